Context: an optimization exercise on an open-source flow, tuned for small area, a short achievable clock period and few clock cycles. The choices shown serve that exercise and are no tape-out recipe.
RTL that was checked went through simulation tests only; none was proved equivalent to the original.
The runs stand in the order in which they began. Some may have run side by side, so a run need not build on the results above it, and the first need not be the original design.
Some runs may be left out. An edit can pass the tests and still lose a function that they never use.
No functional check of the RTL was part of runs 2 to 6, 9 to 17, 24, 26, 27 and 34 to 38.

$ cat design/flow/run.sh
#!/bin/bash
# synth_recipe.tcl (not shown) runs the flow's synth.tcl, then flattens the netlist and writes it again
# the make line also repeats each setting of config.mk as NAME=value (left out here)
make -C /OpenROAD-flow-scripts/flow DESIGN_CONFIG=/design/flow/config.mk WORK_HOME=/design/flow/orfs CLKGATE_MAP_FILE= SYNTH_SCRIPT=/design/flow/synth_recipe.tcl finish
$ cat design/flow/config.mk
export PLATFORM = sky130hd
export DESIGN_NAME = cpu_main
export DESIGN_NICKNAME = cpu_main
export VERILOG_FILES = /design/flow/design.v
export SDC_FILE = /design/flow/constraint.sdc
export NUM_CORES = 4
export LEC_CHECK = 0
export CAP_MARGIN = 20
export CORE_MARGIN = 2
export CORE_UTILIZATION = 40
export SLEW_MARGIN = 20
$ cat design/flow/constraint.sdc
create_clock -name core_clock -period 7.0 [get_ports {clk}]
set_input_delay 1.4000 -clock core_clock [delete_from_list [all_inputs] [get_ports {clk}]]
set_output_delay 1.4000 -clock core_clock [all_outputs]
set_load 0.01 [all_outputs]
$ cat design/flow/design.v
`default_nettype none                
`timescale 1ns/1ps                   
/*verilator lint_off UNUSED*/
typedef enum logic [3:0] {
    NOP     = 4'b0000,       
    LDA     = 4'b0001,       
    ADD     = 4'b0010,       
    SUB     = 4'b0011,       
    STA     = 4'b0100,       
    LDI     = 4'b0101,       
    JMP     = 4'b0110,       
    JC      = 4'b0111,       
    JZ      = 4'b1000,       
    NOP_9   = 4'b1001,       
    NOP_A   = 4'b1010,       
    NOP_B   = 4'b1011,       
    NOP_C   = 4'b1100,       
    NOP_D   = 4'b1101,       
    OUT     = 4'b1110,       
    HLT     = 4'b1111        
} op_t;
typedef logic [3:0] addr_t;
typedef logic [7:0] byte_t;
/*verilator lint_on UNUSED*/
`default_nettype none                
`timescale 1ns/1ps                   
module cpu_core(
    output      logic       hlt_o,               
    output      logic       mem_write_o,         
    output      addr_t      mem_addr_o,          
    input wire  byte_t      mem_data_i,          
    output      byte_t      mem_data_o,          
    output      logic       out_strobe_o,        
    output      byte_t      out_value_o,         
    input wire  logic       reset_i,             
    input wire  logic       clk_en_i,            
    input wire  logic       clk                  
);
typedef enum logic [2:0] {
    TC0 = 3'b000,
    TC1 = 3'b001,
    TC2 = 3'b010,
    TC3 = 3'b011,
    TC4 = 3'b100,
    TC5 = 3'b101,
    TC6 = 3'b110,
    TC7 = 3'b111
} tcyc_t;
tcyc_t      t_cyc;                               
logic       clk_en;                              
op_t        opcode;                              
logic       o_rdy;                               
addr_t      pc;                                  
addr_t      mar;                                 
byte_t      ir;                                  
byte_t      a;                                   
byte_t      b;                                   
byte_t      o;                                   
logic       cf;                                  
logic       zf;                                  
byte_t      cpu_bus;                             
logic       ce;                                  
logic       id;                                  
logic       h;                                   
logic       co;                                  
logic       j;                                   
logic       jc;                                  
logic       jz;                                  
logic       mi;                                  
logic       ri;                                  
logic       ro;                                  
logic       ii;                                  
logic       io;                                  
logic       ai;                                  
logic       ao;                                  
logic       bi;                                  
logic       bo;                                  
byte_t      e;                                   
logic       su;                                  
logic       ec;                                  
logic       eo;                                  
logic       oi;                                  
always_comb clk_en      = clk_en_i && !h;        
always_comb zf          = (a == 0);              
always_comb out_strobe_o    = o_rdy;             
always_comb out_value_o     = o;                 
always_comb mem_addr_o      = mar;               
always_comb mem_data_o      = cpu_bus;           
always_comb mem_write_o     = (ri && clk_en);    
always_ff @(posedge clk) begin : bus_in_block
    if (reset_i) begin
        cf      <= 1'b0;
        pc      <= '0;
        mar     <= '0;
        ir      <= '0;
        a       <= '0;
        b       <= '0;
        o       <= '0;
        o_rdy   <= 1'b0;
    end else begin
        o_rdy   <= 1'b0;                         
    if (clk_en) begin
        if (ce) begin
            pc  <= pc + 1'b1;
        end;
        if (j || (jc && cf) || (jz && zf)) begin
            pc      <= cpu_bus[3:0];
        end
        if (mi) begin
            mar     <= cpu_bus[3:0];
        end
        if (ii) begin
            ir      <= cpu_bus;
        end
        if (ai) begin
            a       <= cpu_bus;
        end
        if (bi) begin
            b       <= cpu_bus;
        end
        if (oi) begin
            o       <= cpu_bus;
            o_rdy   <= 1'b1;
        end
        if (eo) begin
            cf      <= ec;   
        end
    end
    end
end
always_comb begin : bus_out_block
    cpu_bus     = '0;
    if (co) begin
        cpu_bus     = { 4'h0, pc };
    end
    if (ro) begin
        cpu_bus     = mem_data_i;
    end
    if (io) begin
        cpu_bus     = { 4'h0, 4'(ir) };
    end
    if (ao) begin
        cpu_bus     = a;
    end
    if (eo) begin
        cpu_bus     = e;
    end
    if (bo) begin
        cpu_bus     = b;
    end
end
always_comb begin : ALU_block
    if (su) begin
        {ec, e} = {1'b0, a} - {1'b0, b};    
    end else begin
        {ec, e} = {1'b0, a} + {1'b0, b};    
    end
end
always_ff @(posedge clk) begin
    if (reset_i) begin
        opcode  <= NOP;
        t_cyc   <= TC0;
        hlt_o   <= 1'b0;
    end else begin
        if (id) begin
            t_cyc   <= TC0;
            hlt_o   <= h;
        end else if (clk_en) begin
            t_cyc   <= tcyc_t'(t_cyc + 1'b1);
        end
    end
end
always_ff @(negedge clk) begin : control_block
    if (reset_i) begin
        ii <= 1'b0; io <= 1'b0;
        ce <= 1'b0; co <= 1'b0;
        mi <= 1'b0; id <= 1'b0;
        ri <= 1'b0; ro <= 1'b0;
        ai <= 1'b0; ao <= 1'b0;
        bi <= 1'b0; bo <= 1'b0;
        oi <= 1'b0; h  <= 1'b0;
        su <= 1'b0; eo <= 1'b0;
        j  <= 1'b0; jc <= 1'b0; jz <= 1'b0;
    end else if (clk_en) begin
        ii <= 1'b0; io <= 1'b0;
        ce <= 1'b0; co <= 1'b0;
        mi <= 1'b0; id <= 1'b0;
        ri <= 1'b0; ro <= 1'b0;
        ai <= 1'b0; ao <= 1'b0;
        bi <= 1'b0; bo <= 1'b0;
        oi <= 1'b0; h  <= 1'b0;
        su <= 1'b0; eo <= 1'b0;
        j  <= 1'b0; jc <= 1'b0; jz <= 1'b0;
        case (t_cyc)
            TC0: begin  co <= 1'b1; mi <= 1'b1;                         end      
            TC1: begin  ro <= 1'b1; ii <= 1'b1; ce <= 1'b1;             end      
            default:    begin
            case (4'(ir >> 4))
                NOP:         
                    case (t_cyc)
                        TC2: begin  id <= 1'b1;                                     end      
                        default:    ;
                    endcase
                LDA:         
                    case (t_cyc)
                        TC2: begin  io <= 1'b1; mi <= 1'b1;                         end      
                        TC3: begin  ro <= 1'b1; ai <= 1'b1; id <= 1'b1;             end      
                        default:    ;
                    endcase
                ADD:         
                    case (t_cyc)
                        TC2: begin  io <= 1'b1; mi <= 1'b1;                         end      
                        TC3: begin  ro <= 1'b1; bi <= 1'b1;                         end      
                        TC4: begin  eo <= 1'b1; ai <= 1'b1; su <= 1'b0; id <= 1'b1; end      
                        default:    ;
                    endcase
                SUB:         
                    case (t_cyc)
                        TC2: begin  io <= 1'b1; mi <= 1'b1;                         end      
                        TC3: begin  ro <= 1'b1; bi <= 1'b1;                         end      
                        TC4: begin  eo <= 1'b1; ai <= 1'b1; su <= 1'b1; id <= 1'b1; end      
                        default:    ;
                    endcase
                STA:         
                    case (t_cyc)
                        TC2: begin  io <= 1'b1; mi <= 1'b1;                         end      
                        TC3: begin  ao <= 1'b1; ri <= 1'b1; id <= 1'b1;             end      
                        default:    ;
                    endcase
                LDI:         
                    case (t_cyc)
                        TC2: begin  io <= 1'b1; ai <= 1'b1; id <= 1'b1;             end      
                        default:    ;
                    endcase
                JMP:         
                    case (t_cyc)
                        TC2: begin  io <= 1'b1; j  <= 1'b1; id <= 1'b1;             end      
                        default:    ;
                    endcase
                JC:          
                    case (t_cyc)
                        TC2: begin  io <= 1'b1; jc <= 1'b1; id <= 1'b1;             end      
                        default:    ;
                    endcase
                JZ:          
                    case (t_cyc)
                        TC2: begin  io <= 1'b1; jz <= 1'b1; id <= 1'b1;             end      
                        default:    ;
                    endcase
                NOP_9:       
                    case (t_cyc)
                        TC2: begin  id <= 1'b1;                                     end      
                        default:    ;
                    endcase
                NOP_A:       
                    case (t_cyc)
                        TC2: begin  id <= 1'b1;                                     end      
                        default:    ;
                    endcase
                NOP_B:       
                    case (t_cyc)
                        TC2: begin  id <= 1'b1;                                     end      
                        default:    ;
                    endcase
                NOP_C:       
                    case (t_cyc)
                        TC2: begin  id <= 1'b1;                                     end      
                        default:    ;
                    endcase
                NOP_D:       
                    case (t_cyc)
                        TC2: begin  id <= 1'b1;                                     end      
                        default:    ;
                    endcase
                OUT:         
                    case (t_cyc)
                        TC2: begin  ao <= 1'b1; oi <= 1'b1; id <= 1'b1;             end      
                        default:    ;
                    endcase
                HLT:         
                    case (t_cyc)
                        TC2: begin  h  <= 1'b1; id <= 1'b1;                         end      
                        default:    ;
                    endcase
                default:        ;
            endcase
        end
        endcase
    end
end
logic unused_signals = &{ 1'b0, opcode };            
endmodule
`default_nettype wire                
`default_nettype none                
`timescale 1ns/1ps                   
module cpu_mem #(
    parameter   ADDR_W      =   4,
    parameter	DATA_W      =   8
) (
    input wire  logic                   we_i,
    input wire  logic [ADDR_W-1:0]      addr_i,
    input wire  logic [DATA_W-1:0]      data_in_i,
    output      logic [DATA_W-1:0]      data_out_o,
    input wire  logic                   clk
);
byte_t memory[0:2**ADDR_W-1];
always_ff @(negedge clk) begin
    if (we_i) begin
        memory[addr_i] <= data_in_i;
    end
end
always_ff @(negedge clk) begin
    data_out_o <= memory[addr_i];
end
endmodule
`default_nettype wire                
`default_nettype none                
`timescale 1ns/1ps                   
module cpu_main (
    input wire  logic       clk_en_i,
    input wire  logic       reset_i,
    output      logic       out_strobe_o,
    output      byte_t      out_value_o,
    output      logic       halt_o,
    input wire  logic       prog_we_i,           
    input wire  addr_t      prog_addr_i,         
    input wire  byte_t      prog_data_i,         
    input wire  logic       clk
);
logic       mem_we;
addr_t      mem_addr;
byte_t      data_mem_to_cpu;
byte_t      data_cpu_to_ram;
cpu_core core (
    .hlt_o(halt_o),
    .mem_write_o(mem_we),
    .mem_addr_o(mem_addr),
    .mem_data_i(data_mem_to_cpu),
    .mem_data_o(data_cpu_to_ram),
    .out_strobe_o(out_strobe_o),
    .out_value_o(out_value_o),
    .reset_i(reset_i),
    .clk_en_i(clk_en_i),
    .clk(clk)
);
cpu_mem #(
    .ADDR_W(4),
    .DATA_W(8)
    ) mem (
    .we_i(reset_i ? prog_we_i : mem_we),
    .addr_i(reset_i ? prog_addr_i : mem_addr),
    .data_in_i(reset_i ? prog_data_i : data_cpu_to_ram),
    .data_out_o(data_mem_to_cpu),
    .clk(clk)
);
endmodule
`default_nettype wire                
==> summary.md, run 1 <==
| Metric | Value |
|---|---|
| Status | `no timing/DRC/antenna violations` |
| Mapped Cells | `709` |
| Die X-Extent | `150.5 microns` |
| Ant diodes | `0` |
| Number of synthesized flops with an enable pin | `128` |
| Synth area leaders | `edfxtp_1 (45%), dfxtp_1 (17%), a21oi_1 (3.7%), mux4_2 (3.4%), a22oi_1 (3.1%)` |
| Die Y | `150.5 microns` |
| Core Region | `21020 sq um` |
| Yosys top cell area share | `0.4479` |
| Root buf cell | `clkbuf_16` |
| Reg2Reg Launch Point | `core.b[2]` |
| Core Rows | `53` |
| Worst-margin pin slew | `953.3 ps` |
| Setup_tns | `0 ps` |
| Global-route wire length before repair | `33.52 mm` |
| Final Max Slew Viols | `0` |
| Setup violators final | `0` |
| Post-synthesis sequential area ratio | `0.6135` |
| RSZ-0062 raised after global routing | `no` |
| Hold Crit Class | `flop to flop` |
| All-Layer GR Usage | `0.1962` |
| Critical Path End | `mem.data_out_o[4]` |
| Router iterations before antenna repair | `5` |
| Largest net degree at the start of global routing | `38` |
| HPWL Detailed | `14.49 mm` |
| Area growth syn-to-layout | `23.46%` |
| Worst-Skew Late Latency | `480 ps` |
| Avg Cell Area, Syn | `12.10 sq um` |
| Drt drc | `0` |
| Worst r2r path cells | `11` |
| Min-Delay Path Depth | `2` |
| # IOs | `26` |
| Via count | `6515` |
| Seq cells post-synth | `199` |
| Synth warn | `2` |
| Worst Path Arrival | `3380 ps` |
| Setup bufs post-CTS | `0` |
| Kind of critical path | `primary input to flop` |
| Vias per cell | `5.429` |
| Setup crit start | `prog_addr_i[0]` |
| Critical Path Source Type | `primary input` |
| Req. time, crit path | `3840 ps` |
| Most frequent cells in the layout | `inv_1 (173), edfxtp_1 (128), dfxtp_1 (71)` |
| WL/cell | `17.53 microns` |
| Total Wirelength | `21.03 mm` |
| Share of layout cells above drive strength 1 | `0.1124` |
| Routability Congestion | `0.8416` |
| Synth area leader | `edfxtp_1` |
| Clk buf depth | `2` |
| Max transition margin | `0.3645` |
| Top_reg_cell synth | `edfxtp_1` |
| Post-Syn Nets | `741` |
| Initial antenna violation count | `0` |
| Starting Density | `0.4082` |
| Synth cell types | `60` |
| IO buf count | `25` |
| Fin. Hold Viols | `0` |
| Worst clock skew | `42.97 ps` |
| CTS resizes | `0` |
| Post-Synthesis Cell Area | `8582 sq um` |
| Clk sinks | `199` |
| Ys async rst share | `0` |
| Max-cap violations | `0` |
| Clock-pin slew on the worst setup and hold paths | `40 ps` |
| H-tree depth | `4` |
| Reg2reg end | `mem.memory[2][6]` |
| TritonCTS clock tree | `yes` |
| Commonest non-fill, non-tap cell in the layout | `inv_1` |
| Vias in the first global route | `6547` |
| Post-route ant nets | `0` |
| Worst-path maximum fanout | `20` |
| Overflow after GRT | `0` |
| Critical Path End Type | `flop` |
| Num CTS Buffers | `17` |
| Cts hold-fix bufs | `0` |
| Flop2flop setup slack | `490 ps` |
| Net count, final | `944` |
| Full die area | `22640 sq um` |
| 1st-iter DRT viols | `585` |
[critical path: stages]
cell and delay [ps]:
clkdlybuf4s50_1 410, nand2_1 90, and2_4 360, mux4_1 610, a22o_1 200, or3_1 310
[synthesized netlist by cell type, types with 7 or more instances]
cell type / count
nand2b_1: 8
clkbuf_1: 28
dfxtp_1: 71
a211oi_1: 21
or3_1: 13
a21oi_1: 64
a22o_1: 9
a22oi_1: 36
nand3_1: 7
xnor2_1: 10
ha_1: 15
nor2_1: 68
nand2_1: 62
mux4_2: 13
nor3_1: 8
o21ai_0: 17
inv_1: 21
nor2b_1: 7
nand3b_1: 10
edfxtp_1: 128
[state kept, by name, summed over array words and instances (netlist names), 3 cells and up]
register        cells
mem.data_out_o      8
core.ir             8
core.t_cyc          3
core.pc             4
mem.memory        128
core.o              8
core.b              8
core.mar            4
core.a              8
[kinds of logic after synthesis]
group	count (synthesis)	share of synthesized area
AO/OA/AOI/OAI	188	0.1459
XOR/XNOR	11	0.01123
adder cells (fa/ha/maj)	16	0.02420
buffers and inverters	60	0.03018
flip-flops	199	0.6135
multiplexers	27	0.05715
AND/OR/NAND/NOR	208	0.1178
[cell type report]
class | instances | area [sq um]
inverter | 20 | 75.07
clock inverter | 168 | 782.0
multi-input combinational | 450 | 3075
sequential | 199 | 5265
timing repair buffer | 71 | 628.1
tap | 275 | 344.1
fill | 1831 | 10430
clock buffer | 17 | 425.4
[routing by layer]
| layer | vias to the layer above | share of wire | GRT usage |
|---|---|---|---|
| met4 | 0 | 0.025 | 0.09340 |
| met3 | 34 | 0.061 | 0.05242 |
| met2 | 229 | 0.47 | 0.3018 |
| li1 | 3098 | - | - |
| met1 | 3154 | 0.44 | 0.2583 |
| met5 | - | 0 | 0 |
[metrics by stage]
step	setup WS [ps]	cell area, sq um	cells	utilization	hold slack (ps)
finish	462.9	10600	1200	0.5040	459.6
global route	294.8	10600	1200	0.5040	486.1
CTS	455.2	10600	1200	0.5040	461.0
detailed placement	-36.95	9392	1016	0.4468	454.1
global placement	24.58	9392	1016	0.4468	441.0
floorplan	153.4	8582	709	-	431.8
[how the worst min path moves through the flow]
stage / slack (ps) / to / start
6_report: 460 / core.j / core.j
5_1_grt: 490 / core.j / core.j
4_1_cts: 460 / core.j / core.j
3_5_place_dp: 450 / core.ir[0] / core.ir[0]
3_3_place_gp: 440 / core.ir[0] / core.ir[0]
2_1_floorplan: 430 / core.ri / core.ri
Testbench counts, summed over its fixed seeds: cycles 63,435.
Power of run 1 is not shown: the default activity estimate is doubtful for this run.
==> run 2: changes to the inputs <==
==> design/flow/design.v (replaced) <==
`default_nettype none                
`timescale 1ns/1ps                   
/*verilator lint_off UNUSED*/
typedef enum logic [3:0] {
    NOP     = 4'b0000,       
    LDA     = 4'b0001,       
    ADD     = 4'b0010,       
    SUB     = 4'b0011,       
    STA     = 4'b0100,       
    LDI     = 4'b0101,       
    JMP     = 4'b0110,       
    JC      = 4'b0111,       
    JZ      = 4'b1000,       
    NOP_9   = 4'b1001,       
    NOP_A   = 4'b1010,       
    NOP_B   = 4'b1011,       
    NOP_C   = 4'b1100,       
    NOP_D   = 4'b1101,       
    OUT     = 4'b1110,       
    HLT     = 4'b1111        
} op_t;
typedef logic [3:0] addr_t;
typedef logic [7:0] byte_t;
/*verilator lint_on UNUSED*/
`default_nettype none
`timescale 1ns/1ps
module cpu_core (
    output      logic   hlt_o,           
    output      logic   mem_write_o,     
    output      addr_t  mem_waddr_o,     
    output      byte_t  mem_wdata_o,     
    output      addr_t  mem_faddr_o,     
    input  wire byte_t  mem_fdata_i,     
    output      addr_t  mem_eaddr_o,     
    input  wire byte_t  mem_edata_i,     
    input  wire byte_t  mem_word0_i,     
    input  wire logic   prog_we_i,       
    input  wire addr_t  prog_addr_i,
    input  wire byte_t  prog_data_i,
    output      logic   out_strobe_o,    
    output      byte_t  out_value_o,     
    input  wire logic   reset_i,
    input  wire logic   clk_en_i,
    input  wire logic   clk
);
addr_t      pc;                          
byte_t      ir;                          
byte_t      a;                           
logic       cf;                          
logic       o_rdy;                       
op_t        op;
addr_t      arg;
logic       run;
logic       taken;
addr_t      faddr;
byte_t      fetched;
logic [8:0] sum;
logic [8:0] dif;
always_comb op      = op_t'(ir[7:4]);
always_comb arg     = ir[3:0];
always_comb run     = clk_en_i && !hlt_o;
always_comb taken   = (op == JMP) || (op == JC && cf) || (op == JZ && a == 8'h00);
always_comb faddr   = taken ? arg : pc;
always_comb fetched = (op == STA && arg == pc) ? a : mem_fdata_i;
always_comb sum     = {1'b0, a} + {1'b0, mem_edata_i};
always_comb dif     = {1'b0, a} - {1'b0, mem_edata_i};
always_comb mem_faddr_o  = faddr;
always_comb mem_eaddr_o  = arg;
always_comb mem_write_o  = run && (op == STA);
always_comb mem_waddr_o  = arg;
always_comb mem_wdata_o  = a;
always_comb out_strobe_o = o_rdy;
always_comb out_value_o  = a;            
always_ff @(posedge clk) begin
    if (reset_i) begin
        pc      <= 4'h1;
        ir      <= (prog_we_i && prog_addr_i == 4'h0) ? prog_data_i : mem_word0_i;
        a       <= '0;
        cf      <= 1'b0;
        o_rdy   <= 1'b0;
        hlt_o   <= 1'b0;
    end else begin
        o_rdy   <= 1'b0;
        if (run) begin
            ir      <= fetched;
            pc      <= faddr + 4'h1;
            case (op)
                LDA:    a        <= mem_edata_i;
                ADD:    {cf, a}  <= sum;
                SUB:    {cf, a}  <= dif;
                LDI:    a        <= {4'h0, arg};
                OUT:    o_rdy    <= 1'b1;
                HLT:    hlt_o    <= 1'b1;
                default: ;
            endcase
            if (fetched[7:4] == HLT) begin
                hlt_o   <= 1'b1;
            end
        end
    end
end
endmodule
`default_nettype wire
`default_nettype none
`timescale 1ns/1ps
module cpu_mem (
    input  wire logic   we_i,            
    input  wire addr_t  waddr_i,         
    input  wire byte_t  wdata_i,         
    input  wire addr_t  raddr_f_i,       
    output      byte_t  rdata_f_o,       
    input  wire addr_t  raddr_e_i,       
    output      byte_t  rdata_e_o,       
    output      byte_t  word0_o,         
    input  wire logic   clk
);
byte_t memory [0:15];
always_ff @(posedge clk) begin
    if (we_i) begin
        memory[waddr_i] <= wdata_i;
    end
end
always_comb rdata_f_o = memory[raddr_f_i];
always_comb rdata_e_o = memory[raddr_e_i];
always_comb word0_o   = memory[0];
endmodule
`default_nettype wire
`default_nettype none
`timescale 1ns/1ps
module cpu_main (
    input wire  logic       clk_en_i,
    input wire  logic       reset_i,
    output      logic       out_strobe_o,
    output      byte_t      out_value_o,
    output      logic       halt_o,
    input wire  logic       prog_we_i,           
    input wire  addr_t      prog_addr_i,         
    input wire  byte_t      prog_data_i,         
    input wire  logic       clk
);
logic       cpu_we;
addr_t      cpu_waddr;
byte_t      cpu_wdata;
addr_t      faddr;
byte_t      fdata;
addr_t      eaddr;
byte_t      edata;
byte_t      word0;
cpu_core core (
    .hlt_o(halt_o),
    .mem_write_o(cpu_we),
    .mem_waddr_o(cpu_waddr),
    .mem_wdata_o(cpu_wdata),
    .mem_faddr_o(faddr),
    .mem_fdata_i(fdata),
    .mem_eaddr_o(eaddr),
    .mem_edata_i(edata),
    .mem_word0_i(word0),
    .prog_we_i(prog_we_i),
    .prog_addr_i(prog_addr_i),
    .prog_data_i(prog_data_i),
    .out_strobe_o(out_strobe_o),
    .out_value_o(out_value_o),
    .reset_i(reset_i),
    .clk_en_i(clk_en_i),
    .clk(clk)
);
cpu_mem mem (
    .we_i(reset_i ? prog_we_i : cpu_we),
    .waddr_i(reset_i ? prog_addr_i : cpu_waddr),
    .wdata_i(reset_i ? prog_data_i : cpu_wdata),
    .raddr_f_i(faddr),
    .rdata_f_o(fdata),
    .raddr_e_i(eaddr),
    .rdata_e_o(edata),
    .word0_o(word0),
    .clk(clk)
);
endmodule
`default_nettype wire
==> run 2 against run 1 <==
Still clean. Non-clock buffer count shrank 36. Wire length grew 5.2%. Clock-buffer cell count increased by 1. Worst hold slack gained 37 ps. Die area is 1.5% lower. Sequential share of layout area is 2.7 points lower. Highest routed layer unchanged.
==> summary.md, run 2 <==
| Metric | Value |
|---|---|
| Status | `no timing/DRC/antenna violations` |
| Largest net degree at the start of global routing | `63` |
| Most flop-heavy register | `mem.memory` |
| DR WL met3 | `1.660 mm` |
| Starting Density | `0.4044` |
| Worst-margin pin slew | `1065 ps` |
| Seq cells post-synth | `155` |
| Router iterations before antenna repair | `5` |
| Setup violators final | `0` |
| Final min period | `4272 ps` |
| Hold Crit Class | `flop to flop` |
| Worst r2r path cells | `13` |
| Final core utilization | `0.4549` |
| Max reg flops | `128` |
| Fin Hold WS | `496.1 ps` |
| Share of layout cells above drive strength 1 | `0.1565` |
| Synth cell types | `65` |
| WL/cell | `23.39 microns` |
| Clock-pin slew on the worst setup and hold paths | `60 ps` |
| Full die area | `22300 sq um` |
| CTS resizes | `0` |
| Net count, final | `694` |
| Top_reg_cell synth | `edfxtp_1` |
| Yosys top cell area share | `0.4834` |
| HPWL Detailed | `15.52 mm` |
| Setup_tns | `0 ps` |
| Synth warn | `2` |
| Max-cap violations | `0` |
| Most frequent cells in the layout | `edfxtp_1 (136), mux2i_1 (78), nand2_1 (61)` |
| Root buf cell | `clkbuf_16` |
| Fin crit share | `0.6102` |
| H-tree depth | `4` |
| Ys async rst share | `0` |
| Total Wirelength | `22.13 mm` |
| Via count | `5641` |
| Setup bufs post-CTS | `0` |
| Initial antenna violation count | `0` |
| All-Layer GR Usage | `0.2074` |
| Post-synthesis sequential area ratio | `0.5284` |
| Die X-Extent | `149.3 microns` |
| Avg Cell Area, Syn | `13.08 sq um` |
| Max transition margin | `0.2875` |
| Worst Path Arrival | `4620 ps` |
| Most common library cells after synthesis | `edfxtp_1 (136), mux2i_1 (79), nand2_1 (61), nor2_1 (44), mux4_2 (40)` |
| Post-Synthesis Cell Area | `8448 sq um` |
| TritonCTS clock tree | `yes` |
| Multi-input logic area | `3714 sq um` |
| FF/Latch Area | `4466 sq um` |
| Final Max Slew Viols | `0` |
| Clk sinks | `155` |
| Synth area leaders | `edfxtp_1 (48%), mux4_2 (11%), mux2i_1 (9.4%), dfxtp_1 (4.5%), nand2_1 (2.7%)` |
| Fin cells | `946` |
| Critical Path End Type | `flop` |
| Vias in the first global route | `5609` |
| Area growth syn-to-layout | `12.49%` |
| Core Region | `20890 sq um` |
| Die Y | `149.3 microns` |
| Vias per cell | `5.963` |
| Fin. Hold Viols | `0` |
| Post-route ant nets | `0` |
| Placed insts | `915` |
| Fmax achieved | `234.1 MHz` |
| Overflow after GRT | `0` |
| IO buf count | `25` |
| Routability Congestion | `0.8691` |
| Global-route wire length before repair | `34.12 mm` |
| RSZ-0062 raised after global routing | `no` |
| Worst-path maximum fanout | `19` |
| Biggest regs | `mem.memory: 128 flops, core.a: 8 flops, core.ir: 8 flops` |
| Kind of critical path | `flop to flop` |
| # IOs | `26` |
| WL met2 | `10.36 mm` |
| Mapped Cells | `646` |
| Num CTS Buffers | `17` |
| Req. time, crit path | `7350 ps` |
| Drt drc | `0` |
| Clk buf depth | `2` |
| Commonest non-fill, non-tap cell in the layout | `edfxtp_1` |
| Most frequent cell after synthesis | `edfxtp_1` |
| Number of synthesized flops with an enable pin | `136` |
| Highest routed layer | `met4` |
| Critical Path Source Type | `flop` |
| Cts hold-fix bufs | `0` |
| Ant diodes | `0` |
| Min-Delay Path Depth | `2` |
| Routed length on met1 | `9.822 mm` |
| Worst clock skew | `11.74 ps` |
| Core Rows | `53` |
| Fillers | `1878` |
| 1st-iter DRT viols | `498` |
| Worst-Skew Late Latency | `430 ps` |
| Synth area leader | `edfxtp_1` |
| Post-Syn Nets | `681` |
## run 2: cell count changes in the layout (fill, tap and decap cells not counted), moves of 9 or more
cell,change
a22o_1,-9
dfxtp_1,-53
nor2_1,-24
mux2_2,+10
buf_4,-33
mux4_2,+27
inv_1,-152
a22oi_1,-33
a21oi_1,-42
mux2i_1,+72
or3_1,-12
## run 2: critical path, cell delays in order (launching register included)
cell	delay [ps]
dfxtp_2	770
buf_4	420
mux4_2	540
mux4_2	520
ha_1	250
fa_1	420
o21ai_0	220
a21o_1	170
a21o_1	120
a21o_1	120
a21oi_1	70
xnor2_1	190
a22oi_1	110
a211oi_1	250
## run 2: routing by layer
layer / vias to the layer above / global-route usage
li1: 2522 / -
met1: 2853 / 0.2961
met2: 240 / 0.3240
met3: 26 / 0.04495
met4: 0 / 0.05238
met5: - / 0
## run 2: path summary, 6_finish.rpt
kind	slack [ps]	start	end
worst max-delay path	2730	flop	core.a[6]
worst min-delay path	500	core.pc[2]	core.pc[2]
worst min register to register	500	core.pc[2]	core.pc[2]
worst max register to register	2730	flop	core.a[6]
## run 2: metrics by stage
stage	worst slack (ps)	cell area, sq um
after floorplan	2991	8448
after global placement	2587	8931
after detailed placement	2502	8931
after CTS	2673	9503
after global routing	2411	9503
final	2728	9503
## run 2: logic make-up after synthesis
kind of cell | synth area share
muxes | 0.2189
adders and majority gates | 0.02992
buffers and inverters | 0.03421
and+or+nand+nor | 0.08398
AOI/OAI and AO/OA | 0.09212
DFF | 0.5284
xor gates and xnor gates | 0.01244
## run 2: cell type report
class | instances | share of cell area
Multi-Input combinational cell | 428 | 0.3908
Timing Repair Buffer | 35 | 0.03371
Clock inverter | 13 | 0.01501
Tap cell | 275 | 0.03621
Clock buffer | 18 | 0.04516
Sequential cell | 155 | 0.4699
Inverter | 22 | 0.009217
Power of run 2 is not shown: the default activity estimate is doubtful for this run.
==> run 3: changes to the inputs <==
--- a/design/flow/config.mk
+++ b/design/flow/config.mk
@@ -6,6 +6,8 @@
 export NUM_CORES = 4
 export LEC_CHECK = 0
+export ABC_CLOCK_PERIOD_IN_PS = 2500
 export CAP_MARGIN = 20
 export CORE_MARGIN = 2
 export CORE_UTILIZATION = 40
+export SETUP_SLACK_MARGIN = 4.5
 export SLEW_MARGIN = 20
==> run 3 against run 2 <==
Final area grew 20%. Setup slack gained 740 ps. Via count grew 11%. Die area is the same. First-iteration DRC count grew 0.40%. Worst hold slack lost 9.9 ps.
==> summary.md, run 3 <==
| Metric | Value |
|---|---|
| Status | `no timing/DRC/antenna violations` |
| Die X-Extent | `149.3 microns` |
| IO buf count | `25` |
| Critical Path End Type | `flop` |
| Most frequent cell after synthesis | `edfxtp_1` |
| Overflow after GRT | `0` |
| Full die area | `22300 sq um` |
| Max reg flops | `128` |
| Ant diodes | `0` |
| Via count | `6234` |
| Net count, final | `784` |
| Router iterations before antenna repair | `6` |
| Yosys top cell area share | `0.4834` |
| Global-route wire length before repair | `37.43 mm` |
| Kind of critical path | `flop to flop` |
| WL/cell | `25.62 microns` |
| Fillers | `1647` |
| Post-route ant nets | `0` |
| # IOs | `26` |
| Biggest regs | `mem.memory: 128 flops, core.a: 8 flops, core.ir: 8 flops` |
| Core Region | `20890 sq um` |
| Mapped Cells | `646` |
| Multi-input logic area | `4369 sq um` |
| Clk sinks | `155` |
| RSZ-0062 raised after global routing | `yes` |
| Avg Cell Area, Syn | `13.08 sq um` |
| Setup_tns | `0 ps` |
| Synth warn | `2` |
| HPWL Detailed | `15.45 mm` |
| Hold Crit Class | `flop to flop` |
| Most flop-heavy register | `mem.memory` |
| Worst-path maximum fanout | `8` |
| Share of layout cells above drive strength 1 | `0.3961` |
| Req. time, crit path | `7350 ps` |
| TritonCTS clock tree | `yes` |
| Critical Path Source Type | `flop` |
| Commonest non-fill, non-tap cell in the layout | `edfxtp_1` |
| Seq cells post-synth | `155` |
| Die Y | `149.3 microns` |
| Worst-margin pin slew | `863.9 ps` |
| Drt drc | `0` |
| Post-synthesis sequential area ratio | `0.5284` |
| Vias per cell | `6.023` |
| Fin. Hold Viols | `0` |
| Cts hold-fix bufs | `0` |
| Fmax achieved | `283.4 MHz` |
| Setup violators final | `0` |
| Starting Density | `0.4044` |
| Area growth syn-to-layout | `34.91%` |
| Worst-Skew Late Latency | `440 ps` |
| Initial antenna violation count | `0` |
| Largest net degree at the start of global routing | `51` |
| Worst clock skew | `6.626 ps` |
| Total Wirelength | `26.52 mm` |
| Core Rows | `53` |
| Clock-pin slew on the worst setup and hold paths | `60 ps` |
| Most common library cells after synthesis | `edfxtp_1 (136), mux2i_1 (79), nand2_1 (61), nor2_1 (44), mux4_2 (40)` |
| Top_reg_cell synth | `edfxtp_1` |
| All-Layer GR Usage | `0.2326` |
| Max transition margin | `0.4233` |
| Final min period | `3529 ps` |
| Final Max Slew Viols | `0` |
| Vias in the first global route | `6131` |
| Synth cell types | `65` |
| Synth area leaders | `edfxtp_1 (48%), mux4_2 (11%), mux2i_1 (9.4%), dfxtp_1 (4.5%), nand2_1 (2.7%)` |
| Routability Congestion | `0.8470` |
| Worst Path Arrival | `3880 ps` |
| Ys async rst share | `0` |
| Post-Syn Nets | `681` |
| H-tree depth | `4` |
| Number of synthesized flops with an enable pin | `136` |
| Max-cap violations | `0` |
| Root buf cell | `clkbuf_16` |
| Synth area leader | `edfxtp_1` |
| Clk buf depth | `2` |
| Num CTS Buffers | `17` |
| 1st-iter DRT viols | `500` |
| Post-Synthesis Cell Area | `8448 sq um` |
| Fin crit share | `0.5041` |
| Most frequent cells in the layout | `edfxtp_1 (136), mux2i_1 (77), nand2_1 (53)` |
| FF/Latch Area | `4499 sq um` |
[run 3: layer usage]
metal	wire, microns	up-vias	global-route usage	share of wire
met5	0	-	0	0
met4	844	0	0.09095	0.032
met3	1897	60	0.04312	0.072
met2	12960	269	0.3820	0.49
met1	10820	3185	0.3069	0.41
li1	-	2720	-	-
[run 3: path summary, 6_finish.rpt]
kind,cells past startpoint,slack (ps),from,to
hold reg to reg,2,490,core.cf,core.cf
setup / recovery,14,3470,flop,core.a[7]
setup reg to reg,14,3470,flop,core.a[7]
hold / removal,2,490,core.cf,core.cf
[run 3: worst max-delay path, stage by stage (launching register included)]
cell and delay [ps]:
dfxtp_4 420, buf_12 160, mux4_2 520, mux4_2 580, inv_1 100, ha_1 240, inv_2 100, o21ai_1 100
a21o_1 170, a21o_1 190, a2111oi_4 300, a221oi_2 70, xor2_1 160, a22oi_1 80, a211oi_1 230
[run 3: kinds of logic (layout without fill, tap and decap cells)]
kind of cell | count (synthesis) | count (layout) | synth area share
buffers and inverters | 63 | 175 | 0.03421
and+or+nand+nor | 152 | 153 | 0.08398
xor gates and xnor gates | 12 | 12 | 0.01244
muxes | 133 | 134 | 0.2189
adders and majority gates | 19 | 19 | 0.02992
AOI/OAI and AO/OA | 112 | 112 | 0.09212
DFF | 155 | 155 | 0.5284
[run 3: area by class of cell]
type / instances / share of cell area
clock buffer: 17 / 0.03733
clock inverter: 13 / 0.01669
inverter: 22 / 0.009880
multi-input combinational: 430 / 0.3834
sequential: 155 / 0.3948
tap: 275 / 0.03019
timing repair buffer: 120 / 0.1242
timing repair inverter: 3 / 0.003623
[run 3: through the flow]
stage               instance area [sq um]  utilization  setup WS (ps)  instances  hold slack (ps)
floorplan                            8847            -           3721        646            450.0
global placement                     9180       0.4395           3047        912            477.6
detailed placement                   9180       0.4395           2948        912            476.8
CTS                                 10770       0.5156           3535       1003            491.5
global route                        11400       0.5456           3340       1035            521.4
finish                              11400       0.5456           3471       1035            486.2
[run 3: what timing repair did]
| action | 4_1_cts | 5_1_grt |
|---|---|---|
| resized for setup | 102 | 64 |
| cloned | 4 | 6 |
| pin swaps | 39 | 40 |
| setup buffers | 57 | 26 |
| endpoints found under the setup margin | 236 | 130 |
Power of run 3 is not shown: the default activity estimate is doubtful for this run.
==> run 4: changes to the inputs <==
--- a/design/flow/config.mk
+++ b/design/flow/config.mk
@@ -6,8 +6,7 @@
 export NUM_CORES = 4
 export LEC_CHECK = 0
-export ABC_CLOCK_PERIOD_IN_PS = 2500
+export ABC_AREA = 1
 export CAP_MARGIN = 20
 export CORE_MARGIN = 2
 export CORE_UTILIZATION = 40
-export SETUP_SLACK_MARGIN = 4.5
 export SLEW_MARGIN = 20
==> run 4 against run 3 <==
Still clean on timing, DRC and antenna. Via count is 23% higher. Critical path type unchanged. Die area increased by 6.1%. Non-clock buffer count shrank 79. Setup slack worse by 560 ps. Register-to-register slack got worse by 560 ps. Highest routed layer unchanged. Synthesized area rose by 6.2%. Cell count up 31%.
==> summary.md, run 4 <==
| Metric | Value |
|---|---|
| Number of synthesized flops with an enable pin | `136` |
| Num CTS Buffers | `17` |
| RSZ-0062 raised after global routing | `no` |
| Reg2reg end | `core.cf` |
| All-Layer GR Usage | `0.2428` |
| Fin crit share | `0.5846` |
| Final Max Slew Viols | `0` |
| Hold_sp | `core.hlt_o` |
| Synth area leader | `edfxtp_1` |
| Die Y | `153.8 microns` |
| Post-route ant nets | `0` |
| Seq cells post-synth | `155` |
| Starting Density | `0.4100` |
| Most flop-heavy register | `mem.memory` |
| Drt drc | `0` |
| Avg Cell Area, Syn | `8.467 sq um` |
| Post-synthesis sequential area ratio | `0.4974` |
| Max reg flops | `128` |
| Top_reg_cell synth | `edfxtp_1` |
| Worst-margin pin slew | `1066 ps` |
| Biggest regs | `mem.memory: 128 flops, core.a: 8 flops, core.ir: 8 flops` |
| Critical Path Source Type | `flop` |
| Initial antenna violation count | `0` |
| Overflow after GRT | `0` |
| Final min period | `4092 ps` |
| Core Region | `21890 sq um` |
| Total Wirelength | `28.50 mm` |
| Crit path max-delay cell type | `dfxtp_2` |
| Fin Hold WS | `478.6 ps` |
| Hold Crit Class | `flop to flop` |
| CTS resizes | `0` |
| Largest stage delay, worst path | `850 ps` |
| # IOs | `26` |
| Critical Path End Type | `flop` |
| WHS Endpoint | `core.hlt_o` |
| Synth cell types | `48` |
| Fin. Hold Viols | `0` |
| Global-route wire length before repair | `42.85 mm` |
| Clk sinks | `155` |
| Routability Congestion | `0.9226` |
| Flop2flop setup slack | `2910 ps` |
| Largest net degree at the start of global routing | `62` |
| Crit-path cells | `inv_1 > buf_4 > o21ai_0 > o22ai_1 > o221ai_1 > nand2_1 > ha_1 > fa_1 > o31ai_1 > inv_1 > nor2_1 > o21ai_0 > nand2_1 > nand2_1 > a21boi_0 > o21ai_0 > nand4_1 > a21oi_1` |
| Worst-Skew Late Latency | `420 ps` |
| Post-Synthesis Cell Area | `8975 sq um` |
| Ys async rst share | `0` |
| Cts hold-fix bufs | `0` |
| IO buf count | `25` |
| Worst clock skew | `10.07 ps` |
| Vias per cell | `5.643` |
| Share of layout cells above drive strength 1 | `0.07222` |
| 1st-iter DRT viols | `800` |
| Setup violators final | `0` |
| Most common library cells after synthesis | `nand2_1 (187), inv_1 (152), edfxtp_1 (136), o21ai_0 (131), nor2_1 (89)` |
| Vias in the first global route | `6903` |
| Final core utilization | `0.4597` |
| Mapped Cells | `1060` |
| Yosys top cell area share | `0.4550` |
| Most frequent cells in the layout | `nand2_1 (187), inv_1 (152), edfxtp_1 (136)` |
| Req. time, crit path | `7310 ps` |
| Worst-path maximum fanout | `42` |
| Die X-Extent | `153.8 microns` |
| Net count, final | `1103` |
| Clock-pin slew on the worst setup and hold paths | `60 ps` |
| Via count | `7675` |
| Setup_tns | `0 ps` |
| Worst Path Arrival | `4400 ps` |
| Most frequent cell after synthesis | `nand2_1` |
| Ant diodes | `0` |
| Worst r2r path cells | `18` |
| Core Rows | `54` |
| HPWL Detailed | `19.04 mm` |
| H-tree depth | `4` |
| Root buf cell | `clkbuf_16` |
| Min-Delay Path Depth | `2` |
| Area growth syn-to-layout | `12.13%` |
| Commonest non-fill, non-tap cell in the layout | `nand2_1` |
| Clk buf depth | `2` |
| Fmax achieved | `244.4 MHz` |
| Max transition margin | `0.2894` |
| Max-cap violations | `0` |
| Post-Syn Nets | `1095` |
| Router iterations before antenna repair | `8` |
| Setup bufs post-CTS | `0` |
| TritonCTS clock tree | `yes` |
| Synth area leaders | `edfxtp_1 (46%), nand2_1 (7.8%), o21ai_0 (7.3%), inv_1 (6.4%), nand3_1 (4.7%)` |
| Synth warn | `2` |
| Kind of critical path | `flop to flop` |
| Full die area | `23650 sq um` |
| Status | `no timing/DRC/antenna violations` |
| WL/cell | `20.96 microns` |
## run 4: changes by cell type after synthesis, moves of 40 or more
cell	delta
o21ai_0	+110
nand3_1	+72
mux4_2	-40
nor2_1	+45
mux2i_1	-79
nand2_1	+126
inv_1	+131
## run 4: worst max-delay path by stage
| stage | startpoint | endpoint | cells after the start |
|---|---|---|---|
| finish | flop | core.cf | 18 |
| global route | flop | core.cf | 18 |
| CTS | flop | core.cf | 18 |
| detailed placement | reset_i | mem.memory[6][6] | 8 |
| global placement | reset_i | mem.memory[10][5] | 7 |
| floorplan | flop | core.a[7] | 22 |
## run 4: area by class of cell
cell class,instances,area [sq um]
repair buffers,41,382.9
inverters,155,581.8
clock buffers,21,440.4
multi-input cells,698,3676
well taps,280,350.3
fillers,2123,11830
flip-flops and latches,155,4466
clock inverters,10,166.4
## run 4: metal layers
layer,vias up,wire length (microns),GRT usage
li1,3650,-,-
met1,3567,12220,0.3410
met2,386,12540,0.3647
met3,72,2502,0.04453
met4,0,1238,0.1131
met5,-,0,0
## run 4: worst max-delay path, delay by kind of cell, from the launching register on
family                     cells  cell delay, ps
AOI/OAI and AO/OA              8            1390
adders and majority gates      2             710
buffers and inverters          3             430
DFF                            1             850
and+or+nand+nor                5             570
## run 4: kinds of logic (layout without fill, tap and decap cells)
group / Yosys count / after routing / share of synthesized area
simple gates: 398 / 398 / 0.1924
compound gates: 276 / 276 / 0.1818
buf+inv: 207 / 227 / 0.09536
flops: 155 / 155 / 0.4974
fa+ha+maj: 19 / 19 / 0.02816
xor+xnor: 5 / 5 / 0.004879
## run 4: metrics by stage
step           cells  worst slack, ps  cell area (sq um)
6_report        1360             2908              10060
5_1_grt         1360             2543              10060
4_1_cts         1360             2940              10060
3_5_place_dp    1329             2624               9457
3_3_place_gp    1329             2379               9443
2_1_floorplan   1060             3767               8975
Power of run 4 is not shown: the default activity estimate is doubtful for this run.
==> run 5: changes to the inputs <==
==> design/flow/design.v (replaced) <==
`default_nettype none                
`timescale 1ns/1ps                   
/*verilator lint_off UNUSED*/
typedef enum logic [3:0] {
    NOP     = 4'b0000,       
    LDA     = 4'b0001,       
    ADD     = 4'b0010,       
    SUB     = 4'b0011,       
    STA     = 4'b0100,       
    LDI     = 4'b0101,       
    JMP     = 4'b0110,       
    JC      = 4'b0111,       
    JZ      = 4'b1000,       
    NOP_9   = 4'b1001,       
    NOP_A   = 4'b1010,       
    NOP_B   = 4'b1011,       
    NOP_C   = 4'b1100,       
    NOP_D   = 4'b1101,       
    OUT     = 4'b1110,       
    HLT     = 4'b1111        
} op_t;
typedef logic [3:0] addr_t;
typedef logic [7:0] byte_t;
/*verilator lint_on UNUSED*/
`default_nettype none
`timescale 1ns/1ps
module cpu_core (
    output      logic   hlt_o,           
    output      logic   mem_write_o,     
    output      addr_t  mem_waddr_o,     
    output      byte_t  mem_wdata_o,     
    input  wire logic   wr_en_i,         
    input  wire addr_t  wr_addr_i,       
    input  wire byte_t  wr_data_i,       
    output      addr_t  mem_addr0_o,     
    input  wire byte_t  mem_data0_i,
    output      addr_t  mem_addr1_o,     
    input  wire byte_t  mem_data1_i,
    output      addr_t  mem_eaddr_o,     
    input  wire byte_t  mem_edata_i,
    output      logic   out_strobe_o,    
    output      byte_t  out_value_o,     
    input  wire logic   reset_i,
    input  wire logic   clk_en_i,
    input  wire logic   clk
);
addr_t      q;                           
byte_t      ir0;                         
byte_t      ir1;                         
logic       ctl0;                        
byte_t      a;                           
logic       cf;                          
logic       o_rdy;                       
function automatic logic is_ctl(input logic [3:0] op);
    is_ctl = (op == NOP) || (op == JMP) || (op == JC) || (op == JZ) ||
           (op == NOP_9) || (op == NOP_A) || (op == NOP_B) || (op == NOP_C) || (op == NOP_D);
endfunction
function automatic logic is_nop(input logic [3:0] op);
    is_nop = (op == NOP) || (op == NOP_9) || (op == NOP_A) || (op == NOP_B) || (op == NOP_C) || (op == NOP_D);
endfunction
op_t        op0, op1, dop;
addr_t      arg0, arg1, darg;
logic       run;
logic       zf;
logic       tk0, tk1;
logic       fold1;
logic       dval;
logic       halt_e;
addr_t      nq, nq1;
logic       fwd0, fwd1;
byte_t      f0, f1;
logic       sub;
logic [8:0] alu;
always_comb op0     = op_t'(ir0[7:4]);
always_comb op1     = op_t'(ir1[7:4]);
always_comb arg0    = ir0[3:0];
always_comb arg1    = ir1[3:0];
always_comb run     = clk_en_i && !hlt_o;
always_comb zf      = (a == 8'h00);
always_comb dop     = ctl0 ? op1 : op0;
always_comb darg    = ctl0 ? arg1 : arg0;
always_comb tk0     = (op0 == JMP) || (op0 == JC && cf) || (op0 == JZ && zf);
always_comb tk1     = (op1 == JMP) || (op1 == JC && cf) ||
                      (op1 == JZ && ((op0 == LDI) ? (arg0 == 4'h0) : zf));
always_comb fold1   = (is_nop(op1) || op1 == JMP || op1 == HLT ||
                       (op1 == JC && op0 != ADD && op0 != SUB) ||
                       (op1 == JZ && (op0 == STA || op0 == OUT || op0 == LDI))) &&
                      !(op0 == STA && arg0 == q + 4'h1);
always_comb begin
    dval    = 1'b0;
    halt_e  = 1'b0;
    nq      = q + 4'h1;
    nq1     = q + 4'h2;
    if (ctl0) begin
        if (tk0) begin
            nq      = arg0;
            nq1     = arg0 + 4'h1;
        end else begin
            dval    = 1'b1;
            halt_e  = (op1 == HLT);
            if (is_ctl(op1) && tk1) begin
                nq      = arg1;
                nq1     = arg1 + 4'h1;
            end else begin
                nq      = q + 4'h2;
                nq1     = q + 4'h3;
            end
        end
    end else if (op0 == HLT) begin
        halt_e  = 1'b1;
    end else begin
        dval    = 1'b1;
        if (fold1) begin
            halt_e  = (op1 == HLT);
            if (tk1) begin
                nq      = arg1;
                nq1     = arg1 + 4'h1;
            end else begin
                nq      = q + 4'h2;
                nq1     = q + 4'h3;
            end
        end
    end
    if (reset_i) begin
        nq      = 4'h0;
        nq1     = 4'h1;
    end
end
always_comb fwd0    = wr_en_i && wr_addr_i == nq;
always_comb fwd1    = wr_en_i && wr_addr_i == nq1;
always_comb f0      = fwd0 ? wr_data_i : mem_data0_i;
always_comb f1      = fwd1 ? wr_data_i : mem_data1_i;
always_comb sub     = (dop == SUB);
always_comb alu     = {1'b0, a} + {1'b0, mem_edata_i ^ {8{sub}}} + {8'h00, sub};
always_comb mem_addr0_o  = nq;
always_comb mem_addr1_o  = nq1;
always_comb mem_eaddr_o  = darg;
always_comb mem_write_o  = run && dval && (dop == STA);
always_comb mem_waddr_o  = darg;
always_comb mem_wdata_o  = a;
always_comb out_strobe_o = o_rdy;
always_comb out_value_o  = a;            
always_ff @(posedge clk) begin
    if (reset_i) begin
        q       <= 4'h0;
        ir0     <= f0;
        ir1     <= f1;
        ctl0    <= is_ctl(f0[7:4]);
        a       <= '0;
        cf      <= 1'b0;
        o_rdy   <= 1'b0;
        hlt_o   <= 1'b0;
    end else begin
        o_rdy   <= 1'b0;
        if (run) begin
            q       <= nq;
            ir0     <= f0;
            ir1     <= f1;
            ctl0    <= is_ctl(f0[7:4]);
            if (dval) begin
                case (dop)
                    LDA:    a        <= mem_edata_i;
                    ADD, SUB: begin
                        a       <= alu[7:0];
                        cf      <= alu[8] ^ sub;
                    end
                    LDI:    a        <= {4'h0, darg};
                    OUT:    o_rdy    <= 1'b1;
                    default: ;
                endcase
            end
            if (halt_e || f0[7:4] == HLT || (is_nop(f0[7:4]) && f1[7:4] == HLT)) begin
                hlt_o   <= 1'b1;
            end
        end
    end
end
endmodule
`default_nettype wire
`default_nettype none
`timescale 1ns/1ps
module cpu_mem (
    input  wire logic   we_i,            
    input  wire addr_t  waddr_i,         
    input  wire byte_t  wdata_i,         
    input  wire addr_t  raddr_0_i,       
    output      byte_t  rdata_0_o,
    input  wire addr_t  raddr_1_i,       
    output      byte_t  rdata_1_o,
    input  wire addr_t  raddr_e_i,       
    output      byte_t  rdata_e_o,
    input  wire logic   clk
);
byte_t memory [0:15];
always_ff @(posedge clk) begin
    if (we_i) begin
        memory[waddr_i] <= wdata_i;
    end
end
always_comb rdata_0_o = memory[raddr_0_i];
always_comb rdata_1_o = memory[raddr_1_i];
always_comb rdata_e_o = memory[raddr_e_i];
endmodule
`default_nettype wire
`default_nettype none
`timescale 1ns/1ps
module cpu_main (
    input wire  logic       clk_en_i,
    input wire  logic       reset_i,
    output      logic       out_strobe_o,
    output      byte_t      out_value_o,
    output      logic       halt_o,
    input wire  logic       prog_we_i,           
    input wire  addr_t      prog_addr_i,         
    input wire  byte_t      prog_data_i,         
    input wire  logic       clk
);
logic       cpu_we;
addr_t      cpu_waddr;
byte_t      cpu_wdata;
logic       we;
addr_t      waddr;
byte_t      wdata;
addr_t      addr0, addr1, eaddr;
byte_t      data0, data1, edata;
always_comb we      = reset_i ? prog_we_i   : cpu_we;
always_comb waddr   = reset_i ? prog_addr_i : cpu_waddr;
always_comb wdata   = reset_i ? prog_data_i : cpu_wdata;
cpu_core core (
    .hlt_o(halt_o),
    .mem_write_o(cpu_we),
    .mem_waddr_o(cpu_waddr),
    .mem_wdata_o(cpu_wdata),
    .wr_en_i(we),
    .wr_addr_i(waddr),
    .wr_data_i(wdata),
    .mem_addr0_o(addr0),
    .mem_data0_i(data0),
    .mem_addr1_o(addr1),
    .mem_data1_i(data1),
    .mem_eaddr_o(eaddr),
    .mem_edata_i(edata),
    .out_strobe_o(out_strobe_o),
    .out_value_o(out_value_o),
    .reset_i(reset_i),
    .clk_en_i(clk_en_i),
    .clk(clk)
);
cpu_mem mem (
    .we_i(we),
    .waddr_i(waddr),
    .wdata_i(wdata),
    .raddr_0_i(addr0),
    .rdata_0_o(data0),
    .raddr_1_i(addr1),
    .rdata_1_o(data1),
    .raddr_e_i(eaddr),
    .rdata_e_o(edata),
    .clk(clk)
);
endmodule
`default_nettype wire
--- a/design/flow/config.mk
+++ b/design/flow/config.mk
@@ -6,5 +6,4 @@
 export NUM_CORES = 4
 export LEC_CHECK = 0
-export ABC_AREA = 1
 export CAP_MARGIN = 20
 export CORE_MARGIN = 2
==> run 5 against run 4 <==
Synthesized cell count shrank 9.2%. Wire length grew 20%. Critical path depth shrank 6. First-iteration DRC count grew 43%. Utilization shrank 1.1 points. Clock-buffer cell count shrank 4. Worst hold slack gained 83 ps. Clock skew shrank 0.60 ps. Final area grew 20%. Synthesized area grew 21%. Die area grew 21%. Critical path type unchanged.
==> summary.md, run 5 <==
| Metric | Value |
|---|---|
| WHS Endpoint | `core.a[0]` |
| Critical Path Source Type | `flop` |
| Setup crit start | `core.a[0]` |
| Buf+Inv Stages, Crit Path | `1` |
| Share of layout cells above drive strength 1 | `0.1701` |
| Reg2reg end | `core.ctl0` |
| Commonest non-fill, non-tap cell in the layout | `edfxtp_1` |
| Core Region | `26800 sq um` |
| IO buf count | `25` |
| Via count | `8489` |
| Hold_sp | `core.a[0]` |
| Top_reg_cell synth | `edfxtp_1` |
| Kind of critical path | `flop to flop` |
| Num CTS Buffers | `17` |
| Max transition margin | `0.2775` |
| Overflow after GRT | `0` |
| Avg Cell Area, Syn | `11.30 sq um` |
| Setup bufs post-CTS | `0` |
| Dpl cell area | `11490 sq um` |
| Yosys top cell area share | `0.4006` |
| Synth area leaders | `edfxtp_1 (40%), mux4_2 (12%), mux2i_1 (6.4%), nand2_1 (3.5%), dfxtp_1 (2.8%)` |
| Net count, final | `1000` |
| CTS resizes | `0` |
| Most flop-heavy register | `mem.memory` |
| Root buf cell | `clkbuf_16` |
| Min-Delay Path Depth | `2` |
| Die X-Extent | `168.8 microns` |
| Area growth syn-to-layout | `10.66%` |
| Final min period | `5045 ps` |
| Fmax achieved | `198.2 MHz` |
| Crit-path cells | `nor4_1 > nand4_1 > and4_1 > nor4_1 > o311a_1 > buf_4 > xnor2_1 > nand4_1 > or2_1 > o21ai_1 > and2_1 > o22ai_2` |
| Critical Path End Type | `flop` |
| WL/cell | `25.80 microns` |
| Worst-margin pin slew | `1063 ps` |
| Fin crit share | `0.7207` |
| Fin. Hold Viols | `0` |
| Post-synthesis sequential area ratio | `0.4282` |
| FF/Latch Area | `4654 sq um` |
| Most frequent cells in the layout | `edfxtp_1 (145), nand2_1 (100), mux2i_1 (67)` |
| Clk sinks | `160` |
| Multi-input logic area | `5814 sq um` |
| Max-cap violations | `0` |
| Fillers | `2415` |
| Core Rows | `60` |
| Top delay family on crit path | `simple AND/OR/NAND/NOR gates` |
| Post-route ant nets | `0` |
| Hold Crit Class | `flop to flop` |
| Most common library cells after synthesis | `edfxtp_1 (145), nand2_1 (100), mux2i_1 (69), mux4_2 (57), nand3_1 (49)` |
| Setup_tns | `0 ps` |
| Global-route wire length before repair | `51.63 mm` |
| Largest stage delay, worst path | `780 ps` |
| Most frequent cell after synthesis | `edfxtp_1` |
| TritonCTS clock tree | `yes` |
| Clk buf depth | `2` |
| Total Wirelength | `34.13 mm` |
| Flop2flop setup slack | `1960 ps` |
| Worst clock skew | `9.475 ps` |
| Ant diodes | `0` |
| Fin cells | `1323` |
| All-Layer GR Usage | `0.2442` |
| Req. time, crit path | `7190 ps` |
| Status | `no timing/DRC/antenna violations` |
| # IOs | `26` |
| Worst Path Arrival | `5240 ps` |
| Worst-Skew Late Latency | `440 ps` |
| Router iterations before antenna repair | `5` |
| Synth area leader | `edfxtp_1` |
| Synth cell types | `94` |
| HPWL Detailed | `23.68 mm` |
| Vias per cell | `6.416` |
| Reg2Reg Launch Point | `core.a[0]` |
| Placed insts | `1291` |
| Die Y | `168.8 microns` |
| Starting Density | `0.4056` |
| Initial antenna violation count | `0` |
| Cts hold-fix bufs | `0` |
| Setup violators final | `0` |
| Ys async rst share | `0` |
| H-tree depth | `4` |
| Final Max Slew Viols | `0` |
| Synth warn | `3` |
| Largest net degree at the start of global routing | `51` |
| Worst r2r path cells | `12` |
| Mapped Cells | `962` |
| Number of synthesized flops with an enable pin | `145` |
| Drt drc | `0` |
| Design Area, Final | `12030 sq um` |
| Post-Synthesis Cell Area | `10870 sq um` |
| Seq cells post-synth | `160` |
| Vias in the first global route | `8052` |
| 1st-iter DRT viols | `1140` |
| Max reg flops | `128` |
| Clock-pin slew on the worst setup and hold paths | `70 ps` |
| Full die area | `28510 sq um` |
| Post-Syn Nets | `993` |
| Routability Congestion | `0.9813` |
| Worst-path maximum fanout | `19` |
| Crit path max-delay cell type | `nor4_1` |
| RSZ-0062 raised after global routing | `no` |
## run 5: changes by cell type in the layout (fill, tap and decap cells not counted), moves of 35 or more
cell | previous run | this run
inv_1 | 152 | 27
mux2i_1 | 0 | 67
mux4_2 | 0 | 57
nand2_1 | 187 | 100
nand3_1 | 84 | 49
nor2_1 | 89 | 45
o21ai_0 | 123 | 47
## run 5: cell type report
class | count | share of cell area
Multi-Input combinational cell | 704 | 0.4834
Sequential cell | 160 | 0.3870
Timing Repair Buffer | 58 | 0.04099
Tap cell | 341 | 0.03547
Clock buffer | 17 | 0.03537
Clock inverter | 15 | 0.009050
Inverter | 28 | 0.008738
## run 5: through the flow
stage | utilization | setup WS, ps | hold slack [ps]
2_1_floorplan | - | 2325 | 494.1
3_3_place_gp | 0.4288 | 1747 | 541.3
6_report | 0.4488 | 1955 | 561.9
5_1_grt | 0.4488 | 1534 | 606.9
4_1_cts | 0.4487 | 1977 | 551.2
3_5_place_dp | 0.4288 | 1673 | 538.6
## run 5: worst reg2reg max path, delay by kind of cell (launching register included)
family,cells,cell delay (ps)
AND/OR/NAND/NOR,7,2790
AO/OA/AOI/OAI,3,1110
flip-flops,1,370
buffers and inverters,1,370
XOR/XNOR,1,150
## run 5: metal layers
layer / GRT usage / share of wire / up-vias
met5: 0 / 0 / -
met4: 0.1023 / 0.040 / 0
met3: 0.04279 / 0.079 / 94
met2: 0.3781 / 0.45 / 425
met1: 0.3399 / 0.43 / 4183
li1: - / - / 3787
## run 5: cells by family (layout without fill, tap and decap cells)
| family | Yosys count | in the layout | share of synthesized area |
|---|---|---|---|
| AND/OR/NAND/NOR | 288 | 288 | 0.1333 |
| XOR/XNOR | 33 | 33 | 0.02866 |
| flip-flops | 160 | 160 | 0.4282 |
| adder cells (fa/ha/maj) | 15 | 15 | 0.01796 |
| multiplexers | 144 | 144 | 0.2023 |
| buffers and inverters | 98 | 118 | 0.04087 |
| AO/OA/AOI/OAI | 224 | 224 | 0.1487 |
## run 5: worst max path at each step
stage	to	slack, ps	cells past startpoint
floorplan	core.cf	2330	18
global placement	core.hlt_o	1750	13
detailed placement	core.hlt_o	1670	13
CTS	core.ctl0	1980	12
global route	core.hlt_o	1530	12
finish	core.ctl0	1960	12
Power of run 5 is not shown: the default activity estimate is doubtful for this run.
==> run 6: changes to the inputs <==
==> design/flow/design.v (replaced) <==
`default_nettype none                
`timescale 1ns/1ps                   
/*verilator lint_off UNUSED*/
typedef enum logic [3:0] {
    NOP     = 4'b0000,       
    LDA     = 4'b0001,       
    ADD     = 4'b0010,       
    SUB     = 4'b0011,       
    STA     = 4'b0100,       
    LDI     = 4'b0101,       
    JMP     = 4'b0110,       
    JC      = 4'b0111,       
    JZ      = 4'b1000,       
    NOP_9   = 4'b1001,       
    NOP_A   = 4'b1010,       
    NOP_B   = 4'b1011,       
    NOP_C   = 4'b1100,       
    NOP_D   = 4'b1101,       
    OUT     = 4'b1110,       
    HLT     = 4'b1111        
} op_t;
typedef logic [3:0] addr_t;
typedef logic [7:0] byte_t;
/*verilator lint_on UNUSED*/
`default_nettype none
`timescale 1ns/1ps
module cpu_core (
    output      logic   hlt_o,           
    output      logic   mem_write_o,     
    output      addr_t  mem_waddr_o,     
    output      byte_t  mem_wdata_o,     
    output      addr_t  mem_faddr_o,     
    input  wire byte_t  mem_fdata_i,     
    output      addr_t  mem_eaddr_o,     
    input  wire byte_t  mem_edata_i,     
    input  wire byte_t  mem_word0_i,     
    input  wire logic   prog_we_i,       
    input  wire addr_t  prog_addr_i,
    input  wire byte_t  prog_data_i,
    output      logic   out_strobe_o,    
    output      byte_t  out_value_o,     
    input  wire logic   reset_i,
    input  wire logic   clk_en_i,
    input  wire logic   clk
);
addr_t      pc;                          
byte_t      ir;                          
byte_t      a;                           
logic       cf;                          
logic       o_rdy;                       
op_t        op;
addr_t      arg;
logic       run;
logic       taken;
addr_t      faddr;
byte_t      fetched;
logic       sub;
logic [8:0] alu;
always_comb op      = op_t'(ir[7:4]);
always_comb arg     = ir[3:0];
always_comb run     = clk_en_i && !hlt_o;
always_comb taken   = (op == JMP) || (op == JC && cf) || (op == JZ && a == 8'h00);
always_comb faddr   = taken ? arg : pc;
always_comb fetched = (op == STA && arg == pc) ? a : mem_fdata_i;
always_comb sub     = (op == SUB);
always_comb alu     = {1'b0, a} + {1'b0, mem_edata_i ^ {8{sub}}} + {8'h00, sub};
always_comb mem_faddr_o  = faddr;
always_comb mem_eaddr_o  = arg;
always_comb mem_write_o  = run && (op == STA);
always_comb mem_waddr_o  = arg;
always_comb mem_wdata_o  = a;
always_comb out_strobe_o = o_rdy;
always_comb out_value_o  = a;            
always_ff @(posedge clk) begin
    if (reset_i) begin
        pc      <= 4'h1;
        ir      <= (prog_we_i && prog_addr_i == 4'h0) ? prog_data_i : mem_word0_i;
        a       <= '0;
        cf      <= 1'b0;
        o_rdy   <= 1'b0;
        hlt_o   <= 1'b0;
    end else begin
        o_rdy   <= 1'b0;
        if (run) begin
            ir      <= fetched;
            pc      <= faddr + 4'h1;
            case (op)
                LDA:    a        <= mem_edata_i;
                ADD, SUB: begin
                    a       <= alu[7:0];
                    cf      <= alu[8] ^ sub;
                end
                LDI:    a        <= {4'h0, arg};
                OUT:    o_rdy    <= 1'b1;
                HLT:    hlt_o    <= 1'b1;
                default: ;
            endcase
            if (fetched[7:4] == HLT) begin
                hlt_o   <= 1'b1;
            end
        end
    end
end
endmodule
`default_nettype wire
`default_nettype none
`timescale 1ns/1ps
module cpu_mem (
    input  wire logic   we_i,            
    input  wire addr_t  waddr_i,         
    input  wire byte_t  wdata_i,         
    input  wire addr_t  raddr_f_i,       
    output      byte_t  rdata_f_o,       
    input  wire addr_t  raddr_e_i,       
    output      byte_t  rdata_e_o,       
    output      byte_t  word0_o,         
    input  wire logic   clk
);
byte_t memory [0:15];
always_ff @(posedge clk) begin
    if (we_i) begin
        memory[waddr_i] <= wdata_i;
    end
end
always_comb begin
    rdata_f_o = '0;
    rdata_e_o = '0;
    for (int i = 0; i < 16; i++) begin
        rdata_f_o = rdata_f_o | (memory[i] & {8{raddr_f_i == 4'(i)}});
        rdata_e_o = rdata_e_o | (memory[i] & {8{raddr_e_i == 4'(i)}});
    end
end
always_comb word0_o   = memory[0];
endmodule
`default_nettype wire
`default_nettype none
`timescale 1ns/1ps
module cpu_main (
    input wire  logic       clk_en_i,
    input wire  logic       reset_i,
    output      logic       out_strobe_o,
    output      byte_t      out_value_o,
    output      logic       halt_o,
    input wire  logic       prog_we_i,           
    input wire  addr_t      prog_addr_i,         
    input wire  byte_t      prog_data_i,         
    input wire  logic       clk
);
logic       cpu_we;
addr_t      cpu_waddr;
byte_t      cpu_wdata;
addr_t      faddr;
byte_t      fdata;
addr_t      eaddr;
byte_t      edata;
byte_t      word0;
cpu_core core (
    .hlt_o(halt_o),
    .mem_write_o(cpu_we),
    .mem_waddr_o(cpu_waddr),
    .mem_wdata_o(cpu_wdata),
    .mem_faddr_o(faddr),
    .mem_fdata_i(fdata),
    .mem_eaddr_o(eaddr),
    .mem_edata_i(edata),
    .mem_word0_i(word0),
    .prog_we_i(prog_we_i),
    .prog_addr_i(prog_addr_i),
    .prog_data_i(prog_data_i),
    .out_strobe_o(out_strobe_o),
    .out_value_o(out_value_o),
    .reset_i(reset_i),
    .clk_en_i(clk_en_i),
    .clk(clk)
);
cpu_mem mem (
    .we_i(reset_i ? prog_we_i : cpu_we),
    .waddr_i(reset_i ? prog_addr_i : cpu_waddr),
    .wdata_i(reset_i ? prog_data_i : cpu_wdata),
    .raddr_f_i(faddr),
    .rdata_f_o(fdata),
    .raddr_e_i(eaddr),
    .rdata_e_o(edata),
    .word0_o(word0),
    .clk(clk)
);
endmodule
`default_nettype wire
--- a/design/flow/config.mk
+++ b/design/flow/config.mk
@@ -6,4 +6,5 @@
 export NUM_CORES = 4
 export LEC_CHECK = 0
+export ABC_AREA = 1
 export CAP_MARGIN = 20
 export CORE_MARGIN = 2
==> run 6 against run 5 <==
Largest cell class is now registers. Clock-buffer cell count up 2. Synthesized area down 26%. Synthesized cell count down 6.1%. Utilization up 2.1 points. Critical path type unchanged. Cell count down 8.0%.
==> summary.md, run 6 <==
| Metric | Value |
|---|---|
| Multi-input logic area | `3142 sq um` |
| Ant diodes | `0` |
| Hold Crit Class | `flop to flop` |
| Net count, final | `963` |
| TritonCTS clock tree | `yes` |
| CTS resizes | `0` |
| Clk sinks | `151` |
| Vias per cell | `5.875` |
| Biggest regs | `mem.memory: 128 flops, core.a: 8 flops, core.ir: 8 flops` |
| Post-Synthesis Cell Area | `8059 sq um` |
| Num CTS Buffers | `17` |
| Full die area | `21300 sq um` |
| Mapped Cells | `903` |
| Die Y | `145.9 microns` |
| Fin Hold WS | `486.0 ps` |
| Flop2flop setup slack | `2670 ps` |
| Design Area, Final | `9203 sq um` |
| Worst clock skew | `9.687 ps` |
| Largest net degree at the start of global routing | `31` |
| Core Rows | `51` |
| RSZ-0062 raised after global routing | `no` |
| Avg Cell Area, Syn | `8.925 sq um` |
| Total Wirelength | `29.46 mm` |
| Max reg flops | `128` |
| Synth area leader | `edfxtp_1` |
| # IOs | `26` |
| Fillers | `1889` |
| Most flop-heavy register | `mem.memory` |
| Kind of critical path | `flop to flop` |
| Die X-Extent | `145.9 microns` |
| Setup violators final | `0` |
| Number of synthesized flops with an enable pin | `136` |
| Clock-pin slew on the worst setup and hold paths | `70 ps` |
| FF/Latch Area | `4384 sq um` |
| Fin cells | `1217` |
| Max transition margin | `0.1930` |
| Worst-Skew Late Latency | `430 ps` |
| Final Max Slew Viols | `0` |
| Vias in the first global route | `6615` |
| Worst-path maximum fanout | `7` |
| Placed insts | `1183` |
| Critical Path End Type | `flop` |
| Worst r2r path cells | `23` |
| WL met2 | `12.29 mm` |
| Post-synthesis sequential area ratio | `0.5440` |
| Clk buf depth | `2` |
| Critical Path Source Type | `flop` |
| Root buf cell | `clkbuf_16` |
| Reg2Reg Launch Point | `core.ir[3]` |
| Most frequent cell after synthesis | `nand2_1` |
| Synth cell types | `48` |
| Final min period | `4328 ps` |
| Starting Density | `0.4114` |
| Status | `no timing/DRC/antenna violations` |
| IO buf count | `25` |
| Area growth syn-to-layout | `14.19%` |
| Global-route wire length before repair | `43.35 mm` |
| WL/cell | `24.21 microns` |
| Drt drc | `0` |
| 1st-iter DRT viols | `1089` |
| HPWL Detailed | `21.76 mm` |
| Synth warn | `2` |
| Req. time, crit path | `7330 ps` |
| Cts hold-fix bufs | `0` |
| Worst-margin pin slew | `1210 ps` |
| Most frequent cells in the layout | `nand2_1 (213), edfxtp_1 (136), inv_1 (111)` |
| Share of layout cells above drive strength 1 | `0.08403` |
| Ys async rst share | `0` |
| Via count | `7150` |
| Core Region | `19590 sq um` |
| Fmax achieved | `231.1 MHz` |
| Max-cap violations | `0` |
| Setup bufs post-CTS | `0` |
| Most common library cells after synthesis | `nand2_1 (213), edfxtp_1 (136), inv_1 (111), nor2_1 (84), nand3_1 (75)` |
| Commonest non-fill, non-tap cell in the layout | `nand2_1` |
| H-tree depth | `4` |
| Post-Syn Nets | `927` |
| Fin crit share | `0.6182` |
| Dpl cell area | `8598 sq um` |
| DR WL met3 | `3.219 mm` |
| Routed length on met1 | `12.39 mm` |
| Reg2reg end | `core.cf` |
| Highest routed layer | `met4` |
| Routability Congestion | `1.058` |
| Fin. Hold Viols | `0` |
| Critical Path End | `core.cf` |
| Yosys top cell area share | `0.5068` |
| Worst Path Arrival | `4660 ps` |
| All-Layer GR Usage | `0.2791` |
| Top_reg_cell synth | `edfxtp_1` |
| Overflow after GRT | `0` |
| Initial antenna violation count | `0` |
| Setup_tns | `0 ps` |
| Router iterations before antenna repair | `7` |
| Synth area leaders | `edfxtp_1 (51%), nand2_1 (9.9%), inv_1 (5.2%), nand3_1 (4.7%), nor2_1 (3.9%)` |
| Setup crit start | `core.ir[3]` |
| Seq cells post-synth | `151` |
| Post-route ant nets | `0` |
==> run 6: cell types whose count changed after synthesis, sizes merged, moves of 21 or more <==
| cell | previous run | this run |
|---|---|---|
| nand2 | 101 | 224 |
| inv | 27 | 117 |
| mux2i | 70 | 0 |
| mux4 | 58 | 0 |
| nor2 | 50 | 98 |
| buf | 42 | 9 |
| nand3 | 49 | 75 |
| a31oi | 29 | 7 |
| o22ai | 5 | 27 |
| xnor2 | 23 | 2 |
==> run 6: worst min path at each step <==
| stage | start | end | slack, ps | cells after the start |
|---|---|---|---|---|
| floorplan | core.pc[3] | core.pc[3] | 490 | 2 |
| global placement | core.hlt_o | core.hlt_o | 460 | 2 |
| detailed placement | core.hlt_o | core.hlt_o | 480 | 2 |
| CTS | core.hlt_o | core.hlt_o | 480 | 2 |
| global route | core.hlt_o | core.hlt_o | 550 | 2 |
| finish | core.hlt_o | core.hlt_o | 490 | 2 |
==> run 6: through the flow <==
stage | worst slack (ps) | utilization
after floorplan | 3731 | -
after global placement | 2642 | 0.4389
after detailed placement | 2520 | 0.4389
after CTS | 2780 | 0.4684
after global routing | 2408 | 0.4698
final | 2672 | 0.4698
==> run 6: logic make-up (layout without fill, tap and decap cells) <==
logic type	count (synthesis)	after routing	share of synthesized area
AO/OA/AOI/OAI	162	162	0.1240
XOR/XNOR	9	9	0.009782
adder cells (fa/ha/maj)	8	8	0.01335
buffers and inverters	136	185	0.06831
flip-flops	151	151	0.5440
AND/OR/NAND/NOR	437	437	0.2405
==> run 6: layout make-up <==
cell class                      instances  share of cell area
Inverter                              119             0.04867
Sequential cell                       151              0.4764
Timing Repair Buffer                   34             0.03467
Tap cell                              265             0.03603
Clock inverter                         13             0.01577
Clock buffer                           19             0.04704
Multi-Input combinational cell        616              0.3414
==> run 6: critical path: stages, from the launching register on <==
cell      delay, ps
edfxtp_1        510
inv_1           180
nor2_1          140
nand2_1         150
inv_1           130
nand2_1          80
nand3_1         100
a221oi_1        340
nand4_1         150
nor4_1          590
xor2_1          150
ha_1            370
a21oi_1         150
o31ai_1         100
inv_1            60
nor2_1           40
o21a_1          170
o21ai_0         210
nand2_1          90
a21oi_1         160
xnor2_1         130
nand2_1          70
o211ai_1         80
inv_1            50
==> run 6: routing by layer <==
layer	vias to the layer above	GRT usage
li1	3212	-
met1	3373	0.3961
met2	479	0.3927
met3	86	0.07210
met4	0	0.1422
met5	-	0
Power of run 6 is not shown: the default activity estimate is doubtful for this run.
==> run 7: changes to the inputs <==
==> design/flow/design.v (replaced) <==
`default_nettype none                
`timescale 1ns/1ps                   
/*verilator lint_off UNUSED*/
typedef enum logic [3:0] {
    NOP     = 4'b0000,       
    LDA     = 4'b0001,       
    ADD     = 4'b0010,       
    SUB     = 4'b0011,       
    STA     = 4'b0100,       
    LDI     = 4'b0101,       
    JMP     = 4'b0110,       
    JC      = 4'b0111,       
    JZ      = 4'b1000,       
    NOP_9   = 4'b1001,       
    NOP_A   = 4'b1010,       
    NOP_B   = 4'b1011,       
    NOP_C   = 4'b1100,       
    NOP_D   = 4'b1101,       
    OUT     = 4'b1110,       
    HLT     = 4'b1111        
} op_t;
typedef logic [3:0] addr_t;
typedef logic [7:0] byte_t;
/*verilator lint_on UNUSED*/
`default_nettype none
`timescale 1ns/1ps
module cpu_core (
    output      logic   hlt_o,           
    output      logic   mem_write_o,     
    output      addr_t  mem_waddr_o,     
    output      byte_t  mem_wdata_o,     
    input  wire logic   wr_en_i,         
    input  wire addr_t  wr_addr_i,       
    input  wire byte_t  wr_data_i,       
    output      logic [2:0] mem_addr_ev_o,   
    input  wire byte_t  mem_data_ev_i,
    output      logic [2:0] mem_addr_od_o,   
    input  wire byte_t  mem_data_od_i,
    output      addr_t  mem_eaddr_o,     
    input  wire byte_t  mem_edata_i,
    output      logic   out_strobe_o,    
    output      byte_t  out_value_o,     
    input  wire logic   reset_i,
    input  wire logic   clk_en_i,
    input  wire logic   clk
);
addr_t      q;                           
byte_t      ir0;                         
byte_t      ir1;                         
logic       ctl0;                        
byte_t      a;                           
logic       cf;                          
logic       o_rdy;                       
function automatic logic is_ctl(input logic [3:0] op);
    is_ctl = (op == NOP) || (op == JMP) || (op == JC) || (op == JZ) ||
           (op == NOP_9) || (op == NOP_A) || (op == NOP_B) || (op == NOP_C) || (op == NOP_D);
endfunction
function automatic logic is_nop(input logic [3:0] op);
    is_nop = (op == NOP) || (op == NOP_9) || (op == NOP_A) || (op == NOP_B) || (op == NOP_C) || (op == NOP_D);
endfunction
op_t        op0, op1, dop;
addr_t      arg0, arg1, darg;
logic       run;
logic       zf;
logic       tk0, tk1;
logic       fold1;
logic       dval;
logic       halt_e;
addr_t      nq, nq1;
logic       fwd0, fwd1;
byte_t      f0, f1;
logic       sub;
logic [8:0] alu;
always_comb op0     = op_t'(ir0[7:4]);
always_comb op1     = op_t'(ir1[7:4]);
always_comb arg0    = ir0[3:0];
always_comb arg1    = ir1[3:0];
always_comb run     = clk_en_i && !hlt_o;
always_comb zf      = (a == 8'h00);
always_comb dop     = ctl0 ? op1 : op0;
always_comb darg    = ctl0 ? arg1 : arg0;
always_comb tk0     = (op0 == JMP) || (op0 == JC && cf) || (op0 == JZ && zf);
always_comb tk1     = (op1 == JMP) || (op1 == JC && cf) ||
                      (op1 == JZ && ((op0 == LDI) ? (arg0 == 4'h0) : zf));
always_comb fold1   = (is_nop(op1) || op1 == JMP || op1 == HLT ||
                       (op1 == JC && op0 != ADD && op0 != SUB) ||
                       (op1 == JZ && (op0 == STA || op0 == OUT || op0 == LDI))) &&
                      !(op0 == STA && arg0 == q + 4'h1);
always_comb begin
    dval    = 1'b0;
    halt_e  = 1'b0;
    nq      = q + 4'h1;
    nq1     = q + 4'h2;
    if (ctl0) begin
        if (tk0) begin
            nq      = arg0;
            nq1     = arg0 + 4'h1;
        end else begin
            dval    = 1'b1;
            halt_e  = (op1 == HLT);
            if (is_ctl(op1) && tk1) begin
                nq      = arg1;
                nq1     = arg1 + 4'h1;
            end else begin
                nq      = q + 4'h2;
                nq1     = q + 4'h3;
            end
        end
    end else if (op0 == HLT) begin
        halt_e  = 1'b1;
    end else begin
        dval    = 1'b1;
        if (fold1) begin
            halt_e  = (op1 == HLT);
            if (tk1) begin
                nq      = arg1;
                nq1     = arg1 + 4'h1;
            end else begin
                nq      = q + 4'h2;
                nq1     = q + 4'h3;
            end
        end
    end
    if (reset_i) begin
        nq      = 4'h0;
        nq1     = 4'h1;
    end
end
always_comb fwd0    = wr_en_i && wr_addr_i == nq;
always_comb fwd1    = wr_en_i && wr_addr_i == nq1;
always_comb f0      = fwd0 ? wr_data_i : (nq[0] ? mem_data_od_i : mem_data_ev_i);
always_comb f1      = fwd1 ? wr_data_i : (nq[0] ? mem_data_ev_i : mem_data_od_i);
always_comb sub     = (dop == SUB);
always_comb alu     = {1'b0, a} + {1'b0, mem_edata_i ^ {8{sub}}} + {8'h00, sub};
always_comb mem_addr_ev_o = nq1[3:1];
always_comb mem_addr_od_o = nq[3:1];
always_comb mem_eaddr_o  = darg;
always_comb mem_write_o  = run && dval && (dop == STA);
always_comb mem_waddr_o  = darg;
always_comb mem_wdata_o  = a;
always_comb out_strobe_o = o_rdy;
always_comb out_value_o  = a;            
always_ff @(posedge clk) begin
    if (reset_i) begin
        q       <= 4'h0;
        ir0     <= f0;
        ir1     <= f1;
        ctl0    <= is_ctl(f0[7:4]);
        a       <= '0;
        cf      <= 1'b0;
        o_rdy   <= 1'b0;
        hlt_o   <= 1'b0;
    end else begin
        o_rdy   <= 1'b0;
        if (run) begin
            q       <= nq;
            ir0     <= f0;
            ir1     <= f1;
            ctl0    <= is_ctl(f0[7:4]);
            if (dval) begin
                case (dop)
                    LDA:    a        <= mem_edata_i;
                    ADD, SUB: begin
                        a       <= alu[7:0];
                        cf      <= alu[8] ^ sub;
                    end
                    LDI:    a        <= {4'h0, darg};
                    OUT:    o_rdy    <= 1'b1;
                    default: ;
                endcase
            end
            if (halt_e || f0[7:4] == HLT || (is_nop(f0[7:4]) && f1[7:4] == HLT)) begin
                hlt_o   <= 1'b1;
            end
        end
    end
end
endmodule
`default_nettype wire
`default_nettype none
`timescale 1ns/1ps
module cpu_mem (
    input  wire logic       we_i,        
    input  wire addr_t      waddr_i,     
    input  wire byte_t      wdata_i,     
    input  wire logic [2:0] raddr_ev_i,  
    output      byte_t      rdata_ev_o,
    input  wire logic [2:0] raddr_od_i,  
    output      byte_t      rdata_od_o,
    input  wire addr_t      raddr_e_i,   
    output      byte_t      rdata_e_o,
    input  wire logic       clk
);
byte_t memory [0:15];
always_ff @(posedge clk) begin
    if (we_i) begin
        memory[waddr_i] <= wdata_i;
    end
end
always_comb begin
    rdata_ev_o = '0;
    rdata_od_o = '0;
    for (int i = 0; i < 8; i++) begin
        rdata_ev_o = rdata_ev_o | (memory[2*i]   & {8{raddr_ev_i == 3'(i)}});
        rdata_od_o = rdata_od_o | (memory[2*i+1] & {8{raddr_od_i == 3'(i)}});
    end
end
always_comb begin
    rdata_e_o = '0;
    for (int i = 0; i < 16; i++) begin
        rdata_e_o = rdata_e_o | (memory[i] & {8{raddr_e_i == 4'(i)}});
    end
end
endmodule
`default_nettype wire
`default_nettype none
`timescale 1ns/1ps
module cpu_main (
    input wire  logic       clk_en_i,
    input wire  logic       reset_i,
    output      logic       out_strobe_o,
    output      byte_t      out_value_o,
    output      logic       halt_o,
    input wire  logic       prog_we_i,           
    input wire  addr_t      prog_addr_i,         
    input wire  byte_t      prog_data_i,         
    input wire  logic       clk
);
logic       cpu_we;
addr_t      cpu_waddr;
byte_t      cpu_wdata;
logic       we;
addr_t      waddr;
byte_t      wdata;
logic [2:0] addr_ev, addr_od;
addr_t      eaddr;
byte_t      data_ev, data_od, edata;
always_comb we      = reset_i ? prog_we_i   : cpu_we;
always_comb waddr   = reset_i ? prog_addr_i : cpu_waddr;
always_comb wdata   = reset_i ? prog_data_i : cpu_wdata;
cpu_core core (
    .hlt_o(halt_o),
    .mem_write_o(cpu_we),
    .mem_waddr_o(cpu_waddr),
    .mem_wdata_o(cpu_wdata),
    .wr_en_i(we),
    .wr_addr_i(waddr),
    .wr_data_i(wdata),
    .mem_addr_ev_o(addr_ev),
    .mem_data_ev_i(data_ev),
    .mem_addr_od_o(addr_od),
    .mem_data_od_i(data_od),
    .mem_eaddr_o(eaddr),
    .mem_edata_i(edata),
    .out_strobe_o(out_strobe_o),
    .out_value_o(out_value_o),
    .reset_i(reset_i),
    .clk_en_i(clk_en_i),
    .clk(clk)
);
cpu_mem mem (
    .we_i(we),
    .waddr_i(waddr),
    .wdata_i(wdata),
    .raddr_ev_i(addr_ev),
    .rdata_ev_o(data_ev),
    .raddr_od_i(addr_od),
    .rdata_od_o(data_od),
    .raddr_e_i(eaddr),
    .rdata_e_o(edata),
    .clk(clk)
);
endmodule
`default_nettype wire
--- a/design/flow/config.mk
+++ b/design/flow/config.mk
@@ -10,3 +10,4 @@
 export CORE_MARGIN = 2
 export CORE_UTILIZATION = 40
+export SETUP_SLACK_MARGIN = 3.5
 export SLEW_MARGIN = 20
==> run 7 against run 6 <==
Worst hold slack improved by 16 ps. Synthesized cell count increased by 23%. First-iteration DRC count increased by 22%. Register-to-register slack improved by 270 ps. Wire length increased by 23%. Die area increased by 18%. Final area increased by 33%. Clock-buffer cell count decreased by 2. Sequential cell count increased by 9. Via count increased by 28%. Critical path type unchanged. Largest cell class is now multi-input combinational cells. Highest routed layer unchanged.
==> summary.md, run 7 <==
| Metric | Value |
|---|---|
| Fmax achieved | `246.7 MHz` |
| Status | `no timing/DRC/antenna violations` |
| Crit-path cells | `buf_6 > buf_12 > o21ai_4 > nor2_4 > nand2_1 > inv_2 > a2111oi_4 > o2111a_2 > xor2_1 > ha_1 > a21oi_2 > o31ai_4 > inv_1 > nor2_2 > nor2_1 > inv_1 > a21oi_2 > nor2_2 > o21ai_1 > nand2_1 > xor2_1 > nor2_1 > a211oi_2` |
| Min-Delay Path Depth | `2` |
| Seq cells post-synth | `160` |
| Synth cell types | `55` |
| Core Region | `23470 sq um` |
| Core Rows | `56` |
| Post-synthesis sequential area ratio | `0.4874` |
| Post-route ant nets | `0` |
| Most frequent cells in the layout | `nand2_1 (226), edfxtp_1 (145), inv_1 (112)` |
| TritonCTS clock tree | `yes` |
| Clock-pin slew on the worst setup and hold paths | `70 ps` |
| HPWL Detailed | `25.37 mm` |
| Post-Syn Nets | `1146` |
| Mapped Cells | `1115` |
| Buf+Inv Stages, Crit Path | `5` |
| 1st-iter DRT viols | `1327` |
| Crit path max-delay cell type | `edfxtp_1` |
| Num CTS Buffers | `17` |
| Worst-path maximum fanout | `6` |
| Worst-Skew Late Latency | `440 ps` |
| Max-cap violations | `0` |
| Routability Congestion | `1.080` |
| Critical Path Source Type | `flop` |
| Initial antenna violation count | `0` |
| Setup violators final | `0` |
| Largest stage delay, worst path | `420 ps` |
| Area growth syn-to-layout | `28.52%` |
| Die Y | `158.5 microns` |
| Yosys top cell area share | `0.4560` |
| Clk sinks | `160` |
| Drt drc | `0` |
| Via count | `9159` |
| Clk buf depth | `2` |
| Kind of critical path | `flop to flop` |
| Fin. Hold Viols | `0` |
| Top delay family on crit path | `compound AO/OA/AOI/OAI gates` |
| Critical Path End Type | `flop` |
| Top_reg_cell synth | `edfxtp_1` |
| All-Layer GR Usage | `0.2872` |
| Ant diodes | `0` |
| Final Max Slew Viols | `0` |
| Most frequent cell after synthesis | `nand2_1` |
| Hold Crit Class | `flop to flop` |
| Commonest non-fill, non-tap cell in the layout | `nand2_1` |
| Fin crit share | `0.5790` |
| WL/cell | `23.22 microns` |
| Vias per cell | `5.886` |
| Net count, final | `1255` |
| Full die area | `25130 sq um` |
| Router iterations before antenna repair | `5` |
| Overflow after GRT | `0` |
| Die X-Extent | `158.5 microns` |
| Root buf cell | `clkbuf_16` |
| # IOs | `26` |
| Setup_tns | `0 ps` |
| Worst r2r path cells | `23` |
| Ys async rst share | `0` |
| Stages on worst setup path | `23` |
| Total Wirelength | `36.12 mm` |
| Worst clock skew | `10.43 ps` |
| Req. time, crit path | `7320 ps` |
| H-tree depth | `4` |
| Most flop-heavy register | `mem.memory` |
| Synth area leaders | `edfxtp_1 (46%), nand2_1 (9.8%), nand3_1 (5.7%), inv_1 (5.2%), nor2_1 (3.8%)` |
| Post-Synthesis Cell Area | `9549 sq um` |
| Number of synthesized flops with an enable pin | `145` |
| Vias in the first global route | `8470` |
| Most common library cells after synthesis | `nand2_1 (249), edfxtp_1 (145), inv_1 (133), nand3_1 (108), nor2_1 (97)` |
| Synth area leader | `edfxtp_1` |
| Cts hold-fix bufs | `0` |
| Max transition margin | `0.3403` |
| Avg Cell Area, Syn | `8.564 sq um` |
| Synth warn | `3` |
| Max reg flops | `128` |
| RSZ-0062 raised after global routing | `yes` |
| Worst Path Arrival | `4370 ps` |
| Largest net degree at the start of global routing | `26` |
| Share of layout cells above drive strength 1 | `0.2749` |
| Worst-margin pin slew | `989.3 ps` |
| Global-route wire length before repair | `52.08 mm` |
| Final min period | `4053 ps` |
| IO buf count | `25` |
| Starting Density | `0.4068` |
run 7: cell types whose count changed after synthesis, sizes merged, moves of 8 or more:
cell    previous run  this run
a221oi            13        21
buf                9        17
edfxtp           136       145
inv              117       154
nand2            224       266
nand3             75       116
nand4             16        33
nor2              98       109
o21ai             59        73
or2                3        13
run 7: final cells by class:
type	count	area (sq um)
fillers	2145	11200
multi-input cells	777	4954
flip-flops and latches	160	4663
repair buffers	110	993.5
inverters	156	633.1
clock buffers	17	425.4
well taps	319	399.1
clock inverters	15	192.7
repair inverters	2	12.51
run 7: what timing repair did:
item,4_1_cts,5_1_grt
cloned,5,1
endpoints found under the setup margin,139,102
pin swaps,29,51
gates resized for setup,126,100
setup buffers,43,35
run 7: metal layers:
metal / up-vias / track usage / wire [microns]
li1: 4120 / - / -
met1: 4337 / 0.3690 / 14600
met2: 569 / 0.4677 / 16840
met3: 133 / 0.06287 / 2936
met4: 0 / 0.1253 / 1748
met5: - / 0 / 0
run 7: metrics by stage:
stage / cell area (sq um) / instances / setup slack, ps / hold slack [ps] / utilization
3_3_place_gp: 10110 / 1440 / 2027 / 474.7 / 0.4308
2_1_floorplan: 9577 / 1115 / 3431 / 463.6 / -
3_5_place_dp: 10110 / 1440 / 1920 / 489.2 / 0.4308
6_report: 12270 / 1556 / 2947 / 501.8 / 0.5229
5_1_grt: 12270 / 1556 / 2683 / 533.6 / 0.5229
4_1_cts: 11550 / 1520 / 2994 / 504.7 / 0.4922
run 7: tightest hold or removal path, stage by stage (launching register included):
cell and delay (ps):
dfxtp_1 320, inv_1 80, a21oi_2 50
run 7: cell families after synthesis:
logic type,count (synthesis),synth area share
AOI/OAI and AO/OA,190,0.1306
buffers and inverters,181,0.08019
DFF,160,0.4874
adders and majority gates,15,0.02044
xor gates and xnor gates,16,0.01468
and+or+nand+nor,553,0.2666
run 7: worst paths after layout:
check,slack [ps],startpoint,endpoint
min,500,core.hlt_o,core.hlt_o
min reg2reg,500,core.hlt_o,core.hlt_o
max,2950,core.ctl0,core.cf
max reg2reg,2950,core.ctl0,core.cf
Testbench counts for the RTL of run 7, summed over its fixed seeds: cycles 12,008.
Power of run 7 is not shown: the default activity estimate is doubtful for this run.
==> run 8: changes to the inputs <==
--- a/design/flow/config.mk
+++ b/design/flow/config.mk
@@ -10,4 +10,4 @@
 export CORE_MARGIN = 2
 export CORE_UTILIZATION = 40
-export SETUP_SLACK_MARGIN = 3.5
+export SETUP_SLACK_MARGIN = 2.5
 export SLEW_MARGIN = 20
==> run 8 against run 7 <==
Global-route usage down 1.2 points. Sequential share of layout area up 4.8 points. Critical path depth down 2. Still clean. Critical path type is now primary input to flop. Synthesized area unchanged.
==> summary.md, run 8 <==
| Metric | Value |
|---|---|
| Core Region | `23470 sq um` |
| Critical Path End Type | `flop` |
| Seq cells post-synth | `160` |
| Yosys top cell area share | `0.4560` |
| Via count | `8711` |
| Kind of critical path | `primary input to flop` |
| IO buf count | `25` |
| Worst Path Arrival | `4670 ps` |
| Root buf cell | `clkbuf_16` |
| Critical Path Source Type | `primary input` |
| Overflow after GRT | `0` |
| Post-synthesis mux area share | `0` |
| Fmax achieved | `233.4 MHz` |
| Largest family of logic cells by synthesized area | `simple AND/OR/NAND/NOR gates` |
| Cts hold-fix bufs | `0` |
| Max-cap violations | `0` |
| Clk buf depth | `2` |
| Req. time, crit path | `7390 ps` |
| Synth area leader | `edfxtp_1` |
| HPWL Detailed | `25.90 mm` |
| Post-synthesis compound-gate area fraction | `0.1306` |
| Commonest non-fill, non-tap cell in the layout | `nand2_1` |
| Synth area leaders | `edfxtp_1 (46%), nand2_1 (9.8%), nand3_1 (5.7%), inv_1 (5.2%), nor2_1 (3.8%)` |
| Routability Congestion | `1.087` |
| Synth warn | `3` |
| Avg Cell Area, Syn | `8.564 sq um` |
| Area growth syn-to-layout | `13.95%` |
| Net count, final | `1182` |
| Synth Area in Adders | `0.02044` |
| Router iterations before antenna repair | `6` |
| Synth Area in Simple Gates | `0.2666` |
| All-Layer GR Usage | `0.2754` |
| Post-Syn Nets | `1146` |
| Mapped Cells | `1115` |
| Number of synthesized flops with an enable pin | `145` |
| Clock-pin slew on the worst setup and hold paths | `80 ps` |
| Post-route ant nets | `0` |
| Global-route wire length before repair | `49.74 mm` |
| Top_reg_cell synth | `edfxtp_1` |
| Vias per cell | `5.870` |
| Worst-margin pin slew | `1031 ps` |
| WL/cell | `23.05 microns` |
| Fin crit share | `0.6120` |
| Max transition margin | `0.3101` |
| Final min period | `4284 ps` |
| Setup_tns | `0 ps` |
| Total Wirelength | `34.20 mm` |
| Fin cells | `1484` |
| 1st-iter DRT viols | `1148` |
| Clk sinks | `160` |
| Hold Crit Class | `flop to flop` |
| Die X-Extent | `158.5 microns` |
| TritonCTS clock tree | `yes` |
| Drt drc | `0` |
| Fin. Hold Viols | `0` |
| Worst-path maximum fanout | `22` |
| Die Y | `158.5 microns` |
| Max reg flops | `128` |
| Worst-Skew Late Latency | `450 ps` |
| Placed insts | `1441` |
| Most common library cells after synthesis | `nand2_1 (249), edfxtp_1 (145), inv_1 (133), nand3_1 (108), nor2_1 (97)` |
| Setup violators final | `0` |
| Vias in the first global route | `8019` |
| H-tree depth | `4` |
| Starting Density | `0.4068` |
| Most frequent cell after synthesis | `nand2_1` |
| Full die area | `25130 sq um` |
| Largest net degree at the start of global routing | `26` |
| Worst clock skew | `17.82 ps` |
| Most frequent cells in the layout | `nand2_1 (248), edfxtp_1 (145), inv_1 (126)` |
| RSZ-0062 raised after global routing | `yes` |
| Synth cell types | `55` |
| Ys async rst share | `0` |
| Core Rows | `56` |
| Status | `no timing/DRC/antenna violations` |
| Post-synthesis sequential area ratio | `0.4874` |
| Fillers | `2304` |
| Share of layout cells above drive strength 1 | `0.1349` |
| Most flop-heavy register | `mem.memory` |
| # IOs | `26` |
| XOR/XNOR Fraction of Synth Area | `0.01468` |
| Num CTS Buffers | `17` |
| Initial antenna violation count | `0` |
| Post-Synthesis Cell Area | `9549 sq um` |
| Final Max Slew Viols | `0` |
==> run 8: cell counts after synthesis <==
Identical to the previous run, type by type.
==> run 8: final timing paths <==
path	cells after the start	to	start	slack, ps
setup / recovery	21	core.hlt_o	reset_i	2720
hold reg to reg	2	core.hlt_o	core.hlt_o	500
hold / removal	2	core.hlt_o	core.hlt_o	500
setup reg to reg	25	core.cf	core.ir0[2]	2760
==> run 8: final cells by class <==
type                            instances  area [sq um]  area share
Tap cell                              319         399.1     0.03668
Timing Repair Buffer                   42         372.9     0.03426
Clock buffer                           17         425.4     0.03909
Sequential cell                       160          4654      0.4277
Inverter                              156         601.8     0.05531
Antenna cell                            1         2.502   0.0002300
Multi-Input combinational cell        774          4259      0.3914
Clock inverter                         15         166.4     0.01529
==> run 8: critical path, cell delays in order <==
cell and delay [ps]:
clkdlybuf4s50_1 540, clkinvlp_4 370, o21ai_1 200, inv_1 60, nand2_1 70, inv_2 40
nand2_4 130, inv_2 60, nor2_2 520, nand3_1 180, nand2_1 170, nor2_1 70
nand3_1 60, nand3_1 110, nand2_2 140, nand2_1 80, nor3_1 150, nor2_1 60
nand2_1 70, nand2_1 60, a21oi_2 100
==> run 8: what timing repair did <==
| action | CTS | global route |
|---|---|---|
| pin swaps | 0 | 3 |
| gates resized for setup | 7 | 30 |
| endpoints found under the setup margin | 6 | 7 |
| setup buffers | 5 | 5 |
==> run 8: metrics by stage <==
stage	utilization	setup WS [ps]	hold slack, ps	cell area, sq um
floorplan	-	3294	463.6	9549
global placement	0.4297	1799	475.8	10090
detailed placement	0.4297	1811	480.0	10090
CTS	0.4574	2449	498.0	10740
global route	0.4635	2365	513.2	10880
finish	0.4636	2716	496.2	10880
==> run 8: cells by family after synthesis <==
kind of cell	after synthesis
compound gates	190
buf+inv	181
fa+ha+maj	15
xor+xnor	16
flops	160
simple gates	553
==> run 8: routing by layer <==
metal	wire (microns)	vias to the layer above	global-route usage
met5	0	-	0
met4	1801	0	0.1304
met3	2800	115	0.03974
met2	15330	493	0.4348
met1	14270	4139	0.3743
li1	-	3964	-
Power of run 8 is not shown: the default activity estimate is doubtful for this run.
==> run 9: changes to the inputs <==
--- a/design/flow/design.v
+++ b/design/flow/design.v
@@ -28,7 +28,8 @@
     output      logic   hlt_o,           
     output      logic   mem_write_o,     
+    output      logic   mem_store_o,     
     output      addr_t  mem_waddr_o,     
     output      byte_t  mem_wdata_o,     
-    input  wire logic   wr_en_i,         
+    input  wire logic   wr_fwd_i,        
     input  wire addr_t  wr_addr_i,       
     input  wire byte_t  wr_data_i,       
@@ -49,4 +50,5 @@
 byte_t      ir1;                         
 logic       ctl0;                        
+addr_t      darg;                        
 byte_t      a;                           
 logic       cf;                          
@@ -60,5 +62,5 @@
 endfunction
 op_t        op0, op1, dop;
-addr_t      arg0, arg1, darg;
+addr_t      arg0, arg1;
 logic       run;
 logic       zf;
@@ -79,5 +81,4 @@
 always_comb zf      = (a == 8'h00);
 always_comb dop     = ctl0 ? op1 : op0;
-always_comb darg    = ctl0 ? arg1 : arg0;
 always_comb tk0     = (op0 == JMP) || (op0 == JC && cf) || (op0 == JZ && zf);
 always_comb tk1     = (op1 == JMP) || (op1 == JC && cf) ||
@@ -127,6 +128,6 @@
     end
 end
-always_comb fwd0    = wr_en_i && wr_addr_i == nq;
-always_comb fwd1    = wr_en_i && wr_addr_i == nq1;
+always_comb fwd0    = wr_fwd_i && wr_addr_i == nq;
+always_comb fwd1    = wr_fwd_i && wr_addr_i == nq1;
 always_comb f0      = fwd0 ? wr_data_i : (nq[0] ? mem_data_od_i : mem_data_ev_i);
 always_comb f1      = fwd1 ? wr_data_i : (nq[0] ? mem_data_ev_i : mem_data_od_i);
@@ -136,5 +137,6 @@
 always_comb mem_addr_od_o = nq[3:1];
 always_comb mem_eaddr_o  = darg;
-always_comb mem_write_o  = run && dval && (dop == STA);
+always_comb mem_store_o  = dval && (dop == STA);
+always_comb mem_write_o  = run && mem_store_o;
 always_comb mem_waddr_o  = darg;
 always_comb mem_wdata_o  = a;
@@ -147,4 +149,5 @@
         ir1     <= f1;
         ctl0    <= is_ctl(f0[7:4]);
+        darg    <= is_ctl(f0[7:4]) ? f1[3:0] : f0[3:0];
         a       <= '0;
         cf      <= 1'b0;
@@ -158,4 +161,5 @@
             ir1     <= f1;
             ctl0    <= is_ctl(f0[7:4]);
+            darg    <= is_ctl(f0[7:4]) ? f1[3:0] : f0[3:0];
             if (dval) begin
                 case (dop)
@@ -228,4 +232,6 @@
 );
 logic       cpu_we;
+logic       cpu_st;
+logic       wfwd;
 addr_t      cpu_waddr;
 byte_t      cpu_wdata;
@@ -237,4 +243,5 @@
 byte_t      data_ev, data_od, edata;
 always_comb we      = reset_i ? prog_we_i   : cpu_we;
+always_comb wfwd    = reset_i ? prog_we_i   : cpu_st;
 always_comb waddr   = reset_i ? prog_addr_i : cpu_waddr;
 always_comb wdata   = reset_i ? prog_data_i : cpu_wdata;
@@ -242,7 +249,8 @@
     .hlt_o(halt_o),
     .mem_write_o(cpu_we),
+    .mem_store_o(cpu_st),
     .mem_waddr_o(cpu_waddr),
     .mem_wdata_o(cpu_wdata),
-    .wr_en_i(we),
+    .wr_fwd_i(wfwd),
     .wr_addr_i(waddr),
     .wr_data_i(wdata),
==> run 9 against run 8 <==
Highest routed layer unchanged. Global-route usage down 1.8 points. Non-clock buffer count shrank 8. Utilization decreased by 0.55 points. Wire length is 3.9% lower. Register-to-register slack improved by 80 ps. Worst hold slack lost 13 ps. Critical path type unchanged.
==> summary.md, run 9 <==
| Metric | Value |
|---|---|
| Setup_tns | `0 ps` |
| Ant diodes | `0` |
| Routability Congestion | `0.9985` |
| Max transition margin | `0.2407` |
| Status | `no timing/DRC/antenna violations` |
| PnR worst setup slack | `2666 ps` |
| Synth cell types | `60` |
| Die Y | `160.2 microns` |
| WL/cell | `22.01 microns` |
| Top_reg_cell synth | `edfxtp_1` |
| Worst r2r path cells | `23` |
| Yosys top cell area share | `0.4585` |
| Avg Cell Area, Syn | `8.683 sq um` |
| Starting Density | `0.4049` |
| Core Region | `24110 sq um` |
| Area growth syn-to-layout | `13.14%` |
| Crit path max-delay cell type | `clkdlybuf4s50_1` |
| Post-route ant nets | `0` |
| Post-synthesis sequential area ratio | `0.4892` |
| Most flop-heavy register | `mem.memory` |
| Router iterations before antenna repair | `6` |
| Final min period | `4334 ps` |
| Clock-pin slew on the worst setup and hold paths | `80 ps` |
| Most frequent cells in the layout | `nand2_1 (265), edfxtp_1 (149), inv_1 (131)` |
| Fmax achieved | `230.7 MHz` |
| Fin crit share | `0.6191` |
| Total Wirelength | `32.86 mm` |
| Clk buf depth | `2` |
| 1st-iter DRT viols | `1369` |
| TritonCTS clock tree | `yes` |
| Reg2Reg Launch Point | `core.darg[2]` |
| Worst-margin pin slew | `1135 ps` |
| All-Layer GR Usage | `0.2572` |
| Number of synthesized flops with an enable pin | `149` |
| Global-route wire length before repair | `49.47 mm` |
| Net count, final | `1187` |
| Seq cells post-synth | `164` |
| Num CTS Buffers | `17` |
| RSZ-0062 raised after global routing | `no` |
| Kind of critical path | `primary input to flop` |
| Req. time, crit path | `7200 ps` |
| Vias in the first global route | `7921` |
| Fin. Hold Viols | `0` |
| Most frequent cell after synthesis | `nand2_1` |
| Flop2flop setup slack | `2840 ps` |
| Setup violators final | `0` |
| Root buf cell | `clkbuf_16` |
| Most common library cells after synthesis | `nand2_1 (265), edfxtp_1 (149), inv_1 (132), nand3_1 (108), nor2_1 (101)` |
| Hold Crit Class | `flop to flop` |
| Critical Path End | `core.darg[2]` |
| Fillers | `2357` |
| Via count | `8608` |
| Vias per cell | `5.766` |
| Synth warn | `3` |
| Core Rows | `57` |
| Synth area leader | `edfxtp_1` |
| Worst-Skew Late Latency | `450 ps` |
| Synth area leaders | `edfxtp_1 (46%), nand2_1 (10%), nand3_1 (5.5%), inv_1 (5.1%), nor2_1 (3.9%)` |
| Full die area | `25660 sq um` |
| Multi-input logic area | `4309 sq um` |
| Initial antenna violation count | `0` |
| Post-Synthesis Cell Area | `9759 sq um` |
| FF/Latch Area | `4775 sq um` |
| Crit-path cells | `clkdlybuf4s50_1 > buf_4 > clkinvlp_4 > buf_4 > o21ai_0 > inv_1 > nand2_1 > inv_1 > nand2_4 > inv_2 > nor2_1 > nor2_4 > nand3_4 > clkinv_4 > nand2_1 > nand2_2 > nor2_2 > a22oi_2 > nand2_2 > nand2_4 > nand2_1 > nand2_1` |
| Clk sinks | `164` |
| Overflow after GRT | `0` |
| Max reg flops | `128` |
| Die X-Extent | `160.2 microns` |
| Final Max Slew Viols | `0` |
| Post-Syn Nets | `1155` |
| Largest net degree at the start of global routing | `25` |
| Setup WS pre-CTS | `1913 ps` |
| Ys async rst share | `0` |
| Critical Path Source Type | `primary input` |
| Worst Path Arrival | `4530 ps` |
| Setup crit start | `reset_i` |
| Share of layout cells above drive strength 1 | `0.1206` |
| # IOs | `26` |
| HPWL Detailed | `24.55 mm` |
| Largest stage delay, worst path | `450 ps` |
| Worst clock skew | `25.73 ps` |
| Drt drc | `0` |
| Reg2reg end | `core.cf` |
| Commonest non-fill, non-tap cell in the layout | `nand2_1` |
| Max-cap violations | `0` |
| Most frequent CP cell | `nand2_1` |
| Mapped Cells | `1124` |
| H-tree depth | `4` |
| Critical Path End Type | `flop` |
| Worst-path maximum fanout | `24` |
| IO buf count | `25` |
## run 9: cell count changes after synthesis, moves of 4 or more
cell and delta:
o21ai_2 -7, a221oi_1 +5, nor2_1 +4, o21ai_0 -9, edfxtp_1 +4, nand2_4 +5
a32o_1 -4, xnor2_1 +4, nand2_1 +16, nor3_1 -6, nor2_2 +6
## run 9: worst max-delay path, delay by kind of cell
family,cells,cell delay [ps]
buffers and inverters,8,1510
AO/OA/AOI/OAI,2,130
AND/OR/NAND/NOR,12,1450
## run 9: layer usage
metal,share of wire,vias up,track usage
met5,0,-,0
li1,-,3963,-
met3,0.095,65,0.04468
met1,0.44,4080,0.3743
met2,0.44,500,0.3853
met4,0.034,0,0.09378
## run 9: layout make-up
class,instances,share of cell area
clock buffers,17,0.03853
multi-input cells,783,0.3903
repair buffers,34,0.02878
well taps,324,0.03671
clock inverters,15,0.01836
flip-flops and latches,164,0.4324
inverters,154,0.05382
repair inverters,2,0.001133
## run 9: how the worst min path moves through the flow
stage / startpoint / endpoint / slack (ps) / cells past startpoint
after detailed placement: core.hlt_o / core.hlt_o / 480 / 2
after floorplan: core.cf / core.cf / 460 / 2
final: core.hlt_o / core.hlt_o / 480 / 2
after global routing: core.hlt_o / core.hlt_o / 530 / 2
after CTS: core.hlt_o / core.hlt_o / 490 / 2
after global placement: core.hlt_o / core.hlt_o / 490 / 2
## run 9: kinds of logic after synthesis
kind of cell	after synthesis	share of synthesized area
DFF	164	0.4892
and+or+nand+nor	578	0.2809
adders and majority gates	15	0.02000
AOI/OAI and AO/OA	171	0.1162
buffers and inverters	177	0.07667
xor gates and xnor gates	19	0.01705
## run 9: through the flow
stage | cells | utilization | hold WS, ps | cell area [sq um]
6_report | 1493 | 0.4581 | 483.2 | 11040
5_1_grt | 1493 | 0.4581 | 532.9 | 11040
4_1_cts | 1489 | 0.4549 | 492.9 | 10970
3_5_place_dp | 1457 | 0.4277 | 481.2 | 10310
3_3_place_gp | 1457 | 0.4277 | 486.2 | 10310
2_1_floorplan | 1124 | - | 461.0 | 9759
## run 9: repair_timing
item / in CTS / in global routing
gates cloned: 0 / 2
pin swaps: 0 / 1
gates resized for setup: 5 / 13
hold buffers: 0 / 0
endpoints found under the hold margin: 0 / 0
endpoints found under the setup margin: 6 / 15
setup buffers: 0 / 2
Power of run 9 is not shown: the default activity estimate is doubtful for this run.
==> run 10: changes to the inputs <==
--- a/design/flow/design.v
+++ b/design/flow/design.v
@@ -53,4 +53,5 @@
 byte_t      a;                           
 logic       cf;                          
+logic       zf;                          
 logic       o_rdy;                       
 function automatic logic is_ctl(input logic [3:0] op);
@@ -61,9 +62,28 @@
     is_nop = (op == NOP) || (op == NOP_9) || (op == NOP_A) || (op == NOP_B) || (op == NOP_C) || (op == NOP_D);
 endfunction
+function automatic logic [8:0] add8(input logic [7:0] x, input logic [7:0] y, input logic ci);
+    logic [8:0] g, p, gn, pn;
+    logic [8:0] c;
+    g = {x & y, ci};
+    p = {x ^ y, 1'b0};
+    for (int d = 1; d < 9; d = d * 2) begin
+        gn = g;
+        pn = p;
+        for (int i = d; i < 9; i++) begin
+            gn[i] = g[i] | (p[i] & g[i-d]);
+            pn[i] = p[i] & p[i-d];
+        end
+        g = gn;
+        p = pn;
+    end
+    c = g;
+    add8 = {c[8], (x ^ y) ^ c[7:0]};
+endfunction
 op_t        op0, op1, dop;
 addr_t      arg0, arg1;
 logic       run;
-logic       zf;
 logic       tk0, tk1;
+byte_t      opnd;
+logic       sum_zero;
 logic       fold1;
 logic       dval;
@@ -79,10 +99,9 @@
 always_comb arg1    = ir1[3:0];
 always_comb run     = clk_en_i && !hlt_o;
-always_comb zf      = (a == 8'h00);
 always_comb dop     = ctl0 ? op1 : op0;
 always_comb tk0     = (op0 == JMP) || (op0 == JC && cf) || (op0 == JZ && zf);
 always_comb tk1     = (op1 == JMP) || (op1 == JC && cf) ||
                       (op1 == JZ && ((op0 == LDI) ? (arg0 == 4'h0) : zf));
-always_comb fold1   = (is_nop(op1) || op1 == JMP || op1 == HLT ||
+always_comb fold1   = (is_nop(op1) || op1 == JMP || op1 == HLT || (op1 == OUT && op0 != OUT) ||
                        (op1 == JC && op0 != ADD && op0 != SUB) ||
                        (op1 == JZ && (op0 == STA || op0 == OUT || op0 == LDI))) &&
@@ -133,5 +152,7 @@
 always_comb f1      = fwd1 ? wr_data_i : (nq[0] ? mem_data_ev_i : mem_data_od_i);
 always_comb sub     = (dop == SUB);
-always_comb alu     = {1'b0, a} + {1'b0, mem_edata_i ^ {8{sub}}} + {8'h00, sub};
+always_comb opnd    = mem_edata_i ^ {8{sub}};
+always_comb alu     = add8(a, opnd, sub);
+always_comb sum_zero = ((a ^ opnd) == {a[6:0] | opnd[6:0], sub});
 always_comb mem_addr_ev_o = nq1[3:1];
 always_comb mem_addr_od_o = nq[3:1];
@@ -152,4 +173,5 @@
         a       <= '0;
         cf      <= 1'b0;
+        zf      <= 1'b1;
         o_rdy   <= 1'b0;
         hlt_o   <= 1'b0;
@@ -164,13 +186,23 @@
             if (dval) begin
                 case (dop)
-                    LDA:    a        <= mem_edata_i;
+                    LDA: begin
+                        a       <= mem_edata_i;
+                        zf      <= (mem_edata_i == 8'h00);
+                    end
                     ADD, SUB: begin
                         a       <= alu[7:0];
                         cf      <= alu[8] ^ sub;
+                        zf      <= sum_zero;
                     end
-                    LDI:    a        <= {4'h0, darg};
+                    LDI: begin
+                        a       <= {4'h0, darg};
+                        zf      <= (darg == 4'h0);
+                    end
                     OUT:    o_rdy    <= 1'b1;
                     default: ;
                 endcase
+            end
+            if (!ctl0 && fold1 && op1 == OUT) begin
+                o_rdy   <= 1'b1;
             end
             if (halt_e || f0[7:4] == HLT || (is_nop(f0[7:4]) && f1[7:4] == HLT)) begin
==> run 10 against run 9 <==
Still clean on timing, DRC and antenna. Via count is 3.7% higher. Setup slack improved by 54 ps. Utilization fell by 0.43 points. Sequential cell count grew 1. Global-route usage is 0.48 points lower. Synthesized area up 3.9%. Synthesized cell count rose by 5.4%. Clock-buffer cell count up 1.
==> summary.md, run 10 <==
| Metric | Value |
|---|---|
| Status | `no timing/DRC/antenna violations` |
| Hold_sp | `core.hlt_o` |
| # IOs | `26` |
| Fin. Hold Viols | `0` |
| Final core utilization | `0.4537` |
| Routability Congestion | `1.013` |
| 1st-iter DRT viols | `941` |
| H-tree depth | `4` |
| Critical Path End Type | `flop` |
| Synth Area in Adders | `0.02713` |
| Avg Cell Area, Syn | `8.561 sq um` |
| Post-Synthesis Cell Area | `10140 sq um` |
| Area growth syn-to-layout | `11.98%` |
| Ant diodes | `0` |
| All-Layer GR Usage | `0.2524` |
| IO buf count | `25` |
| Setup violators final | `0` |
| Worst Path Arrival | `4620 ps` |
| Post-Syn Nets | `1223` |
| Post-route ant nets | `0` |
| Critical Path Source Type | `flop` |
| Root buf cell | `clkbuf_16` |
| Largest family of logic cells by synthesized area | `simple AND/OR/NAND/NOR gates` |
| PnR worst setup slack | `2720 ps` |
| Synth warn | `3` |
| Fin crit share | `0.6115` |
| Vias per cell | `5.738` |
| Fmax achieved | `233.6 MHz` |
| Num CTS Buffers | `17` |
| Starting Density | `0.4052` |
| Cts hold-fix bufs | `0` |
| Number of synthesized flops with an enable pin | `149` |
| Initial antenna violation count | `0` |
| Worst-margin pin slew | `980.6 ps` |
| Max transition margin | `0.3439` |
| WL/cell | `21.33 microns` |
| Setup_tns | `0 ps` |
| Req. time, crit path | `7340 ps` |
| Core Rows | `58` |
| Global-route wire length before repair | `49.69 mm` |
| Synth area leaders | `edfxtp_1 (44%), nand2_1 (9.1%), inv_1 (6.0%), nand3_1 (5.5%), nor2_1 (3.9%)` |
| Worst r2r path cells | `22` |
| Setup WS pre-CTS | `2321 ps` |
| Die X-Extent | `163.3 microns` |
| Final min period | `4280 ps` |
| XOR/XNOR Fraction of Synth Area | `0.01986` |
| Worst clock skew | `13.42 ps` |
| Largest net degree at the start of global routing | `33` |
| Core Region | `25040 sq um` |
| Via count | `8929` |
| Router iterations before antenna repair | `6` |
| Total Wirelength | `33.19 mm` |
| Share of layout cells above drive strength 1 | `0.1085` |
| Worst-Skew Late Latency | `440 ps` |
| Mapped Cells | `1185` |
| Kind of critical path | `flop to flop` |
| Worst-path maximum fanout | `6` |
| Reg2reg end | `core.cf` |
| Net count, final | `1251` |
| Clk buf depth | `2` |
| Post-synthesis sequential area ratio | `0.4726` |
| HPWL Detailed | `25.45 mm` |
| TritonCTS clock tree | `yes` |
| Clock-pin slew on the worst setup and hold paths | `70 ps` |
| Most frequent cell after synthesis | `nand2_1` |
| Post-synthesis compound-gate area fraction | `0.1336` |
| Max reg flops | `128` |
| Drt drc | `0` |
| Seq cells post-synth | `165` |
| Vias in the first global route | `8300` |
| Flop2flop setup slack | `2720 ps` |
| Dpl cell area | `10670 sq um` |
| Overflow after GRT | `0` |
| Full die area | `26650 sq um` |
| Most common library cells after synthesis | `nand2_1 (247), inv_1 (163), edfxtp_1 (149), nand3_1 (111), nor2_1 (105)` |
| Commonest non-fill, non-tap cell in the layout | `nand2_1` |
| Die Y | `163.3 microns` |
| WHS Endpoint | `core.hlt_o` |
| Synth area leader | `edfxtp_1` |
| Clk sinks | `165` |
| Post-synthesis mux area share | `0` |
| RSZ-0062 raised after global routing | `yes` |
| Final Max Slew Viols | `0` |
| Design Area, Final | `11360 sq um` |
| Ys async rst share | `0` |
| Max-cap violations | `0` |
| Min-Delay Path Depth | `2` |
| Synth Area in Simple Gates | `0.2637` |
| Most flop-heavy register | `mem.memory` |
| Reg2Reg Launch Point | `core.darg[0]` |
| Top_reg_cell synth | `edfxtp_1` |
| Synth cell types | `51` |
| Hold Crit Class | `flop to flop` |
| Yosys top cell area share | `0.4410` |
| Most frequent cells in the layout | `nand2_1 (247), inv_1 (162), edfxtp_1 (149)` |
[run 10: cell types whose count changed in the layout (fill, tap and decap cells not counted), moves of 5 or more]
cell,delta
nand2_4,-6
a22o_1,+5
inv_1,+31
a21oi_1,+9
nand2_1,-18
nor3_1,+8
inv_2,-6
ha_1,+8
nand2_2,+8
o22ai_1,+10
[run 10: worst max-delay path by stage]
stage                             from            to  slack (ps)  depth (start not counted)
after floorplan              core.ctl0       core.cf        3610                         21
after global placement         reset_i  core.darg[3]        2390                         15
after detailed placement       reset_i  core.darg[3]        2320                         15
after CTS                 core.darg[1]       core.cf        2540                         18
after global routing      core.darg[3]       core.cf        2490                         18
final                     core.darg[0]       core.cf        2720                         22
[run 10: timing repair]
item | in CTS | in global routing
setup endpoints to repair | 0 | 10
resized for setup | 0 | 9
setup buffers | 0 | 6
[run 10: through the flow]
step / hold WS (ps) / instances
6_report: 488.5 / 1556
5_1_grt: 515.7 / 1556
4_1_cts: 490.5 / 1550
3_5_place_dp: 481.3 / 1518
3_3_place_gp: 469.0 / 1518
2_1_floorplan: 482.3 / 1185
[run 10: cell type report]
class                      count  area, sq um
sequential                   165         4795
multi-input combinational    816         4537
inverter                     176        664.4
timing repair buffer          37        352.8
clock buffer                  18        429.2
tap                          330        412.9
clock inverter                14        168.9
fill                        2462        13680
[run 10: cells by family (layout without fill, tap and decap cells)]
kind of cell,Yosys count,after routing
AOI/OAI and AO/OA,202,202
xor gates and xnor gates,23,23
adders and majority gates,22,22
buffers and inverters,204,245
DFF,165,165
and+or+nand+nor,569,569
[run 10: worst max-delay path, cell delays in order (launching register included)]
cell and delay [ps]:
edfxtp_1 580, inv_1 130, nor2_1 520, nand2_1 220
inv_1 230, nand2_1 90, o21ai_0 80, a21oi_1 50
nand4_1 260, xor2_1 160, ha_1 400, nand3_1 100
nand2_1 120, a21oi_1 80, o21bai_1 180, nand2_1 90
o21ai_0 290, nand2_1 100, nand2_1 70, a21oi_1 80
nor2_1 100, nor2_1 50, a221oi_1 210
[run 10: layer usage]
metal | global-route usage | routed length (microns) | part of all wire
met5 | 0 | 0 | 0
met4 | 0.08246 | 914 | 0.028
met3 | 0.05536 | 2840 | 0.086
met2 | 0.4066 | 15400 | 0.46
met1 | 0.3382 | 14040 | 0.42
Power of run 10 is not shown: the default activity estimate is doubtful for this run.
==> run 11: changes to the inputs <==
--- a/design/flow/design.v
+++ b/design/flow/design.v
@@ -50,9 +50,11 @@
 byte_t      ir1;                         
 logic       ctl0;                        
+logic       pass0;                       
 addr_t      darg;                        
 byte_t      a;                           
 logic       cf;                          
-logic       zf;                          
 logic       o_rdy;                       
+byte_t      out_hold;                    
+logic       out_old;                     
 function automatic logic is_ctl(input logic [3:0] op);
     is_ctl = (op == NOP) || (op == JMP) || (op == JC) || (op == JZ) ||
@@ -62,4 +64,7 @@
     is_nop = (op == NOP) || (op == NOP_9) || (op == NOP_A) || (op == NOP_B) || (op == NOP_C) || (op == NOP_D);
 endfunction
+function automatic logic is_pass(input logic [3:0] op);
+    is_pass = is_ctl(op) || (op == OUT) || (op == STA);
+endfunction
 function automatic logic [8:0] add8(input logic [7:0] x, input logic [7:0] y, input logic ci);
     logic [8:0] g, p, gn, pn;
@@ -83,10 +88,12 @@
 addr_t      arg0, arg1;
 logic       run;
+logic       zf;
 logic       tk0, tk1;
-byte_t      opnd;
-logic       sum_zero;
+logic       ctl1;
 logic       fold1;
+logic       exec0, exec1;
 logic       dval;
 logic       halt_e;
+logic       st;
 addr_t      nq, nq1;
 logic       fwd0, fwd1;
@@ -99,39 +106,40 @@
 always_comb arg1    = ir1[3:0];
 always_comb run     = clk_en_i && !hlt_o;
-always_comb dop     = ctl0 ? op1 : op0;
+always_comb zf      = (a == 8'h00);
+always_comb ctl1    = is_ctl(op1);
+always_comb dop     = pass0 ? op1 : op0;
 always_comb tk0     = (op0 == JMP) || (op0 == JC && cf) || (op0 == JZ && zf);
 always_comb tk1     = (op1 == JMP) || (op1 == JC && cf) ||
                       (op1 == JZ && ((op0 == LDI) ? (arg0 == 4'h0) : zf));
-always_comb fold1   = (is_nop(op1) || op1 == JMP || op1 == HLT || (op1 == OUT && op0 != OUT) ||
-                       (op1 == JC && op0 != ADD && op0 != SUB) ||
-                       (op1 == JZ && (op0 == STA || op0 == OUT || op0 == LDI))) &&
-                      !(op0 == STA && arg0 == q + 4'h1);
 always_comb begin
-    dval    = 1'b0;
+    case (op0)
+        OUT:     fold1 = (op1 != OUT);
+        STA:     fold1 = ((op1 == LDA || op1 == ADD || op1 == SUB) && arg1 != arg0) ||
+                         op1 == LDI || op1 == OUT || ctl1 || op1 == HLT;
+        LDA:     fold1 = is_nop(op1) || op1 == JMP || op1 == JC || op1 == HLT || op1 == OUT;
+        LDI:     fold1 = ctl1 || op1 == HLT || op1 == OUT;
+        default: fold1 = is_nop(op1) || op1 == JMP || op1 == HLT || op1 == OUT;   
+    endcase
+    if (op0 == STA && arg0 == q + 4'h1) begin
+        fold1 = 1'b0;                    
+    end
+end
+always_comb begin
+    exec0   = 1'b0;                      
+    exec1   = 1'b0;                      
     halt_e  = 1'b0;
     nq      = q + 4'h1;
     nq1     = q + 4'h2;
-    if (ctl0) begin
-        if (tk0) begin
-            nq      = arg0;
-            nq1     = arg0 + 4'h1;
-        end else begin
-            dval    = 1'b1;
-            halt_e  = (op1 == HLT);
-            if (is_ctl(op1) && tk1) begin
-                nq      = arg1;
-                nq1     = arg1 + 4'h1;
-            end else begin
-                nq      = q + 4'h2;
-                nq1     = q + 4'h3;
-            end
-        end
+    if (ctl0 && tk0) begin
+        nq      = arg0;
+        nq1     = arg0 + 4'h1;
     end else if (op0 == HLT) begin
         halt_e  = 1'b1;
     end else begin
-        dval    = 1'b1;
-        if (fold1) begin
+        exec0   = !ctl0;
+        if (ctl0 || fold1) begin
+            exec1   = 1'b1;
             halt_e  = (op1 == HLT);
-            if (tk1) begin
+            if (ctl1 && tk1) begin
                 nq      = arg1;
                 nq1     = arg1 + 4'h1;
@@ -147,4 +155,6 @@
     end
 end
+always_comb dval    = pass0 ? exec1 : exec0;
+always_comb st      = (exec0 && op0 == STA) || (exec1 && op1 == STA);
 always_comb fwd0    = wr_fwd_i && wr_addr_i == nq;
 always_comb fwd1    = wr_fwd_i && wr_addr_i == nq1;
@@ -152,16 +162,17 @@
 always_comb f1      = fwd1 ? wr_data_i : (nq[0] ? mem_data_ev_i : mem_data_od_i);
 always_comb sub     = (dop == SUB);
-always_comb opnd    = mem_edata_i ^ {8{sub}};
-always_comb alu     = add8(a, opnd, sub);
-always_comb sum_zero = ((a ^ opnd) == {a[6:0] | opnd[6:0], sub});
+always_comb alu     = add8(a, mem_edata_i ^ {8{sub}}, sub);
 always_comb mem_addr_ev_o = nq1[3:1];
 always_comb mem_addr_od_o = nq[3:1];
 always_comb mem_eaddr_o  = darg;
-always_comb mem_store_o  = dval && (dop == STA);
-always_comb mem_write_o  = run && mem_store_o;
-always_comb mem_waddr_o  = darg;
+always_comb mem_store_o  = st;
+always_comb mem_write_o  = run && st;
+always_comb mem_waddr_o  = (op0 == STA) ? arg0 : arg1;
 always_comb mem_wdata_o  = a;
 always_comb out_strobe_o = o_rdy;
-always_comb out_value_o  = a;            
+always_comb out_value_o  = out_old ? out_hold : a;
+always_ff @(posedge clk) begin
+    out_hold <= a;
+end
 always_ff @(posedge clk) begin
     if (reset_i) begin
@@ -170,9 +181,10 @@
         ir1     <= f1;
         ctl0    <= is_ctl(f0[7:4]);
-        darg    <= is_ctl(f0[7:4]) ? f1[3:0] : f0[3:0];
+        pass0   <= is_pass(f0[7:4]);
+        darg    <= is_pass(f0[7:4]) ? f1[3:0] : f0[3:0];
         a       <= '0;
         cf      <= 1'b0;
-        zf      <= 1'b1;
         o_rdy   <= 1'b0;
+        out_old <= 1'b0;
         hlt_o   <= 1'b0;
     end else begin
@@ -183,25 +195,19 @@
             ir1     <= f1;
             ctl0    <= is_ctl(f0[7:4]);
-            darg    <= is_ctl(f0[7:4]) ? f1[3:0] : f0[3:0];
+            pass0   <= is_pass(f0[7:4]);
+            darg    <= is_pass(f0[7:4]) ? f1[3:0] : f0[3:0];
             if (dval) begin
                 case (dop)
-                    LDA: begin
-                        a       <= mem_edata_i;
-                        zf      <= (mem_edata_i == 8'h00);
-                    end
+                    LDA:    a        <= mem_edata_i;
                     ADD, SUB: begin
                         a       <= alu[7:0];
                         cf      <= alu[8] ^ sub;
-                        zf      <= sum_zero;
-                    end
-                    LDI: begin
-                        a       <= {4'h0, darg};
-                        zf      <= (darg == 4'h0);
                     end
-                    OUT:    o_rdy    <= 1'b1;
+                    LDI:    a        <= {4'h0, darg};
                     default: ;
                 endcase
             end
-            if (!ctl0 && fold1 && op1 == OUT) begin
+            out_old <= exec0 && op0 == OUT;
+            if ((exec0 && op0 == OUT) || (exec1 && op1 == OUT)) begin
                 o_rdy   <= 1'b1;
             end
--- a/design/flow/config.mk
+++ b/design/flow/config.mk
@@ -10,4 +10,5 @@
 export CORE_MARGIN = 2
 export CORE_UTILIZATION = 40
-export SETUP_SLACK_MARGIN = 2.5
+export CTS_BUF_LIST = sky130_fd_sc_hd__clkbuf_4 sky130_fd_sc_hd__clkbuf_8
+export SETUP_SLACK_MARGIN = 2.8
 export SLEW_MARGIN = 20
==> run 11 against run 10 <==
Clock skew rose by 6.7 ps. Still clean. Wire length is 6.1% higher. Critical path depth increased by 6. Synthesized area decreased by 0.89%. Non-clock buffer count increased by 100. Sequential share of layout area fell by 1.9 points. Via count up 6.2%. Critical endpoint unchanged. Global-route usage rose by 0.64 points. Maximum frequency rose by 1.2%. Sequential cell count increased by 9. Clock-buffer cell count unchanged.
==> summary.md, run 11 <==
| Metric | Value |
|---|---|
| Worst r2r path cells | `28` |
| Most frequent cell after synthesis | `nand2_1` |
| Most flop-heavy register | `mem.memory` |
| Drt drc | `0` |
| Largest net degree at the start of global routing | `28` |
| Req. time, crit path | `7400 ps` |
| Stages on worst setup path | `28` |
| Setup violators final | `0` |
| Kind of critical path | `flop to flop` |
| Vias in the first global route | `8944` |
| Vias per cell | `5.727` |
| Top_reg_cell synth | `edfxtp_1` |
| Net count, final | `1343` |
| Largest stage delay, worst path | `520 ps` |
| Fin crit share | `0.6040` |
| Area growth syn-to-layout | `23.26%` |
| Seq cells post-synth | `174` |
| Initial antenna violation count | `0` |
| Fmax achieved | `236.5 MHz` |
| Worst-margin pin slew | `1000 ps` |
| RSZ-0062 raised after global routing | `yes` |
| Overflow after GRT | `0` |
| Die Y | `162.5 microns` |
| Most common library cells after synthesis | `nand2_1 (292), edfxtp_1 (150), inv_1 (131), nand3_1 (119), nor2_1 (94)` |
| Critical Path End Type | `flop` |
| Setup_tns | `0 ps` |
| Reg2Reg Launch Point | `core.darg[2]` |
| Clock-pin slew on the worst setup and hold paths | `100 ps` |
| Root buf cell | `clkbuf_8` |
| GR peak layer | `met2` |
| Post-synthesis sequential area ratio | `0.4958` |
| Number of synthesized flops with an enable pin | `150` |
| Die X-Extent | `162.5 microns` |
| Top delay family on crit path | `simple AND/OR/NAND/NOR gates` |
| Synth warn | `3` |
| Hold Crit Class | `flop to flop` |
| Post-Syn Nets | `1211` |
| Fin Hold WS | `383.1 ps` |
| H-tree depth | `4` |
| 1st-iter DRT viols | `1252` |
| Max reg flops | `128` |
| Buf+Inv Stages, Crit Path | `6` |
| Max-cap violations | `0` |
| WHS Endpoint | `core.out_hold[5]` |
| Critical Path Source Type | `flop` |
| Worst-Skew Late Latency | `490 ps` |
| Flop2flop setup slack | `2770 ps` |
| Final min period | `4228 ps` |
| Yosys top cell area share | `0.4480` |
| Num CTS Buffers | `17` |
| Global-route wire length before repair | `51.63 mm` |
| TritonCTS clock tree | `yes` |
| Share of layout cells above drive strength 1 | `0.2377` |
| Full die area | `26420 sq um` |
| Clk buf depth | `2` |
| Clk sinks | `174` |
| Synth cell types | `48` |
| Min-Delay Path Depth | `0` |
| Most frequent cells in the layout | `nand2_1 (273), edfxtp_1 (150), inv_1 (119)` |
| Fin. Hold Viols | `0` |
| IO buf count | `25` |
| Mapped Cells | `1180` |
| Ys async rst share | `0` |
| Commonest non-fill, non-tap cell in the layout | `nand2_1` |
| Fillers | `2358` |
| Core Region | `24960 sq um` |
| Global Route met3 Usage | `0.05195` |
| Worst-path maximum fanout | `5` |
| WL/cell | `21.27 microns` |
| Router iterations before antenna repair | `6` |
| Worst clock skew | `20.13 ps` |
| Crit path max-delay cell type | `edfxtp_1` |
| All-Layer GR Usage | `0.2588` |
| Total Wirelength | `35.21 mm` |
| Status | `no timing/DRC/antenna violations` |
| Ant diodes | `0` |
| Max transition margin | `0.3307` |
| Routability Congestion | `0.9975` |
| Grt met2 use | `0.4201` |
| Starting Density | `0.4028` |
| # IOs | `26` |
| Post-route ant nets | `0` |
| Reg2reg end | `core.cf` |
| Worst Path Arrival | `4630 ps` |
| Most frequent CP cell | `nor2_2` |
| Hold_sp | `core.a[5]` |
| Via count | `9479` |
| Core Rows | `58` |
| Post-Synthesis Cell Area | `10050 sq um` |
| Synth area leader | `edfxtp_1` |
| Avg Cell Area, Syn | `8.521 sq um` |
| Synth area leaders | `edfxtp_1 (45%), nand2_1 (11%), nand3_1 (5.9%), inv_1 (4.9%), dfxtp_1 (4.8%)` |
| GR Util met1 | `0.3427` |
| HPWL Detailed | `23.70 mm` |
| Final Max Slew Viols | `0` |
-- run 11: what timing repair did --
action	in CTS	in global routing
buffers inserted	61	34
endpoints found under the setup margin	86	71
hold buffers	0	0
cloned	2	5
gates resized for setup	69	87
pin swaps	15	37
endpoints found under the hold margin	0	0
-- run 11: kinds of logic after synthesis --
logic type,count (synthesis),share of synthesized area
XOR/XNOR,23,0.02003
buffers and inverters,176,0.07379
AND/OR/NAND/NOR,594,0.2673
AO/OA/AOI/OAI,198,0.1244
adder cells (fa/ha/maj),15,0.01867
flip-flops,174,0.4958
-- run 11: routing by layer --
layer | wire, microns | vias to the layer above
li1 | - | 4349
met1 | 14240 | 4482
met2 | 16110 | 510
met3 | 3141 | 138
met4 | 1707 | 0
met5 | 0 | -
-- run 11: how the worst max path moves through the flow --
stage	start	endpoint	slack, ps
floorplan	reset_i	mem.memory[11][0]	2830
global placement	reset_i	core.darg[1]	1630
detailed placement	reset_i	core.darg[3]	1480
CTS	core.darg[2]	core.cf	2800
global route	core.darg[3]	core.cf	2540
finish	core.darg[2]	core.cf	2770
-- run 11: layout make-up --
cell class	instances	area, sq um	share of cell area
Sequential cell	174	4991	0.4027
Multi-Input combinational cell	836	4887	0.3943
Timing Repair Buffer	137	1170	0.09440
Inverter	146	565.5	0.04563
Tap cell	330	412.9	0.03332
Clock buffer	18	241.5	0.01949
Clock inverter	14	125.1	0.01010
-- run 11: metrics by stage --
stage / instance area (sq um) / util / worst slack [ps] / instances
after global routing: 12390 / 0.4964 / 2536 / 1655
after global placement: 10650 / 0.4267 / 1628 / 1521
after floorplan: 10050 / - / 2834 / 1180
final: 12390 / 0.4964 / 2772 / 1655
after detailed placement: 10660 / 0.4270 / 1479 / 1521
after CTS: 11760 / 0.4711 / 2802 / 1616
-- run 11: worst reg2reg max path: cells and delay by family, from the launching register on --
kind / cells / cell delay (ps)
AOI/OAI and AO/OA: 6 / 950
and+or+nand+nor: 13 / 1390
adders and majority gates: 1 / 310
buffers and inverters: 6 / 710
DFF: 1 / 520
xor gates and xnor gates: 2 / 270
Power of run 11 is not shown: the default activity estimate is doubtful for this run.
==> run 12: changes to the inputs <==
--- a/design/flow/config.mk
+++ b/design/flow/config.mk
@@ -11,4 +11,4 @@
 export CORE_UTILIZATION = 40
 export CTS_BUF_LIST = sky130_fd_sc_hd__clkbuf_4 sky130_fd_sc_hd__clkbuf_8
-export SETUP_SLACK_MARGIN = 2.8
+export SETUP_SLACK_MARGIN = 2.5
 export SLEW_MARGIN = 20
==> run 12 against run 11 <==
Still clean. Clock-buffer cell count unchanged. Utilization decreased by 2.9 points. Global-route usage decreased by 1.2 points. Die area unchanged. First-iteration DRC count decreased by 16%. Final area decreased by 5.8%. Cell count decreased by 3.9%. Critical path type unchanged. Critical endpoint unchanged. Largest cell class unchanged.
==> summary.md, run 12 <==
| Metric | Value |
|---|---|
| Worst-Skew Late Latency | `480 ps` |
| Fillers | `2431` |
| Max reg flops | `128` |
| Fin crit share | `0.6257` |
| WL/cell | `20.58 microns` |
| Min-Delay Path Depth | `0` |
| Critical Path Source Type | `flop` |
| Synth area leaders | `edfxtp_1 (45%), nand2_1 (11%), nand3_1 (5.9%), inv_1 (4.9%), dfxtp_1 (4.8%)` |
| Worst Path Arrival | `4770 ps` |
| TritonCTS clock tree | `yes` |
| Fin. Hold Viols | `0` |
| Core Rows | `58` |
| All-Layer GR Usage | `0.2471` |
| Setup violators final | `0` |
| Share of layout cells above drive strength 1 | `0.1792` |
| Ys async rst share | `0` |
| Total Wirelength | `32.74 mm` |
| Drt drc | `0` |
| Ant diodes | `0` |
| Largest stage delay, worst path | `520 ps` |
| Hold_sp | `core.a[5]` |
| # IOs | `26` |
| Most common library cells after synthesis | `nand2_1 (292), edfxtp_1 (150), inv_1 (131), nand3_1 (119), nor2_1 (94)` |
| Post-Syn Nets | `1211` |
| Crit path max-delay cell type | `edfxtp_1` |
| Synth area leader | `edfxtp_1` |
| Global-route wire length before repair | `49.09 mm` |
| Final Max Slew Viols | `0` |
| Worst-margin pin slew | `1019 ps` |
| H-tree depth | `4` |
| Core Region | `24960 sq um` |
| WHS Endpoint | `core.out_hold[5]` |
| Post-synthesis sequential area ratio | `0.4958` |
| Routability Congestion | `0.9975` |
| Fmax achieved | `228.3 MHz` |
| Via count | `9043` |
| Area growth syn-to-layout | `16.06%` |
| Number of synthesized flops with an enable pin | `150` |
| Avg Cell Area, Syn | `8.521 sq um` |
| Most frequent cells in the layout | `nand2_1 (277), edfxtp_1 (150), inv_1 (118), nand3_1 (118), nor2_1 (75)` |
| Critical Path End Type | `flop` |
| Most frequent cell after synthesis | `nand2_1` |
| Buf+Inv Stages, Crit Path | `6` |
| Vias per cell | `5.684` |
| HPWL Detailed | `23.70 mm` |
| Initial antenna violation count | `0` |
| Cts hold-fix bufs | `0` |
| Reg2reg end | `core.cf` |
| Flop2flop setup slack | `2620 ps` |
| Post-Synthesis Cell Area | `10050 sq um` |
| Req. time, crit path | `7390 ps` |
| Commonest non-fill, non-tap cell in the layout | `nand2_1` |
| Worst r2r path cells | `27` |
| Most frequent CP cell | `nor2_2` |
| Seq cells post-synth | `174` |
| Synth warn | `3` |
| Kind of critical path | `flop to flop` |
| Router iterations before antenna repair | `7` |
| Clk buf depth | `2` |
| IO buf count | `25` |
| Die X-Extent | `162.5 microns` |
| Max transition margin | `0.3179` |
| Num CTS Buffers | `17` |
| Worst clock skew | `19.41 ps` |
| Clock-pin slew on the worst setup and hold paths | `100 ps` |
| Synth cell types | `48` |
| RSZ-0062 raised after global routing | `yes` |
| Overflow after GRT | `0` |
| Net count, final | `1279` |
| Die Y | `162.5 microns` |
| Max-cap violations | `0` |
| Worst-path maximum fanout | `6` |
| Status | `no timing/DRC/antenna violations` |
| Setup_tns | `0 ps` |
| Final min period | `4380 ps` |
| Top_reg_cell synth | `edfxtp_1` |
| Root buf cell | `clkbuf_8` |
| Top delay family on crit path | `compound AO/OA/AOI/OAI gates` |
| Mapped Cells | `1180` |
| Full die area | `26420 sq um` |
| Hold Crit Class | `flop to flop` |
| Starting Density | `0.4028` |
| Yosys top cell area share | `0.4480` |
| Most flop-heavy register | `mem.memory` |
| 1st-iter DRT viols | `1054` |
| Clk sinks | `174` |
| Reg2Reg Launch Point | `core.darg[2]` |
| Post-route ant nets | `0` |
| Setup crit start | `core.darg[2]` |
| Largest net degree at the start of global routing | `36` |
| Vias in the first global route | `8438` |
run 12: cell types whose count changed in the layout (fill, tap and decap cells not counted), moves of 3 or more:
cell | previous run | this run
nand2_1 | 273 | 277
nor2_2 | 25 | 21
nor2_1 | 64 | 75
a221oi_1 | 12 | 15
buf_4 | 100 | 51
nor2_4 | 24 | 14
nand2_2 | 27 | 22
a221oi_2 | 7 | 4
buf_6 | 9 | 0
inv_2 | 21 | 24
run 12: worst register-to-register path: cells and delay by family, from the launching register on:
kind | cells | cell delay (ps)
and+or+nand+nor | 11 | 1170
DFF | 1 | 520
buffers and inverters | 6 | 720
AOI/OAI and AO/OA | 7 | 1330
adders and majority gates | 1 | 310
xor gates and xnor gates | 2 | 250
run 12: repair_timing:
item	CTS	global route
pin swaps	2	30
resized for setup	11	88
setup endpoints to repair	35	80
setup buffers	7	29
gates cloned	1	1
endpoints found under the hold margin	0	0
run 12: through the flow:
step | cells | hold slack, ps | setup slack (ps) | util | instance area (sq um)
floorplan | 1180 | 354.6 | 2834 | - | 10050
global placement | 1521 | 369.9 | 1628 | 0.4267 | 10650
detailed placement | 1521 | 370.0 | 1479 | 0.4270 | 10660
CTS | 1561 | 383.3 | 2511 | 0.4460 | 11130
global route | 1591 | 399.6 | 2337 | 0.4675 | 11670
finish | 1591 | 384.0 | 2620 | 0.4675 | 11670
run 12: layout make-up:
type | count | area, sq um | area share
clock buffers | 18 | 241.5 | 0.02069
inverters | 146 | 565.5 | 0.04846
well taps | 330 | 412.9 | 0.03538
multi-input cells | 831 | 4657 | 0.3991
repair buffers | 78 | 680.7 | 0.05833
clock inverters | 14 | 125.1 | 0.01072
flip-flops and latches | 174 | 4987 | 0.4274
run 12: how the worst max path moves through the flow:
stage / slack, ps / cells past startpoint / endpoint
finish: 2620 / 27 / core.cf
global route: 2340 / 28 / core.cf
CTS: 2510 / 27 / core.cf
detailed placement: 1480 / 20 / core.darg[3]
global placement: 1630 / 20 / core.darg[1]
floorplan: 2830 / 8 / mem.memory[11][0]
run 12: logic make-up (layout without fill, tap and decap cells):
kind of cell,count (synthesis),count (layout),share of synthesized area
AND/OR/NAND/NOR,594,594,0.2673
XOR/XNOR,23,23,0.02003
buffers and inverters,176,256,0.07379
flip-flops,174,174,0.4958
adder cells (fa/ha/maj),15,15,0.01867
AO/OA/AOI/OAI,198,199,0.1244
run 12: per-layer routing:
metal | vias to the layer above | wire (microns) | track usage
met5 | - | 0 | 0
met4 | 0 | 1211 | 0.08286
met3 | 87 | 2679 | 0.04151
met2 | 442 | 14910 | 0.3996
met1 | 4294 | 13940 | 0.3382
li1 | 4220 | - | -
Power of run 12 is not shown: the default activity estimate is doubtful for this run.
==> run 13: changes to the inputs <==
--- a/design/flow/design.v
+++ b/design/flow/design.v
@@ -50,11 +50,8 @@
 byte_t      ir1;                         
 logic       ctl0;                        
-logic       pass0;                       
 addr_t      darg;                        
 byte_t      a;                           
 logic       cf;                          
 logic       o_rdy;                       
-byte_t      out_hold;                    
-logic       out_old;                     
 function automatic logic is_ctl(input logic [3:0] op);
     is_ctl = (op == NOP) || (op == JMP) || (op == JC) || (op == JZ) ||
@@ -64,7 +61,4 @@
     is_nop = (op == NOP) || (op == NOP_9) || (op == NOP_A) || (op == NOP_B) || (op == NOP_C) || (op == NOP_D);
 endfunction
-function automatic logic is_pass(input logic [3:0] op);
-    is_pass = is_ctl(op) || (op == OUT) || (op == STA);
-endfunction
 function automatic logic [8:0] add8(input logic [7:0] x, input logic [7:0] y, input logic ci);
     logic [8:0] g, p, gn, pn;
@@ -90,14 +84,13 @@
 logic       zf;
 logic       tk0, tk1;
-logic       ctl1;
 logic       fold1;
-logic       exec0, exec1;
 logic       dval;
 logic       halt_e;
-logic       st;
 addr_t      nq, nq1;
 logic       fwd0, fwd1;
 byte_t      f0, f1;
+logic       f0_ctl, f0_hlt, f0_nop, f1_hlt;
 logic       sub;
+byte_t      ax;
 logic [8:0] alu;
 always_comb op0     = op_t'(ir0[7:4]);
@@ -107,39 +100,39 @@
 always_comb run     = clk_en_i && !hlt_o;
 always_comb zf      = (a == 8'h00);
-always_comb ctl1    = is_ctl(op1);
-always_comb dop     = pass0 ? op1 : op0;
+always_comb dop     = ctl0 ? op1 : op0;
 always_comb tk0     = (op0 == JMP) || (op0 == JC && cf) || (op0 == JZ && zf);
 always_comb tk1     = (op1 == JMP) || (op1 == JC && cf) ||
                       (op1 == JZ && ((op0 == LDI) ? (arg0 == 4'h0) : zf));
+always_comb fold1   = (is_nop(op1) || op1 == JMP || op1 == HLT || (op1 == OUT && op0 != OUT) ||
+                       (op1 == JC && op0 != ADD && op0 != SUB) ||
+                       (op1 == JZ && (op0 == STA || op0 == OUT || op0 == LDI))) &&
+                      !(op0 == STA && arg0 == q + 4'h1);
 always_comb begin
-    case (op0)
-        OUT:     fold1 = (op1 != OUT);
-        STA:     fold1 = ((op1 == LDA || op1 == ADD || op1 == SUB) && arg1 != arg0) ||
-                         op1 == LDI || op1 == OUT || ctl1 || op1 == HLT;
-        LDA:     fold1 = is_nop(op1) || op1 == JMP || op1 == JC || op1 == HLT || op1 == OUT;
-        LDI:     fold1 = ctl1 || op1 == HLT || op1 == OUT;
-        default: fold1 = is_nop(op1) || op1 == JMP || op1 == HLT || op1 == OUT;   
-    endcase
-    if (op0 == STA && arg0 == q + 4'h1) begin
-        fold1 = 1'b0;                    
-    end
-end
-always_comb begin
-    exec0   = 1'b0;                      
-    exec1   = 1'b0;                      
+    dval    = 1'b0;
     halt_e  = 1'b0;
     nq      = q + 4'h1;
     nq1     = q + 4'h2;
-    if (ctl0 && tk0) begin
-        nq      = arg0;
-        nq1     = arg0 + 4'h1;
+    if (ctl0) begin
+        if (tk0) begin
+            nq      = arg0;
+            nq1     = arg0 + 4'h1;
+        end else begin
+            dval    = 1'b1;
+            halt_e  = (op1 == HLT);
+            if (is_ctl(op1) && tk1) begin
+                nq      = arg1;
+                nq1     = arg1 + 4'h1;
+            end else begin
+                nq      = q + 4'h2;
+                nq1     = q + 4'h3;
+            end
+        end
     end else if (op0 == HLT) begin
         halt_e  = 1'b1;
     end else begin
-        exec0   = !ctl0;
-        if (ctl0 || fold1) begin
-            exec1   = 1'b1;
+        dval    = 1'b1;
+        if (fold1) begin
             halt_e  = (op1 == HLT);
-            if (ctl1 && tk1) begin
+            if (tk1) begin
                 nq      = arg1;
                 nq1     = arg1 + 4'h1;
@@ -155,24 +148,26 @@
     end
 end
-always_comb dval    = pass0 ? exec1 : exec0;
-always_comb st      = (exec0 && op0 == STA) || (exec1 && op1 == STA);
 always_comb fwd0    = wr_fwd_i && wr_addr_i == nq;
 always_comb fwd1    = wr_fwd_i && wr_addr_i == nq1;
 always_comb f0      = fwd0 ? wr_data_i : (nq[0] ? mem_data_od_i : mem_data_ev_i);
 always_comb f1      = fwd1 ? wr_data_i : (nq[0] ? mem_data_ev_i : mem_data_od_i);
+always_comb begin
+    f0_ctl  = fwd0 ? is_ctl(wr_data_i[7:4]) : (nq[0] ? is_ctl(mem_data_od_i[7:4]) : is_ctl(mem_data_ev_i[7:4]));
+    f0_hlt  = fwd0 ? (wr_data_i[7:4] == HLT) : (nq[0] ? (mem_data_od_i[7:4] == HLT) : (mem_data_ev_i[7:4] == HLT));
+    f0_nop  = fwd0 ? is_nop(wr_data_i[7:4]) : (nq[0] ? is_nop(mem_data_od_i[7:4]) : is_nop(mem_data_ev_i[7:4]));
+    f1_hlt  = fwd1 ? (wr_data_i[7:4] == HLT) : (nq[0] ? (mem_data_ev_i[7:4] == HLT) : (mem_data_od_i[7:4] == HLT));
+end
 always_comb sub     = (dop == SUB);
-always_comb alu     = add8(a, mem_edata_i ^ {8{sub}}, sub);
+always_comb ax      = a ^ {8{sub}};
+always_comb alu     = add8(ax, mem_edata_i, 1'b0);
 always_comb mem_addr_ev_o = nq1[3:1];
 always_comb mem_addr_od_o = nq[3:1];
 always_comb mem_eaddr_o  = darg;
-always_comb mem_store_o  = st;
-always_comb mem_write_o  = run && st;
-always_comb mem_waddr_o  = (op0 == STA) ? arg0 : arg1;
+always_comb mem_store_o  = dval && (dop == STA);
+always_comb mem_write_o  = run && mem_store_o;
+always_comb mem_waddr_o  = darg;
 always_comb mem_wdata_o  = a;
 always_comb out_strobe_o = o_rdy;
-always_comb out_value_o  = out_old ? out_hold : a;
-always_ff @(posedge clk) begin
-    out_hold <= a;
-end
+always_comb out_value_o  = a;            
 always_ff @(posedge clk) begin
     if (reset_i) begin
@@ -180,11 +175,9 @@
         ir0     <= f0;
         ir1     <= f1;
-        ctl0    <= is_ctl(f0[7:4]);
-        pass0   <= is_pass(f0[7:4]);
-        darg    <= is_pass(f0[7:4]) ? f1[3:0] : f0[3:0];
+        ctl0    <= f0_ctl;
+        darg    <= f0_ctl ? f1[3:0] : f0[3:0];
         a       <= '0;
         cf      <= 1'b0;
         o_rdy   <= 1'b0;
-        out_old <= 1'b0;
         hlt_o   <= 1'b0;
     end else begin
@@ -194,23 +187,22 @@
             ir0     <= f0;
             ir1     <= f1;
-            ctl0    <= is_ctl(f0[7:4]);
-            pass0   <= is_pass(f0[7:4]);
-            darg    <= is_pass(f0[7:4]) ? f1[3:0] : f0[3:0];
+            ctl0    <= f0_ctl;
+            darg    <= f0_ctl ? f1[3:0] : f0[3:0];
             if (dval) begin
                 case (dop)
                     LDA:    a        <= mem_edata_i;
                     ADD, SUB: begin
-                        a       <= alu[7:0];
-                        cf      <= alu[8] ^ sub;
+                        a       <= alu[7:0] ^ {8{sub}};
+                        cf      <= alu[8];
                     end
                     LDI:    a        <= {4'h0, darg};
+                    OUT:    o_rdy    <= 1'b1;
                     default: ;
                 endcase
             end
-            out_old <= exec0 && op0 == OUT;
-            if ((exec0 && op0 == OUT) || (exec1 && op1 == OUT)) begin
+            if (!ctl0 && fold1 && op1 == OUT) begin
                 o_rdy   <= 1'b1;
             end
-            if (halt_e || f0[7:4] == HLT || (is_nop(f0[7:4]) && f1[7:4] == HLT)) begin
+            if (halt_e || f0_hlt || (f0_nop && f1_hlt)) begin
                 hlt_o   <= 1'b1;
             end
--- a/design/flow/config.mk
+++ b/design/flow/config.mk
@@ -11,4 +11,4 @@
 export CORE_UTILIZATION = 40
 export CTS_BUF_LIST = sky130_fd_sc_hd__clkbuf_4 sky130_fd_sc_hd__clkbuf_8
-export SETUP_SLACK_MARGIN = 2.5
+export SETUP_SLACK_MARGIN = 2.8
 export SLEW_MARGIN = 20
==> run 13 against run 12 <==
Wire length down 1.1%. Cell count decreased by 3.3%. Maximum frequency grew 7.1%. Synthesized area fell by 1.1%. Sequential cell count is 10 lower. Die area decreased by 1.1%. Largest cell class unchanged.
==> summary.md, run 13 <==
| Metric | Value |
|---|---|
| Status | `no timing/DRC/antenna violations` |
| Largest stage delay, worst path | `490 ps` |
| WL/cell | `21.04 microns` |
| # IOs | `26` |
| Worst Path Arrival | `4330 ps` |
| Most frequent CP cell | `nand2_1` |
| Full die area | `26140 sq um` |
| Max reg flops | `128` |
| Vias in the first global route | `8101` |
| Most frequent cell after synthesis | `nand2_1` |
| Routability Congestion | `0.9404` |
| Setup WS pre-CTS | `1380 ps` |
| Critical Path End Type | `flop` |
| Critical Path Source Type | `primary input` |
| Final core utilization | `0.4589` |
| TritonCTS clock tree | `yes` |
| 1st-iter DRT viols | `884` |
| RSZ-0062 raised after global routing | `no` |
| PnR worst setup slack | `2911 ps` |
| Post-synthesis sequential area ratio | `0.4801` |
| Vias per cell | `5.680` |
| Worst clock skew | `14.17 ps` |
| Final Max Slew Viols | `0` |
| Fmax achieved | `244.6 MHz` |
| Starting Density | `0.4077` |
| All-Layer GR Usage | `0.2456` |
| Worst-margin pin slew | `1062 ps` |
| Seq cells post-synth | `164` |
| HPWL Detailed | `23.68 mm` |
| Via count | `8741` |
| Clock-pin slew on the worst setup and hold paths | `90 ps` |
| Ant diodes | `0` |
| Initial antenna violation count | `0` |
| Post-route ant nets | `0` |
| Global-route wire length before repair | `47.54 mm` |
| Number of synthesized flops with an enable pin | `149` |
| Worst-path maximum fanout | `25` |
| Root buf cell | `clkbuf_8` |
| Clk buf depth | `2` |
| Top delay family on crit path | `buffers and inverters` |
| Buf+Inv Stages, Crit Path | `5` |
| Hold Crit Class | `flop to flop` |
| Most flop-heavy register | `mem.memory` |
| H-tree depth | `4` |
| Crit path max-delay cell type | `clkdlybuf4s50_1` |
| Die Y | `161.7 microns` |
| Router iterations before antenna repair | `6` |
| Crit-path cells | `clkdlybuf4s50_1 > buf_8 > clkinvlp_4 > nand3_4 > inv_8 > nand2_2 > inv_1 > nand2_1 > o21ai_0 > a221oi_1 > nand2_1 > o21ai_0 > o22ai_1 > nand2_1 > nand2_1` |
| Top_reg_cell synth | `edfxtp_1` |
| Most frequent cells in the layout | `nand2_1 (226), inv_1 (154), edfxtp_1 (149)` |
| Worst-Skew Late Latency | `480 ps` |
| Setup violators final | `0` |
| Req. time, crit path | `7240 ps` |
| Net count, final | `1234` |
| Fin. Hold Viols | `0` |
| Kind of critical path | `primary input to flop` |
| Cts hold-fix bufs | `0` |
| Setup_tns | `0 ps` |
| Yosys top cell area share | `0.4499` |
| Area growth syn-to-layout | `12.54%` |
| Synth cell types | `53` |
| Ys async rst share | `0` |
| Final min period | `4089 ps` |
| Overflow after GRT | `0` |
| Mapped Cells | `1158` |
| Drt drc | `0` |
| Synth warn | `3` |
| Fin crit share | `0.5841` |
| Max transition margin | `0.2895` |
| IO buf count | `25` |
| Synth area leaders | `edfxtp_1 (45%), nand2_1 (8.5%), inv_1 (5.9%), nor2_1 (4.5%), nand3_1 (4.1%)` |
| Core Region | `24390 sq um` |
| Die X-Extent | `161.7 microns` |
| Share of layout cells above drive strength 1 | `0.1300` |
| Fillers | `2401` |
| Clk sinks | `164` |
| Core Rows | `57` |
| Max-cap violations | `0` |
| Synth area leader | `edfxtp_1` |
| Most common library cells after synthesis | `nand2_1 (226), inv_1 (157), edfxtp_1 (149), nor2_1 (119), nand3_1 (82)` |
| Post-Syn Nets | `1190` |
| Post-Synthesis Cell Area | `9945 sq um` |
| Total Wirelength | `32.38 mm` |
| Fin Hold WS | `505.3 ps` |
| Avg Cell Area, Syn | `8.588 sq um` |
| Num CTS Buffers | `17` |
| Commonest non-fill, non-tap cell in the layout | `nand2_1` |
| Largest net degree at the start of global routing | `26` |
-- run 13: cell count changes after synthesis, moves of 18 or more --
cell / change
nand4_1: +18
nand2_1: -66
inv_1: +26
nor2_1: +25
nand3_1: -37
o22ai_1: +20
-- run 13: layout make-up --
| cell class | count | area [sq um] | area share |
|---|---|---|---|
| sequential | 164 | 4776 | 0.4267 |
| multi-input combinational | 794 | 4464 | 0.3989 |
| inverter | 174 | 671.9 | 0.06003 |
| timing repair buffer | 49 | 450.4 | 0.04025 |
| tap | 324 | 405.4 | 0.03622 |
| clock buffer | 17 | 234.0 | 0.02091 |
| clock inverter | 15 | 177.7 | 0.01587 |
| timing repair inverter | 2 | 12.51 | 0.001118 |
-- run 13: path summary, 6_finish.rpt --
| kind | start | endpoint | slack (ps) | cells after the start |
|---|---|---|---|---|
| setup / recovery | reset_i | core.darg[0] | 2910 | 15 |
| hold / removal | core.hlt_o | core.hlt_o | 510 | 2 |
| setup reg to reg | core.q[0] | core.darg[1] | 3010 | 20 |
| hold reg to reg | core.hlt_o | core.hlt_o | 510 | 2 |
-- run 13: stage by stage --
stage | cell area, sq um | cells
global route | 11190 | 1539
CTS | 10970 | 1527
global placement | 10480 | 1491
floorplan | 9945 | 1158
finish | 11190 | 1539
detailed placement | 10480 | 1491
-- run 13: routing by layer --
metal / global-route usage / vias up / share of wire
li1: - / 4105 / -
met3: 0.05465 / 92 / 0.074
met1: 0.3075 / 4164 / 0.41
met2: 0.3916 / 380 / 0.46
met4: 0.1448 / 0 / 0.057
met5: 0 / - / 0
-- run 13: tightest hold or removal path: cells and delay by family (launching register included) --
kind                   cells  cell delay, ps
buffers and inverters      1              80
AO/OA/AOI/OAI              1              50
flip-flops                 1             330
-- run 13: kinds of logic after synthesis --
family          synth area share
xor+xnor                 0.02026
buf+inv                  0.08694
flops                     0.4801
compound gates            0.1413
fa+ha+maj                0.02089
simple gates              0.2505
-- run 13: timing repair --
action                     CTS  global route
setup endpoints to repair   64            48
buffers inserted             3             9
gates cloned                 1             3
resized for setup            9            33
pin swaps                    1             5
hold endpoints to repair     0             0
Power of run 13 is not shown: the default activity estimate is doubtful for this run.
==> run 14: changes to the inputs <==
--- a/design/flow/design.v
+++ b/design/flow/design.v
@@ -90,7 +90,5 @@
 logic       fwd0, fwd1;
 byte_t      f0, f1;
-logic       f0_ctl, f0_hlt, f0_nop, f1_hlt;
 logic       sub;
-byte_t      ax;
 logic [8:0] alu;
 always_comb op0     = op_t'(ir0[7:4]);
@@ -146,19 +144,15 @@
         nq      = 4'h0;
         nq1     = 4'h1;
+    end else if (!run) begin
+        nq      = q;
+        nq1     = q + 4'h1;
     end
 end
-always_comb fwd0    = wr_fwd_i && wr_addr_i == nq;
-always_comb fwd1    = wr_fwd_i && wr_addr_i == nq1;
+always_comb fwd0    = wr_fwd_i && (run || reset_i) && wr_addr_i == nq;
+always_comb fwd1    = wr_fwd_i && (run || reset_i) && wr_addr_i == nq1;
 always_comb f0      = fwd0 ? wr_data_i : (nq[0] ? mem_data_od_i : mem_data_ev_i);
 always_comb f1      = fwd1 ? wr_data_i : (nq[0] ? mem_data_ev_i : mem_data_od_i);
-always_comb begin
-    f0_ctl  = fwd0 ? is_ctl(wr_data_i[7:4]) : (nq[0] ? is_ctl(mem_data_od_i[7:4]) : is_ctl(mem_data_ev_i[7:4]));
-    f0_hlt  = fwd0 ? (wr_data_i[7:4] == HLT) : (nq[0] ? (mem_data_od_i[7:4] == HLT) : (mem_data_ev_i[7:4] == HLT));
-    f0_nop  = fwd0 ? is_nop(wr_data_i[7:4]) : (nq[0] ? is_nop(mem_data_od_i[7:4]) : is_nop(mem_data_ev_i[7:4]));
-    f1_hlt  = fwd1 ? (wr_data_i[7:4] == HLT) : (nq[0] ? (mem_data_ev_i[7:4] == HLT) : (mem_data_od_i[7:4] == HLT));
-end
 always_comb sub     = (dop == SUB);
-always_comb ax      = a ^ {8{sub}};
-always_comb alu     = add8(ax, mem_edata_i, 1'b0);
+always_comb alu     = add8(a, mem_edata_i ^ {8{sub}}, sub);
 always_comb mem_addr_ev_o = nq1[3:1];
 always_comb mem_addr_od_o = nq[3:1];
@@ -171,10 +165,12 @@
 always_comb out_value_o  = a;            
 always_ff @(posedge clk) begin
+    q       <= nq;
+    ir0     <= f0;
+    ir1     <= f1;
+    ctl0    <= is_ctl(f0[7:4]);
+    darg    <= is_ctl(f0[7:4]) ? f1[3:0] : f0[3:0];
+end
+always_ff @(posedge clk) begin
     if (reset_i) begin
-        q       <= 4'h0;
-        ir0     <= f0;
-        ir1     <= f1;
-        ctl0    <= f0_ctl;
-        darg    <= f0_ctl ? f1[3:0] : f0[3:0];
         a       <= '0;
         cf      <= 1'b0;
@@ -184,15 +180,10 @@
         o_rdy   <= 1'b0;
         if (run) begin
-            q       <= nq;
-            ir0     <= f0;
-            ir1     <= f1;
-            ctl0    <= f0_ctl;
-            darg    <= f0_ctl ? f1[3:0] : f0[3:0];
             if (dval) begin
                 case (dop)
                     LDA:    a        <= mem_edata_i;
                     ADD, SUB: begin
-                        a       <= alu[7:0] ^ {8{sub}};
-                        cf      <= alu[8];
+                        a       <= alu[7:0];
+                        cf      <= alu[8] ^ sub;
                     end
                     LDI:    a        <= {4'h0, darg};
@@ -204,5 +195,5 @@
                 o_rdy   <= 1'b1;
             end
-            if (halt_e || f0_hlt || (f0_nop && f1_hlt)) begin
+            if (halt_e || f0[7:4] == HLT || (is_nop(f0[7:4]) && f1[7:4] == HLT)) begin
                 hlt_o   <= 1'b1;
             end
==> run 14 against run 13 <==
Critical endpoint is now core.darg[2]. Utilization rose by 0.63 points. Maximum frequency grew 1.9%. Critical path depth up 10. Synthesized area down 4.3%. Non-clock buffer count unchanged. Global-route usage rose by 2.5 points. Register-to-register slack improved by 20 ps.
==> summary.md, run 14 <==
| Metric | Value |
|---|---|
| Status | `no timing/DRC/antenna violations` |
| Reg2Reg Launch Point | `core.darg[0]` |
| Cts hold-fix bufs | `0` |
| Router iterations before antenna repair | `8` |
| Max-cap violations | `0` |
| Post-Syn Nets | `1198` |
| Drt drc | `0` |
| Fillers | `2343` |
| Net count, final | `1245` |
| Max transition margin | `0.3267` |
| Max reg flops | `128` |
| Worst r2r path cells | `21` |
| Worst-path maximum fanout | `26` |
| Core Rows | `56` |
| Mapped Cells | `1167` |
| Ant diodes | `0` |
| Core Region | `23400 sq um` |
| # IOs | `26` |
| IO buf count | `25` |
| Hold Crit Class | `flop to flop` |
| Critical Path End Type | `flop` |
| Worst clock skew | `18.39 ps` |
| Die Y | `158.3 microns` |
| Critical Path End | `core.darg[2]` |
| WL/cell | `21.66 microns` |
| Ys async rst share | `0` |
| Post-synthesis sequential area ratio | `0.4795` |
| Req. time, crit path | `7400 ps` |
| Kind of critical path | `primary input to flop` |
| All-Layer GR Usage | `0.2708` |
| Setup_tns | `0 ps` |
| HPWL Detailed | `24.99 mm` |
| Initial antenna violation count | `0` |
| Vias per cell | `5.720` |
| Fmax achieved | `249.3 MHz` |
| Critical Path Source Type | `primary input` |
| Commonest non-fill, non-tap cell in the layout | `nand2_1` |
| Final min period | `4012 ps` |
| Largest net degree at the start of global routing | `27` |
| Avg Cell Area, Syn | `8.157 sq um` |
| Reg2reg end | `core.cf` |
| Seq cells post-synth | `164` |
| Vias in the first global route | `8094` |
| Most frequent CP cell | `nand2_1` |
| Post-route ant nets | `0` |
| Via count | `8843` |
| Setup violators final | `0` |
| Clk buf depth | `2` |
| Multi-input logic area | `4519 sq um` |
| Yosys top cell area share | `0.4038` |
| Fin crit share | `0.5731` |
| FF/Latch Area | `4582 sq um` |
| Full die area | `25050 sq um` |
| Synth area leaders | `edfxtp_1 (40%), nand2_1 (12%), dfxtp_1 (7.6%), nand3_1 (5.8%), inv_1 (5.1%)` |
| Top_reg_cell synth | `edfxtp_1` |
| Top delay family on crit path | `simple AND/OR/NAND/NOR gates` |
| Number of synthesized flops with an enable pin | `128` |
| Most common library cells after synthesis | `nand2_1 (304), inv_1 (130), edfxtp_1 (128), nor2_1 (123), nand3_1 (111)` |
| TritonCTS clock tree | `yes` |
| Overflow after GRT | `0` |
| Worst Path Arrival | `4410 ps` |
| Num CTS Buffers | `17` |
| Clock-pin slew on the worst setup and hold paths | `100 ps` |
| Flop2flop setup slack | `3030 ps` |
| Share of layout cells above drive strength 1 | `0.1402` |
| Worst-Skew Late Latency | `470 ps` |
| Final Max Slew Viols | `0` |
| Stages on worst setup path | `25` |
| Clk sinks | `164` |
| Synth cell types | `47` |
| Area growth syn-to-layout | `14.37%` |
| Die X-Extent | `158.3 microns` |
| Most frequent cell after synthesis | `nand2_1` |
| Routability Congestion | `1.058` |
| Setup crit start | `reset_i` |
| Most frequent cells in the layout | `nand2_1 (300), edfxtp_1 (128), inv_1 (125)` |
| Starting Density | `0.4068` |
| Root buf cell | `clkbuf_8` |
| Worst-margin pin slew | `1008 ps` |
| Post-Synthesis Cell Area | `9519 sq um` |
| Synth area leader | `edfxtp_1` |
| Crit path max-delay cell type | `clkdlybuf4s50_1` |
| Most flop-heavy register | `mem.memory` |
| Largest stage delay, worst path | `510 ps` |
| RSZ-0062 raised after global routing | `no` |
| Fin. Hold Viols | `0` |
| H-tree depth | `4` |
| Synth warn | `3` |
| 1st-iter DRT viols | `1308` |
| Total Wirelength | `33.48 mm` |
| Global-route wire length before repair | `49.71 mm` |
| Buf+Inv Stages, Crit Path | `6` |
run 14: changes by cell type after synthesis, moves of 21 or more:
cell / before / now
edfxtp_1: 149 / 128
o22ai_1: 40 / 13
nand3_1: 82 / 111
dfxtp_1: 15 / 36
nand2_1: 226 / 304
inv_1: 157 / 130
run 14: repair_timing:
action | in CTS | in global routing
endpoints found under the setup margin | 19 | 67
pin swaps | 0 | 16
setup buffers | 2 | 16
gates cloned | 0 | 1
resized for setup | 22 | 63
run 14: stage by stage:
stage	hold WS, ps	instance area [sq um]	setup WS [ps]	instances	utilization
finish	494.1	10890	2988	1546	0.4652
global route	535.2	10890	2774	1546	0.4652
CTS	495.2	10550	2808	1529	0.4509
detailed placement	480.1	10080	1797	1495	0.4306
global placement	476.8	10070	1884	1495	0.4303
floorplan	493.9	9519	3361	1167	-
run 14: worst min path at each step:
stage	startpoint	endpoint	slack (ps)	depth (start not counted)
after floorplan	core.hlt_o	core.hlt_o	490	2
after global placement	core.hlt_o	core.hlt_o	480	2
after detailed placement	core.hlt_o	core.hlt_o	480	2
after CTS	core.hlt_o	core.hlt_o	500	2
after global routing	core.hlt_o	core.hlt_o	540	2
final	core.hlt_o	core.hlt_o	490	2
run 14: worst reg2reg max path, delay by kind of cell, from the launching register on:
family	cells	cell delay (ps)
fa+ha+maj	1	380
xor+xnor	2	250
compound gates	12	2240
simple gates	5	490
flops	1	440
buf+inv	1	110
run 14: per-layer routing:
layer / share of wire / global-route usage / up-vias
li1: - / - / 4085
met1: 0.43 / 0.3826 / 4145
met2: 0.43 / 0.4093 / 503
met3: 0.080 / 0.04137 / 110
met4: 0.056 / 0.1270 / 0
met5: 0 / 0 / -
run 14: cell families after synthesis:
family,count (synthesis),synth area share
AO/OA/AOI/OAI,173,0.1130
XOR/XNOR,21,0.01932
adder cells (fa/ha/maj),15,0.01972
buffers and inverters,167,0.07242
flip-flops,164,0.4795
AND/OR/NAND/NOR,627,0.2960
run 14: final cells by class:
cell class / count / area share
well taps: 319 / 0.03666
clock inverters: 14 / 0.01287
multi-input cells: 837 / 0.4151
clock buffers: 18 / 0.02218
repair buffers: 49 / 0.04068
flip-flops and latches: 164 / 0.4209
inverters: 145 / 0.05160
Power of run 14 is not shown: the default activity estimate is doubtful for this run.
==> run 15: changes to the inputs <==
--- a/design/flow/design.v
+++ b/design/flow/design.v
@@ -91,4 +91,5 @@
 byte_t      f0, f1;
 logic       sub;
+byte_t      ax;
 logic [8:0] alu;
 always_comb op0     = op_t'(ir0[7:4]);
@@ -154,5 +155,6 @@
 always_comb f1      = fwd1 ? wr_data_i : (nq[0] ? mem_data_ev_i : mem_data_od_i);
 always_comb sub     = (dop == SUB);
-always_comb alu     = add8(a, mem_edata_i ^ {8{sub}}, sub);
+always_comb ax      = a ^ {8{sub}};
+always_comb alu     = add8(ax, mem_edata_i, 1'b0);
 always_comb mem_addr_ev_o = nq1[3:1];
 always_comb mem_addr_od_o = nq[3:1];
@@ -184,6 +186,6 @@
                     LDA:    a        <= mem_edata_i;
                     ADD, SUB: begin
-                        a       <= alu[7:0];
-                        cf      <= alu[8] ^ sub;
+                        a       <= alu[7:0] ^ {8{sub}};
+                        cf      <= alu[8];
                     end
                     LDI:    a        <= {4'h0, darg};
==> run 15 against run 14 <==
Cell count down 2.1%. First-iteration DRC count down 12%. Setup slack worse by 35 ps. Clock skew down 0.51 ps. Sequential cell count unchanged. Utilization down 0.78 points. Wire length down 0.67%.
==> summary.md, run 15 <==
| Metric | Value |
|---|---|
| Status | `no timing/DRC/antenna violations` |
| Number of synthesized flops with an enable pin | `128` |
| Global-route wire length before repair | `49.60 mm` |
| Critical Path Source Type | `primary input` |
| Overflow after GRT | `0` |
| # IOs | `26` |
| Ant diodes | `0` |
| Avg Cell Area, Syn | `8.413 sq um` |
| Synth warn | `3` |
| Seq cells post-synth | `164` |
| Clk sinks | `164` |
| Crit path max-delay cell type | `clkdlybuf4s50_1` |
| Fin crit share | `0.5781` |
| Fin. Hold Viols | `0` |
| Worst clock skew | `17.89 ps` |
| Largest net degree at the start of global routing | `25` |
| Post-Synthesis Cell Area | `9608 sq um` |
| Grt met2 use | `0.4250` |
| Final Max Slew Viols | `0` |
| Router iterations before antenna repair | `6` |
| Global Route met3 Usage | `0.03569` |
| Num CTS Buffers | `17` |
| Setup WS pre-CTS | `1846 ps` |
| Core Rows | `56` |
| Stages on worst setup path | `21` |
| Synth area leader | `edfxtp_1` |
| Routability Congestion | `0.9602` |
| Worst r2r path cells | `22` |
| Worst-margin pin slew | `1017 ps` |
| Mapped Cells | `1142` |
| Total Wirelength | `33.26 mm` |
| Yosys top cell area share | `0.4001` |
| Max transition margin | `0.3194` |
| Min-Delay Path Depth | `2` |
| Req. time, crit path | `7420 ps` |
| Crit-path cells | `clkdlybuf4s50_1 > nand2_2 > inv_1 > nor2_2 > inv_1 > nor2_2 > a21oi_2 > nor2_4 > nand3_1 > nand2_1 > nor2_1 > nand2_1 > nand2_1 > nand3_2 > nand2_4 > nand2_2 > a22oi_4 > nand2_4 > nand2_4 > nand2_1 > nand2_1` |
| 1st-iter DRT viols | `1151` |
| Post-route ant nets | `0` |
| Buf+Inv Stages, Crit Path | `3` |
| Vias per cell | `5.742` |
| Top delay family on crit path | `simple AND/OR/NAND/NOR gates` |
| Final min period | `4047 ps` |
| Die Y | `159.0 microns` |
| HPWL Detailed | `24.74 mm` |
| Ys async rst share | `0` |
| TritonCTS clock tree | `yes` |
| Starting Density | `0.4081` |
| Drt drc | `0` |
| Post-synthesis sequential area ratio | `0.4751` |
| Most common library cells after synthesis | `nand2_1 (280), edfxtp_1 (128), inv_1 (125), nand3_1 (112), nor2_1 (112)` |
| H-tree depth | `4` |
| Vias in the first global route | `8138` |
| Via count | `8693` |
| Worst Path Arrival | `4470 ps` |
| Most frequent CP cell | `nand2_1` |
| Synth area leaders | `edfxtp_1 (40%), nand2_1 (11%), dfxtp_1 (7.5%), nand3_1 (5.8%), inv_1 (4.9%)` |
| Top_reg_cell synth | `edfxtp_1` |
| GR Util met1 | `0.3464` |
| WL/cell | `21.96 microns` |
| Initial antenna violation count | `0` |
| Commonest non-fill, non-tap cell in the layout | `nand2_1` |
| Fmax achieved | `247.1 MHz` |
| Net count, final | `1214` |
| Post-Syn Nets | `1174` |
| All-Layer GR Usage | `0.2603` |
| Root buf cell | `clkbuf_8` |
| Full die area | `25280 sq um` |
| Area growth syn-to-layout | `12.07%` |
| Worst-path maximum fanout | `8` |
| Clk buf depth | `2` |
| Cts hold-fix bufs | `0` |
| Max-cap violations | `0` |
| Synth cell types | `55` |
| Critical Path End Type | `flop` |
| IO buf count | `25` |
| Clock-pin slew on the worst setup and hold paths | `90 ps` |
| Kind of critical path | `primary input to flop` |
| Most flop-heavy register | `mem.memory` |
| Share of layout cells above drive strength 1 | `0.1305` |
| RSZ-0062 raised after global routing | `no` |
| Die X-Extent | `159.0 microns` |
| Fillers | `2374` |
| Largest stage delay, worst path | `530 ps` |
| Most frequent cell after synthesis | `nand2_1` |
| PnR worst setup slack | `2953 ps` |
| Hold Crit Class | `flop to flop` |
| Setup_tns | `0 ps` |
| Max reg flops | `128` |
| Core Region | `23540 sq um` |
| Worst-Skew Late Latency | `470 ps` |
| Most frequent cells in the layout | `nand2_1 (278), edfxtp_1 (128), inv_1 (122)` |
| GR peak layer | `met2` |
| Setup violators final | `0` |
run 15: changes by cell type in the layout (fill, tap and decap cells not counted), sizes merged, moves of 5 or more:
cell / before / now
nor3: 7 / 14
nor2: 138 / 128
a221oi: 21 / 30
buf: 24 / 19
nand2: 321 / 303
o22ai: 13 / 22
nand4: 34 / 27
a21oi: 49 / 25
o21ai: 61 / 56
a32o: 0 / 6
run 15: worst paths after layout:
| path | startpoint | endpoint | slack [ps] |
|---|---|---|---|
| max | clk_en_i | core.darg[2] | 2950 |
| min | core.hlt_o | core.hlt_o | 520 |
| max reg2reg | core.darg[3] | core.a[7] | 3000 |
| min reg2reg | core.hlt_o | core.hlt_o | 520 |
run 15: repair_timing:
item,in CTS,in global routing
pin swaps,1,7
setup endpoints to repair,79,60
gates resized for setup,13,32
buffers inserted,0,13
cloned,1,0
run 15: cells by family (layout without fill, tap and decap cells):
logic type,Yosys count,count (layout),synth area share
xor gates and xnor gates,25,25,0.02279
DFF,164,164,0.4751
adders and majority gates,16,16,0.02162
buffers and inverters,165,217,0.07149
and+or+nand+nor,599,600,0.2842
AOI/OAI and AO/OA,173,173,0.1249
run 15: metal layers:
metal  wire length (microns)  part of all wire
met1                   13830              0.42
met4                    1729             0.052
met3                    2425             0.073
met2                   15270              0.46
met5                       0                 0
run 15: per-stage QoR:
| step | hold WS (ps) | utilization | cell area, sq um | instances |
|---|---|---|---|---|
| final | 519.3 | 0.4574 | 10770 | 1514 |
| after global routing | 548.0 | 0.4574 | 10770 | 1514 |
| after CTS | 493.3 | 0.4500 | 10600 | 1501 |
| after detailed placement | 480.1 | 0.4316 | 10160 | 1468 |
| after global placement | 480.2 | 0.4316 | 10160 | 1468 |
| after floorplan | 493.9 | - | 9608 | 1142 |
run 15: worst reg2reg max path: cells and delay by family (launching register included):
kind	cells	cell delay, ps
AND/OR/NAND/NOR	8	1260
AO/OA/AOI/OAI	7	1070
flip-flops	1	520
buffers and inverters	4	480
adder cells (fa/ha/maj)	1	320
XOR/XNOR	2	290
run 15: layout make-up:
type | instances | area [sq um] | share of cell area
Multi-Input combinational cell | 814 | 4489 | 0.4169
Timing Repair Buffer | 44 | 387.9 | 0.03602
Tap cell | 319 | 399.1 | 0.03707
Sequential cell | 164 | 4569 | 0.4244
Clock inverter | 14 | 135.1 | 0.01255
Inverter | 141 | 545.5 | 0.05066
Clock buffer | 18 | 241.5 | 0.02243
Power of run 15 is not shown: the default activity estimate is doubtful for this run.
==> run 16: changes to the inputs <==
--- a/design/flow/design.v
+++ b/design/flow/design.v
@@ -91,5 +91,4 @@
 byte_t      f0, f1;
 logic       sub;
-byte_t      ax;
 logic [8:0] alu;
 always_comb op0     = op_t'(ir0[7:4]);
@@ -155,6 +154,5 @@
 always_comb f1      = fwd1 ? wr_data_i : (nq[0] ? mem_data_ev_i : mem_data_od_i);
 always_comb sub     = (dop == SUB);
-always_comb ax      = a ^ {8{sub}};
-always_comb alu     = add8(ax, mem_edata_i, 1'b0);
+always_comb alu     = add8(a, mem_edata_i ^ {8{sub}}, sub);
 always_comb mem_addr_ev_o = nq1[3:1];
 always_comb mem_addr_od_o = nq[3:1];
@@ -186,6 +184,6 @@
                     LDA:    a        <= mem_edata_i;
                     ADD, SUB: begin
-                        a       <= alu[7:0] ^ {8{sub}};
-                        cf      <= alu[8];
+                        a       <= alu[7:0];
+                        cf      <= alu[8] ^ sub;
                     end
                     LDI:    a        <= {4'h0, darg};
--- a/design/flow/config.mk
+++ b/design/flow/config.mk
@@ -11,4 +11,4 @@
 export CORE_UTILIZATION = 40
 export CTS_BUF_LIST = sky130_fd_sc_hd__clkbuf_4 sky130_fd_sc_hd__clkbuf_8
-export SETUP_SLACK_MARGIN = 2.8
+export SETUP_SLACK_MARGIN = 3.0
 export SLEW_MARGIN = 20
==> run 16 against run 15 <==
Still clean on timing, DRC and antenna. Non-clock buffer count is 37 higher. Critical path depth is 2 higher. Via count is 5.8% higher. Critical path type is now flop to flop. Largest cell class is now multi-input combinational cells.
==> summary.md, run 16 <==
| Metric | Value |
|---|---|
| Ant diodes | `0` |
| Area growth syn-to-layout | `20.43%` |
| Max reg flops | `128` |
| Global-route wire length before repair | `49.84 mm` |
| Die Y | `158.3 microns` |
| Total Wirelength | `35.01 mm` |
| Router iterations before antenna repair | `6` |
| Mapped Cells | `1167` |
| HPWL Detailed | `24.99 mm` |
| Setup WS pre-CTS | `1797 ps` |
| Worst clock skew | `19.23 ps` |
| Routability Congestion | `1.058` |
| Synth cell types | `47` |
| Worst Path Arrival | `4310 ps` |
| Cts hold-fix bufs | `0` |
| Post-route ant nets | `0` |
| Design Area, Final | `11460 sq um` |
| Vias per cell | `5.815` |
| Final Max Slew Viols | `0` |
| Commonest non-fill, non-tap cell in the layout | `nand2_1` |
| Fin. Hold Viols | `0` |
| Overflow after GRT | `0` |
| Top_reg_cell synth | `edfxtp_1` |
| Most flop-heavy register | `mem.memory` |
| IO buf count | `25` |
| WL/cell | `22.13 microns` |
| Seq cells post-synth | `164` |
| Synth area leaders | `edfxtp_1 (40%), nand2_1 (12%), dfxtp_1 (7.6%), nand3_1 (5.8%), inv_1 (5.1%)` |
| Largest net degree at the start of global routing | `27` |
| Post-Synthesis Cell Area | `9519 sq um` |
| Clock-pin slew on the worst setup and hold paths | `100 ps` |
| Ys async rst share | `0` |
| Number of synthesized flops with an enable pin | `128` |
| Req. time, crit path | `7390 ps` |
| Worst-path maximum fanout | `5` |
| Core Rows | `56` |
| Status | `no timing/DRC/antenna violations` |
| Hold Crit Class | `flop to flop` |
| Starting Density | `0.4068` |
| Fin crit share | `0.5602` |
| Root buf cell | `clkbuf_8` |
| H-tree depth | `4` |
| Final min period | `3921 ps` |
| All-Layer GR Usage | `0.2716` |
| Fmax achieved | `255.0 MHz` |
| Final core utilization | `0.4898` |
| Post-Syn Nets | `1198` |
| Via count | `9200` |
| Most frequent cell after synthesis | `nand2_1` |
| Max-cap violations | `0` |
| Yosys top cell area share | `0.4038` |
| Setup violators final | `0` |
| # IOs | `26` |
| Clk buf depth | `2` |
| RSZ-0062 raised after global routing | `yes` |
| Synth area leader | `edfxtp_1` |
| Most common library cells after synthesis | `nand2_1 (304), inv_1 (130), edfxtp_1 (128), nor2_1 (123), nand3_1 (111)` |
| Initial antenna violation count | `0` |
| Die X-Extent | `158.3 microns` |
| Worst-Skew Late Latency | `470 ps` |
| Kind of critical path | `flop to flop` |
| Drt drc | `0` |
| 1st-iter DRT viols | `1431` |
| Full die area | `25050 sq um` |
| Most frequent cells in the layout | `nand2_1 (289), edfxtp_1 (128), inv_1 (116)` |
| Core Region | `23400 sq um` |
| Synth warn | `3` |
| PnR worst setup slack | `3079 ps` |
| Clk sinks | `164` |
| TritonCTS clock tree | `yes` |
| Net count, final | `1281` |
| Avg Cell Area, Syn | `8.157 sq um` |
| Share of layout cells above drive strength 1 | `0.2059` |
| Post-synthesis sequential area ratio | `0.4795` |
| Dpl cell area | `10080 sq um` |
| Worst-margin pin slew | `1023 ps` |
| Num CTS Buffers | `17` |
| Setup_tns | `0 ps` |
| Critical Path Source Type | `flop` |
| Max transition margin | `0.3161` |
| Critical Path End Type | `flop` |
| Vias in the first global route | `8120` |
run 16: cell count changes after synthesis, sizes merged, moves of 5 or more:
cell and delta:
a21oi +24, a221oi -9, a32o -6, nand2 +19, nand4 +7, nor2 +9, nor3 -7, o21ai +5
o22ai -9
run 16: worst max-delay path: stages, from the launching register on:
cell       delay (ps)
dfxtp_4           450
nor2_2             70
inv_2             130
nor2_4             90
inv_2              70
buf_4             110
o22ai_1            70
a211oi_2          330
nand4_1           210
a2111oi_4         290
buf_4             200
xor2_1             80
ha_1              360
nand3_2            90
nand2_2           100
a21oi_2            60
o21bai_1          200
nand2_1           130
o21ai_2           200
nand2_1            90
nand2_2            80
a21oi_2            60
xor2_1            140
a311oi_1          240
run 16: routing by layer:
layer | up-vias | GRT usage | routed length [microns]
li1 | 4165 | - | -
met1 | 4358 | 0.3818 | 14790
met2 | 557 | 0.4126 | 15210
met3 | 120 | 0.04300 | 3145
met4 | 0 | 0.1253 | 1859
met5 | - | 0 | 0
run 16: cell families after synthesis:
| group | after synthesis | synth area share |
|---|---|---|
| flops | 164 | 0.4795 |
| compound gates | 173 | 0.1130 |
| fa+ha+maj | 15 | 0.01972 |
| simple gates | 627 | 0.2960 |
| buf+inv | 167 | 0.07242 |
| xor+xnor | 21 | 0.01932 |
run 16: what timing repair did:
item	4_1_cts	5_1_grt
pin swaps	0	45
resized for setup	34	130
gates cloned	0	6
endpoints found under the setup margin	77	85
hold endpoints to repair	0	0
buffers inserted	3	46
run 16: layout make-up:
type,instances,area (sq um)
tap,319,399.1
inverter,145,576.8
clock inverter,14,140.1
sequential,164,4586
multi-input combinational,841,4792
clock buffer,18,241.5
timing repair buffer,81,728.2
fill,2301,11940
run 16: path summary, 6_finish.rpt:
path,start,depth (start not counted),slack (ps),end
min,core.hlt_o,2,510,core.hlt_o
min reg2reg,core.hlt_o,2,510,core.hlt_o
max reg2reg,core.darg[1],23,3080,core.cf
max,core.darg[1],23,3080,core.cf
run 16: per-stage QoR:
| stage | hold slack, ps | cells |
|---|---|---|
| floorplan | 493.9 | 1167 |
| global placement | 476.8 | 1495 |
| detailed placement | 480.1 | 1495 |
| CTS | 495.2 | 1530 |
| global route | 548.6 | 1582 |
| finish | 514.7 | 1582 |
Power of run 16 is not shown: the default activity estimate is doubtful for this run.
==> run 17: changes to the inputs <==
--- a/design/flow/config.mk
+++ b/design/flow/config.mk
@@ -11,4 +11,4 @@
 export CORE_UTILIZATION = 40
 export CTS_BUF_LIST = sky130_fd_sc_hd__clkbuf_4 sky130_fd_sc_hd__clkbuf_8
-export SETUP_SLACK_MARGIN = 3.0
+export SETUP_SLACK_MARGIN = 2.6
 export SLEW_MARGIN = 20
==> run 17 against run 16 <==
Maximum frequency shrank 6.7%. Sequential share of layout area grew 3.1 points. Global-route usage shrank 0.10 points. Clock skew shrank 2.2 ps. Cell count shrank 3.3%. Final area shrank 7.4%. Die area is the same. Wire length shrank 5.6%. Setup slack lost 280 ps. Critical path type is now primary input to flop.
==> summary.md, run 17 <==
| Metric | Value |
|---|---|
| Clock-pin slew on the worst setup and hold paths | `100 ps` |
| Mapped Cells | `1167` |
| All-Layer GR Usage | `0.2706` |
| Top_reg_cell synth | `edfxtp_1` |
| Worst-Skew Late Latency | `480 ps` |
| Seq cells post-synth | `164` |
| Fmax achieved | `237.9 MHz` |
| Final min period | `4204 ps` |
| Die X-Extent | `158.3 microns` |
| Overflow after GRT | `0` |
| IO buf count | `25` |
| Max-cap violations | `0` |
| Net count, final | `1229` |
| Critical Path Source Type | `primary input` |
| Core Rows | `56` |
| Number of synthesized flops with an enable pin | `128` |
| Post-Synthesis Cell Area | `9519 sq um` |
| WL/cell | `21.61 microns` |
| Initial antenna violation count | `0` |
| Total Wirelength | `33.06 mm` |
| Synth area leaders | `edfxtp_1 (40%), nand2_1 (12%), dfxtp_1 (7.6%), nand3_1 (5.8%), inv_1 (5.1%)` |
| Core Region | `23400 sq um` |
| Kind of critical path | `primary input to flop` |
| Commonest non-fill, non-tap cell in the layout | `nand2_1` |
| Area growth syn-to-layout | `11.54%` |
| Synth area leader | `edfxtp_1` |
| Fillers | `2384` |
| Synth warn | `3` |
| Status | `no timing/DRC/antenna violations` |
| # IOs | `26` |
| Most flop-heavy register | `mem.memory` |
| Worst clock skew | `17.01 ps` |
| Fin. Hold Viols | `0` |
| Worst Path Arrival | `4610 ps` |
| Most common library cells after synthesis | `nand2_1 (304), inv_1 (130), edfxtp_1 (128), nor2_1 (123), nand3_1 (111)` |
| Final Max Slew Viols | `0` |
| Worst-path maximum fanout | `26` |
| Setup_tns | `0 ps` |
| Vias in the first global route | `8055` |
| Clk sinks | `164` |
| Largest net degree at the start of global routing | `27` |
| Post-synthesis sequential area ratio | `0.4795` |
| Req. time, crit path | `7410 ps` |
| Routability Congestion | `1.058` |
| Share of layout cells above drive strength 1 | `0.1140` |
| Fin crit share | `0.6006` |
| Starting Density | `0.4068` |
| Die Y | `158.3 microns` |
| Critical Path End Type | `flop` |
| Yosys top cell area share | `0.4038` |
| Full die area | `25050 sq um` |
| Max reg flops | `128` |
| Avg Cell Area, Syn | `8.157 sq um` |
| H-tree depth | `4` |
| Via count | `8670` |
| Vias per cell | `5.667` |
| Num CTS Buffers | `17` |
| TritonCTS clock tree | `yes` |
| Synth cell types | `47` |
| Ant diodes | `0` |
| RSZ-0062 raised after global routing | `yes` |
| Post-route ant nets | `0` |
| Most frequent cells in the layout | `nand2_1 (301), inv_1 (128), edfxtp_1 (128)` |
| Clk buf depth | `2` |
| 1st-iter DRT viols | `1217` |
| Hold Crit Class | `flop to flop` |
| HPWL Detailed | `24.99 mm` |
| Setup violators final | `0` |
| Ys async rst share | `0` |
| Global-route wire length before repair | `49.65 mm` |
| Most frequent cell after synthesis | `nand2_1` |
| Max transition margin | `0.3421` |
| Root buf cell | `clkbuf_8` |
| Drt drc | `0` |
| Post-Syn Nets | `1198` |
| Router iterations before antenna repair | `5` |
| Worst-margin pin slew | `984.5 ps` |
| Cts hold-fix bufs | `0` |
-- run 17: path summary, 6_finish.rpt --
| kind | from | end | slack [ps] | cells after the start |
|---|---|---|---|---|
| worst min register to register | core.hlt_o | core.hlt_o | 500 | 2 |
| worst max register to register | core.darg[1] | core.a[7] | 2840 | 21 |
| worst max-delay path | reset_i | core.darg[3] | 2800 | 19 |
| worst min-delay path | core.hlt_o | core.hlt_o | 500 | 2 |
-- run 17: layout make-up --
class / count / area (sq um) / area share
clock buffer: 18 / 241.5 / 0.02274
clock inverter: 14 / 140.1 / 0.01320
inverter: 145 / 554.3 / 0.05220
multi-input combinational: 836 / 4385 / 0.4130
sequential: 164 / 4572 / 0.4306
tap: 319 / 399.1 / 0.03759
timing repair buffer: 34 / 325.3 / 0.03064
-- run 17: per-stage QoR --
| stage | instance area, sq um | hold slack (ps) | util | setup slack [ps] | instances |
|---|---|---|---|---|---|
| 6_report | 10620 | 498.8 | 0.4537 | 2796 | 1530 |
| 5_1_grt | 10620 | 535.2 | 0.4537 | 2597 | 1530 |
| 4_1_cts | 10490 | 495.2 | 0.4482 | 2617 | 1527 |
| 3_5_place_dp | 10080 | 480.1 | 0.4306 | 1797 | 1495 |
| 3_3_place_gp | 10070 | 476.8 | 0.4303 | 1884 | 1495 |
| 2_1_floorplan | 9519 | 493.9 | - | 3361 | 1167 |
-- run 17: cells by family after synthesis --
group	share of synthesized area
compound gates	0.1130
xor+xnor	0.01932
fa+ha+maj	0.01972
buf+inv	0.07242
flops	0.4795
simple gates	0.2960
-- run 17: repair_timing --
item / CTS / global route
resized for setup: 9 / 33
endpoints found under the setup margin: 10 / 15
pin swaps: 0 / 1
endpoints found under the hold margin: 0 / 0
setup buffers: 0 / 3
-- run 17: worst max-delay path, cell delays in order --
cell             delay (ps)
clkdlybuf4s50_1         490
buf_8                   220
clkinvlp_4              130
or2_2                   290
o21ai_0                 200
inv_1                   200
nand3_1                 180
nand2_1                  70
nor2_1                  170
nand3_4                 200
inv_4                   190
nand3_1                 120
nand2_1                 110
nand2_1                  80
a22oi_2                 160
nand2_2                 140
nand2_4                 110
nand2_1                  50
nand2_1                  70
-- run 17: layer usage --
metal / global-route usage / vias up / routed length [microns]
met3: 0.04137 / 102 / 2822
met4: 0.1257 / 0 / 1715
met5: 0 / - / 0
met1: 0.3837 / 4073 / 14210
li1: - / 4040 / -
met2: 0.4079 / 455 / 14310
Power of run 17 is not shown: the default activity estimate is doubtful for this run.
==> run 18: changes to the inputs <==
--- a/design/flow/design.v
+++ b/design/flow/design.v
@@ -50,12 +50,18 @@
 byte_t      ir1;                         
 logic       ctl0;                        
+logic       pass0;                       
 addr_t      darg;                        
 byte_t      a;                           
 logic       cf;                          
 logic       o_rdy;                       
+byte_t      out_hold;                    
+logic       out_old;                     
 function automatic logic is_ctl(input logic [3:0] op);
     is_ctl = (op == NOP) || (op == JMP) || (op == JC) || (op == JZ) ||
            (op == NOP_9) || (op == NOP_A) || (op == NOP_B) || (op == NOP_C) || (op == NOP_D);
 endfunction
+function automatic logic is_pass(input logic [3:0] op);
+    is_pass = is_ctl(op) || (op == OUT);
+endfunction
 function automatic logic is_nop(input logic [3:0] op);
     is_nop = (op == NOP) || (op == NOP_9) || (op == NOP_A) || (op == NOP_B) || (op == NOP_C) || (op == NOP_D);
@@ -84,5 +90,7 @@
 logic       zf;
 logic       tk0, tk1;
+logic       ctl1;
 logic       fold1;
+logic       exec0, exec1;
 logic       dval;
 logic       halt_e;
@@ -98,39 +106,38 @@
 always_comb run     = clk_en_i && !hlt_o;
 always_comb zf      = (a == 8'h00);
-always_comb dop     = ctl0 ? op1 : op0;
+always_comb ctl1    = is_ctl(op1);
+always_comb dop     = pass0 ? op1 : op0;
 always_comb tk0     = (op0 == JMP) || (op0 == JC && cf) || (op0 == JZ && zf);
 always_comb tk1     = (op1 == JMP) || (op1 == JC && cf) ||
                       (op1 == JZ && ((op0 == LDI) ? (arg0 == 4'h0) : zf));
-always_comb fold1   = (is_nop(op1) || op1 == JMP || op1 == HLT || (op1 == OUT && op0 != OUT) ||
-                       (op1 == JC && op0 != ADD && op0 != SUB) ||
-                       (op1 == JZ && (op0 == STA || op0 == OUT || op0 == LDI))) &&
-                      !(op0 == STA && arg0 == q + 4'h1);
 always_comb begin
-    dval    = 1'b0;
+    case (op0)
+        OUT:     fold1 = (op1 != OUT);
+        STA:     fold1 = ctl1 || op1 == HLT || op1 == OUT;
+        LDI:     fold1 = ctl1 || op1 == HLT || op1 == OUT;
+        LDA:     fold1 = is_nop(op1) || op1 == JMP || op1 == JC || op1 == HLT || op1 == OUT;
+        default: fold1 = is_nop(op1) || op1 == JMP || op1 == HLT || op1 == OUT;   
+    endcase
+    if (op0 == STA && arg0 == q + 4'h1) begin
+        fold1 = 1'b0;                    
+    end
+end
+always_comb begin
+    exec0   = 1'b0;                      
+    exec1   = 1'b0;                      
     halt_e  = 1'b0;
     nq      = q + 4'h1;
     nq1     = q + 4'h2;
-    if (ctl0) begin
-        if (tk0) begin
-            nq      = arg0;
-            nq1     = arg0 + 4'h1;
-        end else begin
-            dval    = 1'b1;
-            halt_e  = (op1 == HLT);
-            if (is_ctl(op1) && tk1) begin
-                nq      = arg1;
-                nq1     = arg1 + 4'h1;
-            end else begin
-                nq      = q + 4'h2;
-                nq1     = q + 4'h3;
-            end
-        end
+    if (ctl0 && tk0) begin
+        nq      = arg0;
+        nq1     = arg0 + 4'h1;
     end else if (op0 == HLT) begin
         halt_e  = 1'b1;
     end else begin
-        dval    = 1'b1;
-        if (fold1) begin
+        exec0   = !ctl0;
+        if (ctl0 || fold1) begin
+            exec1   = 1'b1;
             halt_e  = (op1 == HLT);
-            if (tk1) begin
+            if (ctl1 && tk1) begin
                 nq      = arg1;
                 nq1     = arg1 + 4'h1;
@@ -151,4 +158,5 @@
 always_comb fwd0    = wr_fwd_i && (run || reset_i) && wr_addr_i == nq;
 always_comb fwd1    = wr_fwd_i && (run || reset_i) && wr_addr_i == nq1;
+always_comb dval    = pass0 ? exec1 : exec0;
 always_comb f0      = fwd0 ? wr_data_i : (nq[0] ? mem_data_od_i : mem_data_ev_i);
 always_comb f1      = fwd1 ? wr_data_i : (nq[0] ? mem_data_ev_i : mem_data_od_i);
@@ -163,5 +171,8 @@
 always_comb mem_wdata_o  = a;
 always_comb out_strobe_o = o_rdy;
-always_comb out_value_o  = a;            
+always_comb out_value_o  = out_old ? out_hold : a;
+always_ff @(posedge clk) begin
+    out_hold <= a;
+end
 always_ff @(posedge clk) begin
     q       <= nq;
@@ -169,5 +180,6 @@
     ir1     <= f1;
     ctl0    <= is_ctl(f0[7:4]);
-    darg    <= is_ctl(f0[7:4]) ? f1[3:0] : f0[3:0];
+    pass0   <= is_pass(f0[7:4]);
+    darg    <= is_pass(f0[7:4]) ? f1[3:0] : f0[3:0];
 end
 always_ff @(posedge clk) begin
@@ -176,4 +188,5 @@
         cf      <= 1'b0;
         o_rdy   <= 1'b0;
+        out_old <= 1'b0;
         hlt_o   <= 1'b0;
     end else begin
@@ -188,9 +201,9 @@
                     end
                     LDI:    a        <= {4'h0, darg};
-                    OUT:    o_rdy    <= 1'b1;
                     default: ;
                 endcase
             end
-            if (!ctl0 && fold1 && op1 == OUT) begin
+            out_old <= exec0 && op0 == OUT;
+            if ((exec0 && op0 == OUT) || (exec1 && op1 == OUT)) begin
                 o_rdy   <= 1'b1;
             end
--- a/design/flow/config.mk
+++ b/design/flow/config.mk
@@ -11,4 +11,4 @@
 export CORE_UTILIZATION = 40
 export CTS_BUF_LIST = sky130_fd_sc_hd__clkbuf_4 sky130_fd_sc_hd__clkbuf_8
-export SETUP_SLACK_MARGIN = 2.6
+export SETUP_SLACK_MARGIN = 2.8
 export SLEW_MARGIN = 20
==> run 18 against run 17 <==
Setup slack better by 220 ps. Critical path depth up 2. Worst hold slack worse by 110 ps. Maximum frequency increased by 5.4%. Highest routed layer unchanged. Sequential share of layout area fell by 0.20 points. Synthesized cell count shrank 0.51%. Sequential cell count is 10 higher. Register-to-register slack improved by 170 ps. First-iteration DRC count down 13%. Die area rose by 3.1%. Largest cell class unchanged. Clock skew is 2.4 ps higher. Final area is 4.8% higher.
==> summary.md, run 18 <==
| Metric | Value |
|---|---|
| Synth warn | `3` |
| Area growth syn-to-layout | `13.30%` |
| Full die area | `25820 sq um` |
| Hold_sp | `core.a[3]` |
| # IOs | `26` |
| Synth area leader | `edfxtp_1` |
| Critical Path Source Type | `flop` |
| All-Layer GR Usage | `0.2604` |
| HPWL Detailed | `25.05 mm` |
| Largest stage delay, worst path | `400 ps` |
| Most common library cells after synthesis | `nand2_1 (268), inv_1 (149), edfxtp_1 (128), nand3_1 (114), nor2_1 (92)` |
| Seq cells post-synth | `174` |
| Largest net degree at the start of global routing | `32` |
| Ant diodes | `0` |
| Total Wirelength | `33.91 mm` |
| Crit-path cells | `nand2_1 > inv_1 > nand2_1 > inv_1 > nand2_1 > nand4_1 > a221oi_1 > nand4_1 > a21oi_1 > nand3_1 > a221oi_1 > nand3_1 > xor2_1 > ha_1 > o21ai_1 > nand2_1 > nand2_1 > nand2_1 > a21oi_1 > xor2_1 > a311oi_1` |
| Synth area leaders | `edfxtp_1 (39%), nand2_1 (10%), dfxtp_1 (9.4%), nand3_1 (5.8%), inv_1 (5.7%)` |
| Post-Syn Nets | `1192` |
| Router iterations before antenna repair | `6` |
| TritonCTS clock tree | `yes` |
| Share of layout cells above drive strength 1 | `0.1289` |
| Commonest non-fill, non-tap cell in the layout | `nand2_1` |
| Most frequent CP cell | `nand2_1` |
| Mapped Cells | `1161` |
| Reg2reg end | `core.cf` |
| Drt drc | `0` |
| Core Region | `24180 sq um` |
| Buf+Inv Stages, Crit Path | `2` |
| Flop2flop setup slack | `3010 ps` |
| Clock-pin slew on the worst setup and hold paths | `100 ps` |
| Kind of critical path | `flop to flop` |
| Top delay family on crit path | `simple AND/OR/NAND/NOR gates` |
| Worst-margin pin slew | `1111 ps` |
| Most frequent cells in the layout | `nand2_1 (265), inv_1 (148), edfxtp_1 (128)` |
| Min-Delay Path Depth | `0` |
| Most frequent cell after synthesis | `nand2_1` |
| Most flop-heavy register | `mem.memory` |
| Die X-Extent | `160.7 microns` |
| 1st-iter DRT viols | `1058` |
| Worst Path Arrival | `4400 ps` |
| Num CTS Buffers | `17` |
| Top_reg_cell synth | `edfxtp_1` |
| Net count, final | `1236` |
| Fmax achieved | `250.8 MHz` |
| Initial antenna violation count | `0` |
| Worst r2r path cells | `21` |
| Post-synthesis sequential area ratio | `0.4852` |
| Overflow after GRT | `0` |
| Vias per cell | `5.717` |
| Critical Path End Type | `flop` |
| Via count | `8815` |
| Clk buf depth | `2` |
| Final min period | `3988 ps` |
| Core Rows | `57` |
| Crit path max-delay cell type | `dfxtp_2` |
| Root buf cell | `clkbuf_8` |
| Cts hold-fix bufs | `0` |
| Clk sinks | `174` |
| H-tree depth | `4` |
| Worst clock skew | `19.38 ps` |
| Max-cap violations | `0` |
| Fin. Hold Viols | `0` |
| Synth cell types | `55` |
| Die Y | `160.7 microns` |
| Fin crit share | `0.5696` |
| Post-Synthesis Cell Area | `9819 sq um` |
| Yosys top cell area share | `0.3914` |
| WHS Endpoint | `core.out_hold[3]` |
| Worst-path maximum fanout | `6` |
| RSZ-0062 raised after global routing | `yes` |
| Vias in the first global route | `8127` |
| Max reg flops | `128` |
| Worst-Skew Late Latency | `500 ps` |
| Post-route ant nets | `0` |
| Setup violators final | `0` |
| Routability Congestion | `1.031` |
| WL/cell | `21.99 microns` |
| IO buf count | `25` |
| Starting Density | `0.4061` |
| Hold Crit Class | `flop to flop` |
| Req. time, crit path | `7420 ps` |
| Setup_tns | `0 ps` |
| Ys async rst share | `0` |
| Number of synthesized flops with an enable pin | `128` |
| Global-route wire length before repair | `49.78 mm` |
| Final Max Slew Viols | `0` |
| Max transition margin | `0.2563` |
| Status | `no timing/DRC/antenna violations` |
| Avg Cell Area, Syn | `8.458 sq um` |
| Reg2Reg Launch Point | `core.darg[1]` |
run 18: final cells by class:
class | count | area, sq um
Fill cell | 2374 | 13050
Sequential cell | 174 | 4768
Multi-Input combinational cell | 795 | 4442
Inverter | 169 | 656.9
Timing Repair Buffer | 48 | 467.9
Tap cell | 324 | 405.4
Clock buffer | 17 | 234.0
Clock inverter | 15 | 151.4
run 18: per-stage QoR:
stage	hold slack, ps	cell area [sq um]	worst slack, ps	util	instances
after floorplan	354.6	9819	3440	-	1161
after global placement	379.9	10420	1805	0.4309	1499
after detailed placement	383.7	10430	1776	0.4313	1500
after CTS	390.2	10860	2827	0.4491	1532
after global routing	395.8	11130	2751	0.4602	1542
final	391.2	11130	3012	0.4602	1542
run 18: timing repair:
action,CTS,global route
endpoints found under the setup margin,17,16
buffers inserted,0,9
pin swaps,0,6
cloned,0,1
gates resized for setup,12,38
run 18: logic make-up (layout without fill, tap and decap cells):
group | Yosys count | in the layout | synth area share
DFF | 174 | 174 | 0.4852
buffers and inverters | 192 | 249 | 0.08155
adders and majority gates | 15 | 15 | 0.01911
and+or+nand+nor | 573 | 573 | 0.2751
AOI/OAI and AO/OA | 188 | 188 | 0.1221
xor gates and xnor gates | 19 | 19 | 0.01695
run 18: how the worst max path moves through the flow:
stage                     slack (ps)      endpoint          from  cells past startpoint
final                           3010       core.cf  core.darg[1]                     21
after global routing            2750       core.cf  core.darg[1]                     21
after CTS                       2830    core.hlt_o       reset_i                     18
after detailed placement        1780  core.darg[1]       reset_i                     23
after global placement          1810  core.darg[2]       reset_i                     22
after floorplan                 3440  core.darg[0]       reset_i                     12
run 18: per-layer routing:
metal,track usage,vias to the layer above,share of wire
met1,0.3319,4162,0.41
met2,0.4338,447,0.47
met5,0,-,0
met4,0.1220,0,0.054
met3,0.04339,136,0.066
li1,-,4070,-
Testbench counts for the RTL of run 18, summed over its fixed seeds: cycles 10,980.
Power of run 18 is not shown: the default activity estimate is doubtful for this run.
==> run 19: changes to the inputs <==
--- a/design/flow/config.mk
+++ b/design/flow/config.mk
@@ -11,4 +11,4 @@
 export CORE_UTILIZATION = 40
 export CTS_BUF_LIST = sky130_fd_sc_hd__clkbuf_4 sky130_fd_sc_hd__clkbuf_8
-export SETUP_SLACK_MARGIN = 2.8
+export SETUP_SLACK_MARGIN = 2.9
 export SLEW_MARGIN = 20
==> run 19 against run 18 <==
Still clean on timing, DRC and antenna. Maximum frequency rose by 1.7%. Final area increased by 0.74%. Worst hold slack barely moved. First-iteration DRC count rose by 2.2%. Sequential share of layout area fell by 0.26 points. Critical path type is now primary input to flop.
==> summary.md, run 19 <==
| Metric | Value |
|---|---|
| Worst clock skew | `18.93 ps` |
| Setup violators final | `0` |
| Synth area leaders | `edfxtp_1 (39%), nand2_1 (10%), dfxtp_1 (9.4%), nand3_1 (5.8%), inv_1 (5.7%)` |
| Number of synthesized flops with an enable pin | `128` |
| HPWL Detailed | `25.05 mm` |
| Reg2reg end | `core.cf` |
| Max transition margin | `0.2534` |
| Clk buf depth | `2` |
| Req. time, crit path | `7430 ps` |
| Multi-input logic area | `4473 sq um` |
| # IOs | `26` |
| Most flop-heavy register | `mem.memory` |
| Worst-path maximum fanout | `13` |
| Reg2Reg Launch Point | `core.darg[1]` |
| Post-synthesis sequential area ratio | `0.4852` |
| Crit path max-delay cell type | `clkdlybuf4s50_1` |
| Largest family of logic cells by synthesized area | `simple AND/OR/NAND/NOR gates` |
| Avg Cell Area, Syn | `8.458 sq um` |
| Status | `no timing/DRC/antenna violations` |
| Global-route wire length before repair | `49.85 mm` |
| Most frequent cell after synthesis | `nand2_1` |
| Router iterations before antenna repair | `6` |
| Most frequent CP cell | `nand2_1` |
| Worst-margin pin slew | `1116 ps` |
| Overflow after GRT | `0` |
| Fin crit share | `0.5599` |
| Synth cell types | `55` |
| Max-cap violations | `0` |
| Die Y | `160.7 microns` |
| Critical Path End Type | `flop` |
| Global Route met3 Usage | `0.04700` |
| Post-synthesis compound-gate area fraction | `0.1221` |
| Clk sinks | `174` |
| Synth Area in Simple Gates | `0.2751` |
| Critical Path Source Type | `primary input` |
| Post-Syn Nets | `1192` |
| Fin. Hold Viols | `0` |
| Ant diodes | `0` |
| Mapped Cells | `1161` |
| Largest stage delay, worst path | `500 ps` |
| WL/cell | `21.86 microns` |
| All-Layer GR Usage | `0.2609` |
| Worst r2r path cells | `22` |
| Top_reg_cell synth | `edfxtp_1` |
| GR Util met1 | `0.3311` |
| Num CTS Buffers | `17` |
| Fillers | `2368` |
| Ys async rst share | `0` |
| Crit-path cells | `clkdlybuf4s50_1 > nand2_2 > nor2_4 > o21ai_0 > inv_1 > nand2_1 > nand2_4 > inv_4 > nor2_4 > buf_12 > nand3_1 > nand2_1 > nor2_1 > nand3_1 > nand3_1 > nand2_2 > inv_2 > nand2_1 > nand2_1 > nand2_2 > nand3_4 > inv_2 > nand2_1 > nand2_1` |
| 1st-iter DRT viols | `1081` |
| Via count | `8754` |
| Seq cells post-synth | `174` |
| Root buf cell | `clkbuf_8` |
| Fmax achieved | `255.1 MHz` |
| H-tree depth | `4` |
| Full die area | `25820 sq um` |
| FF/Latch Area | `4775 sq um` |
| Post-route ant nets | `0` |
| Vias in the first global route | `8154` |
| Most common library cells after synthesis | `nand2_1 (268), inv_1 (149), edfxtp_1 (128), nand3_1 (114), nor2_1 (92)` |
| Synth warn | `3` |
| GR peak layer | `met2` |
| Routability Congestion | `1.031` |
| Commonest non-fill, non-tap cell in the layout | `nand2_1` |
| Die X-Extent | `160.7 microns` |
| Post-Synthesis Cell Area | `9819 sq um` |
| Share of layout cells above drive strength 1 | `0.1422` |
| Stages on worst setup path | `24` |
| Buf+Inv Stages, Crit Path | `6` |
| Vias per cell | `5.655` |
| Hold Crit Class | `flop to flop` |
| Starting Density | `0.4061` |
| Final min period | `3919 ps` |
| Synth area leader | `edfxtp_1` |
| Core Region | `24180 sq um` |
| Most frequent cells in the layout | `nand2_1 (263), inv_1 (147), edfxtp_1 (128)` |
| Synth Area in Adders | `0.01911` |
| Critical Path End | `core.darg[0]` |
| Worst Path Arrival | `4350 ps` |
| Top delay family on crit path | `simple AND/OR/NAND/NOR gates` |
| Net count, final | `1242` |
| Yosys top cell area share | `0.3914` |
| RSZ-0062 raised after global routing | `no` |
| Kind of critical path | `primary input to flop` |
| Area growth syn-to-layout | `14.14%` |
| Setup crit start | `clk_en_i` |
| Worst-Skew Late Latency | `490 ps` |
| XOR/XNOR Fraction of Synth Area | `0.01695` |
| IO buf count | `25` |
| Initial antenna violation count | `0` |
| Post-synthesis mux area share | `0` |
| Setup_tns | `0 ps` |
| Grt met2 use | `0.4338` |
| Largest net degree at the start of global routing | `32` |
| Max reg flops | `128` |
| Final Max Slew Viols | `0` |
| TritonCTS clock tree | `yes` |
| Drt drc | `0` |
| Core Rows | `57` |
| Clock-pin slew on the worst setup and hold paths | `100 ps` |
| Total Wirelength | `33.84 mm` |
| Flop2flop setup slack | `3130 ps` |
## run 19: cell type report
class,count,share of cell area
sequential,174,0.4260
tap,324,0.03617
clock inverter,15,0.01351
multi-input combinational,795,0.3991
inverter,169,0.05861
timing repair buffer,54,0.04577
clock buffer,17,0.02088
## run 19: through the flow
stage / setup slack (ps) / utilization / instances / area (sq um) / hold slack (ps)
after floorplan: 3440 / - / 1161 / 9819 / 354.6
after global placement: 1805 / 0.4309 / 1499 / 10420 / 379.9
after detailed placement: 1776 / 0.4313 / 1500 / 10430 / 383.7
after CTS: 2905 / 0.4504 / 1532 / 10890 / 390.2
after global routing: 2863 / 0.4636 / 1548 / 11210 / 395.8
final: 3081 / 0.4636 / 1548 / 11210 / 391.1
## run 19: repair_timing
action                                  CTS  global route
buffers inserted                          0            15
gates resized for setup                  20            43
pin swaps                                 0            13
endpoints found under the setup margin   21            18
hold buffers                              0             0
hold endpoints to repair                  0             0
cloned                                    0             1
## run 19: routing by layer
layer,part of all wire,routed length [microns],vias to the layer above
li1,-,-,4078
met1,0.40,13650,4100
met2,0.47,15930,435
met3,0.070,2359,141
met4,0.056,1893,0
met5,0,0,-
## run 19: how the worst min path moves through the flow
stage	cells after the start	slack, ps	from	to
2_1_floorplan	0	350	core.a[3]	core.out_hold[3]
3_3_place_gp	0	380	core.a[3]	core.out_hold[3]
3_5_place_dp	0	380	core.a[3]	core.out_hold[3]
4_1_cts	0	390	core.a[3]	core.out_hold[3]
5_1_grt	0	400	core.a[3]	core.out_hold[3]
6_report	0	390	core.a[3]	core.out_hold[3]
## run 19: kinds of logic after synthesis
family                     count (synthesis)
AOI/OAI and AO/OA                        188
xor gates and xnor gates                  19
adders and majority gates                 15
buffers and inverters                    192
DFF                                      174
and+or+nand+nor                          573
Power of run 19 is not shown: the default activity estimate is doubtful for this run.
==> run 20: changes to the inputs <==
--- a/design/flow/config.mk
+++ b/design/flow/config.mk
@@ -11,4 +11,4 @@
 export CORE_UTILIZATION = 40
 export CTS_BUF_LIST = sky130_fd_sc_hd__clkbuf_4 sky130_fd_sc_hd__clkbuf_8
-export SETUP_SLACK_MARGIN = 2.9
+export SETUP_SLACK_MARGIN = 3.0
 export SLEW_MARGIN = 20
==> run 20 against run 19 <==
Sequential share of layout area is 0.93 points lower. Critical path depth unchanged. Clock-buffer cell count did not move. Register-to-register slack improved by 80 ps. Die area is the same. Via count rose by 2.4%. Synthesized cell count unchanged. Sequential cell count stayed put. Non-clock buffer count is 18 higher. Maximum frequency is 1.1% higher. Wire length rose by 2.4%.
==> summary.md, run 20 <==
| Metric | Value |
|---|---|
| Status | `no timing/DRC/antenna violations` |
| Synth area leaders | `edfxtp_1 (39%), nand2_1 (10%), dfxtp_1 (9.4%), nand3_1 (5.8%), inv_1 (5.7%)` |
| Post-synthesis sequential area ratio | `0.4852` |
| Clock-pin slew on the worst setup and hold paths | `100 ps` |
| Post-route ant nets | `0` |
| Max transition margin | `0.2801` |
| Final Max Slew Viols | `0` |
| Starting Density | `0.4061` |
| Die Y | `160.7 microns` |
| Crit-path cells | `clkdlybuf4s50_1 > nand2_2 > nor2_4 > buf_6 > o21ai_0 > inv_1 > nand2_2 > nand2_4 > inv_6 > nor2_4 > clkbuf_16 > nand3_1 > nand2_1 > nor2_1 > nand3_1 > nand3_2 > nand2_4 > nand2_1 > inv_1 > nand3_1 > nand3_4 > inv_4 > nand2_1 > nand2_1` |
| Full die area | `25820 sq um` |
| Worst-path maximum fanout | `8` |
| Crit path max-delay cell type | `clkdlybuf4s50_1` |
| Largest stage delay, worst path | `500 ps` |
| Fin crit share | `0.5541` |
| Drt drc | `0` |
| Net count, final | `1262` |
| Global-route wire length before repair | `49.95 mm` |
| Synth warn | `3` |
| Clk sinks | `174` |
| Kind of critical path | `primary input to flop` |
| # IOs | `26` |
| Worst r2r path cells | `22` |
| Worst-Skew Late Latency | `490 ps` |
| Number of synthesized flops with an enable pin | `128` |
| Die X-Extent | `160.7 microns` |
| Buf+Inv Stages, Crit Path | `7` |
| Share of layout cells above drive strength 1 | `0.1688` |
| Hold Crit Class | `flop to flop` |
| Commonest non-fill, non-tap cell in the layout | `nand2_1` |
| Core Rows | `57` |
| H-tree depth | `4` |
| TritonCTS clock tree | `yes` |
| Mapped Cells | `1161` |
| Ys async rst share | `0` |
| Synth cell types | `55` |
| Critical Path End Type | `flop` |
| Cts hold-fix bufs | `0` |
| Top delay family on crit path | `simple AND/OR/NAND/NOR gates` |
| Post-Syn Nets | `1192` |
| Top_reg_cell synth | `edfxtp_1` |
| Req. time, crit path | `7380 ps` |
| Max reg flops | `128` |
| HPWL Detailed | `25.05 mm` |
| Avg Cell Area, Syn | `8.458 sq um` |
| RSZ-0062 raised after global routing | `yes` |
| Largest net degree at the start of global routing | `32` |
| Fin. Hold Viols | `0` |
| Most frequent cells in the layout | `nand2_1 (258), inv_1 (147), edfxtp_1 (128)` |
| Via count | `8961` |
| Initial antenna violation count | `0` |
| Vias per cell | `5.715` |
| Root buf cell | `clkbuf_8` |
| 1st-iter DRT viols | `1180` |
| Num CTS Buffers | `17` |
| Clk buf depth | `2` |
| Yosys top cell area share | `0.3914` |
| Max-cap violations | `0` |
| Worst Path Arrival | `4260 ps` |
| Post-Synthesis Cell Area | `9819 sq um` |
| Seq cells post-synth | `174` |
| WL/cell | `22.09 microns` |
| Synth area leader | `edfxtp_1` |
| Min-Delay Path Depth | `0` |
| Setup_tns | `0 ps` |
| Ant diodes | `0` |
| Router iterations before antenna repair | `7` |
| Most frequent CP cell | `nand2_1` |
| Overflow after GRT | `0` |
| Most flop-heavy register | `mem.memory` |
| Area growth syn-to-layout | `16.87%` |
| Core Region | `24180 sq um` |
| Routability Congestion | `1.031` |
| Worst clock skew | `15.64 ps` |
| Fillers | `2337` |
| Worst-margin pin slew | `1076 ps` |
| Setup violators final | `0` |
| Most frequent cell after synthesis | `nand2_1` |
| IO buf count | `25` |
| Stages on worst setup path | `24` |
| Fmax achieved | `257.8 MHz` |
| Critical Path Source Type | `primary input` |
| Final min period | `3879 ps` |
| Total Wirelength | `34.64 mm` |
| Vias in the first global route | `8135` |
| Most common library cells after synthesis | `nand2_1 (268), inv_1 (149), edfxtp_1 (128), nand3_1 (114), nor2_1 (92)` |
| All-Layer GR Usage | `0.2619` |
-- run 20: cell counts after synthesis --
Identical to the previous run, type by type.
-- run 20: per-stage QoR --
| stage | worst slack [ps] | utilization | area [sq um] | instances | hold slack (ps) |
|---|---|---|---|---|---|
| final | 3121 | 0.4747 | 11480 | 1568 | 390.6 |
| after CTS | 3006 | 0.4543 | 10980 | 1535 | 390.2 |
| after detailed placement | 1776 | 0.4313 | 10430 | 1500 | 383.7 |
| after floorplan | 3440 | - | 9819 | 1161 | 354.6 |
| after global routing | 2957 | 0.4747 | 11480 | 1568 | 395.8 |
| after global placement | 1805 | 0.4309 | 10420 | 1499 | 379.9 |
-- run 20: worst register-to-register path, cell delays in order, from the launching register on --
cell      delay, ps
dfxtp_4         410
inv_1           130
nor2_1          110
nand2_1         260
inv_1           190
a21oi_2         220
nand2_1         110
nor4_4          370
xor2_1          130
ha_1            380
a21oi_1         150
nand2_1          60
inv_1            70
nor2_1           50
o21ai_1         160
a21oi_1         110
o21ai_1         130
nand2_1          90
nand2_1          70
nand2_1          50
a21oi_1         170
xor2_1           90
a311oi_1        200
-- run 20: final timing paths --
check,endpoint,slack [ps],from
max,core.darg[3],3120,clk_en_i
min,core.out_hold[3],390,core.a[3]
max reg2reg,core.cf,3210,core.darg[1]
min reg2reg,core.out_hold[3],390,core.a[3]
-- run 20: cells by family after synthesis --
kind of cell / Yosys count / synth area share
flops: 174 / 0.4852
xor+xnor: 19 / 0.01695
fa+ha+maj: 15 / 0.01911
compound gates: 188 / 0.1221
simple gates: 573 / 0.2751
buf+inv: 192 / 0.08155
-- run 20: timing repair --
action	4_1_cts	5_1_grt
endpoints found under the hold margin	0	0
endpoints found under the setup margin	36	34
resized for setup	34	59
gates cloned	0	4
setup buffers	3	29
pin swaps	2	21
-- run 20: area by class of cell --
type	count	area (sq um)	area share
Tap cell	324	405.4	0.03532
Sequential cell	174	4782	0.4167
Clock buffer	17	234.0	0.02039
Timing Repair Buffer	72	681.9	0.05942
Clock inverter	15	151.4	0.01319
Multi-Input combinational cell	797	4554	0.3969
Inverter	169	666.9	0.05811
-- run 20: routing by layer --
metal / GRT usage / up-vias / share of wire
met5: 0 / - / 0
met4: 0.1278 / 0 / 0.053
met2: 0.4353 / 492 / 0.47
met1: 0.3350 / 4219 / 0.40
li1: - / 4128 / -
met3: 0.03951 / 122 / 0.072
Power of run 20 is not shown: the default activity estimate is doubtful for this run.
==> run 21: changes to the inputs <==
--- a/design/flow/config.mk
+++ b/design/flow/config.mk
@@ -11,4 +11,6 @@
 export CORE_UTILIZATION = 40
 export CTS_BUF_LIST = sky130_fd_sc_hd__clkbuf_4 sky130_fd_sc_hd__clkbuf_8
-export SETUP_SLACK_MARGIN = 3.0
+export CTS_CLUSTER_DIAMETER = 80
+export CTS_CLUSTER_SIZE = 30
+export SETUP_SLACK_MARGIN = 2.9
 export SLEW_MARGIN = 20
==> run 21 against run 20 <==
Wire length is 2.3% lower. Maximum frequency decreased by 1.0%. Clock-buffer cell count did not move. Sequential cell count is the same.
==> summary.md, run 21 <==
| Metric | Value |
|---|---|
| Total Wirelength | `33.84 mm` |
| Most frequent cells in the layout | `nand2_1 (263), inv_1 (147), edfxtp_1 (128)` |
| Largest net degree at the start of global routing | `32` |
| Via count | `8754` |
| Reg2reg end | `core.cf` |
| Full die area | `25820 sq um` |
| Num CTS Buffers | `17` |
| Ant diodes | `0` |
| Number of synthesized flops with an enable pin | `128` |
| Reg2Reg Launch Point | `core.darg[1]` |
| Worst-Skew Late Latency | `490 ps` |
| Router iterations before antenna repair | `6` |
| Worst-margin pin slew | `1116 ps` |
| Worst clock skew | `18.93 ps` |
| HPWL Detailed | `25.05 mm` |
| Max reg flops | `128` |
| TritonCTS clock tree | `yes` |
| Most frequent cell after synthesis | `nand2_1` |
| RSZ-0062 raised after global routing | `no` |
| Worst-path maximum fanout | `13` |
| Fmax achieved | `255.1 MHz` |
| Critical Path Source Type | `primary input` |
| Starting Density | `0.4061` |
| Cts hold-fix bufs | `0` |
| Most common library cells after synthesis | `nand2_1 (268), inv_1 (149), edfxtp_1 (128), nand3_1 (114), nor2_1 (92)` |
| Synth area leaders | `edfxtp_1 (39%), nand2_1 (10%), dfxtp_1 (9.4%), nand3_1 (5.8%), inv_1 (5.7%)` |
| Clk buf depth | `2` |
| Drt drc | `0` |
| Yosys top cell area share | `0.3914` |
| Clock-pin slew on the worst setup and hold paths | `100 ps` |
| Overflow after GRT | `0` |
| Post-route ant nets | `0` |
| Vias in the first global route | `8154` |
| Worst r2r path cells | `22` |
| Synth area leader | `edfxtp_1` |
| Initial antenna violation count | `0` |
| Status | `no timing/DRC/antenna violations` |
| Min-Delay Path Depth | `0` |
| Max transition margin | `0.2534` |
| # IOs | `26` |
| Synth warn | `3` |
| Fin crit share | `0.5599` |
| Setup_tns | `0 ps` |
| Die Y | `160.7 microns` |
| Final min period | `3919 ps` |
| Critical Path End Type | `flop` |
| Area growth syn-to-layout | `14.14%` |
| Mapped Cells | `1161` |
| H-tree depth | `4` |
| 1st-iter DRT viols | `1081` |
| Worst Path Arrival | `4350 ps` |
| Kind of critical path | `primary input to flop` |
| Die X-Extent | `160.7 microns` |
| Clk sinks | `174` |
| Core Region | `24180 sq um` |
| Hold_sp | `core.a[3]` |
| Avg Cell Area, Syn | `8.458 sq um` |
| Post-Syn Nets | `1192` |
| WL/cell | `21.86 microns` |
| Flop2flop setup slack | `3130 ps` |
| Net count, final | `1242` |
| Root buf cell | `clkbuf_8` |
| Post-Synthesis Cell Area | `9819 sq um` |
| Post-synthesis sequential area ratio | `0.4852` |
| WHS Endpoint | `core.out_hold[3]` |
| Global-route wire length before repair | `49.85 mm` |
| Vias per cell | `5.655` |
| Fin. Hold Viols | `0` |
| Most flop-heavy register | `mem.memory` |
| Final Max Slew Viols | `0` |
| Share of layout cells above drive strength 1 | `0.1422` |
| Ys async rst share | `0` |
| Max-cap violations | `0` |
| Synth cell types | `55` |
| All-Layer GR Usage | `0.2609` |
| Setup violators final | `0` |
| IO buf count | `25` |
| Seq cells post-synth | `174` |
| Commonest non-fill, non-tap cell in the layout | `nand2_1` |
| Req. time, crit path | `7430 ps` |
| Core Rows | `57` |
| Routability Congestion | `1.031` |
| Top_reg_cell synth | `edfxtp_1` |
| Hold Crit Class | `flop to flop` |
| Fillers | `2368` |
## run 21: cell type report
class / instances / area (sq um) / share of cell area
Timing Repair Buffer: 54 / 513.0 / 0.04577
Clock buffer: 17 / 234.0 / 0.02088
Sequential cell: 174 / 4775 / 0.4260
Inverter: 169 / 656.9 / 0.05861
Tap cell: 324 / 405.4 / 0.03617
Multi-Input combinational cell: 795 / 4473 / 0.3991
Clock inverter: 15 / 151.4 / 0.01351
## run 21: routing by layer
metal	routed length [microns]	part of all wire	vias to the layer above	global-route usage
met1	13650	0.40	4100	0.3311
li1	-	-	4078	-
met2	15930	0.47	435	0.4338
met4	1893	0.056	0	0.1220
met5	0	0	-	0
met3	2359	0.070	141	0.04700
## run 21: worst max-delay path by stage
stage,startpoint,to,slack (ps),cells past startpoint
6_report,clk_en_i,core.darg[0],3080,24
5_1_grt,core.q[2],core.darg[0],2860,32
4_1_cts,reset_i,core.darg[3],2900,18
3_5_place_dp,reset_i,core.darg[1],1780,23
3_3_place_gp,reset_i,core.darg[2],1810,22
2_1_floorplan,reset_i,core.darg[0],3440,12
## run 21: what timing repair did
action | CTS | global route
buffers inserted | 0 | 15
resized for setup | 20 | 43
pin swaps | 0 | 13
endpoints found under the hold margin | 0 | 0
gates cloned | 0 | 1
setup endpoints to repair | 21 | 18
## run 21: cells by family (layout without fill, tap and decap cells)
logic type / Yosys count / count (layout) / synth area share
flip-flops: 174 / 174 / 0.4852
AND/OR/NAND/NOR: 573 / 573 / 0.2751
XOR/XNOR: 19 / 19 / 0.01695
buffers and inverters: 192 / 255 / 0.08155
adder cells (fa/ha/maj): 15 / 15 / 0.01911
AO/OA/AOI/OAI: 188 / 188 / 0.1221
## run 21: metrics by stage
stage                     worst slack (ps)  area (sq um)  std cells  utilization  hold WS (ps)
final                                 3081         11210       1548       0.4636         391.1
after global routing                  2863         11210       1548       0.4636         395.8
after CTS                             2905         10890       1532       0.4504         390.2
after detailed placement              1776         10430       1500       0.4313         383.7
after global placement                1805         10420       1499       0.4309         379.9
after floorplan                       3440          9819       1161            -         354.6
## run 21: worst max-delay path, cell delays in order
cell	delay, ps
clkdlybuf4s50_1	500
nand2_2	120
nor2_4	220
o21ai_0	120
inv_1	70
nand2_1	90
nand2_4	180
inv_4	100
nor2_4	140
buf_12	170
nand3_1	80
nand2_1	90
nor2_1	70
nand3_1	90
nand3_1	130
nand2_2	140
inv_2	50
nand2_1	70
nand2_1	70
nand2_2	90
nand3_4	120
inv_2	120
nand2_1	60
nand2_1	50
Power of run 21 is not shown: the default activity estimate is doubtful for this run.
==> run 22: changes to the inputs <==
--- a/design/flow/config.mk
+++ b/design/flow/config.mk
@@ -9,8 +9,6 @@
 export CAP_MARGIN = 20
 export CORE_MARGIN = 2
-export CORE_UTILIZATION = 40
+export CORE_UTILIZATION = 30
 export CTS_BUF_LIST = sky130_fd_sc_hd__clkbuf_4 sky130_fd_sc_hd__clkbuf_8
-export CTS_CLUSTER_DIAMETER = 80
-export CTS_CLUSTER_SIZE = 30
 export SETUP_SLACK_MARGIN = 2.9
 export SLEW_MARGIN = 20
==> run 22 against run 21 <==
Highest routed layer unchanged. Synthesized area did not move. Maximum frequency down 0.41%. Setup slack got worse by 16 ps.
==> summary.md, run 22 <==
| Metric | Value |
|---|---|
| Global-route wire length before repair | `49.68 mm` |
| Synth warn | `3` |
| Mapped Cells | `1161` |
| Fin cells | `1670` |
| Reg2reg end | `core.cf` |
| Most common library cells after synthesis | `nand2_1 (268), inv_1 (149), edfxtp_1 (128), nand3_1 (114), nor2_1 (92)` |
| Avg Cell Area, Syn | `8.458 sq um` |
| Post-route ant nets | `0` |
| Yosys top cell area share | `0.3914` |
| Fillers | `3393` |
| WL/cell | `20.45 microns` |
| Clock-pin slew on the worst setup and hold paths | `90 ps` |
| Stages on worst setup path | `19` |
| Core Rows | `66` |
| H-tree depth | `4` |
| Reg2Reg Launch Point | `core.darg[0]` |
| Kind of critical path | `primary input to flop` |
| Worst-path maximum fanout | `9` |
| Post-Syn Nets | `1192` |
| Synth cell types | `55` |
| Overflow after GRT | `0` |
| Most frequent CP cell | `nand2_1` |
| Most frequent cells in the layout | `nand2_1 (262), inv_1 (147), edfxtp_1 (128)` |
| Req. time, crit path | `7420 ps` |
| Post-synthesis sequential area ratio | `0.4852` |
| Final min period | `3935 ps` |
| Root buf cell | `clkbuf_8` |
| Critical Path Source Type | `primary input` |
| Largest stage delay, worst path | `460 ps` |
| Number of synthesized flops with an enable pin | `128` |
| Ant diodes | `0` |
| Vias in the first global route | `8037` |
| HPWL Detailed | `25.18 mm` |
| IO buf count | `25` |
| Design Area, Final | `11420 sq um` |
| Clk sinks | `174` |
| Seq cells post-synth | `174` |
| PnR worst setup slack | `3065 ps` |
| Share of layout cells above drive strength 1 | `0.1466` |
| Max transition margin | `0.2400` |
| Die Y | `184.9 microns` |
| Starting Density | `0.3033` |
| Hold Crit Class | `flop to flop` |
| 1st-iter DRT viols | `1239` |
| Total Wirelength | `34.15 mm` |
| Largest net degree at the start of global routing | `32` |
| Die X-Extent | `184.9 microns` |
| Worst clock skew | `18.75 ps` |
| Full die area | `34200 sq um` |
| Worst-margin pin slew | `1136 ps` |
| Synth area leaders | `edfxtp_1 (39%), nand2_1 (10%), dfxtp_1 (9.4%), nand3_1 (5.8%), inv_1 (5.7%)` |
| Top_reg_cell synth | `edfxtp_1` |
| Most frequent cell after synthesis | `nand2_1` |
| Final Max Slew Viols | `0` |
| Fin crit share | `0.5622` |
| Setup WS pre-CTS | `1677 ps` |
| Worst-Skew Late Latency | `490 ps` |
| Setup_tns | `0 ps` |
| Synth area leader | `edfxtp_1` |
| Placed insts | `1617` |
| Fmax achieved | `254.1 MHz` |
| Flop2flop setup slack | `3120 ps` |
| RSZ-0062 raised after global routing | `yes` |
| Via count | `8859` |
| Worst r2r path cells | `24` |
| Critical Path End | `core.darg[0]` |
| All-Layer GR Usage | `0.1974` |
| Setup violators final | `0` |
| Status | `no timing/DRC/antenna violations` |
| Initial antenna violation count | `0` |
| Net count, final | `1248` |
| Max-cap violations | `0` |
| Ys async rst share | `0` |
| Crit path max-delay cell type | `clkdlybuf4s50_1` |
| Dpl cell area | `10570 sq um` |
| Most flop-heavy register | `mem.memory` |
| # IOs | `26` |
| Fin. Hold Viols | `0` |
| Vias per cell | `5.305` |
| Max reg flops | `128` |
| Core Region | `32370 sq um` |
| Buf+Inv Stages, Crit Path | `6` |
| Worst Path Arrival | `4360 ps` |
| Post-Synthesis Cell Area | `9819 sq um` |
| TritonCTS clock tree | `yes` |
| Crit-path cells | `clkdlybuf4s50_1 > nand2_4 > inv_1 > nor2_4 > inv_1 > nor2_1 > inv_1 > nand2_4 > inv_4 > nor2_4 > buf_4 > nand2_1 > o22ai_1 > a311oi_1 > nand2_1 > nand2_1 > a31oi_1 > nand2_1 > nand2_1` |
| Area growth syn-to-layout | `16.27%` |
| Routability Congestion | `1.014` |
| Setup crit start | `clk_en_i` |
| Commonest non-fill, non-tap cell in the layout | `nand2_1` |
| Router iterations before antenna repair | `6` |
| Clk buf depth | `2` |
| Top delay family on crit path | `simple AND/OR/NAND/NOR gates` |
| Critical Path End Type | `flop` |
| Drt drc | `0` |
| Num CTS Buffers | `17` |
[run 22: cell families (layout without fill, tap and decap cells)]
group | count (synthesis) | in the layout | share of synthesized area
AOI/OAI and AO/OA | 188 | 188 | 0.1221
xor gates and xnor gates | 19 | 19 | 0.01695
adders and majority gates | 15 | 15 | 0.01911
buffers and inverters | 192 | 256 | 0.08155
DFF | 174 | 174 | 0.4852
and+or+nand+nor | 573 | 576 | 0.2751
[run 22: worst min-delay path by stage]
stage / endpoint / from / cells past startpoint / slack, ps
5_1_grt: core.out_hold[7] / core.a[7] / 0 / 410
4_1_cts: core.out_hold[7] / core.a[7] / 0 / 390
3_3_place_gp: core.out_hold[5] / core.a[5] / 0 / 380
3_5_place_dp: core.out_hold[7] / core.a[7] / 0 / 380
2_1_floorplan: core.out_hold[3] / core.a[3] / 0 / 350
6_report: core.out_hold[7] / core.a[7] / 0 / 390
[run 22: what timing repair did]
action                                  in CTS  in global routing
pin swaps                                    2                 12
endpoints found under the setup margin      26                 17
hold endpoints to repair                     0                  0
resized for setup                           24                 46
cloned                                       0                  4
setup buffers                                2                 17
hold buffers                                 0                  0
[run 22: final cells by class]
cell class                      count  area, sq um  area share
Sequential cell                   174         4773      0.4181
Multi-Input combinational cell    798         4526      0.3964
Inverter                          169        656.9     0.05753
Tap cell                          442        553.0     0.04844
Timing Repair Buffer               57        535.5     0.04690
Clock buffer                       17        234.0     0.02049
Clock inverter                     13        138.9     0.01216
[run 22: layer usage]
layer / global-route usage / up-vias / wire length (microns) / share of wire
li1: - / 4096 / - / -
met1: 0.2624 / 4177 / 14340 / 0.42
met2: 0.3101 / 488 / 15530 / 0.45
met3: 0.05368 / 98 / 3134 / 0.092
met4: 0.06635 / 0 / 1147 / 0.034
met5: 0 / - / 0 / 0
[run 22: through the flow]
step | hold slack, ps | utilization
final | 393.7 | 0.3527
after global routing | 409.9 | 0.3527
after CTS | 394.0 | 0.3413
after detailed placement | 381.2 | 0.3265
after global placement | 379.2 | 0.3263
after floorplan | 354.6 | -
Power of run 22 is not shown: the default activity estimate is doubtful for this run.
==> run 23: changes to the inputs <==
--- a/design/flow/config.mk
+++ b/design/flow/config.mk
@@ -9,5 +9,5 @@
 export CAP_MARGIN = 20
 export CORE_MARGIN = 2
-export CORE_UTILIZATION = 30
+export CORE_UTILIZATION = 50
 export CTS_BUF_LIST = sky130_fd_sc_hd__clkbuf_4 sky130_fd_sc_hd__clkbuf_8
 export SETUP_SLACK_MARGIN = 2.9
==> run 23 against run 22 <==
Still clean on timing, DRC and antenna. Wire length decreased by 0.32%. Highest routed layer unchanged. Utilization increased by 23 points. Non-clock buffer count increased by 3. Clock-buffer cell count unchanged. Cell count decreased by 10%. Clock skew increased by 1.7 ps. Critical endpoint is now core.darg[1].
==> summary.md, run 23 <==
| Metric | Value |
|---|---|
| Clk buf depth | `2` |
| Max transition margin | `0.2432` |
| Commonest non-fill, non-tap cell in the layout | `nand2_1` |
| Critical Path End | `core.darg[1]` |
| Post-route ant nets | `0` |
| Mapped Cells | `1161` |
| Post-Synthesis Cell Area | `9819 sq um` |
| FF/Latch Area | `4781 sq um` |
| Reg2reg end | `core.darg[1]` |
| DR WL met3 | `2.468 mm` |
| Hold Crit Class | `flop to flop` |
| Final min period | `4125 ps` |
| Root buf cell | `clkbuf_8` |
| Ys async rst share | `0` |
| Routability Congestion | `1.033` |
| WL met2 | `15.55 mm` |
| Overflow after GRT | `0` |
| Die Y | `144.1 microns` |
| Worst Path Arrival | `4500 ps` |
| Max reg flops | `128` |
| Total Wirelength | `34.04 mm` |
| Synth warn | `3` |
| 1st-iter DRT viols | `976` |
| Avg Cell Area, Syn | `8.458 sq um` |
| Synth cell types | `55` |
| Flop2flop setup slack | `3000 ps` |
| WL/cell | `22.72 microns` |
| Routed length on met1 | `13.59 mm` |
| Fin crit share | `0.5892` |
| Multi-input logic area | `4556 sq um` |
| Status | `no timing/DRC/antenna violations` |
| Req. time, crit path | `7370 ps` |
| Vias in the first global route | `7988` |
| Most frequent cells in the layout | `nand2_1 (259), inv_1 (145), edfxtp_1 (128)` |
| Highest routed layer | `met4` |
| Full die area | `20780 sq um` |
| H-tree depth | `4` |
| Post-Syn Nets | `1192` |
| Most flop-heavy register | `mem.memory` |
| IO buf count | `25` |
| Number of synthesized flops with an enable pin | `128` |
| Critical Path Source Type | `primary input` |
| Reg2Reg Launch Point | `core.q[1]` |
| Synth area leaders | `edfxtp_1 (39%), nand2_1 (10%), dfxtp_1 (9.4%), nand3_1 (5.8%), inv_1 (5.7%)` |
| Global-route wire length before repair | `47.99 mm` |
| Drt drc | `0` |
| Fmax achieved | `242.4 MHz` |
| Seq cells post-synth | `174` |
| Router iterations before antenna repair | `6` |
| Core Rows | `51` |
| Worst-Skew Late Latency | `480 ps` |
| RSZ-0062 raised after global routing | `yes` |
| Setup_tns | `0 ps` |
| HPWL Detailed | `24.79 mm` |
| Starting Density | `0.5062` |
| Largest net degree at the start of global routing | `32` |
| Via count | `8885` |
| Die X-Extent | `144.1 microns` |
| Critical Path End Type | `flop` |
| Synth area leader | `edfxtp_1` |
| Setup crit start | `clk_en_i` |
| Final Max Slew Viols | `0` |
| Worst-path maximum fanout | `13` |
| Cts hold-fix bufs | `0` |
| TritonCTS clock tree | `yes` |
| Core Region | `19400 sq um` |
| Area growth syn-to-layout | `14.91%` |
| Setup violators final | `0` |
| Yosys top cell area share | `0.3914` |
| Num CTS Buffers | `17` |
| Initial antenna violation count | `0` |
| Fillers | `1833` |
| Top_reg_cell synth | `edfxtp_1` |
| Ant diodes | `0` |
| Share of layout cells above drive strength 1 | `0.1541` |
| Max-cap violations | `0` |
| Worst r2r path cells | `25` |
| Most common library cells after synthesis | `nand2_1 (268), inv_1 (149), edfxtp_1 (128), nand3_1 (114), nor2_1 (92)` |
| All-Layer GR Usage | `0.3225` |
| Post-synthesis sequential area ratio | `0.4852` |
| Clk sinks | `174` |
| Vias per cell | `5.931` |
| Clock-pin slew on the worst setup and hold paths | `110 ps` |
| # IOs | `26` |
| Worst clock skew | `20.47 ps` |
| Most frequent cell after synthesis | `nand2_1` |
| Kind of critical path | `primary input to flop` |
| Net count, final | `1251` |
| Worst-margin pin slew | `1131 ps` |
| Fin. Hold Viols | `0` |
-- run 23: cell families after synthesis --
| family | count (synthesis) | synth area share |
|---|---|---|
| AOI/OAI and AO/OA | 188 | 0.1221 |
| xor gates and xnor gates | 19 | 0.01695 |
| adders and majority gates | 15 | 0.01911 |
| buffers and inverters | 192 | 0.08155 |
| DFF | 174 | 0.4852 |
| and+or+nand+nor | 573 | 0.2751 |
-- run 23: repair_timing --
action,4_1_cts,5_1_grt
gates resized for setup,22,64
buffers inserted,3,20
cloned,0,4
endpoints found under the setup margin,26,22
pin swaps,2,13
-- run 23: cell type report --
cell class / instances / area share
inverters: 169 / 0.05866
well taps: 265 / 0.02939
multi-input cells: 798 / 0.4037
clock inverters: 15 / 0.01430
repair buffers: 60 / 0.04946
flip-flops and latches: 174 / 0.4237
clock buffers: 17 / 0.02074
-- run 23: how the worst min path moves through the flow --
stage,startpoint,end,slack (ps),cells after the start
6_report,core.a[6],core.out_hold[6],380,0
2_1_floorplan,core.a[3],core.out_hold[3],350,0
3_5_place_dp,core.a[3],core.out_hold[3],370,0
5_1_grt,core.a[6],core.out_hold[6],390,0
3_3_place_gp,core.a[3],core.out_hold[3],370,0
4_1_cts,core.a[6],core.out_hold[6],380,0
-- run 23: worst max-delay path, stage by stage --
cell	delay [ps]
clkdlybuf4s50_1	510
nand2_2	120
inv_1	110
nor2_4	60
nand2_1	330
nand2_8	210
inv_6	180
nor2_4	80
buf_4	140
nand2_1	40
o21ai_0	80
a311oi_1	510
and3_1	340
nand2_1	70
nand3_1	70
o21ai_0	110
nand2_1	80
nand2_1	40
-- run 23: per-layer routing --
metal	up-vias	global-route usage
met1	4126	0.4078
met3	146	0.05596
met4	0	0.1814
li1	4121	-
met2	492	0.5261
met5	-	0
-- run 23: stage by stage --
stage	hold WS (ps)	utilization	worst slack, ps	cells	area [sq um]
6_report	380.9	0.5817	2875	1498	11280
5_1_grt	394.6	0.5817	2854	1498	11280
4_1_cts	383.9	0.5586	2879	1474	10840
3_5_place_dp	373.0	0.5328	1709	1439	10330
3_3_place_gp	366.6	0.5328	1722	1439	10330
2_1_floorplan	354.6	-	3440	1161	9819
Power of run 23 is not shown: the default activity estimate is doubtful for this run.
==> run 24: changes to the inputs <==
--- a/design/flow/design.v
+++ b/design/flow/design.v
@@ -54,4 +54,5 @@
 byte_t      a;                           
 logic       cf;                          
+logic       zf;                          
 logic       o_rdy;                       
 byte_t      out_hold;                    
@@ -88,6 +89,7 @@
 addr_t      arg0, arg1;
 logic       run;
-logic       zf;
 logic       tk0, tk1;
+byte_t      opnd;
+logic       sum_zero;
 logic       ctl1;
 logic       fold1;
@@ -105,5 +107,4 @@
 always_comb arg1    = ir1[3:0];
 always_comb run     = clk_en_i && !hlt_o;
-always_comb zf      = (a == 8'h00);
 always_comb ctl1    = is_ctl(op1);
 always_comb dop     = pass0 ? op1 : op0;
@@ -162,5 +163,7 @@
 always_comb f1      = fwd1 ? wr_data_i : (nq[0] ? mem_data_ev_i : mem_data_od_i);
 always_comb sub     = (dop == SUB);
-always_comb alu     = add8(a, mem_edata_i ^ {8{sub}}, sub);
+always_comb opnd    = mem_edata_i ^ {8{sub}};
+always_comb alu     = add8(a, opnd, sub);
+always_comb sum_zero = ((a ^ opnd) == {a[6:0] | opnd[6:0], sub});
 always_comb mem_addr_ev_o = nq1[3:1];
 always_comb mem_addr_od_o = nq[3:1];
@@ -187,4 +190,5 @@
         a       <= '0;
         cf      <= 1'b0;
+        zf      <= 1'b1;
         o_rdy   <= 1'b0;
         out_old <= 1'b0;
@@ -195,10 +199,17 @@
             if (dval) begin
                 case (dop)
-                    LDA:    a        <= mem_edata_i;
+                    LDA: begin
+                        a       <= mem_edata_i;
+                        zf      <= (mem_edata_i == 8'h00);
+                    end
                     ADD, SUB: begin
                         a       <= alu[7:0];
                         cf      <= alu[8] ^ sub;
+                        zf      <= sum_zero;
+                    end
+                    LDI: begin
+                        a       <= {4'h0, darg};
+                        zf      <= (darg == 4'h0);
                     end
-                    LDI:    a        <= {4'h0, darg};
                     default: ;
                 endcase
--- a/design/flow/config.mk
+++ b/design/flow/config.mk
@@ -9,5 +9,5 @@
 export CAP_MARGIN = 20
 export CORE_MARGIN = 2
-export CORE_UTILIZATION = 50
+export CORE_UTILIZATION = 40
 export CTS_BUF_LIST = sky130_fd_sc_hd__clkbuf_4 sky130_fd_sc_hd__clkbuf_8
 export SETUP_SLACK_MARGIN = 2.9
==> run 24 against run 23 <==
Non-clock buffer count fell by 3. Clock-buffer cell count unchanged. Global-route usage is 8.2 points lower. Clock skew fell by 4.6 ps. Utilization shrank 11 points. Wire length shrank 5.4%.
==> summary.md, run 24 <==
| Metric | Value |
|---|---|
| Status | `no timing/DRC/antenna violations` |
| Flop2flop setup slack | `3150 ps` |
| Max transition margin | `0.3184` |
| Max-cap violations | `0` |
| Worst r2r path cells | `27` |
| Kind of critical path | `primary input to flop` |
| Fin. Hold Viols | `0` |
| Cts hold-fix bufs | `0` |
| Setup violators final | `0` |
| Req. time, crit path | `7380 ps` |
| Ys async rst share | `0` |
| Min-Delay Path Depth | `0` |
| # IOs | `26` |
| Worst clock skew | `15.86 ps` |
| All-Layer GR Usage | `0.2404` |
| Vias per cell | `5.703` |
| Synth area leader | `edfxtp_1` |
| Clk buf depth | `2` |
| Net count, final | `1277` |
| Dpl cell area | `10550 sq um` |
| H-tree depth | `4` |
| Num CTS Buffers | `17` |
| Post-route ant nets | `0` |
| Synth cell types | `54` |
| RSZ-0062 raised after global routing | `no` |
| Commonest non-fill, non-tap cell in the layout | `nand2_1` |
| HPWL Detailed | `24.01 mm` |
| Worst-margin pin slew | `1019 ps` |
| Core Region | `24390 sq um` |
| Yosys top cell area share | `0.3853` |
| Die X-Extent | `161.9 microns` |
| Vias in the first global route | `8282` |
| Synth warn | `3` |
| Avg Cell Area, Syn | `8.411 sq um` |
| Via count | `8983` |
| Worst-path maximum fanout | `30` |
| Starting Density | `0.4090` |
| Post-Synthesis Cell Area | `9976 sq um` |
| Worst Path Arrival | `4340 ps` |
| Clk sinks | `175` |
| Share of layout cells above drive strength 1 | `0.1583` |
| Max reg flops | `128` |
| Synth area leaders | `edfxtp_1 (39%), nand2_1 (9.9%), dfxtp_1 (9.4%), inv_1 (6.3%), nand3_1 (5.0%)` |
| Seq cells post-synth | `175` |
| Largest net degree at the start of global routing | `31` |
| Reg2reg end | `core.darg[3]` |
| Drt drc | `0` |
| Setup_tns | `0 ps` |
| Final Max Slew Viols | `0` |
| WL/cell | `20.44 microns` |
| Mapped Cells | `1186` |
| Initial antenna violation count | `0` |
| Most frequent cells in the layout | `nand2_1 (258), inv_1 (160), edfxtp_1 (128)` |
| Hold Crit Class | `flop to flop` |
| Setup crit start | `reset_i` |
| Most common library cells after synthesis | `nand2_1 (264), inv_1 (167), edfxtp_1 (128), nand3_1 (99), nor2_1 (93)` |
| Final min period | `3955 ps` |
| Core Rows | `57` |
| Most flop-heavy register | `mem.memory` |
| Design Area, Final | `11440 sq um` |
| Critical Path End | `core.darg[3]` |
| Number of synthesized flops with an enable pin | `128` |
| Ant diodes | `0` |
| 1st-iter DRT viols | `1088` |
| Overflow after GRT | `0` |
| Root buf cell | `clkbuf_8` |
| Area growth syn-to-layout | `14.67%` |
| Fin crit share | `0.5651` |
| Routability Congestion | `1.166` |
| Fmax achieved | `252.8 MHz` |
| Post-synthesis sequential area ratio | `0.4796` |
| Post-Syn Nets | `1224` |
| IO buf count | `25` |
| Reg2Reg Launch Point | `core.q[0]` |
| TritonCTS clock tree | `yes` |
| Critical Path End Type | `flop` |
| Clock-pin slew on the worst setup and hold paths | `100 ps` |
| Top_reg_cell synth | `edfxtp_1` |
| Critical Path Source Type | `primary input` |
| Total Wirelength | `32.19 mm` |
| Router iterations before antenna repair | `9` |
| Full die area | `26220 sq um` |
| Global-route wire length before repair | `47.69 mm` |
| Fillers | `2409` |
| Die Y | `161.9 microns` |
| Worst-Skew Late Latency | `490 ps` |
| Most frequent cell after synthesis | `nand2_1` |
==> run 24: changes by cell type in the layout (fill, tap and decap cells not counted), sizes merged, moves of 3 or more <==
cell	previous run	this run
a22o	4	10
nand4	33	37
clkinv	8	4
nor3	6	2
nand2	290	282
o21ai	67	84
a21oi	36	31
nand3	124	109
clkinvlp	1	5
xnor2	0	5
ha	15	22
inv	174	193
a311oi	4	1
nor2	106	101
==> run 24: kinds of logic (layout without fill, tap and decap cells) <==
logic type | after synthesis | count (layout) | share of synthesized area
buffers and inverters | 211 | 276 | 0.08717
XOR/XNOR | 26 | 26 | 0.02283
AND/OR/NAND/NOR | 552 | 552 | 0.2572
flip-flops | 175 | 175 | 0.4796
adder cells (fa/ha/maj) | 22 | 22 | 0.02759
AO/OA/AOI/OAI | 200 | 200 | 0.1256
==> run 24: worst min path at each step <==
stage,from,end
floorplan,core.a[3],core.out_hold[3]
global route,core.a[6],core.out_hold[6]
CTS,core.a[6],core.out_hold[6]
detailed placement,core.a[6],core.out_hold[6]
global placement,core.a[3],core.out_hold[3]
finish,core.a[6],core.out_hold[6]
==> run 24: critical path, stage by stage <==
cell and delay (ps):
clkdlybuf4s50_1 510, buf_12 210, nor2_4 90, o21ai_0 90
inv_1 100, nand2_1 110, nand2_4 140, nand2_2 160
nor2_4 80, buf_4 150, inv_1 100, nor2_1 60
inv_1 50, o21ai_0 110, nor4_2 510, nand2_1 110
nand3_1 90, o21ai_0 110, nand2_1 90, nand2_1 40
==> run 24: area by class of cell <==
type                    count  area, sq um  share of cell area
flip-flops and latches    175         4791              0.4188
multi-input cells         800         4652              0.4067
inverters                 188        715.7             0.06256
repair buffers             57        503.0             0.04397
well taps                 324        405.4             0.03544
clock buffers              17        234.0             0.02045
clock inverters            14        138.9             0.01214
==> run 24: layer usage <==
layer / global-route usage / vias to the layer above / part of all wire
met5: 0 / - / 0
met4: 0.09010 / 0 / 0.041
met3: 0.06512 / 117 / 0.095
met2: 0.3781 / 536 / 0.44
met1: 0.3181 / 4175 / 0.42
li1: - / 4155 / -
==> run 24: what timing repair did <==
action	in CTS	in global routing
pin swaps	0	14
endpoints found under the hold margin	0	0
resized for setup	19	72
setup endpoints to repair	17	19
setup buffers	0	23
==> run 24: through the flow <==
stage | hold slack [ps] | worst slack [ps] | std cells | util
2_1_floorplan | 354.6 | 3379 | 1186 | -
3_3_place_gp | 361.6 | 1975 | 1521 | 0.4324
3_5_place_dp | 364.6 | 1959 | 1521 | 0.4324
4_1_cts | 379.3 | 2902 | 1552 | 0.4509
5_1_grt | 389.0 | 2869 | 1575 | 0.4690
6_report | 376.6 | 3045 | 1575 | 0.4690
Power of run 24 is not shown: the default activity estimate is doubtful for this run.
==> run 25: changes to the inputs <==
--- a/design/flow/design.v
+++ b/design/flow/design.v
@@ -54,5 +54,4 @@
 byte_t      a;                           
 logic       cf;                          
-logic       zf;                          
 logic       o_rdy;                       
 byte_t      out_hold;                    
@@ -89,7 +88,6 @@
 addr_t      arg0, arg1;
 logic       run;
+logic       zf;
 logic       tk0, tk1;
-byte_t      opnd;
-logic       sum_zero;
 logic       ctl1;
 logic       fold1;
@@ -101,4 +99,5 @@
 byte_t      f0, f1;
 logic       sub;
+byte_t      ax;
 logic [8:0] alu;
 always_comb op0     = op_t'(ir0[7:4]);
@@ -107,4 +106,5 @@
 always_comb arg1    = ir1[3:0];
 always_comb run     = clk_en_i && !hlt_o;
+always_comb zf      = (a == 8'h00);
 always_comb ctl1    = is_ctl(op1);
 always_comb dop     = pass0 ? op1 : op0;
@@ -163,7 +163,6 @@
 always_comb f1      = fwd1 ? wr_data_i : (nq[0] ? mem_data_ev_i : mem_data_od_i);
 always_comb sub     = (dop == SUB);
-always_comb opnd    = mem_edata_i ^ {8{sub}};
-always_comb alu     = add8(a, opnd, sub);
-always_comb sum_zero = ((a ^ opnd) == {a[6:0] | opnd[6:0], sub});
+always_comb ax      = a ^ {8{sub}};
+always_comb alu     = add8(ax, mem_edata_i, 1'b0);
 always_comb mem_addr_ev_o = nq1[3:1];
 always_comb mem_addr_od_o = nq[3:1];
@@ -190,5 +189,4 @@
         a       <= '0;
         cf      <= 1'b0;
-        zf      <= 1'b1;
         o_rdy   <= 1'b0;
         out_old <= 1'b0;
@@ -199,17 +197,10 @@
             if (dval) begin
                 case (dop)
-                    LDA: begin
-                        a       <= mem_edata_i;
-                        zf      <= (mem_edata_i == 8'h00);
-                    end
+                    LDA:    a        <= mem_edata_i;
                     ADD, SUB: begin
-                        a       <= alu[7:0];
-                        cf      <= alu[8] ^ sub;
-                        zf      <= sum_zero;
-                    end
-                    LDI: begin
-                        a       <= {4'h0, darg};
-                        zf      <= (darg == 4'h0);
+                        a       <= alu[7:0] ^ {8{sub}};
+                        cf      <= alu[8];
                     end
+                    LDI:    a        <= {4'h0, darg};
                     default: ;
                 endcase
==> run 25 against run 24 <==
Still clean. Synthesized area down 2.1%. First-iteration DRC count rose by 20%. Cell count fell by 1.3%. Final area down 2.4%. Via count decreased by 2.7%. Register-to-register slack worse by 20 ps. Maximum frequency grew 2.2%. Critical path depth rose by 4. Setup slack better by 83 ps. Critical path type is now flop to flop. Critical endpoint is now core.darg[2]. Largest cell class unchanged.
==> summary.md, run 25 <==
| Metric | Value |
|---|---|
| Most common library cells after synthesis | `nand2_1 (257), inv_1 (150), edfxtp_1 (128), nor2_1 (127), nand3_1 (98)` |
| Max transition margin | `0.3075` |
| Fin crit share | `0.5532` |
| Global-route wire length before repair | `49.92 mm` |
| Synth area leaders | `edfxtp_1 (39%), nand2_1 (9.9%), dfxtp_1 (9.4%), inv_1 (5.8%), nand3_1 (5.0%)` |
| Vias per cell | `5.619` |
| Setup_tns | `0 ps` |
| Die X-Extent | `160.3 microns` |
| Largest net degree at the start of global routing | `27` |
| WL/cell | `22.00 microns` |
| GR Util met1 | `0.3293` |
| Post-Syn Nets | `1194` |
| Most frequent cell after synthesis | `nand2_1` |
| Fmax achieved | `258.3 MHz` |
| Root buf cell | `clkbuf_8` |
| Routability Congestion | `1.047` |
| Full die area | `25680 sq um` |
| Number of synthesized flops with an enable pin | `128` |
| Overflow after GRT | `0` |
| Hold Crit Class | `flop to flop` |
| Status | `no timing/DRC/antenna violations` |
| Dpl cell area | `10370 sq um` |
| Setup WS pre-CTS | `1821 ps` |
| Fin Hold WS | `392.4 ps` |
| Initial antenna violation count | `0` |
| Most flop-heavy register | `mem.memory` |
| Mapped Cells | `1162` |
| Worst Path Arrival | `4260 ps` |
| Ant diodes | `0` |
| Kind of critical path | `flop to flop` |
| Worst-path maximum fanout | `11` |
| RSZ-0062 raised after global routing | `no` |
| Synth cell types | `50` |
| Min-Delay Path Depth | `0` |
| Fillers | `2354` |
| Most frequent cells in the layout | `nand2_1 (252), inv_1 (147), edfxtp_1 (128)` |
| Router iterations before antenna repair | `5` |
| Max reg flops | `128` |
| Yosys top cell area share | `0.3936` |
| PnR worst setup slack | `3128 ps` |
| Cts hold-fix bufs | `0` |
| 1st-iter DRT viols | `1302` |
| TritonCTS clock tree | `yes` |
| Critical Path End Type | `flop` |
| Req. time, crit path | `7390 ps` |
| Final Max Slew Viols | `0` |
| Post-synthesis sequential area ratio | `0.4879` |
| Final min period | `3872 ps` |
| Drt drc | `0` |
| Clk sinks | `174` |
| Global Route met3 Usage | `0.05325` |
| Synth warn | `3` |
| H-tree depth | `4` |
| Synth area leader | `edfxtp_1` |
| Post-route ant nets | `0` |
| # IOs | `26` |
| Worst-Skew Late Latency | `490 ps` |
| Net count, final | `1250` |
| Commonest non-fill, non-tap cell in the layout | `nand2_1` |
| Vias in the first global route | `8331` |
| Fin. Hold Viols | `0` |
| Top_reg_cell synth | `edfxtp_1` |
| Die Y | `160.3 microns` |
| HPWL Detailed | `25.46 mm` |
| Share of layout cells above drive strength 1 | `0.1470` |
| Clock-pin slew on the worst setup and hold paths | `100 ps` |
| Clk buf depth | `2` |
| Worst-margin pin slew | `1035 ps` |
| Total Wirelength | `34.20 mm` |
| Max-cap violations | `0` |
| GR peak layer | `met2` |
| FF/Latch Area | `4773 sq um` |
| Design Area, Final | `11170 sq um` |
| All-Layer GR Usage | `0.2642` |
| Core Rows | `57` |
| Worst r2r path cells | `24` |
| IO buf count | `25` |
| Avg Cell Area, Syn | `8.404 sq um` |
| Critical Path Source Type | `flop` |
| Via count | `8737` |
| Ys async rst share | `0` |
| Grt met2 use | `0.4410` |
| Area growth syn-to-layout | `14.36%` |
| Starting Density | `0.4039` |
| Seq cells post-synth | `174` |
| Setup violators final | `0` |
| Multi-input logic area | `4427 sq um` |
| Core Region | `24180 sq um` |
| Post-Synthesis Cell Area | `9766 sq um` |
| Worst clock skew | `17.64 ps` |
| Num CTS Buffers | `17` |
-- run 25: cell type report --
type,count,share of cell area
Sequential cell,174,0.4274
Multi-Input combinational cell,799,0.3964
Inverter,167,0.05781
Timing Repair Buffer,59,0.04952
Tap cell,324,0.03630
Clock buffer,18,0.02162
Clock inverter,14,0.01098
-- run 25: worst paths after layout --
| check | slack (ps) | start | to |
|---|---|---|---|
| max reg2reg | 3130 | core.q[0] | core.darg[2] |
| max | 3130 | core.q[0] | core.darg[2] |
| min | 390 | core.a[7] | core.out_hold[7] |
| min reg2reg | 390 | core.a[7] | core.out_hold[7] |
-- run 25: layer usage --
metal  vias up  wire length, microns
met5         -                     0
met4         0                  1722
met3       123                  2418
met2       436                 16180
met1      4100                 13890
li1       4078                     -
-- run 25: metrics by stage --
step           instances    util
2_1_floorplan       1162       -
3_3_place_gp        1499  0.4289
3_5_place_dp        1499  0.4289
4_1_cts             1536  0.4494
5_1_grt             1555  0.4619
6_report            1555  0.4619
-- run 25: kinds of logic after synthesis --
logic type	share of synthesized area
AOI/OAI and AO/OA	0.1268
buffers and inverters	0.08046
DFF	0.4879
xor gates and xnor gates	0.02242
adders and majority gates	0.02127
and+or+nand+nor	0.2611
-- run 25: worst max-delay path, stage by stage, from the launching register on --
cell and delay [ps]:
dfxtp_2 400, inv_1 140, ha_2 420, xnor2_1 130, nand2_1 60, nor2_1 80, nand3_1 100, nand3_2 130
nand2_4 100, nand2_4 110, nand2_1 60, nand3_1 90, nand2_2 120, nand2_4 170, buf_4 180, nor2_4 70
buf_4 150, nand2_1 100, nor2_1 50, nor4_1 640, nand2_1 100, nand3_1 110, o21ai_0 110, nand2_1 70
nand2_1 50
-- run 25: what timing repair did --
item,in CTS,in global routing
buffers inserted,4,16
pin swaps,2,10
resized for setup,27,45
setup endpoints to repair,27,39
gates cloned,1,3
Testbench counts for the RTL of run 25, summed over its fixed seeds: cycles 10,980.
Power of run 25 is not shown: the default activity estimate is doubtful for this run.
==> run 26: changes to the inputs <==
--- a/design/flow/design.v
+++ b/design/flow/design.v
@@ -98,4 +98,5 @@
 logic       fwd0, fwd1;
 byte_t      f0, f1;
+logic       f0_ctl, f0_pass, f0_hlt, f0_nop, f1_hlt;
 logic       sub;
 byte_t      ax;
@@ -162,4 +163,11 @@
 always_comb f0      = fwd0 ? wr_data_i : (nq[0] ? mem_data_od_i : mem_data_ev_i);
 always_comb f1      = fwd1 ? wr_data_i : (nq[0] ? mem_data_ev_i : mem_data_od_i);
+always_comb begin
+    f0_ctl  = fwd0 ? is_ctl(wr_data_i[7:4])  : (nq[0] ? is_ctl(mem_data_od_i[7:4])  : is_ctl(mem_data_ev_i[7:4]));
+    f0_pass = fwd0 ? is_pass(wr_data_i[7:4]) : (nq[0] ? is_pass(mem_data_od_i[7:4]) : is_pass(mem_data_ev_i[7:4]));
+    f0_hlt  = fwd0 ? (wr_data_i[7:4] == HLT) : (nq[0] ? (mem_data_od_i[7:4] == HLT) : (mem_data_ev_i[7:4] == HLT));
+    f0_nop  = fwd0 ? is_nop(wr_data_i[7:4])  : (nq[0] ? is_nop(mem_data_od_i[7:4])  : is_nop(mem_data_ev_i[7:4]));
+    f1_hlt  = fwd1 ? (wr_data_i[7:4] == HLT) : (nq[0] ? (mem_data_ev_i[7:4] == HLT) : (mem_data_od_i[7:4] == HLT));
+end
 always_comb sub     = (dop == SUB);
 always_comb ax      = a ^ {8{sub}};
@@ -181,7 +189,7 @@
     ir0     <= f0;
     ir1     <= f1;
-    ctl0    <= is_ctl(f0[7:4]);
-    pass0   <= is_pass(f0[7:4]);
-    darg    <= is_pass(f0[7:4]) ? f1[3:0] : f0[3:0];
+    ctl0    <= f0_ctl;
+    pass0   <= f0_pass;
+    darg    <= f0_pass ? f1[3:0] : f0[3:0];
 end
 always_ff @(posedge clk) begin
@@ -210,5 +218,5 @@
                 o_rdy   <= 1'b1;
             end
-            if (halt_e || f0[7:4] == HLT || (is_nop(f0[7:4]) && f1[7:4] == HLT)) begin
+            if (halt_e || f0_hlt || (f0_nop && f1_hlt)) begin
                 hlt_o   <= 1'b1;
             end
==> run 26 against run 25 <==
Global-route usage increased by 1.1 points. First-iteration DRC count shrank 4.0%. Highest routed layer unchanged. Clock-buffer cell count shrank 1. Synthesized cell count up 7.3%. Setup slack got worse by 130 ps. Non-clock buffer count is 6 higher. Worst hold slack worse by 2.0 ps. Die area increased by 4.8%. Critical path depth fell by 8.
==> summary.md, run 26 <==
| Metric | Value |
|---|---|
| Status | `no timing/DRC/antenna violations` |
| Synth warn | `3` |
| Worst-margin pin slew | `1012 ps` |
| Reg2Reg Launch Point | `core.darg[3]` |
| Most frequent cell after synthesis | `nand2_1` |
| Vias per cell | `5.714` |
| Yosys top cell area share | `0.3751` |
| Top delay family on crit path | `buffers and inverters` |
| Seq cells post-synth | `174` |
| Number of synthesized flops with an enable pin | `128` |
| Max-cap violations | `0` |
| Drt drc | `0` |
| Avg Cell Area, Syn | `8.217 sq um` |
| Fmax achieved | `250.2 MHz` |
| Critical Path Source Type | `primary input` |
| 1st-iter DRT viols | `1250` |
| Overflow after GRT | `0` |
| Max reg flops | `128` |
| Total Wirelength | `36.71 mm` |
| Cts hold-fix bufs | `0` |
| Most frequent cells in the layout | `nand2_1 (247), inv_1 (167), nor2_1 (130)` |
| All-Layer GR Usage | `0.2749` |
| Max transition margin | `0.3228` |
| Crit path max-delay cell type | `o2111ai_1` |
| Setup_tns | `0 ps` |
| Crit-path cells | `clkdlybuf4s50_1 > nand2_2 > inv_1 > nor2_4 > inv_4 > nor2_2 > inv_2 > nand2_8 > nor2_2 > buf_4 > nand2_1 > o2111ai_1 > nand2_1 > a31oi_1 > nand3_1 > nand2_1` |
| Most common library cells after synthesis | `nand2_1 (253), inv_1 (172), nor2_1 (150), edfxtp_1 (128), nand3_1 (84)` |
| IO buf count | `25` |
| Core Rows | `58` |
| Hold_sp | `core.a[1]` |
| H-tree depth | `4` |
| Flop2flop setup slack | `3030 ps` |
| Vias in the first global route | `8746` |
| Req. time, crit path | `7430 ps` |
| Fillers | `2456` |
| Area growth syn-to-layout | `14.57%` |
| Buf+Inv Stages, Crit Path | `5` |
| Die Y | `164.0 microns` |
| Synth area leader | `edfxtp_1` |
| Num CTS Buffers | `17` |
| WHS Endpoint | `core.out_hold[1]` |
| Critical Path End Type | `flop` |
| Post-Synthesis Cell Area | `10250 sq um` |
| Min-Delay Path Depth | `0` |
| Post-route ant nets | `0` |
| Router iterations before antenna repair | `6` |
| Reg2reg end | `core.a[6]` |
| Fin crit share | `0.5710` |
| Final min period | `3997 ps` |
| Design Area, Final | `11740 sq um` |
| Largest net degree at the start of global routing | `24` |
| Setup violators final | `0` |
| Core Region | `25180 sq um` |
| Die X-Extent | `164.0 microns` |
| Routability Congestion | `1.014` |
| Ys async rst share | `0` |
| Clock-pin slew on the worst setup and hold paths | `110 ps` |
| Clk buf depth | `2` |
| Worst clock skew | `27.83 ps` |
| Worst r2r path cells | `16` |
| Most flop-heavy register | `mem.memory` |
| Share of layout cells above drive strength 1 | `0.1485` |
| RSZ-0062 raised after global routing | `yes` |
| WL/cell | `22.25 microns` |
| Mapped Cells | `1247` |
| Synth area leaders | `edfxtp_1 (38%), nand2_1 (9.3%), dfxtp_1 (9.0%), inv_1 (6.3%), nor2_1 (5.5%)` |
| Top_reg_cell synth | `edfxtp_1` |
| Root buf cell | `clkbuf_8` |
| Worst-Skew Late Latency | `490 ps` |
| Synth cell types | `52` |
| Clk sinks | `174` |
| Initial antenna violation count | `0` |
| Via count | `9428` |
| Net count, final | `1339` |
| Final Max Slew Viols | `0` |
| Post-synthesis sequential area ratio | `0.4650` |
| HPWL Detailed | `27.25 mm` |
| Largest stage delay, worst path | `530 ps` |
| Worst-path maximum fanout | `10` |
| Hold Crit Class | `flop to flop` |
| Most frequent CP cell | `nand2_1` |
| Commonest non-fill, non-tap cell in the layout | `nand2_1` |
| Ant diodes | `0` |
| Kind of critical path | `primary input to flop` |
| TritonCTS clock tree | `yes` |
| Dpl cell area | `10780 sq um` |
| Full die area | `26910 sq um` |
| Global-route wire length before repair | `54.18 mm` |
| Fin. Hold Viols | `0` |
| # IOs | `26` |
| Worst Path Arrival | `4430 ps` |
| Starting Density | `0.4069` |
| Post-Syn Nets | `1279` |
==> run 26: logic make-up after synthesis <==
logic type | share of synthesized area
muxes | 0.002198
AOI/OAI and AO/OA | 0.1385
buffers and inverters | 0.08475
and+or+nand+nor | 0.2671
DFF | 0.4650
xor gates and xnor gates | 0.02222
adders and majority gates | 0.02027
==> run 26: layout make-up <==
cell class / count / area (sq um) / area share
repair buffers: 65 / 588.1 / 0.05010
clock inverters: 15 / 177.7 / 0.01514
clock buffers: 17 / 234.0 / 0.01993
multi-input cells: 868 / 4871 / 0.4149
flip-flops and latches: 174 / 4767 / 0.4061
inverters: 181 / 688.2 / 0.05862
well taps: 330 / 412.9 / 0.03517
==> run 26: timing repair <==
item	in CTS	in global routing
pin swaps	3	12
gates cloned	1	2
setup buffers	8	25
endpoints found under the hold margin	0	0
endpoints found under the setup margin	135	111
gates resized for setup	28	39
==> run 26: layer usage <==
layer	share of wire	track usage	up-vias	wire length [microns]
met5	0	0	-	0
met4	0.044	0.1236	0	1628
met3	0.078	0.04596	101	2868
met2	0.46	0.4398	527	16950
met1	0.42	0.3663	4424	15270
li1	-	-	4376	-
==> run 26: how the worst max path moves through the flow <==
stage | start | to | cells after the start
final | clk_en_i | core.darg[0] | 16
after global routing | reset_i | core.hlt_o | 15
after CTS | core.q[0] | core.darg[3] | 28
after detailed placement | reset_i | core.darg[3] | 15
after global placement | reset_i | mem.memory[4][1] | 8
after floorplan | clk_en_i | core.darg[1] | 23
==> run 26: metrics by stage <==
stage	utilization	hold slack (ps)	setup slack, ps	std cells
2_1_floorplan	-	361.0	3422	1247
3_3_place_gp	0.4280	381.0	1610	1582
3_5_place_dp	0.4282	374.5	1569	1582
4_1_cts	0.4517	386.9	2897	1623
5_1_grt	0.4662	387.8	2866	1650
6_report	0.4662	390.5	3003	1650
Power of run 26 is not shown: the default activity estimate is doubtful for this run.
==> run 27: changes to the inputs <==
--- a/design/flow/design.v
+++ b/design/flow/design.v
@@ -51,4 +51,5 @@
 logic       ctl0;                        
 logic       pass0;                       
+logic       self0;                       
 addr_t      darg;                        
 byte_t      a;                           
@@ -98,5 +99,4 @@
 logic       fwd0, fwd1;
 byte_t      f0, f1;
-logic       f0_ctl, f0_pass, f0_hlt, f0_nop, f1_hlt;
 logic       sub;
 byte_t      ax;
@@ -121,5 +121,5 @@
         default: fold1 = is_nop(op1) || op1 == JMP || op1 == HLT || op1 == OUT;   
     endcase
-    if (op0 == STA && arg0 == q + 4'h1) begin
+    if (self0) begin
         fold1 = 1'b0;                    
     end
@@ -163,11 +163,4 @@
 always_comb f0      = fwd0 ? wr_data_i : (nq[0] ? mem_data_od_i : mem_data_ev_i);
 always_comb f1      = fwd1 ? wr_data_i : (nq[0] ? mem_data_ev_i : mem_data_od_i);
-always_comb begin
-    f0_ctl  = fwd0 ? is_ctl(wr_data_i[7:4])  : (nq[0] ? is_ctl(mem_data_od_i[7:4])  : is_ctl(mem_data_ev_i[7:4]));
-    f0_pass = fwd0 ? is_pass(wr_data_i[7:4]) : (nq[0] ? is_pass(mem_data_od_i[7:4]) : is_pass(mem_data_ev_i[7:4]));
-    f0_hlt  = fwd0 ? (wr_data_i[7:4] == HLT) : (nq[0] ? (mem_data_od_i[7:4] == HLT) : (mem_data_ev_i[7:4] == HLT));
-    f0_nop  = fwd0 ? is_nop(wr_data_i[7:4])  : (nq[0] ? is_nop(mem_data_od_i[7:4])  : is_nop(mem_data_ev_i[7:4]));
-    f1_hlt  = fwd1 ? (wr_data_i[7:4] == HLT) : (nq[0] ? (mem_data_ev_i[7:4] == HLT) : (mem_data_od_i[7:4] == HLT));
-end
 always_comb sub     = (dop == SUB);
 always_comb ax      = a ^ {8{sub}};
@@ -189,7 +182,8 @@
     ir0     <= f0;
     ir1     <= f1;
-    ctl0    <= f0_ctl;
-    pass0   <= f0_pass;
-    darg    <= f0_pass ? f1[3:0] : f0[3:0];
+    ctl0    <= is_ctl(f0[7:4]);
+    pass0   <= is_pass(f0[7:4]);
+    darg    <= is_pass(f0[7:4]) ? f1[3:0] : f0[3:0];
+    self0   <= (f0[7:4] == STA) && (f0[3:0] == nq1);
 end
 always_ff @(posedge clk) begin
@@ -218,5 +212,5 @@
                 o_rdy   <= 1'b1;
             end
-            if (halt_e || f0_hlt || (f0_nop && f1_hlt)) begin
+            if (halt_e || f0[7:4] == HLT || (is_nop(f0[7:4]) && f1[7:4] == HLT)) begin
                 hlt_o   <= 1'b1;
             end
==> run 27 against run 26 <==
Still clean. First-iteration DRC count did not move. Wire length fell by 0.87%. Maximum frequency is 0.44% higher. Synthesized cell count fell by 8.7%. Clock skew grew 3.6 ps. Clock-buffer cell count is 1 higher. Sequential share of layout area is 2.0 points higher. Via count down 5.7%. Cell count decreased by 7.4%. Setup slack better by 17 ps. Critical path type is now flop to flop. Highest routed layer unchanged.
==> summary.md, run 27 <==
| Metric | Value |
|---|---|
| Post-synthesis sequential area ratio | `0.4866` |
| Most flop-heavy register | `mem.memory` |
| Synth cell types | `58` |
| Starting Density | `0.4055` |
| Clk sinks | `175` |
| Full die area | `25850 sq um` |
| Fin crit share | `0.5685` |
| Final Max Slew Viols | `0` |
| Vias in the first global route | `8364` |
| Yosys top cell area share | `0.3909` |
| Root buf cell | `clkbuf_8` |
| Req. time, crit path | `7370 ps` |
| Worst-path maximum fanout | `7` |
| Routability Congestion | `1.049` |
| H-tree depth | `4` |
| Post-route ant nets | `0` |
| FF/Latch Area | `4797 sq um` |
| Vias per cell | `5.816` |
| Kind of critical path | `flop to flop` |
| Hold Crit Class | `flop to flop` |
| Top_reg_cell synth | `edfxtp_1` |
| Clk buf depth | `2` |
| Num CTS Buffers | `17` |
| Post-Syn Nets | `1170` |
| Drt drc | `0` |
| Synth area leaders | `edfxtp_1 (39%), nand2_1 (9.7%), dfxtp_1 (9.6%), nand3_1 (5.2%), inv_1 (5.1%)` |
| RSZ-0062 raised after global routing | `yes` |
| Avg Cell Area, Syn | `8.641 sq um` |
| Worst clock skew | `31.41 ps` |
| WL/cell | `23.82 microns` |
| Via count | `8887` |
| Max transition margin | `0.2498` |
| Synth warn | `3` |
| 1st-iter DRT viols | `1250` |
| Core Rows | `57` |
| Final min period | `3980 ps` |
| Commonest non-fill, non-tap cell in the layout | `nand2_1` |
| Fillers | `2430` |
| Mapped Cells | `1138` |
| Worst-Skew Late Latency | `490 ps` |
| Initial antenna violation count | `0` |
| Most common library cells after synthesis | `nand2_1 (253), inv_1 (134), edfxtp_1 (128), nor2_1 (112), nand3_1 (102)` |
| Global-route wire length before repair | `53.23 mm` |
| Ant diodes | `0` |
| Multi-input logic area | `4613 sq um` |
| HPWL Detailed | `26.52 mm` |
| Critical Path Source Type | `flop` |
| Fmax achieved | `251.3 MHz` |
| Status | `no timing/DRC/antenna violations` |
| Max reg flops | `128` |
| Synth area leader | `edfxtp_1` |
| Cts hold-fix bufs | `0` |
| Overflow after GRT | `0` |
| Core Region | `24250 sq um` |
| Most frequent cell after synthesis | `nand2_1` |
| # IOs | `26` |
| Max-cap violations | `0` |
| Worst Path Arrival | `4350 ps` |
| Setup_tns | `0 ps` |
| Clock-pin slew on the worst setup and hold paths | `110 ps` |
| Total Wirelength | `36.40 mm` |
| Fin. Hold Viols | `0` |
| Share of layout cells above drive strength 1 | `0.1686` |
| Net count, final | `1223` |
| All-Layer GR Usage | `0.2811` |
| IO buf count | `25` |
| Worst-margin pin slew | `1125 ps` |
| Seq cells post-synth | `175` |
| Largest net degree at the start of global routing | `28` |
| Setup violators final | `0` |
| Area growth syn-to-layout | `14.54%` |
| Die Y | `160.8 microns` |
| Ys async rst share | `0` |
| Die X-Extent | `160.8 microns` |
| Number of synthesized flops with an enable pin | `128` |
| Post-Synthesis Cell Area | `9833 sq um` |
| Router iterations before antenna repair | `5` |
| TritonCTS clock tree | `yes` |
| Critical Path End Type | `flop` |
| Most frequent cells in the layout | `nand2_1 (249), inv_1 (128), edfxtp_1 (128)` |
[run 27: cell types whose count changed in the layout (fill, tap and decap cells not counted), sizes merged, moves of 3 or more]
cell	delta
buf	-10
xor2	-4
nand3	+12
nor2	-35
o211ai	-4
o21ai	-15
inv	-36
xnor2	+3
nand4	-11
a211oi	+5
a21oi	-27
a22o	+3
[run 27: worst max-delay path: stages, from the launching register on]
cell and delay [ps]:
dfxtp_2 440, nor2_1 80, inv_2 130, nor2_2 150, nand2_1 100, o211ai_1 100
a221oi_1 290, nand3_1 200, a221oi_2 400, nand4_1 150, a221oi_1 280, nand3_1 270
ha_1 400, o21ai_0 110, nand2_1 140, xnor2_2 150, xor2_1 170, nor2_1 50
a211oi_1 190, a211oi_1 60
[run 27: stage by stage]
stage          area, sq um  setup WS (ps)  hold slack (ps)  std cells    util
2_1_floorplan         9833           3224            374.5       1138       -
3_3_place_gp         10400           1602            385.7       1471  0.4289
3_5_place_dp         10400           1598            385.1       1471  0.4289
4_1_cts              10990           2906            400.6       1512  0.4534
5_1_grt              11260           2863            411.1       1528  0.4645
6_report             11260           3020            399.9       1528  0.4645
[run 27: repair_timing]
item,4_1_cts,5_1_grt
cloned,0,1
setup buffers,9,15
pin swaps,4,11
gates resized for setup,32,50
setup endpoints to repair,137,12
[run 27: cell families after synthesis]
logic type | Yosys count | share of synthesized area
muxes | 4 | 0.004580
and+or+nand+nor | 561 | 0.2635
DFF | 175 | 0.4866
AOI/OAI and AO/OA | 188 | 0.1309
adders and majority gates | 16 | 0.02112
xor gates and xnor gates | 25 | 0.02227
buffers and inverters | 169 | 0.07100
[run 27: worst paths after layout]
kind | startpoint | slack, ps | to | cells after the start
setup / recovery | core.darg[1] | 3020 | core.a[7] | 19
hold / removal | core.a[7] | 400 | core.out_hold[7] | 0
hold reg to reg | core.a[7] | 400 | core.out_hold[7] | 0
setup reg to reg | core.darg[1] | 3020 | core.a[7] | 19
[run 27: layer usage]
| metal | GRT usage | routed length [microns] | vias to the layer above |
|---|---|---|---|
| li1 | - | - | 4014 |
| met3 | 0.04804 | 3088 | 129 |
| met1 | 0.3786 | 15080 | 4201 |
| met4 | 0.1319 | 1910 | 0 |
| met5 | 0 | 0 | - |
| met2 | 0.4436 | 16320 | 543 |
[run 27: final cells by class]
cell class                      instances  area share
Clock inverter                         14     0.01277
Timing Repair Buffer                   55     0.04366
Multi-Input combinational cell        795      0.4096
Tap cell                              324     0.03599
Sequential cell                       175      0.4259
Clock buffer                           18     0.02200
Inverter                              147     0.05010
Power of run 27 is not shown: the default activity estimate is doubtful for this run.
==> run 28: changes to the inputs <==
--- a/design/flow/design.v
+++ b/design/flow/design.v
@@ -51,5 +51,4 @@
 logic       ctl0;                        
 logic       pass0;                       
-logic       self0;                       
 addr_t      darg;                        
 byte_t      a;                           
@@ -121,5 +120,5 @@
         default: fold1 = is_nop(op1) || op1 == JMP || op1 == HLT || op1 == OUT;   
     endcase
-    if (self0) begin
+    if (op0 == STA && arg0 == q + 4'h1) begin
         fold1 = 1'b0;                    
     end
@@ -185,5 +184,4 @@
     pass0   <= is_pass(f0[7:4]);
     darg    <= is_pass(f0[7:4]) ? f1[3:0] : f0[3:0];
-    self0   <= (f0[7:4] == STA) && (f0[3:0] == nq1);
 end
 always_ff @(posedge clk) begin
--- a/design/flow/config.mk
+++ b/design/flow/config.mk
@@ -11,4 +11,4 @@
 export CORE_UTILIZATION = 40
 export CTS_BUF_LIST = sky130_fd_sc_hd__clkbuf_4 sky130_fd_sc_hd__clkbuf_8
-export SETUP_SLACK_MARGIN = 2.9
+export SETUP_SLACK_MARGIN = 3.0
 export SLEW_MARGIN = 20
==> run 28 against run 27 <==
Worst hold slack worse by 10 ps. Sequential share of layout area is 0.42 points lower. Critical endpoint unchanged. Clock-buffer cell count stayed put. Wire length is 5.5% lower. Critical path type unchanged. Clock skew is 14 ps lower. Global-route usage is 1.6 points lower. Maximum frequency is 5.9% higher. Cell count is 2.1% higher. Die area is 0.67% lower. Via count is 1.3% lower. Setup slack better by 220 ps. First-iteration DRC count is 5.4% lower.
==> summary.md, run 28 <==
| Metric | Value |
|---|---|
| Largest net degree at the start of global routing | `27` |
| Full die area | `25680 sq um` |
| Num CTS Buffers | `17` |
| Fin crit share | `0.5370` |
| Most frequent CP cell | `nor2_1` |
| Synth area leaders | `edfxtp_1 (39%), nand2_1 (9.9%), dfxtp_1 (9.4%), inv_1 (5.8%), nand3_1 (5.0%)` |
| Global-route wire length before repair | `50.02 mm` |
| Fmax achieved | `266.0 MHz` |
| Total Wirelength | `34.41 mm` |
| Multi-input logic area | `4524 sq um` |
| PnR worst setup slack | `3241 ps` |
| Top_reg_cell synth | `edfxtp_1` |
| Largest stage delay, worst path | `450 ps` |
| Worst r2r path cells | `21` |
| Final core utilization | `0.4683` |
| Kind of critical path | `flop to flop` |
| Drt drc | `0` |
| Hold_sp | `core.a[7]` |
| 1st-iter DRT viols | `1182` |
| Die Y | `160.3 microns` |
| Most flop-heavy register | `mem.memory` |
| Synth cell types | `50` |
| Dpl cell area | `10370 sq um` |
| Max transition margin | `0.3152` |
| Cts hold-fix bufs | `0` |
| Synth area leader | `edfxtp_1` |
| Synth warn | `3` |
| Most common library cells after synthesis | `nand2_1 (257), inv_1 (150), edfxtp_1 (128), nor2_1 (127), nand3_1 (98)` |
| Worst clock skew | `17.16 ps` |
| Clock-pin slew on the worst setup and hold paths | `110 ps` |
| Max-cap violations | `0` |
| Starting Density | `0.4039` |
| Reg2reg end | `core.a[7]` |
| WL/cell | `22.05 microns` |
| Setup violators final | `0` |
| WHS Endpoint | `core.out_hold[7]` |
| Worst Path Arrival | `4130 ps` |
| Number of synthesized flops with an enable pin | `128` |
| Hold Crit Class | `flop to flop` |
| Vias in the first global route | `8342` |
| IO buf count | `25` |
| Die X-Extent | `160.3 microns` |
| Flop2flop setup slack | `3240 ps` |
| Clk buf depth | `2` |
| Yosys top cell area share | `0.3936` |
| # IOs | `26` |
| Largest family of logic cells by synthesized area | `simple AND/OR/NAND/NOR gates` |
| Worst-path maximum fanout | `7` |
| Post-synthesis sequential area ratio | `0.4879` |
| Core Region | `24180 sq um` |
| Final min period | `3759 ps` |
| H-tree depth | `4` |
| Min-Delay Path Depth | `0` |
| Routability Congestion | `1.047` |
| Mapped Cells | `1162` |
| Avg Cell Area, Syn | `8.404 sq um` |
| Fillers | `2337` |
| Setup_tns | `0 ps` |
| Net count, final | `1255` |
| Post-Syn Nets | `1194` |
| Synth Area in Simple Gates | `0.2611` |
| Buf+Inv Stages, Crit Path | `2` |
| Crit path max-delay cell type | `nor2_2` |
| Reg2Reg Launch Point | `core.darg[1]` |
| FF/Latch Area | `4775 sq um` |
| Top delay family on crit path | `simple AND/OR/NAND/NOR gates` |
| Critical Path Source Type | `flop` |
| Share of layout cells above drive strength 1 | `0.1691` |
| Req. time, crit path | `7370 ps` |
| Initial antenna violation count | `0` |
| Final Max Slew Viols | `0` |
| XOR/XNOR Fraction of Synth Area | `0.02242` |
| Design Area, Final | `11320 sq um` |
| Status | `no timing/DRC/antenna violations` |
| Critical Path End Type | `flop` |
| Clk sinks | `174` |
| Router iterations before antenna repair | `5` |
| Setup WS pre-CTS | `1821 ps` |
| Post-synthesis mux area share | `0` |
| Via count | `8773` |
| Overflow after GRT | `0` |
| Crit-path cells | `nor2_1 > inv_2 > nor2_2 > inv_1 > o22ai_1 > a221oi_1 > nand4_1 > ha_1 > a21oi_1 > nand2_1 > a21oi_1 > nor2_1 > nor2_1 > nor2_1 > o21ai_0 > nand2_1 > xnor2_1 > xor2_1 > nor2_1 > a211oi_1 > a211oi_1` |
| Seq cells post-synth | `174` |
| Max reg flops | `128` |
| Post-Synthesis Cell Area | `9766 sq um` |
| Post-route ant nets | `0` |
| Most frequent cells in the layout | `nand2_1 (248), inv_1 (143), edfxtp_1 (128)` |
| TritonCTS clock tree | `yes` |
| Most frequent cell after synthesis | `nand2_1` |
| Synth Area in Adders | `0.02127` |
| Post-synthesis compound-gate area fraction | `0.1268` |
| Worst-Skew Late Latency | `490 ps` |
| Ys async rst share | `0` |
| Worst-margin pin slew | `1023 ps` |
| Core Rows | `57` |
| HPWL Detailed | `25.46 mm` |
| All-Layer GR Usage | `0.2649` |
| Ant diodes | `0` |
| Commonest non-fill, non-tap cell in the layout | `nand2_1` |
| Area growth syn-to-layout | `15.94%` |
| Vias per cell | `5.624` |
| RSZ-0062 raised after global routing | `yes` |
| Fin. Hold Viols | `0` |
| Root buf cell | `clkbuf_8` |
## run 28: metal layers
metal,share of wire,vias up,global-route usage,wire length (microns)
li1,-,4082,-,-
met1,0.41,4130,0.3305,14010
met2,0.47,434,0.4418,16050
met3,0.072,127,0.05221,2462
met4,0.055,0,0.1278,1878
met5,0,-,0,0
## run 28: final cells by class
class | count | share of cell area
clock buffer | 18 | 0.02133
timing repair buffer | 65 | 0.05349
inverter | 167 | 0.05724
clock inverter | 14 | 0.01083
tap | 324 | 0.03581
sequential | 174 | 0.4217
multi-input combinational | 798 | 0.3996
## run 28: timing repair
item,4_1_cts,5_1_grt
pin swaps,4,22
gates cloned,1,2
setup buffers,6,20
setup endpoints to repair,87,32
resized for setup,33,77
## run 28: stage by stage
step | cells | hold WS (ps)
floorplan | 1162 | 374.5
global placement | 1499 | 386.4
detailed placement | 1499 | 388.6
CTS | 1538 | 395.3
global route | 1560 | 417.4
finish | 1560 | 389.8
## run 28: cell families (layout without fill, tap and decap cells)
family                     count (synthesis)  in the layout
and+or+nand+nor                          567            569
xor gates and xnor gates                  25             25
buffers and inverters                    192            264
AOI/OAI and AO/OA                        188            188
adders and majority gates                 16             16
DFF                                      174            174
## run 28: worst max-delay path by stage
| stage | start | end | slack [ps] | cells after the start |
|---|---|---|---|---|
| 6_report | core.darg[1] | core.a[7] | 3240 | 21 |
| 2_1_floorplan | core.pass0 | core.a[7] | 3200 | 23 |
| 5_1_grt | core.darg[1] | core.a[7] | 2980 | 21 |
| 4_1_cts | clk_en_i | core.darg[0] | 3010 | 24 |
| 3_3_place_gp | reset_i | core.darg[2] | 1890 | 22 |
| 3_5_place_dp | reset_i | core.darg[2] | 1820 | 18 |
Testbench counts for the RTL of run 28, summed over its fixed seeds: cycles 10,980.
Power of run 28 is not shown: the default activity estimate is doubtful for this run.
==> run 29: changes to the inputs <==
--- a/design/flow/config.mk
+++ b/design/flow/config.mk
@@ -11,4 +11,4 @@
 export CORE_UTILIZATION = 40
 export CTS_BUF_LIST = sky130_fd_sc_hd__clkbuf_4 sky130_fd_sc_hd__clkbuf_8
-export SETUP_SLACK_MARGIN = 3.0
+export SETUP_SLACK_MARGIN = 3.2
 export SLEW_MARGIN = 20
==> run 29 against run 28 <==
Critical path depth up 1. Maximum frequency rose by 3.1%. Wire length is 2.9% higher. Synthesized area stayed put. Clock skew rose by 5.9 ps.
==> summary.md, run 29 <==
| Metric | Value |
|---|---|
| Status | `no timing/DRC/antenna violations` |
| Most frequent cells in the layout | `nand2_1 (246), inv_1 (138), edfxtp_1 (128)` |
| Fin crit share | `0.5208` |
| Ant diodes | `0` |
| Overflow after GRT | `0` |
| Final min period | `3646 ps` |
| Post-synthesis sequential area ratio | `0.4879` |
| Largest stage delay, worst path | `390 ps` |
| Commonest non-fill, non-tap cell in the layout | `nand2_1` |
| All-Layer GR Usage | `0.2698` |
| Die X-Extent | `160.3 microns` |
| Largest family of logic cells by synthesized area | `simple AND/OR/NAND/NOR gates` |
| Fmax achieved | `274.3 MHz` |
| Total Wirelength | `35.39 mm` |
| Top_reg_cell synth | `edfxtp_1` |
| IO buf count | `25` |
| TritonCTS clock tree | `yes` |
| Critical Path End Type | `flop` |
| HPWL Detailed | `25.26 mm` |
| Worst-margin pin slew | `937.6 ps` |
| Crit path max-delay cell type | `dfxtp_2` |
| XOR/XNOR Fraction of Synth Area | `0.02242` |
| Initial antenna violation count | `0` |
| Req. time, crit path | `7380 ps` |
| Full die area | `25680 sq um` |
| Number of synthesized flops with an enable pin | `128` |
| Root buf cell | `clkbuf_8` |
| Worst clock skew | `23.07 ps` |
| Synth cell types | `50` |
| Clock-pin slew on the worst setup and hold paths | `100 ps` |
| Most common library cells after synthesis | `nand2_1 (257), inv_1 (150), edfxtp_1 (128), nor2_1 (127), nand3_1 (98)` |
| Post-synthesis mux area share | `0` |
| Min-Delay Path Depth | `0` |
| Net count, final | `1285` |
| Synth Area in Adders | `0.02127` |
| Synth Area in Simple Gates | `0.2611` |
| Hold Crit Class | `flop to flop` |
| Area growth syn-to-layout | `19.09%` |
| Post-Syn Nets | `1194` |
| Post-synthesis compound-gate area fraction | `0.1268` |
| Most flop-heavy register | `mem.memory` |
| Cts hold-fix bufs | `0` |
| Global-route wire length before repair | `51.37 mm` |
| Vias in the first global route | `8380` |
| Avg Cell Area, Syn | `8.404 sq um` |
| Clk sinks | `174` |
| Core Rows | `57` |
| # IOs | `26` |
| Ys async rst share | `0` |
| Crit-path cells | `nor2_1 > inv_2 > nor2_1 > buf_4 > inv_1 > o22ai_1 > a221oi_1 > nand4_1 > ha_1 > a21oi_1 > nand2_1 > a21oi_1 > nor2_1 > nor2_2 > nor2_1 > o21ai_0 > nand2_1 > xnor2_1 > xor2_1 > nor2_1 > a211oi_2 > a211oi_1` |
| Starting Density | `0.4039` |
| Synth area leaders | `edfxtp_1 (39%), nand2_1 (9.9%), dfxtp_1 (9.4%), inv_1 (5.8%), nand3_1 (5.0%)` |
| Routability Congestion | `1.016` |
| Largest net degree at the start of global routing | `25` |
| Yosys top cell area share | `0.3936` |
| 1st-iter DRT viols | `1419` |
| Clk buf depth | `2` |
| Seq cells post-synth | `174` |
| Share of layout cells above drive strength 1 | `0.1962` |
| Setup violators final | `0` |
| Kind of critical path | `flop to flop` |
| WL/cell | `22.29 microns` |
| Post-route ant nets | `0` |
| Final Max Slew Viols | `0` |
| Most frequent CP cell | `nor2_1` |
| Synth warn | `3` |
| Via count | `9015` |
| Setup crit start | `core.darg[1]` |
| Max-cap violations | `0` |
| Synth area leader | `edfxtp_1` |
| Fin. Hold Viols | `0` |
| Reg2Reg Launch Point | `core.darg[1]` |
| Drt drc | `0` |
| Worst Path Arrival | `4030 ps` |
| Post-Synthesis Cell Area | `9766 sq um` |
| Most frequent cell after synthesis | `nand2_1` |
| Worst-path maximum fanout | `7` |
| Worst r2r path cells | `22` |
| H-tree depth | `4` |
| Core Region | `24180 sq um` |
| Router iterations before antenna repair | `6` |
| Hold_sp | `core.a[7]` |
| Die Y | `160.3 microns` |
| Worst-Skew Late Latency | `480 ps` |
| Num CTS Buffers | `17` |
| Max transition margin | `0.3726` |
| Critical Path Source Type | `flop` |
| Mapped Cells | `1162` |
| Setup_tns | `0 ps` |
| Max reg flops | `128` |
| RSZ-0062 raised after global routing | `yes` |
| Vias per cell | `5.677` |
## run 29: cell counts after synthesis
Identical to the previous run, type by type.
## run 29: what timing repair did
item                       4_1_cts  5_1_grt
buffers inserted                18       31
setup endpoints to repair      128      123
gates cloned                     4        2
resized for setup               66       63
pin swaps                       13       25
## run 29: layout make-up
type	instances	area, sq um
Fill cell	2296	12550
Timing Repair Buffer	92	800.8
Tap cell	324	405.4
Multi-Input combinational cell	801	4633
Clock buffer	17	234.0
Inverter	167	645.6
Clock inverter	13	128.9
Sequential cell	174	4782
## run 29: worst max-delay path: cells and delay by family (launching register included)
| family | cells | cell delay [ps] |
|---|---|---|
| xor gates and xnor gates | 2 | 340 |
| DFF | 1 | 390 |
| and+or+nand+nor | 9 | 1030 |
| adders and majority gates | 1 | 330 |
| AOI/OAI and AO/OA | 7 | 1060 |
| buffers and inverters | 3 | 400 |
## run 29: path summary, 6_finish.rpt
kind                      endpoint  slack, ps
setup / recovery         core.a[7]       3350
hold / removal    core.out_hold[7]        410
setup reg to reg         core.a[7]       3350
hold reg to reg   core.out_hold[7]        410
## run 29: logic make-up after synthesis
group                      after synthesis
and+or+nand+nor                        567
xor gates and xnor gates                25
buffers and inverters                  192
DFF                                    174
AOI/OAI and AO/OA                      188
adders and majority gates               16
## run 29: layer usage
metal  track usage  vias to the layer above  routed length (microns)
li1              -                     4144                        -
met1        0.3464                     4268                    14320
met2        0.4526                      484                    16590
met3       0.04519                      119                     2652
met4        0.1130                        0                     1830
met5             0                        -                        0
## run 29: stage by stage
stage          area, sq um  std cells    util  hold slack [ps]  setup slack (ps)
2_1_floorplan         9767       1162       -            374.5              3306
3_5_place_dp         10400       1503  0.4300            389.0              1886
5_1_grt              11630       1588  0.4810            415.2              3129
4_1_cts              11160       1555  0.4617            411.3              3200
3_3_place_gp         10400       1503  0.4300            388.9              1930
6_report             11630       1588  0.4810            412.7              3354
Power of run 29 is not shown: the default activity estimate is doubtful for this run.
==> run 30: changes to the inputs <==
--- a/design/flow/config.mk
+++ b/design/flow/config.mk
@@ -11,4 +11,4 @@
 export CORE_UTILIZATION = 40
 export CTS_BUF_LIST = sky130_fd_sc_hd__clkbuf_4 sky130_fd_sc_hd__clkbuf_8
-export SETUP_SLACK_MARGIN = 3.2
+export SETUP_SLACK_MARGIN = 3.3
 export SLEW_MARGIN = 20
==> run 30 against run 29 <==
Still clean on timing, DRC and antenna. Clock-buffer cell count did not move. Non-clock buffer count rose by 21. Global-route usage barely moved. Setup slack improved by 46 ps. Synthesized area did not move. Sequential share of layout area fell by 1.1 points. Critical path type is now primary input to flop.
==> summary.md, run 30 <==
| Metric | Value |
|---|---|
| Setup violators final | `0` |
| Most frequent CP cell | `nand2_1` |
| Largest net degree at the start of global routing | `25` |
| Vias in the first global route | `8410` |
| Full die area | `25680 sq um` |
| Top_reg_cell synth | `edfxtp_1` |
| Die Y | `160.3 microns` |
| Largest stage delay, worst path | `360 ps` |
| Post-Synthesis Cell Area | `9766 sq um` |
| Critical Path Source Type | `primary input` |
| Net count, final | `1307` |
| Avg Cell Area, Syn | `8.404 sq um` |
| Die X-Extent | `160.3 microns` |
| Most common library cells after synthesis | `nand2_1 (257), inv_1 (150), edfxtp_1 (128), nor2_1 (127), nand3_1 (98)` |
| Total Wirelength | `35.53 mm` |
| Share of layout cells above drive strength 1 | `0.2372` |
| Final Max Slew Viols | `0` |
| 1st-iter DRT viols | `1361` |
| Area growth syn-to-layout | `22.91%` |
| Ant diodes | `0` |
| Fmax achieved | `277.8 MHz` |
| Cts hold-fix bufs | `0` |
| TritonCTS clock tree | `yes` |
| Buf+Inv Stages, Crit Path | `5` |
| Commonest non-fill, non-tap cell in the layout | `nand2_1` |
| Starting Density | `0.4039` |
| HPWL Detailed | `25.26 mm` |
| Overflow after GRT | `0` |
| Mapped Cells | `1162` |
| Drt drc | `0` |
| Via count | `9136` |
| Status | `no timing/DRC/antenna violations` |
| Top delay family on crit path | `simple AND/OR/NAND/NOR gates` |
| Synth area leaders | `edfxtp_1 (39%), nand2_1 (9.9%), dfxtp_1 (9.4%), inv_1 (5.8%), nand3_1 (5.0%)` |
| Routability Congestion | `1.016` |
| H-tree depth | `4` |
| Vias per cell | `5.675` |
| Synth cell types | `50` |
| Core Rows | `57` |
| # IOs | `26` |
| Final min period | `3600 ps` |
| Global-route wire length before repair | `51.41 mm` |
| Ys async rst share | `0` |
| Clk sinks | `174` |
| Max transition margin | `0.3855` |
| Most flop-heavy register | `mem.memory` |
| Worst-margin pin slew | `918.3 ps` |
| Yosys top cell area share | `0.3936` |
| Fin. Hold Viols | `0` |
| Synth warn | `3` |
| Number of synthesized flops with an enable pin | `128` |
| Clock-pin slew on the worst setup and hold paths | `100 ps` |
| Fin cells | `1610` |
| Post-route ant nets | `0` |
| Seq cells post-synth | `174` |
| Worst-Skew Late Latency | `480 ps` |
| Crit path max-delay cell type | `nor3_1` |
| Clk buf depth | `2` |
| IO buf count | `25` |
| Crit-path cells | `dlygate4sd2_1 > nand2_2 > inv_2 > nor2_4 > inv_6 > nor2_1 > inv_2 > nand2_8 > inv_8 > nor3_1 > a221oi_1 > nand2_1 > nand2_1 > a21oi_1 > nand2_1 > nand2_1` |
| Hold Crit Class | `flop to flop` |
| RSZ-0062 raised after global routing | `yes` |
| Worst-path maximum fanout | `20` |
| Max-cap violations | `0` |
| Kind of critical path | `primary input to flop` |
| Worst Path Arrival | `4000 ps` |
| Placed insts | `1503` |
| Worst clock skew | `23.21 ps` |
| Post-synthesis sequential area ratio | `0.4879` |
| Req. time, crit path | `7400 ps` |
| Post-Syn Nets | `1194` |
| Fillers | `2248` |
| Fin crit share | `0.5143` |
| Initial antenna violation count | `0` |
| All-Layer GR Usage | `0.2700` |
| Critical Path End Type | `flop` |
| Most frequent cells in the layout | `nand2_1 (239), inv_1 (132), edfxtp_1 (128)` |
| Router iterations before antenna repair | `5` |
| Most frequent cell after synthesis | `nand2_1` |
| Worst r2r path cells | `21` |
| Max reg flops | `128` |
| Num CTS Buffers | `17` |
| Min-Delay Path Depth | `0` |
| Stages on worst setup path | `16` |
| Core Region | `24180 sq um` |
| Setup_tns | `0 ps` |
| Synth area leader | `edfxtp_1` |
| WL/cell | `22.07 microns` |
| Root buf cell | `clkbuf_8` |
## run 30: changes by cell type in the layout (fill, tap and decap cells not counted), sizes merged
cell / before / now
nor2: 139 / 140
buf: 66 / 87
## run 30: layout make-up
cell class | instances | area (sq um) | share of cell area
inverter | 167 | 655.6 | 0.05462
tap | 324 | 405.4 | 0.03377
clock inverter | 13 | 128.9 | 0.01074
multi-input combinational | 802 | 4830 | 0.4024
sequential | 174 | 4800 | 0.3999
timing repair buffer | 113 | 949.7 | 0.07912
clock buffer | 17 | 234.0 | 0.01949
## run 30: repair_timing
action | CTS | global route
endpoints found under the setup margin | 129 | 114
cloned | 4 | 3
resized for setup | 87 | 107
setup buffers | 20 | 50
pin swaps | 15 | 49
## run 30: worst paths after layout
path         slack [ps]               end      start
max                3400      core.darg[1]   clk_en_i
min                 410  core.out_hold[7]  core.a[7]
max reg2reg        3480      core.darg[1]  core.a[3]
min reg2reg         410  core.out_hold[7]  core.a[7]
## run 30: cell families (layout without fill, tap and decap cells)
family / after synthesis / after routing / share of synthesized area
compound gates: 188 / 188 / 0.1268
xor+xnor: 25 / 25 / 0.02242
fa+ha+maj: 16 / 16 / 0.02127
buf+inv: 192 / 310 / 0.08046
flops: 174 / 174 / 0.4879
simple gates: 567 / 573 / 0.2611
## run 30: layer usage
metal / share of wire / GRT usage / vias up
met4: 0.053 / 0.1048 / 0
met2: 0.47 / 0.4567 / 463
met3: 0.076 / 0.04545 / 116
met1: 0.40 / 0.3469 / 4348
li1: - / - / 4209
met5: 0 / 0 / -
## run 30: stage by stage
step	setup slack, ps	cell area, sq um	utilization	hold slack, ps
after global routing	3241	12000	0.4965	415.8
after floorplan	3306	9767	-	374.5
final	3400	12000	0.4965	411.3
after global placement	1930	10400	0.4300	388.9
after CTS	3305	11240	0.4649	411.3
after detailed placement	1886	10400	0.4300	389.0
Power of run 30 is not shown: the default activity estimate is doubtful for this run.
==> run 31: changes to the inputs <==
--- a/design/flow/config.mk
+++ b/design/flow/config.mk
@@ -11,4 +11,4 @@
 export CORE_UTILIZATION = 40
 export CTS_BUF_LIST = sky130_fd_sc_hd__clkbuf_4 sky130_fd_sc_hd__clkbuf_8
-export SETUP_SLACK_MARGIN = 3.3
+export SETUP_SLACK_MARGIN = 3.1
 export SLEW_MARGIN = 20
==> run 31 against run 30 <==
Maximum frequency down 2.1%. Wire length is 2.3% lower. Cell count is 2.6% lower.
==> summary.md, run 31 <==
| Metric | Value |
|---|---|
| Max reg flops | `128` |
| Fmax achieved | `271.9 MHz` |
| Most common library cells after synthesis | `nand2_1 (257), inv_1 (150), edfxtp_1 (128), nor2_1 (127), nand3_1 (98)` |
| Worst r2r path cells | `28` |
| Core Rows | `57` |
| Drt drc | `0` |
| Final core utilization | `0.4711` |
| Critical Path End Type | `flop` |
| Post-route ant nets | `0` |
| Reg2Reg Launch Point | `core.q[0]` |
| Final Max Slew Viols | `0` |
| Stages on worst setup path | `28` |
| Share of layout cells above drive strength 1 | `0.1777` |
| Area growth syn-to-layout | `16.63%` |
| Crit path max-delay cell type | `dfxtp_2` |
| Die Y | `160.3 microns` |
| Total Wirelength | `34.71 mm` |
| Post-Syn Nets | `1194` |
| Net count, final | `1263` |
| Initial antenna violation count | `0` |
| Worst-Skew Late Latency | `490 ps` |
| Via count | `8871` |
| WHS Endpoint | `core.out_hold[7]` |
| Fin. Hold Viols | `0` |
| Largest net degree at the start of global routing | `27` |
| Kind of critical path | `flop to flop` |
| Clk buf depth | `2` |
| Synth area leader | `edfxtp_1` |
| Starting Density | `0.4039` |
| IO buf count | `25` |
| Clk sinks | `174` |
| Commonest non-fill, non-tap cell in the layout | `nand2_1` |
| Req. time, crit path | `7430 ps` |
| Core Region | `24180 sq um` |
| Ys async rst share | `0` |
| Fin Hold WS | `392.8 ps` |
| Setup violators final | `0` |
| Vias in the first global route | `8368` |
| Post-synthesis sequential area ratio | `0.4879` |
| Root buf cell | `clkbuf_8` |
| Max-cap violations | `0` |
| Routability Congestion | `1.047` |
| Most flop-heavy register | `mem.memory` |
| RSZ-0062 raised after global routing | `no` |
| Vias per cell | `5.658` |
| Overflow after GRT | `0` |
| Worst-path maximum fanout | `8` |
| TritonCTS clock tree | `yes` |
| Buf+Inv Stages, Crit Path | `4` |
| # IOs | `26` |
| Worst clock skew | `18.30 ps` |
| Critical Path Source Type | `flop` |
| Largest stage delay, worst path | `400 ps` |
| Synth warn | `3` |
| Synth cell types | `50` |
| Status | `no timing/DRC/antenna violations` |
| Final min period | `3677 ps` |
| Reg2reg end | `core.darg[0]` |
| Worst Path Arrival | `4110 ps` |
| Global-route wire length before repair | `50.29 mm` |
| Synth area leaders | `edfxtp_1 (39%), nand2_1 (9.9%), dfxtp_1 (9.4%), inv_1 (5.8%), nand3_1 (5.0%)` |
| Seq cells post-synth | `174` |
| Full die area | `25680 sq um` |
| 1st-iter DRT viols | `1332` |
| Cts hold-fix bufs | `0` |
| H-tree depth | `4` |
| Number of synthesized flops with an enable pin | `128` |
| Hold Crit Class | `flop to flop` |
| Mapped Cells | `1162` |
| Avg Cell Area, Syn | `8.404 sq um` |
| Max transition margin | `0.3364` |
| Setup_tns | `0 ps` |
| Min-Delay Path Depth | `0` |
| Hold_sp | `core.a[7]` |
| Num CTS Buffers | `17` |
| Yosys top cell area share | `0.3936` |
| Die X-Extent | `160.3 microns` |
| Worst-margin pin slew | `991.7 ps` |
| Most frequent cell after synthesis | `nand2_1` |
| Router iterations before antenna repair | `6` |
| Most frequent CP cell | `nand2_1` |
| Post-Synthesis Cell Area | `9766 sq um` |
| Fin crit share | `0.5253` |
| Top delay family on crit path | `simple AND/OR/NAND/NOR gates` |
| Top_reg_cell synth | `edfxtp_1` |
| HPWL Detailed | `25.46 mm` |
| WL/cell | `22.14 microns` |
| Flop2flop setup slack | `3320 ps` |
| All-Layer GR Usage | `0.2663` |
| Most frequent cells in the layout | `nand2_1 (247), inv_1 (141), edfxtp_1 (128)` |
| Clock-pin slew on the worst setup and hold paths | `100 ps` |
| Ant diodes | `0` |
-- run 31: cell count changes in the layout (fill, tap and decap cells not counted), sizes merged, moves of 2 or more --
cell / before / now
dlymetal6s2s: 0 / 2
clkinvlp: 2 / 5
buf: 87 / 45
nand2: 278 / 276
-- run 31: cells by family after synthesis --
kind of cell             count (synthesis)  synth area share
AND/OR/NAND/NOR                        567            0.2611
buffers and inverters                  192           0.08046
AO/OA/AOI/OAI                          188            0.1268
flip-flops                             174            0.4879
XOR/XNOR                                25           0.02242
adder cells (fa/ha/maj)                 16           0.02127
-- run 31: metal layers --
metal	GRT usage	part of all wire	vias to the layer above
met5	0	0	-
met4	0.1314	0.050	0
met3	0.04571	0.071	120
met2	0.4435	0.47	461
met1	0.3359	0.41	4187
li1	-	-	4103
-- run 31: cell type report --
class,instances,area [sq um]
fillers,2338,12790
clock inverters,14,122.6
inverters,167,646.9
multi-input cells,799,4554
flip-flops and latches,174,4778
clock buffers,18,241.5
repair buffers,71,634.4
repair inverters,1,6.256
well taps,324,405.4
-- run 31: worst max path at each step --
stage / start / endpoint / slack, ps
6_report: core.q[0] / core.darg[0] / 3320
2_1_floorplan: core.pass0 / core.a[7] / 3200
5_1_grt: core.q[0] / core.darg[0] / 3070
3_3_place_gp: reset_i / core.darg[2] / 1890
4_1_cts: reset_i / core.darg[0] / 3090
3_5_place_dp: reset_i / core.darg[2] / 1820
-- run 31: metrics by stage --
stage          cell area, sq um  setup WS [ps]  cells
5_1_grt                   11390           3067   1568
3_5_place_dp              10370           1821   1499
2_1_floorplan              9766           3197   1162
3_3_place_gp              10370           1890   1499
6_report                  11390           3323   1568
4_1_cts                   10970           3090   1543
-- run 31: repair_timing --
action / in CTS / in global routing
hold endpoints to repair: 0 / 0
gates resized for setup: 44 / 67
endpoints found under the setup margin: 120 / 35
gates cloned: 2 / 3
pin swaps: 8 / 19
buffers inserted: 10 / 22
Power of run 31 is not shown: the default activity estimate is doubtful for this run.
==> run 32: changes to the inputs <==
--- a/design/flow/design.v
+++ b/design/flow/design.v
@@ -210,5 +210,5 @@
                 o_rdy   <= 1'b1;
             end
-            if (halt_e || f0[7:4] == HLT || (is_nop(f0[7:4]) && f1[7:4] == HLT)) begin
+            if (halt_e || f0[7:4] == HLT) begin
                 hlt_o   <= 1'b1;
             end
--- a/design/flow/config.mk
+++ b/design/flow/config.mk
@@ -11,4 +11,4 @@
 export CORE_UTILIZATION = 40
 export CTS_BUF_LIST = sky130_fd_sc_hd__clkbuf_4 sky130_fd_sc_hd__clkbuf_8
-export SETUP_SLACK_MARGIN = 3.1
+export SETUP_SLACK_MARGIN = 3.2
 export SLEW_MARGIN = 20
==> run 32 against run 31 <==
Final area shrank 2.6%. Sequential cell count unchanged. Utilization down 0.14 points. Synthesized cell count is 3.1% lower. Wire length shrank 3.9%. Sequential share of layout area up 1.1 points. Clock-buffer cell count decreased by 1. Non-clock buffer count is 10 lower. Worst hold slack better by 19 ps. Still clean on timing, DRC and antenna. Maximum frequency shrank 0.22%. Via count down 2.8%. Cell count down 3.1%. Critical endpoint is now core.a[6].
==> summary.md, run 32 <==
| Metric | Value |
|---|---|
| Largest net degree at the start of global routing | `25` |
| Reg2Reg Launch Point | `core.darg[3]` |
| TritonCTS clock tree | `yes` |
| Post-synthesis sequential area ratio | `0.4929` |
| Req. time, crit path | `7380 ps` |
| Root buf cell | `clkbuf_8` |
| Worst-path maximum fanout | `5` |
| Post-Syn Nets | `1158` |
| Clock-pin slew on the worst setup and hold paths | `110 ps` |
| Total Wirelength | `33.34 mm` |
| Status | `no timing/DRC/antenna violations` |
| Seq cells post-synth | `174` |
| Design Area, Final | `11090 sq um` |
| Core Region | `23610 sq um` |
| Worst-Skew Late Latency | `490 ps` |
| Most frequent cells in the layout | `nand2_1 (241), inv_1 (138), edfxtp_1 (128)` |
| IO buf count | `25` |
| Cts hold-fix bufs | `0` |
| RSZ-0062 raised after global routing | `yes` |
| Most flop-heavy register | `mem.memory` |
| WL/cell | `21.94 microns` |
| # IOs | `26` |
| Post-route ant nets | `0` |
| Setup crit start | `core.darg[3]` |
| Dpl cell area | `10260 sq um` |
| Via count | `8621` |
| Min-Delay Path Depth | `0` |
| Vias per cell | `5.672` |
| Routability Congestion | `1.052` |
| Critical Path Source Type | `flop` |
| Mapped Cells | `1126` |
| All-Layer GR Usage | `0.2571` |
| Kind of critical path | `flop to flop` |
| Number of synthesized flops with an enable pin | `128` |
| Top_reg_cell synth | `edfxtp_1` |
| Core Rows | `56` |
| Worst-margin pin slew | `991.5 ps` |
| Synth cell types | `54` |
| Fin. Hold Viols | `0` |
| Area growth syn-to-layout | `14.74%` |
| Synth area leader | `edfxtp_1` |
| Critical Path End Type | `flop` |
| Setup violators final | `0` |
| Avg Cell Area, Syn | `8.585 sq um` |
| Setup_tns | `0 ps` |
| Synth area leaders | `edfxtp_1 (40%), nand2_1 (9.6%), dfxtp_1 (9.5%), inv_1 (5.5%), nand3_1 (4.9%)` |
| Grt met2 use | `0.4196` |
| GR Util met1 | `0.3291` |
| Most common library cells after synthesis | `nand2_1 (246), inv_1 (141), edfxtp_1 (128), nor2_1 (109), nand3_1 (94)` |
| Vias in the first global route | `8056` |
| Starting Density | `0.4094` |
| Max reg flops | `128` |
| Worst r2r path cells | `18` |
| 1st-iter DRT viols | `1136` |
| Fin crit share | `0.5265` |
| Final Max Slew Viols | `0` |
| Full die area | `25430 sq um` |
| Hold Crit Class | `flop to flop` |
| Share of layout cells above drive strength 1 | `0.1507` |
| Worst clock skew | `23.41 ps` |
| Post-Synthesis Cell Area | `9667 sq um` |
| Global Route met3 Usage | `0.04767` |
| Initial antenna violation count | `1` |
| Clk sinks | `174` |
| Max-cap violations | `0` |
| HPWL Detailed | `24.87 mm` |
| Net count, final | `1220` |
| Critical Path End | `core.a[6]` |
| Global-route wire length before repair | `48.76 mm` |
| Max transition margin | `0.3366` |
| Flop2flop setup slack | `3310 ps` |
| Clk buf depth | `2` |
| Drt drc | `0` |
| Die X-Extent | `159.5 microns` |
| Overflow after GRT | `0` |
| Synth warn | `3` |
| Ant diodes | `0` |
| Num CTS Buffers | `17` |
| Yosys top cell area share | `0.3976` |
| Commonest non-fill, non-tap cell in the layout | `nand2_1` |
| Ys async rst share | `0` |
| GR peak layer | `met2` |
| Final min period | `3685 ps` |
| Die Y | `159.5 microns` |
| Fmax achieved | `271.4 MHz` |
| Worst Path Arrival | `4070 ps` |
| Reg2reg end | `core.a[6]` |
| Router iterations before antenna repair | `18` |
| H-tree depth | `4` |
| Most frequent cell after synthesis | `nand2_1` |
[run 32: through the flow]
stage / hold WS [ps] / setup WS (ps) / util / cells
floorplan: 371.8 / 3488 / - / 1126
global placement: 392.0 / 1666 / 0.4347 / 1459
detailed placement: 392.4 / 1519 / 0.4347 / 1459
CTS: 414.6 / 3211 / 0.4575 / 1495
global route: 421.6 / 3087 / 0.4697 / 1520
finish: 411.8 / 3315 / 0.4697 / 1520
[run 32: repair_timing]
action,in CTS,in global routing
endpoints found under the setup margin,151,65
endpoints found under the hold margin,0,0
resized for setup,33,25
pin swaps,3,17
buffers inserted,4,25
[run 32: logic make-up (layout without fill, tap and decap cells)]
| family | after synthesis | count (layout) | share of synthesized area |
|---|---|---|---|
| muxes | 1 | 1 | 0.001165 |
| AOI/OAI and AO/OA | 193 | 193 | 0.1263 |
| buffers and inverters | 172 | 247 | 0.07145 |
| adders and majority gates | 16 | 16 | 0.02149 |
| DFF | 174 | 174 | 0.4929 |
| and+or+nand+nor | 544 | 544 | 0.2631 |
| xor gates and xnor gates | 26 | 26 | 0.02356 |
[run 32: worst max-delay path, cell delays in order, from the launching register on]
cell       delay [ps]
dfxtp_1           440
nor2_1             70
inv_1             140
nor2_1            160
inv_1             230
o22ai_1           100
a2111oi_0         410
nand4_1           150
buf_4             190
ha_1              210
fa_1              400
nand3_1            90
nand2_1            80
a21oi_1           160
o21ai_0           150
xnor2_1           210
o221ai_1          150
o21ai_0           180
a21oi_1            50
[run 32: how the worst min path moves through the flow]
stage / startpoint / end / slack [ps]
2_1_floorplan: core.a[1] / core.out_hold[1] / 370
3_3_place_gp: core.a[1] / core.out_hold[1] / 390
3_5_place_dp: core.a[5] / core.out_hold[5] / 390
4_1_cts: core.a[0] / core.out_hold[0] / 410
5_1_grt: core.a[5] / core.out_hold[5] / 420
6_report: core.a[5] / core.out_hold[5] / 410
[run 32: per-layer routing]
metal | part of all wire | wire [microns]
met1 | 0.41 | 13600
met2 | 0.46 | 15360
met3 | 0.078 | 2592
met4 | 0.054 | 1791
met5 | 0 | 0
[run 32: cell type report]
type,instances,area (sq um)
Clock buffer,17,234.0
Clock inverter,15,167.7
Fill cell,2340,12520
Inverter,154,594.3
Multi-Input combinational cell,780,4407
Sequential cell,174,4772
Tap cell,319,399.1
Timing Repair Buffer,61,518.0
Testbench counts for the RTL of run 32, summed over its fixed seeds: cycles 11,002.
Power of run 32 is not shown: the default activity estimate is doubtful for this run.
==> run 33: changes to the inputs <==
--- a/design/flow/config.mk
+++ b/design/flow/config.mk
@@ -11,4 +11,4 @@
 export CORE_UTILIZATION = 40
 export CTS_BUF_LIST = sky130_fd_sc_hd__clkbuf_4 sky130_fd_sc_hd__clkbuf_8
-export SETUP_SLACK_MARGIN = 3.2
+export SETUP_SLACK_MARGIN = 3.1
 export SLEW_MARGIN = 20
==> run 33 against run 32 <==
Non-clock buffer count down 1. Utilization is essentially flat. Synthesized area unchanged. Highest routed layer unchanged. Wire length fell by 0.35%. Clock skew down 2.7 ps. Final area is essentially flat. Synthesized cell count is the same. Critical endpoint is now core.darg[0]. Critical path depth stayed put. First-iteration DRC count fell by 9.7%.
==> summary.md, run 33 <==
| Metric | Value |
|---|---|
| Hold Crit Class | `flop to flop` |
| Full die area | `25430 sq um` |
| Final Max Slew Viols | `0` |
| Worst clock skew | `20.75 ps` |
| Ant diodes | `0` |
| Synth warn | `3` |
| Core Rows | `56` |
| Commonest non-fill, non-tap cell in the layout | `nand2_1` |
| Reg2reg end | `core.a[6]` |
| Core Region | `23610 sq um` |
| Die X-Extent | `159.5 microns` |
| Vias per cell | `5.668` |
| Fin. Hold Viols | `0` |
| Most frequent cell after synthesis | `nand2_1` |
| Root buf cell | `clkbuf_8` |
| HPWL Detailed | `24.87 mm` |
| Number of synthesized flops with an enable pin | `128` |
| IO buf count | `25` |
| Overflow after GRT | `0` |
| Via count | `8616` |
| Worst-Skew Late Latency | `480 ps` |
| Synth cell types | `54` |
| Setup_tns | `0 ps` |
| H-tree depth | `4` |
| Kind of critical path | `primary input to flop` |
| Status | `no timing/DRC/antenna violations` |
| TritonCTS clock tree | `yes` |
| Post-Syn Nets | `1158` |
| Fin crit share | `0.5297` |
| Req. time, crit path | `7380 ps` |
| Die Y | `159.5 microns` |
| Hold_sp | `core.a[5]` |
| Mapped Cells | `1126` |
| Worst-margin pin slew | `976.1 ps` |
| Clk buf depth | `2` |
| Most common library cells after synthesis | `nand2_1 (246), inv_1 (141), edfxtp_1 (128), nor2_1 (109), nand3_1 (94)` |
| Area growth syn-to-layout | `14.73%` |
| Global-route wire length before repair | `48.60 mm` |
| Avg Cell Area, Syn | `8.585 sq um` |
| Share of layout cells above drive strength 1 | `0.1515` |
| Top_reg_cell synth | `edfxtp_1` |
| Synth area leader | `edfxtp_1` |
| Fmax achieved | `269.7 MHz` |
| Net count, final | `1220` |
| Critical Path End Type | `flop` |
| All-Layer GR Usage | `0.2565` |
| Min-Delay Path Depth | `0` |
| Vias in the first global route | `8024` |
| Worst Path Arrival | `4090 ps` |
| Worst-path maximum fanout | `24` |
| 1st-iter DRT viols | `1026` |
| # IOs | `26` |
| Final min period | `3708 ps` |
| Critical Path Source Type | `primary input` |
| Router iterations before antenna repair | `6` |
| WL/cell | `21.86 microns` |
| Routability Congestion | `1.052` |
| Synth Area in Simple Gates | `0.2631` |
| Reg2Reg Launch Point | `core.darg[3]` |
| Drt drc | `0` |
| Most frequent cells in the layout | `nand2_1 (238), inv_1 (139), edfxtp_1 (128)` |
| Total Wirelength | `33.23 mm` |
| Seq cells post-synth | `174` |
| Max reg flops | `128` |
| Yosys top cell area share | `0.3976` |
| XOR/XNOR Fraction of Synth Area | `0.02356` |
| Largest net degree at the start of global routing | `25` |
| Clock-pin slew on the worst setup and hold paths | `110 ps` |
| Max-cap violations | `0` |
| Ys async rst share | `0` |
| Worst r2r path cells | `18` |
| Most flop-heavy register | `mem.memory` |
| Post-Synthesis Cell Area | `9667 sq um` |
| Flop2flop setup slack | `3340 ps` |
| Clk sinks | `174` |
| Num CTS Buffers | `17` |
| Initial antenna violation count | `0` |
| Post-route ant nets | `0` |
| Post-synthesis compound-gate area fraction | `0.1263` |
| Starting Density | `0.4094` |
| Post-synthesis sequential area ratio | `0.4929` |
| RSZ-0062 raised after global routing | `no` |
| Largest family of logic cells by synthesized area | `simple AND/OR/NAND/NOR gates` |
| Post-synthesis mux area share | `0.001165` |
| Max transition margin | `0.3468` |
| Synth Area in Adders | `0.02149` |
| WHS Endpoint | `core.out_hold[5]` |
| Setup violators final | `0` |
| Synth area leaders | `edfxtp_1 (40%), nand2_1 (9.6%), dfxtp_1 (9.5%), inv_1 (5.5%), nand3_1 (4.9%)` |
| Cts hold-fix bufs | `0` |
==> run 33: cell counts after synthesis <==
No cell type changed its count.
==> run 33: cell families after synthesis <==
kind of cell | after synthesis
xor+xnor | 26
mux | 1
flops | 174
fa+ha+maj | 16
compound gates | 193
simple gates | 544
buf+inv | 172
==> run 33: per-stage QoR <==
step,hold WS (ps),setup WS [ps],cells,utilization,area (sq um)
2_1_floorplan,371.8,3488,1126,-,9667
3_3_place_gp,392.0,1666,1459,0.4347,10260
3_5_place_dp,392.4,1519,1459,0.4347,10260
4_1_cts,414.6,3132,1493,0.4550,10740
5_1_grt,421.6,3075,1520,0.4697,11090
6_report,411.1,3292,1520,0.4697,11090
==> run 33: routing by layer <==
layer	GRT usage	wire, microns
met2	0.4170	15420
met4	0.1269	1699
met5	0	0
met3	0.04767	2379
met1	0.3295	13730
==> run 33: cell type report <==
class | count | area, sq um
fill | 2337 | 12520
sequential | 174 | 4771
multi-input combinational | 781 | 4399
inverter | 154 | 594.3
timing repair buffer | 60 | 525.5
tap | 319 | 399.1
clock buffer | 17 | 234.0
clock inverter | 15 | 167.7
==> run 33: worst max-delay path, stage by stage <==
cell and delay [ps]:
clkbuf_4 320, clkinvlp_4 240, or2_2 330, o21ai_0 230, inv_1 210, xor2_1 210
nor3_2 190, nand2_4 150, inv_4 130, nand2_1 90, nand2_4 110, nor2_1 50
nand2_1 60, nand2_2 70, nand2_4 100, nand2_4 70, nand2_1 60, nand2_1 40
==> run 33: worst max-delay path by stage <==
stage | start | endpoint | slack, ps | depth (start not counted)
after global placement | reset_i | core.darg[1] | 1670 | 20
after global routing | core.q[2] | core.darg[2] | 3070 | 23
after detailed placement | reset_i | core.darg[2] | 1520 | 20
after floorplan | clk_en_i | core.darg[0] | 3490 | 20
after CTS | core.q[0] | core.darg[2] | 3130 | 23
final | reset_i | core.darg[0] | 3290 | 18
==> run 33: what timing repair did <==
item / in CTS / in global routing
cloned: 0 / 1
endpoints found under the setup margin: 151 / 123
endpoints found under the hold margin: 0 / 0
buffers inserted: 2 / 26
pin swaps: 2 / 14
gates resized for setup: 21 / 37
Power of run 33 is not shown: the default activity estimate is doubtful for this run.
==> run 34: changes to the inputs <==
--- a/design/flow/design.v
+++ b/design/flow/design.v
@@ -51,4 +51,5 @@
 logic       ctl0;                        
 logic       pass0;                       
+logic       self0;                       
 addr_t      darg;                        
 byte_t      a;                           
@@ -120,5 +121,5 @@
         default: fold1 = is_nop(op1) || op1 == JMP || op1 == HLT || op1 == OUT;   
     endcase
-    if (op0 == STA && arg0 == q + 4'h1) begin
+    if (self0) begin
         fold1 = 1'b0;                    
     end
@@ -184,4 +185,5 @@
     pass0   <= is_pass(f0[7:4]);
     darg    <= is_pass(f0[7:4]) ? f1[3:0] : f0[3:0];
+    self0   <= (f0[7:4] == STA) && (f0[3:0] == nq1);
 end
 always_ff @(posedge clk) begin
==> run 34 against run 33 <==
Still clean on timing, DRC and antenna. Utilization up 0.37 points. Global-route usage up 2.5 points. First-iteration DRC count down 1.4%. Die area down 0.50%. Maximum frequency about the same. Cell count about the same. Worst hold slack worse by 6.0 ps. Critical path depth down 1. Via count up 0.89%. Sequential share of layout area up 0.057 points. Register-to-register slack worse by 30 ps. Setup slack better by 1.7 ps. Critical path type unchanged. Largest cell class unchanged.
==> summary.md, run 34 <==
| Metric | Value |
|---|---|
| Status | `no timing/DRC/antenna violations` |
| Synth warn | `3` |
| H-tree depth | `4` |
| Synth area leaders | `edfxtp_1 (40%), nand2_1 (11%), dfxtp_1 (9.8%), nand3_1 (5.4%), inv_1 (5.0%)` |
| Final min period | `3706 ps` |
| RSZ-0062 raised after global routing | `yes` |
| Post-Syn Nets | `1163` |
| Seq cells post-synth | `175` |
| Worst clock skew | `18.67 ps` |
| Full die area | `25300 sq um` |
| Avg Cell Area, Syn | `8.503 sq um` |
| Worst-margin pin slew | `939.2 ps` |
| Max reg flops | `128` |
| Share of layout cells above drive strength 1 | `0.1581` |
| Min-Delay Path Depth | `0` |
| Ys async rst share | `0` |
| Fin crit share | `0.5294` |
| Flop2flop setup slack | `3310 ps` |
| FF/Latch Area | `4801 sq um` |
| Post-route ant nets | `0` |
| Worst r2r path cells | `21` |
| TritonCTS clock tree | `yes` |
| Multi-input logic area | `4513 sq um` |
| Clk buf depth | `2` |
| Net count, final | `1221` |
| Kind of critical path | `primary input to flop` |
| All-Layer GR Usage | `0.2810` |
| Yosys top cell area share | `0.3997` |
| Vias in the first global route | `8131` |
| # IOs | `26` |
| HPWL Detailed | `27.37 mm` |
| Starting Density | `0.4085` |
| Clock-pin slew on the worst setup and hold paths | `100 ps` |
| Critical Path End | `core.darg[0]` |
| Req. time, crit path | `7370 ps` |
| Critical Path End Type | `flop` |
| Fillers | `2352` |
| WL/cell | `23.59 microns` |
| Most frequent cells in the layout | `nand2_1 (276), edfxtp_1 (128), inv_1 (121)` |
| Overflow after GRT | `0` |
| Critical Path Source Type | `primary input` |
| Core Region | `23540 sq um` |
| Ant diodes | `0` |
| IO buf count | `25` |
| Die Y | `159.1 microns` |
| 1st-iter DRT viols | `1012` |
| Reg2reg end | `core.a[6]` |
| Commonest non-fill, non-tap cell in the layout | `nand2_1` |
| Final Max Slew Viols | `0` |
| Die X-Extent | `159.1 microns` |
| Most flop-heavy register | `mem.memory` |
| Vias per cell | `5.715` |
| Largest net degree at the start of global routing | `25` |
| Most common library cells after synthesis | `nand2_1 (282), inv_1 (129), edfxtp_1 (128), nor2_1 (112), nand3_1 (103)` |
| Setup_tns | `0 ps` |
| Cts hold-fix bufs | `0` |
| Area growth syn-to-layout | `15.90%` |
| Synth area leader | `edfxtp_1` |
| Most frequent cell after synthesis | `nand2_1` |
| Max transition margin | `0.3716` |
| Via count | `8693` |
| Worst Path Arrival | `4080 ps` |
| Worst-Skew Late Latency | `490 ps` |
| Hold Crit Class | `flop to flop` |
| Total Wirelength | `35.89 mm` |
| Num CTS Buffers | `17` |
| Fin. Hold Viols | `0` |
| Root buf cell | `clkbuf_8` |
| Core Rows | `56` |
| Max-cap violations | `0` |
| Number of synthesized flops with an enable pin | `128` |
| Clk sinks | `175` |
| Initial antenna violation count | `0` |
| Fmax achieved | `269.8 MHz` |
| Router iterations before antenna repair | `6` |
| Global-route wire length before repair | `52.52 mm` |
| Reg2Reg Launch Point | `core.darg[0]` |
| Synth cell types | `56` |
| Mapped Cells | `1131` |
| Worst-path maximum fanout | `22` |
| Setup violators final | `0` |
| Post-Synthesis Cell Area | `9617 sq um` |
| Post-synthesis sequential area ratio | `0.4975` |
| Top_reg_cell synth | `edfxtp_1` |
| Routability Congestion | `1.062` |
| Setup crit start | `reset_i` |
| Drt drc | `0` |
==> run 34: worst min path at each step <==
stage | start | to | slack [ps]
floorplan | core.a[5] | core.out_hold[5] | 370
global placement | core.a[5] | core.out_hold[5] | 390
detailed placement | core.a[6] | core.out_hold[6] | 380
CTS | core.a[6] | core.out_hold[6] | 400
global route | core.a[5] | core.out_hold[5] | 410
finish | core.a[5] | core.out_hold[5] | 410
==> run 34: timing repair <==
item / CTS / global route
resized for setup: 41 / 55
gates cloned: 0 / 1
setup buffers: 4 / 20
setup endpoints to repair: 157 / 20
pin swaps: 4 / 12
==> run 34: layer usage <==
metal / global-route usage / wire [microns] / vias to the layer above
met5: 0 / 0 / -
met4: 0.1091 / 1488 / 0
met3: 0.03855 / 2627 / 88
met2: 0.4494 / 16270 / 446
met1: 0.3884 / 15500 / 4170
li1: - / - / 3989
==> run 34: cell families after synthesis <==
group | share of synthesized area
XOR/XNOR | 0.02264
flip-flops | 0.4975
AND/OR/NAND/NOR | 0.2618
adder cells (fa/ha/maj) | 0.02160
AO/OA/AOI/OAI | 0.1285
buffers and inverters | 0.06440
multiplexers | 0.003513
==> run 34: per-stage QoR <==
| stage | worst slack, ps | hold slack, ps | cell area, sq um | utilization | cells |
|---|---|---|---|---|---|
| 3_5_place_dp | 1616 | 384.5 | 10220 | 0.4342 | 1464 |
| 6_report | 3294 | 405.0 | 11150 | 0.4734 | 1521 |
| 5_1_grt | 3050 | 414.8 | 11150 | 0.4734 | 1521 |
| 2_1_floorplan | 3282 | 374.5 | 9617 | - | 1131 |
| 3_3_place_gp | 1603 | 387.5 | 10220 | 0.4342 | 1464 |
| 4_1_cts | 3104 | 402.0 | 10770 | 0.4573 | 1500 |
==> run 34: final cells by class <==
| cell class | instances | area share |
|---|---|---|
| flip-flops and latches | 175 | 0.4307 |
| multi-input cells | 800 | 0.4049 |
| inverters | 140 | 0.04793 |
| repair buffers | 55 | 0.04603 |
| well taps | 319 | 0.03581 |
| clock buffers | 18 | 0.02167 |
| clock inverters | 14 | 0.01291 |
==> run 34: worst max-delay path: stages <==
cell and delay [ps]:
buf_4 280, clkinvlp_4 210, or2_2 290, o21ai_0 310
inv_1 260, nor2_1 250, nor3_4 80, nand3_4 140
clkinv_4 120, nand2_2 80, nand2_2 110, a21oi_1 140
nand2_1 100, nand2_4 90, nand2_2 80, nand2_1 60
nand2_1 50
Power of run 34 is not shown: the default activity estimate is doubtful for this run.
==> run 35: changes to the inputs <==
--- a/design/flow/design.v
+++ b/design/flow/design.v
@@ -51,5 +51,4 @@
 logic       ctl0;                        
 logic       pass0;                       
-logic       self0;                       
 addr_t      darg;                        
 byte_t      a;                           
@@ -63,5 +62,5 @@
 endfunction
 function automatic logic is_pass(input logic [3:0] op);
-    is_pass = is_ctl(op) || (op == OUT);
+    is_pass = is_ctl(op) || (op == OUT) || (op == STA);
 endfunction
 function automatic logic is_nop(input logic [3:0] op);
@@ -116,10 +115,11 @@
     case (op0)
         OUT:     fold1 = (op1 != OUT);
-        STA:     fold1 = ctl1 || op1 == HLT || op1 == OUT;
+        STA:     fold1 = ctl1 || op1 == HLT || op1 == OUT || op1 == LDI ||
+                         ((op1 == LDA || op1 == ADD || op1 == SUB) && arg1 != arg0);
         LDI:     fold1 = ctl1 || op1 == HLT || op1 == OUT;
         LDA:     fold1 = is_nop(op1) || op1 == JMP || op1 == JC || op1 == HLT || op1 == OUT;
         default: fold1 = is_nop(op1) || op1 == JMP || op1 == HLT || op1 == OUT;   
     endcase
-    if (self0) begin
+    if (op0 == STA && arg0 == q + 4'h1) begin
         fold1 = 1'b0;                    
     end
@@ -169,7 +169,7 @@
 always_comb mem_addr_od_o = nq[3:1];
 always_comb mem_eaddr_o  = darg;
-always_comb mem_store_o  = dval && (dop == STA);
+always_comb mem_store_o  = (exec0 && op0 == STA) || (exec1 && op1 == STA);
 always_comb mem_write_o  = run && mem_store_o;
-always_comb mem_waddr_o  = darg;
+always_comb mem_waddr_o  = (op0 == STA) ? arg0 : arg1;
 always_comb mem_wdata_o  = a;
 always_comb out_strobe_o = o_rdy;
@@ -185,5 +185,4 @@
     pass0   <= is_pass(f0[7:4]);
     darg    <= is_pass(f0[7:4]) ? f1[3:0] : f0[3:0];
-    self0   <= (f0[7:4] == STA) && (f0[3:0] == nq1);
 end
 always_ff @(posedge clk) begin
==> run 35 against run 34 <==
Still clean on timing, DRC and antenna. Maximum frequency is 0.81% lower. Clock-buffer cell count is 1 lower. Global-route usage is 1.5 points lower. Critical path depth is 4 higher. Non-clock buffer count is 17 higher. Worst hold slack worse by 46 ps. Critical endpoint is now core.darg[3].
==> summary.md, run 35 <==
| Metric | Value |
|---|---|
| IO buf count | `25` |
| Num CTS Buffers | `17` |
| Fin crit share | `0.5338` |
| Routed length on met1 | `15.13 mm` |
| TritonCTS clock tree | `yes` |
| 1st-iter DRT viols | `1275` |
| Buf+Inv Stages, Crit Path | `4` |
| Starting Density | `0.4053` |
| Most frequent cell after synthesis | `nand2_1` |
| Worst-margin pin slew | `1080 ps` |
| Max-cap violations | `0` |
| Top_reg_cell synth | `edfxtp_1` |
| Commonest non-fill, non-tap cell in the layout | `nand2_1` |
| RSZ-0062 raised after global routing | `no` |
| Largest stage delay, worst path | `520 ps` |
| # IOs | `26` |
| Crit path max-delay cell type | `clkdlybuf4s50_1` |
| Vias in the first global route | `8193` |
| DR WL met3 | `2.515 mm` |
| Root buf cell | `clkbuf_8` |
| Critical Path End Type | `flop` |
| Post-synthesis sequential area ratio | `0.4848` |
| Post-route ant nets | `0` |
| Most frequent CP cell | `nand2_1` |
| Share of layout cells above drive strength 1 | `0.1631` |
| Status | `no timing/DRC/antenna violations` |
| Synth warn | `3` |
| All-Layer GR Usage | `0.2658` |
| Routability Congestion | `1.045` |
| Worst Path Arrival | `4110 ps` |
| HPWL Detailed | `26.78 mm` |
| Ant diodes | `0` |
| Max reg flops | `128` |
| Critical Path Source Type | `primary input` |
| Initial antenna violation count | `0` |
| Die Y | `160.8 microns` |
| Most frequent cells in the layout | `nand2_1 (258), inv_1 (149), edfxtp_1 (128)` |
| Router iterations before antenna repair | `7` |
| Drt drc | `0` |
| Overflow after GRT | `0` |
| Synth area leaders | `edfxtp_1 (39%), nand2_1 (10%), dfxtp_1 (9.4%), inv_1 (5.9%), nand3_1 (4.5%)` |
| Via count | `9060` |
| H-tree depth | `4` |
| Req. time, crit path | `7380 ps` |
| Largest net degree at the start of global routing | `23` |
| Flop2flop setup slack | `3320 ps` |
| Post-Synthesis Cell Area | `9828 sq um` |
| Avg Cell Area, Syn | `8.386 sq um` |
| Final Max Slew Viols | `0` |
| Yosys top cell area share | `0.3911` |
| Number of synthesized flops with an enable pin | `128` |
| Setup violators final | `0` |
| Total Wirelength | `35.18 mm` |
| Worst-path maximum fanout | `10` |
| Fmax achieved | `267.6 MHz` |
| Seq cells post-synth | `174` |
| Most common library cells after synthesis | `nand2_1 (268), inv_1 (155), edfxtp_1 (128), nor2_1 (114), nand3_1 (89)` |
| Clk sinks | `174` |
| Clk buf depth | `2` |
| Highest routed layer | `met4` |
| Full die area | `25840 sq um` |
| Mapped Cells | `1172` |
| Synth cell types | `52` |
| Cts hold-fix bufs | `0` |
| Crit-path cells | `clkdlybuf4s50_1 > nand2_4 > nor2_4 > o21ai_0 > inv_1 > a21oi_4 > buf_12 > nor2_8 > nand2_1 > o21ai_1 > nor2_1 > nand3_1 > nand3_2 > nand2_2 > inv_1 > nand2_1 > nand2_1 > nand2_4 > nand2_4 > nand2_1 > nand2_1` |
| Kind of critical path | `primary input to flop` |
| Ys async rst share | `0` |
| Clock-pin slew on the worst setup and hold paths | `100 ps` |
| Hold Crit Class | `flop to flop` |
| Top delay family on crit path | `simple AND/OR/NAND/NOR gates` |
| Most flop-heavy register | `mem.memory` |
| Fin. Hold Viols | `0` |
| Setup_tns | `0 ps` |
| Net count, final | `1275` |
| Core Rows | `57` |
| Global-route wire length before repair | `50.72 mm` |
| Fillers | `2399` |
| WL/cell | `22.25 microns` |
| Fin Hold WS | `358.9 ps` |
| Die X-Extent | `160.8 microns` |
| Core Region | `24250 sq um` |
| Worst-Skew Late Latency | `490 ps` |
| Final min period | `3737 ps` |
| Synth area leader | `edfxtp_1` |
| Max transition margin | `0.2760` |
| Worst clock skew | `17.93 ps` |
| Vias per cell | `5.731` |
| Area growth syn-to-layout | `17.11%` |
| WL met2 | `16.04 mm` |
| Post-Syn Nets | `1203` |
run 35: cell count changes after synthesis, moves of 5 or more:
cell,previous run,this run
a221oi_1,25,20
inv_1,129,155
inv_2,9,15
nand2_1,282,268
nand2_2,10,19
nand3_1,103,89
nand4_1,18,24
nor3_1,2,15
o21ai_0,56,49
o22ai_1,28,33
or2_2,10,1
run 35: repair_timing:
item,CTS,global route
resized for setup,27,56
gates cloned,0,3
endpoints found under the hold margin,0,0
buffers inserted,6,32
pin swaps,4,23
endpoints found under the setup margin,104,17
run 35: cell families after synthesis:
family | count (synthesis) | synth area share
AOI/OAI and AO/OA | 191 | 0.1243
xor gates and xnor gates | 28 | 0.02572
adders and majority gates | 15 | 0.01986
buffers and inverters | 193 | 0.07893
DFF | 174 | 0.4848
and+or+nand+nor | 571 | 0.2665
run 35: worst paths after layout:
| kind | startpoint | to | depth (start not counted) |
|---|---|---|---|
| max | clk_en_i | core.darg[3] | 21 |
| min | core.a[0] | core.out_hold[0] | 0 |
| max reg2reg | core.q[0] | core.darg[3] | 23 |
| min reg2reg | core.a[0] | core.out_hold[0] | 0 |
run 35: per-layer routing:
metal  vias to the layer above  GRT usage
met4                         0     0.1063
met5                         -          0
met3                       105    0.04132
met1                      4308     0.3586
met2                       510     0.4304
li1                       4137          -
run 35: area by class of cell:
cell class | instances | area [sq um] | share of cell area
Clock buffer | 17 | 234.0 | 0.02033
Clock inverter | 15 | 220.2 | 0.01913
Inverter | 171 | 649.4 | 0.05642
Multi-Input combinational cell | 808 | 4568 | 0.3969
Sequential cell | 174 | 4785 | 0.4157
Tap cell | 324 | 405.4 | 0.03522
Timing Repair Buffer | 72 | 648.1 | 0.05631
run 35: stage by stage:
step | worst slack [ps] | utilization | instance area [sq um] | std cells
floorplan | 3412 | - | 9828 | 1172
global placement | 2014 | 0.4300 | 10430 | 1508
detailed placement | 1977 | 0.4300 | 10430 | 1508
CTS | 3119 | 0.4542 | 11010 | 1546
global route | 3100 | 0.4747 | 11510 | 1581
finish | 3263 | 0.4747 | 11510 | 1581
Power of run 35 is not shown: the default activity estimate is doubtful for this run.
==> run 36: changes to the inputs <==
--- a/design/flow/config.mk
+++ b/design/flow/config.mk
@@ -11,4 +11,4 @@
 export CORE_UTILIZATION = 40
 export CTS_BUF_LIST = sky130_fd_sc_hd__clkbuf_4 sky130_fd_sc_hd__clkbuf_8
-export SETUP_SLACK_MARGIN = 3.1
+export SETUP_SLACK_MARGIN = 3.0
 export SLEW_MARGIN = 20
==> run 36 against run 35 <==
Still clean on timing, DRC and antenna. Non-clock buffer count decreased by 12. Sequential cell count unchanged. Maximum frequency decreased by 2.4%. Synthesized area unchanged. Wire length decreased by 0.96%. Clock skew increased by 1.8 ps. Cell count decreased by 0.82%. Global-route usage decreased by 0.094 points. Critical path type unchanged. Highest routed layer unchanged.
==> summary.md, run 36 <==
| Metric | Value |
|---|---|
| Largest net degree at the start of global routing | `23` |
| Post-synthesis mux area share | `0` |
| Drt drc | `0` |
| Fillers | `2425` |
| Die Y | `160.8 microns` |
| Final min period | `3827 ps` |
| Worst r2r path cells | `26` |
| Synth Area in Adders | `0.01986` |
| Starting Density | `0.4053` |
| Min-Delay Path Depth | `0` |
| Kind of critical path | `primary input to flop` |
| Via count | `8912` |
| Fin. Hold Viols | `0` |
| IO buf count | `25` |
| Ys async rst share | `0` |
| Most frequent cells in the layout | `nand2_1 (259), inv_1 (149), edfxtp_1 (128)` |
| Max transition margin | `0.2826` |
| WL/cell | `22.22 microns` |
| Overflow after GRT | `0` |
| Yosys top cell area share | `0.3911` |
| Setup_tns | `0 ps` |
| Initial antenna violation count | `0` |
| Commonest non-fill, non-tap cell in the layout | `nand2_1` |
| XOR/XNOR Fraction of Synth Area | `0.02572` |
| Crit-path cells | `clkdlybuf4s50_1 > nand2_1 > nor2_4 > o21ai_0 > inv_1 > nand2_1 > nand2_4 > nand2_1 > nor2_2 > nand2_1 > nand2_1 > nor2_1 > nand3_1 > nand3_1 > nand2_2 > inv_1 > nand2_1 > nand2_1 > nand2_4 > nand2_4 > nand2_1 > nand2_1` |
| Number of synthesized flops with an enable pin | `128` |
| Die X-Extent | `160.8 microns` |
| Largest family of logic cells by synthesized area | `simple AND/OR/NAND/NOR gates` |
| Reg2Reg Launch Point | `core.q[1]` |
| Buf+Inv Stages, Crit Path | `3` |
| RSZ-0062 raised after global routing | `no` |
| Core Rows | `57` |
| Status | `no timing/DRC/antenna violations` |
| Synth warn | `3` |
| Design Area, Final | `11340 sq um` |
| Fmax achieved | `261.3 MHz` |
| Worst-margin pin slew | `1070 ps` |
| FF/Latch Area | `4782 sq um` |
| Critical Path Source Type | `primary input` |
| Clock-pin slew on the worst setup and hold paths | `100 ps` |
| Vias per cell | `5.684` |
| Area growth syn-to-layout | `15.40%` |
| Net count, final | `1262` |
| Seq cells post-synth | `174` |
| Crit path max-delay cell type | `clkdlybuf4s50_1` |
| Synth area leader | `edfxtp_1` |
| Routability Congestion | `1.045` |
| WHS Endpoint | `core.out_hold[0]` |
| Dpl cell area | `10430 sq um` |
| Multi-input logic area | `4496 sq um` |
| Post-Syn Nets | `1203` |
| Worst-path maximum fanout | `9` |
| Worst-Skew Late Latency | `500 ps` |
| Most flop-heavy register | `mem.memory` |
| Fin Hold WS | `358.0 ps` |
| 1st-iter DRT viols | `1247` |
| Top delay family on crit path | `simple AND/OR/NAND/NOR gates` |
| Post-synthesis compound-gate area fraction | `0.1243` |
| Clk sinks | `174` |
| Avg Cell Area, Syn | `8.386 sq um` |
| Global-route wire length before repair | `50.51 mm` |
| Post-route ant nets | `0` |
| Synth Area in Simple Gates | `0.2665` |
| Req. time, crit path | `7380 ps` |
| Reg2reg end | `core.darg[3]` |
| Clk buf depth | `2` |
| Num CTS Buffers | `17` |
| H-tree depth | `4` |
| Total Wirelength | `34.84 mm` |
| Largest stage delay, worst path | `470 ps` |
| Root buf cell | `clkbuf_8` |
| Most frequent CP cell | `nand2_1` |
| Flop2flop setup slack | `3240 ps` |
| Top_reg_cell synth | `edfxtp_1` |
| Final Max Slew Viols | `0` |
| Hold_sp | `core.a[0]` |
| Setup violators final | `0` |
| Hold Crit Class | `flop to flop` |
| # IOs | `26` |
| Synth cell types | `52` |
| Core Region | `24250 sq um` |
| Synth area leaders | `edfxtp_1 (39%), nand2_1 (10%), dfxtp_1 (9.4%), inv_1 (5.9%), nand3_1 (4.5%)` |
| Critical Path End Type | `flop` |
| Router iterations before antenna repair | `7` |
| Most frequent cell after synthesis | `nand2_1` |
| Most common library cells after synthesis | `nand2_1 (268), inv_1 (155), edfxtp_1 (128), nor2_1 (114), nand3_1 (89)` |
| Fin crit share | `0.5467` |
| Share of layout cells above drive strength 1 | `0.1471` |
| TritonCTS clock tree | `yes` |
| Vias in the first global route | `8128` |
| All-Layer GR Usage | `0.2648` |
| Post-Synthesis Cell Area | `9828 sq um` |
| HPWL Detailed | `26.78 mm` |
| Post-synthesis sequential area ratio | `0.4848` |
| Max reg flops | `128` |
| Full die area | `25840 sq um` |
| Ant diodes | `0` |
| Max-cap violations | `0` |
| Mapped Cells | `1172` |
| Worst Path Arrival | `4210 ps` |
| Worst clock skew | `19.72 ps` |
[run 36: cell counts after synthesis]
No cell type changed its count.
[run 36: how the worst max path moves through the flow]
stage | start | to | slack (ps) | cells after the start
finish | clk_en_i | core.darg[3] | 3170 | 22
global placement | reset_i | core.darg[0] | 2010 | 18
detailed placement | reset_i | core.darg[1] | 1980 | 18
global route | core.darg[2] | core.a[6] | 2990 | 19
CTS | core.darg[1] | core.a[6] | 3010 | 19
floorplan | reset_i | core.darg[0] | 3410 | 19
[run 36: logic make-up (layout without fill, tap and decap cells)]
kind of cell,after synthesis,count (layout)
AND/OR/NAND/NOR,571,573
buffers and inverters,193,263
XOR/XNOR,28,28
AO/OA/AOI/OAI,191,191
flip-flops,174,174
adder cells (fa/ha/maj),15,15
[run 36: final cells by class]
type | instances | share of cell area
sequential | 174 | 0.4216
inverter | 171 | 0.05747
multi-input combinational | 807 | 0.3964
tap | 324 | 0.03574
clock buffer | 17 | 0.02063
timing repair buffer | 60 | 0.04876
clock inverter | 15 | 0.01942
[run 36: repair_timing]
action                     4_1_cts  5_1_grt
hold endpoints to repair         0        0
setup endpoints to repair       35       16
gates resized for setup         14       52
setup buffers                    0       26
cloned                           0        2
pin swaps                        0       18
hold buffers                     0        0
[run 36: stage by stage]
stage	utilization	worst slack, ps	std cells
after floorplan	-	3412	1172
after global placement	0.4300	2014	1508
after detailed placement	0.4300	1977	1508
after CTS	0.4507	3013	1540
after global routing	0.4678	2992	1568
final	0.4678	3173	1568
[run 36: layer usage]
layer,vias to the layer above,track usage,wire length (microns)
met5,-,0,0
met4,0,0.1039,1461
met3,97,0.03900,2521
met2,451,0.4306,15900
met1,4256,0.3581,14950
li1,4108,-,-
Power of run 36 is not shown: the default activity estimate is doubtful for this run.
==> run 37: changes to the inputs <==
--- a/design/flow/design.v
+++ b/design/flow/design.v
@@ -62,5 +62,5 @@
 endfunction
 function automatic logic is_pass(input logic [3:0] op);
-    is_pass = is_ctl(op) || (op == OUT) || (op == STA);
+    is_pass = is_ctl(op) || (op == OUT);
 endfunction
 function automatic logic is_nop(input logic [3:0] op);
@@ -110,13 +110,9 @@
 always_comb dop     = pass0 ? op1 : op0;
 always_comb tk0     = (op0 == JMP) || (op0 == JC && cf) || (op0 == JZ && zf);
-always_comb tk1     = (op1 == JMP) || (op1 == JC && cf) ||
-                      (op1 == JZ && ((op0 == LDI) ? (arg0 == 4'h0) : zf));
+always_comb tk1     = (op1 == JMP) || (op1 == JC && cf) || (op1 == JZ && zf);
 always_comb begin
     case (op0)
         OUT:     fold1 = (op1 != OUT);
-        STA:     fold1 = ctl1 || op1 == HLT || op1 == OUT || op1 == LDI ||
-                         ((op1 == LDA || op1 == ADD || op1 == SUB) && arg1 != arg0);
-        LDI:     fold1 = ctl1 || op1 == HLT || op1 == OUT;
-        LDA:     fold1 = is_nop(op1) || op1 == JMP || op1 == JC || op1 == HLT || op1 == OUT;
+        STA:     fold1 = ctl1 || op1 == HLT || op1 == OUT;
         default: fold1 = is_nop(op1) || op1 == JMP || op1 == HLT || op1 == OUT;   
     endcase
@@ -169,7 +165,7 @@
 always_comb mem_addr_od_o = nq[3:1];
 always_comb mem_eaddr_o  = darg;
-always_comb mem_store_o  = (exec0 && op0 == STA) || (exec1 && op1 == STA);
+always_comb mem_store_o  = dval && (dop == STA);
 always_comb mem_write_o  = run && mem_store_o;
-always_comb mem_waddr_o  = (op0 == STA) ? arg0 : arg1;
+always_comb mem_waddr_o  = darg;
 always_comb mem_wdata_o  = a;
 always_comb out_strobe_o = o_rdy;
--- a/design/flow/config.mk
+++ b/design/flow/config.mk
@@ -11,4 +11,4 @@
 export CORE_UTILIZATION = 40
 export CTS_BUF_LIST = sky130_fd_sc_hd__clkbuf_4 sky130_fd_sc_hd__clkbuf_8
-export SETUP_SLACK_MARGIN = 3.0
+export SETUP_SLACK_MARGIN = 3.1
 export SLEW_MARGIN = 20
==> run 37 against run 36 <==
Clock skew hardly changed. Utilization is 0.85 points higher. Synthesized cell count down 3.8%. Critical path depth down 3. Die area is 1.6% lower. Setup slack got worse by 47 ps. Final area decreased by 0.86%. Register-to-register slack got worse by 20 ps. Critical path type unchanged.
==> summary.md, run 37 <==
| Metric | Value |
|---|---|
| Status | `no timing/DRC/antenna violations` |
| HPWL Detailed | `24.87 mm` |
| RSZ-0062 raised after global routing | `yes` |
| Largest net degree at the start of global routing | `26` |
| WL/cell | `22.44 microns` |
| Clock-pin slew on the worst setup and hold paths | `110 ps` |
| Core Region | `23610 sq um` |
| Most flop-heavy register | `mem.memory` |
| Final min period | `3874 ps` |
| Synth area leader | `edfxtp_1` |
| Yosys top cell area share | `0.3977` |
| Critical Path End | `core.darg[0]` |
| Worst r2r path cells | `20` |
| Flop2flop setup slack | `3220 ps` |
| Synth cell types | `55` |
| Synth area leaders | `edfxtp_1 (40%), nand2_1 (9.9%), dfxtp_1 (9.5%), inv_1 (5.5%), nand3_1 (4.1%)` |
| Setup violators final | `0` |
| Setup WS pre-CTS | `2147 ps` |
| Kind of critical path | `primary input to flop` |
| Core Rows | `56` |
| Full die area | `25420 sq um` |
| Hold Crit Class | `flop to flop` |
| Global-route wire length before repair | `50.16 mm` |
| Critical Path Source Type | `primary input` |
| Final Max Slew Viols | `0` |
| Req. time, crit path | `7430 ps` |
| Reg2Reg Launch Point | `core.darg[0]` |
| Fmax achieved | `258.1 MHz` |
| Crit-path cells | `clkdlybuf4s50_1 > nand2_2 > inv_1 > nor2_4 > inv_2 > nor2_2 > inv_1 > nand2_4 > nand2_4 > nor2_4 > buf_4 > nand2_1 > o21ai_0 > nor2_1 > nand3_1 > o21ai_0 > o21ai_1 > nand3_1 > nand2_1` |
| Post-synthesis sequential area ratio | `0.4929` |
| Worst-margin pin slew | `863.3 ps` |
| Most common library cells after synthesis | `nand2_1 (256), inv_1 (142), edfxtp_1 (128), nor2_1 (101), nand3_1 (80)` |
| Avg Cell Area, Syn | `8.576 sq um` |
| Clk buf depth | `2` |
| Reg2reg end | `core.a[6]` |
| Stages on worst setup path | `19` |
| Ys async rst share | `0` |
| PnR worst setup slack | `3126 ps` |
| IO buf count | `25` |
| Top delay family on crit path | `simple AND/OR/NAND/NOR gates` |
| Setup_tns | `0 ps` |
| Max reg flops | `128` |
| # IOs | `26` |
| Post-Synthesis Cell Area | `9666 sq um` |
| Top_reg_cell synth | `edfxtp_1` |
| All-Layer GR Usage | `0.2654` |
| Most frequent cell after synthesis | `nand2_1` |
| Post-route ant nets | `0` |
| Largest stage delay, worst path | `450 ps` |
| Buf+Inv Stages, Crit Path | `5` |
| Area growth syn-to-layout | `16.34%` |
| Crit path max-delay cell type | `clkdlybuf4s50_1` |
| Initial antenna violation count | `0` |
| Cts hold-fix bufs | `0` |
| Die X-Extent | `159.4 microns` |
| Routability Congestion | `1.027` |
| Worst Path Arrival | `4300 ps` |
| Vias per cell | `5.731` |
| Total Wirelength | `34.21 mm` |
| Most frequent cells in the layout | `nand2_1 (252), inv_1 (139), edfxtp_1 (128)` |
| H-tree depth | `4` |
| Max transition margin | `0.4224` |
| Setup crit start | `clk_en_i` |
| TritonCTS clock tree | `yes` |
| Number of synthesized flops with an enable pin | `128` |
| Post-Syn Nets | `1158` |
| Min-Delay Path Depth | `0` |
| Root buf cell | `clkbuf_8` |
| Net count, final | `1223` |
| Mapped Cells | `1127` |
| Num CTS Buffers | `17` |
| Starting Density | `0.4093` |
| Max-cap violations | `0` |
| Seq cells post-synth | `174` |
| Synth warn | `3` |
| Fin crit share | `0.5534` |
| Worst clock skew | `19.46 ps` |
| Vias in the first global route | `8094` |
| Share of layout cells above drive strength 1 | `0.1734` |
| Via count | `8734` |
| Die Y | `159.4 microns` |
| Worst-Skew Late Latency | `480 ps` |
| Commonest non-fill, non-tap cell in the layout | `nand2_1` |
| 1st-iter DRT viols | `997` |
| Router iterations before antenna repair | `8` |
| Overflow after GRT | `0` |
| Fin. Hold Viols | `0` |
| Drt drc | `0` |
| Worst-path maximum fanout | `7` |
| Clk sinks | `174` |
| Ant diodes | `0` |
| Critical Path End Type | `flop` |
## run 37: changes by cell type in the layout (fill, tap and decap cells not counted), moves of 7 or more
cell	previous run	this run
nand3_1	89	80
nor3_1	13	5
nand4_1	24	16
inv_1	149	139
o21ai_1	9	27
nor2_1	101	75
o22ai_1	33	17
inv_2	20	13
nor2_2	14	26
nand2_1	259	252
## run 37: kinds of logic (layout without fill, tap and decap cells)
family,Yosys count,count (layout),synth area share
buf+inv,177,253,0.07560
xor+xnor,25,25,0.02265
compound gates,206,206,0.1317
simple gates,530,532,0.2570
flops,174,174,0.4929
fa+ha+maj,15,15,0.02019
## run 37: worst register-to-register path, cell delays in order (launching register included)
cell	delay, ps
dfxtp_2	380
inv_1	90
nor2_1	40
inv_1	210
nor2_2	140
nand2_1	80
o21ai_0	70
a221oi_1	220
nand2_1	180
a211oi_4	260
o2111ai_4	240
ha_2	270
fa_1	390
nand3_1	80
nand2_1	100
a21oi_2	210
o21ai_0	150
xnor2_1	230
o211ai_1	120
o21ai_0	150
a21oi_1	50
## run 37: how the worst min path moves through the flow
stage,startpoint,end
final,core.a[5],core.out_hold[5]
after global routing,core.a[5],core.out_hold[5]
after CTS,core.a[5],core.out_hold[5]
after detailed placement,core.a[5],core.out_hold[5]
after global placement,core.a[5],core.out_hold[5]
after floorplan,core.a[5],core.out_hold[5]
## run 37: repair_timing
item / CTS / global route
gates cloned: 0 / 2
endpoints found under the hold margin: 0 / 0
pin swaps: 6 / 16
buffers inserted: 8 / 17
resized for setup: 31 / 55
endpoints found under the setup margin: 104 / 77
## run 37: stage by stage
stage | area (sq um) | util | instances | hold WS (ps)
floorplan | 9666 | - | 1127 | 362.5
global placement | 10280 | 0.4354 | 1465 | 368.0
detailed placement | 10290 | 0.4358 | 1465 | 369.4
CTS | 10910 | 0.4621 | 1505 | 386.2
global route | 11240 | 0.4762 | 1524 | 399.2
finish | 11240 | 0.4762 | 1524 | 386.3
## run 37: layout make-up
class,instances,area [sq um]
flip-flops and latches,174,4770
repair buffers,62,553.0
clock inverters,15,202.7
fillers,2335,12370
inverters,159,620.6
clock buffers,17,234.0
well taps,319,399.1
multi-input cells,778,4466
## run 37: layer usage
layer | track usage | vias to the layer above | share of wire
met5 | 0 | - | 0
met4 | 0.1302 | 0 | 0.054
met3 | 0.05079 | 108 | 0.087
met2 | 0.4160 | 513 | 0.45
met1 | 0.3534 | 4147 | 0.41
li1 | - | 3966 | -
Power of run 37 is not shown: the default activity estimate is doubtful for this run.
==> run 38: changes to the inputs <==
--- a/design/flow/config.mk
+++ b/design/flow/config.mk
@@ -11,4 +11,4 @@
 export CORE_UTILIZATION = 40
 export CTS_BUF_LIST = sky130_fd_sc_hd__clkbuf_4 sky130_fd_sc_hd__clkbuf_8
-export SETUP_SLACK_MARGIN = 3.1
+export SETUP_SLACK_MARGIN = 3.0
 export SLEW_MARGIN = 20
==> run 38 against run 37 <==
Critical path depth is 12 lower. Via count down 2.6%. Non-clock buffer count down 17. Register-to-register slack got worse by 40 ps. Utilization shrank 0.95 points. First-iteration DRC count is 12% higher. Still clean. Sequential cell count stayed put. Clock skew rose by 1.5 ps.
==> summary.md, run 38 <==
| Metric | Value |
|---|---|
| Hold Crit Class | `flop to flop` |
| Avg Cell Area, Syn | `8.576 sq um` |
| Fin. Hold Viols | `0` |
| Req. time, crit path | `7100 ps` |
| Clock-pin slew on the worst setup and hold paths | `110 ps` |
| Largest net degree at the start of global routing | `26` |
| Router iterations before antenna repair | `6` |
| Routability Congestion | `1.027` |
| Vias in the first global route | `8057` |
| Post-synthesis mux area share | `0` |
| Core Region | `23610 sq um` |
| Final min period | `3988 ps` |
| Reg2Reg Launch Point | `core.darg[0]` |
| Fin crit share | `0.5697` |
| Number of synthesized flops with an enable pin | `128` |
| Worst-path maximum fanout | `26` |
| Mapped Cells | `1127` |
| Kind of critical path | `primary input to flop` |
| WL/cell | `22.32 microns` |
| Die Y | `159.4 microns` |
| Max transition margin | `0.2909` |
| Min-Delay Path Depth | `0` |
| Worst-margin pin slew | `1060 ps` |
| Die X-Extent | `159.4 microns` |
| Post-Synthesis Cell Area | `9666 sq um` |
| Synth warn | `3` |
| Synth area leaders | `edfxtp_1 (40%), nand2_1 (9.9%), dfxtp_1 (9.5%), inv_1 (5.5%), nand3_1 (4.1%)` |
| # IOs | `26` |
| Post-synthesis sequential area ratio | `0.4929` |
| Overflow after GRT | `0` |
| Largest stage delay, worst path | `870 ps` |
| Post-Syn Nets | `1158` |
| Post-route ant nets | `0` |
| Clk buf depth | `2` |
| Most common library cells after synthesis | `nand2_1 (256), inv_1 (142), edfxtp_1 (128), nor2_1 (101), nand3_1 (80)` |
| Core Rows | `56` |
| H-tree depth | `4` |
| Via count | `8511` |
| Initial antenna violation count | `0` |
| Max-cap violations | `0` |
| Net count, final | `1205` |
| Share of layout cells above drive strength 1 | `0.1508` |
| TritonCTS clock tree | `yes` |
| Root buf cell | `clkbuf_8` |
| Critical Path Source Type | `primary input` |
| Vias per cell | `5.651` |
| Hold_sp | `core.a[5]` |
| All-Layer GR Usage | `0.2646` |
| Post-synthesis compound-gate area fraction | `0.1317` |
| Fillers | `2363` |
| Yosys top cell area share | `0.3977` |
| Final Max Slew Viols | `0` |
| Starting Density | `0.4093` |
| Setup crit start | `reset_i` |
| Worst Path Arrival | `4090 ps` |
| IO buf count | `25` |
| Synth Area in Simple Gates | `0.2570` |
| Num CTS Buffers | `17` |
| HPWL Detailed | `24.87 mm` |
| Area growth syn-to-layout | `14.02%` |
| Top_reg_cell synth | `edfxtp_1` |
| Fmax achieved | `250.7 MHz` |
| Max reg flops | `128` |
| Most frequent cells in the layout | `nand2_1 (255), inv_1 (139), edfxtp_1 (128)` |
| Global-route wire length before repair | `49.97 mm` |
| Seq cells post-synth | `174` |
| 1st-iter DRT viols | `1115` |
| RSZ-0062 raised after global routing | `yes` |
| Most frequent cell after synthesis | `nand2_1` |
| Full die area | `25420 sq um` |
| Worst-Skew Late Latency | `480 ps` |
| Synth cell types | `55` |
| Total Wirelength | `33.61 mm` |
| Most flop-heavy register | `mem.memory` |
| Crit path max-delay cell type | `nor2_1` |
| Worst clock skew | `20.94 ps` |
| Synth area leader | `edfxtp_1` |
| Cts hold-fix bufs | `0` |
| Largest family of logic cells by synthesized area | `simple AND/OR/NAND/NOR gates` |
| Crit-path cells | `clkdlybuf4s50_1 > buf_12 > clkinvlp_4 > or2_2 > o21ai_1 > nand2_1 > nor2_1` |
| Status | `no timing/DRC/antenna violations` |
| Drt drc | `0` |
| Ant diodes | `0` |
| Setup_tns | `0 ps` |
| Clk sinks | `174` |
| Critical Path End Type | `flop` |
| Setup violators final | `0` |
| Synth Area in Adders | `0.02019` |
| XOR/XNOR Fraction of Synth Area | `0.02265` |
| Worst r2r path cells | `21` |
| Ys async rst share | `0` |
| Commonest non-fill, non-tap cell in the layout | `nand2_1` |
## run 38: kinds of logic (layout without fill, tap and decap cells)
group / after synthesis / count (layout)
fa+ha+maj: 15 / 15
xor+xnor: 25 / 25
buf+inv: 177 / 236
simple gates: 530 / 531
flops: 174 / 174
compound gates: 206 / 206
## run 38: timing repair
action                                  CTS  global route
pin swaps                                 0             7
endpoints found under the setup margin   81            94
endpoints found under the hold margin     0             0
buffers inserted                          2             6
gates resized for setup                  14            53
gates cloned                              0             1
## run 38: layout make-up
type | instances | area, sq um | share of cell area
Sequential cell | 174 | 4771 | 0.4329
Multi-Input combinational cell | 777 | 4383 | 0.3977
Inverter | 159 | 618.1 | 0.05609
Timing Repair Buffer | 45 | 412.9 | 0.03747
Tap cell | 319 | 399.1 | 0.03622
Clock buffer | 17 | 234.0 | 0.02123
Clock inverter | 15 | 202.7 | 0.01839
## run 38: final timing paths
| check | slack, ps | end |
|---|---|---|
| max | 3010 | mem.memory[7][3] |
| min | 390 | core.out_hold[5] |
| max reg2reg | 3180 | core.a[6] |
| min reg2reg | 390 | core.out_hold[5] |
## run 38: through the flow
stage,setup WS [ps],hold WS [ps],cells,instance area (sq um),util
finish,3012,386.1,1506,11020,0.4667
global route,2867,399.2,1506,11020,0.4667
CTS,2870,386.2,1499,10790,0.4569
detailed placement,2147,369.4,1465,10290,0.4358
global placement,1959,368.0,1465,10280,0.4354
floorplan,3503,362.5,1127,9666,-
## run 38: metal layers
layer	GRT usage	routed length (microns)	vias up
met5	0	0	-
met4	0.1335	2018	0
met3	0.04168	2547	115
met2	0.4115	14890	450
met1	0.3594	14160	4019
li1	-	-	3927
## run 38: critical path, delay by kind of cell
kind,cells,cell delay [ps]
simple gates,3,1460
buf+inv,3,880
compound gates,1,340
Power of run 38 is not shown: the default activity estimate is doubtful for this run.

afterwards: timing with drivers on the ports:
The flow's constraints put no driver on any port. The routed layouts listed below were extracted and timed again, unchanged, in two steps.
Step 1 assumes that a clkbuf_16 drives the clock port and a buf_2 every other input.
Step 2 times the ports against the registers' clock, not the clock port: input delays grow and output delays shrink by t, the midpoint of the rising clock arrivals with the driver on.
Slacks: ideal / step 1 / step 2; pairs: ideal / step 1.
run	shift t [ns]	setup slack, ns	worst setup path at the end	pins driven straight from the clock port
run 2	0.473	2.728 / 2.728 / 2.514	input to register	1
run 3	0.471	3.471 / 3.471 / 3.471	register to register	1
run 4	0.467	2.908 / 2.908 / 2.625	input to register	1
run 5	0.485	1.955 / 1.955 / 1.588	input to register	1
run 6	0.477	2.672 / 2.672 / 2.589	input to register	1
run 7	0.482	2.947 / 2.947 / 2.824	input to register	1
run 8	0.484	2.716 / 2.732 / 2.248	input to register	1
run 9	0.489	2.666 / 2.689 / 2.200	input to register	1
run 10	0.477	2.720 / 2.720 / 2.419	input to register	1
run 11	0.526	2.772 / 2.772 / 2.522	input to register	1
run 12	0.516	2.620 / 2.620 / 2.286	input to register	1
run 13	0.516	2.911 / 2.929 / 2.412	input to register	1
run 14	0.507	2.988 / 3.005 / 2.498	input to register	1
run 15	0.513	2.953 / 2.977 / 2.464	input to register	1
run 16	0.508	3.079 / 3.079 / 2.624	input to register	1
run 17	0.510	2.796 / 2.813 / 2.303	input to register	1
run 18	0.536	3.012 / 3.012 / 2.496	input to register	1
run 19	0.524	3.081 / 3.096 / 2.572	input to register	1
run 20	0.528	3.121 / 3.134 / 2.607	input to register	1
run 21	0.524	3.081 / 3.096 / 2.572	input to register	1
run 22	0.525	3.065 / 3.076 / 2.551	input to register	1
run 23	0.520	2.875 / 2.897 / 2.377	input to register	1
run 24	0.518	3.045 / 3.060 / 2.542	input to register	1
run 25	0.527	3.128 / 3.128 / 2.749	input to register	1
run 26	0.521	3.003 / 3.022 / 2.501	input to register	1
run 27	0.526	3.020 / 3.020 / 2.728	input to register	1
run 28	0.526	3.241 / 3.241 / 2.818	input to register	1
run 29	0.518	3.354 / 3.354 / 2.868	input to register	1
run 30	0.516	3.400 / 3.425 / 2.909	input to register	1
run 31	0.527	3.323 / 3.323 / 2.890	input to register	1
run 32	0.520	3.315 / 3.315 / 2.828	input to register	1
run 33	0.516	3.292 / 3.303 / 2.786	input to register	1
run 34	0.524	3.294 / 3.306 / 2.792	input to register	1
run 35	0.526	3.263 / 3.279 / 2.753	input to register	1
run 36	0.529	3.173 / 3.187 / 2.658	input to register	1
run 37	0.519	3.126 / 3.148 / 2.629	input to register	1
run 38	0.518	3.012 / 3.033 / 2.516	input to register	1
After both steps setup and hold are still met in every run listed. The setup slack of run 18, which loses most, moves by 0.000 ns with the drivers and by -0.516 ns with both steps.
